This is an optimization exercise on Yosys and OpenROAD, whose aim is small area and a short achievable clock period, not a production implementation. Where RTL was checked, it was by simulation tests only, not by an equivalence proof against the original. The runs stand in the order in which they began. Some may have run side by side, so a run need not build on the results above it, and the first need not be the original design. The series may have gaps, and a smaller design here may also do less where the tests do not look. Function not checked in runs 2 to 4, 8, 9, 15, 21, 22, 24 to 27, 29 to 32, 36 and 37: the RTL went through the layout flow alone. Power is estimated from default activity; no workload was simulated.

File: flow/run.sh
#!/bin/bash
# synth_recipe.tcl (not shown) runs the flow's synth.tcl, then flattens the netlist and writes it again
# the make line also repeats each setting of config.mk as NAME=value (left out here)
make -C /OpenROAD-flow-scripts/flow DESIGN_CONFIG=/design/flow/config.mk WORK_HOME=/design/flow/orfs CLKGATE_MAP_FILE= SYNTH_SCRIPT=/design/flow/synth_recipe.tcl finish
File: flow/config.mk
export PLATFORM = sky130hd
export DESIGN_NAME = MIPS
export DESIGN_NICKNAME = MIPS
export VERILOG_FILES = /design/flow/design.v
export SDC_FILE = /design/flow/constraint.sdc
export NUM_CORES = 8
export LEC_CHECK = 0
export CAP_MARGIN = 20
export CORE_MARGIN = 2
export CORE_UTILIZATION = 40
export SLEW_MARGIN = 20
File: flow/constraint.sdc
create_clock -name core_clock -period 12.0 [get_ports {cclk}]
set_input_delay 2.4000 -clock core_clock [delete_from_list [all_inputs] [get_ports {cclk}]]
set_output_delay 2.4000 -clock core_clock [all_outputs]
set_load 0.01 [all_outputs]
File: flow/design.v
`timescale 1ns / 1ps
module MUX(
	input a,
	input b,
	input sel,
	output result
	);
	assign result = (sel)? b : a;
endmodule
module MUX_4(
	input [4:0] a,
	input [4:0] b,
	input sel,
	output [4:0] result
	);
	assign result = (sel)? b : a;
endmodule
module MUX_3(				 
	input a,
	input b,
	input c,
	input [1:0] sel,
	output result
);
	assign result = (sel == 2'b10) ? c :
						 (sel == 2'b01) ? b : a; 
endmodule
module MUX_33(				 
	input a,
	input b,
	input c,
	input [1:0] sel,
	output result
);
	assign result = (sel == 2'b10|sel == 2'b11) ? c :
						 (sel == 2'b01) ? b : a; 
endmodule 
`timescale 1ns / 1ps
module FF(
	input a,
	input clk,
	input rst,
	output reg b
    );
	 always @(posedge clk, posedge rst) begin
		if(rst)begin
			b<= 1'b0;
		end
		else begin
			b<=a;
		end
	end
endmodule
module FFIFID(
	input a,
	input clk,
	input rst,
	input IFID_Write,
	input IF_flush,
	output reg b
);
	always @(posedge clk or posedge rst) begin
		if(rst)begin
			b<= 1'b0;
		end
		else begin 
			if(IFID_Write==1) begin
				b<=a;
			end
			else if(IF_flush) begin
				b<=1'b0;
			end
		end
	end
endmodule 
`timescale 1ns / 1ps
module PC_reg(
	input clk,rst, PCwrite,
	input [31:0] PC_in,
	output reg [31:0] PC_out
);
	always@(posedge clk, posedge rst) begin
		if(rst) begin 
			PC_out <= 32'b0;
		end
		else if(PCwrite)begin
			PC_out <= PC_in;
		end
	end
endmodule
`timescale 1ns / 1ps
module ALU(
	input rst,
	input [31:0] in_data_32_1,
	input [31:0] in_data_32_2,
	input [3:0] opcode,
	output reg [31:0] out_data_32,
	output zero
    );
	assign zero = (out_data_32 == 0)? 1'b1 : 1'b0;
	always @(*) begin
			case(opcode)
				4'b0000 : out_data_32 <= (in_data_32_1) & (in_data_32_2); 
				4'b0001 : out_data_32 <= (in_data_32_1) | (in_data_32_2); 
				4'b0010 : out_data_32 <= in_data_32_1 + in_data_32_2;
				4'b0110 : out_data_32 <= in_data_32_1 - in_data_32_2;
				4'b0111 : out_data_32 <= (in_data_32_1 < in_data_32_2)? 1 : 0;
				default : out_data_32 <= 32'b0;
			endcase
	end
endmodule 
`timescale 1ns / 1ps
module control_unit(
	input [5:0] opcode,
	input [31:0] inst,
	output reg [1:0] control_wb,
	output reg [2:0] control_mem,
	output reg [3:0] control_ex,
	output reg IF_flush, branch,
	output reg [1:0]jump, 
	output reg jal
);
	always@(*) begin
			if(opcode == 6'h0)begin 
					control_wb <= 2'b10;
					control_mem <= 3'b000;
					control_ex <= 4'b0101;
					IF_flush <= 1'b0;
					branch <= 1'b0;
					jump <= 2'b00;
					jal <= 1'b0;
			end
			else if (opcode == 6'b100011) begin	
					control_wb <= 2'b11;
					control_mem <= 3'b010;
					control_ex <= 4'b1000;
					IF_flush <= 1'b0;
					branch <= 1'b0;
					jump <= 2'b00;
					jal <= 1'b0;
			end
			else if (opcode == 6'h2b) begin		
					control_wb <= 2'b00;
					control_mem <= 3'b001;
					control_ex <= 4'b1000;
					IF_flush <= 1'b0;
					branch <= 1'b0;
					jump <= 2'b00;
					jal <= 1'b0;
			end
			else if (opcode == 6'b000100) begin		
					control_wb <= 2'b00;
					control_mem <= 3'b100;
					control_ex <= 4'b0010;
					IF_flush <= 1'b1;
					branch <= 1'b1;
					jump <= 2'b00;
					jal <= 1'b0;
			end
			else if(opcode == 6'b000011) begin		
					control_wb <= 2'b11;
					control_mem <= 3'b001;
					control_ex <= 4'b0000;
					IF_flush <= 1'b1; 
					branch <= 1'b0;
					jump <= 2'b10;
					jal <= 1'b1;
			end
			else if(opcode == 6'b001100) begin	
					control_wb <= 2'b11;
					control_mem <= 3'b000;
					control_ex <= 4'b0000;
					IF_flush <= 1'b0; 
					branch <= 1'b0;
					jump <= 2'b01;
					jal <= 1'b0;
			end
			else begin
				control_wb <= 2'b00;
				control_mem <= 3'b000;
				control_ex <= 4'b0000;
				IF_flush <= 1'b0;
				branch <= 1'b0;
				jump <= 2'b00;
				jal <= 1'b0;
			end
	end
endmodule
module ALU_Ctrl(
	input [5:0] func,
	input [1:0] ALUOP,
	output reg [3:0] ALU_Ctrl_sig
);
	always@(*) begin
		if(ALUOP == 2'b00) begin
			ALU_Ctrl_sig <= 4'b0010;
		end
		else begin
			if(ALUOP[1] == 1) begin
				if(func[3:0] == 4'b0000) ALU_Ctrl_sig <= 4'b0010;
				else if(func[3:0] == 4'b0010) ALU_Ctrl_sig <= 4'b0110;
				else if(func[3:0] == 4'b0100) ALU_Ctrl_sig <= 4'b0000;
				else if(func[3:0] == 4'b0101) ALU_Ctrl_sig <= 4'b0001;
				else if(func[3:0] == 4'b1010) ALU_Ctrl_sig <= 4'b0111;
				else 	ALU_Ctrl_sig <= 4'b0;
			end
			else begin
				ALU_Ctrl_sig <= 4'b0110;
			end
		end
	end
endmodule
module forwarding_unit(								
	input [4:0] EXE_rs, EXE_rt, MEM_dst, WB_dst,
	input  E_M_RegWrite, M_W_RegWrite,
	output [1:0] forwardA, forwardB
);
	assign forwardA = (E_M_RegWrite && (MEM_dst) && (MEM_dst == EXE_rs))? 2'b10 :
							(M_W_RegWrite && (WB_dst) && ((MEM_dst != EXE_rs) || !(E_M_RegWrite)) && (WB_dst == EXE_rs))? 2'b01 : 2'b00;
	assign forwardB = (E_M_RegWrite && (MEM_dst) && (MEM_dst == EXE_rt))? 2'b10 :
							(M_W_RegWrite && (WB_dst) && ((MEM_dst != EXE_rt)|| (!(E_M_RegWrite))) && (WB_dst == EXE_rt))? 2'b01 : 2'b00;						
endmodule 
module hazard_detection(
	input clk,rst,
	input [4:0] ID_rs, ID_rt, EXE_rt,
	input EXE_MemRead,
	input IF_flush,
	output reg PCwrite, IFID_write ,control_mux_sel
);
	wire hazard ;
	always @ (*) begin
		if(rst) begin
			PCwrite <= 0;
			IFID_write <= 0;
			control_mux_sel <= 0;
		end
		else begin
			PCwrite <= 1'b1;
			IFID_write <= !(hazard);
			control_mux_sel <= hazard;
		end
	end
	assign hazard = ((EXE_MemRead != 0) && ((ID_rs == EXE_rt) || (ID_rt == EXE_rt)))| IF_flush;
endmodule 
`timescale 1ns / 1ps
module data_memory(
	input clk,
	input rst,
	input [4:0] addr,
	input MemRead,			 
	input MemWrite,		 
	input [31:0] Write_Data, 
	output [31:0] Read_Data
    );
	integer i;
	reg [31:0] data_mem[31:0]; 
	always @(posedge clk, posedge rst) begin
		case(rst) 		 
			1'b1 : begin
				for(i = 0; i<32; i = i+1) begin
					data_mem[i] <= 32'h0;
				end
					data_mem[12] <= 32'b0000000000_0000000000_0000000111_10;
			end
			default  begin  
				if(!MemRead && MemWrite) begin  
					data_mem[addr[4:0]] <= Write_Data;  
				end
			end
		endcase
	end	
	assign Read_Data = (rst) ? 32'b0 : data_mem[addr[4:0]] ;
endmodule
module reg_IFID(
	input clk, rst,
	input [31:0] IFID_PC,
	input [31:0] IFID_inst,
	input IFID_write,
	input IF_flush,
	output [31:0] IFIDPC_out ,
	output [31:0] IFIDinst_out
	);
	FFIFID FF_PC [31:0](.clk(clk),.a(IFID_PC),.rst(rst),.IFID_Write(IFID_write),.IF_flush(IF_flush),.b(IFIDPC_out));	
	FFIFID FF_inst [31:0](.clk(clk),.rst(rst),.a(IFID_inst),.IFID_Write(IFID_write),.IF_flush(IF_flush),.b(IFIDinst_out));
endmodule	
module reg_IDEXE(
	input clk, rst,
	input [1:0] control_wb_in,
	input [2:0] control_mem_in,
	input [3:0] control_ex_in,
	input [31:0] Read_data1_in, Read_data2_in,Sign_extended_in,
	input [4:0] rs_in,		
	input [4:0] dest_1_in, dest_2_in,
	input lw,IF_flush,jal,
	input [31:0] pc_in,
	output [1:0] control_wb_out,
	output [2:0] control_mem_out,
	output [3:0] control_ex_out,
	output [31:0] Read_data1_out,Read_data2_out,Sign_extended_out,
	output [4:0] rs_out, dest_1_out, dest_2_out,
	output lw_a,IF_flush_a,jal_a,
	output [31:0] pc_out
);
	FF Flush(.a(IF_flush),.clk(clk),.rst(rst),.b(IF_flush_a));
	FF PC [31:0](.a(pc_in),.clk(clk),.rst(rst),.b(pc_out));
	FF lw_ff (.a(lw),.clk(clk),.rst(rst),.b(lw_a));
	FF Ctrl_wb [1:0] (.a(control_wb_in),.clk(clk),.rst(rst),.b(control_wb_out));
	FF Ctrl_mem [2:0] (.a(control_mem_in),.clk(clk),.rst(rst),.b(control_mem_out));
	FF Ctrl_ex [3:0] (.a(control_ex_in),.clk(clk),.rst(rst),.b(control_ex_out));
	FF Read_data1 [31:0](.a(Read_data1_in),.clk(clk),.rst(rst),.b(Read_data1_out));
	FF Read_data2 [31:0](.a(Read_data2_in),.clk(clk),.rst(rst),.b(Read_data2_out));
	FF Sign_extend_result [31:0](.a(Sign_extended_in),.clk(clk),.rst(rst),.b(Sign_extended_out));
	FF rs_reg [4:0] (.a(rs_in),.clk(clk),.rst(rst),.b(rs_out));
	FF dest_1 [4:0](.a(dest_1_in),.clk(clk),.rst(rst),.b(dest_1_out));
	FF dest_2 [4:0](.a(dest_2_in),.clk(clk),.rst(rst),.b(dest_2_out));
	FF jal_f(.a(jal),.clk(clk),.rst(rst),.b(jal_a)); 
endmodule 
module reg_EXEMEM(
	input clk, rst,
	input jal,
	input [1:0] control_wb_in,
	input [2:0] control_mem_in,
	input [4:0] dst_reg_in,
	input [31:0] read_data2_in, pc_in,ALUresult_in,
	output jal_a,
	output [1:0] control_wb_out,
	output [2:0] control_mem_out,
	output [4:0] dst_reg_out,
	output [31:0] ALUresult_out, read_data2_out, pc_out
);
	FF pc_IO [31:0](.a(pc_in),.clk(clk),.rst(rst),.b(pc_out));
	FF control_wb [1:0](.a(control_wb_in),.clk(clk),.rst(rst),.b(control_wb_out));
	FF control_mem [2:0](.a(control_mem_in),.clk(clk),.rst(rst),.b(control_mem_out));
	FF ALUresult [31:0](.a(ALUresult_in),.clk(clk),.rst(rst),.b(ALUresult_out));
	FF read_data2 [31:0](.a(read_data2_in),.clk(clk),.rst(rst),.b(read_data2_out));
	FF dst_reg [4:0](.a(dst_reg_in),.clk(clk),.rst(rst),.b(dst_reg_out));
	FF jal_ff(.a(jal),.clk(clk),.rst(rst),.b(jal_a));
endmodule 
module reg_MEMWB(
	input clk, rst,
	input jal,
	input [1:0] wb_control_in,
	input [4:0] dst_reg_in,
	input [31:0] read_data_in,address_in,pc_in,
	output jal_a,
	output [1:0] wb_control_out,
	output [4:0] dst_reg_out,
	output [31:0] read_data_out,address_out,pc_out
);
	FF pc_IO [31:0](.a(pc_in),.clk(clk),.rst(rst),.b(pc_out));
	FF wb_control [1:0](.a(wb_control_in),.clk(clk),.rst(rst),.b(wb_control_out));
	FF read_data [31:0](.a(read_data_in),.clk(clk),.rst(rst),.b(read_data_out));
	FF address [31:0](.a(address_in),.clk(clk),.rst(rst),.b(address_out));
	FF dst_reg [4:0](.a(dst_reg_in),.clk(clk),.rst(rst),.b(dst_reg_out));
	FF jal_ff(.a(jal),.clk(clk),.rst(rst),.b(jal_a));
endmodule
module IF(
	input clk, rst,
	input [1:0] jump,
	input PCwrite, same, branch, 
	input [31:0] BeqPc, jr_pc, jal_pc,
	input [31:0] imem_data,
	output [31:0] imem_addr,
	output [31:0] next_PC,  
	output [31:0] inst
   );
	wire PCSrc;
	wire [31:0] PC_out, PC_in, pc_temp;
	assign next_PC = PC_out +4;
	assign PCSrc = branch & same;
	MUX_3 JumpMUX[31:0](.a(PC_in),.b(jr_pc),.c(jal_pc), .sel(jump),.result(pc_temp));
	MUX PCsrcMUX[31:0](.a(next_PC),.b(BeqPc),.sel(PCSrc),.result(PC_in));
	PC_reg PC (.clk(clk),.rst(rst),.PCwrite(PCwrite),.PC_in(pc_temp),.PC_out(PC_out));
	assign imem_addr = PC_out;
	assign inst = imem_data;
endmodule
module ID(
	input clk,rst,
	input [31:0] inst, 			 
	input Reg_Write,				 
	input EXE_MemRead,			 
	input [4:0] EXE_rt,			 
	input [4:0] Write_reg,
	input [4:0] MEM_dst, WB_dst,	
	input [31:0] Write_data,
	input [31:0] pc_inn,
	output [31:0] Read_data1, Read_data2,
	output [31:0] Sign_extend_res,
	output [4:0] rs_reg, desti_1, desti_2,
	output [1:0]control_WB,		 
	output [2:0]control_MEM,	 
	output [3:0]control_EX,		 
	output same, 			
	output IFID_write, PCwrite,		
	output IF_flush, branch, lw_f,
	output [31:0] BeqPc, jr_pc, jal_pc,
	output [1:0] jump,
	output jal,
	output [31:0] pc_outt
);
	integer i ;	
	wire control_sel;
	wire [1:0] control_wb_in;  
	wire [2:0] control_mem_in;
	wire [3:0] control_ex_in;
	wire [5:0] op_code ;
	wire [31:0] shifted ;
	reg [31:0] register [31:0]; 
	assign op_code = inst[31:26] ; 								 
	assign pc_outt = pc_inn;
	assign desti_1 = inst[20:16];									 
	assign desti_2 = inst[15:11];									 
	assign rs_reg = inst[25:21];
	assign shifted = (Sign_extend_res <<2);					
	assign Sign_extend_res = (inst[15] == 1) ? {16'hFFFF, inst[15:0]} : {16'h0000, inst[15:0]} ; 
	assign same = (Read_data1 == Read_data2)? 1 : 0;
	assign BeqPc = pc_inn + shifted;
	assign Read_data1 = (rst)? 32'b0 : register[inst[25:21]];		
	assign Read_data2 = (rst)? 32'b0 : register[inst[20:16]];
	assign lw_f = control_sel;
	assign jr_pc = register[31];
	assign jal_pc =  { pc_inn[31:28],(inst[25:0] << 2)};
	always @(negedge clk or posedge rst) begin
		if(rst)  begin
			for(i = 0; i<32; i = i+1) begin
				register[i] <= 32'h0;
			end
			register[2] <= 32'b0000000000_0000000000_0000000010_00;
			register[4] <= 32'b0000000000_0000000000_0000000010_01;
			register[5] <= 32'b0000000000_0000000000_0000000010_00;
			register[6] <= 32'b0000000000_0000000000_0000000001_11;
			register[7] <= 32'b0000000000_0000000000_0000000001_10;
		end
		else begin
			if(Reg_Write) begin
				register[Write_reg] <= Write_data;
			end
		end
	end
	control_unit control_Unit(
	.opcode(op_code),
	.control_wb(control_wb_in),
	.control_mem(control_mem_in),
	.control_ex(control_ex_in),
	.IF_flush(IF_flush),
	.branch(branch),
	.jump(jump),
	.jal(jal),
	.inst(inst)
);
	MUX control_WB_mux [1:0](
		.a(control_wb_in),
		.b(2'b0),
		.sel(control_sel),
		.result(control_WB)
	);
	MUX control_MEM_mux [2:0](
		.a(control_mem_in),
		.b(3'b0),
		.sel(control_sel),
		.result(control_MEM)
	);
	MUX control_EX_mux [3:0](
		.a(control_ex_in),
		.b(4'b0),
		.sel(control_sel),
		.result(control_EX)
	);
	hazard_detection hazard_detection_unit(		
		.clk(clk),
		.ID_rs(rs_reg), 
		.ID_rt(desti_1), 
		.EXE_rt(EXE_rt),
		.EXE_MemRead(EXE_MemRead),
		.rst(rst),
		.PCwrite(PCwrite),
		.IFID_write(IFID_write),
		.control_mux_sel(control_sel),
		.IF_flush(IF_flush)
	);
endmodule
module EXE(
	input clk, rst,
	input [3:0] control_ex,
	input [4:0] desti_1, desti_2,
	input [4:0] EXE_rs, EXE_rd, MEM_dst, WB_dst,
	input E_M_RegWrite, M_W_RegWrite,F,IF_flush,	
	input [31:0] Sign_extend_res,
	input [31:0] WB_writedata, ALU_Result_MEM,
	input [31:0] read_data1, read_data2,
	output [31:0] ALU_result,
	output [4:0] dest_reg_out,
	output [31:0] read_data2_prev
);	
	wire ALUSrc;
	wire RegDst;
	wire [1:0] ALUOp = control_ex[2:1];
	wire [1:0] forwardA, forwardB;
	wire zero;
	wire [3:0] alu_control_signal;
	wire [31:0] alu_inn1, alu_inn2, alu_inn2_temp;
	wire [31:0] ALU_result1;
	assign ALUSrc = control_ex[3];
	assign RegDst = control_ex[0];
	assign read_data2_prev = alu_inn2_temp;
	assign ALU_result = (F|IF_flush)? 32'b0 : ALU_result1;
	MUX_3 ALU_inn1 [31:0](.a(read_data1),.b(WB_writedata),.c(ALU_Result_MEM),.sel(forwardA),.result(alu_inn1));
	MUX_3 ALU_inn2T [31:0](.a(read_data2),.b(WB_writedata),.c(ALU_Result_MEM),.sel(forwardB),.result(alu_inn2_temp));
	MUX ALU_inn2 [31:0](.a(alu_inn2_temp), .b(Sign_extend_res),.sel(ALUSrc),.result(alu_inn2)	);
	ALU_Ctrl ALU_Ctrl(.func(Sign_extend_res[5:0]),.ALUOP(ALUOp), .ALU_Ctrl_sig(alu_control_signal));
	ALU ALU(.rst(rst),.in_data_32_1(alu_inn1),.in_data_32_2(alu_inn2),.opcode(alu_control_signal),.out_data_32(ALU_result1),.zero(zero));
	MUX MUX_dest [4:0](.a(desti_1),.b(desti_2),.sel(RegDst),.result(dest_reg_out));	
	forwarding_unit forwarding_unit(
	.EXE_rs(EXE_rs), 
	.EXE_rt(EXE_rd), 
	.MEM_dst(MEM_dst), 
	.WB_dst(WB_dst),
	.E_M_RegWrite(E_M_RegWrite), 
	.M_W_RegWrite(M_W_RegWrite),
	.forwardA(forwardA),
	.forwardB(forwardB)
	);
endmodule
module MEM(
	input clk, rst,
	input [2:0] control_sig,
	input [31:0] address, write_data,
	output [31:0] read_data, address_outt
);
	wire Branch ;
	wire MemRead ;
	wire MemWrite ;
	assign Branch = control_sig[2];
	assign MemRead = control_sig[1];
	assign MemWrite = control_sig[0];
	assign address_outt = address;
	data_memory data_memory_mem(
	.clk(clk),	
	.rst(rst),
	.addr(address[4:0]),      
	.MemRead(MemRead),			 
	.MemWrite(MemWrite),		 
	.Write_Data(write_data), 
	.Read_Data(read_data)
	);
endmodule
module WB(
	input clk,rst,jal, 
	input [1:0] control_wb,
	input [4:0] dst_reg_in,
	input [31:0] pc, read_address, pc_address,
	output RegWrite,
	output [4:0] dst_reg_out,
	output [31:0] write_data
);
	MUX_4 RegWriteMux (.a(dst_reg_in),.b(5'b11111),.sel(jal),.result(dst_reg_out));
	FF regWrite_ff(.a(control_wb[1]),.b(RegWrite),.clk,.rst);
	MUX_33 MemtoRegMux [31:0](.a(pc_address),.b(read_address),.c(pc),.sel({jal , MemtoReg}),.result(write_data));
	assign MemtoReg = control_wb[0];
endmodule	
`timescale 1ns / 1ps
module MIPS(
	input cclk,
	input reset,
	input [31:0] imem_data,
	output [31:0] imem_addr,
	output [31:0] result
    );
	wire w2, w41, w42, w43, w44, w45, w46, w47, w48, w55, w56, w57, w61,w62,w63,w64;
	wire [1:0] w32, w33, w34, w35, w60;
	wire [2:0] w36, w37, w38;
	wire [3:0] w39, w40;
	wire [4:0] w7,w8,w9,w10, w49, w50, w19, w20, w21, w22, w23, w24,w25;
	wire [31:0] w1, w3, w4, w5, w6, w11, w12, w13, w14, w15, w16, w17, w18, w26, w27, w28, w29, w30, w31, w65, w66,w67,w68,w51,w52, w53, w54, w58, w59;
	wire clk;
	assign clk = cclk;
	IF IF(
	.clk(clk),
	.rst(reset),
	.BeqPc(w1),
	.same(w41), 
	.branch(w42),
	.PCwrite(w43),
	.inst(w53), 
	.next_PC(w3),
	.jr_pc(w58),
	.jal_pc(w59),
	.jump(w60),
	.imem_data(imem_data),
	.imem_addr(imem_addr)
   );
	ID ID(
	.clk(clk),
	.rst(reset),
	.inst(w54),
	.Write_reg(w9),
	.Write_data(w11),
	.Reg_Write(w2),
	.EXE_MemRead(w37[1]),	
	.EXE_rt (w21),
	.same(w41),
	.Read_data1(w12),
	.Read_data2(w14),
	.Sign_extend_res(w17),
	.rs_reg(w49), 
	.desti_1(w19), 
	.desti_2(w20),
	.control_WB(w32),
	.control_MEM(w36),
	.control_EX(w39),
	.IFID_write(w44), 
	.PCwrite(w43),		
	.IF_flush(w45),
	.branch(w42),
	.pc_inn(w4),
	.BeqPc(w1),
	.lw_f(w55),
	.jr_pc(w58),
	.jal_pc(w59),
	.jump(w60),
	.jal(w61),
	.pc_outt(w65),
	.MEM_dst(w24), 
	.WB_dst(w9)
);
	EXE EXE(
	.clk(clk), 
	.rst(reset),
	.control_ex(w40),
	.read_data1(w13),
	.read_data2(w15), 	
	.Sign_extend_res(w18),
	.desti_1(w21), 
	.desti_2(w22),
	.ALU_result(w26),
	.dest_reg_out(w23),
	.EXE_rs(w50), 
	.EXE_rd(w21), 
	.MEM_dst(w24), 
	.WB_dst(w9),
	.E_M_RegWrite(w34[1]), 
	.M_W_RegWrite(w35[1]),
	.WB_writedata(w11), 
	.ALU_Result_MEM(w27),
	.read_data2_prev(w51),    
	.F(w56),
	.IF_flush(w46)
);	
assign result = w26;
	MEM MEM(
	.clk(clk), 
	.rst(reset),
	.control_sig(w38),
	.address(w27),
	.write_data(w52),
	.read_data(w28),
	.address_outt(w30)
);
	WB WB(
	.clk(clk),
	.rst(reset),
	.control_wb(w35),
	.read_address(w29), 
	.pc_address(w31),
	.dst_reg_in(w8),
	.dst_reg_out(w9),
	.RegWrite(w2),
	.write_data(w11),
	.jal(w64),
	.pc(w68)
);
	reg_IFID reg_IFID(
	.clk(clk), 
	.rst(reset),
	.IFID_PC(w3),
	.IFID_inst(w53),
	.IFID_write(w44),			
	.IF_flush(w45),
	.IFIDPC_out(w4) ,
	.IFIDinst_out(w54)
	);
	reg_IDEXE reg_IDEXE(
	.clk(clk), 
	.rst(reset),
	.control_wb_in(w32),
	.control_mem_in(w36),
	.control_ex_in(w39),
	.Read_data1_in(w12),
	.Read_data2_in(w14),
	.Sign_extended_in(w17),
	.rs_in(w49),		
	.dest_1_in(w19), 
	.dest_2_in(w20),
	.control_wb_out(w33),
	.control_mem_out(w37),
	.control_ex_out(w40),
	.Read_data1_out(w13),
	.Read_data2_out(w15),
	.Sign_extended_out(w18),
	.rs_out(w50), 
	.dest_1_out(w21), 
	.dest_2_out(w22),
	.lw(w55),
	.lw_a(w56),
	.jal(w61),
	.jal_a(w62),
	.pc_in(w65),
	.pc_out(w66),
	.IF_flush(w45),
	.IF_flush_a(w46)
);
	reg_EXEMEM reg_EXEMEM(
	.clk(clk),
	.rst(reset),
	.control_wb_in(w33),
	.control_mem_in(w37),
	.ALUresult_in(w26),
	.read_data2_in(w51),
	.dst_reg_in(w23), 
	.control_wb_out(w34),
	.control_mem_out(w38),
	.ALUresult_out(w27),
	.read_data2_out(w52),
	.dst_reg_out(w24),
	.jal(w62),
	.jal_a(w63),
	.pc_in(w66),
	.pc_out(w67)
);
	reg_MEMWB reg_MEMWB(
	.clk(clk),
	.rst(reset),
	.wb_control_in(w34),
	.read_data_in(w28),
	.address_in(w30),
	.dst_reg_in(w24),
	.wb_control_out(w35),
	.read_data_out(w29),
	.address_out(w31),
	.dst_reg_out(w8),
	.jal(w63),
	.jal_a(w64),
	.pc_in(w67),
	.pc_out(w68)
);
endmodule 
==> impl_metrics.ini, run 1 <==
[status]
status = timing/DRC/antenna clean

[placed_design]
pre_cts_slack_ns = 1.33
io_buffers = 97
placed_cells = 14700
dp_hpwl_mm = 344
gp_congestion = 1.03

[global_route]
grt_max_degree = 171
grt-ovfl-total = 0
grt_pass1_wl_mm = 796
grtUsageTotal = 0.374
grt_pass1_vias = 99900
antenna_found_initial = 74

[detailed_routing]
wl_per_cell_um = 37.5
drcViolationCount = 0
dr.pass1.iters = 11
ant_nets = 0
drt_iter0_markers = 18500
vias = 106000
routed_wl_mm = 576
routed_via_density = 6.89

[finish]
seq_area_um2 = 62300
areaGrowthSynthToFinish_pct = 12.8
final_util = 0.454
multi_input_area_um2 = 52200
nFillCells = 27200
final_nets = 11300
layout-drive-gt1-share = 0.191
fin_cells = 15300

[min_path]
hp-class = register to register

[setup_path]
max_stage_delay_ns = 0.74
worst_path_dominant_cell_family = compound AO/OA/AOI/OAI gates
crit_arrival_ns = 9.35
path_buf_inv = 2
worstSetupStartpointType = register
crit_slowest_cell = nor3b_1
path_cells = nor3_1 > nor3b_1 > nand2_1 > nand4_1 > nor3_2 > buf_4 > mux2i_1 > o21ai_0 > mux2_2 > ha_1 > fa_1 > a211oi_1 > o21ai_0 > a311o_1 > a211oi_1 > or3_1 > a31oi_1 > a221o_1 > a2111o_1 > o22ai_1 > clkdlybuf4s50_1
critical_path_class = register to output pin
required_ns = 9.60
path_max_fanout = 43
end_kind = output pin

[yosys]
synthArstFlopShare = 1.00
ys.flop_type = dfrtp_1
avgSynthCellArea_um2 = 10.3
ys_types = 83
netlist_area_um2 = 118000
yosysSeqAreaShare = 0.526
synth-edff-count = 0
post-synth-top-area-cell = dfrtp_1
synth_common_cells = dfrtp_1 (1459), nand2_1 (1385), o21ai_0 (1158)
synthCells = 11400
synth-seq-cells = 2487
synth.area.top_cells = dfrtp_1 (31%), dfrtn_1 (21%), mux2_2 (10%), o21ai_0 (4.9%), nand2_1 (4.4%)
yosysMostFrequentCell = dfrtp_1
synth_top_area_frac = 0.309
yosysWarnings = 12
syn_nets = 11600

[floorplanning]
die_area_um2 = 300000
start_util = 0.402
die_x_um = 548
fp.coreArea_um2 = 294000
io_pins = 98
rows = 199
dieHeight_um = 548

[timing]
relSlewSlack = 0.0669
slew_violations = 0
worstMarginPinSlew_ns = 1.39
tns_ns = 0
period_needed_ns = 11.75
finalWorstSetupSlack_ns = 0.251
max_freq_ghz = 0.0851
skew_ns = 0.0862
finalHoldViolCount = 0
setup_violations = 0
fin_crit_sh = 0.979
rsz0062_at_grt = no

[cts]
post_cts_resized = 0
cts_hold_buffers = 0
cts_tree = built
postCtsSetupBuffers = 0
clock_latency_ns = 0.93
clk_path_buf_depth = 4
cts_made_buffers = 285
htreeDepth = 5
path_clk_slew_ns = 0.06
cts.sinks = 2487
root_buffer = clkbuf_16

[pwr]
vdd_ir_drop_max_uv = 112
p_total_mw = 22.7
power_density_nw_per_um2 = 170
power.leakage_nw = 61.4

[flow_run]
maxCapViolCount = 0
worst register-to-register path: cells and delay by family, from the launching register on:
family / cells / cell delay, ns
xor gates and xnor gates: 1 / 0.44
buffers and inverters: 2 / 0.64
and+or+nand+nor: 4 / 1.20
muxes: 1 / 0.36
AOI/OAI and AO/OA: 5 / 2.00
DFF: 1 / 0.45
report_power, final:
group / switching, mW / total (mW) / internal, mW
combinational: 2.99 / 4.00 / 1.01
clock: 3.80 / 8.96 / 5.15
sequential: 0.745 / 9.78 / 9.04
placed cells by master, fill, tap and decap left out, types with 41 or more instances in the layout:
cell and n:
clkbuf_1 71, a21oi_1 240, nor4_1 48, clkbuf_8 45, clkdlybuf4s50_1 96, a2111oi_0 81
ha_1 138, inv_1 158, nand2_1 1342, o21ai_0 1158, mux2i_1 110, a22oi_1 579
nor2_4 53, dfrtp_1 1425, xnor2_1 47, xor2_1 72, mux2_2 1049, clkinv_2 47
nor2_2 49, nand3_1 580, a221oi_1 213, nor3_1 117, dfrtn_1 1015, and3_1 266
o21a_1 41, a22o_1 230, clkbuf_16 291, nand4_1 276, a21o_1 43, diode_2 83
nor2_1 352, buf_4 328
cell families after synthesis:
| family | after synthesis | synth area share |
|---|---|---|
| multiplexers | 1160 | 0.109 |
| AND/OR/NAND/NOR | 3376 | 0.134 |
| adder cells (fa/ha/maj) | 143 | 0.0153 |
| flip-flops | 2487 | 0.526 |
| AO/OA/AOI/OAI | 2928 | 0.164 |
| buffers and inverters | 1235 | 0.0425 |
| XOR/XNOR | 120 | 0.00888 |
stage by stage:
step	cell area, um2	hold slack (ns)
after floorplan	118000	0.331
after CTS	133000	0.339
final	133000	0.329
after detailed placement	124000	0.335
after global routing	133000	0.352
after global placement	124000	0.332
per-layer routing:
layer,vias to the layer above,part of all wire,global-route usage
met4,32,0.084,0.250
met1,52700,0.37,0.477
met5,-,0.00046,0.00142
li1,41000,-,-
met3,2705,0.15,0.150
met2,9259,0.40,0.519
state kept, by name, summed over array words and instances (netlist names), 3 cells and up:
| name | count |
|---|---|
| ID.register | 1024 |
| MEM.data_memory_mem.data_mem | 1024 |
| IF.PC.PC_out | 32 |
| reg_EXEMEM.ALUresult.b | 32 |
| reg_EXEMEM.pc_IO.b | 32 |
| reg_EXEMEM.read_data2.b | 32 |
| reg_IDEXE.PC.b | 32 |
| reg_IDEXE.Read_data1.b | 32 |
| reg_IDEXE.Read_data2.b | 32 |
| reg_IFID.FF_PC.b | 32 |
| reg_IFID.FF_inst.b | 32 |
| reg_MEMWB.address.b | 32 |
| reg_MEMWB.pc_IO.b | 32 |
| reg_MEMWB.read_data.b | 32 |
| reg_IDEXE.Sign_extend_result.b | 16 |
| reg_EXEMEM.dst.b | 5 |
| reg_IDEXE.dest_1.b | 5 |
| reg_IDEXE.rs.b | 5 |
| reg_MEMWB.dst.b | 5 |
| reg_IDEXE.Ctrl_ex.b | 3 |
worst paths after layout:
kind                                                       start                                    to  slack (ns)  depth (start not counted)
worst max register to register    ID.register[4][22]$_DFFE_NP0P_           IF.PC.PC_out[0]$_DFFE_PP0P_        0.81                         13
worst min register to register  reg_EXEMEM.pc_IO[29].b$_DFF_PP0_       reg_MEMWB.pc_IO[29].b$_DFF_PP0_        0.33                          0
min in group asynchronous                                  reset  reg_IDEXE.Read_data2[29].b$_DFF_PP0_        1.87                          2
worst min-delay path            reg_EXEMEM.pc_IO[29].b$_DFF_PP0_       reg_MEMWB.pc_IO[29].b$_DFF_PP0_        0.33                          0
max in group asynchronous                                  reset        ID.register[5][25]$_DFFE_NP0P_        2.86                          3
worst max-delay path                reg_MEMWB.jal_ff.b$_DFF_PP0_                            result[28]        0.25                         21
layout make-up:
type / count / share of cell area
diodes: 83 / 0.00156
multi-input cells: 7727 / 0.391
well taps: 3919 / 0.0368
clock inverters: 117 / 0.00931
repair buffers: 448 / 0.0288
inverters: 151 / 0.00445
flip-flops and latches: 2487 / 0.467
clock buffers: 407 / 0.0612
==> run 2: changes to the inputs <==
==> flow/design.v (replaced) <==
module MIPS(
	input cclk,
	input reset,
	input [31:0] imem_data,
	output [31:0] imem_addr,
	output [31:0] result
    );
	reg  [31:0] pc;
	reg  [31:0] ifid_pc4;           
	reg  [31:0] ifid_inst;          
	reg  [31:0] ex_res;             
	reg  [31:0] ex_sdata;           
	reg  [4:0]  ex_dst;             
	reg  [4:0]  ex_rt;              
	reg         ex_rw, ex_m2r, ex_mr, ex_mw, ex_jal;
	reg  [31:0] mem_wd;             
	reg  [4:0]  mem_dst;            
	reg         mem_rw;             
	reg         wb_rw;              
	reg  [31:0] rf   [0:31];
	reg  [31:0] rf_v;
	reg  [31:0] dm   [0:31];
	reg  [31:0] dm_v;
	wire [5:0]  op  = ifid_inst[31:26];
	wire [4:0]  rs  = ifid_inst[25:21];
	wire [4:0]  rt  = ifid_inst[20:16];
	wire [4:0]  rd  = ifid_inst[15:11];
	wire [15:0] imm = ifid_inst[15:0];
	wire [31:0] sext = {{16{imm[15]}}, imm};
	wire is_R   = (op == 6'b000000);
	wire is_lw  = (op == 6'b100011);
	wire is_sw  = (op == 6'b101011);
	wire is_beq = (op == 6'b000100);
	wire is_jal = (op == 6'b000011);
	wire is_jr  = (op == 6'b001100);
	function [31:0] rf_init(input [4:0] a);
		case (a)
			5'd2: rf_init = 32'd8;
			5'd4: rf_init = 32'd9;
			5'd5: rf_init = 32'd8;
			5'd6: rf_init = 32'd7;
			5'd7: rf_init = 32'd6;
			default: rf_init = 32'd0;
		endcase
	endfunction
	wire [31:0] rfA = rf_v[rs] ? rf[rs] : rf_init(rs);
	wire [31:0] rfB = rf_v[rt] ? rf[rt] : rf_init(rt);
	wire [31:0] r31 = rf_v[31] ? rf[31] : 32'd0;
	wire if_flush = is_beq | is_jal;
	wire loaduse  = ex_mr & ((rs == ex_rt) | (rt == ex_rt));
	wire hz       = loaduse | if_flush;
	wire fA_ex  = ex_rw  & (ex_dst  != 5'd0) & (ex_dst  == rs);
	wire fA_mem = mem_rw & (mem_dst != 5'd0) & (mem_dst == rs);
	wire fB_ex  = ex_rw  & (ex_dst  != 5'd0) & (ex_dst  == rt);
	wire fB_mem = mem_rw & (mem_dst != 5'd0) & (mem_dst == rt);
	wire [31:0] opA  = fA_ex ? ex_res : fA_mem ? mem_wd : rfA;
	wire [31:0] opBt = fB_ex ? ex_res : fB_mem ? mem_wd : rfB;
	wire [31:0] opB  = (is_lw | is_sw) ? sext : opBt;
	wire [3:0] fn = imm[3:0];
	wire do_sub = is_R & (fn == 4'b0010);
	wire do_slt = is_R & (fn == 4'b1010);
	wire do_or  = is_R & (fn == 4'b0101);
	wire do_add = ~is_R | (fn == 4'b0000);
	wire do_and = is_R & ~((fn == 4'b0000) | (fn == 4'b0010) | (fn == 4'b0101) | (fn == 4'b1010));
	wire [32:0] sum  = {1'b0, opA} + {1'b0, opB};
	wire [32:0] diff = {1'b0, opA} + {1'b0, ~opB} + 33'd1;
	wire [31:0] alu  = do_add ? sum[31:0] :
	                   do_sub ? diff[31:0] :
	                   do_slt ? {31'd0, ~diff[32]} :
	                   do_or  ? (opA | opB) :
	                            (opA & opB);
	wire        same   = (rfA == rfB);
	wire [31:0] pc4    = pc + 32'd4;
	wire [31:0] beq_pc = ifid_pc4 + {sext[29:0], 2'b00};
	wire [31:0] jal_pc = {2'b00, ifid_pc4[31:28], ifid_inst[23:0], 2'b00};
	wire [31:0] pc_nx  = is_jal ? jal_pc :
	                     is_jr  ? r31 :
	                     (is_beq & same) ? beq_pc : pc4;
	always @(posedge cclk or posedge reset) begin
		if (reset) pc <= 32'd0;
		else pc <= pc_nx;
	end
	always @(posedge cclk or posedge reset) begin
		if (reset) ifid_inst <= 32'd0;
		else if (if_flush) ifid_inst <= 32'd0;
		else if (!loaduse) ifid_inst <= imem_data;
	end
	always @(posedge cclk) begin
		if (!hz) ifid_pc4 <= pc4;
	end
	always @(posedge cclk or posedge reset) begin
		if (reset) begin
			ex_res <= 32'd0;
			ex_rw  <= 1'b0;
			ex_m2r <= 1'b0;
			ex_mr  <= 1'b0;
			ex_mw  <= 1'b0;
			ex_jal <= 1'b0;
		end else begin
			ex_res <= hz ? 32'd0 : alu;
			ex_rw  <= ~hz & (is_R | is_lw | is_jr);
			ex_m2r <= ~hz & (is_lw | is_jr);
			ex_mr  <= ~hz & is_lw;
			ex_mw  <= ~hz & is_sw;
			ex_jal <= is_jal;
		end
	end
	always @(posedge cclk) begin
		ex_sdata <= is_jal ? ifid_pc4 : opBt;
		ex_dst   <= (~hz & is_R) ? rd : rt;
		ex_rt    <= rt;
	end
	wire [4:0]  maddr = ex_res[4:0];
	wire [31:0] mrd   = dm_v[maddr] ? dm[maddr] : ((maddr == 5'd12) ? 32'd30 : 32'd0);
	integer k;
	always @(posedge cclk or posedge reset) begin
		if (reset) dm_v <= 32'd0;
		else if (ex_mw) dm_v[maddr] <= 1'b1;
	end
	always @(posedge cclk) begin
		if (ex_mw) dm[maddr] <= ex_sdata;
	end
	always @(posedge cclk) begin
		mem_wd  <= ex_jal ? ex_sdata : ex_m2r ? mrd : ex_res;
		mem_dst <= ex_jal ? 5'd31 : ex_dst;
	end
	always @(posedge cclk or posedge reset) begin
		if (reset) begin
			mem_rw <= 1'b0;
			wb_rw  <= 1'b0;
		end else begin
			mem_rw <= ex_rw;
			wb_rw  <= mem_rw;
		end
	end
	always @(posedge cclk or posedge reset) begin
		if (reset) rf_v <= 32'd0;
		else if (wb_rw) rf_v[mem_dst] <= 1'b1;
	end
	always @(posedge cclk) begin
		if (wb_rw) rf[mem_dst] <= mem_wd;
	end
	assign imem_addr = pc;
	assign result    = ex_res;
endmodule
==> run 2 against run 1 <==
Global-route usage decreased by 10 points. Final cell count is 33% lower. Hold slack improved by 0.052 ns. Sequential share of layout area up 10 points. Clock skew rose by 0.018 ns. Wire length decreased by 36%. Critical path depth is 4 higher. Design area is 10% lower. Clock power shrank 15%. Largest cell class unchanged. Synthesized cell count decreased by 44%. Critical path type is now register to register. Maximum frequency up 38%. Die area shrank 10%.
==> impl_metrics.ini, run 2 <==
[pwr]
p_switching_mw = 6.68
switching_share = 0.303
p_seq_frac = 0.455
p_int_mw = 15.4
clkPwrFrac = 0.344
combPwrFrac = 0.201
power_density_nw_per_um2 = 184
power.leakage_nw = 40.2
vdd_ir_drop_max_uv = 169

[global_route]
grt_pass1_wl_mm = 512
grt_max_degree = 112
busiest_layer = met2
grt_util_met3 = 0.0638
grt-ovfl-total = 0
antenna_found_initial = 33
grtUsageTotal = 0.270
grtUsageMet1 = 0.368
grt_pass1_vias = 64300
use_met2 = 0.407

[yosys]
synthMuxAreaShare = 0.182
yosysWarnings = 1
synth_common_cells = edfxtp_1 (2080), mux4_2 (743), nand2_1 (403)
yosys.area_share.xor_xnor = 0.00843
yosysSeqAreaShare = 0.644
yosysMostFrequentCell = edfxtp_1
ys_types = 92
ys.flop_type = edfxtp_1
synthArstFlopShare = 0.0718
synth_top_area_frac = 0.589
synth-seq-cells = 2326
synth-adder-area-share = 0.0167
synthCells = 6418
avgSynthCellArea_um2 = 16.5
yosys.area_share.simple = 0.0522
post-synth-top-area-cell = edfxtp_1
synth-edff-count = 2080
synth_top_family_by_area = multiplexers
synth.area.top_cells = edfxtp_1 (59%), mux4_2 (16%), dfrtp_1 (3.9%), mux2i_1 (2.1%), ha_1 (1.6%)
synth_compound_area_frac = 0.0721
syn_nets = 6592
netlist_area_um2 = 106000

[timing]
skew_ns = 0.105
rsz0062_at_grt = no
finalHoldViolCount = 0
tns_ns = 0
max_freq_ghz = 0.118
fin_crit_sh = 0.707
setup_violations = 0
worstMarginPinSlew_ns = 1.20
slew_violations = 0
relSlewSlack = 0.187
period_needed_ns = 8.48

[cts]
path_clk_slew_ns = 0.06
clk_path_buf_depth = 3
root_buffer = clkbuf_16
cts.sinks = 2326
postCtsSetupBuffers = 0
cts_tree = built
htreeDepth = 4
cts_hold_buffers = 0
cts_made_buffers = 238
clock_latency_ns = 0.91
post_cts_resized = 0

[placed_design]
gp_congestion = 0.973
placed_cells = 9844
io_buffers = 97
dp_hpwl_mm = 228

[detailed_routing]
dr.pass1.iters = 6
drt_iter0_markers = 10500
routed_wl_mm = 371
ant_nets = 0
wl_per_cell_um = 36.0
drcViolationCount = 0
routed_via_density = 6.47
vias = 66700

[setup_path]
r2r_start = ifid_inst[18]$_DFFE_PP0P_
required_ns = 12.67
path_max_fanout = 36
worstSetupStartpointType = register
crit_start = ifid_inst[18]$_DFFE_PP0P_
crit_arrival_ns = 9.15
end_kind = register
critical_path_class = register to register

[floorplanning]
fp.coreArea_um2 = 263000
dieHeight_um = 519
start_util = 0.403
io_pins = 98
rows = 188
die_area_um2 = 269000
die_x_um = 519

[finish]
layout-drive-gt1-share = 0.227
final_util = 0.456
fin_cells = 10300
areaGrowthSynthToFinish_pct = 13.1
top_regs = dm (1024), rf (1024)
final_common_cell = edfxtp_1
final_nets = 6744
final_cell_mix = edfxtp_1 (2080), mux4_2 (743), nand2_1 (402)

[min_path]
worst_hold_startpoint = mem_rw$_DFF_PP0_
hp-class = register to register

[status]
status = timing/DRC/antenna clean

[flow_run]
maxCapViolCount = 0
[run 2: cells by family (layout without fill, tap and decap cells)]
group | count (synthesis) | count (layout)
other | 0 | 19
buffers and inverters | 551 | 913
adder cells (fa/ha/maj) | 140 | 140
AO/OA/AOI/OAI | 1135 | 1135
XOR/XNOR | 102 | 102
flip-flops | 2326 | 2326
multiplexers | 993 | 993
AND/OR/NAND/NOR | 1171 | 1171
[run 2: final cells by class]
cell class / count / area [um2]
inverter: 127 / 484
multi-input combinational: 3541 / 35800
tap: 3515 / 4400
sequential: 2326 / 68300
fill: 22700 / 143000
antenna: 19 / 47.5
clock buffer: 292 / 6310
timing repair buffer: 336 / 2890
clock inverter: 158 / 1710
[run 2: per-stage QoR]
step	area, um2	setup WS [ns]	hold slack (ns)	power (mW)
global route	120000	3.32	0.401	22.6
finish	120000	3.52	0.380	22.0
global placement	112000	3.88	0.364	14.5
CTS	120000	3.70	0.379	22.0
floorplan	106000	5.08	0.348	12.4
detailed placement	112000	3.78	0.367	14.5
[run 2: power by group through the flow]
stage          sequential [mW]  clock [mW]  combinational (mW)
6_report                  10.0        7.59                4.43
5_1_grt                   10.0        7.98                4.63
4_1_cts                   10.0        7.66                4.35
3_5_place_dp              10.2           0                4.34
3_3_place_gp              10.2           0                4.30
2_1_floorplan             10.1           0                2.35
[run 2: worst max-delay path: stages (launching register included)]
cell and delay [ns]:
dfrtp_4 0.87, buf_4 0.59, and4b_1 0.74, a22o_1 0.25, nor3_1 0.07, nand3b_1 0.09, buf_4 0.35, mux2_2 0.38
o21ai_0 0.50, mux2i_1 0.16, nor2_1 0.22, a21oi_1 0.09, nor2_1 0.13, a21oi_1 0.10, fa_1 0.48, o21bai_1 0.18
a21oi_1 0.17, o21ai_0 0.41, a2111oi_0 0.23, o311ai_0 0.58, nand2_1 0.28, o32a_1 0.46, a31oi_1 0.28, a221o_1 0.26
mux2i_1 0.21, a31oi_1 0.10
[run 2: per-layer routing]
layer	wire length, um	vias to the layer above	share of wire
met2	167000	4293	0.45
met4	20200	16	0.055
met1	142000	35300	0.38
met3	41000	801	0.11
li1	-	26400	-
met5	110	-	0.00030
[run 2: worst paths after layout]
check	endpoint	slack [ns]	cells after the start
min reg2reg	wb_rw$_DFF_PP0_	0.38	0
max in group asynchronous	ex_res[0]$_DFF_PP0_	8.38	3
max reg2reg	ex_res[30]$_DFF_PP0_	3.52	25
max	ex_res[30]$_DFF_PP0_	3.52	25
min	wb_rw$_DFF_PP0_	0.38	0
min in group asynchronous	ex_res[11]$_DFF_PP0_	2.05	2
==> run 3: changes to the inputs <==
==> flow/design.v (replaced) <==
module MIPS(
	input cclk,
	input reset,
	input [31:0] imem_data,
	output [31:0] imem_addr,
	output [31:0] result
    );
	reg  [31:0] pc;
	reg  [31:0] ifid_pc4;           
	reg  [31:0] ifid_inst;          
	reg  [31:0] preA, preB;         
	reg         fa_ex, fa_mem;      
	reg         fb_ex, fb_mem;      
	reg  [31:0] res_q;              
	reg  [31:0] ex_alu;             
	reg  [31:0] ex_sdata;           
	reg  [4:0]  ex_dst;             
	reg  [4:0]  ex_rt;              
	reg         ex_rw, ex_m2r, ex_mr, ex_mw, ex_jal, ex_bub;
	reg  [31:0] mem_wd;             
	reg  [4:0]  mem_dst;            
	reg         mem_rw;             
	reg         wb_rw;              
	reg  [31:0] rf   [0:31];
	reg  [31:0] rf_v;
	reg  [31:0] dm   [0:31];
	reg  [31:0] dm_v;
	wire [5:0]  op  = ifid_inst[31:26];
	wire [4:0]  rs  = ifid_inst[25:21];
	wire [4:0]  rt  = ifid_inst[20:16];
	wire [4:0]  rd  = ifid_inst[15:11];
	wire [15:0] imm = ifid_inst[15:0];
	wire [31:0] sext = {{16{imm[15]}}, imm};
	wire is_R   = (op == 6'b000000);
	wire is_lw  = (op == 6'b100011);
	wire is_sw  = (op == 6'b101011);
	wire is_beq = (op == 6'b000100);
	wire is_jal = (op == 6'b000011);
	wire is_jr  = (op == 6'b001100);
	wire if_flush = is_beq | is_jal;
	wire loaduse  = ex_mr & ((rs == ex_rt) | (rt == ex_rt));
	wire hz       = loaduse | if_flush;
	wire [31:0] opA  = fa_ex ? ex_alu : fa_mem ? mem_wd : preA;
	wire [31:0] opBt = fb_ex ? ex_alu : fb_mem ? mem_wd : preB;
	wire        alusrc = is_lw | is_sw;
	wire [31:0] opB  = alusrc ? sext : opBt;
	wire [3:0] fn = imm[3:0];
	wire f_add = (fn == 4'b0000);
	wire f_sub = (fn == 4'b0010);
	wire f_or  = (fn == 4'b0101);
	wire f_slt = (fn == 4'b1010);
	wire do_sub   = is_R & (f_sub | f_slt);
	wire sel_sum  = ~is_R | f_add | f_sub;
	wire sel_slt  = is_R & f_slt;
	wire sel_or   = is_R & f_or;
	wire sel_and  = is_R & ~(f_add | f_sub | f_or | f_slt);
	wire [31:0] bx   = opB ^ {32{do_sub}};
	wire [33:0] s2   = {1'b0, opA, 1'b1} + {1'b0, bx, do_sub};
	wire [31:0] sum  = s2[32:1];
	wire        cout = s2[33];
	wire [31:0] alu  = ({32{sel_sum}} & sum) |
	                   ({32{sel_slt}} & {31'd0, ~cout}) |
	                   ({32{sel_or}}  & (opA | opB)) |
	                   ({32{sel_and}} & (opA & opB));
	wire [31:0] r31    = rf_v[31] ? rf[31] : 32'd0;
	wire        same   = (preA == preB);
	wire [31:0] pc4    = pc + 32'd4;
	wire [31:0] beq_pc = ifid_pc4 + {sext[29:0], 2'b00};
	wire [31:0] jal_pc = {2'b00, ifid_pc4[31:28], ifid_inst[23:0], 2'b00};
	wire [31:0] pc_nx  = is_jal ? jal_pc :
	                     is_jr  ? r31 :
	                     (is_beq & same) ? beq_pc : pc4;
	wire        ex_rw_n  = ~hz & (is_R | is_lw | is_jr);
	wire [4:0]  ex_dst_n = (~hz & is_R) ? rd : rt;
	wire [31:0] inst_n = if_flush ? 32'd0 : loaduse ? ifid_inst : imem_data;
	wire [4:0]  rs_n   = inst_n[25:21];
	wire [4:0]  rt_n   = inst_n[20:16];
	function [31:0] rf_init(input [4:0] a);
		case (a)
			5'd2: rf_init = 32'd8;
			5'd4: rf_init = 32'd9;
			5'd5: rf_init = 32'd8;
			5'd6: rf_init = 32'd7;
			5'd7: rf_init = 32'd6;
			default: rf_init = 32'd0;
		endcase
	endfunction
	wire [31:0] rdA = rf_v[rs_n] ? rf[rs_n] : rf_init(rs_n);
	wire [31:0] rdB = rf_v[rt_n] ? rf[rt_n] : rf_init(rt_n);
	wire [31:0] preA_n = (wb_rw & (mem_dst == rs_n)) ? mem_wd : rdA;
	wire [31:0] preB_n = (wb_rw & (mem_dst == rt_n)) ? mem_wd : rdB;
	wire [4:0]  mdst_n   = ex_jal ? 5'd31 : ex_dst;
	wire        fa_ex_n  = ex_rw_n & (ex_dst_n != 5'd0) & (ex_dst_n == rs_n);
	wire        fb_ex_n  = ex_rw_n & (ex_dst_n != 5'd0) & (ex_dst_n == rt_n);
	wire        fa_mem_n = ~fa_ex_n & ex_rw & (mdst_n != 5'd0) & (mdst_n == rs_n);
	wire        fb_mem_n = ~fb_ex_n & ex_rw & (mdst_n != 5'd0) & (mdst_n == rt_n);
	always @(posedge cclk or posedge reset) begin
		if (reset) pc <= 32'd0;
		else pc <= pc_nx;
	end
	always @(posedge cclk or posedge reset) begin
		if (reset) begin
			ifid_inst <= 32'd0;
			preA   <= 32'd0;
			preB   <= 32'd0;
			fa_ex  <= 1'b0;
			fa_mem <= 1'b0;
			fb_ex  <= 1'b0;
			fb_mem <= 1'b0;
		end else begin
			ifid_inst <= inst_n;
			preA   <= preA_n;
			preB   <= preB_n;
			fa_ex  <= fa_ex_n;
			fa_mem <= fa_mem_n;
			fb_ex  <= fb_ex_n;
			fb_mem <= fb_mem_n;
		end
	end
	always @(posedge cclk) begin
		if (!hz) ifid_pc4 <= pc4;
	end
	always @(posedge cclk or posedge reset) begin
		if (reset) begin
			res_q  <= 32'd0;
			ex_rw  <= 1'b0;
			ex_m2r <= 1'b0;
			ex_mr  <= 1'b0;
			ex_mw  <= 1'b0;
			ex_jal <= 1'b0;
		end else begin
			res_q  <= hz ? 32'd0 : alu;
			ex_rw  <= ex_rw_n;
			ex_m2r <= ~hz & (is_lw | is_jr);
			ex_mr  <= ~hz & is_lw;
			ex_mw  <= ~hz & is_sw;
			ex_jal <= is_jal;
		end
	end
	always @(posedge cclk) begin
		ex_alu   <= alu;
		ex_bub   <= hz;
		ex_sdata <= is_jal ? ifid_pc4 : opBt;
		ex_dst   <= ex_dst_n;
		ex_rt    <= rt;
	end
	wire [4:0]  maddr = ex_alu[4:0];
	wire [31:0] mrd   = dm_v[maddr] ? dm[maddr] : ((maddr == 5'd12) ? 32'd30 : 32'd0);
	always @(posedge cclk or posedge reset) begin
		if (reset) dm_v <= 32'd0;
		else if (ex_mw) dm_v[maddr] <= 1'b1;
	end
	always @(posedge cclk) begin
		if (ex_mw) dm[maddr] <= ex_sdata;
	end
	always @(posedge cclk) begin
		mem_wd  <= ex_jal ? ex_sdata : ex_m2r ? mrd : ex_bub ? 32'd0 : ex_alu;
		mem_dst <= mdst_n;
	end
	always @(posedge cclk or posedge reset) begin
		if (reset) begin
			mem_rw <= 1'b0;
			wb_rw  <= 1'b0;
		end else begin
			mem_rw <= ex_rw;
			wb_rw  <= mem_rw;
		end
	end
	always @(posedge cclk or posedge reset) begin
		if (reset) rf_v <= 32'd0;
		else if (wb_rw) rf_v[mem_dst] <= 1'b1;
	end
	always @(posedge cclk) begin
		if (wb_rw) rf[mem_dst] <= mem_wd;
	end
	assign imem_addr = pc;
	assign result    = res_q;
endmodule
==> run 3 against run 2 <==
Still clean. Wire length rose by 9.0%. Register-to-register slack better by 1.8 ns. Critical path depth is 11 lower. Sequential power is 4% higher. Combinational power is 5.0% lower. First-iteration DRC count rose by 30%.
==> impl_metrics.ini, run 3 <==
[yosys]
synthArstFlopShare = 0.0968
synthCells = 8070
synth-adder-area-share = 0.00843
yosysSeqAreaShare = 0.655
yosys.area_share.simple = 0.0999
synth-seq-cells = 2427
yosysWarnings = 1
synth_compound_area_frac = 0.109
synth-edff-count = 2080
synthMuxAreaShare = 0.0870
post-synth-top-area-cell = edfxtp_1
yosys.area_share.xor_xnor = 0.0145
synth_top_family_by_area = compound AO/OA/AOI/OAI gates
yosysMostFrequentCell = edfxtp_1
synth_top_area_frac = 0.580
synth.area.top_cells = edfxtp_1 (58%), mux4_2 (6.0%), dfrtp_1 (5.5%), nand2_1 (4.8%), mux2i_1 (2.5%)
ys_types = 98
synth_common_cells = edfxtp_1 (2080), nand2_1 (1390), clkbuf_1 (321), nand3_1 (321), mux4_2 (286)
ys.flop_type = edfxtp_1
avgSynthCellArea_um2 = 13.4
netlist_area_um2 = 108000
syn_nets = 8176

[setup_path]
crit_arrival_ns = 7.35
worstSetupStartpointType = register
path_max_fanout = 37
critical_path_class = register to register
end_kind = register
required_ns = 12.71

[global_route]
grt_pass1_wl_mm = 560
grt_max_degree = 161
grt_pass1_vias = 73300
antenna_found_initial = 23
grt-ovfl-total = 0
grtUsageTotal = 0.287

[pwr]
power.leakage_nw = 41.1
power_density_nw_per_um2 = 185
combPwrFrac = 0.187
p_switching_mw = 6.62
p_int_mw = 15.9
p_seq_frac = 0.460
switching_share = 0.294
vdd_ir_drop_max_uv = 145
clkPwrFrac = 0.353

[cts]
path_clk_slew_ns = 0.07
postCtsSetupBuffers = 0
clock_latency_ns = 0.94
htreeDepth = 4
clk_path_buf_depth = 4
cts_made_buffers = 246
cts_hold_buffers = 0
cts.sinks = 2427
root_buffer = clkbuf_16
cts_tree = built
post_cts_resized = 0

[timing]
slew_violations = 0
period_needed_ns = 6.64
finalWorstSetupSlack_ns = 5.36
finalHoldViolCount = 0
worstMarginPinSlew_ns = 1.30
setup_violations = 0
rsz0062_at_grt = no
tns_ns = 0
skew_ns = 0.103
max_freq_ghz = 0.151
relSlewSlack = 0.133
fin_crit_sh = 0.553

[placed_design]
pre_cts_slack_ns = 4.95
gp_congestion = 0.943
placed_cells = 11400
dp_hpwl_mm = 230
io_buffers = 97
placed_area_um2 = 113000

[finish]
fin_cells = 11800
fin_area_um2 = 122000
layout-drive-gt1-share = 0.132
nFillCells = 23300
final_common_cell = edfxtp_1
final_nets = 8171
final_util = 0.454
final_cell_mix = edfxtp_1 (2080), nand2_1 (1388), nand3_1 (319)
areaGrowthSynthToFinish_pct = 12.9
top_regs = dm (1024), rf (1024)

[detailed_routing]
dr.pass1.iters = 10
drt_iter0_markers = 13600
drcViolationCount = 0
routed_via_density = 6.59
wl_per_cell_um = 34.2
ant_nets = 0
vias = 77900
routed_wl_mm = 405

[flow_run]
maxCapViolCount = 0

[floorplanning]
fp.coreArea_um2 = 268000
dieHeight_um = 523
die_x_um = 523
die_area_um2 = 274000
start_util = 0.402
io_pins = 98
rows = 190

[status]
status = timing/DRC/antenna clean

[min_path]
hp-class = register to register
## run 3: cell families after synthesis
kind of cell             count (synthesis)
AND/OR/NAND/NOR                       2463
buffers and inverters                  653
flip-flops                            2427
adder cells (fa/ha/maj)                 72
XOR/XNOR                               178
AO/OA/AOI/OAI                         1702
multiplexers                           575
## run 3: metrics by stage
step | total power, mW | hold slack, ns
after global routing | 23.1 | 0.372
after floorplan | 12.7 | 0.331
after detailed placement | 14.6 | 0.336
after CTS | 22.4 | 0.360
final | 22.5 | 0.363
after global placement | 14.6 | 0.337
## run 3: critical path, stage by stage, from the launching register on
cell,delay [ns]
dfrtp_1,0.52
xor2_1,0.22
nor4_2,0.44
a32o_2,0.23
buf_4,0.53
mux2i_1,0.25
or2_4,0.13
buf_4,0.56
clkinv_2,0.72
buf_4,0.55
o221ai_1,0.15
o211ai_1,0.16
a22oi_2,0.58
or2_1,0.96
o21ai_0,0.28
## run 3: area by class of cell
| type | instances | area [um2] | share of cell area |
|---|---|---|---|
| Sequential cell | 2427 | 70600 | 0.580 |
| Multi-Input combinational cell | 4990 | 35200 | 0.289 |
| Antenna cell | 13 | 32.5 | 0.000267 |
| Clock buffer | 309 | 6780 | 0.0557 |
| Timing Repair Buffer | 334 | 2830 | 0.0233 |
| Tap cell | 3552 | 4440 | 0.0365 |
| Inverter | 66 | 293 | 0.00241 |
| Clock inverter | 138 | 1480 | 0.0122 |
## run 3: final timing paths
kind / start / slack, ns / depth (start not counted) / endpoint
worst max register to register: ifid_inst[21]$_DFF_PP0_ / 5.36 / 14 / preA[8]$_DFF_PP0_
worst max-delay path: ifid_inst[21]$_DFF_PP0_ / 5.36 / 14 / preA[8]$_DFF_PP0_
max in group asynchronous: reset / 8.48 / 3 / preA[23]$_DFF_PP0_
worst min register to register: mem_rw$_DFF_PP0_ / 0.36 / 0 / wb_rw$_DFF_PP0_
worst min-delay path: mem_rw$_DFF_PP0_ / 0.36 / 0 / wb_rw$_DFF_PP0_
min in group asynchronous: reset / 1.90 / 2 / pc[24]$_DFF_PP0_
## run 3: power groups by stage
stage	logic, mW	registers [mW]	clock network [mW]
final	4.21	10.4	7.94
after global routing	4.38	10.4	8.30
after CTS	4.12	10.3	7.98
after detailed placement	4.11	10.5	0
after global placement	4.07	10.5	0
after floorplan	2.23	10.5	0
## run 3: metal layers
metal  up-vias  track usage  part of all wire
met5         -            0           0.00025
met4        16        0.136             0.054
met3      1183       0.0921              0.14
met2      6089        0.424              0.43
met1     39300        0.383              0.37
li1      31300            -                 -
==> run 4: changes to the inputs <==
--- a/flow/config.mk
+++ b/flow/config.mk
@@ -10,2 +10,3 @@
 export CORE_UTILIZATION = 40
+export SETUP_SLACK_MARGIN = 5
 export SLEW_MARGIN = 20
==> run 4 against run 3 <==
Final cell count is essentially flat. Critical path depth is the same. Flip-flop and latch count is the same. Sequential share of layout area is essentially flat. Design area is essentially flat. Sequential power is essentially flat. Hold slack lost 0.011 ns. Critical endpoint is now preA[7]$_DFF_PP0_.
==> impl_metrics.ini, run 4 <==
[status]
status = timing/DRC/antenna clean

[min_path]
whs_path_depth = 0
hp-class = register to register
hold_end = wb_rw$_DFF_PP0_
worst_hold_startpoint = mem_rw$_DFF_PP0_

[setup_path]
reg2reg_to = preA[7]$_DFF_PP0_
worstSetupStartpointType = register
required_ns = 12.70
rrSetupSlack_ns = 5.13
crit_arrival_ns = 7.57
critical_path_class = register to register
path_max_fanout = 46
ff2ff_path_depth = 14
r2r_start = ifid_inst[21]$_DFF_PP0_
end_kind = register

[timing]
slew_violations = 0
relSlewSlack = 0.121
period_needed_ns = 6.87
max_freq_ghz = 0.146
setup_violations = 0
tns_ns = 0
worstMarginPinSlew_ns = 1.32
rsz0062_at_grt = no
skew_ns = 0.110
finalHoldViolCount = 0
fin_crit_sh = 0.573

[floorplanning]
fp.coreArea_um2 = 268000
start_util = 0.402
die_x_um = 523
dieHeight_um = 523
rows = 190
io_pins = 98
die_area_um2 = 274000

[yosys]
ys.flop_type = edfxtp_1
synth.area.top_cells = edfxtp_1 (58%), mux4_2 (6.0%), dfrtp_1 (5.5%), nand2_1 (4.8%), mux2i_1 (2.5%)
synth-edff-count = 2080
synthCells = 8070
yosys.area_share.xor_xnor = 0.0145
yosysWarnings = 1
synth_top_family_by_area = compound AO/OA/AOI/OAI gates
synthMuxAreaShare = 0.0870
syn_nets = 8176
netlist_area_um2 = 108000
avgSynthCellArea_um2 = 13.4
post-synth-top-area-cell = edfxtp_1
yosysMostFrequentCell = edfxtp_1
synth_top_area_frac = 0.580
synth_common_cells = edfxtp_1 (2080), nand2_1 (1390), clkbuf_1 (321), nand3_1 (321), mux4_2 (286)
synth_compound_area_frac = 0.109
synth-adder-area-share = 0.00843
synthArstFlopShare = 0.0968
yosysSeqAreaShare = 0.655
yosys.area_share.simple = 0.0999
ys_types = 98
synth-seq-cells = 2427

[global_route]
grt_pass1_vias = 74400
grt_max_degree = 147
grt_pass1_wl_mm = 566
grt-ovfl-total = 0
grtUsageTotal = 0.291
antenna_found_initial = 21

[pwr]
switching_share = 0.298
power_density_nw_per_um2 = 185
vdd_ir_drop_max_uv = 149
clkPwrFrac = 0.351
combPwrFrac = 0.191
p_switching_mw = 6.71
p_seq_frac = 0.458
power.leakage_nw = 41.1
p_int_mw = 15.8

[finish]
areaGrowthSynthToFinish_pct = 12.9
top_regs = dm (1024), rf (1024)
final_cell_mix = edfxtp_1 (2080), nand2_1 (1388), nand3_1 (319)
final_nets = 8182
layout-drive-gt1-share = 0.133
final_common_cell = edfxtp_1
fin_area_um2 = 122000

[cts]
clock_latency_ns = 0.95
cts_made_buffers = 249
root_buffer = clkbuf_16
path_clk_slew_ns = 0.07
cts_tree = built
htreeDepth = 4
cts.sinks = 2427
postCtsSetupBuffers = 0
clk_path_buf_depth = 4

[detailed_routing]
dr.pass1.iters = 12
wl_per_cell_um = 34.5
drt_iter0_markers = 13200
vias = 78100
drcViolationCount = 0
routed_wl_mm = 409
routed_via_density = 6.60
ant_nets = 0

[placed_design]
dp_hpwl_mm = 236
io_buffers = 97
placed_area_um2 = 113000
gp_congestion = 0.954

[flow_run]
maxCapViolCount = 0
run 4: cell count changes in the layout (fill, tap and decap cells not counted), moves of 5 or more:
cell	previous run	this run
bufinv_16	29	24
clkinv_4	3	12
clkinv_1	40	28
buf_4	231	238
dfxtp_2	20	14
dfxtp_1	90	96
run 4: timing repair:
item	in CTS	in global routing
gates resized for setup	0	1
hold buffers	0	0
endpoints found under the hold margin	0	0
endpoints found under the setup margin	0	2
run 4: logic make-up after synthesis:
group | after synthesis
AND/OR/NAND/NOR | 2463
flip-flops | 2427
AO/OA/AOI/OAI | 1702
buffers and inverters | 653
multiplexers | 575
XOR/XNOR | 178
adder cells (fa/ha/maj) | 72
run 4: how the worst max path moves through the flow:
| stage | cells past startpoint | endpoint | slack, ns | from |
|---|---|---|---|---|
| after CTS | 11 | preA[8]$_DFF_PP0_ | 5.19 | imem_data[21] |
| after global placement | 11 | preA[8]$_DFF_PP0_ | 4.42 | imem_data[21] |
| after global routing | 11 | preA[8]$_DFF_PP0_ | 5.19 | imem_data[21] |
| after detailed placement | 11 | preA[14]$_DFF_PP0_ | 4.30 | imem_data[21] |
| after floorplan | 1 | dm_v[0]$_DFFE_PP0P_ | 6.52 | reset |
| final | 14 | preA[7]$_DFF_PP0_ | 5.13 | ifid_inst[21]$_DFF_PP0_ |
run 4: cell type report:
class / instances / area, um2
fillers: 23300 / 146000
diodes: 9 / 22.5
well taps: 3552 / 4440
repair buffers: 342 / 2890
inverters: 66 / 289
multi-input cells: 4990 / 35100
clock buffers: 315 / 6800
clock inverters: 137 / 1470
flip-flops and latches: 2427 / 70600
run 4: critical path, cell delays in order, from the launching register on:
cell and delay, ns:
dfrtp_1 0.52, xor2_1 0.22, nor4_2 0.45, a32o_2 0.33
buf_4 0.53, mux2i_1 0.25, or2_4 0.82, clkinv_2 0.18
buf_4 0.37, buf_4 0.47, o221ai_1 0.22, o211ai_1 0.16
a22oi_2 0.50, or2_1 0.99, o21ai_0 0.34
run 4: power by group through the flow:
stage,Combinational [mW],Clock (mW),Sequential (mW)
4_1_cts,4.21,7.95,10.3
6_report,4.30,7.90,10.3
3_3_place_gp,4.16,0,10.5
3_5_place_dp,4.20,0,10.5
2_1_floorplan,2.23,0,10.5
5_1_grt,4.46,8.27,10.3
run 4: layer usage:
layer | track usage | part of all wire | routed length (um) | vias to the layer above
met5 | 0 | 0.00027 | 111 | -
met4 | 0.145 | 0.057 | 23500 | 16
met3 | 0.0932 | 0.14 | 55500 | 1257
met2 | 0.435 | 0.44 | 178000 | 5955
met1 | 0.381 | 0.37 | 152000 | 39500
li1 | - | - | - | 31300
run 4: stage by stage:
step	total power, mW	hold slack, ns	cells	util	worst slack [ns]
after floorplan	12.7	0.331	8070	-	6.52
after global placement	14.6	0.335	11400	0.423	4.42
after detailed placement	14.7	0.346	11400	0.423	4.30
after CTS	22.5	0.349	11800	0.454	5.19
after global routing	23.1	0.355	11800	0.454	5.19
final	22.5	0.352	11800	0.454	5.13
==> run 5: changes to the inputs <==
--- a/flow/design.v
+++ b/flow/design.v
@@ -13,4 +13,5 @@
 	reg         fb_ex, fb_mem;      
+	reg         d_R, d_lw, d_sw, d_beq, d_jal, d_jr;    
+	reg         lu_q;               
 	reg  [31:0] res_q;              
-	reg  [31:0] ex_alu;             
 	reg  [31:0] ex_sdata;           
@@ -18,3 +19,3 @@
 	reg  [4:0]  ex_rt;              
-	reg         ex_rw, ex_m2r, ex_mr, ex_mw, ex_jal, ex_bub;
+	reg         ex_rw, ex_m2r, ex_mr, ex_mw, ex_jal;
 	reg  [31:0] mem_wd;             
@@ -23,6 +24,6 @@
 	reg         wb_rw;              
-	reg  [31:0] rf   [0:31];
-	reg  [31:0] rf_v;
-	reg  [31:0] dm   [0:31];
-	reg  [31:0] dm_v;
+	reg  [31:0] rf_v;               
+	reg  [31:0] dm_v;               
+	wire [1023:0] rf_all;           
+	wire [1023:0] dm_all;           
 	wire [5:0]  op  = ifid_inst[31:26];
@@ -33,13 +34,13 @@
 	wire [31:0] sext = {{16{imm[15]}}, imm};
-	wire is_R   = (op == 6'b000000);
-	wire is_lw  = (op == 6'b100011);
-	wire is_sw  = (op == 6'b101011);
-	wire is_beq = (op == 6'b000100);
-	wire is_jal = (op == 6'b000011);
-	wire is_jr  = (op == 6'b001100);
+	wire is_R   = d_R;
+	wire is_lw  = d_lw;
+	wire is_sw  = d_sw;
+	wire is_beq = d_beq;
+	wire is_jal = d_jal;
+	wire is_jr  = d_jr;
 	wire if_flush = is_beq | is_jal;
-	wire loaduse  = ex_mr & ((rs == ex_rt) | (rt == ex_rt));
+	wire loaduse  = lu_q;
 	wire hz       = loaduse | if_flush;
-	wire [31:0] opA  = fa_ex ? ex_alu : fa_mem ? mem_wd : preA;
-	wire [31:0] opBt = fb_ex ? ex_alu : fb_mem ? mem_wd : preB;
+	wire [31:0] opA  = fa_ex ? res_q : fa_mem ? mem_wd : preA;
+	wire [31:0] opBt = fb_ex ? res_q : fb_mem ? mem_wd : preB;
 	wire        alusrc = is_lw | is_sw;
@@ -64,3 +65,3 @@
 	                   ({32{sel_and}} & (opA & opB));
-	wire [31:0] r31    = rf_v[31] ? rf[31] : 32'd0;
+	wire [31:0] r31    = {32{rf_v[31]}} & rf_all[32*31 +: 32];
 	wire        same   = (preA == preB);
@@ -77,2 +78,4 @@
 	wire [4:0]  rt_n   = inst_n[20:16];
+	wire [5:0]  op_n   = inst_n[31:26];
+	wire        lu_n   = ~hz & is_lw & ((rs_n == rt) | (rt_n == rt));
 	function [31:0] rf_init(input [4:0] a);
@@ -87,4 +90,16 @@
 	endfunction
-	wire [31:0] rdA = rf_v[rs_n] ? rf[rs_n] : rf_init(rs_n);
-	wire [31:0] rdB = rf_v[rt_n] ? rf[rt_n] : rf_init(rt_n);
+	function [31:0] rf_read(input [4:0] a, input [31:0] v, input [1023:0] w);
+		reg [31:0] dec, r;
+		integer i;
+		begin
+			dec = 32'd1 << a;
+			r = 32'd0;
+			for (i = 0; i < 32; i = i + 1)
+				r = r | ({32{dec[i] & v[i]}} & w[32*i +: 32]) |
+				        ({32{dec[i] & ~v[i]}} & rf_init(i[4:0]));
+			rf_read = r;
+		end
+	endfunction
+	wire [31:0] rdA = rf_read(rs_n, rf_v, rf_all);
+	wire [31:0] rdB = rf_read(rt_n, rf_v, rf_all);
 	wire [31:0] preA_n = (wb_rw & (mem_dst == rs_n)) ? mem_wd : rdA;
@@ -103,2 +118,9 @@
 			ifid_inst <= 32'd0;
+			d_R    <= 1'b1;
+			d_lw   <= 1'b0;
+			d_sw   <= 1'b0;
+			d_beq  <= 1'b0;
+			d_jal  <= 1'b0;
+			d_jr   <= 1'b0;
+			lu_q   <= 1'b0;
 			preA   <= 32'd0;
@@ -111,2 +133,9 @@
 			ifid_inst <= inst_n;
+			d_R    <= (op_n == 6'b000000);
+			d_lw   <= (op_n == 6'b100011);
+			d_sw   <= (op_n == 6'b101011);
+			d_beq  <= (op_n == 6'b000100);
+			d_jal  <= (op_n == 6'b000011);
+			d_jr   <= (op_n == 6'b001100);
+			lu_q   <= lu_n;
 			preA   <= preA_n;
@@ -140,4 +169,2 @@
 	always @(posedge cclk) begin
-		ex_alu   <= alu;
-		ex_bub   <= hz;
 		ex_sdata <= is_jal ? ifid_pc4 : opBt;
@@ -146,4 +173,16 @@
 	end
-	wire [4:0]  maddr = ex_alu[4:0];
-	wire [31:0] mrd   = dm_v[maddr] ? dm[maddr] : ((maddr == 5'd12) ? 32'd30 : 32'd0);
+	wire [4:0]  maddr = res_q[4:0];
+	function [31:0] dm_read(input [4:0] a, input [31:0] v, input [1023:0] w);
+		reg [31:0] dec, r;
+		integer i;
+		begin
+			dec = 32'd1 << a;
+			r = 32'd0;
+			for (i = 0; i < 32; i = i + 1)
+				r = r | ({32{dec[i] & v[i]}} & w[32*i +: 32]) |
+				        ({32{dec[i] & ~v[i]}} & ((i == 12) ? 32'd30 : 32'd0));
+			dm_read = r;
+		end
+	endfunction
+	wire [31:0] mrd   = dm_read(maddr, dm_v, dm_all);
 	always @(posedge cclk or posedge reset) begin
@@ -152,7 +191,14 @@
 	end
+	genvar g;
+	generate
+		for (g = 0; g < 32; g = g + 1) begin : DM
+			reg [31:0] w;
+			always @(posedge cclk) begin
+				if (ex_mw && maddr == g) w <= ex_sdata;
+			end
+			assign dm_all[32*g +: 32] = w;
+		end
+	endgenerate
 	always @(posedge cclk) begin
-		if (ex_mw) dm[maddr] <= ex_sdata;
-	end
-	always @(posedge cclk) begin
-		mem_wd  <= ex_jal ? ex_sdata : ex_m2r ? mrd : ex_bub ? 32'd0 : ex_alu;
+		mem_wd  <= ex_jal ? ex_sdata : ex_m2r ? mrd : res_q;
 		mem_dst <= mdst_n;
@@ -172,5 +218,11 @@
 	end
-	always @(posedge cclk) begin
-		if (wb_rw) rf[mem_dst] <= mem_wd;
-	end
+	generate
+		for (g = 0; g < 32; g = g + 1) begin : RF
+			reg [31:0] w;
+			always @(posedge cclk) begin
+				if (wb_rw && mem_dst == g) w <= mem_wd;
+			end
+			assign rf_all[32*g +: 32] = w;
+		end
+	endgenerate
 	assign imem_addr = pc;
--- a/flow/config.mk
+++ b/flow/config.mk
@@ -10,3 +10,2 @@
 export CORE_UTILIZATION = 40
-export SETUP_SLACK_MARGIN = 5
 export SLEW_MARGIN = 20
==> run 5 against run 4 <==
Clock skew fell by 0.037 ns. Sequential power barely moved. Wire length rose by 8.2%. Global-route usage rose by 5.1 points. Largest power group unchanged. Clock power fell by 4.3%. Area after synthesis fell by 8.2%. Power fell by 15%. Combinational power fell by about 60%. Highest routed layer unchanged. Maximum frequency rose by 21%. Still clean. First-iteration DRC count rose by 14%. Non-clock buffer count fell by 19. Worst setup slack improved by 1.2 ns.
==> impl_metrics.ini, run 5 <==
[finish]
final_nets = 6959
fin_cells = 10300
layout-drive-gt1-share = 0.121
final_util = 0.456
final_cell_mix = edfxtp_1 (2080), a22oi_1 (825), a221oi_1 (303)
areaGrowthSynthToFinish_pct = 13.3
top_regs = DM.w (1024), RF.w (1024)
final_common_cell = edfxtp_1

[placed_design]
io_buffers = 97
gp_congestion = 0.967
pre_cts_slack_ns = 5.79
dp_hpwl_mm = 239
placed_cells = 9831

[pwr]
p_switching_mw = 4.89
p_total_mw = 19.3
power.leakage_nw = 37.2
clkPwrFrac = 0.393
combPwrFrac = 0.090
power_density_nw_per_um2 = 172
p_seq_frac = 0.517
vdd_ir_drop_max_uv = 149
switching_share = 0.254
p_int_mw = 14.4

[global_route]
grt_max_degree = 134
grtUsageTotal = 0.342
grt_pass1_vias = 69300
grt_pass1_wl_mm = 591
grt-ovfl-total = 0
antenna_found_initial = 37

[timing]
finalWorstSetupSlack_ns = 6.30
relSlewSlack = 0.178
finalHoldViolCount = 0
fin_crit_sh = 0.475
rsz0062_at_grt = no
max_freq_ghz = 0.175
slew_violations = 0
tns_ns = 0
setup_violations = 0
period_needed_ns = 5.70
skew_ns = 0.0732
worstMarginPinSlew_ns = 1.23

[yosys]
synthArstFlopShare = 0.101
ys_types = 96
yosysMostFrequentCell = edfxtp_1
avgSynthCellArea_um2 = 14.5
syn_nets = 6919
netlist_area_um2 = 98900
post-synth-top-area-cell = edfxtp_1
synth_top_area_frac = 0.631
synth_common_cells = edfxtp_1 (2080), a22oi_1 (825), clkbuf_1 (333)
ys.flop_type = edfxtp_1
yosysSeqAreaShare = 0.707
yosysWarnings = 1
synth.area.top_cells = edfxtp_1 (63%), a22oi_1 (6.3%), dfrtp_1 (6.1%), a221oi_1 (2.7%), a22o_1 (2.2%)
synth-seq-cells = 2395
synthCells = 6806
synth-edff-count = 2080

[cts]
htreeDepth = 4
post_cts_resized = 0
cts_hold_buffers = 0
path_clk_slew_ns = 0.06
cts.sinks = 2395
cts_tree = built
root_buffer = clkbuf_16
clock_latency_ns = 0.91
cts_made_buffers = 233
clk_path_buf_depth = 3
postCtsSetupBuffers = 0

[floorplanning]
start_util = 0.402
fp.coreArea_um2 = 246000
die_x_um = 501
io_pins = 98
dieHeight_um = 501
rows = 182
die_area_um2 = 251000

[setup_path]
critical_path_class = primary input to register
r2r_start = fb_mem$_DFF_PP0_
required_ns = 12.81
crit_path_frequent_cell = nor3_1
rrSetupSlack_ns = 6.96
end_kind = register
worstSetupStartpointType = primary input
reg2reg_to = res_q[31]$_DFF_PP0_
ff2ff_path_depth = 17
crit_arrival_ns = 6.51
crit_slowest_cell = and3_2
path_cells = clkdlybuf4s50_1 > mux2_2 > nand2_2 > clkinv_1 > nor3_1 > and3_2 > buf_4 > a22o_1 > a221oi_1 > nand3_1 > nor3_1 > a31oi_1
max_stage_delay_ns = 0.84
path_max_fanout = 22

[detailed_routing]
dr.pass1.iters = 13
routed_via_density = 7.27
wl_per_cell_um = 42.9
routed_wl_mm = 442
drt_iter0_markers = 15000
drcViolationCount = 0
vias = 74900
ant_nets = 0

[flow_run]
maxCapViolCount = 0

[min_path]
worst_hold_startpoint = mem_rw$_DFF_PP0_
hold_end = wb_rw$_DFF_PP0_
whs_path_depth = 0
hp-class = register to register

[status]
status = timing/DRC/antenna clean
[run 5: how the worst max path moves through the flow]
stage / slack, ns / startpoint / depth (start not counted) / to
2_1_floorplan: 2.99 / reset / 1 / d_beq$_DFF_PP0_
3_3_place_gp: 5.86 / imem_data[16] / 12 / preB[26]$_DFF_PP0_
4_1_cts: 6.74 / imem_data[22] / 12 / preA[0]$_DFF_PP0_
3_5_place_dp: 5.79 / imem_data[22] / 12 / preA[0]$_DFF_PP0_
6_report: 6.30 / imem_data[22] / 12 / preA[0]$_DFF_PP0_
5_1_grt: 6.45 / imem_data[22] / 12 / preA[0]$_DFF_PP0_
[run 5: power by group through the flow]
stage          clock network [mW]  logic (mW)  registers (mW)
2_1_floorplan                   0       0.852            9.96
3_3_place_gp                    0        1.64            10.1
3_5_place_dp                    0        1.66            10.1
4_1_cts                      7.57        1.67            9.93
5_1_grt                      7.90        1.82            9.96
6_report                     7.56        1.73            9.96
[run 5: cells by family (layout without fill, tap and decap cells)]
family	count (synthesis)	in the layout	synth area share
AND/OR/NAND/NOR	1296	1296	0.0659
XOR/XNOR	183	183	0.0162
multiplexers	123	123	0.0126
adder cells (fa/ha/maj)	79	79	0.0101
AO/OA/AOI/OAI	2139	2139	0.163
other	0	30	0
buffers and inverters	591	839	0.0253
flip-flops	2395	2395	0.707
[run 5: final cells by class]
class                      count  area (um2)
clock buffer                 321        6500
clock inverter               122        1380
multi-input combinational   3820       27100
fill                       21300      134000
antenna                       30        75.1
inverter                      73         282
tap                         3220        4030
timing repair buffer         323        2680
sequential                  2395       70000
[run 5: routing by layer]
metal  global-route usage  vias to the layer above  part of all wire
met5              0.00695                        -            0.0012
met4                0.178                       38             0.066
met3                0.150                     1748              0.17
met2                0.480                     7434              0.41
met1                0.445                    37800              0.36
li1                     -                    27900                 -
[run 5: stage by stage]
stage               hold slack, ns  area [um2]
detailed placement           0.346      104000
finish                       0.358      112000
CTS                          0.360      112000
global route                 0.367      112000
global placement             0.335      104000
floorplan                    0.331       98900
[run 5: critical path: cells and delay by family]
family | cells | cell delay (ns)
and+or+nand+nor | 5 | 1.81
buffers and inverters | 3 | 1.45
AOI/OAI and AO/OA | 3 | 0.50
muxes | 1 | 0.31
==> run 6: changes to the inputs <==
==> flow/design.v (replaced) <==
module MIPS(
	input cclk,
	input reset,
	input [31:0] imem_data,
	output [31:0] imem_addr,
	output [31:0] result
    );
	reg  [31:0] pc;
	reg  [31:0] ifid_pc4;           
	reg  [31:0] ifid_inst;          
	reg  [31:0] preA, preB;         
	reg         a_ex, a_mem, a_rf;
	reg         b_ex, b_mem, b_rf, b_imm;
	reg         s_ex, s_mem, s_rf;
	reg         d_R, d_lw, d_sw, d_beq, d_jal, d_jr;    
	reg         k_add, k_sub, k_slt, k_or, k_and;       
	reg         lu_q;               
	reg  [31:0] res_q;              
	reg  [31:0] ex_sdata;           
	reg  [4:0]  ex_dst;             
	reg  [4:0]  ex_rt;              
	reg         ex_rw, ex_m2r, ex_mr, ex_mw, ex_jal;
	reg  [31:0] mem_wd;             
	reg  [4:0]  mem_dst;            
	reg         mem_rw;             
	reg         wb_rw;              
	reg  [31:0] pre31;              
	reg  [31:0] rf_v;               
	reg  [31:0] dm_v;               
	wire [1023:0] rf_all;           
	wire [1023:0] dm_all;           
	wire [4:0]  rs  = ifid_inst[25:21];
	wire [4:0]  rt  = ifid_inst[20:16];
	wire [4:0]  rd  = ifid_inst[15:11];
	wire [15:0] imm = ifid_inst[15:0];
	wire [31:0] sext = {{16{imm[15]}}, imm};
	wire if_flush = d_beq | d_jal;
	wire hz       = lu_q | if_flush;
	wire [31:0] opA  = ({32{a_ex}} & res_q) | ({32{a_mem}} & mem_wd) | ({32{a_rf}} & preA);
	wire [31:0] opB  = ({32{b_ex}} & res_q) | ({32{b_mem}} & mem_wd) | ({32{b_rf}} & preB) |
	                   ({32{b_imm}} & sext);
	wire [31:0] opS  = ({32{s_ex}} & res_q) | ({32{s_mem}} & mem_wd) | ({32{s_rf}} & preB);
	wire [31:0] sum  = opA + opB;
	wire [32:0] dif  = {1'b0, opA} - {1'b0, opB};
	wire        ltu  = dif[32];
	wire [31:0] res_n = ({32{k_add & ~hz}} & sum) |
	                    ({32{k_sub & ~hz}} & dif[31:0]) |
	                    ({32{k_slt & ~hz}} & {31'd0, ltu}) |
	                    ({32{k_or  & ~hz}} & (opA | opB)) |
	                    ({32{k_and & ~hz}} & (opA & opB));
	wire [31:0] r31    = pre31;
	wire        same   = (preA == preB);
	wire [31:0] pc4    = pc + 32'd4;
	wire [31:0] beq_pc = ifid_pc4 + {sext[29:0], 2'b00};
	wire [31:0] jal_pc = {2'b00, ifid_pc4[31:28], ifid_inst[23:0], 2'b00};
	wire [31:0] pc_nx  = d_jal ? jal_pc :
	                     d_jr  ? r31 :
	                     (d_beq & same) ? beq_pc : pc4;
	wire        ex_rw_n  = ~hz & (d_R | d_lw | d_jr);
	wire [4:0]  ex_dst_n = (~hz & d_R) ? rd : rt;
	wire [4:0]  maddr = res_q[4:0];
	function [31:0] dm_read(input [4:0] a, input [31:0] v, input [1023:0] w);
		reg [31:0] dec, r;
		integer i;
		begin
			dec = 32'd1 << a;
			r = 32'd0;
			for (i = 0; i < 32; i = i + 1)
				r = r | ({32{dec[i] & v[i]}} & w[32*i +: 32]) |
				        ({32{dec[i] & ~v[i]}} & ((i == 12) ? 32'd30 : 32'd0));
			dm_read = r;
		end
	endfunction
	wire [31:0] mrd    = dm_read(maddr, dm_v, dm_all);
	wire [31:0] wd_n   = ex_jal ? ex_sdata : ex_m2r ? mrd : res_q;
	wire [4:0]  mdst_n = ex_jal ? 5'd31 : ex_dst;
	wire [31:0] wen    = {32{mem_rw}} & (32'd1 << mdst_n);
	wire        go     = ~hz;                     
	wire        keep   = lu_q & ~if_flush;        
	wire [31:0] inst_n = if_flush ? 32'd0 : lu_q ? ifid_inst : imem_data;
	wire [4:0]  irs    = imem_data[25:21];
	wire [4:0]  irt    = imem_data[20:16];
	wire [5:0]  iop    = imem_data[31:26];
	wire [5:0]  ifn    = imem_data[5:0];
	function [31:0] rf_init(input [4:0] a);
		case (a)
			5'd2: rf_init = 32'd8;
			5'd4: rf_init = 32'd9;
			5'd5: rf_init = 32'd8;
			5'd6: rf_init = 32'd7;
			5'd7: rf_init = 32'd6;
			default: rf_init = 32'd0;
		endcase
	endfunction
	function [31:0] rf_read(input [4:0] a, input g, input [31:0] v, input [1023:0] w);
		reg [31:0] dec, r;
		integer i;
		begin
			dec = {32{g}} & (32'd1 << a);
			r = 32'd0;
			for (i = 0; i < 32; i = i + 1)
				r = r | ({32{dec[i] & v[i]}} & w[32*i +: 32]) |
				        ({32{dec[i] & ~v[i]}} & rf_init(i[4:0]));
			rf_read = r;
		end
	endfunction
	wire [31:0] r0     = {32{rf_v[0]}} & rf_all[31:0];
	wire [31:0] holdA  = (wb_rw & (mem_dst == rs)) ? mem_wd : preA;
	wire [31:0] holdB  = (wb_rw & (mem_dst == rt)) ? mem_wd : preB;
	wire [31:0] preA_n = rf_read(irs, go, rf_v, rf_all) |
	                     ({32{keep}} & holdA) | ({32{if_flush}} & r0);
	wire [31:0] preB_n = rf_read(irt, go, rf_v, rf_all) |
	                     ({32{keep}} & holdB) | ({32{if_flush}} & r0);
	wire        ex_nz    = (ex_dst_n != 5'd0);
	wire        mem_nz   = ex_rw & (mdst_n != 5'd0);
	wire        fa_ex_i  = ex_rw_n & ex_nz & (ex_dst_n == irs);
	wire        fb_ex_i  = ex_rw_n & ex_nz & (ex_dst_n == irt);
	wire        fa_mem_i = mem_nz & (mdst_n == irs);
	wire        fb_mem_i = mem_nz & (mdst_n == irt);
	wire        fa_mem_k = mem_nz & (mdst_n == rs);
	wire        fb_mem_k = mem_nz & (mdst_n == rt);
	wire        fa_ex_n  = go & fa_ex_i;
	wire        fb_ex_n  = go & fb_ex_i;
	wire        fa_mem_n = (go & ~fa_ex_i & fa_mem_i) | (keep & fa_mem_k);
	wire        fb_mem_n = (go & ~fb_ex_i & fb_mem_i) | (keep & fb_mem_k);
	wire        n_R    = go ? (iop == 6'b000000) : keep ? d_R   : 1'b1;
	wire        n_lw   = go ? (iop == 6'b100011) : keep & d_lw;
	wire        n_sw   = go ? (iop == 6'b101011) : keep & d_sw;
	wire        n_beq  = go ? (iop == 6'b000100) : keep & d_beq;
	wire        n_jal  = go ? (iop == 6'b000011) : keep & d_jal;
	wire        n_jr   = go ? (iop == 6'b001100) : keep & d_jr;
	wire [3:0]  nfn    = go ? ifn[3:0] : keep ? imm[3:0] : 4'd0;
	wire        nf_add = (nfn == 4'b0000);
	wire        nf_sub = (nfn == 4'b0010);
	wire        nf_or  = (nfn == 4'b0101);
	wire        nf_slt = (nfn == 4'b1010);
	wire        n_imm  = n_lw | n_sw;
	wire        lu_n   = go & d_lw & ((irs == rt) | (irt == rt));
	always @(posedge cclk or posedge reset) begin
		if (reset) pc <= 32'd0;
		else pc <= pc_nx;
	end
	always @(posedge cclk or posedge reset) begin
		if (reset) ifid_inst[15:11] <= 5'd0;
		else ifid_inst[15:11] <= inst_n[15:11];
	end
	always @(posedge cclk) begin
		ifid_inst[31:16] <= inst_n[31:16];
		ifid_inst[10:0]  <= inst_n[10:0];
	end
	always @(posedge cclk or posedge reset) begin
		if (reset) begin
			d_R    <= 1'b1;
			d_lw   <= 1'b0;
			d_sw   <= 1'b0;
			d_beq  <= 1'b0;
			d_jal  <= 1'b0;
			d_jr   <= 1'b0;
			k_add  <= 1'b1;
			k_sub  <= 1'b0;
			k_slt  <= 1'b0;
			k_or   <= 1'b0;
			k_and  <= 1'b0;
			lu_q   <= 1'b0;
			a_ex   <= 1'b0;
			a_mem  <= 1'b0;
			a_rf   <= 1'b0;
			b_ex   <= 1'b0;
			b_mem  <= 1'b0;
			b_rf   <= 1'b0;
			b_imm  <= 1'b0;
			s_ex   <= 1'b0;
			s_mem  <= 1'b0;
			s_rf   <= 1'b0;
		end else begin
			d_R    <= n_R;
			d_lw   <= n_lw;
			d_sw   <= n_sw;
			d_beq  <= n_beq;
			d_jal  <= n_jal;
			d_jr   <= n_jr;
			k_add  <= ~n_R | nf_add;
			k_sub  <= n_R & nf_sub;
			k_slt  <= n_R & nf_slt;
			k_or   <= n_R & nf_or;
			k_and  <= n_R & ~(nf_add | nf_sub | nf_or | nf_slt);
			lu_q   <= lu_n;
			a_ex   <= fa_ex_n;
			a_mem  <= fa_mem_n;
			a_rf   <= ~fa_ex_n & ~fa_mem_n;
			b_ex   <= ~n_imm & fb_ex_n;
			b_mem  <= ~n_imm & fb_mem_n;
			b_rf   <= ~n_imm & ~fb_ex_n & ~fb_mem_n;
			b_imm  <= n_imm;
			s_ex   <= fb_ex_n;
			s_mem  <= fb_mem_n;
			s_rf   <= ~fb_ex_n & ~fb_mem_n;
		end
	end
	always @(posedge cclk) begin
		preA     <= preA_n;
		preB     <= preB_n;
		ifid_pc4 <= pc4;
	end
	always @(posedge cclk or posedge reset) begin
		if (reset) begin
			res_q  <= 32'd0;
			ex_rw  <= 1'b0;
			ex_m2r <= 1'b0;
			ex_mr  <= 1'b0;
			ex_mw  <= 1'b0;
			ex_jal <= 1'b0;
		end else begin
			res_q  <= res_n;
			ex_rw  <= ex_rw_n;
			ex_m2r <= ~hz & (d_lw | d_jr);
			ex_mr  <= ~hz & d_lw;
			ex_mw  <= ~hz & d_sw;
			ex_jal <= d_jal;
		end
	end
	always @(posedge cclk) begin
		ex_sdata <= d_jal ? ifid_pc4 : opS;
		ex_dst   <= ex_dst_n;
		ex_rt    <= rt;
	end
	always @(posedge cclk or posedge reset) begin
		if (reset) dm_v <= 32'd0;
		else if (ex_mw) dm_v[maddr] <= 1'b1;
	end
	genvar g;
	generate
		for (g = 0; g < 32; g = g + 1) begin : DM
			reg [31:0] w;
			always @(posedge cclk) begin
				if (ex_mw && maddr == g) w <= ex_sdata;
			end
			assign dm_all[32*g +: 32] = w;
		end
	endgenerate
	always @(posedge cclk) begin
		mem_wd  <= wd_n;
		mem_dst <= mdst_n;
	end
	always @(posedge cclk or posedge reset) begin
		if (reset) begin
			mem_rw <= 1'b0;
			wb_rw  <= 1'b0;
		end else begin
			mem_rw <= ex_rw;
			wb_rw  <= mem_rw;
		end
	end
	always @(posedge cclk) begin
		pre31 <= {32{rf_v[31]}} & rf_all[32*31 +: 32];
	end
	always @(posedge cclk or posedge reset) begin
		if (reset) rf_v <= 32'd0;
		else rf_v <= rf_v | wen;
	end
	generate
		for (g = 0; g < 32; g = g + 1) begin : RF
			reg [31:0] w;
			always @(posedge cclk) begin
				if (wen[g]) w <= wd_n;
			end
			assign rf_all[32*g +: 32] = w;
		end
	endgenerate
	assign imem_addr = pc;
	assign result    = res_q;
endmodule
==> flow/flow/run.sh (new file) <==
#!/bin/bash
# Own flow: the standard layout (standard.sh, with its unchanged synthesis),
# with two changes to how the layout is made:
#  - the resizer's setup repair aims at a slack margin below the clock period,
#    so that it works on paths well inside the period instead of stopping at it;
#  - the port buffers are plain buffers (buf_2) rather than the delay cell
#    buffer_ports picks by default.
# Each step's full output is in synth.log / layout.log here and in ORFS's own
# per-step logs under orfs/logs.
set -euo pipefail
MARGIN=8
bash standard.sh synth > synth.log 2>&1
bash standard.sh SETUP_SLACK_MARGIN=$MARGIN "BUFFER_PORTS_ARGS=-buffer_cell sky130_fd_sc_hd__buf_2" finish > layout.log 2>&1
==> flow/standard.sh (new file) <==
#!/bin/bash
# synth_recipe.tcl (not shown) runs the flow's synth.tcl, then flattens the netlist and writes it again
# the make line also repeats each setting of config.mk as NAME=value (left out here)
make -C /OpenROAD-flow-scripts/flow DESIGN_CONFIG=/design/flow/config.mk WORK_HOME=/design/flow/orfs CLKGATE_MAP_FILE= SYNTH_SCRIPT=/design/flow/synth_recipe.tcl "${@:-finish}"
--- a/flow/config.mk
+++ b/flow/config.mk
@@ -8,4 +8,8 @@
 export CAP_MARGIN = 20
+export CELL_PAD_IN_SITES_DETAIL_PLACEMENT = 1
 export CORE_MARGIN = 2
-export CORE_UTILIZATION = 40
+export CORE_UTILIZATION = 35
+export CTS_CLUSTER_DIAMETER = 60
+export CTS_CLUSTER_SIZE = 20
+export PLACE_DENSITY = 0.45
 export SLEW_MARGIN = 20
removed: flow/run.sh
==> run 6 against run 5 <==
Still clean. Clock-buffer cell count fell by 89. Critical path depth decreased by 3. Via count grew 5.1%. Critical path type unchanged. Critical endpoint is now preA[10]$_DFF_P_.
==> impl_metrics.ini, run 6 <==
[yosys]
post-synth-top-area-cell = edfxtp_1
synth.area.top_cells = edfxtp_1 (61%), dfxtp_1 (4.4%), a22oi_1 (4.0%), dfrtp_1 (3.9%), a221oi_1 (3.5%)
yosysWarnings = 1
synthArstFlopShare = 0.0662
yosysSeqAreaShare = 0.693
yosysMostFrequentCell = edfxtp_1
netlist_area_um2 = 101000
synth-seq-cells = 2432
avgSynthCellArea_um2 = 14.4
syn_nets = 7177
ys_types = 108
synth-edff-count = 2048
synth_common_cells = edfxtp_1 (2048), a22oi_1 (535), clkbuf_1 (421)
synth_top_area_frac = 0.609
synthCells = 7006
ys.flop_type = edfxtp_1

[setup_path]
rrSetupSlack_ns = 7.90
end_kind = register
crit_start = imem_data[22]
worst_path_dominant_cell_family = simple AND/OR/NAND/NOR gates
worstSetupStartpointType = primary input
r2r_start = mem_wd[1]$_DFF_P_
crit_path_frequent_cell = nand4_1
crit_arrival_ns = 5.00
crit_slowest_cell = and3_2
path_cells = clkbuf_4 > nor4_4 > and3_2 > buf_6 > a22o_1 > a221oi_1 > nand4_1 > nor3_1 > nand4_1
max_stage_delay_ns = 0.72
path_max_fanout = 21
required_ns = 12.86
path_buf_inv = 2
critical_path_class = primary input to register

[cts]
cts_made_buffers = 208
clock_latency_ns = 0.93
clk_path_buf_depth = 4
htreeDepth = 4
cts_tree = built
path_clk_slew_ns = 0.08
root_buffer = clkbuf_16
cts.sinks = 2432

[floorplanning]
die_area_um2 = 293000
rows = 197
fp.coreArea_um2 = 288000
io_pins = 98
start_util = 0.351
die_x_um = 541
dieHeight_um = 541

[status]
status = timing/DRC/antenna clean

[pwr]
vdd_ir_drop_max_uv = 135
p_seq_frac = 0.502
p_int_mw = 14.3
power.leakage_nw = 39.1
power_density_nw_per_um2 = 173
switching_share = 0.299
p_total_mw = 20.4
combPwrFrac = 0.135
p_switching_mw = 6.08
clkPwrFrac = 0.363

[placed_design]
gp_congestion = 0.938
io_buffers = 97
placed_cells = 10600
dp_hpwl_mm = 303

[timing]
period_needed_ns = 4.14
rsz0062_at_grt = yes
worstMarginPinSlew_ns = 1.29
tns_ns = 0
relSlewSlack = 0.139
max_freq_ghz = 0.242
slew_violations = 0
skew_ns = 0.0594
setup_violations = 0
fin_crit_sh = 0.345
finalHoldViolCount = 0

[global_route]
grt_pass1_wl_mm = 700
grt-ovfl-total = 0
antenna_found_initial = 49
grt_pass1_vias = 75800
grt_max_degree = 69
grtUsageTotal = 0.351

[detailed_routing]
drcViolationCount = 0
ant_nets = 0
routed_via_density = 7.04
drt_iter0_markers = 14300
dr.pass1.iters = 13
wl_per_cell_um = 47.5
routed_wl_mm = 532
vias = 78800

[finish]
final_cell_mix = edfxtp_1 (2048), a22oi_1 (521), a22o_1 (371)
top_regs = DM.w (1024), RF.w (1024)
areaGrowthSynthToFinish_pct = 16.3
final_nets = 7375
final_common_cell = edfxtp_1
nFillCells = 28800
fin_cells = 11200
layout-drive-gt1-share = 0.185

[flow_run]
maxCapViolCount = 0

[min_path]
worst_hold_startpoint = ex_rw$_DFF_PP0_
hp-class = register to register
run 6: cell count changes after synthesis, sizes merged, moves of 65 or more:
cell	delta
clkbuf	+88
a22o	+119
inv	+77
dfrtp	-81
dfxtp	+149
nor2	-65
a222oi	+166
a221oi	+100
a22oi	-290
run 6: path summary, 6_finish.rpt:
path / depth (start not counted) / endpoint
setup reg to reg: 14 / res_q[17]$_DFF_PP0_
hold / removal: 0 / mem_rw$_DFF_PP0_
setup / recovery: 9 / preA[10]$_DFF_P_
hold reg to reg: 0 / mem_rw$_DFF_PP0_
min in group asynchronous: 2 / k_sub$_DFF_PP0_
max in group asynchronous: 4 / d_jal$_DFF_PP0_
run 6: cell type report:
| cell class | count | area (um2) | share of cell area |
|---|---|---|---|
| clock buffers | 232 | 5450 | 0.0464 |
| multi-input cells | 3886 | 30300 | 0.257 |
| clock inverters | 152 | 1820 | 0.0155 |
| well taps | 3781 | 4730 | 0.0402 |
| inverters | 149 | 566 | 0.00481 |
| flip-flops and latches | 2432 | 70100 | 0.596 |
| diodes | 39 | 97.6 | 0.000830 |
| repair buffers | 527 | 4540 | 0.0386 |
run 6: cells by family after synthesis:
group                    Yosys count  synth area share
flip-flops                      2432             0.693
AO/OA/AOI/OAI                   2185             0.173
AND/OR/NAND/NOR                 1333            0.0692
buffers and inverters            693            0.0276
adder cells (fa/ha/maj)          137            0.0172
XOR/XNOR                         134            0.0116
multiplexers                      92           0.00913
run 6: routing by layer:
metal / part of all wire / up-vias / global-route usage
met5: 0.00019 / - / 0
met4: 0.071 / 14 / 0.205
met3: 0.13 / 1791 / 0.107
met2: 0.44 / 6264 / 0.532
met1: 0.37 / 41300 / 0.443
li1: - / 29400 / -
run 6: power by group through the flow:
stage	logic (mW)	clock network, mW	registers, mW
after detailed placement	2.32	0	10.4
after global placement	2.27	0	10.4
after floorplan	1.23	0	10.1
after global routing	2.86	7.71	10.2
final	2.76	7.39	10.2
after CTS	2.57	7.41	10.2
run 6: timing repair:
action | CTS | global route
cloned | 4 | 3
buffers inserted | 99 | 43
endpoints found under the setup margin | 1272 | 481
pin swaps | 40 | 48
resized for setup | 202 | 125
hold buffers | 0 | 0
run 6: per-stage QoR:
stage                     instance area (um2)  hold slack, ns  setup slack (ns)  utilization
final                                  118000           0.418              7.86        0.409
after global routing                   118000           0.427              7.88        0.409
after CTS                              116000           0.415              7.92        0.405
after detailed placement               108000           0.398              6.56        0.374
after global placement                 108000           0.390              6.71        0.374
after floorplan                        102000           0.349              7.56            -
run 6: worst register-to-register path: stages (launching register included):
cell,delay (ns)
dfxtp_2,0.37
buf_4,0.21
a222oi_1,0.78
buf_4,0.32
inv_4,0.07
ha_4,0.28
a211oi_2,0.07
o21bai_2,0.25
nor4_4,0.09
o31ai_4,0.45
a211oi_2,0.17
o31a_1,0.36
buf_6,0.14
a221oi_2,0.25
o221ai_1,0.14
==> run 7: changes to the inputs <==
--- a/flow/flow/run.sh
+++ b/flow/flow/run.sh
@@ -5,3 +5,3 @@
 #    so that it works on paths well inside the period instead of stopping at it;
-#  - the port buffers are plain buffers (buf_2) rather than the delay cell
+#  - the port buffers are plain buffers (buf_4) rather than the delay cell
 #    buffer_ports picks by default.
@@ -12,2 +12,2 @@
 bash standard.sh synth > synth.log 2>&1
-bash standard.sh SETUP_SLACK_MARGIN=$MARGIN "BUFFER_PORTS_ARGS=-buffer_cell sky130_fd_sc_hd__buf_2" finish > layout.log 2>&1
+bash standard.sh SETUP_SLACK_MARGIN=$MARGIN "BUFFER_PORTS_ARGS=-buffer_cell sky130_fd_sc_hd__buf_4" finish > layout.log 2>&1
--- a/flow/config.mk
+++ b/flow/config.mk
@@ -11,4 +11,4 @@
 export CORE_UTILIZATION = 35
-export CTS_CLUSTER_DIAMETER = 60
-export CTS_CLUSTER_SIZE = 20
+export CTS_CLUSTER_DIAMETER = 85
+export CTS_CLUSTER_SIZE = 30
 export PLACE_DENSITY = 0.45
==> run 7 against run 6 <==
Hold slack got worse by 0.017 ns. Critical path depth grew 2. First-iteration DRC count fell by 5.1%. Global-route usage fell by 0.065 points. Largest cell class unchanged. Register-to-register slack improved by 0.05 ns. Utilization fell by 0.94 points. Design area shrank 2.3%. Highest routed layer unchanged.
==> impl_metrics.ini, run 7 <==
[detailed_routing]
wl_per_cell_um = 48.1
routed_via_density = 7.07
ant_nets = 0
dr.pass1.iters = 14
drcViolationCount = 0
vias = 78000
drt_iter0_markers = 13600
routed_wl_mm = 531

[timing]
finalHoldViolCount = 0
skew_ns = 0.0806
rsz0062_at_grt = yes
worstMarginPinSlew_ns = 1.24
fin_crit_sh = 0.340
tns_ns = 0
max_freq_ghz = 0.245
period_needed_ns = 4.07
hold_slack_ns = 0.401
slew_violations = 0
relSlewSlack = 0.172
setup_violations = 0

[finish]
top_regs = DM.w (1024), RF.w (1024)
final_nets = 7283
final_common_cell = edfxtp_1
areaGrowthSynthToFinish_pct = 13.7
final_cell_mix = edfxtp_1 (2048), a22oi_1 (518), buf_4 (409)
fin_cells = 11000
layout-drive-gt1-share = 0.168

[global_route]
grt_pass1_wl_mm = 697
grt-ovfl-total = 0
grtUsageTotal = 0.351
grt_pass1_vias = 75000
grt_max_degree = 160
antenna_found_initial = 41

[yosys]
ys_types = 108
synth_common_cells = edfxtp_1 (2048), a22oi_1 (535), clkbuf_1 (421)
yosysWarnings = 1
yosysSeqAreaShare = 0.693
synth.area.top_cells = edfxtp_1 (61%), dfxtp_1 (4.4%), a22oi_1 (4.0%), dfrtp_1 (3.9%), a221oi_1 (3.5%)
avgSynthCellArea_um2 = 14.4
synth-seq-cells = 2432
synth-edff-count = 2048
syn_nets = 7177
synth_top_area_frac = 0.609
post-synth-top-area-cell = edfxtp_1
synthCells = 7006
yosysMostFrequentCell = edfxtp_1
ys.flop_type = edfxtp_1
synthArstFlopShare = 0.0662
netlist_area_um2 = 101000

[floorplanning]
fp.coreArea_um2 = 288000
dieHeight_um = 541
io_pins = 98
die_area_um2 = 293000
rows = 197
start_util = 0.351
die_x_um = 541

[pwr]
vdd_ir_drop_max_uv = 165
power_density_nw_per_um2 = 161
p_total_mw = 18.5
power.leakage_nw = 37.7

[flow_run]
maxCapViolCount = 0

[cts]
path_clk_slew_ns = 0.11
cts.sinks = 2432
htreeDepth = 3
root_buffer = clkbuf_16
cts_made_buffers = 125
clk_path_buf_depth = 4
cts_tree = built
clock_latency_ns = 0.98

[placed_design]
io_buffers = 97
dp_hpwl_mm = 301
gp_congestion = 0.928
placed_cells = 10600

[min_path]
hp-class = register to register

[status]
status = timing/DRC/antenna clean

[setup_path]
crit_arrival_ns = 4.98
path_max_fanout = 12
end_kind = register
critical_path_class = primary input to register
required_ns = 12.90
worstSetupStartpointType = primary input
==> run 7: cell counts after synthesis <==
No cell type changed its count.
==> run 7: what timing repair did <==
item                                    in CTS  in global routing
pin swaps                                   38                 37
cloned                                       4                  1
hold buffers                                 0                  0
endpoints found under the setup margin     930                256
setup buffers                              109                 32
hold endpoints to repair                     0                  0
gates resized for setup                    188                 98
==> run 7: stage by stage <==
stage / util / area [um2] / setup WS, ns
2_1_floorplan: - / 102000 / 7.56
3_3_place_gp: 0.375 / 108000 / 6.46
3_5_place_dp: 0.375 / 108000 / 6.35
4_1_cts: 0.396 / 114000 / 7.92
5_1_grt: 0.399 / 115000 / 7.91
6_report: 0.399 / 115000 / 7.93
==> run 7: final cells by class <==
class | count | area [um2]
fillers | 28900 | 173000
flip-flops and latches | 2432 | 70100
multi-input cells | 3885 | 30200
well taps | 3781 | 4730
repair buffers | 519 | 4590
clock buffers | 146 | 3320
clock inverters | 84 | 1250
inverters | 149 | 563
diodes | 41 | 103
==> run 7: logic make-up after synthesis <==
kind of cell | count (synthesis) | share of synthesized area
buf+inv | 693 | 0.0276
compound gates | 2185 | 0.173
fa+ha+maj | 137 | 0.0172
simple gates | 1333 | 0.0692
xor+xnor | 134 | 0.0116
flops | 2432 | 0.693
mux | 92 | 0.00913
==> run 7: worst max-delay path: stages <==
cell and delay [ns]:
buf_4 0.15, or3_4 0.45, nor4_4 0.36, buf_12 0.19, buf_4 0.13, and3_4 0.21
buf_4 0.47, a22o_1 0.25, a221oi_2 0.05, nand4_1 0.14, or3_1 0.14
==> run 7: worst paths after layout <==
kind | start | end | slack, ns | depth (start not counted)
worst max-delay path | imem_data[19] | preB[12]$_DFF_P_ | 7.93 | 11
worst min-delay path | ex_rw$_DFF_PP0_ | mem_rw$_DFF_PP0_ | 0.40 | 0
worst max register to register | preB[2]$_DFF_P_ | res_q[27]$_DFF_PP0_ | 7.95 | 13
worst min register to register | ex_rw$_DFF_PP0_ | mem_rw$_DFF_PP0_ | 0.40 | 0
max in group asynchronous | reset | pc[2]$_DFF_PP0_ | 9.45 | 4
min in group asynchronous | reset | res_q[30]$_DFF_PP0_ | 1.35 | 2
==> run 7: routing by layer <==
metal / vias up / wire (um) / global-route usage / part of all wire
li1: 29100 / - / - / -
met1: 41100 / 198000 / 0.447 / 0.37
met2: 6136 / 234000 / 0.540 / 0.44
met3: 1688 / 62200 / 0.0969 / 0.12
met4: 14 / 36100 / 0.190 / 0.068
met5: - / 106 / 0 / 0.00020
==> run 7: power breakdown <==
group,internal [mW],leakage [nW],total (mW),switching (mW)
Clock,2.28,2.20,5.51,3.23
Sequential,9.70,22.7,10.2,0.537
Combinational,0.922,12.8,2.77,1.85
Total,12.9,37.7,18.5,5.62
==> run 8: changes to the inputs <==
--- a/flow/design.v
+++ b/flow/design.v
@@ -25,3 +25,2 @@
 	reg         mem_rw;             
-	reg         wb_rw;              
 	reg  [31:0] pre31;              
@@ -45,2 +44,7 @@
 	wire        ltu  = dif[32];
+	wire [4:0]  alu5  = ({5{k_add}} & sum[4:0]) |
+	                    ({5{k_sub}} & dif[4:0]) |
+	                    ({5{k_slt}} & {4'd0, ltu}) |
+	                    ({5{k_or }} & (opA[4:0] | opB[4:0])) |
+	                    ({5{k_and}} & (opA[4:0] & opB[4:0]));
 	wire [31:0] res_n = ({32{k_add & ~hz}} & sum) |
@@ -60,3 +64,3 @@
 	wire [4:0]  ex_dst_n = (~hz & d_R) ? rd : rt;
-	wire [4:0]  maddr = res_q[4:0];
+	reg  [4:0]  maddr;
 	function [31:0] dm_read(input [4:0] a, input [31:0] v, input [1023:0] w);
@@ -94,11 +98,10 @@
 	endfunction
-	function [31:0] rf_read(input [4:0] a, input g, input [31:0] v, input [1023:0] w);
-		reg [31:0] dec, r;
+	function [31:0] rf_read(input [31:0] sel, input [31:0] v, input [1023:0] w);
+		reg [31:0] r;
 		integer i;
 		begin
-			dec = {32{g}} & (32'd1 << a);
 			r = 32'd0;
 			for (i = 0; i < 32; i = i + 1)
-				r = r | ({32{dec[i] & v[i]}} & w[32*i +: 32]) |
-				        ({32{dec[i] & ~v[i]}} & rf_init(i[4:0]));
+				r = r | ({32{sel[i] & v[i]}} & w[32*i +: 32]) |
+				        ({32{sel[i] & ~v[i]}} & rf_init(i[4:0]));
 			rf_read = r;
@@ -106,9 +109,8 @@
 	endfunction
-	wire [31:0] r0     = {32{rf_v[0]}} & rf_all[31:0];
-	wire [31:0] holdA  = (wb_rw & (mem_dst == rs)) ? mem_wd : preA;
-	wire [31:0] holdB  = (wb_rw & (mem_dst == rt)) ? mem_wd : preB;
-	wire [31:0] preA_n = rf_read(irs, go, rf_v, rf_all) |
-	                     ({32{keep}} & holdA) | ({32{if_flush}} & r0);
-	wire [31:0] preB_n = rf_read(irt, go, rf_v, rf_all) |
-	                     ({32{keep}} & holdB) | ({32{if_flush}} & r0);
+	wire [31:0] selA   = ({32{go}} & (32'd1 << irs)) | ({32{keep}} & (32'd1 << rs)) |
+	                     {31'd0, if_flush};
+	wire [31:0] selB   = ({32{go}} & (32'd1 << irt)) | ({32{keep}} & (32'd1 << rt)) |
+	                     {31'd0, if_flush};
+	wire [31:0] preA_n = rf_read(selA, rf_v, rf_all);
+	wire [31:0] preB_n = rf_read(selB, rf_v, rf_all);
 	wire        ex_nz    = (ex_dst_n != 5'd0);
@@ -223,2 +225,3 @@
 		ex_sdata <= d_jal ? ifid_pc4 : opS;
+		maddr    <= alu5;
 		ex_dst   <= ex_dst_n;
@@ -247,6 +250,4 @@
 			mem_rw <= 1'b0;
-			wb_rw  <= 1'b0;
 		end else begin
 			mem_rw <= ex_rw;
-			wb_rw  <= mem_rw;
 		end
==> run 8 against run 7 <==
Still clean. Non-clock buffer count increased by 43. Maximum frequency decreased by 1.9%. Global-route usage decreased by 1.2 points.
==> impl_metrics.ini, run 8 <==
[global_route]
grtUsageTotal = 0.339
antenna_found_initial = 46
grt_pass1_vias = 74200
grt_max_degree = 117
grt-ovfl-total = 0
grt_pass1_wl_mm = 677

[floorplanning]
start_util = 0.351
fp.coreArea_um2 = 288000
dieHeight_um = 541
io_pins = 98
rows = 197
die_area_um2 = 293000
die_x_um = 541

[min_path]
hp-class = register to register

[cts]
root_buffer = clkbuf_16
htreeDepth = 3
clk_path_buf_depth = 4
clock_latency_ns = 0.96
cts.sinks = 2431
cts_tree = built
path_clk_slew_ns = 0.11
cts_made_buffers = 124

[timing]
worstMarginPinSlew_ns = 1.21
skew_ns = 0.0738
setup_violations = 0
max_freq_ghz = 0.241
fin_crit_sh = 0.346
finalWorstSetupSlack_ns = 7.85
slew_violations = 0
tns_ns = 0
rsz0062_at_grt = yes
finalHoldViolCount = 0
hold_slack_ns = 0.380
period_needed_ns = 4.15
relSlewSlack = 0.190

[setup_path]
worst_path_dominant_cell_family = simple AND/OR/NAND/NOR gates
path_cells = buf_4 > nor3b_4 > a32oi_1 > nor2b_4 > buf_4 > a22o_1 > a221oi_1 > nand4_1 > nor2_1 > nand4_1
reg2reg_to = RF[2].w[22]$_DFFE_PP_
critical_path_class = primary input to register
rrSetupSlack_ns = 7.93
required_ns = 12.86
path_max_fanout = 32
endpoint = preA[21]$_DFF_P_
max_stage_delay_ns = 0.75
ff2ff_path_depth = 4
path_buf_inv = 2
crit_slowest_cell = buf_4
worstSetupStartpointType = primary input
end_kind = register
crit_start = imem_data[25]
crit_arrival_ns = 5.01
path_depth = 10
r2r_start = ex_jal$_DFF_PP0_

[placed_design]
io_buffers = 97
dp_hpwl_mm = 295
gp_congestion = 0.937
placed_area_um2 = 108000
pre_cts_slack_ns = 6.43
placed_cells = 10700

[yosys]
synth_common_cells = edfxtp_1 (2048), a221oi_1 (487), a22o_1 (449)
yosysWarnings = 1
yosysSeqAreaShare = 0.693
synth-seq-cells = 2431
ys_types = 104
avgSynthCellArea_um2 = 14.4
post-synth-top-area-cell = edfxtp_1
ys.flop_type = edfxtp_1
synth.area.top_cells = edfxtp_1 (61%), dfxtp_1 (4.4%), a221oi_1 (4.2%), dfrtp_1 (3.9%), a22o_1 (3.9%)
netlist_area_um2 = 101000
synthCells = 7005
synth_top_area_frac = 0.609
yosysMostFrequentCell = edfxtp_1
synth-edff-count = 2048
synthArstFlopShare = 0.0658
syn_nets = 7176

[pwr]
p_seq_frac = 0.556
switching_share = 0.297
p_int_mw = 12.9
power_density_nw_per_um2 = 157
p_total_mw = 18.3
power.leakage_nw = 38.6
combPwrFrac = 0.146
clkPwrFrac = 0.299
p_switching_mw = 5.45
vdd_ir_drop_max_uv = 142

[finish]
areaGrowthSynthToFinish_pct = 15.5
fin_area_um2 = 117000
top_regs = DM.w (1024), RF.w (1024)
layout-drive-gt1-share = 0.182
final_cell_mix = edfxtp_1 (2048), a22o_1 (448), a221oi_1 (416)
final_util = 0.405
nFillCells = 28700
final_nets = 7381
final_common_cell = edfxtp_1
fin_cells = 11100

[detailed_routing]
drt_iter0_markers = 13000
wl_per_cell_um = 46.5
routed_wl_mm = 518
routed_via_density = 6.94
vias = 77200
ant_nets = 0
dr.pass1.iters = 10
drcViolationCount = 0

[flow_run]
maxCapViolCount = 0

[status]
status = timing/DRC/antenna clean
==> run 8: cell families after synthesis <==
group	count (synthesis)	share of synthesized area
XOR/XNOR	112	0.00971
multiplexers	52	0.00520
flip-flops	2431	0.693
adder cells (fa/ha/maj)	137	0.0172
AND/OR/NAND/NOR	1442	0.0732
buffers and inverters	615	0.0253
AO/OA/AOI/OAI	2216	0.176
==> run 8: final cells by class <==
cell class / count / area, um2 / area share
Clock inverter: 75 / 1220 / 0.0105
Sequential cell: 2431 / 70100 / 0.601
Inverter: 131 / 498 / 0.00427
Clock buffer: 155 / 3350 / 0.0287
Antenna cell: 34 / 85.1 / 0.000730
Tap cell: 3781 / 4730 / 0.0406
Timing Repair Buffer: 562 / 5400 / 0.0463
Multi-Input combinational cell: 3960 / 31200 / 0.268
==> run 8: worst min path at each step <==
| stage | startpoint | to | slack [ns] | cells past startpoint |
|---|---|---|---|---|
| floorplan | ex_rw$_DFF_PP0_ | mem_rw$_DFF_PP0_ | 0.35 | 0 |
| global placement | ex_rw$_DFF_PP0_ | mem_rw$_DFF_PP0_ | 0.37 | 0 |
| detailed placement | ex_rw$_DFF_PP0_ | mem_rw$_DFF_PP0_ | 0.37 | 0 |
| CTS | ex_rw$_DFF_PP0_ | mem_rw$_DFF_PP0_ | 0.39 | 0 |
| global route | ex_rw$_DFF_PP0_ | mem_rw$_DFF_PP0_ | 0.40 | 0 |
| finish | ex_rw$_DFF_PP0_ | mem_rw$_DFF_PP0_ | 0.38 | 0 |
==> run 8: worst register-to-register path, stage by stage (launching register included) <==
cell and delay [ns]:
dfrtp_4 0.81, nor2_1 0.52, nand2_1 0.59, nor2_4 1.08, buf_4 0.65
==> run 8: what timing repair did <==
item                       4_1_cts  5_1_grt
pin swaps                       43       61
hold buffers                     0        0
resized for setup              263      176
setup endpoints to repair     1185      345
setup buffers                  145       60
gates cloned                     0       10
==> run 8: per-layer routing <==
| metal | vias up | share of wire | track usage |
|---|---|---|---|
| met5 | - | 0.00050 | 0.00164 |
| met4 | 24 | 0.073 | 0.189 |
| met3 | 1563 | 0.11 | 0.0849 |
| met2 | 5579 | 0.44 | 0.524 |
| met1 | 40800 | 0.38 | 0.434 |
| li1 | 29300 | - | - |
==> run 8: power by group through the flow <==
stage	Clock (mW)	Sequential [mW]	Combinational, mW
final	5.48	10.2	2.67
after global routing	5.77	10.2	2.79
after CTS	5.52	10.2	2.52
after detailed placement	0	10.4	2.20
after global placement	0	10.4	2.17
after floorplan	0	10.1	1.21
==> run 9: changes to the inputs <==
==> flow/flow/run.sh (replaced) <==
#!/bin/bash
# Own flow: the standard layout (standard.sh, with its unchanged synthesis),
# with these changes to how the layout is made:
#  - the resizer's setup repair aims at a slack margin below the clock period,
#    so that it works on paths well inside the period instead of stopping at it;
#  - the port buffers are plain buffers (buf_4) rather than the delay cell
#    buffer_ports picks by default;
#  - after global routing's own repair, one more setup-repair pass
#    (flow/post_grt.tcl, through ORFS's POST_GLOBAL_ROUTE_TCL hook), with the
#    changed nets routed again incrementally, as ORFS does after its own pass.
# Each step's full output is in synth.log / layout.log here and in ORFS's own
# per-step logs under orfs/logs.
set -euo pipefail
MARGIN=8
HERE=$(cd "$(dirname "$0")" && pwd)
bash standard.sh synth > synth.log 2>&1
bash standard.sh SETUP_SLACK_MARGIN=$MARGIN \
  "BUFFER_PORTS_ARGS=-buffer_cell sky130_fd_sc_hd__buf_4" \
  POST_GLOBAL_ROUTE_TCL=$HERE/post_grt.tcl finish > layout.log 2>&1
==> flow/flow/post_grt.tcl (new file) <==
# One more setup-repair pass on global-route parasitics, then the changed
# nets are legalised and routed again incrementally (as global_route.tcl does
# after its own repair pass).
puts "post_grt: extra setup repair"
log_cmd global_route -start_incremental
log_cmd repair_timing -setup -setup_margin $::env(SETUP_SLACK_MARGIN) \
  -sequence "sizeup,swap,buffer,clone,split" -verbose
log_cmd detailed_placement
log_cmd global_route -end_incremental
log_cmd estimate_parasitics -global_routing
report_worst_slack -max
--- a/flow/config.mk
+++ b/flow/config.mk
@@ -11,4 +11,4 @@
 export CORE_UTILIZATION = 35
-export CTS_CLUSTER_DIAMETER = 85
-export CTS_CLUSTER_SIZE = 30
+export CTS_CLUSTER_DIAMETER = 80
+export CTS_CLUSTER_SIZE = 28
 export PLACE_DENSITY = 0.45
==> run 9 against run 8 <==
Non-clock buffer count increased by 17. Still clean. Area after synthesis unchanged. Maximum frequency increased by 1.1%. Largest cell class unchanged. Register-to-register slack got worse by 0.02 ns. Highest routed layer unchanged. Sequential share of layout area decreased by 0.36 points.
==> impl_metrics.ini, run 9 <==
[status]
status = timing/DRC/antenna clean

[timing]
period_needed_ns = 4.11
finalHoldViolCount = 0
setup_violations = 0
worstMarginPinSlew_ns = 1.24
relSlewSlack = 0.174
fin_crit_sh = 0.342
max_freq_ghz = 0.243
skew_ns = 0.0795
finalWorstSetupSlack_ns = 7.89
slew_violations = 0
tns_ns = 0

[setup_path]
path_max_fanout = 23
worstSetupStartpointType = primary input
reg2reg_to = res_q[29]$_DFF_PP0_
critical_path_class = primary input to register
required_ns = 12.80
r2r_start = a_ex$_DFF_PP0_
crit_arrival_ns = 4.91
rrSetupSlack_ns = 7.91
end_kind = register
ff2ff_path_depth = 12

[floorplanning]
io_pins = 98
fp.coreArea_um2 = 288000
die_x_um = 541
start_util = 0.351
dieHeight_um = 541
rows = 197
die_area_um2 = 293000

[cts]
path_clk_slew_ns = 0.11
root_buffer = clkbuf_16
cts_hold_buffers = 0
cts.sinks = 2431
clk_path_buf_depth = 4
postCtsSetupBuffers = 123
clock_latency_ns = 0.93
cts_made_buffers = 140
cts_tree = built
htreeDepth = 4
post_cts_resized = 235

[global_route]
grt-ovfl-total = 0
antenna_found_initial = 49
grtUsageTotal = 0.340
grt_pass1_wl_mm = 678
grt_max_degree = 117
grt_pass1_vias = 74400

[finish]
final_common_cell = edfxtp_1
layout-drive-gt1-share = 0.189
final_cell_mix = edfxtp_1 (2048), a22o_1 (448), buf_4 (440)
areaGrowthSynthToFinish_pct = 16.1
top_regs = DM.w (1024), RF.w (1024)
final_nets = 7414
final_util = 0.408

[placed_design]
pre_cts_slack_ns = 6.43
gp_congestion = 0.937
dp_hpwl_mm = 295
io_buffers = 97

[yosys]
syn_nets = 7176
synth-seq-cells = 2431
synth.area.top_cells = edfxtp_1 (61%), dfxtp_1 (4.4%), a221oi_1 (4.2%), dfrtp_1 (3.9%), a22o_1 (3.9%)
yosysWarnings = 1
synth_common_cells = edfxtp_1 (2048), a221oi_1 (487), a22o_1 (449)
yosys.area_share.simple = 0.0732
synth-edff-count = 2048
yosysMostFrequentCell = edfxtp_1
yosysSeqAreaShare = 0.693
post-synth-top-area-cell = edfxtp_1
synth_compound_area_frac = 0.176
synthMuxAreaShare = 0.00520
avgSynthCellArea_um2 = 14.4
ys_types = 104
ys.flop_type = edfxtp_1
synth-adder-area-share = 0.0172
synthCells = 7005
synth_top_area_frac = 0.609
synth_top_family_by_area = compound AO/OA/AOI/OAI gates
synthArstFlopShare = 0.0658
yosys.area_share.xor_xnor = 0.00971
netlist_area_um2 = 101000

[min_path]
worst_hold_startpoint = ex_rw$_DFF_PP0_
whs_path_depth = 0
hold_end = mem_rw$_DFF_PP0_
hp-class = register to register

[pwr]
p_total_mw = 18.6
power_density_nw_per_um2 = 158
power.leakage_nw = 38.9
vdd_ir_drop_max_uv = 115

[flow_run]
maxCapViolCount = 0

[detailed_routing]
vias = 78100
routed_wl_mm = 522
routed_via_density = 7.00
dr.pass1.iters = 12
drt_iter0_markers = 13100
wl_per_cell_um = 46.7
ant_nets = 0
drcViolationCount = 0
[run 9: report_power, final]
| group | internal [mW] | switching, mW |
|---|---|---|
| sequential | 9.67 | 0.537 |
| clock | 2.51 | 3.22 |
| combinational | 0.922 | 1.71 |
[run 9: logic make-up after synthesis]
group | after synthesis
muxes | 52
and+or+nand+nor | 1442
xor gates and xnor gates | 112
adders and majority gates | 137
AOI/OAI and AO/OA | 2216
buffers and inverters | 615
DFF | 2431
[run 9: final cells by class]
| cell class | instances | area (um2) |
|---|---|---|
| well taps | 3781 | 4730 |
| clock buffers | 164 | 3750 |
| inverters | 131 | 500 |
| clock inverters | 85 | 1100 |
| multi-input cells | 3960 | 31400 |
| diodes | 36 | 90.1 |
| repair buffers | 579 | 5610 |
| flip-flops and latches | 2431 | 70100 |
| fillers | 28700 | 170000 |
[run 9: worst max path at each step]
| stage | slack (ns) | startpoint | cells after the start | to |
|---|---|---|---|---|
| 2_1_floorplan | 7.57 | reset | 1 | a_ex$_DFF_PP0_ |
| 3_3_place_gp | 6.42 | imem_data[19] | 11 | preB[30]$_DFF_P_ |
| 3_5_place_dp | 6.43 | imem_data[19] | 11 | preB[16]$_DFF_P_ |
| 4_1_cts | 7.90 | a_ex$_DFF_PP0_ | 15 | res_q[26]$_DFF_PP0_ |
| 6_report | 7.89 | imem_data[24] | 9 | preA[21]$_DFF_P_ |
[run 9: per-stage QoR]
step / instance area [um2] / std cells / hold slack (ns)
global placement: 108000 / 10600 / 0.368
finish: 117000 / 11200 / 0.386
floorplan: 102000 / 7005 / 0.353
detailed placement: 108000 / 10700 / 0.370
CTS: 115000 / 11000 / 0.393
[run 9: layer usage]
layer / track usage / part of all wire / vias up
li1: - / - / 29300
met1: 0.437 / 0.37 / 41200
met2: 0.531 / 0.45 / 5986
met3: 0.0831 / 0.11 / 1560
met4: 0.174 / 0.066 / 22
met5: 0 / 0.00064 / -
[run 9: worst max-delay path, cell delays in order]
cell      delay [ns]
buf_4           0.18
nor3_4          0.45
a32oi_1         0.28
nor2b_4         0.48
buf_8           0.44
a222oi_1        0.21
nand4_1         0.14
nor2_1          0.06
nand4_1         0.21
==> run 10: changes to the inputs <==
--- a/flow/design.v
+++ b/flow/design.v
@@ -26,4 +26,2 @@
 	reg  [31:0] pre31;              
-	reg  [31:0] rf_v;               
-	reg  [31:0] dm_v;               
 	wire [1023:0] rf_all;           
@@ -65,3 +63,3 @@
 	reg  [4:0]  maddr;
-	function [31:0] dm_read(input [4:0] a, input [31:0] v, input [1023:0] w);
+	function [31:0] dm_read(input [4:0] a, input [1023:0] w);
 		reg [31:0] dec, r;
@@ -72,4 +70,3 @@
 			for (i = 0; i < 32; i = i + 1)
-				r = r | ({32{dec[i] & v[i]}} & w[32*i +: 32]) |
-				        ({32{dec[i] & ~v[i]}} & ((i == 12) ? 32'd30 : 32'd0));
+				r = r | ({32{dec[i]}} & w[32*i +: 32]);
 			dm_read = r;
@@ -77,3 +74,3 @@
 	endfunction
-	wire [31:0] mrd    = dm_read(maddr, dm_v, dm_all);
+	wire [31:0] mrd    = dm_read(maddr, dm_all);
 	wire [31:0] wd_n   = ex_jal ? ex_sdata : ex_m2r ? mrd : res_q;
@@ -98,3 +95,3 @@
 	endfunction
-	function [31:0] rf_read(input [31:0] sel, input [31:0] v, input [1023:0] w);
+	function [31:0] rf_read(input [31:0] sel, input [1023:0] w);
 		reg [31:0] r;
@@ -104,4 +101,3 @@
 			for (i = 0; i < 32; i = i + 1)
-				r = r | ({32{sel[i] & v[i]}} & w[32*i +: 32]) |
-				        ({32{sel[i] & ~v[i]}} & rf_init(i[4:0]));
+				r = r | ({32{sel[i]}} & w[32*i +: 32]);
 			rf_read = r;
@@ -113,4 +109,4 @@
 	                     {31'd0, if_flush};
-	wire [31:0] preA_n = rf_read(selA, rf_v, rf_all);
-	wire [31:0] preB_n = rf_read(selB, rf_v, rf_all);
+	wire [31:0] preA_n = rf_read(selA, rf_all);
+	wire [31:0] preB_n = rf_read(selB, rf_all);
 	wire        ex_nz    = (ex_dst_n != 5'd0);
@@ -229,6 +225,2 @@
 	end
-	always @(posedge cclk or posedge reset) begin
-		if (reset) dm_v <= 32'd0;
-		else if (ex_mw) dm_v[maddr] <= 1'b1;
-	end
 	genvar g;
@@ -237,4 +229,6 @@
 			reg [31:0] w;
+			wire        de = reset | (ex_mw & (maddr == g));
+			wire [31:0] dd = reset ? ((g == 12) ? 32'd30 : 32'd0) : ex_sdata;
 			always @(posedge cclk) begin
-				if (ex_mw && maddr == g) w <= ex_sdata;
+				if (de) w <= dd;
 			end
@@ -255,7 +249,3 @@
 	always @(posedge cclk) begin
-		pre31 <= {32{rf_v[31]}} & rf_all[32*31 +: 32];
-	end
-	always @(posedge cclk or posedge reset) begin
-		if (reset) rf_v <= 32'd0;
-		else rf_v <= rf_v | wen;
+		pre31 <= rf_all[32*31 +: 32];
 	end
@@ -264,4 +254,6 @@
 			reg [31:0] w;
+			wire        de = reset | wen[g];
+			wire [31:0] dd = reset ? rf_init(g) : wd_n;
 			always @(posedge cclk) begin
-				if (wen[g]) w <= wd_n;
+				if (de) w <= dd;
 			end
==> flow/flow/run.sh (replaced) <==
#!/bin/bash
# Own flow: the standard layout (standard.sh, with its unchanged synthesis),
# with two changes to how the layout is made:
#  - the resizer's setup repair aims at a slack margin below the clock period,
#    so that it works on paths well inside the period instead of stopping at it;
#  - the port buffers are plain buffers (buf_4) rather than the delay cell
#    buffer_ports picks by default.
# Each step's full output is in synth.log / layout.log here and in ORFS's own
# per-step logs under orfs/logs.
set -euo pipefail
MARGIN=8
bash standard.sh synth > synth.log 2>&1
bash standard.sh SETUP_SLACK_MARGIN=$MARGIN "BUFFER_PORTS_ARGS=-buffer_cell sky130_fd_sc_hd__buf_4" finish > layout.log 2>&1
removed: flow/flow/post_grt.tcl
==> run 10 against run 9 <==
Highest routed layer unchanged. Critical path depth rose by 7. Largest power group unchanged. Hold slack gained 0.024 ns. Register-to-register slack got worse by 0.11 ns. Largest cell class unchanged. Clock power fell by 2%. First-iteration DRC count is 13% lower. Non-clock buffer count down 66. Global-route usage rose by 0.26 points. Worst setup slack worse by 0.090 ns. Sequential share of layout area is 0.43 points higher. Critical endpoint is now res_q[0]$_DFF_PP0_. Still clean on timing, DRC and antenna.
==> impl_metrics.ini, run 10 <==
[timing]
setup_violations = 0
finalHoldViolCount = 0
skew_ns = 0.0525
rsz0062_at_grt = yes
max_freq_ghz = 0.238
fin_crit_sh = 0.350
hold_slack_ns = 0.410
worstMarginPinSlew_ns = 1.24
finalWorstSetupSlack_ns = 7.80
relSlewSlack = 0.171
slew_violations = 0
tns_ns = 0
period_needed_ns = 4.20

[detailed_routing]
routed_wl_mm = 502
drt_iter0_markers = 11300
wl_per_cell_um = 45.9
ant_nets = 0
vias = 74800
routed_via_density = 6.84
dr.pass1.iters = 9
drcViolationCount = 0

[placed_design]
pre_cts_slack_ns = 6.29
dp_hpwl_mm = 284
gp_congestion = 0.929
placed_cells = 10500
io_buffers = 97

[status]
status = timing/DRC/antenna clean

[finish]
nFillCells = 28100
fin_cells = 10900
final_cell_mix = edfxtp_1 (2048), a22oi_1 (662), nand2_1 (387)
layout-drive-gt1-share = 0.176
top_regs = DM.w (1024), RF.w (1024)
final_common_cell = edfxtp_1
areaGrowthSynthToFinish_pct = 15.6
final_util = 0.407
final_nets = 7265

[setup_path]
ff2ff_path_depth = 16
critical_path_class = register to register
path_max_fanout = 13
crit_arrival_ns = 4.98
end_kind = register
r2r_start = a_ex$_DFF_PP0_
required_ns = 12.78
worstSetupStartpointType = register
reg2reg_to = res_q[0]$_DFF_PP0_
rrSetupSlack_ns = 7.80

[yosys]
synth_compound_area_frac = 0.176
synth_top_area_frac = 0.625
synthCells = 6915
yosys.area_share.xor_xnor = 0.0109
synth_top_family_by_area = compound AO/OA/AOI/OAI gates
netlist_area_um2 = 98400
synth-seq-cells = 2367
yosys.area_share.simple = 0.0727
yosysMostFrequentCell = edfxtp_1
synth-adder-area-share = 0.0166
post-synth-top-area-cell = edfxtp_1
synthArstFlopShare = 0.0406
ys.flop_type = edfxtp_1
synth.area.top_cells = edfxtp_1 (62%), a22oi_1 (5.1%), dfxtp_1 (4.5%), a221oi_1 (3.7%), a22o_1 (3.4%)
syn_nets = 7078
synth-edff-count = 2048
yosysSeqAreaShare = 0.695
ys_types = 95
avgSynthCellArea_um2 = 14.2
synthMuxAreaShare = 0.00440
yosysWarnings = 1
synth_common_cells = edfxtp_1 (2048), a22oi_1 (667), nand2_1 (456)

[cts]
htreeDepth = 4
cts_made_buffers = 141
cts_tree = built
cts_hold_buffers = 0
clk_path_buf_depth = 4
path_clk_slew_ns = 0.10
clock_latency_ns = 0.91
root_buffer = clkbuf_16
cts.sinks = 2367

[pwr]
power_density_nw_per_um2 = 202
power.leakage_nw = 39.3
vdd_ir_drop_max_uv = 219

[global_route]
grtUsageTotal = 0.342
grt_max_degree = 98
grt_pass1_wl_mm = 666
antenna_found_initial = 16
grt_pass1_vias = 73500
grt-ovfl-total = 0

[min_path]
worst_hold_startpoint = ex_rw$_DFF_PP0_
hp-class = register to register
hold_end = mem_rw$_DFF_PP0_
whs_path_depth = 0

[floorplanning]
rows = 194
die_x_um = 534
io_pins = 98
dieHeight_um = 534
fp.coreArea_um2 = 280000
die_area_um2 = 285000
start_util = 0.352

[flow_run]
maxCapViolCount = 0
## run 10: worst max-delay path by stage
stage                   start                endpoint  slack, ns  depth (start not counted)
6_report       a_ex$_DFF_PP0_      res_q[0]$_DFF_PP0_       7.80                         16
5_1_grt        a_ex$_DFF_PP0_      res_q[0]$_DFF_PP0_       7.72                         16
4_1_cts        a_rf$_DFF_PP0_      res_q[0]$_DFF_PP0_       7.85                         16
3_5_place_dp            reset  RF[27].w[19]$_DFFE_PP_       6.29                          5
3_3_place_gp            reset  RF[27].w[19]$_DFFE_PP_       6.33                          5
2_1_floorplan           reset   DM[10].w[0]$_DFFE_PP_       7.84                          4
## run 10: routing by layer
| metal | vias up | wire length [um] | track usage |
|---|---|---|---|
| met2 | 5328 | 230000 | 0.550 |
| met3 | 1559 | 51800 | 0.0795 |
| met5 | - | 195 | 0.00350 |
| met4 | 8 | 36600 | 0.202 |
| li1 | 28700 | - | - |
| met1 | 39200 | 183000 | 0.421 |
## run 10: cell type report
cell class	instances	area, um2	area share
repair buffers	513	4720	0.0415
clock buffers	156	3680	0.0323
multi-input cells	3939	30600	0.269
diodes	13	32.5	0.000286
flip-flops and latches	2367	68500	0.602
inverters	140	538	0.00473
well taps	3724	4660	0.0410
clock inverters	79	1050	0.00925
## run 10: logic make-up after synthesis
group                      after synthesis
AOI/OAI and AO/OA                     2191
muxes                                   43
and+or+nand+nor                       1452
xor gates and xnor gates               123
DFF                                   2367
adders and majority gates              129
buffers and inverters                  610
## run 10: worst max-delay path, cell delays in order (launching register included)
cell      delay, ns
dfrtp_2        0.44
buf_12         0.17
buf_4          0.15
a222oi_1       0.40
inv_1          0.17
ha_4           0.26
or3_4          0.36
or4_4          0.47
nor4b_4        0.23
a21o_1         0.26
o21bai_4       0.12
o41ai_4        0.29
a21oi_2        0.15
nor2_4         0.17
o41ai_4        0.10
buf_6          0.16
and2_1         0.17
## run 10: repair_timing
action | 4_1_cts | 5_1_grt
endpoints found under the setup margin | 2585 | 769
pin swaps | 51 | 47
resized for setup | 303 | 151
endpoints found under the hold margin | 0 | 0
cloned | 1 | 2
buffers inserted | 108 | 48
## run 10: stage by stage
stage	power (mW)	instance area, um2
after floorplan	14.0	100000
after global placement	16.7	106000
after detailed placement	16.8	106000
after CTS	22.7	113000
after global routing	23.6	114000
final	23.0	114000
## run 10: report_power, final
part | total [mW] | switching (mW) | internal, mW
logic | 5.36 | 3.65 | 1.71
registers | 12.0 | 1.24 | 10.8
clock network | 5.63 | 3.15 | 2.48
total | 23.0 | 8.03 | 15.0
==> run 11: changes to the inputs <==
--- a/flow/design.v
+++ b/flow/design.v
@@ -47,7 +47,8 @@
 	                    ({5{k_and}} & (opA[4:0] & opB[4:0]));
-	wire [31:0] res_n = ({32{k_add & ~hz}} & sum) |
-	                    ({32{k_sub & ~hz}} & dif[31:0]) |
-	                    ({32{k_slt & ~hz}} & {31'd0, ltu}) |
-	                    ({32{k_or  & ~hz}} & (opA | opB)) |
-	                    ({32{k_and & ~hz}} & (opA & opB));
+	wire        live  = ~hz & ~reset;
+	wire [31:0] res_n = ({32{k_add & live}} & sum) |
+	                    ({32{k_sub & live}} & dif[31:0]) |
+	                    ({32{k_slt & live}} & {31'd0, ltu}) |
+	                    ({32{k_or  & live}} & (opA | opB)) |
+	                    ({32{k_and & live}} & (opA & opB));
 	wire [31:0] r31    = pre31;
@@ -202,5 +203,7 @@
 	end
+	always @(posedge cclk) begin
+		res_q <= res_n;
+	end
 	always @(posedge cclk or posedge reset) begin
 		if (reset) begin
-			res_q  <= 32'd0;
 			ex_rw  <= 1'b0;
@@ -211,3 +214,2 @@
 		end else begin
-			res_q  <= res_n;
 			ex_rw  <= ex_rw_n;
==> run 11 against run 10 <==
Clock power about the same. Via count rose by 1.8%. Combinational power down 4.1%. Sequential share of layout area fell by 0.14 points. First-iteration DRC count increased by 5.9%. Non-clock buffer count grew 21. Die area fell by 0.55%. Critical path type unchanged. Critical path depth shrank 2. Final cell count about the same.
==> impl_metrics.ini, run 11 <==
[timing]
skew_ns = 0.0896
max_freq_ghz = 0.240
slew_violations = 0
relSlewSlack = 0.238
hold_slack_ns = 0.419
fin_crit_sh = 0.347
worstMarginPinSlew_ns = 1.14
setup_violations = 0
rsz0062_at_grt = yes
finalHoldViolCount = 0
tns_ns = 0
period_needed_ns = 4.16

[placed_design]
io_buffers = 97
placed_cells = 10500
placed_area_um2 = 106000
dp_hpwl_mm = 305
gp_congestion = 0.938

[detailed_routing]
met2_length_mm = 227
routed_via_density = 6.97
drcViolationCount = 0
drt_iter0_markers = 12000
wl_per_cell_um = 47.6
routed_wl_mm = 520
ant_nets = 0
dr.pass1.iters = 11
wl_met3_mm = 60.3
vias = 76100
highest_layer = met5
wl_met1_mm = 191

[yosys]
synth_common_cells = edfxtp_1 (2048), a22oi_1 (737), clkbuf_1 (408)
yosysWarnings = 1
synth_compound_area_frac = 0.174
post-synth-top-area-cell = edfxtp_1
ys_types = 75
synth_top_area_frac = 0.628
yosysSeqAreaShare = 0.697
syn_nets = 7039
synth_top_family_by_area = compound AO/OA/AOI/OAI gates
synthArstFlopShare = 0.0270
synth-seq-cells = 2367
ys.flop_type = edfxtp_1
synth.area.top_cells = edfxtp_1 (63%), a22oi_1 (5.7%), dfxtp_1 (5.2%), a221oi_1 (3.2%), a22o_1 (3.2%)
yosysMostFrequentCell = edfxtp_1
synthCells = 6876
synth-edff-count = 2048
yosys.area_share.xor_xnor = 0.0105
yosys.area_share.simple = 0.0724
synth-adder-area-share = 0.0167
netlist_area_um2 = 97900
synthMuxAreaShare = 0.00639
avgSynthCellArea_um2 = 14.2

[setup_path]
reg2reg_to = res_q[25]$_DFF_P_
max_stage_delay_ns = 0.62
crit_slowest_cell = dfrtp_4
critical_path_class = register to register
crit_arrival_ns = 4.89
crit_path_frequent_cell = a21oi_1
r2r_start = b_imm$_DFF_PP0_
path_max_fanout = 17
rrSetupSlack_ns = 7.84
path_cells = nand2_1 > buf_4 > nand4_1 > ha_2 > inv_1 > a21oi_1 > nor2_1 > o41ai_2 > a21oi_1 > a211o_1 > a221o_1 > a221oi_2 > o221a_2 > o221ai_2
crit_start = b_imm$_DFF_PP0_
worstSetupStartpointType = register
ff2ff_path_depth = 14
end_kind = register
required_ns = 12.73

[global_route]
grt_pass1_vias = 72700
grt_pass1_wl_mm = 677
antenna_found_initial = 41
grtUsageTotal = 0.351
grt-ovfl-total = 0
grt_max_degree = 89

[floorplanning]
die_area_um2 = 284000
io_pins = 98
start_util = 0.351
fp.coreArea_um2 = 279000
die_x_um = 533
rows = 194
dieHeight_um = 533

[cts]
cts_hold_buffers = 0
path_clk_slew_ns = 0.08
cts_made_buffers = 140
cts.sinks = 2367
clock_latency_ns = 0.92
clk_path_buf_depth = 4
htreeDepth = 4
root_buffer = clkbuf_16
cts_tree = built

[finish]
final_cell_mix = edfxtp_1 (2048), a22oi_1 (711), buf_4 (417)
fin_cells = 10900
layout-drive-gt1-share = 0.180
final_common_cell = edfxtp_1
final_nets = 7253
top_regs = DM.w (1024), RF.w (1024)
areaGrowthSynthToFinish_pct = 16.2
fin_area_um2 = 114000

[min_path]
hold_end = mem_rw$_DFF_PP0_
whs_path_depth = 0
worst_hold_startpoint = ex_rw$_DFF_PP0_
hp-class = register to register

[flow_run]
maxCapViolCount = 0

[status]
status = timing/DRC/antenna clean

[pwr]
power_density_nw_per_um2 = 200
vdd_ir_drop_max_uv = 150
p_total_mw = 22.7
power.leakage_nw = 39.3
[run 11: power by group]
part           switching (mW)  internal, mW  leakage, nW  total [mW]
clock network            3.10          2.52         2.27        5.62
logic                    3.54          1.60         13.1        5.14
registers                1.34          10.6         23.9        11.9
[run 11: stage by stage]
stage / setup slack (ns) / util
6_report: 7.84 / 0.408
3_5_place_dp: 6.35 / 0.381
2_1_floorplan: 7.74 / -
3_3_place_gp: 6.41 / 0.380
4_1_cts: 7.81 / 0.402
5_1_grt: 7.76 / 0.408
[run 11: cell families after synthesis]
logic type      Yosys count
fa+ha+maj               129
buf+inv                 599
flops                  2367
mux                      62
xor+xnor                117
compound gates         2178
simple gates           1424
[run 11: per-layer routing]
metal | up-vias | global-route usage
li1 | 28600 | -
met1 | 40000 | 0.444
met2 | 5884 | 0.534
met3 | 1629 | 0.0933
met4 | 22 | 0.224
met5 | - | 0
[run 11: what timing repair did]
item,4_1_cts,5_1_grt
setup endpoints to repair,2117,657
pin swaps,41,69
resized for setup,254,181
buffers inserted,58,69
cloned,0,12
[run 11: worst max path at each step]
stage	endpoint	slack [ns]	depth (start not counted)
2_1_floorplan	RF[23].w[0]$_DFFE_PP_	7.74	5
3_3_place_gp	DM[26].w[16]$_DFFE_PP_	6.41	5
3_5_place_dp	DM[26].w[16]$_DFFE_PP_	6.35	5
4_1_cts	res_q[25]$_DFF_P_	7.81	15
5_1_grt	res_q[25]$_DFF_P_	7.76	15
6_report	res_q[25]$_DFF_P_	7.84	14
[run 11: final cells by class]
cell class / count / area [um2]
flip-flops and latches: 2367 / 68300
clock inverters: 76 / 963
well taps: 3724 / 4660
clock buffers: 161 / 3750
fillers: 28100 / 165000
multi-input cells: 3912 / 30600
diodes: 14 / 35.0
repair buffers: 534 / 4960
inverters: 135 / 528
[run 11: worst max-delay path, delay by kind of cell, from the launching register on]
kind                       cells  cell delay [ns]
buffers and inverters          2             0.44
DFF                            1             0.62
adders and majority gates      1             0.58
AOI/OAI and AO/OA              8             1.77
and+or+nand+nor                3             0.61
==> run 12: changes to the inputs <==
--- a/flow/design.v
+++ b/flow/design.v
@@ -47,8 +47,7 @@
 	                    ({5{k_and}} & (opA[4:0] & opB[4:0]));
-	wire        live  = ~hz & ~reset;
-	wire [31:0] res_n = ({32{k_add & live}} & sum) |
-	                    ({32{k_sub & live}} & dif[31:0]) |
-	                    ({32{k_slt & live}} & {31'd0, ltu}) |
-	                    ({32{k_or  & live}} & (opA | opB)) |
-	                    ({32{k_and & live}} & (opA & opB));
+	wire [31:0] res_n = ({32{k_add & ~hz}} & sum) |
+	                    ({32{k_sub & ~hz}} & dif[31:0]) |
+	                    ({32{k_slt & ~hz}} & {31'd0, ltu}) |
+	                    ({32{k_or  & ~hz}} & (opA | opB)) |
+	                    ({32{k_and & ~hz}} & (opA & opB));
 	wire [31:0] r31    = pre31;
@@ -203,7 +202,5 @@
 	end
-	always @(posedge cclk) begin
-		res_q <= res_n;
-	end
 	always @(posedge cclk or posedge reset) begin
 		if (reset) begin
+			res_q  <= 32'd0;
 			ex_rw  <= 1'b0;
@@ -214,2 +211,3 @@
 		end else begin
+			res_q  <= res_n;
 			ex_rw  <= ex_rw_n;
--- a/flow/config.mk
+++ b/flow/config.mk
@@ -10,6 +10,6 @@
 export CORE_MARGIN = 2
-export CORE_UTILIZATION = 35
+export CORE_UTILIZATION = 40
 export CTS_CLUSTER_DIAMETER = 80
-export CTS_CLUSTER_SIZE = 28
-export PLACE_DENSITY = 0.45
+export CTS_CLUSTER_SIZE = 30
+export PLACE_DENSITY = 0.55
 export SLEW_MARGIN = 20
==> run 12 against run 11 <==
Still clean. Worst setup slack worse by 0.069 ns. Global-route usage is 1.5 points higher. Via count is 0.19% lower. Critical path depth is 1 higher. Maximum frequency is 1.6% lower. First-iteration DRC count is 12% higher. Synthesized cell count is 0.57% higher. Hold slack worse by 0.0024 ns. Utilization is 4.7 points higher. Critical endpoint is now res_q[30]$_DFF_PP0_.
==> impl_metrics.ini, run 12 <==
[status]
status = timing/DRC/antenna clean

[setup_path]
path_max_fanout = 16
required_ns = 12.71
ff2ff_path_depth = 15
reg2reg_to = res_q[30]$_DFF_PP0_
crit_arrival_ns = 4.93
rrSetupSlack_ns = 7.77
worstSetupStartpointType = register
r2r_start = a_ex$_DFF_PP0_
critical_path_class = register to register
end_kind = register

[timing]
setup_violations = 0
rsz0062_at_grt = yes
max_freq_ghz = 0.236
fin_crit_sh = 0.352
tns_ns = 0
period_needed_ns = 4.23
finalHoldViolCount = 0
worstMarginPinSlew_ns = 1.23
slew_violations = 0
relSlewSlack = 0.182
skew_ns = 0.0570

[yosys]
yosysMostFrequentCell = edfxtp_1
yosysSeqAreaShare = 0.695
ys_types = 95
synthArstFlopShare = 0.0406
synthCells = 6915
synth_top_area_frac = 0.625
synth_common_cells = edfxtp_1 (2048), a22oi_1 (667), nand2_1 (456)
netlist_area_um2 = 98400
synth-edff-count = 2048
avgSynthCellArea_um2 = 14.2
synth-seq-cells = 2367
ys.flop_type = edfxtp_1
syn_nets = 7078
synth.area.top_cells = edfxtp_1 (62%), a22oi_1 (5.1%), dfxtp_1 (4.5%), a221oi_1 (3.7%), a22o_1 (3.4%)
yosysWarnings = 1
post-synth-top-area-cell = edfxtp_1

[cts]
root_buffer = clkbuf_16
cts_hold_buffers = 0
clock_latency_ns = 0.89
cts_made_buffers = 117
cts_tree = built
cts.sinks = 2367
path_clk_slew_ns = 0.10
htreeDepth = 3
clk_path_buf_depth = 3

[floorplanning]
die_x_um = 500
die_area_um2 = 250000
io_pins = 98
rows = 182
fp.coreArea_um2 = 245000
start_util = 0.401
dieHeight_um = 500

[min_path]
worst_hold_startpoint = pc[0]$_DFFE_PP0P_
hold_end = ifid_pc4[0]$_DFF_P_
whs_path_depth = 0
hp-class = register to register

[pwr]
p_total_mw = 22.3
power.leakage_nw = 38.6
power_density_nw_per_um2 = 199
vdd_ir_drop_max_uv = 141

[detailed_routing]
ant_nets = 0
vias = 76000
drt_iter0_markers = 13500
wl_per_cell_um = 45.7
dr.pass1.iters = 9
routed_wl_mm = 473
routed_via_density = 7.34
drcViolationCount = 0

[placed_design]
io_buffers = 97
gp_congestion = 0.956
dp_hpwl_mm = 263

[global_route]
grt_pass1_vias = 73400
grt-ovfl-total = 0
grt_max_degree = 90
grtUsageTotal = 0.366
antenna_found_initial = 23
grt_pass1_wl_mm = 630

[finish]
top_regs = DM.w (1024), RF.w (1024)
final_nets = 7180
areaGrowthSynthToFinish_pct = 13.5
layout-drive-gt1-share = 0.162
final_cell_mix = edfxtp_1 (2048), a22oi_1 (661), nand2_1 (387)
final_common_cell = edfxtp_1
nFillCells = 24100

[flow_run]
maxCapViolCount = 0
-- run 12: changes by cell type after synthesis, sizes merged, moves of 49 or more --
| cell | before | now |
|---|---|---|
| nand2 | 407 | 456 |
| nand3 | 178 | 126 |
| a22oi | 737 | 667 |
| buf | 56 | 147 |
| a221oi | 360 | 416 |
| clkbuf | 408 | 323 |
-- run 12: cell families (layout without fill, tap and decap cells) --
kind of cell	count (synthesis)	count (layout)	synth area share
flip-flops	2367	2367	0.695
AO/OA/AOI/OAI	2191	2191	0.176
AND/OR/NAND/NOR	1452	1454	0.0727
buffers and inverters	610	806	0.0251
adder cells (fa/ha/maj)	129	129	0.0166
XOR/XNOR	123	123	0.0109
multiplexers	43	43	0.00440
other	0	19	0
-- run 12: worst max path at each step --
stage | from | endpoint | slack [ns] | cells past startpoint
final | a_ex$_DFF_PP0_ | res_q[30]$_DFF_PP0_ | 7.77 | 15
after global routing | a_mem$_DFF_PP0_ | res_q[30]$_DFF_PP0_ | 7.62 | 15
after CTS | a_ex$_DFF_PP0_ | res_q[0]$_DFF_PP0_ | 7.74 | 16
after detailed placement | reset | DM[20].w[6]$_DFFE_PP_ | 6.43 | 5
after global placement | reset | DM[15].w[22]$_DFFE_PP_ | 6.48 | 5
after floorplan | reset | DM[10].w[0]$_DFFE_PP_ | 7.84 | 4
-- run 12: report_power, final --
part           internal (mW)  leakage, nW  total, mW  switching, mW
clock                   2.14         2.02       5.17           3.03
combinational           1.62         12.7       5.07           3.46
sequential              10.8         23.9       12.0           1.27
-- run 12: per-stage QoR --
stage / cells / utilization / instance area [um2] / setup slack, ns / hold WS, ns
finish: 10400 / 0.456 / 112000 / 7.77 / 0.417
global route: 10300 / 0.455 / 112000 / 7.62 / 0.447
CTS: 10300 / 0.451 / 111000 / 7.74 / 0.417
detailed placement: 9986 / 0.428 / 105000 / 6.43 / 0.380
global placement: 9986 / 0.428 / 105000 / 6.48 / 0.375
floorplan: 6915 / - / 100000 / 7.84 / 0.354
-- run 12: critical path, cell delays in order, from the launching register on --
cell and delay, ns:
dfrtp_2 0.44, buf_12 0.16, a222oi_1 0.37, buf_4 0.20, inv_1 0.08, ha_4 0.27, or3_4 0.36, or4_4 0.46
nor4b_2 0.22, a21o_1 0.30, o21bai_4 0.11, o41ai_4 0.33, a21oi_2 0.16, xor2_1 0.19, a221oi_2 0.28, o21ai_1 0.11
-- run 12: layer usage --
metal	wire, um	track usage	share of wire	vias to the layer above
li1	-	-	-	28500
met1	163000	0.451	0.35	39000
met2	209000	0.566	0.44	6488
met3	61000	0.107	0.13	2063
met4	39400	0.230	0.083	14
met5	172	0.00270	0.00036	-
-- run 12: area by class of cell --
class                           count  area [um2]  share of cell area
Antenna cell                       19        47.5            0.000426
Clock buffer                      128        3020              0.0270
Clock inverter                     87        1200              0.0107
Inverter                          140         538             0.00482
Multi-Input combinational cell   3940       30500               0.273
Sequential cell                  2367       68400               0.612
Tap cell                         3220        4030              0.0361
Timing Repair Buffer              451        4010              0.0358
-- run 12: what timing repair did --
action / CTS / global route
pin swaps: 35 / 31
cloned: 2 / 4
resized for setup: 206 / 130
endpoints found under the setup margin: 2092 / 1079
buffers inserted: 74 / 52
==> run 13: changes to the inputs <==
--- a/flow/config.mk
+++ b/flow/config.mk
@@ -10,6 +10,6 @@
 export CORE_MARGIN = 2
-export CORE_UTILIZATION = 40
-export CTS_CLUSTER_DIAMETER = 80
+export CORE_UTILIZATION = 35
+export CTS_CLUSTER_DIAMETER = 85
 export CTS_CLUSTER_SIZE = 30
-export PLACE_DENSITY = 0.55
+export PLACE_DENSITY = 0.45
 export SLEW_MARGIN = 20
==> run 13 against run 12 <==
Largest cell class unchanged. Die area increased by 14%. Global-route usage decreased by 2.5 points. Wire length increased by 6.0%. Hold slack got worse by 0.012 ns. Sequential power about the same. Worst setup slack improved by 0.071 ns. Clock skew increased by 0.020 ns. Critical endpoint is now res_q[0]$_DFF_PP0_. Highest routed layer unchanged. Non-clock buffer count increased by 56. Combinational power increased by 5.3%.
==> impl_metrics.ini, run 13 <==
[flow_run]
maxCapViolCount = 0

[timing]
slew_violations = 0
tns_ns = 0
max_freq_ghz = 0.241
worstMarginPinSlew_ns = 1.26
finalHoldViolCount = 0
skew_ns = 0.0768
setup_violations = 0
fin_crit_sh = 0.346
period_needed_ns = 4.16
rsz0062_at_grt = yes
relSlewSlack = 0.162

[global_route]
grt_pass1_wl_mm = 663
grtUsageTotal = 0.341
grt_pass1_vias = 73100
antenna_found_initial = 20
grt-ovfl-total = 0
grt_max_degree = 98

[finish]
final_nets = 7235
top_regs = DM.w (1024), RF.w (1024)
final_common_cell = edfxtp_1
final_cell_mix = edfxtp_1 (2048), a22oi_1 (662), nand2_1 (386), a22o_1 (386), buf_4 (373)
fin_area_um2 = 113000
final_util = 0.405
seq_area_um2 = 68500
nFillCells = 28100
fin_cells = 10900
multi_input_area_um2 = 30600
layout-drive-gt1-share = 0.175
areaGrowthSynthToFinish_pct = 15.1

[min_path]
whs_path_depth = 0
hp-class = register to register

[setup_path]
crit_arrival_ns = 4.90
required_ns = 12.74
critical_path_class = register to register
worstSetupStartpointType = register
path_max_fanout = 8
ff2ff_path_depth = 16
end_kind = register

[detailed_routing]
wl_per_cell_um = 46.0
routed_wl_mm = 501
ant_nets = 0
vias = 74700
routed_via_density = 6.85
dr.pass1.iters = 9
drcViolationCount = 0
drt_iter0_markers = 11200

[yosys]
netlist_area_um2 = 98400
yosysWarnings = 1
synthArstFlopShare = 0.0406
post-synth-top-area-cell = edfxtp_1
ys.flop_type = edfxtp_1
synth.area.top_cells = edfxtp_1 (62%), a22oi_1 (5.1%), dfxtp_1 (4.5%), a221oi_1 (3.7%), a22o_1 (3.4%)
synthCells = 6915
synth_common_cells = edfxtp_1 (2048), a22oi_1 (667), nand2_1 (456)
yosysMostFrequentCell = edfxtp_1
yosysSeqAreaShare = 0.695
ys_types = 95
syn_nets = 7078
avgSynthCellArea_um2 = 14.2
synth_top_area_frac = 0.625
synth-seq-cells = 2367
synth-edff-count = 2048

[pwr]
power.leakage_nw = 39.0
power_density_nw_per_um2 = 200
p_total_mw = 22.7
vdd_ir_drop_max_uv = 153

[cts]
cts_tree = built
cts_hold_buffers = 0
cts.sinks = 2367
clock_latency_ns = 0.90
cts_made_buffers = 118
root_buffer = clkbuf_16
htreeDepth = 3
path_clk_slew_ns = 0.11
clk_path_buf_depth = 3

[floorplanning]
fp.coreArea_um2 = 280000
dieHeight_um = 534
die_area_um2 = 285000
rows = 194
io_pins = 98
start_util = 0.352
die_x_um = 534

[placed_design]
placed_area_um2 = 106000
io_buffers = 97
gp_congestion = 0.929
placed_cells = 10500
dp_hpwl_mm = 284

[status]
status = timing/DRC/antenna clean
run 13: final cells by class:
class                           count  share of cell area
Sequential cell                  2367               0.604
Multi-Input combinational cell   3938               0.270
Clock buffer                      127              0.0266
Timing Repair Buffer              507              0.0410
Clock inverter                     92              0.0117
Tap cell                         3724              0.0411
Antenna cell                       10            0.000221
Inverter                          140             0.00477
run 13: what timing repair did:
action	4_1_cts	5_1_grt
resized for setup	280	170
endpoints found under the setup margin	2677	799
pin swaps	42	46
setup buffers	85	63
gates cloned	1	3
run 13: path summary, 6_finish.rpt:
kind	from	end	slack, ns
worst max-delay path	a_ex$_DFF_PP0_	res_q[0]$_DFF_PP0_	7.84
worst min-delay path	ex_rw$_DFF_PP0_	mem_rw$_DFF_PP0_	0.40
worst max register to register	a_ex$_DFF_PP0_	res_q[0]$_DFF_PP0_	7.84
worst min register to register	ex_rw$_DFF_PP0_	mem_rw$_DFF_PP0_	0.40
max in group asynchronous	reset	res_q[10]$_DFF_PP0_	9.51
min in group asynchronous	reset	rd[0]$_DFFE_PP0N_	1.59
run 13: cells by family after synthesis:
kind of cell,after synthesis,synth area share
compound gates,2191,0.176
xor+xnor,123,0.0109
fa+ha+maj,129,0.0166
buf+inv,610,0.0251
flops,2367,0.695
mux,43,0.00440
simple gates,1452,0.0727
run 13: metal layers:
| layer | part of all wire | wire length, um | up-vias | GRT usage |
|---|---|---|---|---|
| met2 | 0.46 | 231000 | 5138 | 0.550 |
| li1 | - | - | 28600 | - |
| met5 | 0.000074 | 37 | - | 0 |
| met1 | 0.37 | 185000 | 39300 | 0.421 |
| met3 | 0.099 | 49500 | 1565 | 0.0778 |
| met4 | 0.073 | 36400 | 6 | 0.194 |
run 13: power breakdown:
group	internal (mW)	switching, mW
combinational	1.72	3.63
clock	2.16	3.15
sequential	10.8	1.26
run 13: worst max-delay path: stages (launching register included):
cell and delay [ns]:
dfrtp_2 0.47, buf_12 0.15, clkbuf_16 0.17, buf_6 0.12, a222oi_1 0.38, inv_1 0.16, ha_4 0.28, or4_4 0.58
nor4b_4 0.23, a21o_1 0.26, o21bai_4 0.12, o41ai_4 0.30, a21oi_2 0.16, nor2_4 0.19, o41ai_4 0.10, buf_6 0.17
and2_1 0.16
run 13: stage by stage:
stage | setup slack, ns | hold slack, ns
2_1_floorplan | 7.84 | 0.354
3_3_place_gp | 6.33 | 0.391
3_5_place_dp | 6.29 | 0.381
4_1_cts | 7.74 | 0.408
5_1_grt | 7.72 | 0.415
6_report | 7.84 | 0.405
==> run 14: changes to the inputs <==
--- a/flow/design.v
+++ b/flow/design.v
@@ -47,7 +47,8 @@
 	                    ({5{k_and}} & (opA[4:0] & opB[4:0]));
-	wire [31:0] res_n = ({32{k_add & ~hz}} & sum) |
-	                    ({32{k_sub & ~hz}} & dif[31:0]) |
-	                    ({32{k_slt & ~hz}} & {31'd0, ltu}) |
-	                    ({32{k_or  & ~hz}} & (opA | opB)) |
-	                    ({32{k_and & ~hz}} & (opA & opB));
+	wire        live  = ~hz & ~reset;
+	wire [31:0] res_n = ({32{k_add & live}} & sum) |
+	                    ({32{k_sub & live}} & dif[31:0]) |
+	                    ({32{k_slt & live}} & {31'd0, ltu}) |
+	                    ({32{k_or  & live}} & (opA | opB)) |
+	                    ({32{k_and & live}} & (opA & opB));
 	wire [31:0] r31    = pre31;
@@ -202,5 +203,7 @@
 	end
+	always @(posedge cclk) begin
+		res_q <= res_n;
+	end
 	always @(posedge cclk or posedge reset) begin
 		if (reset) begin
-			res_q  <= 32'd0;
 			ex_rw  <= 1'b0;
@@ -211,3 +214,2 @@
 		end else begin
-			res_q  <= res_n;
 			ex_rw  <= ex_rw_n;
--- a/flow/config.mk
+++ b/flow/config.mk
@@ -10,6 +10,6 @@
 export CORE_MARGIN = 2
-export CORE_UTILIZATION = 35
-export CTS_CLUSTER_DIAMETER = 85
-export CTS_CLUSTER_SIZE = 30
-export PLACE_DENSITY = 0.45
+export CORE_UTILIZATION = 40
+export CTS_CLUSTER_DIAMETER = 75
+export CTS_CLUSTER_SIZE = 28
+export PLACE_DENSITY = 0.55
 export SLEW_MARGIN = 20
==> run 14 against run 13 <==
Flip-flop and latch count did not move. Sequential power about the same. Area after synthesis down 0.55%. Maximum frequency is 0.71% lower. Critical path type unchanged.
==> impl_metrics.ini, run 14 <==
[setup_path]
end_kind = register
worstSetupStartpointType = register
critical_path_class = register to register
crit_arrival_ns = 4.88
path_max_fanout = 6
required_ns = 12.70

[yosys]
synthCells = 6876
avgSynthCellArea_um2 = 14.2
yosysMostFrequentCell = edfxtp_1
yosysWarnings = 1
post-synth-top-area-cell = edfxtp_1
ys.flop_type = edfxtp_1
yosysSeqAreaShare = 0.697
synth.area.top_cells = edfxtp_1 (63%), a22oi_1 (5.7%), dfxtp_1 (5.2%), a221oi_1 (3.2%), a22o_1 (3.2%)
synth-seq-cells = 2367
synth_common_cells = edfxtp_1 (2048), a22oi_1 (737), clkbuf_1 (408)
synthArstFlopShare = 0.0270
synth-edff-count = 2048
synth_top_area_frac = 0.628
netlist_area_um2 = 97900
ys_types = 75
syn_nets = 7039

[detailed_routing]
ant_nets = 0
vias = 76800
wl_per_cell_um = 46.6
drcViolationCount = 0
routed_wl_mm = 482
drt_iter0_markers = 13000
routed_via_density = 7.42
dr.pass1.iters = 13

[floorplanning]
io_pins = 98
die_x_um = 499
start_util = 0.402
die_area_um2 = 249000
rows = 181
dieHeight_um = 499
fp.coreArea_um2 = 243000

[pwr]
vdd_ir_drop_max_uv = 164
p_total_mw = 22.3
power_density_nw_per_um2 = 199
power.leakage_nw = 38.8

[timing]
skew_ns = 0.0710
setup_violations = 0
rsz0062_at_grt = yes
max_freq_ghz = 0.239
tns_ns = 0
slew_violations = 0
fin_crit_sh = 0.349
worstMarginPinSlew_ns = 1.21
relSlewSlack = 0.193
finalHoldViolCount = 0
period_needed_ns = 4.19
finalWorstSetupSlack_ns = 7.81

[finish]
areaGrowthSynthToFinish_pct = 14.8
fin_cells = 10400
final_common_cell = edfxtp_1
top_regs = DM.w (1024), RF.w (1024)
final_nets = 7189
final_cell_mix = edfxtp_1 (2048), a22oi_1 (712), buf_4 (392)
layout-drive-gt1-share = 0.174

[placed_design]
dp_hpwl_mm = 274
pre_cts_slack_ns = 6.26
placed_cells = 9973
io_buffers = 97
gp_congestion = 0.967

[cts]
htreeDepth = 4
root_buffer = clkbuf_16
path_clk_slew_ns = 0.09
cts_hold_buffers = 0
cts_made_buffers = 130
clock_latency_ns = 0.89
cts.sinks = 2367
cts_tree = built
clk_path_buf_depth = 3

[min_path]
hp-class = register to register

[global_route]
grt_pass1_vias = 74300
grt_pass1_wl_mm = 642
grtUsageTotal = 0.376
antenna_found_initial = 37
grt-ovfl-total = 0
grt_max_degree = 80

[status]
status = timing/DRC/antenna clean

[flow_run]
maxCapViolCount = 0
==> run 14: cell count changes after synthesis, sizes merged, moves of 33 or more <==
cell    change
buf        -91
or3        -33
a221oi     -56
a22oi      +70
nand3      +52
nand2      -49
clkbuf     +85
==> run 14: worst paths after layout <==
| path | start | endpoint | slack [ns] | depth (start not counted) |
|---|---|---|---|---|
| setup / recovery | a_ex$_DFF_PP0_ | res_q[25]$_DFF_P_ | 7.81 | 15 |
| hold / removal | ex_rw$_DFF_PP0_ | mem_rw$_DFF_PP0_ | 0.40 | 0 |
| setup reg to reg | a_ex$_DFF_PP0_ | res_q[25]$_DFF_P_ | 7.81 | 15 |
| hold reg to reg | ex_rw$_DFF_PP0_ | mem_rw$_DFF_PP0_ | 0.40 | 0 |
| max in group asynchronous | reset | ex_jal$_DFF_PP0_ | 9.88 | 2 |
| min in group asynchronous | reset | b_rf$_DFF_PP0_ | 1.71 | 2 |
==> run 14: kinds of logic after synthesis <==
logic type | after synthesis | share of synthesized area
buf+inv | 599 | 0.0232
xor+xnor | 117 | 0.0105
flops | 2367 | 0.697
mux | 62 | 0.00639
simple gates | 1424 | 0.0724
compound gates | 2178 | 0.174
fa+ha+maj | 129 | 0.0167
==> run 14: repair_timing <==
item,in CTS,in global routing
buffers inserted,68,52
cloned,2,0
endpoints found under the setup margin,2849,932
resized for setup,217,188
pin swaps,39,58
==> run 14: area by class of cell <==
cell class | count | area (um2)
Inverter | 135 | 522
Multi-Input combinational cell | 3910 | 30700
Sequential cell | 2367 | 68300
Clock inverter | 81 | 1050
Timing Repair Buffer | 482 | 4220
Clock buffer | 154 | 3470
Fill cell | 23800 | 131000
Tap cell | 3202 | 4010
Antenna cell | 23 | 57.6
==> run 14: stage by stage <==
stage / util / hold slack, ns / area, um2
finish: 0.462 / 0.400 / 112000
detailed placement: 0.432 / 0.369 / 105000
global placement: 0.432 / 0.377 / 105000
global route: 0.462 / 0.418 / 112000
CTS: 0.456 / 0.398 / 111000
floorplan: - / 0.354 / 100000
==> run 14: routing by layer <==
metal | global-route usage | vias to the layer above | wire length, um
li1 | - | 28500 | -
met1 | 0.448 | 39100 | 162000
met2 | 0.567 | 6902 | 208000
met3 | 0.130 | 2267 | 66400
met4 | 0.271 | 28 | 46000
met5 | 0.00154 | - | 233
==> run 14: worst max-delay path, cell delays in order (launching register included) <==
cell and delay (ns):
dfrtp_2 0.47, bufbuf_16 0.30, a222oi_1 0.34, buf_4 0.20
inv_1 0.08, ha_4 0.29, nand2b_1 0.05, o211ai_1 0.13
a31oi_2 0.17, a221oi_2 0.41, o31ai_4 0.14, a211o_4 0.39
a221o_1 0.38, a221oi_2 0.30, o221a_2 0.27, o221ai_2 0.09
==> run 14: report_power, final <==
group	internal, mW	switching (mW)	total (mW)
sequential	10.6	1.36	12.0
combinational	1.56	3.39	4.95
clock	2.33	3.06	5.40
==> run 15: changes to the inputs <==
--- a/flow/design.v
+++ b/flow/design.v
@@ -76,3 +76,6 @@
 	wire [31:0] mrd    = dm_read(maddr, dm_all);
-	wire [31:0] wd_n   = ex_jal ? ex_sdata : ex_m2r ? mrd : res_q;
+	wire        w_jal  = ex_jal & ~reset;
+	wire        w_m2r  = ex_m2r & ~ex_jal & ~reset;
+	wire        w_alu  = ~ex_m2r & ~ex_jal & ~reset;
+	wire [31:0] wd_n   = ({32{w_jal}} & ex_sdata) | ({32{w_m2r}} & mrd) | ({32{w_alu}} & res_q);
 	wire [4:0]  mdst_n = ex_jal ? 5'd31 : ex_dst;
@@ -257,3 +260,3 @@
 			wire        de = reset | wen[g];
-			wire [31:0] dd = reset ? rf_init(g) : wd_n;
+			wire [31:0] dd = wd_n | ({32{reset}} & rf_init(g));
 			always @(posedge cclk) begin
==> run 15 against run 14 <==
Via count down 0.53%. Flip-flop and latch count unchanged. Maximum frequency down 1.2%. Area after synthesis up 0.76%. Sequential power about the same. Critical path type unchanged. Largest power group unchanged. Highest routed layer unchanged.
==> impl_metrics.ini, run 15 <==
[detailed_routing]
vias = 76400
wl_per_cell_um = 44.9
routed_via_density = 7.26
routed_wl_mm = 473
drcViolationCount = 0
dr.pass1.iters = 9
ant_nets = 0
drt_iter0_markers = 12400

[finish]
final_common_cell = edfxtp_1
final_nets = 7352
fin_area_um2 = 113000
final_cell_mix = edfxtp_1 (2048), a22oi_1 (1091), buf_4 (408)
layout-drive-gt1-share = 0.183
top_regs = DM.w (1024), RF.w (1024)
final_util = 0.460
fin_cells = 10500
areaGrowthSynthToFinish_pct = 14.5

[timing]
skew_ns = 0.0467
fin_crit_sh = 0.353
rsz0062_at_grt = yes
worstMarginPinSlew_ns = 1.28
setup_violations = 0
relSlewSlack = 0.139
tns_ns = 0
finalWorstSetupSlack_ns = 7.76
finalHoldViolCount = 0
max_freq_ghz = 0.236
slew_violations = 0
period_needed_ns = 4.24
hold_slack_ns = 0.389

[cts]
cts_made_buffers = 117
root_buffer = clkbuf_16
clk_path_buf_depth = 3
clock_latency_ns = 0.88
cts_tree = built
cts_hold_buffers = 0
cts.sinks = 2367
htreeDepth = 3
path_clk_slew_ns = 0.10

[floorplanning]
dieHeight_um = 501
die_x_um = 501
die_area_um2 = 251000
io_pins = 98
fp.coreArea_um2 = 245000
start_util = 0.402
rows = 182

[yosys]
yosysMostFrequentCell = edfxtp_1
ys.flop_type = edfxtp_1
synthArstFlopShare = 0.0270
synth-seq-cells = 2367
yosysWarnings = 1
synthCells = 7029
synth_common_cells = edfxtp_1 (2048), a22oi_1 (1126), nand2_1 (462)
synth.area.top_cells = edfxtp_1 (62%), a22oi_1 (8.6%), dfxtp_1 (5.2%), a221oi_1 (2.1%), a22o_1 (2.0%)
ys_types = 101
yosysSeqAreaShare = 0.692
avgSynthCellArea_um2 = 14.0
netlist_area_um2 = 98600
synth-edff-count = 2048
post-synth-top-area-cell = edfxtp_1
synth_top_area_frac = 0.624
syn_nets = 7192

[global_route]
grt_pass1_wl_mm = 630
grtUsageTotal = 0.364
grt_max_degree = 58
grt-ovfl-total = 0
antenna_found_initial = 28
grt_pass1_vias = 73900

[pwr]
vdd_ir_drop_max_uv = 170
power.leakage_nw = 39.3
power_density_nw_per_um2 = 194
p_total_mw = 21.9

[setup_path]
path_max_fanout = 6
crit_arrival_ns = 4.97
end_kind = register
required_ns = 12.73
worstSetupStartpointType = register
critical_path_class = register to register

[placed_design]
placed_area_um2 = 106000
io_buffers = 97
placed_cells = 10100
pre_cts_slack_ns = 6.83
dp_hpwl_mm = 265
gp_congestion = 0.992

[min_path]
hp-class = register to register

[flow_run]
maxCapViolCount = 0

[status]
status = timing/DRC/antenna clean
==> run 15: critical path, cell delays in order, from the launching register on <==
cell and delay, ns:
dfrtp_2 0.44, buf_12 0.14, buf_12 0.14, buf_8 0.12, a222oi_1 0.31, buf_4 0.19, inv_1 0.04, ha_2 0.19
fa_2 0.40, a211oi_4 0.25, o21ai_2 0.10, a32oi_2 0.33, a21oi_4 0.15, a2111o_1 0.48, a311oi_2 0.33, nor4b_1 0.09
or3_1 0.39
==> run 15: cell type report <==
cell class	count	area [um2]
Antenna cell	15	37.5
Clock buffer	147	3140
Clock inverter	73	977
Fill cell	24200	133000
Inverter	132	505
Multi-Input combinational cell	4081	31700
Sequential cell	2367	68300
Tap cell	3220	4030
Timing Repair Buffer	490	4230
==> run 15: cell families after synthesis <==
logic type	share of synthesized area
flops	0.692
xor+xnor	0.0101
mux	0.00648
compound gates	0.173
buf+inv	0.0245
fa+ha+maj	0.0166
simple gates	0.0779
==> run 15: timing repair <==
| action | in CTS | in global routing |
|---|---|---|
| pin swaps | 59 | 70 |
| endpoints found under the hold margin | 0 | 0 |
| buffers inserted | 71 | 68 |
| gates cloned | 8 | 4 |
| gates resized for setup | 187 | 143 |
| setup endpoints to repair | 809 | 708 |
==> run 15: path summary, 6_finish.rpt <==
kind | from | endpoint | slack [ns] | cells past startpoint
worst min-delay path | ex_rw$_DFF_PP0_ | mem_rw$_DFF_PP0_ | 0.39 | 0
min in group asynchronous | reset | pc[16]$_DFF_PP0_ | 1.63 | 2
worst min register to register | ex_rw$_DFF_PP0_ | mem_rw$_DFF_PP0_ | 0.39 | 0
worst max register to register | a_ex$_DFF_PP0_ | res_q[24]$_DFF_P_ | 7.76 | 16
worst max-delay path | a_ex$_DFF_PP0_ | res_q[24]$_DFF_P_ | 7.76 | 16
max in group asynchronous | reset | d_R$_DFF_PP1_ | 8.97 | 4
==> run 15: metal layers <==
layer	vias to the layer above	global-route usage	part of all wire
li1	28900	-	-
met1	39100	0.442	0.34
met2	6400	0.570	0.44
met3	2015	0.102	0.13
met4	12	0.236	0.085
met5	-	0	0.00016
==> run 15: where the power goes <==
group / leakage (nW) / switching [mW] / internal (mW)
clock: 1.99 / 2.96 / 2.13
sequential: 23.9 / 1.19 / 10.6
combinational: 13.4 / 3.48 / 1.57
total: 39.3 / 7.63 / 14.3
==> run 16: changes to the inputs <==
--- a/flow/design.v
+++ b/flow/design.v
@@ -76,6 +76,3 @@
 	wire [31:0] mrd    = dm_read(maddr, dm_all);
-	wire        w_jal  = ex_jal & ~reset;
-	wire        w_m2r  = ex_m2r & ~ex_jal & ~reset;
-	wire        w_alu  = ~ex_m2r & ~ex_jal & ~reset;
-	wire [31:0] wd_n   = ({32{w_jal}} & ex_sdata) | ({32{w_m2r}} & mrd) | ({32{w_alu}} & res_q);
+	wire [31:0] wd_n   = ex_jal ? ex_sdata : ex_m2r ? mrd : res_q;
 	wire [4:0]  mdst_n = ex_jal ? 5'd31 : ex_dst;
@@ -260,3 +257,3 @@
 			wire        de = reset | wen[g];
-			wire [31:0] dd = wd_n | ({32{reset}} & rf_init(g));
+			wire [31:0] dd = reset ? rf_init(g) : wd_n;
 			always @(posedge cclk) begin
--- a/flow/config.mk
+++ b/flow/config.mk
@@ -10,6 +10,6 @@
 export CORE_MARGIN = 2
-export CORE_UTILIZATION = 40
+export CORE_UTILIZATION = 45
 export CTS_CLUSTER_DIAMETER = 75
 export CTS_CLUSTER_SIZE = 28
-export PLACE_DENSITY = 0.55
+export PLACE_DENSITY = 0.62
 export SLEW_MARGIN = 20
==> run 16 against run 15 <==
Highest routed layer unchanged. Largest cell class unchanged. Still clean. Clock power about the same. Utilization up 5.3 points. Maximum frequency decreased by 1.5%. Global-route usage rose by 3.7 points. Register-to-register slack worse by 0.06 ns. Largest power group unchanged. Wire length shrank 3.1%.
==> impl_metrics.ini, run 16 <==
[setup_path]
worstSetupStartpointType = register
max_stage_delay_ns = 0.47
critical_path_class = register to register
end_kind = register
ff2ff_path_depth = 16
worst_path_dominant_cell_family = compound AO/OA/AOI/OAI gates
path_buf_inv = 4
r2r_start = a_ex$_DFF_PP0_
crit_arrival_ns = 5.01
path_max_fanout = 16
crit_path_frequent_cell = a221oi_2
reg2reg_to = res_q[25]$_DFF_P_
path_cells = buf_12 > a222oi_1 > inv_1 > ha_2 > nand2b_1 > o211ai_1 > buf_4 > a31oi_4 > a221oi_2 > buf_6 > o31ai_2 > a211o_2 > a221o_1 > a221oi_2 > o221a_2 > o221ai_1
rrSetupSlack_ns = 7.70
required_ns = 12.71
crit_slowest_cell = a222oi_1

[cts]
root_buffer = clkbuf_16
clk_path_buf_depth = 3
path_clk_slew_ns = 0.10
cts_tree = built
clock_latency_ns = 0.88
cts_hold_buffers = 0
cts_made_buffers = 119
htreeDepth = 3
cts.sinks = 2367

[yosys]
synth-seq-cells = 2367
synth_top_area_frac = 0.628
syn_nets = 7039
netlist_area_um2 = 97900
yosysMostFrequentCell = edfxtp_1
post-synth-top-area-cell = edfxtp_1
synth.area.top_cells = edfxtp_1 (63%), a22oi_1 (5.7%), dfxtp_1 (5.2%), a221oi_1 (3.2%), a22o_1 (3.2%)
yosysWarnings = 1
avgSynthCellArea_um2 = 14.2
ys.flop_type = edfxtp_1
synth-edff-count = 2048
yosysSeqAreaShare = 0.697
synthCells = 6876
synthArstFlopShare = 0.0270
ys_types = 75
synth_common_cells = edfxtp_1 (2048), a22oi_1 (737), clkbuf_1 (408)

[detailed_routing]
dr.pass1.iters = 10
vias = 77200
routed_wl_mm = 458
drcViolationCount = 0
ant_nets = 0
drt_iter0_markers = 13800
routed_via_density = 7.73
wl_per_cell_um = 45.9

[global_route]
antenna_found_initial = 27
grt_max_degree = 53
grt_pass1_vias = 76000
grt_pass1_wl_mm = 620
grt-ovfl-total = 0
grtUsageTotal = 0.401

[timing]
tns_ns = 0
worstMarginPinSlew_ns = 1.23
rsz0062_at_grt = yes
finalHoldViolCount = 0
skew_ns = 0.0583
relSlewSlack = 0.178
period_needed_ns = 4.30
slew_violations = 0
fin_crit_sh = 0.359
setup_violations = 0
max_freq_ghz = 0.232
hold_slack_ns = 0.424
finalWorstSetupSlack_ns = 7.70

[finish]
final_common_cell = edfxtp_1
fin_cells = 9983
layout-drive-gt1-share = 0.170
final_util = 0.513
areaGrowthSynthToFinish_pct = 13.7
nFillCells = 20800
final_nets = 7177
final_cell_mix = edfxtp_1 (2048), a22oi_1 (711), buf_4 (394)
fin_area_um2 = 111000
top_regs = DM.w (1024), RF.w (1024)

[pwr]
p_int_mw = 14.2
power_density_nw_per_um2 = 195
p_switching_mw = 7.46
clkPwrFrac = 0.234
p_total_mw = 21.7
power.leakage_nw = 38.6
combPwrFrac = 0.220
vdd_ir_drop_max_uv = 203
p_seq_frac = 0.546
switching_share = 0.344

[min_path]
hp-class = register to register
hold_end = mem_rw$_DFF_PP0_
whs_path_depth = 0
worst_hold_startpoint = ex_rw$_DFF_PP0_

[floorplanning]
die_x_um = 470
fp.coreArea_um2 = 217000
dieHeight_um = 470
rows = 171
start_util = 0.452
io_pins = 98
die_area_um2 = 221000

[placed_design]
io_buffers = 97
dp_hpwl_mm = 263
placed_area_um2 = 105000
gp_congestion = 1.05
pre_cts_slack_ns = 6.23
placed_cells = 9620

[status]
status = timing/DRC/antenna clean

[flow_run]
maxCapViolCount = 0
[run 16: logic make-up (layout without fill, tap and decap cells)]
kind of cell	Yosys count	in the layout	share of synthesized area
flops	2367	2367	0.697
compound gates	2178	2178	0.174
simple gates	1424	1424	0.0724
buf+inv	599	829	0.0232
fa+ha+maj	129	129	0.0167
xor+xnor	117	117	0.0105
mux	62	62	0.00639
other cells	0	23	0
[run 16: power groups by stage]
stage / registers, mW / logic, mW / clock network [mW]
global route: 11.9 / 4.90 / 5.29
floorplan: 11.3 / 2.26 / 0
CTS: 11.7 / 4.38 / 5.02
detailed placement: 11.9 / 4.17 / 0
finish: 11.8 / 4.77 / 5.07
global placement: 11.8 / 4.03 / 0
[run 16: area by class of cell]
| type | count | area, um2 | share of cell area |
|---|---|---|---|
| inverter | 135 | 523 | 0.00470 |
| antenna | 23 | 57.6 | 0.000517 |
| sequential | 2367 | 68300 | 0.614 |
| clock inverter | 73 | 982 | 0.00883 |
| clock buffer | 140 | 3170 | 0.0285 |
| timing repair buffer | 480 | 4200 | 0.0378 |
| multi-input combinational | 3910 | 30400 | 0.274 |
| timing repair inverter | 1 | 8.76 | 0.0000787 |
| tap | 2854 | 3570 | 0.0321 |
[run 16: layer usage]
layer / vias to the layer above / share of wire / track usage
met1: 38600 / 0.32 / 0.471
li1: 28500 / - / -
met4: 22 / 0.098 / 0.303
met2: 7652 / 0.44 / 0.607
met5: - / 0.00082 / 0.00887
met3: 2432 / 0.15 / 0.139
[run 16: what timing repair did]
item | in CTS | in global routing
cloned | 1 | 1
endpoints found under the hold margin | 0 | 0
setup buffers | 63 | 62
gates resized for setup | 213 | 158
setup endpoints to repair | 2270 | 932
pin swaps | 51 | 49
[run 16: worst max path at each step]
stage,start,endpoint,cells past startpoint
3_5_place_dp,reset,res_q[19]$_DFF_P_,9
5_1_grt,a_ex$_DFF_PP0_,res_q[23]$_DFF_P_,18
3_3_place_gp,reset,res_q[19]$_DFF_P_,9
6_report,a_ex$_DFF_PP0_,res_q[25]$_DFF_P_,16
2_1_floorplan,ex_jal$_DFF_PP0_,RF[23].w[0]$_DFFE_PP_,5
4_1_cts,maddr[3]$_DFF_P_,RF[27].w[24]$_DFFE_PP_,9
[run 16: worst register-to-register path: stages, from the launching register on]
cell	delay [ns]
dfrtp_2	0.44
buf_12	0.17
a222oi_1	0.48
inv_1	0.14
ha_2	0.42
nand2b_1	0.07
o211ai_1	0.10
buf_4	0.17
a31oi_4	0.11
a221oi_2	0.33
buf_6	0.21
o31ai_2	0.10
a211o_2	0.42
a221o_1	0.36
a221oi_2	0.29
o221a_2	0.24
o221ai_1	0.11
==> run 17: changes to the inputs <==
--- a/flow/config.mk
+++ b/flow/config.mk
@@ -10,6 +10,6 @@
 export CORE_MARGIN = 2
-export CORE_UTILIZATION = 45
-export CTS_CLUSTER_DIAMETER = 75
-export CTS_CLUSTER_SIZE = 28
-export PLACE_DENSITY = 0.62
+export CORE_UTILIZATION = 40
+export CTS_CLUSTER_DIAMETER = 80
+export CTS_CLUSTER_SIZE = 30
+export PLACE_DENSITY = 0.55
 export SLEW_MARGIN = 20
==> run 17 against run 16 <==
Power is 1.3% higher. Clock-buffer cell count grew 3. Hold slack lost 0.023 ns. Largest power group unchanged. First-iteration DRC count shrank 4.4%. Wire length up 5.2%. Flip-flop and latch count unchanged. Largest cell class unchanged. Critical path depth is 8 lower. Register-to-register slack gained 0.19 ns. Combinational power up 3%. Still clean on timing, DRC and antenna.
==> impl_metrics.ini, run 17 <==
[status]
status = timing/DRC/antenna clean

[pwr]
vdd_ir_drop_max_uv = 181
power_density_nw_per_um2 = 196
power.leakage_nw = 38.7
p_total_mw = 22.0

[timing]
tns_ns = 0
max_freq_ghz = 0.243
fin_crit_sh = 0.343
slew_violations = 0
finalWorstSetupSlack_ns = 7.88
setup_violations = 0
worstMarginPinSlew_ns = 1.19
rsz0062_at_grt = yes
finalHoldViolCount = 0
skew_ns = 0.0550
hold_slack_ns = 0.401
period_needed_ns = 4.12
relSlewSlack = 0.208

[min_path]
whs_path_depth = 0
hp-class = register to register

[finish]
areaGrowthSynthToFinish_pct = 14.5
fin_cells = 10300
final_util = 0.461
top_regs = DM.w (1024), RF.w (1024)
fin_area_um2 = 112000
layout-drive-gt1-share = 0.170
final_cell_mix = edfxtp_1 (2048), a22oi_1 (711), buf_4 (375)
final_nets = 7181
final_common_cell = edfxtp_1

[detailed_routing]
routed_via_density = 7.40
wl_per_cell_um = 46.5
ant_nets = 0
vias = 76500
drt_iter0_markers = 13200
drcViolationCount = 0
routed_wl_mm = 482
dr.pass1.iters = 9

[floorplanning]
dieHeight_um = 499
io_pins = 98
rows = 181
die_x_um = 499
start_util = 0.402
die_area_um2 = 249000
fp.coreArea_um2 = 243000

[yosys]
synth-edff-count = 2048
avgSynthCellArea_um2 = 14.2
synth-seq-cells = 2367
synthCells = 6876
post-synth-top-area-cell = edfxtp_1
yosysWarnings = 1
synth.area.top_cells = edfxtp_1 (63%), a22oi_1 (5.7%), dfxtp_1 (5.2%), a221oi_1 (3.2%), a22o_1 (3.2%)
netlist_area_um2 = 97900
synthArstFlopShare = 0.0270
ys_types = 75
synth_common_cells = edfxtp_1 (2048), a22oi_1 (737), clkbuf_1 (408)
syn_nets = 7039
ys.flop_type = edfxtp_1
yosysMostFrequentCell = edfxtp_1
synth_top_area_frac = 0.628
yosysSeqAreaShare = 0.697

[placed_design]
gp_congestion = 0.967
placed_cells = 9973
pre_cts_slack_ns = 6.26
dp_hpwl_mm = 274
io_buffers = 97
placed_area_um2 = 105000

[cts]
clk_path_buf_depth = 3
cts.sinks = 2367
htreeDepth = 3
cts_made_buffers = 116
root_buffer = clkbuf_16
clock_latency_ns = 0.88
path_clk_slew_ns = 0.11
cts_hold_buffers = 0
cts_tree = built

[setup_path]
path_max_fanout = 32
worstSetupStartpointType = primary input
required_ns = 12.81
end_kind = register
ff2ff_path_depth = 16
crit_arrival_ns = 4.92
critical_path_class = primary input to register

[global_route]
grt_pass1_vias = 74000
antenna_found_initial = 34
grt_max_degree = 80
grt_pass1_wl_mm = 640
grt-ovfl-total = 0
grtUsageTotal = 0.375

[flow_run]
maxCapViolCount = 0
==> run 17: cell counts after synthesis <==
Identical to the previous run, type by type.
==> run 17: repair_timing <==
action	4_1_cts	5_1_grt
setup buffers	73	50
resized for setup	239	177
pin swaps	53	42
cloned	2	2
endpoints found under the setup margin	2855	1056
==> run 17: metal layers <==
layer	share of wire	up-vias	global-route usage
met1	0.34	38900	0.450
met2	0.43	6891	0.564
met5	0.00030	-	0
met4	0.095	20	0.267
li1	-	28500	-
met3	0.14	2178	0.126
==> run 17: cell type report <==
type | count | area (um2)
antenna | 26 | 65.1
clock buffer | 143 | 3050
clock inverter | 75 | 1070
fill | 23900 | 131000
inverter | 135 | 522
multi-input combinational | 3910 | 30700
sequential | 2367 | 68300
tap | 3202 | 4010
timing repair buffer | 488 | 4430
==> run 17: power breakdown <==
part           switching, mW  total [mW]  internal [mW]  leakage [nW]
combinational           3.36        4.92           1.55          12.8
sequential              1.36        12.0           10.6          23.9
clock                   3.04        5.08           2.04          1.96
total                   7.77        22.0           14.2          38.7
==> run 17: logic make-up (layout without fill, tap and decap cells) <==
logic type	after synthesis	in the layout	share of synthesized area
DFF	2367	2367	0.697
AOI/OAI and AO/OA	2178	2178	0.174
and+or+nand+nor	1424	1424	0.0724
buffers and inverters	599	841	0.0232
adders and majority gates	129	129	0.0167
xor gates and xnor gates	117	117	0.0105
muxes	62	62	0.00639
other	0	26	0
==> run 17: critical path, stage by stage <==
cell       delay (ns)
buf_4            0.17
or3b_2           0.62
o22ai_4          0.19
buf_4            0.85
a22o_1           0.30
a221o_1          0.15
a2111oi_2        0.06
nand4_1          0.11
==> run 17: worst paths after layout <==
path	startpoint	endpoint	slack [ns]
setup / recovery	imem_data[17]	preB[17]$_DFF_P_	7.88
hold / removal	ex_rw$_DFF_PP0_	mem_rw$_DFF_PP0_	0.40
setup reg to reg	a_ex$_DFF_PP0_	res_q[25]$_DFF_P_	7.89
hold reg to reg	ex_rw$_DFF_PP0_	mem_rw$_DFF_PP0_	0.40
max in group asynchronous	reset	pc[22]$_DFF_PP0_	9.79
min in group asynchronous	reset	b_ex$_DFF_PP0_	1.82
==> run 18: changes to the inputs <==
--- a/flow/flow/run.sh
+++ b/flow/flow/run.sh
@@ -10,3 +10,3 @@
 set -euo pipefail
-MARGIN=8
+MARGIN=7.5
 bash standard.sh synth > synth.log 2>&1
==> run 18 against run 17 <==
Critical path depth grew 1. First-iteration DRC count fell by 0.15%. Design area fell by 2.5%. Critical endpoint is now preB[25]$_DFF_P_. Area after synthesis is the same. Largest cell class unchanged. Combinational power decreased by 12%. Non-clock buffer count down 109.
==> impl_metrics.ini, run 18 <==
[status]
status = timing/DRC/antenna clean

[yosys]
yosysWarnings = 1
synthArstFlopShare = 0.0270
syn_nets = 7039
synth_top_area_frac = 0.628
yosys.area_share.xor_xnor = 0.0105
avgSynthCellArea_um2 = 14.2
synth_top_family_by_area = compound AO/OA/AOI/OAI gates
netlist_area_um2 = 97900
yosysSeqAreaShare = 0.697
post-synth-top-area-cell = edfxtp_1
synth-edff-count = 2048
synth-adder-area-share = 0.0167
ys_types = 75
yosysMostFrequentCell = edfxtp_1
synth-seq-cells = 2367
synth_common_cells = edfxtp_1 (2048), a22oi_1 (737), clkbuf_1 (408)
yosys.area_share.simple = 0.0724
synth_compound_area_frac = 0.174
synth.area.top_cells = edfxtp_1 (63%), a22oi_1 (5.7%), dfxtp_1 (5.2%), a221oi_1 (3.2%), a22o_1 (3.2%)
ys.flop_type = edfxtp_1
synthMuxAreaShare = 0.00639
synthCells = 6876

[timing]
rsz0062_at_grt = yes
max_freq_ghz = 0.214
tns_ns = 0
fin_crit_sh = 0.389
slew_violations = 0
worstMarginPinSlew_ns = 1.23
setup_violations = 0
skew_ns = 0.0623
period_needed_ns = 4.67
relSlewSlack = 0.181
finalWorstSetupSlack_ns = 7.33
finalHoldViolCount = 0
hold_slack_ns = 0.382

[floorplanning]
start_util = 0.402
rows = 181
die_x_um = 499
die_area_um2 = 249000
dieHeight_um = 499
fp.coreArea_um2 = 243000
io_pins = 98

[setup_path]
required_ns = 12.67
end_kind = register
path_max_fanout = 32
worstSetupStartpointType = primary input
crit_arrival_ns = 5.34
critical_path_class = primary input to register

[detailed_routing]
drcViolationCount = 0
wl_per_cell_um = 45.2
ant_nets = 0
drt_iter0_markers = 13200
routed_wl_mm = 462
dr.pass1.iters = 9
routed_via_density = 7.31
vias = 74800

[pwr]
vdd_ir_drop_max_uv = 155
p_total_mw = 21.4
power_density_nw_per_um2 = 196
power.leakage_nw = 37.8

[global_route]
antenna_found_initial = 25
grt-ovfl-total = 0
grtUsageTotal = 0.361
grt_max_degree = 87
grt_pass1_wl_mm = 623
grt_pass1_vias = 73100

[min_path]
hp-class = register to register

[cts]
cts_tree = built
htreeDepth = 3
path_clk_slew_ns = 0.10
cts_made_buffers = 121
clk_path_buf_depth = 3
clock_latency_ns = 0.87
root_buffer = clkbuf_16
cts_hold_buffers = 0
cts.sinks = 2367

[finish]
final_nets = 7077
final_cell_mix = edfxtp_1 (2048), a22oi_1 (735), buf_4 (368)
final_util = 0.449
final_common_cell = edfxtp_1
top_regs = DM.w (1024), RF.w (1024)
layout-drive-gt1-share = 0.125
fin_cells = 10200
areaGrowthSynthToFinish_pct = 11.7
fin_area_um2 = 109000

[placed_design]
io_buffers = 97
placed_area_um2 = 104000
gp_congestion = 0.978
pre_cts_slack_ns = 6.37
placed_cells = 9956
dp_hpwl_mm = 263

[flow_run]
maxCapViolCount = 0
## run 18: cell type report
| cell class | instances | area, um2 |
|---|---|---|
| clock buffer | 132 | 3180 |
| multi-input combinational | 3910 | 29100 |
| clock inverter | 94 | 1280 |
| antenna | 15 | 37.5 |
| fill | 24100 | 134000 |
| tap | 3202 | 4010 |
| sequential | 2367 | 68200 |
| timing repair buffer | 379 | 2960 |
| inverter | 135 | 519 |
## run 18: layer usage
layer / up-vias / global-route usage / wire length, um
met5: - / 0 / 186
met4: 22 / 0.220 / 36800
met3: 1791 / 0.105 / 59000
met2: 6300 / 0.558 / 205000
met1: 38400 / 0.446 / 161000
li1: 28300 / - / -
## run 18: worst paths after layout
| kind | start | endpoint | slack, ns | cells past startpoint |
|---|---|---|---|---|
| max | imem_data[17] | preB[25]$_DFF_P_ | 7.33 | 9 |
| min | ex_rw$_DFF_PP0_ | mem_rw$_DFF_PP0_ | 0.38 | 0 |
| max reg2reg | d_jal$_DFF_PP0_ | preB[25]$_DFF_P_ | 7.47 | 11 |
| min reg2reg | ex_rw$_DFF_PP0_ | mem_rw$_DFF_PP0_ | 0.38 | 0 |
| max in group asynchronous | reset | ex_m2r$_DFF_PP0_ | 8.68 | 3 |
| min in group asynchronous | reset | k_or$_DFF_PP0_ | 1.92 | 2 |
## run 18: repair_timing
item                       in CTS  in global routing
cloned                          0                  3
setup endpoints to repair     936                360
pin swaps                       8                 13
buffers inserted                9                 24
resized for setup              55                 42
## run 18: worst max-delay path: stages
cell	delay [ns]
buf_4	0.20
nand3b_1	0.44
o22ai_4	0.13
buf_4	0.46
a22o_1	0.37
a221oi_1	0.30
nand3_1	0.15
a2111oi_0	0.55
nand4_1	0.27
## run 18: cells by family (layout without fill, tap and decap cells)
| group | count (synthesis) | after routing |
|---|---|---|
| adders and majority gates | 129 | 129 |
| muxes | 62 | 62 |
| other | 0 | 15 |
| buffers and inverters | 599 | 740 |
| DFF | 2367 | 2367 |
| AOI/OAI and AO/OA | 2178 | 2178 |
| and+or+nand+nor | 1424 | 1424 |
| xor gates and xnor gates | 117 | 117 |
## run 18: power by group
| part | internal [mW] | switching [mW] |
|---|---|---|
| registers | 10.6 | 1.21 |
| logic | 1.30 | 3.04 |
| clock network | 2.21 | 3.09 |
==> run 19: changes to the inputs <==
--- a/flow/flow/run.sh
+++ b/flow/flow/run.sh
@@ -10,3 +10,3 @@
 set -euo pipefail
-MARGIN=7.5
+MARGIN=8
 bash standard.sh synth > synth.log 2>&1
--- a/flow/config.mk
+++ b/flow/config.mk
@@ -15 +15,2 @@
 export SLEW_MARGIN = 20
+export TNS_END_PERCENT = 30
==> run 19 against run 18 <==
Critical endpoint is now result[24]. Final cell count increased by 1.2%. Sequential power about the same. Non-clock buffer count increased by 131. Worst setup slack improved by 0.38 ns. Highest routed layer unchanged. Still clean. Register-to-register slack improved by 0.31 ns. Power increased by 3.5%. Die area unchanged. Utilization increased by 1.4 points.
==> impl_metrics.ini, run 19 <==
[status]
status = timing/DRC/antenna clean

[cts]
clock_latency_ns = 0.89
clk_path_buf_depth = 3
root_buffer = clkbuf_16
cts_made_buffers = 118
cts_hold_buffers = 0
cts.sinks = 2367
cts_tree = built
htreeDepth = 3
path_clk_slew_ns = 0.11

[yosys]
yosysSeqAreaShare = 0.697
ys.flop_type = edfxtp_1
synth-seq-cells = 2367
netlist_area_um2 = 97900
synth_top_area_frac = 0.628
synth.area.top_cells = edfxtp_1 (63%), a22oi_1 (5.7%), dfxtp_1 (5.2%), a221oi_1 (3.2%), a22o_1 (3.2%)
synthCells = 6876
synth-edff-count = 2048
yosysMostFrequentCell = edfxtp_1
yosysWarnings = 1
synthArstFlopShare = 0.0270
post-synth-top-area-cell = edfxtp_1
syn_nets = 7039
synth_common_cells = edfxtp_1 (2048), a22oi_1 (737), clkbuf_1 (408)
avgSynthCellArea_um2 = 14.2
ys_types = 75

[floorplanning]
die_x_um = 499
start_util = 0.402
die_area_um2 = 249000
dieHeight_um = 499
rows = 181
fp.coreArea_um2 = 243000
io_pins = 98

[detailed_routing]
drt_iter0_markers = 13500
drcViolationCount = 0
ant_nets = 0
vias = 76500
wl_per_cell_um = 47.3
dr.pass1.iters = 13
routed_via_density = 7.38
routed_wl_mm = 490

[setup_path]
worst_path_dominant_cell_family = flip-flops
endpoint = result[24]
path_buf_inv = 1
ff2ff_path_depth = 12
max_stage_delay_ns = 0.80
crit_start = res_q[24]$_DFF_P_
end_kind = output pin
r2r_start = maddr[1]$_DFF_P_
required_ns = 9.60
crit_arrival_ns = 1.89
rrSetupSlack_ns = 7.78
path_depth = 1
path_cells = buf_4
path_max_fanout = 5
worstSetupStartpointType = register
critical_path_class = register to output pin
reg2reg_to = RF[25].w[0]$_DFFE_PP_
crit_slowest_cell = dfxtp_1

[timing]
max_freq_ghz = 0.233
slew_violations = 0
skew_ns = 0.0822
setup_violations = 0
period_needed_ns = 4.29
tns_ns = 0
finalHoldViolCount = 0
worstMarginPinSlew_ns = 1.27
relSlewSlack = 0.154
fin_crit_sh = 0.357
rsz0062_at_grt = yes

[global_route]
grtUsageTotal = 0.380
grt_pass1_wl_mm = 649
grt_max_degree = 66
antenna_found_initial = 37
grt_pass1_vias = 73500
grt-ovfl-total = 0

[flow_run]
maxCapViolCount = 0

[pwr]
vdd_ir_drop_max_uv = 187
power.leakage_nw = 38.9
power_density_nw_per_um2 = 197

[finish]
layout-drive-gt1-share = 0.173
top_regs = DM.w (1024), RF.w (1024)
fin_cells = 10400
final_nets = 7205
nFillCells = 23800
final_cell_mix = edfxtp_1 (2048), a22oi_1 (710), buf_4 (402)
final_common_cell = edfxtp_1
fin_area_um2 = 113000
areaGrowthSynthToFinish_pct = 15.1

[placed_design]
io_buffers = 97
dp_hpwl_mm = 281
gp_congestion = 0.973
placed_cells = 9963
placed_area_um2 = 105000

[min_path]
hp-class = register to register
-- run 19: repair_timing --
action                                 in CTS  in global routing
pin swaps                                  31                 79
gates resized for setup                   154                254
buffers inserted                           43                110
endpoints found under the hold margin       0                  0
setup endpoints to repair                2742               1579
cloned                                      2                  5
-- run 19: through the flow --
step                      power (mW)  utilization  hold slack, ns  setup WS [ns]
after floorplan                 13.5            -           0.354           7.74
after global placement          16.2        0.432           0.400           5.97
after detailed placement        16.4        0.432           0.410           5.88
after CTS                       21.6        0.454           0.445           7.69
after global routing            22.6        0.463           0.462           7.74
final                           22.2        0.463           0.447           7.71
-- run 19: logic make-up (layout without fill, tap and decap cells) --
kind of cell / after synthesis / count (layout) / share of synthesized area
simple gates: 1424 / 1424 / 0.0724
xor+xnor: 117 / 117 / 0.0105
flops: 2367 / 2367 / 0.697
compound gates: 2178 / 2178 / 0.174
other cells: 0 / 15 / 0
buf+inv: 599 / 865 / 0.0232
mux: 62 / 62 / 0.00639
fa+ha+maj: 129 / 129 / 0.0167
-- run 19: layout make-up --
cell class / instances / area (um2) / area share
well taps: 3202 / 4010 / 0.0356
flip-flops and latches: 2367 / 68300 / 0.606
clock inverters: 79 / 1200 / 0.0107
repair buffers: 510 / 4590 / 0.0408
multi-input cells: 3910 / 30800 / 0.274
clock buffers: 141 / 3140 / 0.0279
inverters: 135 / 529 / 0.00470
diodes: 15 / 37.5 / 0.000333
-- run 19: layer usage --
layer,wire [um],part of all wire,vias up,global-route usage
met2,213000,0.44,6721,0.578
met3,65300,0.13,1984,0.118
met5,271,0.00055,-,0
met1,169000,0.34,39200,0.465
li1,-,-,28500,-
met4,41900,0.086,28,0.251
-- run 19: worst min path at each step --
stage | start | endpoint | slack, ns | cells after the start
final | RF[31].w[28]$_DFFE_PP_ | pre31[28]$_DFF_P_ | 0.45 | 0
after global routing | RF[31].w[28]$_DFFE_PP_ | pre31[28]$_DFF_P_ | 0.46 | 0
after CTS | ex_rw$_DFF_PP0_ | mem_rw$_DFF_PP0_ | 0.44 | 0
after detailed placement | pc[0]$_DFFE_PP0P_ | ifid_pc4[0]$_DFF_P_ | 0.41 | 0
after global placement | pc[0]$_DFFE_PP0P_ | ifid_pc4[0]$_DFF_P_ | 0.40 | 0
after floorplan | ex_rw$_DFF_PP0_ | mem_rw$_DFF_PP0_ | 0.35 | 0
-- run 19: power by group --
group | total (mW) | leakage, nW | internal [mW] | switching (mW)
Clock | 5.27 | 2.08 | 2.17 | 3.10
Combinational | 4.99 | 12.9 | 1.58 | 3.41
Sequential | 11.9 | 23.9 | 10.6 | 1.34
==> run 20: changes to the inputs <==
--- a/flow/config.mk
+++ b/flow/config.mk
@@ -7,3 +7,3 @@
 export LEC_CHECK = 0
-export CAP_MARGIN = 20
+export CAP_MARGIN = 10
 export CELL_PAD_IN_SITES_DETAIL_PLACEMENT = 1
@@ -14,3 +14,2 @@
 export PLACE_DENSITY = 0.55
-export SLEW_MARGIN = 20
-export TNS_END_PERCENT = 30
+export SLEW_MARGIN = 10
==> run 20 against run 19 <==
Global-route usage fell by 0.38 points. Maximum frequency grew 2.8%. Worst setup slack improved by 0.12 ns. Critical path type is now register to register. Largest cell class unchanged. Largest power group unchanged.
==> impl_metrics.ini, run 20 <==
[status]
status = timing/DRC/antenna clean

[yosys]
avgSynthCellArea_um2 = 14.2
synth-seq-cells = 2367
synthArstFlopShare = 0.0270
synth.area.top_cells = edfxtp_1 (63%), a22oi_1 (5.7%), dfxtp_1 (5.2%), a221oi_1 (3.2%), a22o_1 (3.2%)
yosysWarnings = 1
synth_common_cells = edfxtp_1 (2048), a22oi_1 (737), clkbuf_1 (408)
yosysSeqAreaShare = 0.697
synthCells = 6876
netlist_area_um2 = 97900
synth_top_area_frac = 0.628
ys_types = 75
ys.flop_type = edfxtp_1
syn_nets = 7039
synth-edff-count = 2048
yosysMostFrequentCell = edfxtp_1
post-synth-top-area-cell = edfxtp_1

[min_path]
hp-class = register to register

[setup_path]
required_ns = 12.74
worstSetupStartpointType = register
critical_path_class = register to register
path_buf_inv = 1
max_stage_delay_ns = 0.76
crit_arrival_ns = 4.91
end_kind = register
crit_slowest_cell = dfxtp_1
path_cells = a22oi_1 > nand2_1 > inv_1 > ha_1 > nor2_2 > a31oi_4 > a221oi_4 > o31ai_4 > a211o_1 > a221o_1 > a221oi_2 > o221a_2 > o221ai_2
worst_path_dominant_cell_family = compound AO/OA/AOI/OAI gates
path_max_fanout = 4

[timing]
slew_violations = 0
rsz0062_at_grt = yes
period_needed_ns = 4.17
setup_violations = 0
fin_crit_sh = 0.348
worstMarginPinSlew_ns = 1.18
tns_ns = 0
finalHoldViolCount = 0
relSlewSlack = 0.209
skew_ns = 0.0528
max_freq_ghz = 0.240

[detailed_routing]
routed_via_density = 7.41
drt_iter0_markers = 13500
drcViolationCount = 0
vias = 76800
routed_wl_mm = 483
ant_nets = 0
wl_per_cell_um = 46.6
dr.pass1.iters = 13

[cts]
clock_latency_ns = 0.90
cts_tree = built
cts.sinks = 2367
clk_path_buf_depth = 3
path_clk_slew_ns = 0.11
htreeDepth = 3
cts_made_buffers = 116
cts_hold_buffers = 0
root_buffer = clkbuf_16

[finish]
areaGrowthSynthToFinish_pct = 14.6
final_cell_mix = edfxtp_1 (2048), a22oi_1 (711), buf_4 (410)
layout-drive-gt1-share = 0.175
final_common_cell = edfxtp_1
top_regs = DM.w (1024), RF.w (1024)
final_nets = 7198

[floorplanning]
dieHeight_um = 499
die_x_um = 499
rows = 181
fp.coreArea_um2 = 243000
die_area_um2 = 249000
start_util = 0.402
io_pins = 98

[pwr]
clkPwrFrac = 0.229
p_int_mw = 14.2
vdd_ir_drop_max_uv = 181
p_switching_mw = 7.80
p_total_mw = 22.0
power_density_nw_per_um2 = 196
p_seq_frac = 0.543
power.leakage_nw = 38.7
combPwrFrac = 0.227
switching_share = 0.355

[flow_run]
maxCapViolCount = 0

[global_route]
grt_pass1_wl_mm = 642
grt_pass1_vias = 74000
antenna_found_initial = 33
grtUsageTotal = 0.376
grt-ovfl-total = 0
grt_max_degree = 80

[placed_design]
gp_congestion = 0.967
io_buffers = 97
dp_hpwl_mm = 274
[run 20: cell counts after synthesis]
No cell type changed its count.
[run 20: area by class of cell]
class	count	area [um2]
antenna	21	52.6
clock buffer	144	3070
clock inverter	75	1020
fill	23900	131000
inverter	135	532
multi-input combinational	3910	30700
sequential	2367	68300
tap	3202	4010
timing repair buffer	505	4530
[run 20: per-stage QoR]
| step | util | setup WS (ns) | hold slack, ns | cell area (um2) | cells |
|---|---|---|---|---|---|
| after detailed placement | 0.432 | 6.27 | 0.376 | 105000 | 9973 |
| after floorplan | - | 7.74 | 0.354 | 100000 | 6876 |
| after global placement | 0.432 | 6.35 | 0.377 | 105000 | 9973 |
| after global routing | 0.461 | 7.81 | 0.420 | 112000 | 10300 |
| after CTS | 0.456 | 7.85 | 0.396 | 111000 | 10300 |
| final | 0.461 | 7.83 | 0.398 | 112000 | 10400 |
[run 20: what timing repair did]
item | 4_1_cts | 5_1_grt
gates resized for setup | 242 | 187
hold endpoints to repair | 0 | 0
buffers inserted | 96 | 43
pin swaps | 71 | 49
endpoints found under the setup margin | 2859 | 1124
gates cloned | 6 | 0
[run 20: final timing paths]
path | startpoint | end | slack [ns] | cells after the start
max | preB[6]$_DFF_P_ | res_q[25]$_DFF_P_ | 7.83 | 13
min | ex_rw$_DFF_PP0_ | mem_rw$_DFF_PP0_ | 0.40 | 0
max reg2reg | preB[6]$_DFF_P_ | res_q[25]$_DFF_P_ | 7.83 | 13
min reg2reg | ex_rw$_DFF_PP0_ | mem_rw$_DFF_PP0_ | 0.40 | 0
max in group asynchronous | reset | ex_jal$_DFF_PP0_ | 9.95 | 2
min in group asynchronous | reset | b_imm$_DFF_PP0_ | 1.67 | 2
[run 20: cells by family (layout without fill, tap and decap cells)]
family | count (synthesis) | in the layout | synth area share
flip-flops | 2367 | 2367 | 0.697
AO/OA/AOI/OAI | 2178 | 2178 | 0.174
AND/OR/NAND/NOR | 1424 | 1424 | 0.0724
buffers and inverters | 599 | 859 | 0.0232
adder cells (fa/ha/maj) | 129 | 129 | 0.0167
XOR/XNOR | 117 | 117 | 0.0105
multiplexers | 62 | 62 | 0.00639
other | 0 | 21 | 0
[run 20: power by group through the flow]
stage / logic [mW] / clock network (mW) / registers [mW]
4_1_cts: 4.61 / 5.01 / 11.9
2_1_floorplan: 2.26 / 0 / 11.3
3_3_place_gp: 4.24 / 0 / 12.0
6_report: 5.01 / 5.04 / 12.0
5_1_grt: 5.15 / 5.27 / 12.0
3_5_place_dp: 4.33 / 0 / 12.0
[run 20: layer usage]
layer	wire [um]	global-route usage
met5	139	0
met4	44200	0.257
met3	66300	0.125
met2	210000	0.570
met1	162000	0.454
==> run 21: changes to the inputs <==
--- a/flow/design.v
+++ b/flow/design.v
@@ -96,18 +96,26 @@
 	endfunction
-	function [31:0] rf_read(input [31:0] sel, input [1023:0] w);
-		reg [31:0] r;
-		integer i;
+	function [31:0] rf_read2(input [7:0] lo, input [3:0] hi, input [1023:0] w);
+		reg [31:0] r, b;
+		integer i, j;
 		begin
 			r = 32'd0;
-			for (i = 0; i < 32; i = i + 1)
-				r = r | ({32{sel[i]}} & w[32*i +: 32]);
-			rf_read = r;
+			for (j = 0; j < 4; j = j + 1) begin
+				b = 32'd0;
+				for (i = 0; i < 8; i = i + 1)
+					b = b | ({32{lo[i]}} & w[32*(8*j+i) +: 32]);
+				r = r | ({32{hi[j]}} & b);
+			end
+			rf_read2 = r;
 		end
 	endfunction
-	wire [31:0] selA   = ({32{go}} & (32'd1 << irs)) | ({32{keep}} & (32'd1 << rs)) |
-	                     {31'd0, if_flush};
-	wire [31:0] selB   = ({32{go}} & (32'd1 << irt)) | ({32{keep}} & (32'd1 << rt)) |
-	                     {31'd0, if_flush};
-	wire [31:0] preA_n = rf_read(selA, rf_all);
-	wire [31:0] preB_n = rf_read(selB, rf_all);
+	wire [7:0]  loA    = ({8{go}} & (8'd1 << irs[2:0])) | ({8{keep}} & (8'd1 << rs[2:0])) |
+	                     {7'd0, if_flush};
+	wire [3:0]  hiA    = ({4{go}} & (4'd1 << irs[4:3])) | ({4{keep}} & (4'd1 << rs[4:3])) |
+	                     {3'd0, if_flush};
+	wire [7:0]  loB    = ({8{go}} & (8'd1 << irt[2:0])) | ({8{keep}} & (8'd1 << rt[2:0])) |
+	                     {7'd0, if_flush};
+	wire [3:0]  hiB    = ({4{go}} & (4'd1 << irt[4:3])) | ({4{keep}} & (4'd1 << rt[4:3])) |
+	                     {3'd0, if_flush};
+	wire [31:0] preA_n = rf_read2(loA, hiA, rf_all);
+	wire [31:0] preB_n = rf_read2(loB, hiB, rf_all);
 	wire        ex_nz    = (ex_dst_n != 5'd0);
--- a/flow/config.mk
+++ b/flow/config.mk
@@ -7,3 +7,3 @@
 export LEC_CHECK = 0
-export CAP_MARGIN = 10
+export CAP_MARGIN = 20
 export CELL_PAD_IN_SITES_DETAIL_PLACEMENT = 1
@@ -14,2 +14,2 @@
 export PLACE_DENSITY = 0.55
-export SLEW_MARGIN = 10
+export SLEW_MARGIN = 20
==> run 21 against run 20 <==
Global-route usage fell by 5.1 points. Critical path type unchanged. Die area rose by 0.19%. Clock skew rose by 0.033 ns. Final cell count fell by 0.94%. Sequential share of layout area rose by 0.81 points. Clock-buffer cell count fell by 16. Non-clock buffer count fell by 104. Via count fell by 4.9%. Synthesized cell count rose by 0.93%.
==> impl_metrics.ini, run 21 <==
[yosys]
ys_types = 90
synth_common_cells = edfxtp_1 (2048), nand2_1 (539), a22oi_1 (438)
synth.area.top_cells = edfxtp_1 (63%), dfxtp_1 (5.2%), a222oi_1 (3.6%), a22oi_1 (3.4%), a221oi_1 (2.7%)
yosysSeqAreaShare = 0.696
synth-seq-cells = 2367
yosysWarnings = 1
yosysMostFrequentCell = edfxtp_1
synthArstFlopShare = 0.0270
post-synth-top-area-cell = edfxtp_1
synthCells = 6940
synth_top_area_frac = 0.627
netlist_area_um2 = 98100
ys.flop_type = edfxtp_1
syn_nets = 7103
synth-edff-count = 2048
avgSynthCellArea_um2 = 14.1

[setup_path]
reg2reg_to = RF[25].w[20]$_DFFE_PP_
rrSetupSlack_ns = 7.81
crit_slowest_cell = o31ai_2
ff2ff_path_depth = 9
end_kind = register
path_cells = or3b_2 > nor2_4 > buf_6 > a22o_1 > a221oi_1 > nand4_1 > nor3_2 > o31ai_2 > and2_2
path_max_fanout = 29
path_buf_inv = 1
worst_path_dominant_cell_family = simple AND/OR/NAND/NOR gates
worstSetupStartpointType = register
r2r_start = maddr[0]$_DFF_P_
critical_path_class = register to register
required_ns = 12.59
crit_arrival_ns = 4.78
max_stage_delay_ns = 0.65

[timing]
period_needed_ns = 4.19
max_freq_ghz = 0.239
setup_violations = 0
relSlewSlack = 0.243
tns_ns = 0
finalHoldViolCount = 0
finalWorstSetupSlack_ns = 7.81
worstMarginPinSlew_ns = 1.13
skew_ns = 0.0862
slew_violations = 0
fin_crit_sh = 0.349
rsz0062_at_grt = yes

[pwr]
p_seq_frac = 0.541
p_total_mw = 21.4
p_switching_mw = 7.27
vdd_ir_drop_max_uv = 154
power_density_nw_per_um2 = 194
combPwrFrac = 0.224
clkPwrFrac = 0.235
power.leakage_nw = 38.0
switching_share = 0.339
p_int_mw = 14.2

[cts]
root_buffer = clkbuf_16
clk_path_buf_depth = 3
path_clk_slew_ns = 0.11
cts.sinks = 2367
cts_hold_buffers = 0
cts_made_buffers = 113
htreeDepth = 3
cts_tree = built
clock_latency_ns = 0.87

[global_route]
busiest_layer = met2
grtUsageTotal = 0.325
grt_max_degree = 129
grt_pass1_wl_mm = 573
grt-ovfl-total = 0
grt_util_met3 = 0.0634
grt_pass1_vias = 71800
antenna_found_initial = 19
use_met2 = 0.522
grtUsageMet1 = 0.412

[detailed_routing]
dr.pass1.iters = 10
routed_wl_mm = 430
ant_nets = 0
drt_iter0_markers = 12400
routed_via_density = 7.11
drcViolationCount = 0
vias = 73000
wl_per_cell_um = 41.9

[finish]
nFillCells = 23900
layout-drive-gt1-share = 0.147
fin_area_um2 = 111000
final_nets = 7115
areaGrowthSynthToFinish_pct = 12.9
top_regs = DM.w (1024), RF.w (1024)
final_common_cell = edfxtp_1
final_util = 0.455
final_cell_mix = edfxtp_1 (2048), nand2_1 (475), a22oi_1 (438)

[floorplanning]
rows = 181
start_util = 0.403
die_x_um = 499
fp.coreArea_um2 = 243000
die_area_um2 = 249000
dieHeight_um = 499
io_pins = 98

[min_path]
worst_hold_startpoint = RF[31].w[4]$_DFFE_PP_
whs_path_depth = 0
hold_end = pre31[4]$_DFF_P_
hp-class = register to register

[flow_run]
maxCapViolCount = 0

[placed_design]
placed_area_um2 = 104000
io_buffers = 97
dp_hpwl_mm = 229
gp_congestion = 0.934
pre_cts_slack_ns = 6.08

[status]
status = timing/DRC/antenna clean
==> run 21: cell families after synthesis <==
| logic type | Yosys count | synth area share |
|---|---|---|
| fa+ha+maj | 129 | 0.0167 |
| buf+inv | 649 | 0.0260 |
| flops | 2367 | 0.696 |
| mux | 28 | 0.00287 |
| compound gates | 2238 | 0.180 |
| xor+xnor | 114 | 0.0102 |
| simple gates | 1415 | 0.0687 |
==> run 21: worst max-delay path by stage <==
| stage | start | end | depth (start not counted) |
|---|---|---|---|
| after floorplan | reset | DM[10].w[0]$_DFFE_PP_ | 4 |
| after detailed placement | reset | res_q[30]$_DFF_P_ | 11 |
| after CTS | maddr[0]$_DFF_P_ | RF[12].w[29]$_DFFE_PP_ | 9 |
| after global routing | a_ex$_DFF_PP0_ | res_q[26]$_DFF_P_ | 16 |
| final | maddr[0]$_DFF_P_ | RF[25].w[20]$_DFFE_PP_ | 9 |
| after global placement | reset | res_q[30]$_DFF_P_ | 11 |
==> run 21: metal layers <==
metal / up-vias / wire (um)
li1: 28500 / -
met4: 4 / 30400
met1: 37800 / 154000
met2: 5364 / 197000
met5: - / 25
met3: 1295 / 48300
==> run 21: layout make-up <==
class                           instances  area (um2)  area share
Clock inverter                         81        1050     0.00948
Antenna cell                           14        35.0    0.000316
Clock buffer                          128        3010      0.0272
Inverter                              141         549     0.00496
Timing Repair Buffer                  401        4160      0.0375
Sequential cell                      2367       68300       0.617
Timing Repair inverter                  2        17.5    0.000158
Multi-Input combinational cell       3926       29600       0.267
Tap cell                             3202        4010      0.0362
==> run 21: metrics by stage <==
step / hold WS [ns] / instances
after floorplan: 0.354 / 6940
after global placement: 0.385 / 9915
after detailed placement: 0.387 / 9916
after CTS: 0.410 / 10200
after global routing: 0.425 / 10300
final: 0.395 / 10300
==> run 21: what timing repair did <==
| item | 4_1_cts | 5_1_grt |
|---|---|---|
| gates resized for setup | 205 | 143 |
| gates cloned | 12 | 22 |
| buffers inserted | 26 | 62 |
| pin swaps | 20 | 47 |
| setup endpoints to repair | 1116 | 756 |
==> run 21: power groups by stage <==
stage               sequential (mW)  clock (mW)  combinational (mW)
global placement               11.7           0                4.22
finish                         11.6        5.04                4.79
global route                   11.7        5.29                4.99
floorplan                      11.2           0                2.41
CTS                            11.5        5.03                4.46
detailed placement             11.7           0                4.30
==> run 22: changes to the inputs <==
--- a/flow/design.v
+++ b/flow/design.v
@@ -42,7 +42,2 @@
 	wire        ltu  = dif[32];
-	wire [4:0]  alu5  = ({5{k_add}} & sum[4:0]) |
-	                    ({5{k_sub}} & dif[4:0]) |
-	                    ({5{k_slt}} & {4'd0, ltu}) |
-	                    ({5{k_or }} & (opA[4:0] | opB[4:0])) |
-	                    ({5{k_and}} & (opA[4:0] & opB[4:0]));
 	wire        live  = ~hz & ~reset;
@@ -63,11 +58,10 @@
 	wire [4:0]  ex_dst_n = (~hz & d_R) ? rd : rt;
-	reg  [4:0]  maddr;
-	function [31:0] dm_read(input [4:0] a, input [1023:0] w);
-		reg [31:0] dec, r;
+	reg  [31:0] dsel;
+	function [31:0] dm_read(input [31:0] sel, input [1023:0] w);
+		reg [31:0] r;
 		integer i;
 		begin
-			dec = 32'd1 << a;
 			r = 32'd0;
 			for (i = 0; i < 32; i = i + 1)
-				r = r | ({32{dec[i]}} & w[32*i +: 32]);
+				r = r | ({32{sel[i]}} & w[32*i +: 32]);
 			dm_read = r;
@@ -75,3 +69,3 @@
 	endfunction
-	wire [31:0] mrd    = dm_read(maddr, dm_all);
+	wire [31:0] mrd    = dm_read(dsel, dm_all);
 	wire [31:0] wd_n   = ex_jal ? ex_sdata : ex_m2r ? mrd : res_q;
@@ -231,3 +225,3 @@
 		ex_sdata <= d_jal ? ifid_pc4 : opS;
-		maddr    <= alu5;
+		dsel     <= 32'd1 << sum[4:0];
 		ex_dst   <= ex_dst_n;
@@ -239,3 +233,3 @@
 			reg [31:0] w;
-			wire        de = reset | (ex_mw & (maddr == g));
+			wire        de = reset | (ex_mw & dsel[g]);
 			wire [31:0] dd = reset ? ((g == 12) ? 32'd30 : 32'd0) : ex_sdata;
==> run 22 against run 21 <==
Register-to-register slack improved by 0.13 ns. Non-clock buffer count shrank 71. Critical endpoint is now preA[31]$_DFF_P_. Die area increased by 0.54%. First-iteration DRC count rose by 2.2%. Global-route usage down 0.31 points. Sequential share of layout area rose by 0.82 points. Design area down 0.48%. Clock skew fell by 0.015 ns. Highest routed layer unchanged. Clock-buffer cell count up 1. Combinational power down 9.4%. Wire length down 1.6%.
==> impl_metrics.ini, run 22 <==
[status]
status = timing/DRC/antenna clean

[setup_path]
max_stage_delay_ns = 0.67
rrSetupSlack_ns = 7.94
ff2ff_path_depth = 9
path_max_fanout = 128
crit_arrival_ns = 4.89
path_cells = buf_4 > nand2_2 > o32ai_4 > buf_12 > a222oi_1 > a41oi_1 > or4_4
reg2reg_to = RF[9].w[18]$_DFFE_PP_
crit_start = imem_data[22]
worstSetupStartpointType = primary input
crit_slowest_cell = or4_4
end_kind = register
worst_path_dominant_cell_family = compound AO/OA/AOI/OAI gates
r2r_start = dsel[28]$_SDFF_PN0_
critical_path_class = primary input to register
required_ns = 12.71
path_buf_inv = 2

[global_route]
grtUsageTotal = 0.321
grt_max_degree = 129
grt_pass1_wl_mm = 571
grt-ovfl-total = 0
grt_pass1_vias = 72400
antenna_found_initial = 24

[pwr]
clkPwrFrac = 0.242
p_total_mw = 21.2
vdd_ir_drop_max_uv = 171
p_switching_mw = 7.11
combPwrFrac = 0.205
power.leakage_nw = 37.1
p_seq_frac = 0.553
power_density_nw_per_um2 = 193
p_int_mw = 14.1
switching_share = 0.335

[cts]
clk_path_buf_depth = 3
cts_tree = built
path_clk_slew_ns = 0.11
htreeDepth = 3
cts_made_buffers = 115
cts.sinks = 2394
root_buffer = clkbuf_16
clock_latency_ns = 0.88

[timing]
setup_violations = 0
worstMarginPinSlew_ns = 1.30
slew_violations = 0
max_freq_ghz = 0.239
fin_crit_sh = 0.348
relSlewSlack = 0.134
finalHoldViolCount = 0
rsz0062_at_grt = yes
skew_ns = 0.0710
period_needed_ns = 4.18
tns_ns = 0

[min_path]
whs_path_depth = 0
hp-class = register to register
hold_end = mem_rw$_DFF_PP0_
worst_hold_startpoint = ex_rw$_DFF_PP0_

[floorplanning]
rows = 182
fp.coreArea_um2 = 245000
start_util = 0.402
die_x_um = 500
io_pins = 98
die_area_um2 = 250000
dieHeight_um = 500

[detailed_routing]
vias = 72700
dr.pass1.iters = 12
ant_nets = 0
drt_iter0_markers = 12600
wl_per_cell_um = 41.4
routed_wl_mm = 423
routed_via_density = 7.12
drcViolationCount = 0

[yosys]
netlist_area_um2 = 98600
avgSynthCellArea_um2 = 14.1
yosysMostFrequentCell = edfxtp_1
synthCells = 6982
ys.flop_type = edfxtp_1
synth_common_cells = edfxtp_1 (2048), nand2_1 (653), a22oi_1 (466)
yosysWarnings = 1
yosysSeqAreaShare = 0.697
synth-seq-cells = 2394
synth-edff-count = 2048
synthArstFlopShare = 0.0267
syn_nets = 7145
synth_top_area_frac = 0.624
ys_types = 91
synth.area.top_cells = edfxtp_1 (62%), dfxtp_1 (5.7%), a222oi_1 (3.6%), a22oi_1 (3.5%), a22o_1 (2.5%)
post-synth-top-area-cell = edfxtp_1

[finish]
seq_area_um2 = 68900
nFillCells = 24300
layout-drive-gt1-share = 0.134
top_regs = DM.w (1024), RF.w (1024)
final_cell_mix = edfxtp_1 (2048), nand2_1 (585), a22oi_1 (465)
final_common_cell = edfxtp_1
fin_area_um2 = 110000
areaGrowthSynthToFinish_pct = 11.7
multi_input_area_um2 = 29200
final_util = 0.449
final_nets = 7054

[placed_design]
io_buffers = 97
gp_congestion = 0.945
dp_hpwl_mm = 219
placed_area_um2 = 104000

[flow_run]
maxCapViolCount = 0
## run 22: power groups by stage
stage          clock network [mW]  logic (mW)  registers [mW]
3_3_place_gp                    0        3.83            11.8
5_1_grt                      5.39        4.54            11.8
2_1_floorplan                   0        2.31            11.3
3_5_place_dp                    0        3.93            11.9
4_1_cts                      5.13        4.08            11.7
6_report                     5.14        4.34            11.8
## run 22: worst max path at each step
stage                                        end  slack, ns  cells past startpoint
after floorplan            DM[10].w[0]$_DFFE_PP_       7.84                      4
after global placement          preB[20]$_DFF_P_       6.25                      8
after detailed placement  RF[28].w[24]$_DFFE_PP_       6.23                      4
after CTS                      res_q[29]$_DFF_P_       7.97                     14
after global routing           res_q[28]$_DFF_P_       7.91                     16
final                           preA[31]$_DFF_P_       7.82                      7
## run 22: timing repair
action                                   CTS  global route
hold buffers                               0             0
gates cloned                              10            16
hold endpoints to repair                   0             0
resized for setup                        134           118
setup buffers                             35            34
pin swaps                                 27            48
endpoints found under the setup margin  1920           920
## run 22: area by class of cell
class	count	area share
clock inverter	86	0.0105
tap	3220	0.0366
antenna	11	0.000250
timing repair buffer	330	0.0302
sequential	2394	0.625
timing repair inverter	1	0.000102
inverter	129	0.00463
clock buffer	129	0.0276
multi-input combinational	3920	0.265
## run 22: through the flow
step / cells / worst slack, ns / hold WS [ns]
3_3_place_gp: 9899 / 6.25 / 0.385
3_5_place_dp: 9899 / 6.23 / 0.382
4_1_cts: 10200 / 7.97 / 0.412
6_report: 10200 / 7.82 / 0.418
5_1_grt: 10200 / 7.91 / 0.424
2_1_floorplan: 6982 / 7.84 / 0.354
## run 22: cells by family after synthesis
group           count (synthesis)  synth area share
flops                        2394             0.697
mux                            23           0.00239
fa+ha+maj                     129            0.0166
compound gates               2185             0.177
xor+xnor                      118            0.0105
buf+inv                       670            0.0265
simple gates                 1463            0.0700
## run 22: layer usage
metal  share of wire  vias to the layer above  routed length [um]  global-route usage
li1                -                    28300                   -                   -
met1            0.36                    37700              151000               0.406
met5         0.00013                        -                  54                   0
met2            0.46                     5350              195000               0.519
met4           0.069                       10               29300               0.185
met3            0.11                     1331               47400              0.0598
==> run 23: changes to the inputs <==
--- a/flow/design.v
+++ b/flow/design.v
@@ -70,3 +70,6 @@
 	wire [31:0] mrd    = dm_read(dsel, dm_all);
-	wire [31:0] wd_n   = ex_jal ? ex_sdata : ex_m2r ? mrd : res_q;
+	wire        w_jal  = ex_jal & ~reset;
+	wire        w_m2r  = ex_m2r & ~ex_jal & ~reset;
+	wire        w_alu  = ~ex_m2r & ~ex_jal & ~reset;
+	wire [31:0] wd_n   = ({32{w_jal}} & ex_sdata) | ({32{w_m2r}} & mrd) | ({32{w_alu}} & res_q);
 	wire [4:0]  mdst_n = ex_jal ? 5'd31 : ex_dst;
@@ -259,3 +262,3 @@
 			wire        de = reset | wen[g];
-			wire [31:0] dd = reset ? rf_init(g) : wd_n;
+			wire [31:0] dd = wd_n | ({32{reset}} & rf_init(g));
 			always @(posedge cclk) begin
==> run 23 against run 22 <==
Largest power group unchanged. Design area fell by 1.1%. Highest routed layer unchanged. Critical path type unchanged. Global-route usage shrank 0.35 points. Sequential share of layout area up 0.72 points. Non-clock buffer count is 22 higher. Utilization is 0.097 points lower. Maximum frequency increased by 2.1%. Via count shrank 2.1%. Clock power barely moved.
==> impl_metrics.ini, run 23 <==
[yosys]
synth-edff-count = 2048
synth-seq-cells = 2394
yosysSeqAreaShare = 0.703
synth.area.top_cells = edfxtp_1 (63%), dfxtp_1 (5.8%), a222oi_1 (4.6%), a22oi_1 (3.3%), a22o_1 (2.4%)
ys_types = 100
netlist_area_um2 = 97800
synthCells = 6785
syn_nets = 6948
synth_common_cells = edfxtp_1 (2048), nand2_1 (485), clkbuf_1 (457)
synthArstFlopShare = 0.0267
yosysMostFrequentCell = edfxtp_1
ys.flop_type = edfxtp_1
synth_top_area_frac = 0.629
yosysWarnings = 1
post-synth-top-area-cell = edfxtp_1
avgSynthCellArea_um2 = 14.4

[detailed_routing]
routed_via_density = 7.08
vias = 71200
routed_wl_mm = 411
dr.pass1.iters = 13
drt_iter0_markers = 12100
wl_per_cell_um = 40.9
ant_nets = 0
drcViolationCount = 0

[floorplanning]
dieHeight_um = 498
rows = 181
fp.coreArea_um2 = 243000
die_area_um2 = 248000
die_x_um = 498
start_util = 0.402
io_pins = 98

[setup_path]
path_max_fanout = 128
ff2ff_path_depth = 15
worstSetupStartpointType = primary input
path_cells = buf_4 > nand3_1 > o22ai_4 > buf_12 > a222oi_1 > a31oi_1 > or4_1
rrSetupSlack_ns = 7.95
end_kind = register
crit_slowest_cell = or4_1
r2r_start = a_ex$_DFF_PP0_
reg2reg_to = res_q[27]$_DFF_P_
max_stage_delay_ns = 0.65
crit_arrival_ns = 4.82
critical_path_class = primary input to register
required_ns = 12.72

[min_path]
hp-class = register to register
hold_end = mem_rw$_DFF_PP0_
whs_path_depth = 0
worst_hold_startpoint = ex_rw$_DFF_PP0_

[global_route]
antenna_found_initial = 17
grt-ovfl-total = 0
grt_pass1_vias = 70400
grtUsageTotal = 0.318
grt_pass1_wl_mm = 560
grt_max_degree = 129

[cts]
clock_latency_ns = 0.87
cts_hold_buffers = 0
cts_made_buffers = 114
cts_tree = built
root_buffer = clkbuf_16
cts.sinks = 2394
htreeDepth = 3
clk_path_buf_depth = 3
path_clk_slew_ns = 0.11

[timing]
slew_violations = 0
finalHoldViolCount = 0
rsz0062_at_grt = yes
fin_crit_sh = 0.341
max_freq_ghz = 0.244
skew_ns = 0.0523
tns_ns = 0
worstMarginPinSlew_ns = 1.30
period_needed_ns = 4.09
setup_violations = 0
relSlewSlack = 0.128

[pwr]
power.leakage_nw = 37.0
vdd_ir_drop_max_uv = 171
power_density_nw_per_um2 = 199
p_total_mw = 21.7

[finish]
final_nets = 6899
multi_input_area_um2 = 28200
layout-drive-gt1-share = 0.129
top_regs = DM.w (1024), RF.w (1024)
seq_area_um2 = 68900
nFillCells = 24000
final_cell_mix = edfxtp_1 (2048), a222oi_1 (449), a22oi_1 (427)
final_common_cell = edfxtp_1
areaGrowthSynthToFinish_pct = 11.4

[flow_run]
maxCapViolCount = 0

[status]
status = timing/DRC/antenna clean

[placed_design]
io_buffers = 97
gp_congestion = 0.977
dp_hpwl_mm = 224
[run 23: cell count changes after synthesis, sizes merged, moves of 15 or more]
cell,delta
buf,-45
a211oi,+26
a222oi,+98
nand2,-168
a22oi,-39
a41oi,-119
a31oi,+123
nand4,+25
and2,-58
nor2,+39
nand3,-48
clkbuf,+25
o21ai,-59
a221oi,-15
[run 23: area by class of cell]
type / instances / area share
inverter: 138 / 0.00496
clock inverter: 89 / 0.0115
timing repair inverter: 1 / 0.0000804
sequential: 2394 / 0.632
multi-input combinational: 3735 / 0.259
timing repair buffer: 352 / 0.0281
tap: 3202 / 0.0368
antenna: 14 / 0.000322
clock buffer: 123 / 0.0269
[run 23: cells by family (layout without fill, tap and decap cells)]
kind of cell,count (synthesis),after routing,share of synthesized area
xor gates and xnor gates,110,110,0.00985
other,0,14,0
DFF,2394,2394,0.703
and+or+nand+nor,1261,1261,0.0615
buffers and inverters,659,703,0.0258
AOI/OAI and AO/OA,2207,2210,0.181
muxes,25,25,0.00261
adders and majority gates,129,129,0.0167
[run 23: report_power, final]
part	switching, mW	internal, mW
registers	1.17	10.6
clock network	2.98	2.13
logic	3.23	1.53
[run 23: how the worst max path moves through the flow]
stage	startpoint	to	slack (ns)	cells past startpoint
6_report	imem_data[17]	preB[26]$_DFF_P_	7.91	7
5_1_grt	a_ex$_DFF_PP0_	res_q[27]$_DFF_P_	7.82	15
4_1_cts	a_ex$_DFF_PP0_	res_q[28]$_DFF_P_	7.96	17
3_5_place_dp	imem_data[22]	preA[3]$_DFF_P_	5.94	9
3_3_place_gp	imem_data[22]	preA[26]$_DFF_P_	5.99	9
2_1_floorplan	imem_data[23]	preA[11]$_DFF_P_	7.82	9
[run 23: worst max-delay path: cells and delay by family]
family,cells,cell delay [ns]
and+or+nand+nor,2,0.85
AOI/OAI and AO/OA,3,0.82
buffers and inverters,2,0.50
[run 23: per-stage QoR]
step           area, um2   util  setup WS [ns]  cells  hold slack [ns]
2_1_floorplan      98600      -           7.82   6785            0.354
5_1_grt           109000  0.448           7.82  10000            0.407
6_report          109000  0.448           7.91  10000            0.398
3_3_place_gp      103000  0.423           5.99   9739            0.366
3_5_place_dp      103000  0.423           5.94   9740            0.377
4_1_cts           108000  0.444           7.96   9989            0.397
[run 23: what timing repair did]
item / CTS / global route
endpoints found under the hold margin: 0 / 0
cloned: 3 / 6
gates resized for setup: 151 / 79
buffers inserted: 34 / 37
setup endpoints to repair: 785 / 75
pin swaps: 40 / 37
[run 23: per-layer routing]
layer,routed length [um],global-route usage
met4,29000,0.190
met5,69,0
met3,43400,0.0645
met2,188000,0.505
met1,150000,0.403
==> run 24: changes to the inputs <==
--- a/flow/design.v
+++ b/flow/design.v
@@ -93,3 +93,3 @@
 	endfunction
-	function [31:0] rf_read2(input [7:0] lo, input [3:0] hi, input [1023:0] w);
+	function [31:0] rf_read2(input [15:0] lo, input [1:0] hi, input [1023:0] w);
 		reg [31:0] r, b;
@@ -98,6 +98,6 @@
 			r = 32'd0;
-			for (j = 0; j < 4; j = j + 1) begin
+			for (j = 0; j < 2; j = j + 1) begin
 				b = 32'd0;
-				for (i = 0; i < 8; i = i + 1)
-					b = b | ({32{lo[i]}} & w[32*(8*j+i) +: 32]);
+				for (i = 0; i < 16; i = i + 1)
+					b = b | ({32{lo[i]}} & w[32*(16*j+i) +: 32]);
 				r = r | ({32{hi[j]}} & b);
@@ -107,10 +107,10 @@
 	endfunction
-	wire [7:0]  loA    = ({8{go}} & (8'd1 << irs[2:0])) | ({8{keep}} & (8'd1 << rs[2:0])) |
-	                     {7'd0, if_flush};
-	wire [3:0]  hiA    = ({4{go}} & (4'd1 << irs[4:3])) | ({4{keep}} & (4'd1 << rs[4:3])) |
-	                     {3'd0, if_flush};
-	wire [7:0]  loB    = ({8{go}} & (8'd1 << irt[2:0])) | ({8{keep}} & (8'd1 << rt[2:0])) |
-	                     {7'd0, if_flush};
-	wire [3:0]  hiB    = ({4{go}} & (4'd1 << irt[4:3])) | ({4{keep}} & (4'd1 << rt[4:3])) |
-	                     {3'd0, if_flush};
+	wire [15:0] loA    = ({16{go}} & (16'd1 << irs[3:0])) | ({16{keep}} & (16'd1 << rs[3:0])) |
+	                     {15'd0, if_flush};
+	wire [1:0]  hiA    = ({2{go}} & (2'd1 << irs[4])) | ({2{keep}} & (2'd1 << rs[4])) |
+	                     {1'd0, if_flush};
+	wire [15:0] loB    = ({16{go}} & (16'd1 << irt[3:0])) | ({16{keep}} & (16'd1 << rt[3:0])) |
+	                     {15'd0, if_flush};
+	wire [1:0]  hiB    = ({2{go}} & (2'd1 << irt[4])) | ({2{keep}} & (2'd1 << rt[4])) |
+	                     {1'd0, if_flush};
 	wire [31:0] preA_n = rf_read2(loA, hiA, rf_all);
==> run 24 against run 23 <==
Utilization rose by 0.19 points. Critical path type is now register to register. Flip-flop and latch count did not move. Register-to-register slack got worse by 0.09 ns. Area after synthesis rose by 1.0%. Global-route usage rose by 1.6 points. Combinational power barely moved. Non-clock buffer count rose by 38. Still clean. Wire length rose by 5.4%.
==> impl_metrics.ini, run 24 <==
[yosys]
yosysSeqAreaShare = 0.696
ys.flop_type = edfxtp_1
synth.area.top_cells = edfxtp_1 (62%), a22oi_1 (5.7%), dfxtp_1 (5.7%), a22o_1 (2.7%), a221oi_1 (2.6%)
ys_types = 100
synthArstFlopShare = 0.0267
post-synth-top-area-cell = edfxtp_1
synth-seq-cells = 2394
netlist_area_um2 = 98800
synth_common_cells = edfxtp_1 (2048), a22oi_1 (754), nand2_1 (346)
synth_top_area_frac = 0.622
synthCells = 6919
syn_nets = 7082
synth-edff-count = 2048
yosysWarnings = 1
yosysMostFrequentCell = edfxtp_1
avgSynthCellArea_um2 = 14.3

[setup_path]
crit_slowest_cell = or4_4
crit_arrival_ns = 4.85
path_cells = buf_12 > buf_12 > a222oi_1 > buf_4 > inv_1 > ha_4 > or4_4 > nor4b_4 > o211ai_1 > o211ai_1 > o22ai_2 > or4_1 > a21oi_2 > o31ai_1
required_ns = 12.72
end_kind = register
worstSetupStartpointType = register
max_stage_delay_ns = 0.62
path_max_fanout = 13
critical_path_class = register to register

[timing]
setup_violations = 0
max_freq_ghz = 0.242
rsz0062_at_grt = yes
tns_ns = 0
finalHoldViolCount = 0
skew_ns = 0.0630
period_needed_ns = 4.14
relSlewSlack = 0.202
fin_crit_sh = 0.345
slew_violations = 0
worstMarginPinSlew_ns = 1.19

[floorplanning]
die_x_um = 501
rows = 182
die_area_um2 = 251000
io_pins = 98
dieHeight_um = 501
start_util = 0.402
fp.coreArea_um2 = 246000

[global_route]
grt_pass1_wl_mm = 589
grtUsageTotal = 0.334
grt_pass1_vias = 72900
antenna_found_initial = 21
grt-ovfl-total = 0
grt_max_degree = 67

[detailed_routing]
routed_via_density = 7.21
drt_iter0_markers = 12500
dr.pass1.iters = 10
routed_wl_mm = 433
drcViolationCount = 0
wl_per_cell_um = 42.2
vias = 74000
ant_nets = 0

[finish]
top_regs = DM.w (1024), RF.w (1024)
final_cell_mix = edfxtp_1 (2048), a22oi_1 (751), buf_4 (309)
layout-drive-gt1-share = 0.141
multi_input_area_um2 = 29200
final_util = 0.450
final_common_cell = edfxtp_1
areaGrowthSynthToFinish_pct = 11.8
final_nets = 7101
seq_area_um2 = 68900
nFillCells = 24200

[pwr]
power_density_nw_per_um2 = 197
vdd_ir_drop_max_uv = 143
power.leakage_nw = 38.0

[placed_design]
gp_congestion = 0.980
dp_hpwl_mm = 243
io_buffers = 97

[cts]
path_clk_slew_ns = 0.10
cts.sinks = 2394
cts_made_buffers = 116
root_buffer = clkbuf_16
cts_tree = built
htreeDepth = 3
clk_path_buf_depth = 3
clock_latency_ns = 0.88

[flow_run]
maxCapViolCount = 0

[status]
status = timing/DRC/antenna clean

[min_path]
hp-class = register to register
## run 24: routing by layer
| metal | routed length [um] | part of all wire | global-route usage |
|---|---|---|---|
| met2 | 200000 | 0.46 | 0.536 |
| met1 | 153000 | 0.35 | 0.415 |
| met5 | 90 | 0.00021 | 0 |
| met3 | 48400 | 0.11 | 0.0719 |
| met4 | 31800 | 0.073 | 0.201 |
## run 24: path summary, 6_finish.rpt
path | start | end | slack (ns) | cells after the start
max in group asynchronous | reset | ex_jal$_DFF_PP0_ | 9.48 | 3
worst min register to register | ex_rw$_DFF_PP0_ | mem_rw$_DFF_PP0_ | 0.40 | 0
worst max-delay path | a_ex$_DFF_PP0_ | res_q[0]$_DFF_P_ | 7.86 | 14
worst max register to register | a_ex$_DFF_PP0_ | res_q[0]$_DFF_P_ | 7.86 | 14
worst min-delay path | ex_rw$_DFF_PP0_ | mem_rw$_DFF_PP0_ | 0.40 | 0
min in group asynchronous | reset | k_and$_DFF_PP0_ | 1.62 | 2
## run 24: cell families after synthesis
kind of cell	count (synthesis)	synth area share
compound gates	2282	0.181
xor+xnor	118	0.0105
fa+ha+maj	129	0.0166
buf+inv	616	0.0259
flops	2394	0.696
mux	21	0.00217
simple gates	1359	0.0677
## run 24: cell type report
| type | count | area share |
|---|---|---|
| clock inverter | 86 | 0.0109 |
| sequential | 2394 | 0.623 |
| tap | 3220 | 0.0365 |
| inverter | 126 | 0.00439 |
| multi-input combinational | 3910 | 0.264 |
| antenna | 14 | 0.000317 |
| timing repair buffer | 390 | 0.0329 |
| clock buffer | 131 | 0.0272 |
## run 24: where the power goes
group / switching (mW) / internal (mW)
sequential: 1.22 / 10.7
clock: 3.03 / 2.14
combinational: 3.30 / 1.48
## run 24: metrics by stage
| step | std cells | hold WS (ns) | worst slack, ns | cell area, um2 | power (mW) |
|---|---|---|---|---|---|
| finish | 10300 | 0.400 | 7.86 | 110000 | 21.8 |
| global placement | 9966 | 0.382 | 6.45 | 104000 | 16.2 |
| CTS | 10200 | 0.397 | 7.84 | 109000 | 21.4 |
| detailed placement | 9967 | 0.376 | 6.40 | 104000 | 16.3 |
| global route | 10300 | 0.425 | 7.82 | 110000 | 22.3 |
| floorplan | 6919 | 0.354 | 7.80 | 99600 | 13.8 |
## run 24: what timing repair did
action,CTS,global route
setup buffers,36,30
setup endpoints to repair,667,153
cloned,1,5
hold buffers,0,0
gates resized for setup,208,142
pin swaps,31,26
## run 24: critical path: cells and delay by family (launching register included)
| kind | cells | cell delay (ns) |
|---|---|---|
| simple gates | 3 | 1.39 |
| compound gates | 6 | 1.24 |
| buf+inv | 4 | 0.58 |
| flops | 1 | 0.47 |
| fa+ha+maj | 1 | 0.28 |
==> run 25: changes to the inputs <==
--- a/flow/design.v
+++ b/flow/design.v
@@ -93,26 +93,18 @@
 	endfunction
-	function [31:0] rf_read2(input [15:0] lo, input [1:0] hi, input [1023:0] w);
-		reg [31:0] r, b;
-		integer i, j;
+	function [31:0] rf_read(input [31:0] sel, input [1023:0] w);
+		reg [31:0] r;
+		integer i;
 		begin
 			r = 32'd0;
-			for (j = 0; j < 2; j = j + 1) begin
-				b = 32'd0;
-				for (i = 0; i < 16; i = i + 1)
-					b = b | ({32{lo[i]}} & w[32*(16*j+i) +: 32]);
-				r = r | ({32{hi[j]}} & b);
-			end
-			rf_read2 = r;
+			for (i = 0; i < 32; i = i + 1)
+				r = r | ({32{sel[i]}} & w[32*i +: 32]);
+			rf_read = r;
 		end
 	endfunction
-	wire [15:0] loA    = ({16{go}} & (16'd1 << irs[3:0])) | ({16{keep}} & (16'd1 << rs[3:0])) |
-	                     {15'd0, if_flush};
-	wire [1:0]  hiA    = ({2{go}} & (2'd1 << irs[4])) | ({2{keep}} & (2'd1 << rs[4])) |
-	                     {1'd0, if_flush};
-	wire [15:0] loB    = ({16{go}} & (16'd1 << irt[3:0])) | ({16{keep}} & (16'd1 << rt[3:0])) |
-	                     {15'd0, if_flush};
-	wire [1:0]  hiB    = ({2{go}} & (2'd1 << irt[4])) | ({2{keep}} & (2'd1 << rt[4])) |
-	                     {1'd0, if_flush};
-	wire [31:0] preA_n = rf_read2(loA, hiA, rf_all);
-	wire [31:0] preB_n = rf_read2(loB, hiB, rf_all);
+	wire [31:0] selA   = ({32{go}} & (32'd1 << irs)) | ({32{keep}} & (32'd1 << rs)) |
+	                     {31'd0, if_flush};
+	wire [31:0] selB   = ({32{go}} & (32'd1 << irt)) | ({32{keep}} & (32'd1 << rt)) |
+	                     {31'd0, if_flush};
+	wire [31:0] preA_n = rf_read(selA, rf_all);
+	wire [31:0] preB_n = rf_read(selB, rf_all);
 	wire        ex_nz    = (ex_dst_n != 5'd0);
==> run 25 against run 24 <==
Still clean. Sequential power is essentially flat. Wire length rose by 6.9%. Utilization up 0.59 points. Area after synthesis down 0.28%. Critical path type unchanged. Largest cell class unchanged.
==> impl_metrics.ini, run 25 <==
[setup_path]
path_max_fanout = 8
required_ns = 12.73
path_cells = buf_12 > buf_4 > a222oi_1 > inv_1 > buf_6 > fa_2 > nor2b_4 > o311a_1 > o211a_1 > o211ai_1 > buf_4 > o311a_4 > o21ai_4 > a21oi_4 > o41a_1 > nor2_1 > a22o_1
worstSetupStartpointType = register
crit_slowest_cell = dfrtp_2
crit_path_frequent_cell = buf_4
ff2ff_path_depth = 17
end_kind = register
max_stage_delay_ns = 0.51
path_buf_inv = 5
worst_path_dominant_cell_family = compound AO/OA/AOI/OAI gates
path_depth = 17
critical_path_class = register to register
crit_arrival_ns = 5.00

[global_route]
grt_max_degree = 71
grtUsageTotal = 0.358
grt_pass1_wl_mm = 620
grt_pass1_vias = 73500
antenna_found_initial = 15
grt-ovfl-total = 0

[detailed_routing]
drcViolationCount = 0
routed_wl_mm = 463
dr.pass1.iters = 9
vias = 75100
ant_nets = 0
wl_per_cell_um = 44.4
drt_iter0_markers = 13000
routed_via_density = 7.20

[pwr]
vdd_ir_drop_max_uv = 175
power_density_nw_per_um2 = 200
power.leakage_nw = 38.7

[placed_design]
placed_cells = 10100
io_buffers = 97
gp_congestion = 0.946
dp_hpwl_mm = 264

[cts]
clock_latency_ns = 0.88
path_clk_slew_ns = 0.11
cts.sinks = 2394
clk_path_buf_depth = 3
htreeDepth = 3
cts_hold_buffers = 0
cts_made_buffers = 121
root_buffer = clkbuf_16
cts_tree = built

[yosys]
synth-seq-cells = 2394
synth-edff-count = 2048
synth_top_area_frac = 0.624
syn_nets = 7100
avgSynthCellArea_um2 = 14.2
ys.flop_type = edfxtp_1
synth_common_cells = edfxtp_1 (2048), a22oi_1 (974), nand2_1 (379)
synthCells = 6937
yosysSeqAreaShare = 0.698
ys_types = 92
yosysWarnings = 1
synthArstFlopShare = 0.0267
post-synth-top-area-cell = edfxtp_1
netlist_area_um2 = 98500
yosysMostFrequentCell = edfxtp_1
synth.area.top_cells = edfxtp_1 (62%), a22oi_1 (7.4%), dfxtp_1 (5.7%), a221oi_1 (2.5%), a22o_1 (2.4%)

[min_path]
whs_path_depth = 0
hp-class = register to register

[floorplanning]
rows = 182
io_pins = 98
fp.coreArea_um2 = 245000
die_x_um = 500
die_area_um2 = 250000
dieHeight_um = 500
start_util = 0.401

[timing]
fin_crit_sh = 0.356
setup_violations = 0
max_freq_ghz = 0.234
period_needed_ns = 4.28
finalHoldViolCount = 0
rsz0062_at_grt = yes
skew_ns = 0.0598
tns_ns = 0
relSlewSlack = 0.179
worstMarginPinSlew_ns = 1.23
slew_violations = 0

[finish]
final_nets = 7260
fin_cells = 10400
final_common_cell = edfxtp_1
multi_input_area_um2 = 29600
nFillCells = 24200
areaGrowthSynthToFinish_pct = 13.5
layout-drive-gt1-share = 0.160
top_regs = DM.w (1024), RF.w (1024)
seq_area_um2 = 68900
final_cell_mix = edfxtp_1 (2048), a22oi_1 (948), buf_4 (430)

[status]
status = timing/DRC/antenna clean

[flow_run]
maxCapViolCount = 0
[run 25: cell count changes after synthesis, sizes merged, moves of 31 or more]
cell     delta
a2111oi    -62
a21oi      -79
a222oi     -95
a22oi     +220
buf        -48
nand2      +33
nand3      -85
nand4     +129
nor3       +31
[run 25: cell type report]
type | count | share of cell area
diodes | 10 | 0.000224
clock buffers | 137 | 0.0284
clock inverters | 79 | 0.0117
inverters | 129 | 0.00440
multi-input cells | 3939 | 0.264
flip-flops and latches | 2394 | 0.616
well taps | 3220 | 0.0360
repair buffers | 512 | 0.0389
[run 25: worst register-to-register path: stages, from the launching register on]
cell      delay (ns)
dfrtp_2         0.51
buf_12          0.19
buf_4           0.15
a222oi_1        0.40
inv_1           0.16
buf_6           0.16
fa_2            0.42
nor2b_4         0.16
o311a_1         0.37
o211a_1         0.26
o211ai_1        0.19
buf_4           0.18
o311a_4         0.20
o21ai_4         0.07
a21oi_4         0.22
o41a_1          0.20
nor2_1          0.05
a22o_1          0.25
[run 25: kinds of logic (layout without fill, tap and decap cells)]
family	after synthesis	count (layout)	synth area share
buffers and inverters	604	857	0.0255
AND/OR/NAND/NOR	1432	1432	0.0719
XOR/XNOR	120	120	0.0107
multiplexers	48	48	0.00490
other	0	10	0
adder cells (fa/ha/maj)	129	129	0.0166
flip-flops	2394	2394	0.698
AO/OA/AOI/OAI	2210	2210	0.173
[run 25: worst paths after layout]
| check | slack [ns] | end | start |
|---|---|---|---|
| max | 7.72 | res_q[28]$_DFF_P_ | a_ex$_DFF_PP0_ |
| min | 0.46 | pre31[4]$_DFF_P_ | RF[31].w[4]$_DFFE_PP_ |
| max reg2reg | 7.72 | res_q[28]$_DFF_P_ | a_ex$_DFF_PP0_ |
| min reg2reg | 0.46 | pre31[4]$_DFF_P_ | RF[31].w[4]$_DFFE_PP_ |
| max in group asynchronous | 9.25 | ex_jal$_DFF_PP0_ | reset |
| min in group asynchronous | 1.52 | pc[10]$_DFF_PP0_ | reset |
[run 25: per-layer routing]
metal  wire length (um)  vias to the layer above  GRT usage
met2             207000                     6034      0.556
met1             161000                    38600      0.439
met5                194                        -    0.00116
met3              57700                     1787      0.106
met4              36800                       12      0.219
li1                   -                    28600          -
[run 25: timing repair]
| item | CTS | global route |
|---|---|---|
| cloned | 2 | 2 |
| setup buffers | 57 | 65 |
| endpoints found under the setup margin | 688 | 647 |
| pin swaps | 35 | 68 |
| hold endpoints to repair | 0 | 0 |
| gates resized for setup | 183 | 136 |
[run 25: per-stage QoR]
stage          hold WS, ns   util  area [um2]  power [mW]  worst slack [ns]
2_1_floorplan        0.352      -       99800        13.9              7.83
3_3_place_gp         0.420  0.428      105000        16.5              6.50
3_5_place_dp         0.421  0.428      105000        16.6              6.49
4_1_cts              0.451  0.451      111000        22.0              7.82
5_1_grt              0.471  0.456      112000        22.9              7.71
6_report             0.462  0.456      112000        22.4              7.72
[run 25: report_power, final]
group / switching, mW / total, mW / internal, mW
combinational: 3.48 / 5.08 / 1.60
sequential: 1.28 / 12.0 / 10.7
clock: 3.09 / 5.34 / 2.25
==> run 26: changes to the inputs <==
--- a/flow/design.v
+++ b/flow/design.v
@@ -93,18 +93,24 @@
 	endfunction
-	function [31:0] rf_read(input [31:0] sel, input [1023:0] w);
-		reg [31:0] r;
+	function [31:0] rf_read2(input [7:0] lo, input [1:0] hb, input [1023:0] w);
+		reg [31:0] b0, b1, b2, b3;
 		integer i;
 		begin
-			r = 32'd0;
-			for (i = 0; i < 32; i = i + 1)
-				r = r | ({32{sel[i]}} & w[32*i +: 32]);
-			rf_read = r;
+			b0 = 32'd0; b1 = 32'd0; b2 = 32'd0; b3 = 32'd0;
+			for (i = 0; i < 8; i = i + 1) begin
+				b0 = b0 | ({32{lo[i]}} & w[32*(i)    +: 32]);
+				b1 = b1 | ({32{lo[i]}} & w[32*(8+i)  +: 32]);
+				b2 = b2 | ({32{lo[i]}} & w[32*(16+i) +: 32]);
+				b3 = b3 | ({32{lo[i]}} & w[32*(24+i) +: 32]);
+			end
+			rf_read2 = hb[1] ? (hb[0] ? b3 : b2) : (hb[0] ? b1 : b0);
 		end
 	endfunction
-	wire [31:0] selA   = ({32{go}} & (32'd1 << irs)) | ({32{keep}} & (32'd1 << rs)) |
-	                     {31'd0, if_flush};
-	wire [31:0] selB   = ({32{go}} & (32'd1 << irt)) | ({32{keep}} & (32'd1 << rt)) |
-	                     {31'd0, if_flush};
-	wire [31:0] preA_n = rf_read(selA, rf_all);
-	wire [31:0] preB_n = rf_read(selB, rf_all);
+	wire [7:0]  loA    = ({8{go}} & (8'd1 << irs[2:0])) | ({8{keep}} & (8'd1 << rs[2:0])) |
+	                     {7'd0, if_flush};
+	wire [1:0]  hbA    = ({2{go}} & irs[4:3]) | ({2{keep}} & rs[4:3]);
+	wire [7:0]  loB    = ({8{go}} & (8'd1 << irt[2:0])) | ({8{keep}} & (8'd1 << rt[2:0])) |
+	                     {7'd0, if_flush};
+	wire [1:0]  hbB    = ({2{go}} & irt[4:3]) | ({2{keep}} & rt[4:3]);
+	wire [31:0] preA_n = rf_read2(loA, hbA, rf_all);
+	wire [31:0] preB_n = rf_read2(loB, hbB, rf_all);
 	wire        ex_nz    = (ex_dst_n != 5'd0);
==> run 26 against run 25 <==
Via count down 2.5%. Design area down 1.8%. Wire length shrank 8.1%. Maximum frequency grew 3.3%. Register-to-register slack improved by 0.26 ns. Area after synthesis increased by 0.22%. Critical endpoint is now preB[6]$_DFF_P_. Largest cell class unchanged. Highest routed layer unchanged.
==> impl_metrics.ini, run 26 <==
[status]
status = timing/DRC/antenna clean

[floorplanning]
die_x_um = 501
start_util = 0.402
die_area_um2 = 251000
io_pins = 98
rows = 182
fp.coreArea_um2 = 246000
dieHeight_um = 501

[pwr]
power.leakage_nw = 38.0
power_density_nw_per_um2 = 197
p_total_mw = 21.7
vdd_ir_drop_max_uv = 169

[setup_path]
path_max_fanout = 64
ff2ff_path_depth = 16
crit_slowest_cell = buf_6
r2r_start = a_ex$_DFF_PP0_
required_ns = 12.83
reg2reg_to = res_q[31]$_DFF_P_
rrSetupSlack_ns = 7.98
end_kind = register
crit_arrival_ns = 4.96
max_stage_delay_ns = 0.76
worstSetupStartpointType = primary input
path_cells = buf_4 > nand2_1 > o32ai_4 > buf_12 > buf_6 > a221o_1 > a21oi_1 > nand3_1 > nand3_1 > nand2_1
path_buf_inv = 3
critical_path_class = primary input to register
worst_path_dominant_cell_family = buffers and inverters

[timing]
worstMarginPinSlew_ns = 1.29
max_freq_ghz = 0.242
relSlewSlack = 0.137
fin_crit_sh = 0.345
period_needed_ns = 4.14
slew_violations = 0
rsz0062_at_grt = yes
skew_ns = 0.0645
finalHoldViolCount = 0
tns_ns = 0
finalWorstSetupSlack_ns = 7.86
setup_violations = 0

[finish]
layout-drive-gt1-share = 0.125
final_cell_mix = edfxtp_1 (2048), a22oi_1 (663), nand3_1 (406)
final_nets = 7118
seq_area_um2 = 68900
final_util = 0.447
fin_area_um2 = 110000
multi_input_area_um2 = 28900
nFillCells = 24300
top_regs = DM.w (1024), RF.w (1024)
areaGrowthSynthToFinish_pct = 11.2
final_common_cell = edfxtp_1

[placed_design]
placed_area_um2 = 104000
io_buffers = 97
pre_cts_slack_ns = 6.56
dp_hpwl_mm = 222
gp_congestion = 0.958

[detailed_routing]
highest_layer = met5
routed_wl_mm = 425
routed_via_density = 7.12
drt_iter0_markers = 11000
vias = 73200
drcViolationCount = 0
met2_length_mm = 193
dr.pass1.iters = 13
wl_met1_mm = 152
wl_met3_mm = 44.9
wl_per_cell_um = 41.3
ant_nets = 0

[min_path]
worst_hold_startpoint = RF[31].w[28]$_DFFE_PP_
hp-class = register to register
whs_path_depth = 0
hold_end = pre31[28]$_DFF_P_

[global_route]
antenna_found_initial = 26
grt_pass1_wl_mm = 583
grt_pass1_vias = 73300
grt-ovfl-total = 0
grtUsageTotal = 0.329
grt_max_degree = 129

[yosys]
avgSynthCellArea_um2 = 14.1
ys_types = 93
synth.area.top_cells = edfxtp_1 (62%), dfxtp_1 (5.7%), a22oi_1 (5.1%), a221o_1 (2.6%), a221oi_1 (2.5%)
synthCells = 7027
yosysSeqAreaShare = 0.696
synth-edff-count = 2048
yosysWarnings = 1
ys.flop_type = edfxtp_1
synth-seq-cells = 2394
synth_top_area_frac = 0.623
synthArstFlopShare = 0.0267
yosysMostFrequentCell = edfxtp_1
netlist_area_um2 = 98800
synth_common_cells = edfxtp_1 (2048), a22oi_1 (668), clkbuf_1 (430)
syn_nets = 7190
post-synth-top-area-cell = edfxtp_1

[cts]
cts.sinks = 2394
path_clk_slew_ns = 0.11
htreeDepth = 3
clk_path_buf_depth = 3
cts_made_buffers = 115
cts_tree = built
root_buffer = clkbuf_16
clock_latency_ns = 0.88
cts_hold_buffers = 0

[flow_run]
maxCapViolCount = 0
-- run 26: cell types whose count changed in the layout (fill, tap and decap cells not counted), sizes merged, moves of 115 or more --
cell,change
a21oi,+144
a22oi,-306
buf,-179
a22o,-115
nand4,-166
a221o,+238
nand3,+294
-- run 26: per-stage QoR --
stage | std cells | hold slack, ns
CTS | 10300 | 0.423
floorplan | 7027 | 0.354
global placement | 9956 | 0.395
detailed placement | 9956 | 0.398
finish | 10300 | 0.424
global route | 10300 | 0.435
-- run 26: cell type report --
type / instances / share of cell area
sequential: 2394 / 0.628
multi-input combinational: 3974 / 0.264
tap: 3220 / 0.0367
timing repair buffer: 338 / 0.0289
clock buffer: 125 / 0.0268
clock inverter: 88 / 0.0112
inverter: 132 / 0.00496
antenna: 14 / 0.000319
-- run 26: worst max path at each step --
stage              startpoint  depth (start not counted)                    end  slack (ns)
2_1_floorplan           reset                          4  RF[0].w[11]$_DFFE_PP_        7.86
3_3_place_gp    imem_data[19]                         10       preB[28]$_DFF_P_        6.57
3_5_place_dp    imem_data[19]                         10        preB[1]$_DFF_P_        6.56
4_1_cts        a_ex$_DFF_PP0_                         16      res_q[30]$_DFF_P_        7.85
5_1_grt                 reset                         11      res_q[29]$_DFF_P_        7.88
6_report        imem_data[16]                         10        preB[6]$_DFF_P_        7.86
-- run 26: worst reg2reg max path: stages (launching register included) --
cell      delay (ns)
dfrtp_4         0.54
buf_8           0.16
buf_4           0.14
a222oi_1        0.32
buf_4           0.23
inv_1           0.08
ha_2            0.40
inv_1           0.08
o21a_1          0.21
o31a_1          0.11
a311o_2         0.46
a211oi_4        0.31
o21bai_4        0.12
a31oi_4         0.22
mux2_4          0.33
a22oi_2         0.11
o21ai_1         0.09
-- run 26: metal layers --
layer,up-vias,GRT usage
met3,1505,0.0669
met2,5214,0.522
met1,37900,0.406
li1,28500,-
met5,-,0
met4,14,0.223
-- run 26: cells by family (layout without fill, tap and decap cells) --
group | after synthesis | count (layout) | synth area share
adder cells (fa/ha/maj) | 129 | 129 | 0.0166
AO/OA/AOI/OAI | 2210 | 2214 | 0.177
other | 0 | 14 | 0
XOR/XNOR | 123 | 123 | 0.0109
multiplexers | 28 | 28 | 0.00288
buffers and inverters | 663 | 683 | 0.0258
AND/OR/NAND/NOR | 1480 | 1480 | 0.0711
flip-flops | 2394 | 2394 | 0.696
-- run 26: where the power goes --
part	internal, mW	switching (mW)
logic	1.46	3.25
registers	10.6	1.16
clock network	2.11	3.04
total	14.2	7.45
-- run 26: what timing repair did --
| action | 4_1_cts | 5_1_grt |
|---|---|---|
| gates cloned | 10 | 1 |
| resized for setup | 139 | 89 |
| pin swaps | 40 | 46 |
| buffers inserted | 71 | 18 |
| endpoints found under the setup margin | 1152 | 90 |
==> run 27: changes to the inputs <==
--- a/flow/design.v
+++ b/flow/design.v
@@ -58,10 +58,15 @@
 	wire [4:0]  ex_dst_n = (~hz & d_R) ? rd : rt;
-	reg  [31:0] dsel;
-	function [31:0] dm_read(input [31:0] sel, input [1023:0] w);
-		reg [31:0] r;
-		integer i;
+	reg  [7:0]  dlo;                
+	reg  [3:0]  dhi;                
+	function [31:0] dm_read(input [7:0] lo, input [3:0] hi, input [1023:0] w);
+		reg [31:0] r, b;
+		integer i, j;
 		begin
 			r = 32'd0;
-			for (i = 0; i < 32; i = i + 1)
-				r = r | ({32{sel[i]}} & w[32*i +: 32]);
+			for (j = 0; j < 4; j = j + 1) begin
+				b = 32'd0;
+				for (i = 0; i < 8; i = i + 1)
+					b = b | ({32{lo[i]}} & w[32*(8*j+i) +: 32]);
+				r = r | ({32{hi[j]}} & b);
+			end
 			dm_read = r;
@@ -69,3 +74,3 @@
 	endfunction
-	wire [31:0] mrd    = dm_read(dsel, dm_all);
+	wire [31:0] mrd    = dm_read(dlo, dhi, dm_all);
 	wire        w_jal  = ex_jal & ~reset;
@@ -93,14 +98,14 @@
 	endfunction
-	function [31:0] rf_read2(input [7:0] lo, input [1:0] hb, input [1023:0] w);
-		reg [31:0] b0, b1, b2, b3;
-		integer i;
+	function [31:0] rf_read2(input [7:0] lo, input [3:0] hi, input [1023:0] w);
+		reg [31:0] r, b;
+		integer i, j;
 		begin
-			b0 = 32'd0; b1 = 32'd0; b2 = 32'd0; b3 = 32'd0;
-			for (i = 0; i < 8; i = i + 1) begin
-				b0 = b0 | ({32{lo[i]}} & w[32*(i)    +: 32]);
-				b1 = b1 | ({32{lo[i]}} & w[32*(8+i)  +: 32]);
-				b2 = b2 | ({32{lo[i]}} & w[32*(16+i) +: 32]);
-				b3 = b3 | ({32{lo[i]}} & w[32*(24+i) +: 32]);
-			end
-			rf_read2 = hb[1] ? (hb[0] ? b3 : b2) : (hb[0] ? b1 : b0);
+			r = 32'd0;
+			for (j = 0; j < 4; j = j + 1) begin
+				b = 32'd0;
+				for (i = 0; i < 8; i = i + 1)
+					b = b | ({32{lo[i]}} & w[32*(8*j+i) +: 32]);
+				r = r | ({32{hi[j]}} & b);
+			end
+			rf_read2 = r;
 		end
@@ -109,8 +114,10 @@
 	                     {7'd0, if_flush};
-	wire [1:0]  hbA    = ({2{go}} & irs[4:3]) | ({2{keep}} & rs[4:3]);
+	wire [3:0]  hiA    = ({4{go}} & (4'd1 << irs[4:3])) | ({4{keep}} & (4'd1 << rs[4:3])) |
+	                     {3'd0, if_flush};
 	wire [7:0]  loB    = ({8{go}} & (8'd1 << irt[2:0])) | ({8{keep}} & (8'd1 << rt[2:0])) |
 	                     {7'd0, if_flush};
-	wire [1:0]  hbB    = ({2{go}} & irt[4:3]) | ({2{keep}} & rt[4:3]);
-	wire [31:0] preA_n = rf_read2(loA, hbA, rf_all);
-	wire [31:0] preB_n = rf_read2(loB, hbB, rf_all);
+	wire [3:0]  hiB    = ({4{go}} & (4'd1 << irt[4:3])) | ({4{keep}} & (4'd1 << rt[4:3])) |
+	                     {3'd0, if_flush};
+	wire [31:0] preA_n = rf_read2(loA, hiA, rf_all);
+	wire [31:0] preB_n = rf_read2(loB, hiB, rf_all);
 	wire        ex_nz    = (ex_dst_n != 5'd0);
@@ -226,3 +233,4 @@
 		ex_sdata <= d_jal ? ifid_pc4 : opS;
-		dsel     <= 32'd1 << sum[4:0];
+		dlo      <= 8'd1 << sum[2:0];
+		dhi      <= 4'd1 << sum[4:3];
 		ex_dst   <= ex_dst_n;
@@ -234,3 +242,3 @@
 			reg [31:0] w;
-			wire        de = reset | (ex_mw & dsel[g]);
+			wire        de = reset | (ex_mw & dlo[g % 8] & dhi[g / 8]);
 			wire [31:0] dd = reset ? ((g == 12) ? 32'd30 : 32'd0) : ex_sdata;
==> run 27 against run 26 <==
Still clean. Final cell count up 1.2%. First-iteration DRC count down 5.7%. Design area up 0.69%. Power up 2.3%. Flip-flop and latch count down 20. Sequential power about the same. Global-route usage down 2.4 points. Via count down 1.4%. Register-to-register slack worse by 0.08 ns. Combinational power up 14%.
==> impl_metrics.ini, run 27 <==
[setup_path]
rrSetupSlack_ns = 7.90
path_max_fanout = 56
crit_arrival_ns = 4.90
end_kind = register
critical_path_class = primary input to register
worstSetupStartpointType = primary input
required_ns = 12.79

[pwr]
p_int_mw = 14.4
switching_share = 0.351
power.leakage_nw = 38.2
clkPwrFrac = 0.231
power_density_nw_per_um2 = 200
p_seq_frac = 0.526
combPwrFrac = 0.243
vdd_ir_drop_max_uv = 149
p_total_mw = 22.2
p_switching_mw = 7.77

[global_route]
grt_max_degree = 129
antenna_found_initial = 17
grt_pass1_wl_mm = 550
grt-ovfl-total = 0
grtUsageTotal = 0.305
grt_pass1_vias = 72200

[finish]
nFillCells = 24400
final_common_cell = edfxtp_1
final_nets = 7232
layout-drive-gt1-share = 0.127
final_cell_mix = edfxtp_1 (2048), a22oi_1 (1254), nand2_1 (334)
areaGrowthSynthToFinish_pct = 11.8
top_regs = DM.w (1024), RF.w (1024)

[yosys]
synth-seq-cells = 2374
synthCells = 7119
yosysMostFrequentCell = edfxtp_1
synth_common_cells = edfxtp_1 (2048), a22oi_1 (1256), clkbuf_1 (502)
yosysWarnings = 1
post-synth-top-area-cell = edfxtp_1
synth_top_area_frac = 0.622
synth.area.top_cells = edfxtp_1 (62%), a22oi_1 (9.5%), dfxtp_1 (5.3%), a221oi_1 (2.4%), a22o_1 (2.4%)
ys.flop_type = edfxtp_1
syn_nets = 7282
netlist_area_um2 = 98900
synthArstFlopShare = 0.0270
yosysSeqAreaShare = 0.691
avgSynthCellArea_um2 = 13.9
ys_types = 87
synth-edff-count = 2048

[placed_design]
dp_hpwl_mm = 215
gp_congestion = 0.974
io_buffers = 97

[floorplanning]
io_pins = 98
die_x_um = 501
start_util = 0.402
dieHeight_um = 501
fp.coreArea_um2 = 246000
die_area_um2 = 251000
rows = 182

[detailed_routing]
routed_via_density = 6.94
routed_wl_mm = 401
drt_iter0_markers = 10400
wl_per_cell_um = 38.6
dr.pass1.iters = 9
ant_nets = 0
vias = 72200
drcViolationCount = 0

[timing]
period_needed_ns = 4.11
setup_violations = 0
relSlewSlack = 0.185
max_freq_ghz = 0.243
finalHoldViolCount = 0
slew_violations = 0
rsz0062_at_grt = yes
fin_crit_sh = 0.343
worstMarginPinSlew_ns = 1.22
skew_ns = 0.0582
tns_ns = 0

[cts]
cts_tree = built
htreeDepth = 3
clock_latency_ns = 0.86
cts.sinks = 2374
cts_made_buffers = 116
root_buffer = clkbuf_16
clk_path_buf_depth = 3
path_clk_slew_ns = 0.10

[flow_run]
maxCapViolCount = 0

[min_path]
hp-class = register to register

[status]
status = timing/DRC/antenna clean
[run 27: worst paths after layout]
path,startpoint,cells past startpoint,to
worst max-delay path,imem_data[21],9,preA[16]$_DFF_P_
worst min-delay path,ex_rw$_DFF_PP0_,0,mem_rw$_DFF_PP0_
worst max register to register,a_ex$_DFF_PP0_,16,res_q[27]$_DFF_P_
max in group asynchronous,reset,4,pc[25]$_DFF_PP0_
worst min register to register,ex_rw$_DFF_PP0_,0,mem_rw$_DFF_PP0_
min in group asynchronous,reset,3,k_sub$_DFF_PP0_
[run 27: final cells by class]
| cell class | count | area (um2) | area share |
|---|---|---|---|
| Sequential cell | 2374 | 68500 | 0.619 |
| Tap cell | 3220 | 4030 | 0.0365 |
| Clock buffer | 134 | 3060 | 0.0276 |
| Clock inverter | 87 | 1200 | 0.0109 |
| Inverter | 129 | 507 | 0.00458 |
| Antenna cell | 13 | 32.5 | 0.000294 |
| Timing Repair Buffer | 377 | 3640 | 0.0330 |
| Multi-Input combinational cell | 4071 | 29600 | 0.268 |
[run 27: worst max-delay path, cell delays in order]
cell and delay (ns):
buf_4 0.18, nor3_4 0.38, o22a_4 0.46, buf_8 0.41, buf_12 0.37, a22oi_1 0.13
nand3_1 0.16, a22oi_1 0.13, nand2_1 0.14
[run 27: timing repair]
item / in CTS / in global routing
gates cloned: 11 / 15
setup endpoints to repair: 2814 / 462
pin swaps: 36 / 51
hold buffers: 0 / 0
gates resized for setup: 175 / 91
buffers inserted: 40 / 52
[run 27: layer usage]
layer	track usage	vias to the layer above	share of wire
met5	0	-	0.00015
li1	-	28900	-
met4	0.162	10	0.065
met3	0.0624	1141	0.11
met1	0.393	37400	0.37
met2	0.485	4779	0.45
[run 27: power groups by stage]
stage	clock network, mW	logic, mW	registers [mW]
2_1_floorplan	0	2.91	11.1
3_3_place_gp	0	4.69	11.7
3_5_place_dp	0	4.78	11.8
4_1_cts	5.16	4.99	11.6
5_1_grt	5.40	5.65	11.7
6_report	5.12	5.37	11.7
[run 27: cells by family (layout without fill, tap and decap cells)]
family / count (synthesis) / count (layout) / synth area share
adder cells (fa/ha/maj): 129 / 129 / 0.0165
AND/OR/NAND/NOR: 1370 / 1379 / 0.0660
AO/OA/AOI/OAI: 2423 / 2427 / 0.188
XOR/XNOR: 118 / 118 / 0.0105
multiplexers: 18 / 18 / 0.00183
flip-flops: 2374 / 2374 / 0.691
buffers and inverters: 687 / 727 / 0.0264
other: 0 / 13 / 0
[run 27: per-stage QoR]
step	hold slack [ns]	std cells	area (um2)	utilization	setup slack [ns]
finish	0.410	10400	111000	0.449	7.89
global route	0.414	10400	111000	0.449	7.73
CTS	0.397	10300	109000	0.445	7.77
detailed placement	0.371	10100	104000	0.422	6.17
global placement	0.363	10100	104000	0.422	6.18
floorplan	0.354	7119	99200	-	7.85
==> run 28: changes to the inputs <==
--- a/flow/design.v
+++ b/flow/design.v
@@ -58,15 +58,10 @@
 	wire [4:0]  ex_dst_n = (~hz & d_R) ? rd : rt;
-	reg  [7:0]  dlo;                
-	reg  [3:0]  dhi;                
-	function [31:0] dm_read(input [7:0] lo, input [3:0] hi, input [1023:0] w);
-		reg [31:0] r, b;
-		integer i, j;
+	reg  [31:0] dsel;
+	function [31:0] dm_read(input [31:0] sel, input [1023:0] w);
+		reg [31:0] r;
+		integer i;
 		begin
 			r = 32'd0;
-			for (j = 0; j < 4; j = j + 1) begin
-				b = 32'd0;
-				for (i = 0; i < 8; i = i + 1)
-					b = b | ({32{lo[i]}} & w[32*(8*j+i) +: 32]);
-				r = r | ({32{hi[j]}} & b);
-			end
+			for (i = 0; i < 32; i = i + 1)
+				r = r | ({32{sel[i]}} & w[32*i +: 32]);
 			dm_read = r;
@@ -74,3 +69,3 @@
 	endfunction
-	wire [31:0] mrd    = dm_read(dlo, dhi, dm_all);
+	wire [31:0] mrd    = dm_read(dsel, dm_all);
 	wire        w_jal  = ex_jal & ~reset;
@@ -233,4 +228,3 @@
 		ex_sdata <= d_jal ? ifid_pc4 : opS;
-		dlo      <= 8'd1 << sum[2:0];
-		dhi      <= 4'd1 << sum[4:3];
+		dsel     <= 32'd1 << sum[4:0];
 		ex_dst   <= ex_dst_n;
@@ -242,3 +236,3 @@
 			reg [31:0] w;
-			wire        de = reset | (ex_mw & dlo[g % 8] & dhi[g / 8]);
+			wire        de = reset | (ex_mw & dsel[g]);
 			wire [31:0] dd = reset ? ((g == 12) ? 32'd30 : 32'd0) : ex_sdata;
--- a/flow/config.mk
+++ b/flow/config.mk
@@ -10,6 +10,6 @@
 export CORE_MARGIN = 2
-export CORE_UTILIZATION = 40
+export CORE_UTILIZATION = 35
 export CTS_CLUSTER_DIAMETER = 80
 export CTS_CLUSTER_SIZE = 30
-export PLACE_DENSITY = 0.55
+export PLACE_DENSITY = 0.45
 export SLEW_MARGIN = 20
==> run 28 against run 27 <==
Critical endpoint is now res_q[23]$_DFF_P_. Sequential power hardly changed. Still clean. Register-to-register slack hardly changed. Sequential share of layout area hardly changed. Via count is 0.96% lower.
==> impl_metrics.ini, run 28 <==
[status]
status = timing/DRC/antenna clean

[cts]
cts_hold_buffers = 0
htreeDepth = 4
clock_latency_ns = 0.91
clk_path_buf_depth = 4
cts_tree = built
cts.sinks = 2394
root_buffer = clkbuf_16
path_clk_slew_ns = 0.10
cts_made_buffers = 140

[detailed_routing]
dr.pass1.iters = 10
routed_wl_mm = 451
drt_iter0_markers = 10600
wl_per_cell_um = 42.3
vias = 71500
ant_nets = 0
drcViolationCount = 0
routed_via_density = 6.71

[setup_path]
ff2ff_path_depth = 17
worstSetupStartpointType = register
rrSetupSlack_ns = 7.90
critical_path_class = register to register
end_kind = register
required_ns = 12.76
crit_start = a_mem$_DFF_PP0_
r2r_start = a_mem$_DFF_PP0_
crit_arrival_ns = 4.86
path_max_fanout = 11

[timing]
relSlewSlack = 0.202
slew_violations = 0
setup_violations = 0
period_needed_ns = 4.10
max_freq_ghz = 0.244
hold_slack_ns = 0.377
finalHoldViolCount = 0
rsz0062_at_grt = yes
fin_crit_sh = 0.342
tns_ns = 0
skew_ns = 0.0495
worstMarginPinSlew_ns = 1.19

[yosys]
netlist_area_um2 = 97800
synthArstFlopShare = 0.0267
syn_nets = 6948
synth_common_cells = edfxtp_1 (2048), nand2_1 (485), clkbuf_1 (457)
synth_top_area_frac = 0.629
ys.flop_type = edfxtp_1
yosysSeqAreaShare = 0.703
synth.area.top_cells = edfxtp_1 (63%), dfxtp_1 (5.8%), a222oi_1 (4.6%), a22oi_1 (3.3%), a22o_1 (2.4%)
post-synth-top-area-cell = edfxtp_1
synth-seq-cells = 2394
ys_types = 100
synth-edff-count = 2048
yosysWarnings = 1
avgSynthCellArea_um2 = 14.4
synthCells = 6785
yosysMostFrequentCell = edfxtp_1

[placed_design]
io_buffers = 97
dp_hpwl_mm = 239
placed_area_um2 = 104000
gp_congestion = 0.889

[pwr]
power.leakage_nw = 37.8
power_density_nw_per_um2 = 201
p_total_mw = 22.4
vdd_ir_drop_max_uv = 174

[global_route]
grt_pass1_wl_mm = 601
grt-ovfl-total = 0
antenna_found_initial = 17
grt_pass1_vias = 70800
grt_max_degree = 129
grtUsageTotal = 0.303

[finish]
fin_area_um2 = 111000
final_common_cell = edfxtp_1
nFillCells = 28100
top_regs = DM.w (1024), RF.w (1024)
final_nets = 6979
layout-drive-gt1-share = 0.145
areaGrowthSynthToFinish_pct = 13.8
final_cell_mix = edfxtp_1 (2048), a222oi_1 (449), a22oi_1 (427)
final_util = 0.399

[min_path]
hp-class = register to register
worst_hold_startpoint = ex_rw$_DFF_PP0_
whs_path_depth = 0

[floorplanning]
fp.coreArea_um2 = 279000
dieHeight_um = 533
die_area_um2 = 284000
rows = 194
die_x_um = 533
start_util = 0.351
io_pins = 98

[flow_run]
maxCapViolCount = 0
==> run 28: cell types whose count changed after synthesis, sizes merged, moves of 44 or more <==
cell    change
a22oi     -829
a222oi    +386
nand3     -277
a31oi     +258
nand2      +82
or4        +70
clkbuf     -44
==> run 28: final timing paths <==
| kind | to |
|---|---|
| worst max-delay path | res_q[23]$_DFF_P_ |
| worst min-delay path | mem_rw$_DFF_PP0_ |
| worst max register to register | res_q[23]$_DFF_P_ |
| worst min register to register | mem_rw$_DFF_PP0_ |
| max in group asynchronous | pc[3]$_DFF_PP0_ |
| min in group asynchronous | k_or$_DFF_PP0_ |
==> run 28: power breakdown <==
group	leakage [nW]	total, mW	internal (mW)	switching, mW
sequential	24.2	11.8	10.6	1.14
clock	2.32	5.71	2.56	3.15
combinational	11.3	4.90	1.56	3.34
==> run 28: timing repair <==
item / in CTS / in global routing
gates cloned: 15 / 14
resized for setup: 175 / 117
pin swaps: 24 / 45
setup endpoints to repair: 2080 / 90
buffers inserted: 51 / 47
==> run 28: logic make-up after synthesis <==
group           count (synthesis)  synth area share
fa+ha+maj                     129            0.0167
buf+inv                       659            0.0258
flops                        2394             0.703
compound gates               2207             0.181
xor+xnor                      110           0.00985
mux                            25           0.00261
simple gates                 1261            0.0615
==> run 28: through the flow <==
step	worst slack, ns	cells
after floorplan	7.82	6785
after global placement	5.80	10300
after detailed placement	5.80	10300
after CTS	7.98	10600
after global routing	7.75	10600
final	7.90	10700
==> run 28: critical path, stage by stage, from the launching register on <==
cell       delay [ns]
dfrtp_2          0.45
buf_12           0.15
clkbuf_16        0.19
buf_4            0.15
a222oi_1         0.31
buf_4            0.21
inv_1            0.08
ha_4             0.33
inv_1            0.10
a221oi_1         0.30
o41a_1           0.34
a21oi_4          0.09
buf_12           0.15
a21bo_4          0.21
a21o_1           0.18
a21oi_1          0.21
o221ai_1         0.15
a221o_1          0.33
==> run 28: area by class of cell <==
class	instances	area, um2	area share
flip-flops and latches	2394	68900	0.619
multi-input cells	3736	28200	0.253
well taps	3724	4660	0.0419
repair buffers	404	4100	0.0369
clock buffers	154	3680	0.0331
clock inverters	85	1140	0.0103
inverters	138	551	0.00495
diodes	13	32.5	0.000292
repair inverters	2	20.0	0.000180
==> run 28: routing by layer <==
| layer | track usage | part of all wire | vias up |
|---|---|---|---|
| met5 | 0 | 0.000053 | - |
| met4 | 0.173 | 0.067 | 4 |
| met3 | 0.0471 | 0.082 | 1105 |
| met2 | 0.496 | 0.47 | 4228 |
| met1 | 0.381 | 0.38 | 38000 |
| li1 | - | - | 28200 |
==> run 29: changes to the inputs <==
--- a/flow/design.v
+++ b/flow/design.v
@@ -94,12 +94,8 @@
 	function [31:0] rf_read2(input [7:0] lo, input [3:0] hi, input [1023:0] w);
-		reg [31:0] r, b;
-		integer i, j;
+		reg [31:0] r;
+		integer i;
 		begin
 			r = 32'd0;
-			for (j = 0; j < 4; j = j + 1) begin
-				b = 32'd0;
-				for (i = 0; i < 8; i = i + 1)
-					b = b | ({32{lo[i]}} & w[32*(8*j+i) +: 32]);
-				r = r | ({32{hi[j]}} & b);
-			end
+			for (i = 0; i < 32; i = i + 1)
+				r = r | ({32{lo[i % 8] & hi[i / 8]}} & w[32*i +: 32]);
 			rf_read2 = r;
--- a/flow/config.mk
+++ b/flow/config.mk
@@ -10,6 +10,6 @@
 export CORE_MARGIN = 2
-export CORE_UTILIZATION = 35
+export CORE_UTILIZATION = 40
 export CTS_CLUSTER_DIAMETER = 80
 export CTS_CLUSTER_SIZE = 30
-export PLACE_DENSITY = 0.45
+export PLACE_DENSITY = 0.55
 export SLEW_MARGIN = 20
==> run 29 against run 28 <==
Still clean. Power rose by 0.13%. Global-route usage rose by 5.0 points. Clock skew rose by 0.017 ns. Critical path type is now primary input to register. Largest cell class unchanged.
==> impl_metrics.ini, run 29 <==
[detailed_routing]
ant_nets = 0
routed_wl_mm = 456
dr.pass1.iters = 10
wl_per_cell_um = 44.3
drt_iter0_markers = 13500
drcViolationCount = 0
vias = 75200
routed_via_density = 7.31

[pwr]
power.leakage_nw = 38.8
vdd_ir_drop_max_uv = 181
power_density_nw_per_um2 = 202

[cts]
path_clk_slew_ns = 0.10
cts_hold_buffers = 0
cts.sinks = 2394
root_buffer = clkbuf_16
htreeDepth = 3
clk_path_buf_depth = 3
cts_tree = built
cts_made_buffers = 116
clock_latency_ns = 0.88

[timing]
finalHoldViolCount = 0
slew_violations = 0
tns_ns = 0
relSlewSlack = 0.147
skew_ns = 0.0664
hold_slack_ns = 0.407
period_needed_ns = 4.15
fin_crit_sh = 0.346
rsz0062_at_grt = yes
finalWorstSetupSlack_ns = 7.85
max_freq_ghz = 0.241
worstMarginPinSlew_ns = 1.27
setup_violations = 0

[setup_path]
path_max_fanout = 32
crit_slowest_cell = or4_1
crit_arrival_ns = 4.88
max_stage_delay_ns = 0.58
required_ns = 12.72
rrSetupSlack_ns = 8.03
worstSetupStartpointType = primary input
critical_path_class = primary input to register
end_kind = register
path_cells = buf_4 > nor3b_1 > a31oi_4 > buf_6 > nor2_4 > buf_12 > a22o_1 > a221oi_2 > nand4_1 > or4_1

[floorplanning]
dieHeight_um = 499
die_x_um = 499
start_util = 0.403
die_area_um2 = 249000
io_pins = 98
rows = 181
fp.coreArea_um2 = 244000

[finish]
nFillCells = 24000
final_nets = 7132
areaGrowthSynthToFinish_pct = 13.1
final_cell_mix = edfxtp_1 (2048), a22oi_1 (704), nand2_1 (346)
top_regs = DM.w (1024), RF.w (1024)
final_common_cell = edfxtp_1
layout-drive-gt1-share = 0.151
fin_cells = 10300

[placed_design]
placed_cells = 9940
gp_congestion = 0.954
dp_hpwl_mm = 251
pre_cts_slack_ns = 6.48
io_buffers = 97

[yosys]
synth-seq-cells = 2394
ys.flop_type = edfxtp_1
synth.area.top_cells = edfxtp_1 (63%), dfxtp_1 (5.8%), a22oi_1 (5.4%), a221oi_1 (2.9%), a22o_1 (2.7%)
synthArstFlopShare = 0.0267
syn_nets = 7045
ys_types = 87
synth-edff-count = 2048
synth_common_cells = edfxtp_1 (2048), a22oi_1 (709), nand2_1 (412)
synth_top_area_frac = 0.627
synthCells = 6882
netlist_area_um2 = 98200
post-synth-top-area-cell = edfxtp_1
yosysWarnings = 1
yosysMostFrequentCell = edfxtp_1
avgSynthCellArea_um2 = 14.3
yosysSeqAreaShare = 0.700

[global_route]
grt_pass1_vias = 73400
grt_max_degree = 69
grt_pass1_wl_mm = 612
grt-ovfl-total = 0
antenna_found_initial = 18
grtUsageTotal = 0.352

[status]
status = timing/DRC/antenna clean

[flow_run]
maxCapViolCount = 0

[min_path]
hp-class = register to register
run 29: timing repair:
action / 4_1_cts / 5_1_grt
resized for setup: 165 / 161
endpoints found under the hold margin: 0 / 0
endpoints found under the setup margin: 1105 / 119
buffers inserted: 55 / 46
pin swaps: 30 / 39
cloned: 4 / 5
run 29: cell families after synthesis:
kind of cell / after synthesis / synth area share
AO/OA/AOI/OAI: 2114 / 0.170
adder cells (fa/ha/maj): 129 / 0.0167
multiplexers: 50 / 0.00512
flip-flops: 2394 / 0.700
buffers and inverters: 599 / 0.0234
XOR/XNOR: 116 / 0.0104
AND/OR/NAND/NOR: 1480 / 0.0738
run 29: worst max-delay path: cells and delay by family:
family / cells / cell delay [ns]
buffers and inverters: 3 / 0.55
and+or+nand+nor: 4 / 0.95
AOI/OAI and AO/OA: 3 / 0.81
run 29: final cells by class:
| cell class | count | area (um2) | area share |
|---|---|---|---|
| clock buffer | 130 | 3030 | 0.0273 |
| multi-input combinational | 3889 | 29100 | 0.262 |
| antenna | 17 | 42.5 | 0.000383 |
| tap | 3202 | 4010 | 0.0361 |
| clock inverter | 87 | 1180 | 0.0106 |
| sequential | 2394 | 68900 | 0.620 |
| timing repair buffer | 432 | 4310 | 0.0388 |
| inverter | 136 | 518 | 0.00466 |
run 29: path summary, 6_finish.rpt:
check,start,endpoint,cells past startpoint
max in group asynchronous,reset,b_imm$_DFF_PP0_,3
worst max-delay path,imem_data[20],preB[12]$_DFF_P_,10
worst max register to register,a_ex$_DFF_PP0_,res_q[29]$_DFF_P_,14
worst min-delay path,ex_rw$_DFF_PP0_,mem_rw$_DFF_PP0_,0
min in group asynchronous,reset,rd[4]$_DFFE_PP0N_,2
worst min register to register,ex_rw$_DFF_PP0_,mem_rw$_DFF_PP0_,0
run 29: per-layer routing:
layer | part of all wire | global-route usage | vias to the layer above | routed length, um
met5 | 0.00010 | 0 | - | 46
met4 | 0.086 | 0.230 | 6 | 39400
met3 | 0.12 | 0.0909 | 1921 | 56300
met2 | 0.45 | 0.558 | 6290 | 205000
met1 | 0.34 | 0.426 | 38600 | 155000
li1 | - | - | 28300 | -
run 29: metrics by stage:
stage	total power, mW	util	instance area [um2]
after detailed placement	16.9	0.427	104000
after global routing	22.9	0.456	111000
after global placement	16.8	0.427	104000
after CTS	22.0	0.450	110000
after floorplan	14.0	-	99200
final	22.4	0.456	111000
run 29: power breakdown:
part	internal [mW]	leakage [nW]	switching, mW	total, mW
registers	10.7	24.2	1.33	12.1
logic	1.57	12.6	3.61	5.18
clock network	2.12	2.03	3.04	5.16
total	14.4	38.8	7.98	22.4
==> run 30: changes to the inputs <==
--- a/flow/design.v
+++ b/flow/design.v
@@ -25,2 +25,3 @@
 	reg         mem_rw;             
+	reg         wb_rw;              
 	reg  [31:0] pre31;              
@@ -94,8 +95,12 @@
 	function [31:0] rf_read2(input [7:0] lo, input [3:0] hi, input [1023:0] w);
-		reg [31:0] r;
-		integer i;
+		reg [31:0] r, b;
+		integer i, j;
 		begin
 			r = 32'd0;
-			for (i = 0; i < 32; i = i + 1)
-				r = r | ({32{lo[i % 8] & hi[i / 8]}} & w[32*i +: 32]);
+			for (j = 0; j < 4; j = j + 1) begin
+				b = 32'd0;
+				for (i = 0; i < 8; i = i + 1)
+					b = b | ({32{lo[i]}} & w[32*(8*j+i) +: 32]);
+				r = r | ({32{hi[j]}} & b);
+			end
 			rf_read2 = r;
@@ -103,12 +108,11 @@
 	endfunction
-	wire [7:0]  loA    = ({8{go}} & (8'd1 << irs[2:0])) | ({8{keep}} & (8'd1 << rs[2:0])) |
-	                     {7'd0, if_flush};
-	wire [3:0]  hiA    = ({4{go}} & (4'd1 << irs[4:3])) | ({4{keep}} & (4'd1 << rs[4:3])) |
-	                     {3'd0, if_flush};
-	wire [7:0]  loB    = ({8{go}} & (8'd1 << irt[2:0])) | ({8{keep}} & (8'd1 << rt[2:0])) |
-	                     {7'd0, if_flush};
-	wire [3:0]  hiB    = ({4{go}} & (4'd1 << irt[4:3])) | ({4{keep}} & (4'd1 << rt[4:3])) |
-	                     {3'd0, if_flush};
-	wire [31:0] preA_n = rf_read2(loA, hiA, rf_all);
-	wire [31:0] preB_n = rf_read2(loB, hiB, rf_all);
+	wire [7:0]  loA    = {8{go}} & (8'd1 << irs[2:0]);
+	wire [3:0]  hiA    = {4{go}} & (4'd1 << irs[4:3]);
+	wire [7:0]  loB    = {8{go}} & (8'd1 << irt[2:0]);
+	wire [3:0]  hiB    = {4{go}} & (4'd1 << irt[4:3]);
+	wire [31:0] r0     = rf_all[31:0];
+	wire [31:0] holdA  = (wb_rw & (mem_dst == rs)) ? mem_wd : preA;
+	wire [31:0] holdB  = (wb_rw & (mem_dst == rt)) ? mem_wd : preB;
+	wire [31:0] preA_n = rf_read2(loA, hiA, rf_all) | ({32{keep}} & holdA) | ({32{if_flush}} & r0);
+	wire [31:0] preB_n = rf_read2(loB, hiB, rf_all) | ({32{keep}} & holdB) | ({32{if_flush}} & r0);
 	wire        ex_nz    = (ex_dst_n != 5'd0);
@@ -247,4 +251,6 @@
 			mem_rw <= 1'b0;
+			wb_rw  <= 1'b0;
 		end else begin
 			mem_rw <= ex_rw;
+			wb_rw  <= mem_rw;
 		end
==> run 30 against run 29 <==
Power fell by 1.7%. Synthesized cell count grew 3.5%. Non-clock buffer count fell by 19. Design area grew 1.1%. Die area increased by 1.9%. Register-to-register slack got worse by 0.28 ns. First-iteration DRC count shrank 8.9%. Clock skew is 0.010 ns lower. Wire length fell by 1.4%. Combinational power down 2%. Via count up 0.31%. Worst setup slack lost 0.17 ns. Critical path type unchanged. Critical endpoint is now preB[16]$_DFF_P_. Largest power group unchanged.
==> impl_metrics.ini, run 30 <==
[detailed_routing]
ant_nets = 0
routed_via_density = 7.13
vias = 75400
drt_iter0_markers = 12300
routed_wl_mm = 449
dr.pass1.iters = 10
drcViolationCount = 0
wl_per_cell_um = 42.5

[cts]
path_clk_slew_ns = 0.10
cts_hold_buffers = 0
cts_made_buffers = 117
root_buffer = clkbuf_16
cts.sinks = 2400
clk_path_buf_depth = 3
htreeDepth = 3
cts_tree = built
clock_latency_ns = 0.86

[finish]
final_cell_mix = edfxtp_1 (2048), a22oi_1 (1029), buf_4 (314)
nFillCells = 24700
final_common_cell = edfxtp_1
final_nets = 7289
layout-drive-gt1-share = 0.134
top_regs = DM.w (1024), RF.w (1024)
fin_area_um2 = 112000
areaGrowthSynthToFinish_pct = 12.2

[yosys]
yosysWarnings = 1
ys_types = 85
synth-seq-cells = 2400
synth_top_area_frac = 0.615
synth-edff-count = 2048
yosysSeqAreaShare = 0.688
avgSynthCellArea_um2 = 14.0
synth_common_cells = edfxtp_1 (2048), a22oi_1 (1037), clkbuf_1 (444)
synthArstFlopShare = 0.0271
syn_nets = 7286
ys.flop_type = edfxtp_1
synthCells = 7123
synth.area.top_cells = edfxtp_1 (61%), a22oi_1 (7.8%), dfxtp_1 (5.7%), a221oi_1 (2.6%), a22o_1 (2.4%)
netlist_area_um2 = 100000
post-synth-top-area-cell = edfxtp_1
yosysMostFrequentCell = edfxtp_1

[placed_design]
io_buffers = 97
gp_congestion = 0.971
dp_hpwl_mm = 255
placed_area_um2 = 106000

[timing]
hold_slack_ns = 0.419
period_needed_ns = 4.33
slew_violations = 0
fin_crit_sh = 0.360
setup_violations = 0
max_freq_ghz = 0.231
tns_ns = 0
rsz0062_at_grt = yes
worstMarginPinSlew_ns = 1.29
relSlewSlack = 0.139
finalHoldViolCount = 0
skew_ns = 0.0559

[setup_path]
crit_slowest_cell = o211ai_1
worstSetupStartpointType = primary input
critical_path_class = primary input to register
end_kind = register
path_cells = buf_4 > nand2b_2 > nor2_4 > buf_12 > a22oi_2 > nand4_1 > o211ai_1 > nand3_1
required_ns = 12.68
max_stage_delay_ns = 0.70
path_max_fanout = 128
crit_arrival_ns = 5.01

[flow_run]
maxCapViolCount = 0

[pwr]
vdd_ir_drop_max_uv = 157
p_switching_mw = 7.69
power_density_nw_per_um2 = 196
power.leakage_nw = 38.1
p_total_mw = 22.0
p_int_mw = 14.3
p_seq_frac = 0.538
clkPwrFrac = 0.230
switching_share = 0.349
combPwrFrac = 0.232

[global_route]
grt-ovfl-total = 0
antenna_found_initial = 46
grt_pass1_wl_mm = 600
grt_max_degree = 129
grtUsageTotal = 0.334
grt_pass1_vias = 73200

[floorplanning]
dieHeight_um = 504
die_area_um2 = 254000
io_pins = 98
rows = 183
start_util = 0.402
die_x_um = 504
fp.coreArea_um2 = 249000

[status]
status = timing/DRC/antenna clean

[min_path]
hp-class = register to register
## run 30: cell types whose count changed in the layout (fill, tap and decap cells not counted), moves of 33 or more
| cell | delta |
|---|---|
| nand2_1 | -76 |
| or4_1 | -63 |
| nor2_4 | -57 |
| a222oi_1 | -134 |
| a22oi_1 | +325 |
| a221oi_2 | -62 |
| o211ai_1 | +69 |
| mux2_2 | +42 |
| a221oi_1 | +35 |
| nand4_1 | +89 |
| a22o_1 | -33 |
## run 30: path summary, 6_finish.rpt
check / startpoint / endpoint / slack [ns] / cells after the start
min in group asynchronous: reset / ex_mw$_DFF_PP0_ / 1.77 / 2
worst max-delay path: imem_data[17] / preB[16]$_DFF_P_ / 7.67 / 8
worst max register to register: a_ex$_DFF_PP0_ / res_q[29]$_DFF_P_ / 7.75 / 13
worst min register to register: ex_rw$_DFF_PP0_ / mem_rw$_DFF_PP0_ / 0.42 / 0
max in group asynchronous: reset / d_R$_DFF_PP1_ / 9.37 / 3
worst min-delay path: ex_rw$_DFF_PP0_ / mem_rw$_DFF_PP0_ / 0.42 / 0
## run 30: layer usage
metal | part of all wire | global-route usage | vias to the layer above
met2 | 0.45 | 0.519 | 5649
met3 | 0.12 | 0.0814 | 1447
met1 | 0.36 | 0.429 | 39200
met4 | 0.072 | 0.187 | 42
met5 | 0.00060 | 0 | -
li1 | - | - | 29100
## run 30: repair_timing
item,CTS,global route
pin swaps,37,51
endpoints found under the hold margin,0,0
setup endpoints to repair,714,61
resized for setup,170,131
buffers inserted,37,45
gates cloned,9,16
## run 30: power groups by stage
stage	logic, mW	clock network (mW)	registers [mW]
3_5_place_dp	4.55	0	12.0
2_1_floorplan	2.45	0	11.3
5_1_grt	5.27	5.31	11.9
3_3_place_gp	4.47	0	11.9
6_report	5.10	5.06	11.9
4_1_cts	4.72	5.06	11.8
## run 30: layout make-up
cell class / instances / area (um2) / area share
well taps: 3330 / 4170 / 0.0371
multi-input cells: 4059 / 30300 / 0.270
diodes: 25 / 62.6 / 0.000557
repair buffers: 413 / 4190 / 0.0373
flip-flops and latches: 2400 / 69000 / 0.615
clock buffers: 137 / 3030 / 0.0270
inverters: 134 / 523 / 0.00466
clock inverters: 78 / 1010 / 0.00904
repair inverters: 1 / 8.76 / 0.0000780
## run 30: cells by family (layout without fill, tap and decap cells)
logic type | count (synthesis) | count (layout) | share of synthesized area
AO/OA/AOI/OAI | 2347 | 2347 | 0.181
XOR/XNOR | 134 | 134 | 0.0117
adder cells (fa/ha/maj) | 129 | 129 | 0.0164
buffers and inverters | 664 | 763 | 0.0251
flip-flops | 2400 | 2400 | 0.688
multiplexers | 108 | 108 | 0.0114
other | 0 | 25 | 0
AND/OR/NAND/NOR | 1341 | 1341 | 0.0659
## run 30: worst max-delay path: cells and delay by family
family / cells / cell delay (ns)
AOI/OAI and AO/OA: 2 / 1.08
and+or+nand+nor: 4 / 0.72
buffers and inverters: 2 / 0.40
## run 30: stage by stage
stage,cells,utilization,setup slack (ns)
final,10600,0.452,7.67
after global routing,10600,0.451,7.68
after CTS,10500,0.446,7.72
after detailed placement,10200,0.424,6.12
after global placement,10200,0.424,6.14
after floorplan,7123,-,7.64
==> run 31: changes to the inputs <==
--- a/flow/design.v
+++ b/flow/design.v
@@ -25,3 +25,2 @@
 	reg         mem_rw;             
-	reg         wb_rw;              
 	reg  [31:0] pre31;              
@@ -36,5 +35,6 @@
 	wire hz       = lu_q | if_flush;
-	wire [31:0] opA  = ({32{a_ex}} & res_q) | ({32{a_mem}} & mem_wd) | ({32{a_rf}} & preA);
-	wire [31:0] opB  = ({32{b_ex}} & res_q) | ({32{b_mem}} & mem_wd) | ({32{b_rf}} & preB) |
-	                   ({32{b_imm}} & sext);
+	wire [31:0] fwA  = a_ex ? res_q : mem_wd;
+	wire [31:0] fwB  = b_ex ? res_q : mem_wd;
+	wire [31:0] opA  = a_rf ? preA : fwA;
+	wire [31:0] opB  = b_imm ? sext : b_rf ? preB : fwB;
 	wire [31:0] opS  = ({32{s_ex}} & res_q) | ({32{s_mem}} & mem_wd) | ({32{s_rf}} & preB);
@@ -108,11 +108,12 @@
 	endfunction
-	wire [7:0]  loA    = {8{go}} & (8'd1 << irs[2:0]);
-	wire [3:0]  hiA    = {4{go}} & (4'd1 << irs[4:3]);
-	wire [7:0]  loB    = {8{go}} & (8'd1 << irt[2:0]);
-	wire [3:0]  hiB    = {4{go}} & (4'd1 << irt[4:3]);
-	wire [31:0] r0     = rf_all[31:0];
-	wire [31:0] holdA  = (wb_rw & (mem_dst == rs)) ? mem_wd : preA;
-	wire [31:0] holdB  = (wb_rw & (mem_dst == rt)) ? mem_wd : preB;
-	wire [31:0] preA_n = rf_read2(loA, hiA, rf_all) | ({32{keep}} & holdA) | ({32{if_flush}} & r0);
-	wire [31:0] preB_n = rf_read2(loB, hiB, rf_all) | ({32{keep}} & holdB) | ({32{if_flush}} & r0);
+	wire [7:0]  loA    = ({8{go}} & (8'd1 << irs[2:0])) | ({8{keep}} & (8'd1 << rs[2:0])) |
+	                     {7'd0, if_flush};
+	wire [3:0]  hiA    = ({4{go}} & (4'd1 << irs[4:3])) | ({4{keep}} & (4'd1 << rs[4:3])) |
+	                     {3'd0, if_flush};
+	wire [7:0]  loB    = ({8{go}} & (8'd1 << irt[2:0])) | ({8{keep}} & (8'd1 << rt[2:0])) |
+	                     {7'd0, if_flush};
+	wire [3:0]  hiB    = ({4{go}} & (4'd1 << irt[4:3])) | ({4{keep}} & (4'd1 << rt[4:3])) |
+	                     {3'd0, if_flush};
+	wire [31:0] preA_n = rf_read2(loA, hiA, rf_all);
+	wire [31:0] preB_n = rf_read2(loB, hiB, rf_all);
 	wire        ex_nz    = (ex_dst_n != 5'd0);
@@ -251,6 +252,4 @@
 			mem_rw <= 1'b0;
-			wb_rw  <= 1'b0;
 		end else begin
 			mem_rw <= ex_rw;
-			wb_rw  <= mem_rw;
 		end
==> run 31 against run 30 <==
Flip-flop and latch count down 8. Clock power about the same. Design area down 1.7%. First-iteration DRC count up 9.1%. Maximum frequency up 3.6%. Sequential share of layout area up 0.92 points. Via count down 3.1%. Largest cell class unchanged. Synthesized cell count down 3.2%. Critical path type is now register to register. Critical path depth up 10. Largest power group unchanged. Final cell count down 3.8%.
==> impl_metrics.ini, run 31 <==
[status]
status = timing/DRC/antenna clean

[detailed_routing]
vias = 73100
wl_per_cell_um = 41.5
routed_wl_mm = 423
routed_via_density = 7.18
drcViolationCount = 0
ant_nets = 0
drt_iter0_markers = 13400
dr.pass1.iters = 13

[timing]
setup_violations = 0
period_needed_ns = 4.17
relSlewSlack = 0.167
slew_violations = 0
fin_crit_sh = 0.348
skew_ns = 0.0744
finalHoldViolCount = 0
worstMarginPinSlew_ns = 1.24
rsz0062_at_grt = yes
tns_ns = 0
max_freq_ghz = 0.240

[setup_path]
crit_arrival_ns = 4.94
end_kind = register
max_stage_delay_ns = 0.49
path_buf_inv = 5
critical_path_class = register to register
path_cells = buf_12 > buf_16 > nor2b_1 > a211oi_1 > o31a_1 > ha_4 > and3_4 > a31oi_4 > a2111oi_4 > o211ai_1 > buf_4 > buf_4 > buf_4 > a31oi_4 > o2111ai_2 > a31o_2 > a21oi_1 > o21ai_1
required_ns = 12.76
crit_path_frequent_cell = buf_4
path_max_fanout = 9
worst_path_dominant_cell_family = compound AO/OA/AOI/OAI gates
worstSetupStartpointType = register
crit_slowest_cell = dfrtp_2

[pwr]
switching_share = 0.348
p_int_mw = 14.2
combPwrFrac = 0.228
p_seq_frac = 0.538
p_switching_mw = 7.57
vdd_ir_drop_max_uv = 155
power.leakage_nw = 37.5
p_total_mw = 21.8
clkPwrFrac = 0.233
power_density_nw_per_um2 = 197

[min_path]
hp-class = register to register

[finish]
fin_cells = 10200
areaGrowthSynthToFinish_pct = 11.9
final_nets = 7013
layout-drive-gt1-share = 0.134
nFillCells = 24100
top_regs = DM.w (1024), RF.w (1024)
final_cell_mix = edfxtp_1 (2048), a22oi_1 (595), a222oi_1 (416)
final_common_cell = edfxtp_1

[floorplanning]
die_x_um = 500
fp.coreArea_um2 = 245000
rows = 182
dieHeight_um = 500
start_util = 0.402
die_area_um2 = 250000
io_pins = 98

[global_route]
grt_util_met3 = 0.0634
grtUsageTotal = 0.319
grt_pass1_vias = 72400
busiest_layer = met2
antenna_found_initial = 20
use_met2 = 0.516
grtUsageMet1 = 0.399
grt_max_degree = 129
grt-ovfl-total = 0
grt_pass1_wl_mm = 568

[yosys]
ys.flop_type = edfxtp_1
synthArstFlopShare = 0.0259
yosysMostFrequentCell = edfxtp_1
synthCells = 6897
yosysSeqAreaShare = 0.697
syn_nets = 7060
synth-seq-cells = 2392
avgSynthCellArea_um2 = 14.3
synth_common_cells = edfxtp_1 (2048), a22oi_1 (595), a222oi_1 (416)
synth-edff-count = 2048
synth.area.top_cells = edfxtp_1 (62%), dfxtp_1 (5.7%), a22oi_1 (4.5%), a222oi_1 (4.2%), ha_1 (1.6%)
post-synth-top-area-cell = edfxtp_1
synth_top_area_frac = 0.624
netlist_area_um2 = 98600
ys_types = 91
yosysWarnings = 1

[cts]
htreeDepth = 3
root_buffer = clkbuf_16
cts_tree = built
clk_path_buf_depth = 3
clock_latency_ns = 0.89
path_clk_slew_ns = 0.11
cts.sinks = 2392
cts_made_buffers = 114

[placed_design]
dp_hpwl_mm = 219
io_buffers = 97
gp_congestion = 0.974
placed_cells = 9848

[flow_run]
maxCapViolCount = 0
[run 31: changes by cell type after synthesis, moves of 60 or more]
cell      previous run  this run
a22oi_1           1037       595
a222oi_1            87       416
nand4_1            306       122
a31oi_1             23       172
a221oi_1           299       164
a22o_1             272       171
o211ai_1            88        16
nor2b_1             74       138
a21oi_1            172       232
[run 31: stage by stage]
step,utilization,setup WS [ns],instance area (um2),hold slack (ns)
floorplan,-,7.87,99100,0.349
global placement,0.421,5.91,103000,0.393
detailed placement,0.422,5.86,103000,0.404
CTS,0.444,7.94,109000,0.410
global route,0.449,7.73,110000,0.415
finish,0.450,7.83,110000,0.412
[run 31: logic make-up after synthesis]
| kind of cell | after synthesis | share of synthesized area |
|---|---|---|
| xor gates and xnor gates | 128 | 0.0114 |
| and+or+nand+nor | 1261 | 0.0624 |
| DFF | 2392 | 0.697 |
| AOI/OAI and AO/OA | 2266 | 0.180 |
| buffers and inverters | 651 | 0.0261 |
| adders and majority gates | 129 | 0.0166 |
| muxes | 70 | 0.00716 |
[run 31: layout make-up]
cell class,instances,area (um2),share of cell area
clock inverters,86,1160,0.0105
flip-flops and latches,2392,68800,0.624
well taps,3220,4030,0.0365
multi-input cells,3862,29300,0.265
diodes,9,22.5,0.000204
inverters,130,504,0.00457
repair buffers,350,3550,0.0322
clock buffers,127,2980,0.0270
[run 31: metal layers]
layer | part of all wire | wire length, um
met3 | 0.11 | 47600
met4 | 0.073 | 30800
met1 | 0.35 | 150000
met2 | 0.46 | 194000
met5 | 0.00022 | 92
[run 31: power by group through the flow]
stage,combinational (mW),clock [mW],sequential (mW)
finish,4.97,5.08,11.7
CTS,4.61,5.07,11.7
detailed placement,4.42,0,11.8
global placement,4.33,0,11.8
floorplan,2.54,0,11.2
global route,5.17,5.33,11.8
[run 31: repair_timing]
item                       4_1_cts  5_1_grt
pin swaps                       25       61
setup buffers                   26       48
setup endpoints to repair     1197      190
gates resized for setup        198      120
hold buffers                     0        0
cloned                          15       15
[run 31: worst paths after layout]
kind,from,end,slack (ns),depth (start not counted)
setup / recovery,b_ex$_DFF_PP0_,res_q[30]$_DFF_P_,7.83,18
min in group asynchronous,reset,rd[4]$_DFFE_PP0N_,1.61,2
setup reg to reg,b_ex$_DFF_PP0_,res_q[30]$_DFF_P_,7.83,18
max in group asynchronous,reset,ex_mw$_DFF_PP0_,9.35,3
hold / removal,ex_rw$_DFF_PP0_,mem_rw$_DFF_PP0_,0.41,0
hold reg to reg,ex_rw$_DFF_PP0_,mem_rw$_DFF_PP0_,0.41,0
[run 31: worst reg2reg max path: stages, from the launching register on]
cell,delay [ns]
dfrtp_2,0.49
buf_12,0.16
buf_16,0.14
nor2b_1,0.12
a211oi_1,0.06
o31a_1,0.37
ha_4,0.40
and3_4,0.21
a31oi_4,0.11
a2111oi_4,0.45
o211ai_1,0.13
buf_4,0.18
buf_4,0.13
buf_4,0.14
a31oi_4,0.22
o2111ai_2,0.15
a31o_2,0.28
a21oi_1,0.22
o21ai_1,0.11
==> run 32: changes to the inputs <==
--- a/flow/design.v
+++ b/flow/design.v
@@ -26,2 +26,4 @@
 	reg  [31:0] pre31;              
+	reg  [31:0] rf_v;               
+	reg  [31:0] dm_v;               
 	wire [1023:0] rf_all;           
@@ -35,6 +37,5 @@
 	wire hz       = lu_q | if_flush;
-	wire [31:0] fwA  = a_ex ? res_q : mem_wd;
-	wire [31:0] fwB  = b_ex ? res_q : mem_wd;
-	wire [31:0] opA  = a_rf ? preA : fwA;
-	wire [31:0] opB  = b_imm ? sext : b_rf ? preB : fwB;
+	wire [31:0] opA  = ({32{a_ex}} & res_q) | ({32{a_mem}} & mem_wd) | ({32{a_rf}} & preA);
+	wire [31:0] opB  = ({32{b_ex}} & res_q) | ({32{b_mem}} & mem_wd) | ({32{b_rf}} & preB) |
+	                   ({32{b_imm}} & sext);
 	wire [31:0] opS  = ({32{s_ex}} & res_q) | ({32{s_mem}} & mem_wd) | ({32{s_rf}} & preB);
@@ -43,3 +44,3 @@
 	wire        ltu  = dif[32];
-	wire        live  = ~hz & ~reset;
+	wire        live  = ~hz;
 	wire [31:0] res_n = ({32{k_add & live}} & sum) |
@@ -70,6 +71,7 @@
 	endfunction
-	wire [31:0] mrd    = dm_read(dsel, dm_all);
-	wire        w_jal  = ex_jal & ~reset;
-	wire        w_m2r  = ex_m2r & ~ex_jal & ~reset;
-	wire        w_alu  = ~ex_m2r & ~ex_jal & ~reset;
+	wire        dm_vs  = |(dsel & dm_v);
+	wire [31:0] mrd    = ({32{dm_vs}} & dm_read(dsel, dm_all)) | ({32{dsel[12] & ~dm_v[12]}} & 32'd30);
+	wire        w_jal  = ex_jal;
+	wire        w_m2r  = ex_m2r & ~ex_jal;
+	wire        w_alu  = ~ex_m2r & ~ex_jal;
 	wire [31:0] wd_n   = ({32{w_jal}} & ex_sdata) | ({32{w_m2r}} & mrd) | ({32{w_alu}} & res_q);
@@ -116,4 +118,20 @@
 	                     {3'd0, if_flush};
-	wire [31:0] preA_n = rf_read2(loA, hiA, rf_all);
-	wire [31:0] preB_n = rf_read2(loB, hiB, rf_all);
+	function [4:0] rf_vi(input [7:0] lo, input [3:0] hi, input [31:0] v);
+		reg [3:0] ini;
+		reg       vs;
+		integer i;
+		begin
+			vs = 1'b0;
+			ini = 4'd0;
+			for (i = 0; i < 32; i = i + 1) begin
+				vs  = vs | (lo[i % 8] & hi[i / 8] & v[i]);
+				ini = ini | ({4{lo[i % 8] & hi[i / 8] & ~v[i]}} & rf_init(i[4:0]));
+			end
+			rf_vi = {ini, vs};
+		end
+	endfunction
+	wire [4:0]  viA    = rf_vi(loA, hiA, rf_v);
+	wire [4:0]  viB    = rf_vi(loB, hiB, rf_v);
+	wire [31:0] preA_n = ({32{viA[0]}} & rf_read2(loA, hiA, rf_all)) | {28'd0, viA[4:1]};
+	wire [31:0] preB_n = ({32{viB[0]}} & rf_read2(loB, hiB, rf_all)) | {28'd0, viB[4:1]};
 	wire        ex_nz    = (ex_dst_n != 5'd0);
@@ -209,7 +227,5 @@
 	end
-	always @(posedge cclk) begin
-		res_q <= res_n;
-	end
 	always @(posedge cclk or posedge reset) begin
 		if (reset) begin
+			res_q  <= 32'd0;
 			ex_rw  <= 1'b0;
@@ -220,2 +236,3 @@
 		end else begin
+			res_q  <= res_n;
 			ex_rw  <= ex_rw_n;
@@ -233,2 +250,6 @@
 	end
+	always @(posedge cclk or posedge reset) begin
+		if (reset) dm_v <= 32'd0;
+		else if (ex_mw) dm_v <= dm_v | dsel;
+	end
 	genvar g;
@@ -237,6 +258,4 @@
 			reg [31:0] w;
-			wire        de = reset | (ex_mw & dsel[g]);
-			wire [31:0] dd = reset ? ((g == 12) ? 32'd30 : 32'd0) : ex_sdata;
 			always @(posedge cclk) begin
-				if (de) w <= dd;
+				if (ex_mw & dsel[g]) w <= ex_sdata;
 			end
@@ -257,3 +276,7 @@
 	always @(posedge cclk) begin
-		pre31 <= rf_all[32*31 +: 32];
+		pre31 <= {32{rf_v[31]}} & rf_all[32*31 +: 32];
+	end
+	always @(posedge cclk or posedge reset) begin
+		if (reset) rf_v <= 32'd0;
+		else rf_v <= rf_v | wen;
 	end
@@ -262,6 +285,4 @@
 			reg [31:0] w;
-			wire        de = reset | wen[g];
-			wire [31:0] dd = wd_n | ({32{reset}} & rf_init(g));
 			always @(posedge cclk) begin
-				if (de) w <= dd;
+				if (wen[g]) w <= wd_n;
 			end
==> run 32 against run 31 <==
Combinational power decreased by 37%. Final cell count increased by 5.3%. Clock skew down 0.011 ns. Power decreased by 15%. Utilization increased by 0.57 points. Worst setup slack better by 0.072 ns. Global-route usage up 1.9 points. Non-clock buffer count is 120 higher. Maximum frequency rose by 1.8%.
==> impl_metrics.ini, run 32 <==
[yosys]
post-synth-top-area-cell = edfxtp_1
syn_nets = 7352
synthCells = 7189
synth_compound_area_frac = 0.182
synth.area.top_cells = edfxtp_1 (61%), a22oi_1 (6.1%), dfxtp_1 (4.9%), dfrtp_1 (3.9%), a222oi_1 (3.3%)
yosysSeqAreaShare = 0.697
yosysMostFrequentCell = edfxtp_1
synthMuxAreaShare = 0.00319
synthArstFlopShare = 0.0651
yosysWarnings = 1
ys.flop_type = edfxtp_1
yosys.area_share.xor_xnor = 0.0103
synth_top_family_by_area = compound AO/OA/AOI/OAI gates
synth-edff-count = 2048
avgSynthCellArea_um2 = 14.1
synth-seq-cells = 2458
synth-adder-area-share = 0.0162
synth_common_cells = edfxtp_1 (2048), a22oi_1 (820), clkbuf_1 (431)
ys_types = 83
synth_top_area_frac = 0.608
netlist_area_um2 = 101000
yosys.area_share.simple = 0.0657

[timing]
period_needed_ns = 4.10
slew_violations = 0
relSlewSlack = 0.177
fin_crit_sh = 0.342
max_freq_ghz = 0.244
finalHoldViolCount = 0
setup_violations = 0
skew_ns = 0.0635
tns_ns = 0
worstMarginPinSlew_ns = 1.22
rsz0062_at_grt = yes

[detailed_routing]
ant_nets = 0
vias = 77100
routed_via_density = 7.20
drt_iter0_markers = 13100
wl_per_cell_um = 42.3
routed_wl_mm = 454
drcViolationCount = 0
dr.pass1.iters = 9

[setup_path]
path_cells = buf_6 > nor3_4 > o22a_4 > buf_4 > a222oi_1 > a21boi_1 > a31oi_1 > a2111oi_4 > buf_6 > buf_12 > buf_12 > nor2_4
worstSetupStartpointType = primary input
critical_path_class = primary input to register
path_max_fanout = 9
max_stage_delay_ns = 0.35
end_kind = register
ff2ff_path_depth = 18
required_ns = 12.72
crit_arrival_ns = 4.82
crit_slowest_cell = a222oi_1

[finish]
layout-drive-gt1-share = 0.158
final_nets = 7410
final_common_cell = edfxtp_1
final_cell_mix = edfxtp_1 (2048), a22oi_1 (820), buf_4 (374)
top_regs = DM.w (1024), RF.w (1024)
fin_cells = 10700
areaGrowthSynthToFinish_pct = 13.1

[cts]
cts_hold_buffers = 0
clock_latency_ns = 0.87
clk_path_buf_depth = 3
cts_made_buffers = 116
cts_tree = built
htreeDepth = 3
cts.sinks = 2458
path_clk_slew_ns = 0.11
root_buffer = clkbuf_16

[min_path]
whs_path_depth = 0
hp-class = register to register

[global_route]
antenna_found_initial = 23
grt_pass1_wl_mm = 612
grt_max_degree = 73
grt_pass1_vias = 76100
grtUsageTotal = 0.338
grt-ovfl-total = 0

[floorplanning]
io_pins = 98
start_util = 0.403
die_x_um = 507
dieHeight_um = 507
die_area_um2 = 257000
fp.coreArea_um2 = 251000
rows = 184

[placed_design]
gp_congestion = 0.938
io_buffers = 97
dp_hpwl_mm = 250
placed_cells = 10300

[pwr]
vdd_ir_drop_max_uv = 165
power_density_nw_per_um2 = 161
power.leakage_nw = 37.8

[status]
status = timing/DRC/antenna clean

[flow_run]
maxCapViolCount = 0
-- run 32: metrics by stage --
step	util	setup WS, ns	hold slack (ns)	area [um2]	total power [mW]
after floorplan	-	7.57	0.354	102000	11.6
after global placement	0.425	5.66	0.414	107000	12.9
after detailed placement	0.425	5.80	0.399	107000	12.9
after CTS	0.449	7.93	0.433	113000	18.1
after global routing	0.455	7.85	0.431	114000	18.8
final	0.455	7.90	0.436	114000	18.4
-- run 32: logic make-up (layout without fill, tap and decap cells) --
family,after synthesis,in the layout
AO/OA/AOI/OAI,2414,2417
other,0,17
buffers and inverters,672,826
AND/OR/NAND/NOR,1365,1365
multiplexers,32,32
XOR/XNOR,119,119
flip-flops,2458,2458
adder cells (fa/ha/maj),129,129
-- run 32: layout make-up --
cell class	count	area [um2]
well taps	3348	4190
inverters	139	537
multi-input cells	4062	30100
clock inverters	77	941
diodes	17	42.5
repair buffers	470	4880
flip-flops and latches	2458	70600
fillers	24900	137000
clock buffers	140	3120
-- run 32: worst max-delay path, delay by kind of cell --
| kind | cells | cell delay (ns) |
|---|---|---|
| buf+inv | 5 | 0.87 |
| compound gates | 5 | 1.36 |
| simple gates | 2 | 0.14 |
-- run 32: timing repair --
action                                  CTS  global route
setup buffers                            64            51
cloned                                   21            10
endpoints found under the hold margin     0             0
pin swaps                                46            83
gates resized for setup                 221           163
endpoints found under the setup margin  388            96
-- run 32: path summary, 6_finish.rpt --
path,start,endpoint,slack (ns)
min in group asynchronous,reset,res_q[2]$_DFF_PP0_,1.75
max in group asynchronous,reset,a_mem$_DFF_PP0_,8.47
min reg2reg,ex_rw$_DFF_PP0_,mem_rw$_DFF_PP0_,0.44
max,imem_data[22],preA[25]$_DFF_P_,7.90
max reg2reg,a_ex$_DFF_PP0_,res_q[24]$_DFF_PP0_,7.95
min,ex_rw$_DFF_PP0_,mem_rw$_DFF_PP0_,0.44
-- run 32: where the power goes --
| group | leakage, nW | switching (mW) | total, mW | internal, mW |
|---|---|---|---|---|
| registers | 23.0 | 0.471 | 10.2 | 9.69 |
| clock network | 1.95 | 3.05 | 5.11 | 2.06 |
| logic | 12.9 | 2.02 | 3.12 | 1.10 |
| total | 37.8 | 5.54 | 18.4 | 12.8 |
-- run 32: layer usage --
| layer | routed length [um] | track usage | vias to the layer above |
|---|---|---|---|
| met5 | 53 | 0 | - |
| met4 | 38500 | 0.223 | 4 |
| li1 | - | - | 29400 |
| met2 | 205000 | 0.538 | 6057 |
| met1 | 158000 | 0.417 | 39900 |
| met3 | 52100 | 0.0697 | 1671 |
==> run 33: changes to the inputs <==
--- a/flow/design.v
+++ b/flow/design.v
@@ -26,4 +26,3 @@
 	reg  [31:0] pre31;              
-	reg  [31:0] rf_v;               
-	reg  [31:0] dm_v;               
+	reg         z;                  
 	wire [1023:0] rf_all;           
@@ -71,7 +70,6 @@
 	endfunction
-	wire        dm_vs  = |(dsel & dm_v);
-	wire [31:0] mrd    = ({32{dm_vs}} & dm_read(dsel, dm_all)) | ({32{dsel[12] & ~dm_v[12]}} & 32'd30);
-	wire        w_jal  = ex_jal;
-	wire        w_m2r  = ex_m2r & ~ex_jal;
-	wire        w_alu  = ~ex_m2r & ~ex_jal;
+	wire [31:0] mrd    = dm_read(dsel, dm_all);
+	wire        w_jal  = ex_jal & ~z;
+	wire        w_m2r  = ex_m2r & ~ex_jal & ~z;
+	wire        w_alu  = ~ex_m2r & ~ex_jal & ~z;
 	wire [31:0] wd_n   = ({32{w_jal}} & ex_sdata) | ({32{w_m2r}} & mrd) | ({32{w_alu}} & res_q);
@@ -110,28 +108,16 @@
 	endfunction
-	wire [7:0]  loA    = ({8{go}} & (8'd1 << irs[2:0])) | ({8{keep}} & (8'd1 << rs[2:0])) |
-	                     {7'd0, if_flush};
-	wire [3:0]  hiA    = ({4{go}} & (4'd1 << irs[4:3])) | ({4{keep}} & (4'd1 << rs[4:3])) |
-	                     {3'd0, if_flush};
-	wire [7:0]  loB    = ({8{go}} & (8'd1 << irt[2:0])) | ({8{keep}} & (8'd1 << rt[2:0])) |
-	                     {7'd0, if_flush};
-	wire [3:0]  hiB    = ({4{go}} & (4'd1 << irt[4:3])) | ({4{keep}} & (4'd1 << rt[4:3])) |
-	                     {3'd0, if_flush};
-	function [4:0] rf_vi(input [7:0] lo, input [3:0] hi, input [31:0] v);
-		reg [3:0] ini;
-		reg       vs;
-		integer i;
-		begin
-			vs = 1'b0;
-			ini = 4'd0;
-			for (i = 0; i < 32; i = i + 1) begin
-				vs  = vs | (lo[i % 8] & hi[i / 8] & v[i]);
-				ini = ini | ({4{lo[i % 8] & hi[i / 8] & ~v[i]}} & rf_init(i[4:0]));
-			end
-			rf_vi = {ini, vs};
-		end
-	endfunction
-	wire [4:0]  viA    = rf_vi(loA, hiA, rf_v);
-	wire [4:0]  viB    = rf_vi(loB, hiB, rf_v);
-	wire [31:0] preA_n = ({32{viA[0]}} & rf_read2(loA, hiA, rf_all)) | {28'd0, viA[4:1]};
-	wire [31:0] preB_n = ({32{viB[0]}} & rf_read2(loB, hiB, rf_all)) | {28'd0, viB[4:1]};
+	wire        gz     = go & ~z;
+	wire        kz     = keep & ~z;
+	wire [7:0]  loA    = ({8{gz}} & (8'd1 << irs[2:0])) | ({8{kz}} & (8'd1 << rs[2:0])) |
+	                     {7'd0, if_flush & ~z};
+	wire [3:0]  hiA    = ({4{gz}} & (4'd1 << irs[4:3])) | ({4{kz}} & (4'd1 << rs[4:3])) |
+	                     {3'd0, if_flush & ~z};
+	wire [7:0]  loB    = ({8{gz}} & (8'd1 << irt[2:0])) | ({8{kz}} & (8'd1 << rt[2:0])) |
+	                     {7'd0, if_flush & ~z};
+	wire [3:0]  hiB    = ({4{gz}} & (4'd1 << irt[4:3])) | ({4{kz}} & (4'd1 << rt[4:3])) |
+	                     {3'd0, if_flush & ~z};
+	wire [3:0]  iniA   = {4{z}} & rf_init(irs);
+	wire [3:0]  iniB   = {4{z}} & rf_init(irt);
+	wire [31:0] preA_n = rf_read2(loA, hiA, rf_all) | {28'd0, iniA};
+	wire [31:0] preB_n = rf_read2(loB, hiB, rf_all) | {28'd0, iniB};
 	wire        ex_nz    = (ex_dst_n != 5'd0);
@@ -250,6 +236,2 @@
 	end
-	always @(posedge cclk or posedge reset) begin
-		if (reset) dm_v <= 32'd0;
-		else if (ex_mw) dm_v <= dm_v | dsel;
-	end
 	genvar g;
@@ -258,4 +240,6 @@
 			reg [31:0] w;
+			wire        de = z | (ex_mw & dsel[g]);
+			wire [31:0] dd = z ? ((g == 12) ? 32'd30 : 32'd0) : ex_sdata;
 			always @(posedge cclk) begin
-				if (ex_mw & dsel[g]) w <= ex_sdata;
+				if (de) w <= dd;
 			end
@@ -276,7 +260,7 @@
 	always @(posedge cclk) begin
-		pre31 <= {32{rf_v[31]}} & rf_all[32*31 +: 32];
-	end
-	always @(posedge cclk or posedge reset) begin
-		if (reset) rf_v <= 32'd0;
-		else rf_v <= rf_v | wen;
+		pre31 <= {32{~z}} & rf_all[32*31 +: 32];
+	end
+	always @(posedge cclk or posedge reset) begin
+		if (reset) z <= 1'b1;
+		else z <= 1'b0;
 	end
@@ -285,4 +269,6 @@
 			reg [31:0] w;
+			wire        de = z | wen[g];
+			wire [31:0] dd = wd_n | ({32{z}} & rf_init(g));
 			always @(posedge cclk) begin
-				if (wen[g]) w <= wd_n;
+				if (de) w <= dd;
 			end
==> run 33 against run 32 <==
Synthesized cell count decreased by 3.5%. Critical path depth rose by 5. Utilization is 0.72 points lower. First-iteration DRC count is 12% lower. Via count fell by 6.9%. Still clean on timing, DRC and antenna. Clock power is essentially flat. Final cell count shrank 4.5%. Global-route usage down 2.2 points. Hold slack lost 0.040 ns. Wire length decreased by 9.3%. Die area shrank 2.5%.
==> impl_metrics.ini, run 33 <==
[status]
status = timing/DRC/antenna clean

[floorplanning]
dieHeight_um = 501
io_pins = 98
die_area_um2 = 251000
die_x_um = 501
start_util = 0.402
rows = 182
fp.coreArea_um2 = 245000

[cts]
htreeDepth = 3
cts_made_buffers = 116
clk_path_buf_depth = 3
cts_hold_buffers = 0
clock_latency_ns = 0.88
cts.sinks = 2395
cts_tree = built
path_clk_slew_ns = 0.11
root_buffer = clkbuf_16

[yosys]
yosys.area_share.simple = 0.0602
avgSynthCellArea_um2 = 14.2
synth-seq-cells = 2395
yosysWarnings = 1
ys_types = 90
yosys.area_share.xor_xnor = 0.0107
synth.area.top_cells = edfxtp_1 (62%), a22oi_1 (6.0%), dfxtp_1 (5.1%), a222oi_1 (3.2%), dfrtp_1 (2.4%)
synthMuxAreaShare = 0.00320
netlist_area_um2 = 98600
post-synth-top-area-cell = edfxtp_1
synthArstFlopShare = 0.0405
synthCells = 6938
synth_compound_area_frac = 0.185
synth-edff-count = 2048
syn_nets = 7101
synth_top_family_by_area = compound AO/OA/AOI/OAI gates
yosysMostFrequentCell = edfxtp_1
synth_top_area_frac = 0.623
yosysSeqAreaShare = 0.699
ys.flop_type = edfxtp_1
synth-adder-area-share = 0.0166
synth_common_cells = edfxtp_1 (2048), a22oi_1 (794), a21oi_1 (423)

[global_route]
grt_pass1_vias = 71000
grtUsageTotal = 0.316
grt_pass1_wl_mm = 561
antenna_found_initial = 15
grt-ovfl-total = 0
grt_max_degree = 129

[detailed_routing]
wl_per_cell_um = 40.2
routed_wl_mm = 411
drcViolationCount = 0
drt_iter0_markers = 11600
dr.pass1.iters = 10
vias = 71700
ant_nets = 0
routed_via_density = 7.01

[flow_run]
maxCapViolCount = 0

[timing]
skew_ns = 0.0752
max_freq_ghz = 0.236
relSlewSlack = 0.190
period_needed_ns = 4.24
finalHoldViolCount = 0
tns_ns = 0
rsz0062_at_grt = yes
slew_violations = 0
fin_crit_sh = 0.353
worstMarginPinSlew_ns = 1.21
setup_violations = 0

[placed_design]
gp_congestion = 0.967
io_buffers = 97
dp_hpwl_mm = 218

[finish]
layout-drive-gt1-share = 0.126
top_regs = DM.w (1024), RF.w (1024)
final_nets = 7072
final_cell_mix = edfxtp_1 (2048), a22oi_1 (794), a21oi_1 (415)
final_util = 0.448
final_common_cell = edfxtp_1
areaGrowthSynthToFinish_pct = 11.5

[setup_path]
worstSetupStartpointType = register
crit_arrival_ns = 4.97
critical_path_class = register to register
required_ns = 12.73
path_max_fanout = 8
end_kind = register
ff2ff_path_depth = 17

[pwr]
power_density_nw_per_um2 = 166
power.leakage_nw = 38.0
vdd_ir_drop_max_uv = 193

[min_path]
hp-class = register to register
whs_path_depth = 0
-- run 33: cell types whose count changed in the layout (fill, tap and decap cells not counted), moves of 63 or more --
cell     change
or2_2       -71
a31oi_1     -99
a21oi_1    +124
nor2b_1     +73
buf_4       -63
nand2_1    -126
-- run 33: cells by family (layout without fill, tap and decap cells) --
kind of cell             Yosys count  count (layout)
multiplexers                      31              31
buffers and inverters            655             723
other                              1               6
AND/OR/NAND/NOR                 1203            1203
AO/OA/AOI/OAI                   2404            2406
adder cells (fa/ha/maj)          129             129
XOR/XNOR                         120             120
flip-flops                      2395            2395
-- run 33: per-layer routing --
| metal | vias up | wire, um | track usage |
|---|---|---|---|
| met2 | 4758 | 193000 | 0.517 |
| met3 | 1185 | 40900 | 0.0581 |
| met5 | - | 57 | 0 |
| met1 | 37400 | 149000 | 0.395 |
| li1 | 28400 | - | - |
| met4 | 8 | 28500 | 0.174 |
-- run 33: repair_timing --
action,4_1_cts,5_1_grt
setup buffers,43,45
cloned,6,7
resized for setup,132,100
pin swaps,33,53
setup endpoints to repair,131,76
-- run 33: critical path, cell delays in order, from the launching register on --
cell and delay [ns]:
dfrtp_2 0.53, buf_12 0.19, a222oi_1 0.30, buf_4 0.20, inv_2 0.05, ha_4 0.17, inv_2 0.07, fa_2 0.23
nor2b_4 0.06, o31ai_4 0.25, nand3b_1 0.16, a21bo_2 0.26, a31o_4 0.26, a311o_2 0.44, a41oi_4 0.33, nor2_1 0.08
a211o_1 0.24, a221o_1 0.30
-- run 33: cell type report --
type | count | area [um2]
multi-input combinational | 3890 | 28800
timing repair buffer | 370 | 3350
sequential | 2395 | 69100
fill | 24300 | 136000
clock inverter | 75 | 1170
inverter | 136 | 517
antenna | 5 | 12.5
clock buffer | 142 | 3040
tap | 3220 | 4030
-- run 33: final timing paths --
check                                 from                  end  slack (ns)
max in group asynchronous            reset  res_q[30]$_DFF_PP0_        8.83
hold reg to reg            ex_rw$_DFF_PP0_     mem_rw$_DFF_PP0_        0.40
setup reg to reg            a_ex$_DFF_PP0_  res_q[26]$_DFF_PP0_        7.76
setup / recovery            a_ex$_DFF_PP0_  res_q[26]$_DFF_PP0_        7.76
hold / removal             ex_rw$_DFF_PP0_     mem_rw$_DFF_PP0_        0.40
min in group asynchronous            reset     pc[27]$_DFF_PP0_        1.71
-- run 33: per-stage QoR --
stage          instances  worst slack (ns)  area (um2)  power [mW]  hold WS [ns]
6_report           10200              7.76      110000        18.3         0.396
5_1_grt            10200              7.69      110000        18.7         0.412
4_1_cts            10200              7.86      109000        18.1         0.395
3_5_place_dp        9910              6.18      104000        13.1         0.383
3_3_place_gp        9910              6.24      104000        13.0         0.378
2_1_floorplan       6938              8.00       98800        11.7         0.354
-- run 33: power breakdown --
group	leakage, nW	switching (mW)	internal [mW]
clock	2.01	3.02	2.11
sequential	24.4	0.620	9.87
combinational	11.6	1.82	0.850
total	38.0	5.46	12.8
==> run 34: changes to the inputs <==
--- a/flow/config.mk
+++ b/flow/config.mk
@@ -11,4 +11,4 @@
 export CORE_UTILIZATION = 40
-export CTS_CLUSTER_DIAMETER = 80
-export CTS_CLUSTER_SIZE = 30
+export CTS_CLUSTER_DIAMETER = 75
+export CTS_CLUSTER_SIZE = 28
 export PLACE_DENSITY = 0.55
==> run 34 against run 33 <==
Area after synthesis did not move. Synthesized cell count did not move. Critical path depth fell by 3. Utilization rose by 0.21 points. Maximum frequency rose by 0.43%. Register-to-register slack improved by 0.02 ns. Sequential power barely moved. Clock power rose by 6.8%. Die area did not move. Worst setup slack improved by 0.018 ns. Combinational power barely moved. Critical path type unchanged. Largest cell class unchanged.
==> impl_metrics.ini, run 34 <==
[finish]
fin_area_um2 = 110000
final_cell_mix = edfxtp_1 (2048), a22oi_1 (792), a21oi_1 (413)
top_regs = DM.w (1024), RF.w (1024)
layout-drive-gt1-share = 0.131
final_nets = 7095
fin_cells = 10300
areaGrowthSynthToFinish_pct = 12.0
final_common_cell = edfxtp_1

[placed_design]
dp_hpwl_mm = 218
io_buffers = 97
placed_cells = 9910
gp_congestion = 0.967
placed_area_um2 = 104000

[floorplanning]
dieHeight_um = 501
start_util = 0.402
die_area_um2 = 251000
rows = 182
fp.coreArea_um2 = 245000
io_pins = 98
die_x_um = 501

[timing]
slew_violations = 0
finalHoldViolCount = 0
relSlewSlack = 0.197
setup_violations = 0
max_freq_ghz = 0.237
skew_ns = 0.0450
period_needed_ns = 4.22
rsz0062_at_grt = yes
fin_crit_sh = 0.352
worstMarginPinSlew_ns = 1.20
tns_ns = 0

[pwr]
p_total_mw = 18.6
vdd_ir_drop_max_uv = 166
power.leakage_nw = 38.2
power_density_nw_per_um2 = 169

[yosys]
netlist_area_um2 = 98600
ys.flop_type = edfxtp_1
syn_nets = 7101
synth.area.top_cells = edfxtp_1 (62%), a22oi_1 (6.0%), dfxtp_1 (5.1%), a222oi_1 (3.2%), dfrtp_1 (2.4%)
synthCells = 6938
yosysMostFrequentCell = edfxtp_1
synth-edff-count = 2048
yosysSeqAreaShare = 0.699
synthArstFlopShare = 0.0405
post-synth-top-area-cell = edfxtp_1
synth_top_area_frac = 0.623
ys_types = 90
synth-seq-cells = 2395
yosysWarnings = 1
avgSynthCellArea_um2 = 14.2
synth_common_cells = edfxtp_1 (2048), a22oi_1 (794), a21oi_1 (423)

[detailed_routing]
wl_per_cell_um = 40.2
drt_iter0_markers = 11600
ant_nets = 0
drcViolationCount = 0
vias = 72000
routed_via_density = 7.02
dr.pass1.iters = 10
routed_wl_mm = 412

[cts]
clk_path_buf_depth = 3
htreeDepth = 4
root_buffer = clkbuf_16
cts_made_buffers = 131
path_clk_slew_ns = 0.10
clock_latency_ns = 0.86
cts.sinks = 2395
cts_hold_buffers = 0
cts_tree = built

[status]
status = timing/DRC/antenna clean

[global_route]
grt-ovfl-total = 0
grtUsageTotal = 0.316
grt_pass1_vias = 71400
grt_pass1_wl_mm = 562
grt_max_degree = 129
antenna_found_initial = 12

[min_path]
hp-class = register to register

[flow_run]
maxCapViolCount = 0

[setup_path]
end_kind = register
crit_arrival_ns = 4.92
critical_path_class = register to register
path_max_fanout = 15
worstSetupStartpointType = register
required_ns = 12.70
==> run 34: changes by cell type in the layout (fill, tap and decap cells not counted), moves of 5 or more <==
cell	delta
buf_4	+6
buf_6	-6
clkbuf_1	-6
clkbuf_16	+23
dfrtp_1	-6
dfrtp_2	+5
inv_8	+6
==> run 34: report_power, final <==
part | switching [mW] | internal (mW) | total, mW
Combinational | 1.82 | 0.840 | 2.66
Sequential | 0.618 | 9.87 | 10.5
Clock | 3.04 | 2.44 | 5.48
Total | 5.48 | 13.1 | 18.6
==> run 34: cell type report <==
type / instances / area, um2
inverters: 136 / 519
fillers: 24200 / 135000
multi-input cells: 3891 / 28800
clock inverters: 76 / 1090
diodes: 7 / 17.5
flip-flops and latches: 2395 / 69100
well taps: 3220 / 4030
repair buffers: 377 / 3420
clock buffers: 156 / 3540
==> run 34: worst paths after layout <==
path / startpoint / slack (ns) / cells past startpoint / to
setup / recovery: a_ex$_DFF_PP0_ / 7.78 / 14 / res_q[0]$_DFF_PP0_
setup reg to reg: a_ex$_DFF_PP0_ / 7.78 / 14 / res_q[0]$_DFF_PP0_
max in group asynchronous: reset / 8.85 / 4 / res_q[14]$_DFF_PP0_
min in group asynchronous: reset / 1.73 / 3 / pc[27]$_DFF_PP0_
hold reg to reg: ex_rw$_DFF_PP0_ / 0.38 / 0 / mem_rw$_DFF_PP0_
hold / removal: ex_rw$_DFF_PP0_ / 0.38 / 0 / mem_rw$_DFF_PP0_
==> run 34: metrics by stage <==
| stage | hold slack, ns | worst slack (ns) | utilization |
|---|---|---|---|
| after floorplan | 0.354 | 8.00 | - |
| after global placement | 0.378 | 6.24 | 0.423 |
| after detailed placement | 0.383 | 6.18 | 0.423 |
| after CTS | 0.384 | 7.87 | 0.445 |
| after global routing | 0.397 | 7.69 | 0.450 |
| final | 0.381 | 7.78 | 0.450 |
==> run 34: logic make-up (layout without fill, tap and decap cells) <==
family / Yosys count / count (layout) / share of synthesized area
AOI/OAI and AO/OA: 2404 / 2407 / 0.185
xor gates and xnor gates: 120 / 120 / 0.0107
adders and majority gates: 129 / 129 / 0.0166
buffers and inverters: 655 / 745 / 0.0255
DFF: 2395 / 2395 / 0.699
muxes: 31 / 31 / 0.00320
other: 1 / 8 / 0.0000380
and+or+nand+nor: 1203 / 1203 / 0.0602
==> run 34: what timing repair did <==
action / 4_1_cts / 5_1_grt
setup buffers: 42 / 52
cloned: 5 / 9
resized for setup: 132 / 106
pin swaps: 34 / 44
setup endpoints to repair: 131 / 85
==> run 34: critical path: stages (launching register included) <==
cell      delay [ns]
dfrtp_2         0.45
buf_12          0.17
a222oi_1        0.40
inv_1           0.17
ha_4            0.30
or3_4           0.41
nor3_4          0.21
o21ai_4         0.11
a21oi_4         0.23
o41ai_4         0.14
o31a_1          0.39
o41ai_4         0.44
nor2_4          0.11
o311ai_4        0.40
nand3_1         0.13
==> run 34: layer usage <==
metal / up-vias / routed length [um] / global-route usage
met1: 37400 / 149000 / 0.398
met2: 4955 / 193000 / 0.516
met4: 6 / 28000 / 0.174
li1: 28400 / - / -
met5: - / 33 / 0
met3: 1150 / 41700 / 0.0565
==> run 35: changes to the inputs <==
--- a/flow/config.mk
+++ b/flow/config.mk
@@ -10,6 +10,6 @@
 export CORE_MARGIN = 2
-export CORE_UTILIZATION = 40
+export CORE_UTILIZATION = 35
 export CTS_CLUSTER_DIAMETER = 75
 export CTS_CLUSTER_SIZE = 28
-export PLACE_DENSITY = 0.55
+export PLACE_DENSITY = 0.45
 export SLEW_MARGIN = 20
==> run 35 against run 34 <==
Utilization is 5.0 points lower. Non-clock buffer count is 2 lower. Critical path depth is 2 higher. Still clean. Synthesized cell count stayed put. Wire length is 7.7% higher. Sequential power hardly changed. Via count is 0.34% lower. Register-to-register slack better by 0.07 ns. Clock power is 13% higher. Power is 4.2% higher.
==> impl_metrics.ini, run 35 <==
[timing]
finalHoldViolCount = 0
hold_slack_ns = 0.393
slew_violations = 0
period_needed_ns = 4.15
finalWorstSetupSlack_ns = 7.85
setup_violations = 0
fin_crit_sh = 0.346
skew_ns = 0.0513
rsz0062_at_grt = yes
tns_ns = 0
worstMarginPinSlew_ns = 1.14
max_freq_ghz = 0.241
relSlewSlack = 0.242

[yosys]
synth.area.top_cells = edfxtp_1 (62%), a22oi_1 (6.0%), dfxtp_1 (5.1%), a222oi_1 (3.2%), dfrtp_1 (2.4%)
synthCells = 6938
synth-seq-cells = 2395
yosysMostFrequentCell = edfxtp_1
ys.flop_type = edfxtp_1
netlist_area_um2 = 98600
synth_common_cells = edfxtp_1 (2048), a22oi_1 (794), a21oi_1 (423)
synth-edff-count = 2048
yosysSeqAreaShare = 0.699
post-synth-top-area-cell = edfxtp_1
synth_top_area_frac = 0.623
synthArstFlopShare = 0.0405
ys_types = 90
yosysWarnings = 1
syn_nets = 7101
avgSynthCellArea_um2 = 14.2

[finish]
nFillCells = 28100
fin_cells = 10800
final_common_cell = edfxtp_1
fin_area_um2 = 112000
final_util = 0.400
multi_input_area_um2 = 28500
top_regs = DM.w (1024), RF.w (1024)
layout-drive-gt1-share = 0.138
final_nets = 7114
seq_area_um2 = 69100
areaGrowthSynthToFinish_pct = 13.6
final_cell_mix = edfxtp_1 (2048), a22oi_1 (794), a21oi_1 (417)

[global_route]
antenna_found_initial = 17
grt-ovfl-total = 0
grtUsageTotal = 0.297
grt_max_degree = 129
grt_pass1_wl_mm = 597
grt_pass1_vias = 71300

[floorplanning]
die_x_um = 535
dieHeight_um = 535
fp.coreArea_um2 = 280000
rows = 194
start_util = 0.352
die_area_um2 = 286000
io_pins = 98

[detailed_routing]
ant_nets = 0
routed_via_density = 6.64
wl_per_cell_um = 41.1
dr.pass1.iters = 10
drt_iter0_markers = 9982
routed_wl_mm = 444
vias = 71700
drcViolationCount = 0

[setup_path]
r2r_start = res_q[0]$_DFF_PP0_
crit_arrival_ns = 4.89
crit_path_frequent_cell = inv_1
path_max_fanout = 5
critical_path_class = register to register
crit_start = res_q[0]$_DFF_PP0_
path_cells = a222oi_1 > buf_4 > inv_1 > ha_2 > inv_1 > fa_2 > nor2b_4 > o31ai_4 > nand3b_1 > a21bo_2 > a31o_4 > a311o_2 > a41oi_4 > nor2_1 > a211o_1 > a221o_1
path_buf_inv = 3
worstSetupStartpointType = register
worst_path_dominant_cell_family = compound AO/OA/AOI/OAI gates
end_kind = register
required_ns = 12.74
max_stage_delay_ns = 0.56
crit_slowest_cell = dfrtp_2

[placed_design]
placed_cells = 10400
io_buffers = 97
placed_area_um2 = 104000
dp_hpwl_mm = 237
gp_congestion = 0.910
pre_cts_slack_ns = 5.88

[pwr]
power.leakage_nw = 38.7
vdd_ir_drop_max_uv = 156
power_density_nw_per_um2 = 173
p_total_mw = 19.4

[cts]
cts_made_buffers = 155
clock_latency_ns = 0.89
path_clk_slew_ns = 0.09
cts.sinks = 2395
root_buffer = clkbuf_16
clk_path_buf_depth = 4
cts_tree = built
htreeDepth = 4

[min_path]
worst_hold_startpoint = ex_rw$_DFF_PP0_
hp-class = register to register

[flow_run]
maxCapViolCount = 0

[status]
status = timing/DRC/antenna clean
==> run 35: cell counts after synthesis <==
No cell type changed its count.
==> run 35: worst paths after layout <==
check	end	slack, ns	cells after the start
max	res_q[26]$_DFF_PP0_	7.85	16
min	mem_rw$_DFF_PP0_	0.39	0
max reg2reg	res_q[26]$_DFF_PP0_	7.85	16
min reg2reg	mem_rw$_DFF_PP0_	0.39	0
max in group asynchronous	res_q[30]$_DFF_PP0_	8.63	4
min in group asynchronous	pc[4]$_DFF_PP0_	1.56	2
==> run 35: power by group <==
group | switching, mW | total (mW) | leakage [nW] | internal (mW)
sequential | 0.617 | 10.5 | 24.3 | 9.87
combinational | 1.89 | 2.73 | 11.7 | 0.842
clock | 3.34 | 6.20 | 2.67 | 2.86
==> run 35: kinds of logic after synthesis <==
family,Yosys count,synth area share
mux,31,0.00320
fa+ha+maj,129,0.0166
xor+xnor,120,0.0107
simple gates,1203,0.0602
compound gates,2404,0.185
other cells,1,0.0000380
flops,2395,0.699
buf+inv,655,0.0255
==> run 35: timing repair <==
| item | 4_1_cts | 5_1_grt |
|---|---|---|
| gates resized for setup | 167 | 50 |
| hold buffers | 0 | 0 |
| buffers inserted | 63 | 9 |
| cloned | 8 | 10 |
| pin swaps | 31 | 13 |
| setup endpoints to repair | 138 | 55 |
==> run 35: layout make-up <==
| type | count | area share |
|---|---|---|
| tap | 3724 | 0.0416 |
| timing repair buffer | 375 | 0.0324 |
| sequential | 2395 | 0.617 |
| clock buffer | 163 | 0.0357 |
| inverter | 136 | 0.00460 |
| antenna | 7 | 0.000156 |
| multi-input combinational | 3888 | 0.255 |
| clock inverter | 108 | 0.0141 |
==> run 35: routing by layer <==
metal / vias to the layer above / wire length, um / global-route usage
li1: 28500 / - / -
met2: 3862 / 215000 / 0.504
met4: 2 / 24800 / 0.134
met5: - / 13 / 0
met1: 38500 / 171000 / 0.379
met3: 915 / 33300 / 0.0353
==> run 36: changes to the inputs <==
--- a/flow/design.v
+++ b/flow/design.v
@@ -213,5 +213,7 @@
 	end
+	always @(posedge cclk) begin
+		res_q <= res_n;
+	end
 	always @(posedge cclk or posedge reset) begin
 		if (reset) begin
-			res_q  <= 32'd0;
 			ex_rw  <= 1'b0;
@@ -222,3 +224,2 @@
 		end else begin
-			res_q  <= res_n;
 			ex_rw  <= ex_rw_n;
@@ -278,3 +279,3 @@
 	assign imem_addr = pc;
-	assign result    = res_q;
+	assign result    = res_q & {32{~z}};
 endmodule
==> run 36 against run 35 <==
Hold slack got worse by 0.0052 ns. Power fell by 1.9%. Clock power down 7.3%. Combinational power up 2%. Still clean on timing, DRC and antenna. Critical endpoint is now result[27].
==> impl_metrics.ini, run 36 <==
[pwr]
vdd_ir_drop_max_uv = 108
power_density_nw_per_um2 = 168
p_total_mw = 19.0
power.leakage_nw = 38.4

[yosys]
synth.area.top_cells = edfxtp_1 (62%), a22oi_1 (6.9%), dfxtp_1 (5.7%), a222oi_1 (1.9%), a221oi_1 (1.9%)
synthCells = 6990
yosysSeqAreaShare = 0.693
post-synth-top-area-cell = edfxtp_1
netlist_area_um2 = 99300
synthArstFlopShare = 0.0271
avgSynthCellArea_um2 = 14.2
yosysMostFrequentCell = edfxtp_1
synth-edff-count = 2048
ys_types = 102
synth_common_cells = edfxtp_1 (2048), a22oi_1 (910), clkbuf_1 (386)
ys.flop_type = edfxtp_1
synth_top_area_frac = 0.619
synth-seq-cells = 2395
syn_nets = 7153
yosysWarnings = 1

[setup_path]
max_stage_delay_ns = 0.67
crit_slowest_cell = dfstp_4
path_max_fanout = 6
end_kind = output pin
required_ns = 9.60
critical_path_class = register to output pin
worstSetupStartpointType = register
crit_arrival_ns = 2.16
path_cells = buf_12 > buf_16 > nor2b_4 > buf_6

[timing]
finalWorstSetupSlack_ns = 7.44
period_needed_ns = 4.56
fin_crit_sh = 0.380
rsz0062_at_grt = yes
finalHoldViolCount = 0
skew_ns = 0.0653
setup_violations = 0
max_freq_ghz = 0.219
slew_violations = 0
tns_ns = 0
relSlewSlack = 0.154
worstMarginPinSlew_ns = 1.27

[cts]
cts_made_buffers = 145
cts_hold_buffers = 0
cts.sinks = 2395
clock_latency_ns = 0.90
clk_path_buf_depth = 4
cts_tree = built
htreeDepth = 4
path_clk_slew_ns = 0.09
root_buffer = clkbuf_16

[status]
status = timing/DRC/antenna clean

[floorplanning]
io_pins = 98
rows = 195
die_area_um2 = 288000
start_util = 0.352
fp.coreArea_um2 = 282000
die_x_um = 537
dieHeight_um = 537

[global_route]
grt-ovfl-total = 0
grt_pass1_wl_mm = 606
grtUsageTotal = 0.301
grt_pass1_vias = 71600
grt_max_degree = 129
antenna_found_initial = 23

[placed_design]
gp_congestion = 0.947
dp_hpwl_mm = 243
pre_cts_slack_ns = 5.77
io_buffers = 97

[finish]
top_regs = DM.w (1024), RF.w (1024)
layout-drive-gt1-share = 0.154
final_cell_mix = edfxtp_1 (2048), a22oi_1 (910), buf_4 (336)
areaGrowthSynthToFinish_pct = 14.1
nFillCells = 28300
final_common_cell = edfxtp_1
final_nets = 7213

[detailed_routing]
ant_nets = 0
routed_wl_mm = 447
vias = 72400
dr.pass1.iters = 10
drt_iter0_markers = 9882
wl_per_cell_um = 41.0
drcViolationCount = 0
routed_via_density = 6.64

[min_path]
hp-class = register to register

[flow_run]
maxCapViolCount = 0
## run 36: changes by cell type in the layout (fill, tap and decap cells not counted), sizes merged, moves of 35 or more
| cell | previous run | this run |
|---|---|---|
| a22o | 156 | 203 |
| a31oi | 17 | 91 |
| a222oi | 318 | 190 |
| a22oi | 794 | 910 |
| a221oi | 151 | 213 |
| nor2b | 105 | 140 |
| nand3 | 277 | 153 |
| buf | 361 | 419 |
| a41oi | 2 | 64 |
| a21oi | 423 | 306 |
## run 36: timing repair
item | CTS | global route
gates resized for setup | 194 | 131
setup buffers | 82 | 39
gates cloned | 14 | 4
pin swaps | 48 | 61
setup endpoints to repair | 144 | 172
## run 36: logic make-up after synthesis
family | synth area share
muxes | 0.00537
adders and majority gates | 0.0165
xor gates and xnor gates | 0.0106
and+or+nand+nor | 0.0608
AOI/OAI and AO/OA | 0.188
other | 0.0000378
DFF | 0.693
buffers and inverters | 0.0256
## run 36: final timing paths
kind                            startpoint                end  slack [ns]  depth (start not counted)
setup / recovery               z$_DFF_PP1_         result[27]        7.44                          4
hold / removal             ex_rw$_DFF_PP0_   mem_rw$_DFF_PP0_        0.39                          0
setup reg to reg            a_ex$_DFF_PP0_  res_q[30]$_DFF_P_        7.71                         21
hold reg to reg            ex_rw$_DFF_PP0_   mem_rw$_DFF_PP0_        0.39                          0
max in group asynchronous            reset    b_imm$_DFF_PP0_        9.46                          3
min in group asynchronous            reset     lu_q$_DFF_PP0_        1.82                          3
## run 36: report_power, final
group          switching (mW)  total, mW  leakage, nW  internal (mW)
sequential              0.625       10.5         24.2           9.87
combinational            1.91       2.79         11.8          0.886
clock                    3.19       5.75         2.38           2.57
total                    5.72       19.0         38.4           13.3
## run 36: cell type report
cell class / count / area [um2] / share of cell area
clock inverter: 98 / 1200 / 0.0106
multi-input combinational: 3948 / 30000 / 0.265
inverter: 132 / 502 / 0.00443
timing repair buffer: 428 / 4240 / 0.0374
antenna: 8 / 20.0 / 0.000177
sequential: 2395 / 68900 / 0.608
tap: 3743 / 4680 / 0.0413
clock buffer: 152 / 3720 / 0.0328
## run 36: per-stage QoR
stage	hold WS, ns	instances	instance area (um2)	util
after floorplan	0.349	6990	99900	-
after global placement	0.386	10500	105000	0.373
after detailed placement	0.380	10500	105000	0.374
after CTS	0.397	10900	112000	0.398
after global routing	0.420	10900	113000	0.401
final	0.387	10900	113000	0.401
## run 36: worst max-delay path: cells and delay by family, from the launching register on
| family | cells | cell delay, ns |
|---|---|---|
| flops | 1 | 0.67 |
| simple gates | 1 | 0.08 |
| buf+inv | 3 | 0.47 |
## run 36: layer usage
| metal | GRT usage | wire length, um |
|---|---|---|
| met4 | 0.136 | 22800 |
| met1 | 0.387 | 177000 |
| met5 | 0 | 51 |
| met2 | 0.502 | 214000 |
| met3 | 0.0426 | 33800 |
==> run 37: changes to the inputs <==
--- a/flow/config.mk
+++ b/flow/config.mk
@@ -10,6 +10,6 @@
 export CORE_MARGIN = 2
-export CORE_UTILIZATION = 35
+export CORE_UTILIZATION = 40
 export CTS_CLUSTER_DIAMETER = 75
 export CTS_CLUSTER_SIZE = 28
-export PLACE_DENSITY = 0.45
+export PLACE_DENSITY = 0.55
 export SLEW_MARGIN = 20
==> run 37 against run 36 <==
Worst setup slack better by 0.049 ns. Sequential share of layout area up 0.51 points. Critical path type unchanged. Critical path depth up 1. Die area down 12%. Register-to-register slack better by 0.11 ns. Clock power down 7.7%. Clock-buffer cell count down 18. Sequential power about the same. Hold slack better by 0.023 ns. Largest cell class unchanged. Wire length down 4.6%. First-iteration DRC count up 14%. Synthesized cell count unchanged.
==> impl_metrics.ini, run 37 <==
[finish]
areaGrowthSynthToFinish_pct = 13.1
multi_input_area_um2 = 30200
final_common_cell = edfxtp_1
final_cell_mix = edfxtp_1 (2048), a22oi_1 (910), buf_4 (320)
seq_area_um2 = 68900
layout-drive-gt1-share = 0.147
top_regs = DM.w (1024), RF.w (1024)
nFillCells = 24300
final_nets = 7192

[cts]
cts_made_buffers = 121
path_clk_slew_ns = 0.09
cts_hold_buffers = 0
root_buffer = clkbuf_16
cts.sinks = 2395
clock_latency_ns = 0.88
clk_path_buf_depth = 3
htreeDepth = 3
cts_tree = built

[yosys]
avgSynthCellArea_um2 = 14.2
synth_top_area_frac = 0.619
yosysWarnings = 1
syn_nets = 7153
synth-edff-count = 2048
synth-seq-cells = 2395
ys.flop_type = edfxtp_1
synthArstFlopShare = 0.0271
yosysSeqAreaShare = 0.693
post-synth-top-area-cell = edfxtp_1
yosysMostFrequentCell = edfxtp_1
synth_common_cells = edfxtp_1 (2048), a22oi_1 (910), clkbuf_1 (386)
synthCells = 6990
netlist_area_um2 = 99300
ys_types = 102
synth.area.top_cells = edfxtp_1 (62%), a22oi_1 (6.9%), dfxtp_1 (5.7%), a222oi_1 (1.9%), a221oi_1 (1.9%)

[global_route]
grtUsageTotal = 0.323
grt_pass1_vias = 72800
grt-ovfl-total = 0
grt_max_degree = 129
antenna_found_initial = 14
grt_pass1_wl_mm = 577

[floorplanning]
dieHeight_um = 502
start_util = 0.403
fp.coreArea_um2 = 246000
rows = 182
io_pins = 98
die_area_um2 = 252000
die_x_um = 502

[placed_design]
dp_hpwl_mm = 229
io_buffers = 97
gp_congestion = 0.975

[detailed_routing]
routed_via_density = 7.07
ant_nets = 0
drt_iter0_markers = 11300
vias = 73800
drcViolationCount = 0
wl_per_cell_um = 40.9
dr.pass1.iters = 8
routed_wl_mm = 427

[setup_path]
endpoint = result[5]
crit_arrival_ns = 2.11
crit_path_frequent_cell = buf_12
path_cells = buf_12 > buf_12 > buf_16 > nor2b_1 > buf_4
max_stage_delay_ns = 0.65
ff2ff_path_depth = 16
required_ns = 9.60
path_max_fanout = 7
crit_slowest_cell = dfstp_4
worstSetupStartpointType = register
r2r_start = a_ex$_DFF_PP0_
critical_path_class = register to output pin
rrSetupSlack_ns = 7.82
end_kind = output pin
reg2reg_to = res_q[31]$_DFF_P_
crit_start = z$_DFF_PP1_

[timing]
rsz0062_at_grt = yes
relSlewSlack = 0.221
worstMarginPinSlew_ns = 1.17
max_freq_ghz = 0.222
period_needed_ns = 4.51
tns_ns = 0
hold_slack_ns = 0.410
finalHoldViolCount = 0
skew_ns = 0.0726
setup_violations = 0
slew_violations = 0
fin_crit_sh = 0.376

[pwr]
power.leakage_nw = 38.2
vdd_ir_drop_max_uv = 189
power_density_nw_per_um2 = 165

[status]
status = timing/DRC/antenna clean

[min_path]
hp-class = register to register

[flow_run]
maxCapViolCount = 0
## run 37: cell count changes in the layout (fill, tap and decap cells not counted), sizes merged, moves of 3 or more
cell / previous run / this run
clkinv: 35 / 30
clkbuf: 155 / 143
bufinv: 7 / 13
inv: 178 / 168
buf: 419 / 416
clkinvlp: 10 / 7
## run 37: worst min-delay path by stage
stage,startpoint,endpoint,cells after the start
after floorplan,d_jal$_DFF_PP0_,ex_jal$_DFF_PP0_,0
final,ex_rw$_DFF_PP0_,mem_rw$_DFF_PP0_,0
after CTS,ex_rw$_DFF_PP0_,mem_rw$_DFF_PP0_,0
after global routing,ex_rw$_DFF_PP0_,mem_rw$_DFF_PP0_,0
after global placement,ex_rw$_DFF_PP0_,mem_rw$_DFF_PP0_,0
after detailed placement,ex_rw$_DFF_PP0_,mem_rw$_DFF_PP0_,0
## run 37: area by class of cell
type                            count  share of cell area
Clock inverter                     86              0.0112
Antenna cell                        9            0.000200
Inverter                          132             0.00444
Timing Repair Buffer              431              0.0377
Multi-Input combinational cell   3948               0.269
Clock buffer                      134              0.0279
Tap cell                         3312              0.0369
Sequential cell                  2395               0.613
## run 37: routing by layer
layer	track usage	vias to the layer above	wire length, um	part of all wire
met3	0.0602	1320	45400	0.11
met2	0.523	5190	198000	0.46
li1	-	28700	-	-
met5	0	-	47	0.00011
met4	0.177	8	28300	0.066
met1	0.409	38600	155000	0.36
## run 37: report_power, final
part	leakage (nW)	switching (mW)	internal (mW)
clock network	2.11	3.01	2.30
logic	11.9	1.82	0.876
registers	24.2	0.674	9.87
total	38.2	5.50	13.0
## run 37: repair_timing
item,CTS,global route
pin swaps,49,64
cloned,9,13
gates resized for setup,221,120
setup endpoints to repair,163,95
setup buffers,84,42
hold endpoints to repair,0,0
## run 37: metrics by stage
| stage | util | total power, mW | area [um2] | setup WS, ns | cells |
|---|---|---|---|---|---|
| 6_report | 0.456 | 18.5 | 112000 | 7.49 | 10400 |
| 2_1_floorplan | - | 11.7 | 99900 | 7.85 | 6990 |
| 3_3_place_gp | 0.426 | 13.0 | 105000 | 6.05 | 10100 |
| 4_1_cts | 0.451 | 18.3 | 111000 | 7.44 | 10400 |
| 5_1_grt | 0.456 | 18.9 | 112000 | 7.44 | 10400 |
| 3_5_place_dp | 0.426 | 13.1 | 105000 | 5.98 | 10100 |
## run 37: logic make-up (layout without fill, tap and decap cells)
| kind of cell | Yosys count | after routing | share of synthesized area |
|---|---|---|---|
| compound gates | 2453 | 2455 | 0.188 |
| flops | 2395 | 2395 | 0.693 |
| simple gates | 1190 | 1190 | 0.0608 |
| buf+inv | 649 | 783 | 0.0256 |
| fa+ha+maj | 129 | 129 | 0.0165 |
| xor+xnor | 120 | 120 | 0.0106 |
| mux | 53 | 53 | 0.00537 |
| other cells | 1 | 10 | 0.0000378 |
## run 37: critical path, delay by kind of cell (launching register included)
kind / cells / cell delay, ns
simple gates: 1 / 0.04
buf+inv: 4 / 0.59
flops: 1 / 0.65

re-timing with driven ports:
The flow's constraints put no driver on any port. The routed layouts listed below were extracted and timed again, unchanged, in two steps. Step 1: set_driving_cell puts a clkbuf_16 on cclk and a buf_2 on each other input, an assumption about the parent block. Step 2 also shifts input and output timing later by t, the mid clock arrival at the registers, as if the neighbouring blocks saw the same clock. a / b / c = ideal / step 1 / step 2; a / b = the first two.
run	t (ns)	setup WS [ns]	clock arrival spread, ns	worst data-port slew with drivers (ns)
run 2	0.956	3.516 / 3.516 / 3.516	0.105 / 0.105	0.08
run 3	0.981	5.358 / 5.358 / 4.572	0.103 / 0.104	0.13
run 4	1.008	5.129 / 5.129 / 4.183	0.115 / 0.114	0.12
run 5	0.984	6.299 / 6.366 / 5.382	0.078 / 0.078	0.17
run 6	1.002	7.861 / 7.886 / 6.942	0.065 / 0.065	0.09
run 7	1.040	7.925 / 7.859 / 6.958	0.080 / 0.081	0.09
run 8	1.028	7.846 / 7.813 / 6.893	0.080 / 0.079	0.14
run 9	0.988	7.891 / 7.895 / 6.980	0.080 / 0.079	0.12
run 10	0.974	7.801 / 7.801 / 7.037	0.055 / 0.054	0.05
run 11	0.963	7.840 / 7.840 / 7.023	0.092 / 0.091	0.09
run 12	0.963	7.772 / 7.772 / 6.909	0.066 / 0.065	0.15
run 13	0.963	7.842 / 7.832 / 7.043	0.079 / 0.080	0.05
run 14	0.964	7.812 / 7.812 / 7.020	0.077 / 0.077	0.05
run 15	0.953	7.761 / 7.761 / 6.896	0.048 / 0.048	0.15
run 16	0.948	7.696 / 7.696 / 6.964	0.059 / 0.059	0.06
run 17	0.959	7.884 / 7.885 / 7.008	0.055 / 0.056	0.05
run 18	0.939	7.332 / 7.352 / 6.414	0.062 / 0.063	0.12
run 19	0.950	7.711 / 7.612 / 6.837	0.092 / 0.092	0.18
run 20	0.960	7.827 / 7.827 / 6.976	0.057 / 0.057	0.05
run 21	0.923	7.810 / 7.810 / 7.032	0.088 / 0.088	0.22
run 22	0.941	7.821 / 7.895 / 6.954	0.076 / 0.076	0.06
run 23	0.941	7.908 / 7.875 / 6.934	0.054 / 0.054	0.31
run 24	0.949	7.864 / 7.864 / 7.004	0.065 / 0.065	0.08
run 25	0.934	7.725 / 7.725 / 6.835	0.064 / 0.064	0.32
run 26	0.948	7.863 / 7.594 / 6.647	0.071 / 0.071	0.49
run 27	0.930	7.889 / 7.835 / 6.905	0.058 / 0.058	0.35
run 28	0.973	7.902 / 7.796 / 6.823	0.050 / 0.050	0.31
run 29	0.949	7.846 / 7.918 / 6.983	0.079 / 0.078	0.13
run 30	0.943	7.675 / 7.749 / 6.812	0.069 / 0.069	0.15
run 31	0.953	7.827 / 7.818 / 6.865	0.075 / 0.074	0.29
run 32	0.940	7.899 / 7.871 / 6.997	0.075 / 0.075	0.08
run 33	0.940	7.762 / 7.762 / 6.951	0.077 / 0.077	0.18
run 34	0.936	7.780 / 7.780 / 7.037	0.046 / 0.046	0.17
run 35	0.968	7.854 / 7.852 / 6.960	0.054 / 0.054	0.17
run 36	0.968	7.440 / 7.339 / 6.978	0.068 / 0.068	0.19
run 37	0.943	7.489 / 7.389 / 6.913	0.077 / 0.077	0.19
After both steps every run listed still meets setup and hold. For run 26, which loses most, drivers alone change the setup slack by -0.269 ns; drivers and shift together by -1.216 ns.
